Context: an optimization exercise on an open-source flow, tuned for small area and a short achievable clock period. The choices shown serve that exercise and are no tape-out recipe.
Function was checked by simulation only, so behaviour that the tests miss may differ from the original.
Runs are listed by start time; runs that overlapped did not see each other's results, and the first one shown may already differ from the original design.
The series may have gaps, and a smaller design here may also do less where the tests do not look.
The clock port is modelled as an ideal driver; clocking choices that lean on that would not hold on a real chip.

### flow/run.sh
#!/bin/bash
# synth_recipe.tcl (not shown) runs the flow's synth.tcl, then flattens the netlist and writes it again
# the make line also repeats each setting of config.mk as NAME=value (left out here)
make -C /OpenROAD-flow-scripts/flow DESIGN_CONFIG=/design/flow/config.mk WORK_HOME=/design/flow/orfs CLKGATE_MAP_FILE= SYNTH_SCRIPT=/design/flow/synth_recipe.tcl finish
### flow/config.mk
export PLATFORM = sky130hd
export DESIGN_NAME = systolic_4x4
export DESIGN_NICKNAME = systolic_4x4
export VERILOG_FILES = /design/flow/design.v
export SDC_FILE = /design/flow/constraint.sdc
export NUM_CORES = 4
export LEC_CHECK = 0
export CAP_MARGIN = 20
export CORE_MARGIN = 2
export CORE_UTILIZATION = 40
export SLEW_MARGIN = 20
### flow/design.v
`timescale 1ns / 1ps
module PE_int8( input  wire         clk, 
                input  wire         rst,
                input  wire signed [7: 0] x_in, 
                input  wire signed [7: 0] y_in, 
                output reg  signed [7: 0] x_out,  
                output reg  signed [7: 0] y_out,
                output reg  signed [15:0] result 
    ); 
    wire signed [15:0] mult;
    reg  signed [15:0] result_reg; 
    assign mult = x_in*y_in;  
    always@(posedge clk) begin 
        if(rst) begin 
            result     <= 16'b0; 
            x_out      <= 8'b0; 
            y_out      <= 8'b0; 
        end 
        else begin 
            y_out      <= y_in; 
            x_out      <= x_in; 
            result     <= result + mult; 
        end 
    end 
endmodule
`timescale 1ns / 1ps
module systolic_4x4(    input  wire clk, 
                        input  wire rst, 
                        input  wire [31: 0] x_flat,    
                        input  wire [31: 0] y_flat,    
                        output wire [255:0] out_flat,  
                        output wire done
        );
    wire signed [7 : 0] x_i [3: 0]; 
    wire signed [7 : 0] y_i [3: 0];
    reg  signed [15: 0] out [15: 0];
    genvar g;
    generate
        for (g = 0; g < 4; g = g + 1) begin : g_in
            assign x_i[g] = x_flat[8*g +: 8];
            assign y_i[g] = y_flat[8*g +: 8];
        end
        for (g = 0; g < 16; g = g + 1) begin : g_out
            assign out_flat[16*g +: 16] = out[g];
        end
    endgenerate
    integer i;
    integer k;
    reg  signed [7 : 0] x_o [15: 0]; 
    reg  signed [7 : 0] y_o [15: 0]; 
    reg  signed [15: 0] r_o [15: 0]; 
    reg  [3: 0] counter;
    reg  done_r; 
    assign done = done_r;
    PE_int8 Pe_00 (.clk(clk), .rst(rst), .x_in(x_i[0]), .y_in(y_i[0]), .x_out(x_o[0]), .y_out(y_o[0]), .result(r_o[0]));
    PE_int8 Pe_01 (.clk(clk), .rst(rst), .x_in(x_o[0]), .y_in(y_i[1]), .x_out(x_o[1]), .y_out(y_o[1]), .result(r_o[1]));
    PE_int8 Pe_02 (.clk(clk), .rst(rst), .x_in(x_o[1]), .y_in(y_i[2]), .x_out(x_o[2]), .y_out(y_o[2]), .result(r_o[2]));
    PE_int8 Pe_03 (.clk(clk), .rst(rst), .x_in(x_o[2]), .y_in(y_i[3]), .x_out(x_o[3]), .y_out(y_o[3]), .result(r_o[3]));
    PE_int8 Pe_10 (.clk(clk), .rst(rst), .x_in(x_i[1]), .y_in(y_o[0]), .x_out(x_o[4]), .y_out(y_o[4]), .result(r_o[4]));
    PE_int8 Pe_11 (.clk(clk), .rst(rst), .x_in(x_o[4]), .y_in(y_o[1]), .x_out(x_o[5]), .y_out(y_o[5]), .result(r_o[5]));
    PE_int8 Pe_12 (.clk(clk), .rst(rst), .x_in(x_o[5]), .y_in(y_o[2]), .x_out(x_o[6]), .y_out(y_o[6]), .result(r_o[6]));
    PE_int8 Pe_13 (.clk(clk), .rst(rst), .x_in(x_o[6]), .y_in(y_o[3]), .x_out(x_o[7]), .y_out(y_o[7]), .result(r_o[7]));
    PE_int8 Pe_20 (.clk(clk), .rst(rst), .x_in(x_i[2]) , .y_in(y_o[4]), .x_out(x_o[8]),  .y_out(y_o[8]),   .result(r_o[8]));
    PE_int8 Pe_21 (.clk(clk), .rst(rst), .x_in(x_o[8]) , .y_in(y_o[5]), .x_out(x_o[9]),  .y_out(y_o[9]),   .result(r_o[9]));
    PE_int8 Pe_22 (.clk(clk), .rst(rst), .x_in(x_o[9]) , .y_in(y_o[6]), .x_out(x_o[10]), .y_out(y_o[10]),  .result(r_o[10]));
    PE_int8 Pe_23 (.clk(clk), .rst(rst), .x_in(x_o[10]), .y_in(y_o[7]), .x_out(x_o[11]), .y_out(y_o[11]),  .result(r_o[11]));
    PE_int8 Pe_30 (.clk(clk), .rst(rst), .x_in(x_i[3]),  .y_in(y_o[8]),  .x_out(x_o[12]), .y_out(y_o[12]), .result(r_o[12]));
    PE_int8 Pe_31 (.clk(clk), .rst(rst), .x_in(x_o[12]), .y_in(y_o[9]),  .x_out(x_o[13]), .y_out(y_o[13]), .result(r_o[13]));
    PE_int8 Pe_32 (.clk(clk), .rst(rst), .x_in(x_o[13]), .y_in(y_o[10]), .x_out(x_o[14]), .y_out(y_o[14]), .result(r_o[14]));
    PE_int8 Pe_33 (.clk(clk), .rst(rst), .x_in(x_o[14]), .y_in(y_o[11]), .x_out(x_o[15]), .y_out(y_o[15]), .result(r_o[15]));
    always @(posedge clk) begin
        if(rst) begin 
            for (i = 0; i < 16; i = i + 1) begin 
                out[i] <= 16'b0; 
            end 
                done_r    <= 1'b0;
                counter   <= 4'd0;
        end 
        else begin 
            if(counter == 4'd10) begin 
                for (k = 0; k < 16; k = k + 1) begin 
                    out[k] <= r_o[k]; 
                end 
                done_r  <= 1'b1; 
                counter <= 4'd0;   
            end 
            else begin 
                done_r  <= 1'b0; 
                counter <= counter + 1'b1; 
            end 
        end 
    end 
endmodule    
### flow/constraint.sdc
create_clock -name core_clock -period 5.5 [get_ports {clk}]
set_input_delay 1.1000 -clock core_clock [delete_from_list [all_inputs] [get_ports {clk}]]
set_output_delay 1.1000 -clock core_clock [all_outputs]
set_load 0.01 [all_outputs]
==> results of run 1 <==
[layer usage]
metal / GRT usage (%) / up-vias / routed length, um
met3: 3.206 / 173 / 6691
met1: 25.76 / 21791 / 69080
met5: 0 / - / 25
met2: 31.76 / 642 / 72680
met4: 5.096 / 4 / 3610
li1: - / 20705 / -
[final cells by class]
| class | instances | share of cell area (%) |
|---|---|---|
| Timing Repair Buffer | 623 | 7.298 |
| Sequential cell | 709 | 18.66 |
| Inverter | 1141 | 5.631 |
| Clock inverter | 50 | 0.7831 |
| Clock buffer | 121 | 3.396 |
| Multi-Input combinational cell | 4314 | 60.65 |
| Tap cell | 2175 | 3.578 |
[worst register-to-register path, stage by stage (launching register included)]
cell and delay, ps:
sky130_fd_sc_hd__dfxtp_1 610, sky130_fd_sc_hd__and2_1 230, sky130_fd_sc_hd__inv_1 60, sky130_fd_sc_hd__fa_1 480, sky130_fd_sc_hd__inv_1 50, sky130_fd_sc_hd__fa_1 480, sky130_fd_sc_hd__fa_1 590, sky130_fd_sc_hd__fa_1 440
sky130_fd_sc_hd__fa_1 450, sky130_fd_sc_hd__ha_1 340, sky130_fd_sc_hd__o21ai_0 100, sky130_fd_sc_hd__nor2_1 90, sky130_fd_sc_hd__o41ai_1 520, sky130_fd_sc_hd__o31ai_1 220, sky130_fd_sc_hd__xnor2_1 180, sky130_fd_sc_hd__nor2_1 60
[cell usage in the layout, fill, tap and decap left out, types with 50 or more instances in the layout]
cell                              instances
sky130_fd_sc_hd__a21oi_1                103
sky130_fd_sc_hd__a22o_1                 256
sky130_fd_sc_hd__nor2b_1                283
sky130_fd_sc_hd__nand2_1                430
sky130_fd_sc_hd__o21a_1                  50
sky130_fd_sc_hd__buf_4                  296
sky130_fd_sc_hd__nor2_1                 297
sky130_fd_sc_hd__dfxtp_1                709
sky130_fd_sc_hd__fa_1                  1136
sky130_fd_sc_hd__clkbuf_16               93
sky130_fd_sc_hd__xor2_1                  85
sky130_fd_sc_hd__xnor2_1                234
sky130_fd_sc_hd__inv_1                 1126
sky130_fd_sc_hd__o21ai_0                 63
sky130_fd_sc_hd__and2_1                 521
sky130_fd_sc_hd__ha_1                   594
sky130_fd_sc_hd__clkdlybuf4s50_1        321
[cells by family (layout without fill, tap and decap cells)]
| group | Yosys count | in the layout | synth area share [%] |
|---|---|---|---|
| compound gates | 647 | 647 | 7.442 |
| xor+xnor | 319 | 319 | 4.283 |
| fa+ha+maj | 1730 | 1730 | 46.26 |
| buf+inv | 1301 | 1935 | 7.563 |
| flops | 709 | 709 | 21.76 |
| simple gates | 1618 | 1618 | 12.70 |
[Yosys cell counts (2+ instances only)]
master / count
sky130_fd_sc_hd__fa_1: 1136
sky130_fd_sc_hd__inv_1: 1126
sky130_fd_sc_hd__dfxtp_1: 709
sky130_fd_sc_hd__ha_1: 594
sky130_fd_sc_hd__and2_1: 525
sky130_fd_sc_hd__nand2_1: 430
sky130_fd_sc_hd__nor2_1: 298
sky130_fd_sc_hd__nor2b_1: 284
sky130_fd_sc_hd__a22o_1: 256
sky130_fd_sc_hd__xnor2_1: 234
sky130_fd_sc_hd__clkbuf_1: 111
sky130_fd_sc_hd__a21oi_1: 103
sky130_fd_sc_hd__xor2_1: 85
sky130_fd_sc_hd__o21ai_0: 63
sky130_fd_sc_hd__o21a_1: 50
sky130_fd_sc_hd__buf_2: 40
sky130_fd_sc_hd__a211oi_1: 34
sky130_fd_sc_hd__a21o_1: 34
sky130_fd_sc_hd__nand2b_1: 27
sky130_fd_sc_hd__o21bai_1: 21
sky130_fd_sc_hd__o211ai_1: 19
sky130_fd_sc_hd__nor3_1: 17
sky130_fd_sc_hd__clkinv_1: 15
sky130_fd_sc_hd__nand3_1: 13
sky130_fd_sc_hd__a31oi_1: 11
sky130_fd_sc_hd__buf_1: 9
sky130_fd_sc_hd__o31ai_1: 9
sky130_fd_sc_hd__a2111o_1: 8
sky130_fd_sc_hd__a21boi_0: 8
sky130_fd_sc_hd__nand4b_1: 8
sky130_fd_sc_hd__o22ai_1: 8
sky130_fd_sc_hd__nand4_1: 5
sky130_fd_sc_hd__and3_1: 4
sky130_fd_sc_hd__nor4_1: 4
sky130_fd_sc_hd__a211oi_2: 3
sky130_fd_sc_hd__a221oi_2: 3
sky130_fd_sc_hd__a41oi_1: 3
sky130_fd_sc_hd__a41oi_2: 3
sky130_fd_sc_hd__o41a_1: 3
sky130_fd_sc_hd__o41ai_1: 2
sky130_fd_sc_hd__or2_2: 2
[final timing paths]
kind / startpoint / endpoint / slack [ps] / cells after the start
setup / recovery: y_flat[24] / Pe_03.result[14]$_SDFF_PP0_ / 300 / 19
hold / removal: Pe_21.result[1]$_SDFF_PP0_ / out[9][1]$_SDFFE_PP0P_ / 460 / 1
setup reg to reg: Pe_21.x_out[7]$_SDFF_PP0_ / Pe_22.result[15]$_SDFF_PP0_ / 440 / 15
hold reg to reg: Pe_21.result[1]$_SDFF_PP0_ / out[9][1]$_SDFFE_PP0P_ / 460 / 1
[stage by stage]
step           instance area [um^2]  hold slack (ps)  cells
6_report                      76050            464.3   9133
4_1_cts                       76050            457.8   9133
3_3_place_gp                  72870            443.0   8962
5_1_grt                       76050            475.1   9133
3_5_place_dp                  72870            455.0   8962
2_1_floorplan                 65240            429.7   6324
==> impl_table.tex, run 1 <==
\begin{tabular}{lr}
\hline
Metric & Value \\
\hline
\multicolumn{2}{l}{\textbf{Floorplan}} \\
\quad Core Rows & 148 \\
\quad Top-level I/O count & 323 \\
\quad Vertical extent of the die & $\sim$400 um \\
\quad Floorplan Core Area & $\sim$160000 um\^{}2 \\
\quad DIE WIDTH & slightly above 400 um \\
\quad Floorplan die area & 166300 um\^{}2 \\
\quad Starting density of the core & 40.17\% \\
\multicolumn{2}{l}{\textbf{GRT}} \\
\quad Vias in the first global route & 47633 \\
\quad Global-route total usage across every layer & 19.10\% \\
\quad Largest net degree at the start of global routing & 200 \\
\quad Global-route wire length before repair & approximately 260 mm \\
\quad Remaining global-route overflow & 0 \\
\quad Initial antenna violation count & 2 \\
\multicolumn{2}{l}{\textbf{Clock network}} \\
\quad Clock latency on the worst-skew pair & 720 ps \\
\quad CTS root buffer & sky130\_fd\_sc\_hd\_\_clkbuf\_16 \\
\quad Clock-pin slew reported for the worst setup and hold paths after clock tree synthesis & 60 ps \\
\quad H-tree depth & 3 \\
\quad Clock net sink count & 709 \\
\quad Number of CTS-inserted buffers & 92 \\
\quad Buffers inserted during post-CTS setup optimization & 0 \\
\quad Clock tree from TritonCTS & built \\
\quad Count of hold-fix buffers inserted at cts & 0 \\
\quad Clk buf depth & 3 \\
\quad Post-cts resize count & 0 \\
\multicolumn{2}{l}{\textbf{Synth}} \\
\quad Synthesized area per cell & between 10 and 15 um\^{}2 \\
\quad Gate count of the mapped netlist & 6324 \\
\quad Most used flip-flop cell after synthesis & sky130\_fd\_sc\_hd\_\_dfxtp\_1 \\
\quad Number of synthesized flops with an enable pin & 0 \\
\quad Main area contributors after synthesis & sky130\_fd\_sc\_hd\_\_fa\_1 (35\%), sky130\_fd\_sc\_hd\_\_dfxtp\_1 (22\%), sky130\_fd\_sc\_hd\_\_ha\_1 (11\%) \\
\quad Count of yosys warnings during synthesis & 55 \\
\quad Cell area after synthesis & 65230 um\^{}2 \\
\quad Flip-flop and latch count after synthesis & roughly 710 \\
\quad Dominant cell type by area after synthesis & sky130\_fd\_sc\_hd\_\_fa\_1 \\
\quad Share of Yosys cell area claimed by the top area cell type & 34.86\% \\
\quad Sequential-to-total area share from yosys stat & 21.76\% \\
\quad Async set or reset register ratio after synthesis & 0\% \\
\quad Synth cell types & 48 \\
\multicolumn{2}{l}{\textbf{Final layout}} \\
\quad Fillers & 15291 \\
\quad Fraction of layout cells with a size suffix above 1 & about 6.9\% \\
\quad Largest reg by FF count & out \\
\quad Ant. Diodes & 0 \\
\quad Number of nets in the finished design & 8677 \\
\quad Max reg flops & between 200 and 300 \\
\quad Layout-stage area growth over the synthesis result & 16.59\% \\
\quad Register area & 14190 um\^{}2 \\
\quad Total area of multi-input combinational cells & 46130 um\^{}2 \\
\quad Fraction of the core area covered by cells at the end of the flow & 46.83\% \\
\multicolumn{2}{l}{\textbf{Flow run}} \\
\quad Max cap viols & 0 \\
\multicolumn{2}{l}{\textbf{Worst hold path}} \\
\quad Path class of the lowest-slack min-delay path & reg2reg \\
\multicolumn{2}{l}{\textbf{Timing}} \\
\quad Endpoints failing hold & 0 \\
\quad Final critical path time including I/O delays and setup & 5202 ps \\
\quad Worst Tran Pin Value & around 1100 ps \\
\quad Final Setup Violations & 0 \\
\quad Max-Slew Margin vs Limit & a little over a quarter \\
\quad Max Fclk & 192.2 MHz \\
\quad Setup TNS after final layout & 0 ps \\
\quad Worst Slack Setup Final & 298.4 ps \\
\quad Post-route fraction of the period consumed by the critical path & between 90 and 100\% \\
\quad RSZ-0062 raised after global routing & false \\
\quad Number of pins with negative max-slew slack in the final report & 0 \\
\quad Clock skew & between 30 and 40 ps \\
\multicolumn{2}{l}{\textbf{Detailed routing}} \\
\quad Initial DRC count & 1550 \\
\quad Residual antenna-violating net count after detailed routing & 0 \\
\quad Routed len/inst & 16.65 um \\
\quad Mean number of vias per cell & 4.743 \\
\quad Drc violations & 0 \\
\quad Number of search-and-repair iterations in the first detailed-routing pass & 6 \\
\quad Total Routed Length & about 150 mm \\
\quad Total number of vias & 43315 \\
\multicolumn{2}{l}{\textbf{Place}} \\
\quad Worst slack at placement & -449.6 ps \\
\quad Post-DP HPWL & between 100 and 150 mm \\
\quad Number of port buffers & 322 \\
\quad Final GP Congestion & around 0.87 \\
\multicolumn{2}{l}{\textbf{Worst setup path}} \\
\quad Startpoint types & input pin \\
\quad Top delay family on crit path & adder cells \\
\quad Arrival time at the worst endpoint & about 5800 ps \\
\quad CP bufs+invs & 5 \\
\quad Endpoint class of the critical path & register \\
\quad Data required time of the critical path & 6070 ps \\
\quad CP max stage delay & 610 ps \\
\quad Cell type with the highest occurrence count on the critical path & sky130\_fd\_sc\_hd\_\_fa\_1 \\
\quad CP max-delay cell & sky130\_fd\_sc\_hd\_\_clkdlybuf4s50\_1 \\
\quad Top fanout value on the critical path & 6 \\
\quad Critical path class & in2reg \\
\quad Cells along the critical path & clkdlybuf4s50\_1 > buf\_4 > nand2\_1 > fa\_1 > inv\_1 > fa\_1 > ha\_1 > inv\_1 > fa\_1 > inv\_1 > ha\_1 > ha\_1 > fa\_1 > a21o\_1 > a21oi\_1 > o21ai\_0 > a41oi\_1 > xor2\_1 > nor2\_1 \\
\multicolumn{2}{l}{\textbf{Run status}} \\
\quad Outcome & finished clean \\
\hline
\end{tabular}
Power of run 1 is not shown: the default activity estimate is doubtful for this run.
==> inputs of run 2 (changes only) <==
==> flow/design.v (replaced) <==
module PE_int8( input  wire               clk,
                input  wire               rst,
                input  wire signed [7: 0] x_in,
                input  wire signed [7: 0] y_in,
                output reg  signed [7: 0] x_out,
                output reg  signed [7: 0] y_out,
                output wire signed [15:0] result    
    );
    reg  signed [15:0] acc;
    wire signed [15:0] sum = acc + x_out * y_out;
    assign result = sum;
    always @(posedge clk) begin
        if (rst) begin
            acc   <= 16'b0;
            x_out <= 8'b0;
            y_out <= 8'b0;
        end else begin
            x_out <= x_in;
            y_out <= y_in;
            acc   <= sum;
        end
    end
endmodule
module systolic_4x4(    input  wire clk,
                        input  wire rst,
                        input  wire [31: 0] x_flat,    
                        input  wire [31: 0] y_flat,    
                        output wire [255:0] out_flat,  
                        output wire done
        );
    wire [7:0]  xo [15:0];
    wire [7:0]  yo [15:0];
    wire [15:0] r_o [15:0];
    reg  [15:0] out [15:0];
    reg  [3:0]  counter;
    reg         done_r;
    assign done = done_r;
    genvar gi, gj;
    generate
        for (gi = 0; gi < 4; gi = gi + 1) begin : g_row
            for (gj = 0; gj < 4; gj = gj + 1) begin : g_col
                wire [7:0] xin = (gj == 0) ? x_flat[8*gi +: 8] : xo[4*gi + gj - 1];
                wire [7:0] yin = (gi == 0) ? y_flat[8*gj +: 8] : yo[4*(gi-1) + gj];
                PE_int8 pe (.clk(clk), .rst(rst), .x_in(xin), .y_in(yin),
                            .x_out(xo[4*gi+gj]), .y_out(yo[4*gi+gj]), .result(r_o[4*gi+gj]));
            end
        end
        for (gi = 0; gi < 16; gi = gi + 1) begin : g_out
            assign out_flat[16*gi +: 16] = out[gi];
        end
    endgenerate
    integer k;
    always @(posedge clk) begin
        if (rst) begin
            for (k = 0; k < 16; k = k + 1) out[k] <= 16'b0;
            done_r  <= 1'b0;
            counter <= 4'd0;
        end else if (counter == 4'd10) begin
            for (k = 0; k < 16; k = k + 1) out[k] <= r_o[k];
            done_r  <= 1'b1;
            counter <= 4'd0;
        end else begin
            done_r  <= 1'b0;
            counter <= counter + 1'b1;
        end
    end
endmodule
==> run 2 against run 1 <==
Effect of this change:
- cell area rose by 1.3%
- register-to-register slack got worse by 130 ps
- area after synthesis rose by 3.4%
- clock skew rose by 9.3 ps
- core utilization fell by 0.82 points
- cell count rose by 0.93%
- via count rose by 2.4%
- non-clock buffer count fell by 233
- maximum frequency rose by 0.21%
- hold slack got worse by 17 ps
- sequential share of layout area rose by 1.4 points
- sequential cell count rose by 64
- critical endpoint is now out[7][13]$_SDFFE_PP0P_
==> impl_table.tex, run 2 <==
\begin{tabular}{lr}
\hline
Metric & Value \\
\hline
\multicolumn{2}{l}{\textbf{Run status}} \\
\quad Outcome & finished clean (unchanged) \\
\multicolumn{2}{l}{\textbf{Worst hold path}} \\
\quad Capture endpoint of the worst hold path & out[14][10]\$\_SDFFE\_PP0P\_ (was out[9][1]\$\_SDFFE\_PP0P\_) \\
\quad Cell depth of the worst min-delay path & 2 (was 1) \\
\quad Path class of the lowest-slack min-delay path & reg2reg (unchanged) \\
\quad Min-Delay Startpoint & out[14][10]\$\_SDFFE\_PP0P\_ (was Pe\_21.result[1]\$\_SDFF\_PP0\_) \\
\multicolumn{2}{l}{\textbf{Synth}} \\
\quad Share of Yosys cell area claimed by the top area cell type & 33.70\% (was 34.86\%) \\
\quad Main area contributors after synthesis & sky130\_fd\_sc\_hd\_\_fa\_1 (34\%), sky130\_fd\_sc\_hd\_\_dfxtp\_1 (23\%), sky130\_fd\_sc\_hd\_\_ha\_1 (11\%) (was sky130\_fd\_sc\_hd\_\_fa\_1 (35\%), sky130\_fd\_sc\_hd\_\_dfxtp\_1 (22\%), sky130\_fd\_sc\_hd\_\_ha\_1 (11\%)) \\
\quad Async set or reset register ratio after synthesis & 0\% (unchanged) \\
\quad Synthesized area per cell & 10.23 um\^{}2 (was 10.32 um\^{}2) \\
\quad Cell area after synthesis & 67480 um\^{}2 (was 65230 um\^{}2) \\
\quad Flip-flop and latch count after synthesis & 773 (was 709) \\
\quad Dominant cell type by area after synthesis & sky130\_fd\_sc\_hd\_\_fa\_1 (unchanged) \\
\quad Most numerous cell types in the synthesized netlist & sky130\_fd\_sc\_hd\_\_inv\_1 (1151), sky130\_fd\_sc\_hd\_\_fa\_1 (1136), sky130\_fd\_sc\_hd\_\_dfxtp\_1 (773) (was sky130\_fd\_sc\_hd\_\_fa\_1 (1136), sky130\_fd\_sc\_hd\_\_inv\_1 (1126), sky130\_fd\_sc\_hd\_\_dfxtp\_1 (709)) \\
\quad Gate count of the mapped netlist & 6596 (was 6324) \\
\quad Synth cell types & 54 (was 48) \\
\quad Count of yosys warnings during synthesis & 4 (was 55) \\
\quad Sequential-to-total area share from yosys stat & 22.93\% (was 21.76\%) \\
\quad Most used flip-flop cell after synthesis & sky130\_fd\_sc\_hd\_\_dfxtp\_1 (unchanged) \\
\quad Most frequently used cell type in the post-synthesis netlist & sky130\_fd\_sc\_hd\_\_inv\_1 (was sky130\_fd\_sc\_hd\_\_fa\_1) \\
\quad Number of synthesized flops with an enable pin & 0 (unchanged) \\
\multicolumn{2}{l}{\textbf{Clock network}} \\
\quad Clk buf depth & 3 (unchanged) \\
\quad Clock-pin slew reported for the worst setup and hold paths after clock tree synthesis & 60 ps (about the same) \\
\quad H-tree depth & 3 (unchanged) \\
\quad Count of hold-fix buffers inserted at cts & 0 (unchanged) \\
\quad Number of CTS-inserted buffers & 98 (was 92) \\
\quad CTS root buffer & sky130\_fd\_sc\_hd\_\_clkbuf\_16 (unchanged) \\
\quad Clock latency on the worst-skew pair & 730 ps (was 720 ps) \\
\quad Clock tree from TritonCTS & built (unchanged) \\
\quad Clock net sink count & 773 (was 709) \\
\multicolumn{2}{l}{\textbf{Final layout}} \\
\quad Ant. Diodes & 0 (unchanged) \\
\quad Leading cell type in the layout, fill and taps excluded & sky130\_fd\_sc\_hd\_\_inv\_1 (was sky130\_fd\_sc\_hd\_\_fa\_1) \\
\quad Post-route cell area & 77020 um\^{}2 (was 76050 um\^{}2) \\
\quad Commonest non-fill, non-tap cells in the layout & sky130\_fd\_sc\_hd\_\_inv\_1 (1150), sky130\_fd\_sc\_hd\_\_fa\_1 (1136), sky130\_fd\_sc\_hd\_\_dfxtp\_1 (771) (was sky130\_fd\_sc\_hd\_\_fa\_1 (1136), sky130\_fd\_sc\_hd\_\_inv\_1 (1126), sky130\_fd\_sc\_hd\_\_dfxtp\_1 (709)) \\
\quad Largest regs & g\_row.g\_col.pe.acc (256), out (256) \\
\quad Fraction of layout cells with a size suffix above 1 & 4.420\% (was 6.855\%) \\
\quad Layout-stage area growth over the synthesis result & 14.14\% (was 16.59\%) \\
\quad Number of nets in the finished design & 8727 (was 8677) \\
\multicolumn{2}{l}{\textbf{Floorplan}} \\
\quad Floorplan die area & 172000 um\^{}2 (was 166300 um\^{}2) \\
\quad Floorplan Core Area & 167400 um\^{}2 (was 162400 um\^{}2) \\
\quad DIE WIDTH & 414.7 um (was 407.8 um) \\
\quad Starting density of the core & 40.31\% (was 40.17\%) \\
\quad Vertical extent of the die & 414.7 um (was 407.8 um) \\
\quad Core Rows & 150 (was 148) \\
\quad Top-level I/O count & 323 (unchanged) \\
\multicolumn{2}{l}{\textbf{Worst setup path}} \\
\quad Endpoint class of the critical path & register (unchanged) \\
\quad Capture instance of the worst register-to-register path & out[7][13]\$\_SDFFE\_PP0P\_ (was Pe\_22.result[15]\$\_SDFF\_PP0\_) \\
\quad Reg-to-reg startpoint & g\_row[1].g\_col[3].pe.y\_out[1]\$\_SDFF\_PP0\_ (was Pe\_21.x\_out[7]\$\_SDFF\_PP0\_) \\
\quad Critical path class & reg2reg (was in2reg) \\
\quad Startpoint types & register (was input pin) \\
\quad Data required time of the critical path & 6090 ps (was 6070 ps) \\
\quad Arrival time at the worst endpoint & 5780 ps (about the same) \\
\quad Register-to-register setup slack & 310 ps (was 440 ps) \\
\quad Top fanout value on the critical path & 9 (was 6) \\
\quad Cells on worst reg2reg path & 13 (was 15) \\
\multicolumn{2}{l}{\textbf{Place}} \\
\quad Number of port buffers & 322 (unchanged) \\
\quad Area after DPL & 73460 um\^{}2 (was 72870 um\^{}2) \\
\quad Final GP Congestion & 0.8611 (was 0.8680) \\
\quad Worst slack at placement & 231.5 ps (was -449.6 ps) \\
\quad Post-DP HPWL & 132.3 mm (was 123.3 mm) \\
\multicolumn{2}{l}{\textbf{Detailed routing}} \\
\quad Drc violations & 0 (unchanged) \\
\quad Number of search-and-repair iterations in the first detailed-routing pass & 7 (was 6) \\
\quad Routed len/inst & 18.09 um (was 16.65 um) \\
\quad Initial DRC count & 1646 (was 1550) \\
\quad Total Routed Length & 166.8 mm (was 152.1 mm) \\
\quad Total number of vias & 44355 (was 43315) \\
\quad Residual antenna-violating net count after detailed routing & 0 (unchanged) \\
\quad Mean number of vias per cell & 4.812 (was 4.743) \\
\multicolumn{2}{l}{\textbf{GRT}} \\
\quad Initial antenna violation count & 3 (was 2) \\
\quad Global-route wire length before repair & 274.4 mm (was 256.4 mm) \\
\quad Remaining global-route overflow & 0 (unchanged) \\
\quad Largest net degree at the start of global routing & 148 (was 200) \\
\quad Global-route total usage across every layer & 20.11\% (was 19.10\%) \\
\quad Vias in the first global route & 49494 (was 47633) \\
\multicolumn{2}{l}{\textbf{Timing}} \\
\quad Max-Slew Margin vs Limit & 21.43\% (was 27.13\%) \\
\quad Endpoints failing hold & 0 (unchanged) \\
\quad Final critical path time including I/O delays and setup & 5191 ps (was 5202 ps) \\
\quad Setup TNS after final layout & 0 ps (unchanged) \\
\quad Worst Slack Setup Final & 309.2 ps (was 298.4 ps) \\
\quad Clock skew & 41.87 ps (was 32.54 ps) \\
\quad Max Fclk & 192.6 MHz (was 192.2 MHz) \\
\quad Worst Tran Pin Value & 1179 ps (was 1093 ps) \\
\quad Number of pins with negative max-slew slack in the final report & 0 (unchanged) \\
\quad Post-route fraction of the period consumed by the critical path & 94.38\% (was 94.57\%) \\
\quad RSZ-0062 raised after global routing & false (unchanged) \\
\quad Final Setup Violations & 0 (unchanged) \\
\multicolumn{2}{l}{\textbf{Flow run}} \\
\quad Max cap viols & 0 (unchanged) \\
\hline
\end{tabular}
[run 2: cells by family after synthesis]
group | synth area share [%]
AO/OA/AOI/OAI | 6.512
flip-flops | 22.93
multiplexers | 0.2967
AND/OR/NAND/NOR | 14.16
XOR/XNOR | 4.076
buffers and inverters | 7.307
adder cells (fa/ha/maj) | 44.72
[run 2: what timing repair did]
action | in CTS | in global routing
setup buffers | 0 | 0
resized for setup | 0 | 6
endpoints found under the setup margin | 0 | 5
[run 2: how the worst max path moves through the flow]
stage / start / endpoint
2_1_floorplan: g_row[0].g_col[1].pe.y_out[0]$_SDFF_PP0_ / out[1][14]$_SDFFE_PP0P_
3_5_place_dp: g_row[2].g_col[1].pe.y_out[1]$_SDFF_PP0_ / out[9][15]$_SDFFE_PP0P_
4_1_cts: g_row[3].g_col[1].pe.y_out[1]$_SDFF_PP0_ / out[13][13]$_SDFFE_PP0P_
5_1_grt: g_row[2].g_col[1].pe.y_out[0]$_SDFF_PP0_ / out[9][13]$_SDFFE_PP0P_
6_report: g_row[1].g_col[3].pe.y_out[1]$_SDFF_PP0_ / out[7][13]$_SDFFE_PP0P_
3_3_place_gp: g_row[2].g_col[1].pe.y_out[1]$_SDFF_PP0_ / out[9][15]$_SDFFE_PP0P_
[run 2: per-layer routing]
metal	wire length [um]	vias up	global-route usage (%)	share of wire [%]
li1	-	20960	-	-
met1	72640	22540	25.80	44
met2	83730	653	35.39	50
met3	5200	202	2.270	3.1
met4	5232	0	6.328	3.1
met5	0	-	0	0
[run 2: stage by stage]
| stage | cells | utilization, % | hold WS, ps |
|---|---|---|---|
| finish | 9218 | 46.01 | 447.7 |
| global route | 9218 | 46.01 | 476.8 |
| CTS | 9218 | 46.00 | 453.4 |
| detailed placement | 9035 | 43.88 | 440.8 |
| global placement | 9035 | 43.88 | 434.8 |
| floorplan | 6596 | - | 429.7 |
[run 2: area by class of cell]
| type | count | area [um^2] |
|---|---|---|
| fillers | 15821 | 90390 |
| multi-input cells | 4517 | 47090 |
| clock buffers | 127 | 2794 |
| clock inverters | 56 | 757.0 |
| inverters | 1151 | 4325 |
| well taps | 2204 | 2758 |
| repair buffers | 390 | 3814 |
| flip-flops and latches | 773 | 15480 |
[run 2: critical path, stage by stage (launching register included)]
cell and delay [ps]:
sky130_fd_sc_hd__dfxtp_1 570, sky130_fd_sc_hd__and2_1 500, sky130_fd_sc_hd__fa_1 520, sky130_fd_sc_hd__fa_1 490, sky130_fd_sc_hd__fa_1 560, sky130_fd_sc_hd__fa_1 420
sky130_fd_sc_hd__ha_1 290, sky130_fd_sc_hd__ha_1 370, sky130_fd_sc_hd__a2111o_1 410, sky130_fd_sc_hd__o21bai_1 190, sky130_fd_sc_hd__a21oi_1 230, sky130_fd_sc_hd__o21bai_1 100
sky130_fd_sc_hd__xnor2_1 260, sky130_fd_sc_hd__o21ai_0 130
Power of run 2 is not shown: the default activity estimate is doubtful for this run.
==> inputs of run 3 (changes only) <==
==> flow/design.v (replaced) <==
module PE_int8(input wire [15:0] acc, input wire [7:0] x, input wire [7:0] y, output wire [15:0] s);
    wire n0 = x[0] & y[0];
    wire n1 = x[0] & y[1];
    wire n2 = x[0] & y[2];
    wire n3 = x[0] & y[3];
    wire n4 = x[0] & y[4];
    wire n5 = x[0] & y[5];
    wire n6 = x[0] & y[6];
    wire n7 = ~(x[0] & y[7]);
    wire n8 = x[1] & y[0];
    wire n9 = x[1] & y[1];
    wire n10 = x[1] & y[2];
    wire n11 = x[1] & y[3];
    wire n12 = x[1] & y[4];
    wire n13 = x[1] & y[5];
    wire n14 = x[1] & y[6];
    wire n15 = ~(x[1] & y[7]);
    wire n16 = x[2] & y[0];
    wire n17 = x[2] & y[1];
    wire n18 = x[2] & y[2];
    wire n19 = x[2] & y[3];
    wire n20 = x[2] & y[4];
    wire n21 = x[2] & y[5];
    wire n22 = x[2] & y[6];
    wire n23 = ~(x[2] & y[7]);
    wire n24 = x[3] & y[0];
    wire n25 = x[3] & y[1];
    wire n26 = x[3] & y[2];
    wire n27 = x[3] & y[3];
    wire n28 = x[3] & y[4];
    wire n29 = x[3] & y[5];
    wire n30 = x[3] & y[6];
    wire n31 = ~(x[3] & y[7]);
    wire n32 = x[4] & y[0];
    wire n33 = x[4] & y[1];
    wire n34 = x[4] & y[2];
    wire n35 = x[4] & y[3];
    wire n36 = x[4] & y[4];
    wire n37 = x[4] & y[5];
    wire n38 = x[4] & y[6];
    wire n39 = ~(x[4] & y[7]);
    wire n40 = x[5] & y[0];
    wire n41 = x[5] & y[1];
    wire n42 = x[5] & y[2];
    wire n43 = x[5] & y[3];
    wire n44 = x[5] & y[4];
    wire n45 = x[5] & y[5];
    wire n46 = x[5] & y[6];
    wire n47 = ~(x[5] & y[7]);
    wire n48 = x[6] & y[0];
    wire n49 = x[6] & y[1];
    wire n50 = x[6] & y[2];
    wire n51 = x[6] & y[3];
    wire n52 = x[6] & y[4];
    wire n53 = x[6] & y[5];
    wire n54 = x[6] & y[6];
    wire n55 = ~(x[6] & y[7]);
    wire n56 = ~(x[7] & y[0]);
    wire n57 = ~(x[7] & y[1]);
    wire n58 = ~(x[7] & y[2]);
    wire n59 = ~(x[7] & y[3]);
    wire n60 = ~(x[7] & y[4]);
    wire n61 = ~(x[7] & y[5]);
    wire n62 = ~(x[7] & y[6]);
    wire n63 = x[7] & y[7];
    wire n64 = ~acc[8];
    wire n65, n66;
    HA un65 (.a(acc[5]), .b(n12), .s(n65), .co(n66));
    wire n67, n68;
    FA un67 (.a(acc[6]), .b(n13), .c(n20), .s(n67), .co(n68));
    wire n69, n70;
    HA un69 (.a(n27), .b(n34), .s(n69), .co(n70));
    wire n71, n72;
    FA un71 (.a(acc[7]), .b(n14), .c(n21), .s(n71), .co(n72));
    wire n73, n74;
    FA un73 (.a(n28), .b(n35), .c(n42), .s(n73), .co(n74));
    wire n75, n76;
    HA un75 (.a(n49), .b(n56), .s(n75), .co(n76));
    wire n77, n78;
    FA un77 (.a(n64), .b(n15), .c(n22), .s(n77), .co(n78));
    wire n79, n80;
    FA un79 (.a(n29), .b(n36), .c(n43), .s(n79), .co(n80));
    wire n81, n82;
    HA un81 (.a(n50), .b(n57), .s(n81), .co(n82));
    wire n83, n84;
    FA un83 (.a(acc[8]), .b(acc[9]), .c(n23), .s(n83), .co(n84));
    wire n85, n86;
    FA un85 (.a(n30), .b(n37), .c(n44), .s(n85), .co(n86));
    wire n87, n88;
    HA un87 (.a(n51), .b(n58), .s(n87), .co(n88));
    wire n89, n90;
    FA un89 (.a(acc[10]), .b(n31), .c(n38), .s(n89), .co(n90));
    wire n91, n92;
    HA un91 (.a(n45), .b(n52), .s(n91), .co(n92));
    wire n93, n94;
    HA un93 (.a(acc[11]), .b(n39), .s(n93), .co(n94));
    wire n95, n96;
    HA un95 (.a(acc[3]), .b(n10), .s(n95), .co(n96));
    wire n97, n98;
    FA un97 (.a(acc[4]), .b(n11), .c(n18), .s(n97), .co(n98));
    wire n99, n100;
    HA un99 (.a(n25), .b(n32), .s(n99), .co(n100));
    wire n101, n102;
    FA un101 (.a(n19), .b(n26), .c(n33), .s(n101), .co(n102));
    wire n103, n104;
    FA un103 (.a(n40), .b(n5), .c(n65), .s(n103), .co(n104));
    wire n105, n106;
    FA un105 (.a(n41), .b(n48), .c(n6), .s(n105), .co(n106));
    wire n107, n108;
    FA un107 (.a(n66), .b(n69), .c(n67), .s(n107), .co(n108));
    wire n109, n110;
    FA un109 (.a(n7), .b(n70), .c(n75), .s(n109), .co(n110));
    wire n111, n112;
    FA un111 (.a(n68), .b(n71), .c(n73), .s(n111), .co(n112));
    wire n113, n114;
    FA un113 (.a(n76), .b(n81), .c(n72), .s(n113), .co(n114));
    wire n115, n116;
    FA un115 (.a(n74), .b(n77), .c(n79), .s(n115), .co(n116));
    wire n117, n118;
    FA un117 (.a(n82), .b(n87), .c(n78), .s(n117), .co(n118));
    wire n119, n120;
    FA un119 (.a(n80), .b(n83), .c(n85), .s(n119), .co(n120));
    wire n121, n122;
    FA un121 (.a(n59), .b(n88), .c(n91), .s(n121), .co(n122));
    wire n123, n124;
    FA un123 (.a(n84), .b(n86), .c(n89), .s(n123), .co(n124));
    wire n125, n126;
    FA un125 (.a(n46), .b(n53), .c(n60), .s(n125), .co(n126));
    wire n127, n128;
    FA un127 (.a(n92), .b(n93), .c(n90), .s(n127), .co(n128));
    wire n129, n130;
    FA un129 (.a(acc[12]), .b(n47), .c(n54), .s(n129), .co(n130));
    wire n131, n132;
    HA un131 (.a(n61), .b(n94), .s(n131), .co(n132));
    wire n133, n134;
    HA un133 (.a(acc[13]), .b(n55), .s(n133), .co(n134));
    wire n135, n136;
    HA un135 (.a(acc[2]), .b(n16), .s(n135), .co(n136));
    wire n137, n138;
    FA un137 (.a(n17), .b(n24), .c(n3), .s(n137), .co(n138));
    wire n139, n140;
    FA un139 (.a(n4), .b(n96), .c(n99), .s(n139), .co(n140));
    wire n141, n142;
    FA un141 (.a(n100), .b(n98), .c(n101), .s(n141), .co(n142));
    wire n143, n144;
    FA un143 (.a(n102), .b(n105), .c(n104), .s(n143), .co(n144));
    wire n145, n146;
    FA un145 (.a(n106), .b(n109), .c(n108), .s(n145), .co(n146));
    wire n147, n148;
    FA un147 (.a(n110), .b(n112), .c(n113), .s(n147), .co(n148));
    wire n149, n150;
    FA un149 (.a(n114), .b(n116), .c(n117), .s(n149), .co(n150));
    wire n151, n152;
    FA un151 (.a(n121), .b(n118), .c(n120), .s(n151), .co(n152));
    wire n153, n154;
    FA un153 (.a(n125), .b(n122), .c(n124), .s(n153), .co(n154));
    wire n155, n156;
    FA un155 (.a(n126), .b(n129), .c(n131), .s(n155), .co(n156));
    wire n157, n158;
    FA un157 (.a(n62), .b(n133), .c(n130), .s(n157), .co(n158));
    wire n159, n160;
    HA un159 (.a(acc[14]), .b(n63), .s(n159), .co(n160));
    wire n161, n162;
    HA un161 (.a(acc[1]), .b(n1), .s(n161), .co(n162));
    wire n163, n164;
    FA un163 (.a(n2), .b(n9), .c(n135), .s(n163), .co(n164));
    wire n165, n166;
    FA un165 (.a(n136), .b(n95), .c(n137), .s(n165), .co(n166));
    wire n167, n168;
    FA un167 (.a(n138), .b(n97), .c(n139), .s(n167), .co(n168));
    wire n169, n170;
    FA un169 (.a(n140), .b(n103), .c(n141), .s(n169), .co(n170));
    wire n171, n172;
    FA un171 (.a(n142), .b(n107), .c(n143), .s(n171), .co(n172));
    wire n173, n174;
    FA un173 (.a(n111), .b(n144), .c(n145), .s(n173), .co(n174));
    wire n175, n176;
    FA un175 (.a(n115), .b(n146), .c(n147), .s(n175), .co(n176));
    wire n177, n178;
    FA un177 (.a(n119), .b(n148), .c(n149), .s(n177), .co(n178));
    wire n179, n180;
    FA un179 (.a(n123), .b(n150), .c(n151), .s(n179), .co(n180));
    wire n181, n182;
    FA un181 (.a(n127), .b(n152), .c(n153), .s(n181), .co(n182));
    wire n183, n184;
    FA un183 (.a(n128), .b(n155), .c(n154), .s(n183), .co(n184));
    wire n185, n186;
    FA un185 (.a(n132), .b(n157), .c(n156), .s(n185), .co(n186));
    wire n187, n188;
    FA un187 (.a(n134), .b(n159), .c(n158), .s(n187), .co(n188));
    wire n189 = 1'b1 ^ acc[15] ^ n160;
    wire [15:0] ra = {n188, n186, n184, n182, n180, n178, n176, n174, n172, n170, n168, n166, n164, n162, n161, acc[0]};
    wire [15:0] rb = {n189, n187, n185, n183, n181, n179, n177, n175, n173, n171, n169, n167, n165, n163, n8, n0};
    assign s = ra + rb;
endmodule
module FA(input wire a, input wire b, input wire c, output wire s, output wire co);
    assign s = a ^ b ^ c;
    assign co = (a & b) | (a & c) | (b & c);
endmodule
module HA(input wire a, input wire b, output wire s, output wire co);
    assign s = a ^ b;
    assign co = a & b;
endmodule
module systolic_4x4(    input  wire clk,
                        input  wire rst,
                        input  wire [31: 0] x_flat,    
                        input  wire [31: 0] y_flat,    
                        output wire [255:0] out_flat,  
                        output wire done
        );
    reg  [7:0]  xo  [15:0];
    reg  [7:0]  yo  [15:0];
    reg  [15:0] acc [15:0];
    reg  [15:0] out [15:0];
    wire [15:0] sum [15:0];
    reg  [3:0]  counter;
    reg         done_r;
    assign done = done_r;
    genvar g;
    generate
        for (g = 0; g < 16; g = g + 1) begin : g_pe
            PE_int8 pe (.acc(acc[g]), .x(xo[g]), .y(yo[g]), .s(sum[g]));
            assign out_flat[16*g +: 16] = out[g];
        end
    endgenerate
    integer i, j;
    always @(posedge clk) begin
        for (i = 0; i < 4; i = i + 1)
            for (j = 0; j < 4; j = j + 1) begin
                if (rst) begin
                    xo[4*i+j]  <= 8'd0;
                    yo[4*i+j]  <= 8'd0;
                    acc[4*i+j] <= 16'd0;
                end else begin
                    xo[4*i+j]  <= (j == 0) ? x_flat[8*i +: 8] : xo[4*i+j-1];
                    yo[4*i+j]  <= (i == 0) ? y_flat[8*j +: 8] : yo[4*i+j-4];
                    acc[4*i+j] <= sum[4*i+j];
                end
            end
        if (rst) begin
            for (i = 0; i < 16; i = i + 1) out[i] <= 16'd0;
            done_r  <= 1'b0;
            counter <= 4'd0;
        end else if (counter == 4'd10) begin
            for (i = 0; i < 16; i = i + 1) out[i] <= sum[i];
            done_r  <= 1'b1;
            counter <= 4'd0;
        end else begin
            done_r  <= 1'b0;
            counter <= counter + 1'b1;
        end
    end
endmodule
--- a/flow/config.mk
+++ b/flow/config.mk
@@ -11 +11,3 @@
 export SLEW_MARGIN = 20
+export SYNTH_HIERARCHICAL = 1
+export SYNTH_MINIMUM_KEEP_SIZE = 0
==> run 3 against run 2 <==
Effect of this change:
- first-iteration DRC count grew 20%
- via count shrank 7.1%
- area after synthesis shrank 13%
- largest cell class unchanged
==> impl_table.tex, run 3 <==
\begin{tabular}{lr}
\hline
Metric & Value \\
\hline
\multicolumn{2}{l}{\textbf{Final layout}} \\
\quad Number of nets in the finished design & 7270 (was 8727) \\
\quad Register area & 15470 um\^{}2 (was 15480 um\^{}2) \\
\quad Fillers & 13769 (was 15821) \\
\quad Leading cell type in the layout, fill and taps excluded & sky130\_fd\_sc\_hd\_\_nand2\_1 (was sky130\_fd\_sc\_hd\_\_inv\_1) \\
\quad Largest regs & acc (256), out (256) (was g\_row.g\_col.pe.acc (256), out (256)) \\
\quad Commonest non-fill, non-tap cells in the layout & sky130\_fd\_sc\_hd\_\_nand2\_1 (867), sky130\_fd\_sc\_hd\_\_and2\_1 (816), sky130\_fd\_sc\_hd\_\_fa\_1 (784) (was sky130\_fd\_sc\_hd\_\_inv\_1 (1150), sky130\_fd\_sc\_hd\_\_fa\_1 (1136), sky130\_fd\_sc\_hd\_\_dfxtp\_1 (771)) \\
\quad Total area of multi-input combinational cells & 41830 um\^{}2 (was 47090 um\^{}2) \\
\quad Fraction of layout cells with a size suffix above 1 & 4.095\% (was 4.420\%) \\
\quad Layout-stage area growth over the synthesis result & 14.17\% (was 14.14\%) \\
\multicolumn{2}{l}{\textbf{Synth}} \\
\quad Sequential-to-total area share from yosys stat & 26.49\% (was 22.93\%) \\
\quad Most frequently used cell type in the post-synthesis netlist & sky130\_fd\_sc\_hd\_\_nand2\_1 (was sky130\_fd\_sc\_hd\_\_inv\_1) \\
\quad Main area contributors after synthesis & sky130\_fd\_sc\_hd\_\_fa\_1 (27\%), sky130\_fd\_sc\_hd\_\_dfxtp\_1 (26\%), sky130\_fd\_sc\_hd\_\_ha\_1 (10\%) (was sky130\_fd\_sc\_hd\_\_fa\_1 (34\%), sky130\_fd\_sc\_hd\_\_dfxtp\_1 (23\%), sky130\_fd\_sc\_hd\_\_ha\_1 (11\%)) \\
\quad Number of synthesized flops with an enable pin & 0 (unchanged) \\
\quad Synthesized area per cell & 10.21 um\^{}2 (was 10.23 um\^{}2) \\
\quad Share of Yosys cell area claimed by the top area cell type & 26.87\% (was 33.70\%) \\
\quad Most numerous cell types in the synthesized netlist & sky130\_fd\_sc\_hd\_\_nand2\_1 (867), sky130\_fd\_sc\_hd\_\_and2\_1 (816), sky130\_fd\_sc\_hd\_\_fa\_1 (784) (was sky130\_fd\_sc\_hd\_\_inv\_1 (1151), sky130\_fd\_sc\_hd\_\_fa\_1 (1136), sky130\_fd\_sc\_hd\_\_dfxtp\_1 (773)) \\
\quad Count of yosys warnings during synthesis & 15 (was 4) \\
\quad Cell area after synthesis & 58410 um\^{}2 (was 67480 um\^{}2) \\
\quad Flip-flop and latch count after synthesis & 773 (unchanged) \\
\quad Gate count of the mapped netlist & 5718 (was 6596) \\
\quad Synth cell types & 42 (was 54) \\
\quad Dominant cell type by area after synthesis & sky130\_fd\_sc\_hd\_\_fa\_1 (unchanged) \\
\quad Most used flip-flop cell after synthesis & sky130\_fd\_sc\_hd\_\_dfxtp\_1 (unchanged) \\
\quad Async set or reset register ratio after synthesis & 0\% (unchanged) \\
\multicolumn{2}{l}{\textbf{Worst hold path}} \\
\quad Cell depth of the worst min-delay path & 2 (unchanged) \\
\quad Capture endpoint of the worst hold path & out[9][10]\$\_SDFFE\_PP0N\_ (was out[14][10]\$\_SDFFE\_PP0P\_) \\
\quad Min-Delay Startpoint & out[9][10]\$\_SDFFE\_PP0N\_ (was out[14][10]\$\_SDFFE\_PP0P\_) \\
\quad Path class of the lowest-slack min-delay path & reg2reg (unchanged) \\
\multicolumn{2}{l}{\textbf{Timing}} \\
\quad Post-route fraction of the period consumed by the critical path & 83.83\% (was 94.38\%) \\
\quad Final Setup Violations & 0 (unchanged) \\
\quad Final critical path time including I/O delays and setup & 4611 ps (was 5191 ps) \\
\quad Max Fclk & 216.9 MHz (was 192.6 MHz) \\
\quad Setup TNS after final layout & 0 ps (unchanged) \\
\quad Clock skew & 24.95 ps (was 41.87 ps) \\
\quad RSZ-0062 raised after global routing & false (unchanged) \\
\quad Worst Tran Pin Value & 837.8 ps (was 1179 ps) \\
\quad Max-Slew Margin vs Limit & 44.15\% (was 21.43\%) \\
\quad Endpoints failing hold & 0 (unchanged) \\
\quad Number of pins with negative max-slew slack in the final report & 0 (unchanged) \\
\multicolumn{2}{l}{\textbf{Clock network}} \\
\quad Post-cts resize count & 0 (unchanged) \\
\quad Number of CTS-inserted buffers & 93 (was 98) \\
\quad Count of hold-fix buffers inserted at cts & 0 (unchanged) \\
\quad Clock latency on the worst-skew pair & 730 ps (about the same) \\
\quad H-tree depth & 3 (unchanged) \\
\quad CTS root buffer & sky130\_fd\_sc\_hd\_\_clkbuf\_16 (unchanged) \\
\quad Clock net sink count & 773 (unchanged) \\
\quad Buffers inserted during post-CTS setup optimization & 0 (unchanged) \\
\quad Clock tree from TritonCTS & built (unchanged) \\
\quad Clk buf depth & 3 (unchanged) \\
\quad Clock-pin slew reported for the worst setup and hold paths after clock tree synthesis & 60 ps (about the same) \\
\multicolumn{2}{l}{\textbf{GRT}} \\
\quad Remaining global-route overflow & 0 (unchanged) \\
\quad Global-route track usage on met2 & 35.55\% (was 35.39\%) \\
\quad Initial antenna violation count & 8 (was 3) \\
\quad Global-route wire length before repair & 252.1 mm (was 274.4 mm) \\
\quad Largest net degree at the start of global routing & 151 (was 148) \\
\quad Global-route total usage across every layer & 21.58\% (was 20.11\%) \\
\quad GR met3 Demand/Resource & 4.022\% (was 2.270\%) \\
\quad Grt met1 use & 28.64\% (was 25.80\%) \\
\quad Gr busiest metal & met2 (unchanged) \\
\quad Vias in the first global route & 44160 (was 49494) \\
\multicolumn{2}{l}{\textbf{Floorplan}} \\
\quad Floorplan die area & 149100 um\^{}2 (was 172000 um\^{}2) \\
\quad Floorplan Core Area & 145400 um\^{}2 (was 167400 um\^{}2) \\
\quad Starting density of the core & 40.17\% (was 40.31\%) \\
\quad Top-level I/O count & 323 (unchanged) \\
\quad Core Rows & 140 (was 150) \\
\quad Vertical extent of the die & 386.1 um (was 414.7 um) \\
\quad DIE WIDTH & 386.1 um (was 414.7 um) \\
\multicolumn{2}{l}{\textbf{Worst setup path}} \\
\quad Critical path class & reg2reg (unchanged) \\
\quad Top fanout value on the critical path & 9 (unchanged) \\
\quad Startpoint types & register (unchanged) \\
\quad Reg-to-reg startpoint & yo[4][5]\$\_SDFF\_PP0\_ (was g\_row[1].g\_col[3].pe.y\_out[1]\$\_SDFF\_PP0\_) \\
\quad Capture instance of the worst register-to-register path & out[4][13]\$\_SDFFE\_PP0N\_ (was out[7][13]\$\_SDFFE\_PP0P\_) \\
\quad Cells on worst reg2reg path & 13 (unchanged) \\
\quad Arrival time at the worst endpoint & 5250 ps (was 5780 ps) \\
\quad Register-to-register setup slack & 890 ps (was 310 ps) \\
\quad Data required time of the critical path & 6140 ps (was 6090 ps) \\
\quad Endpoint class of the critical path & register (unchanged) \\
\multicolumn{2}{l}{\textbf{Run status}} \\
\quad Outcome & finished clean (unchanged) \\
\multicolumn{2}{l}{\textbf{Detailed routing}} \\
\quad Mean number of vias per cell & 5.183 (was 4.812) \\
\quad Total Routed Length & 157.5 mm (was 166.8 mm) \\
\quad Number of search-and-repair iterations in the first detailed-routing pass & 5 (was 7) \\
\quad Drc violations & 0 (unchanged) \\
\quad Residual antenna-violating net count after detailed routing & 0 (unchanged) \\
\quad Routed len/inst & 19.81 um (was 18.09 um) \\
\quad Total number of vias & 41204 (was 44355) \\
\quad Initial DRC count & 1971 (was 1646) \\
\multicolumn{2}{l}{\textbf{Place}} \\
\quad Final GP Congestion & 0.8714 (was 0.8611) \\
\quad Post-DP HPWL & 120.9 mm (was 132.3 mm) \\
\quad Number of port buffers & 322 (unchanged) \\
\multicolumn{2}{l}{\textbf{Flow run}} \\
\quad Max cap viols & 0 (unchanged) \\
\hline
\end{tabular}
run 3: worst max-delay path, stage by stage (launching register included):
cell,delay [ps]
sky130_fd_sc_hd__dfxtp_1,740
sky130_fd_sc_hd__and2_1,240
sky130_fd_sc_hd__fa_1,440
sky130_fd_sc_hd__fa_1,430
sky130_fd_sc_hd__fa_1,540
sky130_fd_sc_hd__fa_1,420
sky130_fd_sc_hd__ha_1,390
sky130_fd_sc_hd__a21oi_1,290
sky130_fd_sc_hd__nor3_1,90
sky130_fd_sc_hd__a2111oi_0,290
sky130_fd_sc_hd__o31ai_1,160
sky130_fd_sc_hd__xor2_1,300
sky130_fd_sc_hd__nand2_1,90
sky130_fd_sc_hd__a21oi_1,130
run 3: logic make-up after synthesis:
group           synth area share (%)
xor+xnor                       3.599
simple gates                   22.75
compound gates                 8.417
flops                          26.49
buf+inv                        1.889
fa+ha+maj                      36.85
run 3: Yosys stat by module, one instance, submodules excluded:
module / cells inside / flops+latches
HA: 1 / 0
FA: 1 / 0
PE_int8: 157 / 0
systolic_4x4: 2214 / 773
run 3: how the worst max path moves through the flow:
stage,end,slack [ps],start
2_1_floorplan,acc[0][14]$_SDFF_PP0_,1480,yo[0][7]$_SDFF_PP0_
3_3_place_gp,out[4][13]$_SDFFE_PP0N_,1000,yo[4][5]$_SDFF_PP0_
3_5_place_dp,out[4][13]$_SDFFE_PP0N_,920,yo[4][5]$_SDFF_PP0_
4_1_cts,out[4][13]$_SDFFE_PP0N_,900,yo[4][5]$_SDFF_PP0_
5_1_grt,out[4][13]$_SDFFE_PP0N_,600,yo[4][5]$_SDFF_PP0_
6_report,out[4][13]$_SDFFE_PP0N_,890,yo[4][5]$_SDFF_PP0_
run 3: per-layer routing:
layer  wire length (um)  part of all wire (%)  vias to the layer above
met5                 70                 0.044                        -
met4               5107                   3.2                       10
met3               7420                   4.7                      239
met2              74620                    47                      847
met1              70300                    45                    20691
li1                   -                     -                    19417
run 3: per-stage QoR:
step                      worst slack, ps  utilization [%]  area, um^2  hold WS, ps  instances
after CTS                           902.6            45.86       66680        454.4       7949
after global routing                596.8            45.86       66680        467.2       7949
final                               889.3            45.87       66680        451.5       7950
after global placement              995.5            43.57       63340        442.6       7776
after detailed placement            918.2            43.57       63340        446.3       7776
after floorplan                      1481                -       58410        436.1       5718
run 3: area by class of cell:
cell class / count / share of cell area (%)
Sequential cell: 773 / 23.21
Tap cell: 1917 / 3.597
Antenna cell: 1 / 0.003753
Multi-Input combinational cell: 4705 / 62.73
Clock inverter: 46 / 1.054
Inverter: 33 / 0.1858
Timing Repair Buffer: 348 / 5.265
Clock buffer: 127 / 3.955
Power of run 3 is not shown: the default activity estimate is doubtful for this run.
==> inputs of run 4 (changes only) <==
--- a/flow/design.v
+++ b/flow/design.v
@@ -215,10 +215,26 @@
     wire [15:0] sum [15:0];
+    wire [15:0] res [15:0];      
+    wire [15:0] clr;
     reg  [3:0]  counter;
     reg         done_r;
+    reg  [4:1]  warm;            
     assign done = done_r;
-    genvar g;
+    genvar gi, gj;
     generate
-        for (g = 0; g < 16; g = g + 1) begin : g_pe
-            PE_int8 pe (.acc(acc[g]), .x(xo[g]), .y(yo[g]), .s(sum[g]));
-            assign out_flat[16*g +: 16] = out[g];
+        for (gi = 0; gi < 4; gi = gi + 1) begin : g_row
+            for (gj = 0; gj < 4; gj = gj + 1) begin : g_col
+                localparam integer N   = 4*gi + gj;
+                localparam integer LAG = (gi == 0 || gj == 0);
+                localparam integer K   = (gi > gj) ? gi : gj;
+                localparam integer M   = LAG ? K + 1 : K;
+                if (LAG) begin : g_lag
+                    PE_int8 pe (.acc(acc[N]), .x(xo[N]), .y(yo[N]), .s(sum[N]));
+                    assign res[N] = sum[N];
+                end else begin : g_nolag
+                    PE_int8 pe (.acc(acc[N]), .x(xo[N-1]), .y(yo[N-4]), .s(sum[N]));
+                    assign res[N] = acc[N];
+                end
+                assign clr[N] = rst | ~warm[M];
+                assign out_flat[16*N +: 16] = out[N];
+            end
         end
@@ -229,12 +245,8 @@
             for (j = 0; j < 4; j = j + 1) begin
-                if (rst) begin
-                    xo[4*i+j]  <= 8'd0;
-                    yo[4*i+j]  <= 8'd0;
-                    acc[4*i+j] <= 16'd0;
-                end else begin
-                    xo[4*i+j]  <= (j == 0) ? x_flat[8*i +: 8] : xo[4*i+j-1];
-                    yo[4*i+j]  <= (i == 0) ? y_flat[8*j +: 8] : yo[4*i+j-4];
-                    acc[4*i+j] <= sum[4*i+j];
-                end
+                if (j < 3 || i == 0) xo[4*i+j] <= (j == 0) ? x_flat[8*i +: 8] : xo[4*i+j-1];
+                if (i < 3 || j == 0) yo[4*i+j] <= (i == 0) ? y_flat[8*j +: 8] : yo[4*i+j-4];
             end
+        for (i = 0; i < 16; i = i + 1)
+            acc[i] <= clr[i] ? 16'd0 : sum[i];
+        warm <= rst ? 4'd0 : {warm[3:1], 1'b1};
         if (rst) begin
@@ -244,3 +256,3 @@
         end else if (counter == 4'd10) begin
-            for (i = 0; i < 16; i = i + 1) out[i] <= sum[i];
+            for (i = 0; i < 16; i = i + 1) out[i] <= res[i];
             done_r  <= 1'b1;
==> run 4 against run 3 <==
Effect of this change:
- cell count shrank 5.2%
- area after synthesis shrank 4.7%
- count of clock-buffer cells in the layout shrank 7
- hold slack is essentially flat
- sequential share of layout area shrank 0.27 points
- via count shrank 4.8%
- register-to-register slack lost 190 ps
- setup slack lost 190 ps
- clock skew grew 8.7 ps
- cell area shrank 4.6%
- core utilization grew 0.30 points
- maximum frequency shrank 3.9%
==> impl_table.tex, run 4 <==
\begin{tabular}{lr}
\hline
Metric & Value \\
\hline
\multicolumn{2}{l}{\textbf{GRT}} \\
\quad Remaining global-route overflow & 0 (unchanged) \\
\quad Global-route wire length before repair & 236.3 mm (was 252.1 mm) \\
\quad Global-route total usage across every layer & 21.12\% (was 21.58\%) \\
\quad Largest net degree at the start of global routing & 191 (was 151) \\
\quad Vias in the first global route & 41712 (was 44160) \\
\quad Initial antenna violation count & 5 (was 8) \\
\multicolumn{2}{l}{\textbf{Synth}} \\
\quad Most numerous cell types in the synthesized netlist & sky130\_fd\_sc\_hd\_\_and2\_1 (1056), sky130\_fd\_sc\_hd\_\_fa\_1 (784), sky130\_fd\_sc\_hd\_\_nand2\_1 (771) (was sky130\_fd\_sc\_hd\_\_nand2\_1 (867), sky130\_fd\_sc\_hd\_\_and2\_1 (816), sky130\_fd\_sc\_hd\_\_fa\_1 (784)) \\
\quad Number of synthesized flops with an enable pin & 0 (unchanged) \\
\quad Most frequently used cell type in the post-synthesis netlist & sky130\_fd\_sc\_hd\_\_and2\_1 (was sky130\_fd\_sc\_hd\_\_nand2\_1) \\
\quad Sequential-to-total area share from yosys stat & 26.23\% (was 26.49\%) \\
\quad Share of cell area taken by muxes after synthesis & 0\% (unchanged) \\
\quad Gate count of the mapped netlist & 5393 (was 5718) \\
\quad Share of Yosys cell area claimed by the top area cell type & 28.21\% (was 26.87\%) \\
\quad Synthesized area per cell & 10.32 um\^{}2 (was 10.21 um\^{}2) \\
\quad Synth Area in Simple Gates & 19.53\% (was 22.75\%) \\
\quad Synth cell types & 43 (was 42) \\
\quad Count of yosys warnings during synthesis & 15 (unchanged) \\
\quad Xor and xnor area share after synthesis & 3.275\% (was 3.599\%) \\
\quad Dominant combinational cell family by area after synthesis & adder cells (unchanged) \\
\quad Synth Area in Compound Gates & 10.20\% (was 8.417\%) \\
\quad Main area contributors after synthesis & sky130\_fd\_sc\_hd\_\_fa\_1 (28\%), sky130\_fd\_sc\_hd\_\_dfxtp\_1 (26\%), sky130\_fd\_sc\_hd\_\_and2\_1 (12\%) (was sky130\_fd\_sc\_hd\_\_fa\_1 (27\%), sky130\_fd\_sc\_hd\_\_dfxtp\_1 (26\%), sky130\_fd\_sc\_hd\_\_ha\_1 (10\%)) \\
\quad Most used flip-flop cell after synthesis & sky130\_fd\_sc\_hd\_\_dfxtp\_1 (unchanged) \\
\quad Async set or reset register ratio after synthesis & 0\% (unchanged) \\
\quad Dominant cell type by area after synthesis & sky130\_fd\_sc\_hd\_\_fa\_1 (unchanged) \\
\quad Synthesized-area fraction occupied by adder cells & 38.69\% (was 36.85\%) \\
\quad Cell area after synthesis & 55630 um\^{}2 (was 58410 um\^{}2) \\
\quad Flip-flop and latch count after synthesis & 729 (was 773) \\
\multicolumn{2}{l}{\textbf{Place}} \\
\quad Post-DP HPWL & 112.3 mm (was 120.9 mm) \\
\quad Number of port buffers & 322 (unchanged) \\
\quad Final GP Congestion & 0.8922 (was 0.8714) \\
\quad Area after DPL & 60540 um\^{}2 (was 63340 um\^{}2) \\
\quad Number of placed instances, taps included & 7375 (was 7776) \\
\multicolumn{2}{l}{\textbf{Worst setup path}} \\
\quad Cells along the critical path & and2\_1 > fa\_1 > fa\_1 > fa\_1 > fa\_1 > ha\_1 > inv\_1 > a211oi\_2 > o41ai\_2 > a21boi\_1 > o41ai\_1 > nor2\_1 > nand2\_1 > a21oi\_1 (was and2\_1 > fa\_1 > fa\_1 > fa\_1 > fa\_1 > ha\_1 > a21oi\_1 > nor3\_1 > a2111oi\_0 > o31ai\_1 > xor2\_1 > nand2\_1 > a21oi\_1) \\
\quad Endpoint class of the critical path & register (unchanged) \\
\quad CP bufs+invs & 1 (was 0) \\
\quad Startpoint types & register (unchanged) \\
\quad Arrival time at the worst endpoint & 5350 ps (was 5250 ps) \\
\quad Critical path class & reg2reg (unchanged) \\
\quad Reg-to-reg startpoint & yo[2][5]\$\_DFF\_P\_ (was yo[4][5]\$\_SDFF\_PP0\_) \\
\quad CP max stage delay & 970 ps (was 740 ps) \\
\quad Top fanout value on the critical path & 17 (was 9) \\
\quad Cell type with the highest occurrence count on the critical path & sky130\_fd\_sc\_hd\_\_fa\_1 (unchanged) \\
\quad Data required time of the critical path & 6060 ps (was 6140 ps) \\
\quad Top delay family on crit path & adder cells (unchanged) \\
\quad Register-to-register setup slack & 700 ps (was 890 ps) \\
\quad Capture instance of the worst register-to-register path & out[2][11]\$\_SDFFE\_PP0N\_ (was out[4][13]\$\_SDFFE\_PP0N\_) \\
\quad CP max-delay cell & sky130\_fd\_sc\_hd\_\_dfxtp\_1 (unchanged) \\
\quad Cells on worst reg2reg path & 14 (was 13) \\
\multicolumn{2}{l}{\textbf{Clock network}} \\
\quad CTS root buffer & sky130\_fd\_sc\_hd\_\_clkbuf\_16 (unchanged) \\
\quad Clock net sink count & 729 (was 773) \\
\quad Post-cts resize count & 0 (unchanged) \\
\quad Clock-pin slew reported for the worst setup and hold paths after clock tree synthesis & 60 ps (about the same) \\
\quad Buffers inserted during post-CTS setup optimization & 0 (unchanged) \\
\quad Count of hold-fix buffers inserted at cts & 0 (unchanged) \\
\quad Number of CTS-inserted buffers & 89 (was 93) \\
\quad Clk buf depth & 3 (unchanged) \\
\quad Clock latency on the worst-skew pair & 720 ps (was 730 ps) \\
\quad Clock tree from TritonCTS & built (unchanged) \\
\quad H-tree depth & 3 (unchanged) \\
\multicolumn{2}{l}{\textbf{Floorplan}} \\
\quad Starting density of the core & 40.36\% (was 40.17\%) \\
\quad Floorplan die area & 142100 um\^{}2 (was 149100 um\^{}2) \\
\quad Vertical extent of the die & 376.9 um (was 386.1 um) \\
\quad DIE WIDTH & 376.9 um (was 386.1 um) \\
\quad Core Rows & 136 (was 140) \\
\quad Top-level I/O count & 323 (unchanged) \\
\quad Floorplan Core Area & 137800 um\^{}2 (was 145400 um\^{}2) \\
\multicolumn{2}{l}{\textbf{Timing}} \\
\quad Endpoints failing hold & 0 (unchanged) \\
\quad Number of pins with negative max-slew slack in the final report & 0 (unchanged) \\
\quad Worst hold slack & 451.2 ps (was 451.5 ps) \\
\quad Final Setup Violations & 0 (unchanged) \\
\quad Clock skew & 33.67 ps (was 24.95 ps) \\
\quad Max-Slew Margin vs Limit & 32.10\% (was 44.15\%) \\
\quad Max Fclk & 208.5 MHz (was 216.9 MHz) \\
\quad Post-route fraction of the period consumed by the critical path & 87.22\% (was 83.83\%) \\
\quad Worst Tran Pin Value & 1019 ps (was 837.8 ps) \\
\quad RSZ-0062 raised after global routing & false (unchanged) \\
\quad Final critical path time including I/O delays and setup & 4797 ps (was 4611 ps) \\
\quad Setup TNS after final layout & 0 ps (unchanged) \\
\multicolumn{2}{l}{\textbf{Run status}} \\
\quad Outcome & finished clean (unchanged) \\
\multicolumn{2}{l}{\textbf{Final layout}} \\
\quad Largest regs & acc (256), out (256) (unchanged) \\
\quad Commonest non-fill, non-tap cells in the layout & sky130\_fd\_sc\_hd\_\_and2\_1 (1056), sky130\_fd\_sc\_hd\_\_fa\_1 (784), sky130\_fd\_sc\_hd\_\_nand2\_1 (771) (was sky130\_fd\_sc\_hd\_\_nand2\_1 (867), sky130\_fd\_sc\_hd\_\_and2\_1 (816), sky130\_fd\_sc\_hd\_\_fa\_1 (784)) \\
\quad Finished Layout Cells & 7538 (was 7950) \\
\quad Leading cell type in the layout, fill and taps excluded & sky130\_fd\_sc\_hd\_\_and2\_1 (was sky130\_fd\_sc\_hd\_\_nand2\_1) \\
\quad Ant. Diodes & 0 (was 1) \\
\quad Fraction of layout cells with a size suffix above 1 & 4.822\% (was 4.095\%) \\
\quad Layout-stage area growth over the synthesis result & 14.38\% (was 14.17\%) \\
\quad Number of nets in the finished design & 6988 (was 7270) \\
\quad Post-route cell area & 63630 um\^{}2 (was 66680 um\^{}2) \\
\multicolumn{2}{l}{\textbf{Detailed routing}} \\
\quad Residual antenna-violating net count after detailed routing & 0 (unchanged) \\
\quad Mean number of vias per cell & 5.206 (was 5.183) \\
\quad Routed len/inst & 19.41 um (was 19.81 um) \\
\quad Total number of vias & 39243 (was 41204) \\
\quad Initial DRC count & 2056 (was 1971) \\
\quad Number of search-and-repair iterations in the first detailed-routing pass & 5 (unchanged) \\
\quad Total Routed Length & 146.3 mm (was 157.5 mm) \\
\quad Drc violations & 0 (unchanged) \\
\multicolumn{2}{l}{\textbf{Worst hold path}} \\
\quad Path class of the lowest-slack min-delay path & reg2reg (unchanged) \\
\quad Min-Delay Startpoint & out[14][3]\$\_SDFFE\_PP0N\_ (was out[9][10]\$\_SDFFE\_PP0N\_) \\
\quad Capture endpoint of the worst hold path & out[14][3]\$\_SDFFE\_PP0N\_ (was out[9][10]\$\_SDFFE\_PP0N\_) \\
\quad Cell depth of the worst min-delay path & 2 (unchanged) \\
\multicolumn{2}{l}{\textbf{Flow run}} \\
\quad Max cap viols & 0 (unchanged) \\
\hline
\end{tabular}
## run 4: changes by cell type after synthesis, moves of 44 or more
cell	change
sky130_fd_sc_hd__and2_1	+240
sky130_fd_sc_hd__clkbuf_1	-76
sky130_fd_sc_hd__inv_1	+49
sky130_fd_sc_hd__nor2b_1	-492
sky130_fd_sc_hd__nor2_1	+48
sky130_fd_sc_hd__a21oi_1	+80
sky130_fd_sc_hd__dfxtp_1	-44
sky130_fd_sc_hd__nand2_1	-96
## run 4: logic make-up after synthesis
group | Yosys count
adder cells (fa/ha/maj) | 1250
buffers and inverters | 243
flip-flops | 729
AO/OA/AOI/OAI | 866
AND/OR/NAND/NOR | 2097
XOR/XNOR | 208
## run 4: metal layers
metal / track usage, % / part of all wire (%) / up-vias
li1: - / - / 18525
met1: 28.24 / 45 / 19690
met2: 34.74 / 47 / 817
met3: 3.651 / 4.7 / 203
met4: 6.747 / 3.1 / 8
met5: 0 / 0.042 / -
## run 4: cell type report
class                           instances  area [um^2]
Fill cell                           12903        74200
Multi-Input combinational cell       4421        39910
Sequential cell                       729        14590
Timing Repair Buffer                  349         3481
Clock buffer                          120         2525
Tap cell                             1794         2245
Clock inverter                         43        569.3
Inverter                               82        307.8
## run 4: modules after synthesis, one instance, submodules excluded
module / cells / times used
PE_int8: 157 / 16
HA: 1 / 224
FA: 1 / 768
systolic_4x4: 1889 / 1
## run 4: worst max path at each step
stage | depth (start not counted) | from | to | slack (ps)
3_5_place_dp | 14 | yo[2][5]$_DFF_P_ | out[2][11]$_SDFFE_PP0N_ | 700
6_report | 14 | yo[2][5]$_DFF_P_ | out[2][11]$_SDFFE_PP0N_ | 700
4_1_cts | 14 | yo[2][3]$_DFF_P_ | out[2][15]$_SDFFE_PP0N_ | 660
5_1_grt | 14 | yo[2][5]$_DFF_P_ | out[2][11]$_SDFFE_PP0N_ | 450
2_1_floorplan | 15 | yo[1][7]$_DFF_P_ | out[1][14]$_SDFFE_PP0N_ | 1590
3_3_place_gp | 14 | yo[2][3]$_DFF_P_ | out[2][15]$_SDFFE_PP0N_ | 680
## run 4: through the flow
step / setup slack, ps / utilization [%]
2_1_floorplan: 1594 / -
3_3_place_gp: 676.9 / 43.92
3_5_place_dp: 703.2 / 43.92
4_1_cts: 656.0 / 46.17
5_1_grt: 451.1 / 46.17
6_report: 702.9 / 46.17
## run 4: worst reg2reg max path: cells and delay by family, from the launching register on
kind	cells	cell delay (ps)
AO/OA/AOI/OAI	5	990
adder cells (fa/ha/maj)	5	2130
buffers and inverters	1	120
flip-flops	1	970
AND/OR/NAND/NOR	3	440
Power of run 4 is not shown: the default activity estimate is doubtful for this run.
==> inputs of run 5 (changes only) <==
--- a/flow/config.mk
+++ b/flow/config.mk
@@ -9,3 +9,5 @@
 export CORE_MARGIN = 2
-export CORE_UTILIZATION = 40
+export CORE_UTILIZATION = 65
+export CTS_BUF_LIST = sky130_fd_sc_hd__clkbuf_4 sky130_fd_sc_hd__clkbuf_8
+export PLACE_DENSITY = 0.75
 export SLEW_MARGIN = 20
==> run 5 against run 4 <==
Effect of this change:
- sequential cell count is the same
- register-to-register slack improved by 80 ps
- area after synthesis is the same
- non-clock buffer count is 9 lower
- cell count fell by 7.8%
- critical path type unchanged
==> impl_table.tex, run 5 <==
\begin{tabular}{lr}
\hline
Metric & Value \\
\hline
\multicolumn{2}{l}{\textbf{Timing}} \\
\quad Number of pins with negative max-slew slack in the final report & 0 (unchanged) \\
\quad Clock skew & 44.00 ps (was 33.67 ps) \\
\quad Worst Tran Pin Value & 1162 ps (was 1019 ps) \\
\quad Post-route fraction of the period consumed by the critical path & 85.79\% (was 87.22\%) \\
\quad Final critical path time including I/O delays and setup & 4718 ps (was 4797 ps) \\
\quad Setup TNS after final layout & 0 ps (unchanged) \\
\quad Final Setup Violations & 0 (unchanged) \\
\quad Max-Slew Margin vs Limit & 22.55\% (was 32.10\%) \\
\quad Endpoints failing hold & 0 (unchanged) \\
\quad RSZ-0062 raised after global routing & false (unchanged) \\
\quad Max Fclk & 211.9 MHz (was 208.5 MHz) \\
\quad Worst Slack Setup Final & 781.8 ps (was 702.9 ps) \\
\multicolumn{2}{l}{\textbf{Clock network}} \\
\quad Buffers inserted during post-CTS setup optimization & 0 (unchanged) \\
\quad Clock tree from TritonCTS & built (unchanged) \\
\quad Number of CTS-inserted buffers & 131 (was 89) \\
\quad Clock net sink count & 729 (unchanged) \\
\quad CTS root buffer & sky130\_fd\_sc\_hd\_\_clkbuf\_8 (was sky130\_fd\_sc\_hd\_\_clkbuf\_16) \\
\quad Clk buf depth & 3 (unchanged) \\
\quad Clock latency on the worst-skew pair & 850 ps (was 720 ps) \\
\quad Clock-pin slew reported for the worst setup and hold paths after clock tree synthesis & 60 ps (about the same) \\
\quad Count of hold-fix buffers inserted at cts & 0 (unchanged) \\
\quad Post-cts resize count & 0 (unchanged) \\
\quad H-tree depth & 4 (was 3) \\
\multicolumn{2}{l}{\textbf{GRT}} \\
\quad Vias in the first global route & 41798 (was 41712) \\
\quad Largest net degree at the start of global routing & 184 (was 191) \\
\quad Remaining global-route overflow & 0 (unchanged) \\
\quad Global-route total usage across every layer & 32.00\% (was 21.12\%) \\
\quad Initial antenna violation count & 8 (was 5) \\
\quad Global-route wire length before repair & 220.7 mm (was 236.3 mm) \\
\multicolumn{2}{l}{\textbf{Worst hold path}} \\
\quad Path class of the lowest-slack min-delay path & reg2reg (unchanged) \\
\quad Min-Delay Startpoint & out[11][12]\$\_SDFFE\_PP0N\_ (was out[14][3]\$\_SDFFE\_PP0N\_) \\
\multicolumn{2}{l}{\textbf{Synth}} \\
\quad Most used flip-flop cell after synthesis & sky130\_fd\_sc\_hd\_\_dfxtp\_1 (unchanged) \\
\quad Sequential-to-total area share from yosys stat & 26.23\% (unchanged) \\
\quad Synthesized area per cell & 10.32 um\^{}2 (unchanged) \\
\quad Most numerous cell types in the synthesized netlist & sky130\_fd\_sc\_hd\_\_and2\_1 (1056), sky130\_fd\_sc\_hd\_\_fa\_1 (784), sky130\_fd\_sc\_hd\_\_nand2\_1 (771) (unchanged) \\
\quad Async set or reset register ratio after synthesis & 0\% (unchanged) \\
\quad Main area contributors after synthesis & sky130\_fd\_sc\_hd\_\_fa\_1 (28\%), sky130\_fd\_sc\_hd\_\_dfxtp\_1 (26\%), sky130\_fd\_sc\_hd\_\_and2\_1 (12\%) (unchanged) \\
\quad Gate count of the mapped netlist & 5393 (unchanged) \\
\quad Synth cell types & 43 (unchanged) \\
\quad Dominant cell type by area after synthesis & sky130\_fd\_sc\_hd\_\_fa\_1 (unchanged) \\
\quad Count of yosys warnings during synthesis & 15 (unchanged) \\
\quad Share of Yosys cell area claimed by the top area cell type & 28.21\% (unchanged) \\
\quad Most frequently used cell type in the post-synthesis netlist & sky130\_fd\_sc\_hd\_\_and2\_1 (unchanged) \\
\quad Cell area after synthesis & 55630 um\^{}2 (unchanged) \\
\quad Flip-flop and latch count after synthesis & 729 (unchanged) \\
\quad Number of synthesized flops with an enable pin & 0 (unchanged) \\
\multicolumn{2}{l}{\textbf{Floorplan}} \\
\quad Floorplan die area & 87940 um\^{}2 (was 142100 um\^{}2) \\
\quad Floorplan Core Area & 85010 um\^{}2 (was 137800 um\^{}2) \\
\quad Starting density of the core & 65.44\% (was 40.36\%) \\
\quad Vertical extent of the die & 296.6 um (was 376.9 um) \\
\quad Top-level I/O count & 323 (unchanged) \\
\quad DIE WIDTH & 296.6 um (was 376.9 um) \\
\quad Core Rows & 107 (was 136) \\
\multicolumn{2}{l}{\textbf{Worst setup path}} \\
\quad Reg-to-reg startpoint & xo[4][1]\$\_DFF\_P\_ (was yo[2][5]\$\_DFF\_P\_) \\
\quad Startpoint types & register (unchanged) \\
\quad Arrival time at the worst endpoint & 5420 ps (was 5350 ps) \\
\quad Crit path launch & xo[4][1]\$\_DFF\_P\_ (was yo[2][5]\$\_DFF\_P\_) \\
\quad Critical path class & reg2reg (unchanged) \\
\quad Endpoint class of the critical path & register (unchanged) \\
\quad Top fanout value on the critical path & 17 (unchanged) \\
\quad Data required time of the critical path & 6200 ps (was 6060 ps) \\
\multicolumn{2}{l}{\textbf{Place}} \\
\quad Final GP Congestion & 0.9122 (was 0.8922) \\
\quad Area after DPL & 59630 um\^{}2 (was 60540 um\^{}2) \\
\quad Post-DP HPWL & 103.2 mm (was 112.3 mm) \\
\quad Worst slack at placement & 865.6 ps (was 703.2 ps) \\
\quad Number of port buffers & 322 (unchanged) \\
\multicolumn{2}{l}{\textbf{Detailed routing}} \\
\quad Routed len/inst & 19.49 um (was 19.41 um) \\
\quad Mean number of vias per cell & 5.744 (was 5.206) \\
\quad Residual antenna-violating net count after detailed routing & 0 (unchanged) \\
\quad Drc violations & 0 (unchanged) \\
\quad Number of search-and-repair iterations in the first detailed-routing pass & 6 (was 5) \\
\quad Initial DRC count & 2009 (was 2056) \\
\quad Total Routed Length & 135.5 mm (was 146.3 mm) \\
\quad Total number of vias & 39938 (was 39243) \\
\multicolumn{2}{l}{\textbf{Final layout}} \\
\quad Fraction of the core area covered by cells at the end of the flow & 73.48\% (was 46.17\%) \\
\quad Leading cell type in the layout, fill and taps excluded & sky130\_fd\_sc\_hd\_\_and2\_1 (unchanged) \\
\quad Number of nets in the finished design & 7021 (was 6988) \\
\quad Layout-stage area growth over the synthesis result & 12.28\% (was 14.38\%) \\
\quad Commonest non-fill, non-tap cells in the layout & sky130\_fd\_sc\_hd\_\_and2\_1 (1056), sky130\_fd\_sc\_hd\_\_fa\_1 (784), sky130\_fd\_sc\_hd\_\_nand2\_1 (771) (unchanged) \\
\quad Fillers & 6352 (was 12903) \\
\quad Largest regs & acc (256), out (256) (unchanged) \\
\quad Fraction of layout cells with a size suffix above 1 & 5.998\% (was 4.822\%) \\
\quad Post-route cell area & 62460 um\^{}2 (was 63630 um\^{}2) \\
\multicolumn{2}{l}{\textbf{Flow run}} \\
\quad Max cap viols & 0 (unchanged) \\
\multicolumn{2}{l}{\textbf{Run status}} \\
\quad Outcome & finished clean (unchanged) \\
\hline
\end{tabular}
[run 5: cell types whose count changed in the layout (fill, tap and decap cells not counted), moves of 4 or more]
cell	before	now
sky130_fd_sc_hd__inv_6	2	6
sky130_fd_sc_hd__inv_8	0	4
sky130_fd_sc_hd__diode_2	0	7
sky130_fd_sc_hd__buf_4	23	16
sky130_fd_sc_hd__clkbuf_4	0	32
sky130_fd_sc_hd__bufinv_16	11	6
sky130_fd_sc_hd__clkbuf_8	16	155
sky130_fd_sc_hd__clkinvlp_4	3	7
sky130_fd_sc_hd__clkbuf_16	90	0
sky130_fd_sc_hd__clkbuf_1	14	0
sky130_fd_sc_hd__clkinv_4	4	0
[run 5: routing by layer]
layer / global-route usage, % / part of all wire [%] / vias up
li1: - / - / 18595
met1: 41.16 / 42 / 19961
met2: 53.57 / 49 / 1106
met3: 6.059 / 5.9 / 272
met4: 12.69 / 3.6 / 4
met5: 0 / 0.025 / -
[run 5: through the flow]
stage	hold slack, ps	instances
global placement	441.9	6716
floorplan	329.0	5393
detailed placement	445.5	6716
global route	466.9	6952
CTS	452.8	6946
finish	449.7	6953
[run 5: modules after synthesis (local to each module, per instance)]
module | cells | times used | flops+latches
PE_int8 | 157 | 16 | 0
HA | 1 | 224 | 0
systolic_4x4 | 1889 | 1 | 729
FA | 1 | 768 | 0
[run 5: layout make-up]
class | instances | area [um^2] | area share [%]
multi-input cells | 4421 | 39910 | 63.89
flip-flops and latches | 729 | 14590 | 23.36
repair buffers | 340 | 3388 | 5.424
clock buffers | 187 | 2374 | 3.800
well taps | 1144 | 1431 | 2.291
clock inverters | 43 | 441.7 | 0.7071
inverters | 82 | 307.8 | 0.4927
diodes | 7 | 17.52 | 0.02804
[run 5: worst paths after layout]
check                        endpoint  slack [ps]  cells after the start
min          out[11][12]$_SDFFE_PP0N_         450                      2
max           out[4][11]$_SDFFE_PP0N_         780                     14
max reg2reg   out[4][11]$_SDFFE_PP0N_         780                     14
min reg2reg  out[11][12]$_SDFFE_PP0N_         450                      2
[run 5: cell families after synthesis]
family          share of synthesized area, %
buf+inv                                2.062
xor+xnor                               3.275
fa+ha+maj                              38.69
flops                                  26.23
compound gates                         10.20
simple gates                           19.53
[run 5: worst max-delay path, stage by stage, from the launching register on]
cell,delay (ps)
sky130_fd_sc_hd__dfxtp_1,750
sky130_fd_sc_hd__and2_1,250
sky130_fd_sc_hd__fa_1,450
sky130_fd_sc_hd__fa_1,440
sky130_fd_sc_hd__fa_1,530
sky130_fd_sc_hd__fa_1,460
sky130_fd_sc_hd__ha_1,350
sky130_fd_sc_hd__inv_1,130
sky130_fd_sc_hd__a211oi_2,70
sky130_fd_sc_hd__o41ai_2,510
sky130_fd_sc_hd__a21boi_1,160
sky130_fd_sc_hd__o41ai_1,270
sky130_fd_sc_hd__nor2_1,110
sky130_fd_sc_hd__nand2_1,70
sky130_fd_sc_hd__a21oi_1,60
Power of run 5 is not shown: the default activity estimate is doubtful for this run.
==> inputs of run 6 (changes only) <==
--- a/flow/config.mk
+++ b/flow/config.mk
@@ -12,2 +12,3 @@
 export PLACE_DENSITY = 0.75
+export SETUP_SLACK_MARGIN = 1.5
 export SLEW_MARGIN = 20
==> run 6 against run 5 <==
Effect of this change:
- still clean on timing, DRC and antenna
- via count is 5.4% higher
- count of clock-buffer cells in the layout stayed put
- hold slack worse by 52 ps
- setup slack better by 590 ps
- sequential cell count stayed put
- synthesized cell count stayed put
- clock skew is 4.4 ps higher
- cell area is 8.9% higher
- maximum frequency is 14% higher
- critical path depth is 1 lower
- critical endpoint is now acc[11][11]$_SDFF_PP0_
- largest cell class unchanged
- highest routed layer unchanged
==> impl_table.tex, run 6 <==
\begin{tabular}{lr}
\hline
Metric & Value \\
\hline
\multicolumn{2}{l}{\textbf{Clock network}} \\
\quad Clock tree from TritonCTS & built (unchanged) \\
\quad Count of hold-fix buffers inserted at cts & 0 (unchanged) \\
\quad Clock net sink count & 729 (unchanged) \\
\quad Clock-pin slew reported for the worst setup and hold paths after clock tree synthesis & 70 ps (was 60 ps) \\
\quad H-tree depth & 4 (unchanged) \\
\quad CTS root buffer & sky130\_fd\_sc\_hd\_\_clkbuf\_8 (unchanged) \\
\quad Clk buf depth & 3 (unchanged) \\
\quad Clock latency on the worst-skew pair & 860 ps (was 850 ps) \\
\quad Number of CTS-inserted buffers & 131 (unchanged) \\
\multicolumn{2}{l}{\textbf{Timing}} \\
\quad RSZ-0062 raised after global routing & true (was false) \\
\quad Max Fclk & 242.0 MHz (was 211.9 MHz) \\
\quad Max-Slew Margin vs Limit & 8.950\% (was 22.55\%) \\
\quad Final critical path time including I/O delays and setup & 4133 ps (was 4718 ps) \\
\quad Number of pins with negative max-slew slack in the final report & 0 (unchanged) \\
\quad Clock skew & 48.41 ps (was 44.00 ps) \\
\quad Worst Tran Pin Value & 1366 ps (was 1162 ps) \\
\quad Setup TNS after final layout & 0 ps (unchanged) \\
\quad Post-route fraction of the period consumed by the critical path & 75.14\% (was 85.79\%) \\
\quad Final Setup Violations & 0 (unchanged) \\
\quad Endpoints failing hold & 0 (unchanged) \\
\multicolumn{2}{l}{\textbf{Synth}} \\
\quad Cell area after synthesis & 55630 um\^{}2 (unchanged) \\
\quad Most numerous cell types in the synthesized netlist & sky130\_fd\_sc\_hd\_\_and2\_1 (1056), sky130\_fd\_sc\_hd\_\_fa\_1 (784), sky130\_fd\_sc\_hd\_\_nand2\_1 (771) (unchanged) \\
\quad Async set or reset register ratio after synthesis & 0\% (unchanged) \\
\quad Share of cell area taken by muxes after synthesis & 0\% (unchanged) \\
\quad Most used flip-flop cell after synthesis & sky130\_fd\_sc\_hd\_\_dfxtp\_1 (unchanged) \\
\quad Synth Area in Compound Gates & 10.20\% (unchanged) \\
\quad Synth cell types & 43 (unchanged) \\
\quad Dominant cell type by area after synthesis & sky130\_fd\_sc\_hd\_\_fa\_1 (unchanged) \\
\quad Most frequently used cell type in the post-synthesis netlist & sky130\_fd\_sc\_hd\_\_and2\_1 (unchanged) \\
\quad Count of yosys warnings during synthesis & 15 (unchanged) \\
\quad Share of Yosys cell area claimed by the top area cell type & 28.21\% (unchanged) \\
\quad Number of synthesized flops with an enable pin & 0 (unchanged) \\
\quad Dominant combinational cell family by area after synthesis & adder cells (unchanged) \\
\quad Synthesized area per cell & 10.32 um\^{}2 (unchanged) \\
\quad Flip-flop and latch count after synthesis & 729 (unchanged) \\
\quad Sequential-to-total area share from yosys stat & 26.23\% (unchanged) \\
\quad Xor and xnor area share after synthesis & 3.275\% (unchanged) \\
\quad Synth Area in Simple Gates & 19.53\% (unchanged) \\
\quad Synthesized-area fraction occupied by adder cells & 38.69\% (unchanged) \\
\quad Main area contributors after synthesis & sky130\_fd\_sc\_hd\_\_fa\_1 (28\%), sky130\_fd\_sc\_hd\_\_dfxtp\_1 (26\%), sky130\_fd\_sc\_hd\_\_and2\_1 (12\%) (unchanged) \\
\quad Gate count of the mapped netlist & 5393 (unchanged) \\
\multicolumn{2}{l}{\textbf{Detailed routing}} \\
\quad Total number of vias & 42091 (was 39938) \\
\quad Drc violations & 0 (unchanged) \\
\quad Initial DRC count & 2378 (was 2009) \\
\quad Residual antenna-violating net count after detailed routing & 0 (unchanged) \\
\quad Total Routed Length & 149.8 mm (was 135.5 mm) \\
\quad Number of search-and-repair iterations in the first detailed-routing pass & 5 (was 6) \\
\quad Routed len/inst & 20.79 um (was 19.49 um) \\
\quad Mean number of vias per cell & 5.842 (was 5.744) \\
\multicolumn{2}{l}{\textbf{Final layout}} \\
\quad Largest regs & acc (256), out (256) (unchanged) \\
\quad Leading cell type in the layout, fill and taps excluded & sky130\_fd\_sc\_hd\_\_and2\_1 (unchanged) \\
\quad Number of nets in the finished design & 7271 (was 7021) \\
\quad Finished Layout Cells & 7205 (was 6953) \\
\quad Fraction of layout cells with a size suffix above 1 & 20.62\% (was 5.998\%) \\
\quad Commonest non-fill, non-tap cells in the layout & sky130\_fd\_sc\_hd\_\_and2\_1 (1020), sky130\_fd\_sc\_hd\_\_nand2\_1 (770), sky130\_fd\_sc\_hd\_\_fa\_1 (697) (was sky130\_fd\_sc\_hd\_\_and2\_1 (1056), sky130\_fd\_sc\_hd\_\_fa\_1 (784), sky130\_fd\_sc\_hd\_\_nand2\_1 (771)) \\
\quad Layout-stage area growth over the synthesis result & 22.25\% (was 12.28\%) \\
\multicolumn{2}{l}{\textbf{Worst setup path}} \\
\quad CP max stage delay & 610 ps (was 750 ps) \\
\quad Top delay family on crit path & adder cells (unchanged) \\
\quad Critical path class & reg2reg (unchanged) \\
\quad Register-to-register setup slack & 1370 ps (was 780 ps) \\
\quad Data required time of the critical path & 6210 ps (was 6200 ps) \\
\quad Cell type with the highest occurrence count on the critical path & sky130\_fd\_sc\_hd\_\_fa\_1 (unchanged) \\
\quad Endpoint class of the critical path & register (unchanged) \\
\quad Startpoint types & register (unchanged) \\
\quad Cells on worst reg2reg path & 13 (was 14) \\
\quad Arrival time at the worst endpoint & 4850 ps (was 5420 ps) \\
\quad Capture instance of the worst register-to-register path & acc[11][11]\$\_SDFF\_PP0\_ (was out[4][11]\$\_SDFFE\_PP0N\_) \\
\quad Cells along the critical path & and2\_4 > fa\_1 > fa\_2 > fa\_1 > fa\_1 > ha\_4 > inv\_4 > nor2\_4 > o41ai\_4 > a21boi\_2 > o41ai\_2 > nor2\_1 > and2\_1 (was and2\_1 > fa\_1 > fa\_1 > fa\_1 > fa\_1 > ha\_1 > inv\_1 > a211oi\_2 > o41ai\_2 > a21boi\_1 > o41ai\_1 > nor2\_1 > nand2\_1 > a21oi\_1) \\
\quad CP bufs+invs & 1 (unchanged) \\
\quad CP max-delay cell & sky130\_fd\_sc\_hd\_\_fa\_1 (was sky130\_fd\_sc\_hd\_\_dfxtp\_1) \\
\quad Reg-to-reg startpoint & yo[7][4]\$\_DFF\_P\_ (was xo[4][1]\$\_DFF\_P\_) \\
\quad Top fanout value on the critical path & 6 (was 17) \\
\multicolumn{2}{l}{\textbf{Floorplan}} \\
\quad Top-level I/O count & 323 (unchanged) \\
\quad Floorplan Core Area & 85010 um\^{}2 (unchanged) \\
\quad Starting density of the core & 65.44\% (unchanged) \\
\quad Vertical extent of the die & 296.6 um (unchanged) \\
\quad DIE WIDTH & 296.6 um (unchanged) \\
\quad Core Rows & 107 (unchanged) \\
\quad Floorplan die area & 87940 um\^{}2 (unchanged) \\
\multicolumn{2}{l}{\textbf{Worst hold path}} \\
\quad Path class of the lowest-slack min-delay path & reg2reg (unchanged) \\
\quad Min-Delay Startpoint & yo[8][6]\$\_DFF\_P\_ (was out[11][12]\$\_SDFFE\_PP0N\_) \\
\quad Cell depth of the worst min-delay path & 0 (was 2) \\
\quad Capture endpoint of the worst hold path & yo[12][6]\$\_DFF\_P\_ (was out[11][12]\$\_SDFFE\_PP0N\_) \\
\multicolumn{2}{l}{\textbf{GRT}} \\
\quad Global-route track usage on met2 & 54.97\% (was 53.57\%) \\
\quad Gr busiest metal & met2 (unchanged) \\
\quad Remaining global-route overflow & 0 (unchanged) \\
\quad Global-route total usage across every layer & 32.90\% (was 32.00\%) \\
\quad Grt met1 use & 42.18\% (was 41.16\%) \\
\quad Vias in the first global route & 42864 (was 41798) \\
\quad Largest net degree at the start of global routing & 184 (unchanged) \\
\quad Global-route wire length before repair & 226.7 mm (was 220.7 mm) \\
\quad GR met3 Demand/Resource & 5.985\% (was 6.059\%) \\
\quad Initial antenna violation count & 13 (was 8) \\
\multicolumn{2}{l}{\textbf{Place}} \\
\quad Number of port buffers & 322 (unchanged) \\
\quad Post-DP HPWL & 103.2 mm (unchanged) \\
\quad Final GP Congestion & 0.9122 (unchanged) \\
\quad Number of placed instances, taps included & 6716 (unchanged) \\
\multicolumn{2}{l}{\textbf{Run status}} \\
\quad Outcome & finished clean (unchanged) \\
\multicolumn{2}{l}{\textbf{Flow run}} \\
\quad Max cap viols & 0 (unchanged) \\
\hline
\end{tabular}
run 6: cell counts after synthesis:
No cell type changed its count.
run 6: layout make-up:
| type | instances | area [um^2] |
|---|---|---|
| multi-input cells | 4421 | 42820 |
| fillers | 5397 | 17000 |
| flip-flops and latches | 729 | 15160 |
| repair buffers | 590 | 5421 |
| clock buffers | 187 | 2374 |
| well taps | 1144 | 1431 |
| clock inverters | 43 | 441.7 |
| inverters | 82 | 337.8 |
| diodes | 9 | 22.52 |
run 6: cells by family (layout without fill, tap and decap cells):
kind of cell	after synthesis	after routing
flops	729	729
fa+ha+maj	1250	1250
other cells	0	9
simple gates	2097	2097
xor+xnor	208	208
buf+inv	243	902
compound gates	866	866
run 6: metrics by stage:
step / hold WS [ps] / setup slack, ps / cell area (um^2) / utilization, %
2_1_floorplan: 329.0 / 1594 / 55630 / -
3_3_place_gp: 441.9 / 934.7 / 59630 / 70.15
3_5_place_dp: 445.5 / 865.6 / 59630 / 70.15
4_1_cts: 399.3 / 1467 / 64400 / 75.75
5_1_grt: 402.8 / 1233 / 68010 / 79.99
6_report: 397.9 / 1367 / 68010 / 80.00
run 6: layer usage:
metal / vias up / share of wire (%)
met2: 1390 / 49
met4: 6 / 4.6
li1: 19073 / -
met5: - / 0.025
met1: 21210 / 40
met3: 412 / 6.2
run 6: repair_timing:
| item | 4_1_cts | 5_1_grt |
|---|---|---|
| pin swaps | 42 | 282 |
| endpoints found under the setup margin | 180 | 141 |
| buffers inserted | 109 | 141 |
| gates resized for setup | 375 | 577 |
run 6: Yosys stat by module (local to each module, per instance):
module	cell area, um^2	cells inside	flip-flops and latches
systolic_4x4	20120	1889	729
HA	12.51	1	0
PE_int8	1084	157	0
FA	20.02	1	0
run 6: how the worst max path moves through the flow:
| stage | end | depth (start not counted) | start | slack [ps] |
|---|---|---|---|---|
| 6_report | acc[11][11]$_SDFF_PP0_ | 13 | yo[7][4]$_DFF_P_ | 1370 |
| 2_1_floorplan | out[1][14]$_SDFFE_PP0N_ | 15 | yo[1][7]$_DFF_P_ | 1590 |
| 5_1_grt | acc[11][11]$_SDFF_PP0_ | 13 | yo[7][4]$_DFF_P_ | 1230 |
| 4_1_cts | out[1][11]$_SDFFE_PP0N_ | 14 | xo[1][2]$_DFF_P_ | 1470 |
| 3_3_place_gp | out[3][11]$_SDFFE_PP0N_ | 14 | yo[3][5]$_DFF_P_ | 930 |
| 3_5_place_dp | out[3][11]$_SDFFE_PP0N_ | 14 | yo[3][5]$_DFF_P_ | 870 |
run 6: worst register-to-register path: cells and delay by family (launching register included):
family | cells | cell delay [ps]
fa+ha+maj | 5 | 2210
compound gates | 3 | 890
flops | 1 | 380
buf+inv | 1 | 90
simple gates | 4 | 450
Power of run 6 is not shown: the default activity estimate is doubtful for this run.
==> inputs of run 7 (changes only) <==
--- a/flow/design.v
+++ b/flow/design.v
@@ -190,6 +190,134 @@
     FA un187 (.a(n134), .b(n159), .c(n158), .s(n187), .co(n188));
-    wire n189 = 1'b1 ^ acc[15] ^ n160;
-    wire [15:0] ra = {n188, n186, n184, n182, n180, n178, n176, n174, n172, n170, n168, n166, n164, n162, n161, acc[0]};
-    wire [15:0] rb = {n189, n187, n185, n183, n181, n179, n177, n175, n173, n171, n169, n167, n165, n163, n8, n0};
-    assign s = ra + rb;
+    wire n189 = acc[15] ^ n160;
+    wire n190, n191;
+    HA un190 (.a(acc[0]), .b(n0), .s(n190), .co(n191));
+    wire n192, n193;
+    HA un192 (.a(n8), .b(n161), .s(n192), .co(n193));
+    wire n194, n195;
+    HA un194 (.a(n162), .b(n163), .s(n194), .co(n195));
+    wire n196, n197;
+    HA un196 (.a(n164), .b(n165), .s(n196), .co(n197));
+    wire n198, n199;
+    HA un198 (.a(n166), .b(n167), .s(n198), .co(n199));
+    wire n200, n201;
+    HA un200 (.a(n168), .b(n169), .s(n200), .co(n201));
+    wire n202, n203;
+    HA un202 (.a(n170), .b(n171), .s(n202), .co(n203));
+    wire n204, n205;
+    HA un204 (.a(n172), .b(n173), .s(n204), .co(n205));
+    wire n206, n207;
+    HA un206 (.a(n174), .b(n175), .s(n206), .co(n207));
+    wire n208, n209;
+    HA un208 (.a(n176), .b(n177), .s(n208), .co(n209));
+    wire n210, n211;
+    HA un210 (.a(n178), .b(n179), .s(n210), .co(n211));
+    wire n212, n213;
+    HA un212 (.a(n180), .b(n181), .s(n212), .co(n213));
+    wire n214, n215;
+    HA un214 (.a(n183), .b(n182), .s(n214), .co(n215));
+    wire n216, n217;
+    HA un216 (.a(n185), .b(n184), .s(n216), .co(n217));
+    wire n218, n219;
+    HA un218 (.a(n187), .b(n186), .s(n218), .co(n219));
+    wire n220 = n189 ^ n188;
+    wire n221;
+    GC111 un221 (.i0(n193), .i1(n192), .i2(n191), .o(n221));
+    wire n222;
+    GC111 un222 (.i0(n197), .i1(n196), .i2(n195), .o(n222));
+    wire n223;
+    PC11 un223 (.i0(n196), .i1(n194), .o(n223));
+    wire n224;
+    GC111 un224 (.i0(n201), .i1(n200), .i2(n199), .o(n224));
+    wire n225;
+    PC11 un225 (.i0(n200), .i1(n198), .o(n225));
+    wire n226;
+    GC111 un226 (.i0(n205), .i1(n204), .i2(n203), .o(n226));
+    wire n227;
+    PC11 un227 (.i0(n204), .i1(n202), .o(n227));
+    wire n228;
+    GC111 un228 (.i0(n209), .i1(n208), .i2(n207), .o(n228));
+    wire n229;
+    PC11 un229 (.i0(n208), .i1(n206), .o(n229));
+    wire n230;
+    GC111 un230 (.i0(n213), .i1(n212), .i2(n211), .o(n230));
+    wire n231;
+    PC11 un231 (.i0(n212), .i1(n210), .o(n231));
+    wire n232;
+    GC111 un232 (.i0(n217), .i1(n216), .i2(n215), .o(n232));
+    wire n233;
+    PC11 un233 (.i0(n216), .i1(n214), .o(n233));
+    wire n234;
+    GC110 un234 (.i0(n195), .i1(n194), .i2(n221), .o(n234));
+    wire n235;
+    GC000 un235 (.i0(n222), .i1(n223), .i2(n221), .o(n235));
+    wire n236;
+    GC110 un236 (.i0(n203), .i1(n202), .i2(n224), .o(n236));
+    wire n237;
+    PC10 un237 (.i0(n202), .i1(n225), .o(n237));
+    wire n238;
+    GC000 un238 (.i0(n226), .i1(n227), .i2(n224), .o(n238));
+    wire n239;
+    PC00 un239 (.i0(n227), .i1(n225), .o(n239));
+    wire n240;
+    GC110 un240 (.i0(n211), .i1(n210), .i2(n228), .o(n240));
+    wire n241;
+    PC10 un241 (.i0(n210), .i1(n229), .o(n241));
+    wire n242;
+    GC000 un242 (.i0(n230), .i1(n231), .i2(n228), .o(n242));
+    wire n243;
+    PC00 un243 (.i0(n231), .i1(n229), .o(n243));
+    wire n244;
+    GC110 un244 (.i0(n219), .i1(n218), .i2(n232), .o(n244));
+    wire n245;
+    PC10 un245 (.i0(n218), .i1(n233), .o(n245));
+    wire n246;
+    GC110 un246 (.i0(n199), .i1(n198), .i2(n235), .o(n246));
+    wire n247;
+    GC000 un247 (.i0(n224), .i1(n225), .i2(n235), .o(n247));
+    wire n248;
+    GC000 un248 (.i0(n236), .i1(n237), .i2(n235), .o(n248));
+    wire n249;
+    GC000 un249 (.i0(n238), .i1(n239), .i2(n235), .o(n249));
+    wire n250;
+    GC110 un250 (.i0(n215), .i1(n214), .i2(n242), .o(n250));
+    wire n251;
+    PC10 un251 (.i0(n214), .i1(n243), .o(n251));
+    wire n252;
+    GC000 un252 (.i0(n232), .i1(n233), .i2(n242), .o(n252));
+    wire n253;
+    PC00 un253 (.i0(n233), .i1(n243), .o(n253));
+    wire n254;
+    GC000 un254 (.i0(n244), .i1(n245), .i2(n242), .o(n254));
+    wire n255;
+    PC00 un255 (.i0(n245), .i1(n243), .o(n255));
+    wire n256;
+    GC110 un256 (.i0(n207), .i1(n206), .i2(n249), .o(n256));
+    wire n257;
+    GC000 un257 (.i0(n228), .i1(n229), .i2(n249), .o(n257));
+    wire n258;
+    GC000 un258 (.i0(n240), .i1(n241), .i2(n249), .o(n258));
+    wire n259;
+    GC000 un259 (.i0(n242), .i1(n243), .i2(n249), .o(n259));
+    wire n260;
+    GC000 un260 (.i0(n250), .i1(n251), .i2(n249), .o(n260));
+    wire n261;
+    GC000 un261 (.i0(n252), .i1(n253), .i2(n249), .o(n261));
+    wire n262;
+    GC000 un262 (.i0(n254), .i1(n255), .i2(n249), .o(n262));
+    assign s[0] = n190;
+    assign s[1] = n192 ^ n191;
+    assign s[2] = n194 ^ ~n221;
+    assign s[3] = n196 ^ ~n234;
+    assign s[4] = n198 ^ ~n235;
+    assign s[5] = n200 ^ ~n246;
+    assign s[6] = n202 ^ ~n247;
+    assign s[7] = n204 ^ ~n248;
+    assign s[8] = n206 ^ ~n249;
+    assign s[9] = n208 ^ ~n256;
+    assign s[10] = n210 ^ ~n257;
+    assign s[11] = n212 ^ ~n258;
+    assign s[12] = n214 ^ ~n259;
+    assign s[13] = n216 ^ ~n260;
+    assign s[14] = n218 ^ ~n261;
+    assign s[15] = n220 ^ n262;
 endmodule
@@ -203,2 +331,20 @@
 endmodule
+module GC000(input wire i0, input wire i1, input wire i2, output wire o);
+    assign o = ~(~i0 | (~i1 & ~i2));
+endmodule
+module GC110(input wire i0, input wire i1, input wire i2, output wire o);
+    assign o = ~(i0 | (i1 & ~i2));
+endmodule
+module GC111(input wire i0, input wire i1, input wire i2, output wire o);
+    assign o = ~(i0 | (i1 & i2));
+endmodule
+module PC00(input wire i0, input wire i1, output wire o);
+    assign o = ~(~i0 & ~i1);
+endmodule
+module PC10(input wire i0, input wire i1, output wire o);
+    assign o = ~(i0 & ~i1);
+endmodule
+module PC11(input wire i0, input wire i1, output wire o);
+    assign o = ~(i0 & i1);
+endmodule
 module systolic_4x4(    input  wire clk,
--- a/flow/config.mk
+++ b/flow/config.mk
@@ -12,3 +12,3 @@
 export PLACE_DENSITY = 0.75
-export SETUP_SLACK_MARGIN = 1.5
+export SETUP_SLACK_MARGIN = 2.0
 export SLEW_MARGIN = 20
==> run 7 against run 6 <==
Effect of this change:
- maximum frequency is 0.72% lower
- setup slack got worse by 30 ps
- sequential cell count did not move
- critical endpoint is now out[8][10]$_SDFFE_PP0N_
==> impl_table.tex, run 7 <==
\begin{tabular}{lr}
\hline
Metric & Value \\
\hline
\multicolumn{2}{l}{\textbf{Flow run}} \\
\quad Max cap viols & 0 (unchanged) \\
\multicolumn{2}{l}{\textbf{Final layout}} \\
\quad Leading cell type in the layout, fill and taps excluded & sky130\_fd\_sc\_hd\_\_and2\_1 (unchanged) \\
\quad Fraction of layout cells with a size suffix above 1 & 27.66\% (was 20.62\%) \\
\quad Layout-stage area growth over the synthesis result & 25.65\% (was 22.25\%) \\
\quad Commonest non-fill, non-tap cells in the layout & sky130\_fd\_sc\_hd\_\_and2\_1 (933), sky130\_fd\_sc\_hd\_\_nand2\_1 (778), sky130\_fd\_sc\_hd\_\_fa\_1 (589) (was sky130\_fd\_sc\_hd\_\_and2\_1 (1020), sky130\_fd\_sc\_hd\_\_nand2\_1 (770), sky130\_fd\_sc\_hd\_\_fa\_1 (697)) \\
\quad Number of nets in the finished design & 7243 (was 7271) \\
\quad Largest regs & acc (256), out (256) (unchanged) \\
\multicolumn{2}{l}{\textbf{Timing}} \\
\quad Final critical path time including I/O delays and setup & 4163 ps (was 4133 ps) \\
\quad Endpoints failing hold & 0 (unchanged) \\
\quad Number of pins with negative max-slew slack in the final report & 0 (unchanged) \\
\quad Setup TNS after final layout & 0 ps (unchanged) \\
\quad Max-Slew Margin vs Limit & 31.49\% (was 8.950\%) \\
\quad Worst Tran Pin Value & 1028 ps (was 1366 ps) \\
\quad Clock skew & 31.30 ps (was 48.41 ps) \\
\quad Final Setup Violations & 0 (unchanged) \\
\quad Post-route fraction of the period consumed by the critical path & 75.69\% (was 75.14\%) \\
\quad Max Fclk & 240.2 MHz (was 242.0 MHz) \\
\quad RSZ-0062 raised after global routing & true (unchanged) \\
\multicolumn{2}{l}{\textbf{Synth}} \\
\quad Gate count of the mapped netlist & 5249 (was 5393) \\
\quad Share of Yosys cell area claimed by the top area cell type & 27.95\% (was 28.21\%) \\
\quad Dominant cell type by area after synthesis & sky130\_fd\_sc\_hd\_\_fa\_1 (unchanged) \\
\quad Most numerous cell types in the synthesized netlist & sky130\_fd\_sc\_hd\_\_and2\_1 (1056), sky130\_fd\_sc\_hd\_\_nand2\_1 (835), sky130\_fd\_sc\_hd\_\_fa\_1 (768) (was sky130\_fd\_sc\_hd\_\_and2\_1 (1056), sky130\_fd\_sc\_hd\_\_fa\_1 (784), sky130\_fd\_sc\_hd\_\_nand2\_1 (771)) \\
\quad Most used flip-flop cell after synthesis & sky130\_fd\_sc\_hd\_\_dfxtp\_1 (unchanged) \\
\quad Async set or reset register ratio after synthesis & 0\% (unchanged) \\
\quad Cell area after synthesis & 55010 um\^{}2 (was 55630 um\^{}2) \\
\quad Main area contributors after synthesis & sky130\_fd\_sc\_hd\_\_fa\_1 (28\%), sky130\_fd\_sc\_hd\_\_dfxtp\_1 (27\%), sky130\_fd\_sc\_hd\_\_and2\_1 (12\%) (was sky130\_fd\_sc\_hd\_\_fa\_1 (28\%), sky130\_fd\_sc\_hd\_\_dfxtp\_1 (26\%), sky130\_fd\_sc\_hd\_\_and2\_1 (12\%)) \\
\quad Most frequently used cell type in the post-synthesis netlist & sky130\_fd\_sc\_hd\_\_and2\_1 (unchanged) \\
\quad Synth cell types & 26 (was 43) \\
\quad Flip-flop and latch count after synthesis & 729 (unchanged) \\
\quad Synthesized area per cell & 10.48 um\^{}2 (was 10.32 um\^{}2) \\
\quad Sequential-to-total area share from yosys stat & 26.53\% (was 26.23\%) \\
\quad Number of synthesized flops with an enable pin & 0 (unchanged) \\
\quad Count of yosys warnings during synthesis & 15 (unchanged) \\
\multicolumn{2}{l}{\textbf{Floorplan}} \\
\quad Starting density of the core & 65.74\% (was 65.44\%) \\
\quad Floorplan Core Area & 83690 um\^{}2 (was 85010 um\^{}2) \\
\quad Top-level I/O count & 323 (unchanged) \\
\quad DIE WIDTH & 294.9 um (was 296.6 um) \\
\quad Floorplan die area & 86980 um\^{}2 (was 87940 um\^{}2) \\
\quad Vertical extent of the die & 294.9 um (was 296.6 um) \\
\quad Core Rows & 106 (was 107) \\
\multicolumn{2}{l}{\textbf{Clock network}} \\
\quad Clk buf depth & 3 (unchanged) \\
\quad CTS root buffer & sky130\_fd\_sc\_hd\_\_clkbuf\_8 (unchanged) \\
\quad Clock latency on the worst-skew pair & 820 ps (was 860 ps) \\
\quad Clock tree from TritonCTS & built (unchanged) \\
\quad Clock net sink count & 729 (unchanged) \\
\quad Clock-pin slew reported for the worst setup and hold paths after clock tree synthesis & 60 ps (was 70 ps) \\
\quad H-tree depth & 4 (unchanged) \\
\quad Number of CTS-inserted buffers & 131 (unchanged) \\
\multicolumn{2}{l}{\textbf{Worst hold path}} \\
\quad Min-Delay Startpoint & yo[8][1]\$\_DFF\_P\_ (was yo[8][6]\$\_DFF\_P\_) \\
\quad Path class of the lowest-slack min-delay path & reg2reg (unchanged) \\
\quad Cell depth of the worst min-delay path & 0 (unchanged) \\
\quad Capture endpoint of the worst hold path & yo[12][1]\$\_DFF\_P\_ (was yo[12][6]\$\_DFF\_P\_) \\
\multicolumn{2}{l}{\textbf{Worst setup path}} \\
\quad Top fanout value on the critical path & 7 (was 6) \\
\quad Data required time of the critical path & 6240 ps (was 6210 ps) \\
\quad Critical path class & reg2reg (unchanged) \\
\quad Arrival time at the worst endpoint & 4900 ps (was 4850 ps) \\
\quad Register-to-register setup slack & 1340 ps (was 1370 ps) \\
\quad Crit path launch & xo[8][2]\$\_DFF\_P\_ (was yo[7][4]\$\_DFF\_P\_) \\
\quad Endpoint class of the critical path & register (unchanged) \\
\quad Cells on worst reg2reg path & 15 (was 13) \\
\quad Startpoint types & register (unchanged) \\
\quad Reg-to-reg startpoint & xo[8][2]\$\_DFF\_P\_ (was yo[7][4]\$\_DFF\_P\_) \\
\quad Capture instance of the worst register-to-register path & out[8][10]\$\_SDFFE\_PP0N\_ (was acc[11][11]\$\_SDFF\_PP0\_) \\
\multicolumn{2}{l}{\textbf{GRT}} \\
\quad Remaining global-route overflow & 0 (unchanged) \\
\quad Vias in the first global route & 42363 (was 42864) \\
\quad Global-route total usage across every layer & 32.85\% (was 32.90\%) \\
\quad Global-route wire length before repair & 223.6 mm (was 226.7 mm) \\
\quad Largest net degree at the start of global routing & 86 (was 184) \\
\quad Initial antenna violation count & 5 (was 13) \\
\multicolumn{2}{l}{\textbf{Detailed routing}} \\
\quad Initial DRC count & 2157 (was 2378) \\
\quad Mean number of vias per cell & 5.550 (was 5.842) \\
\quad Total Routed Length & 145.0 mm (was 149.8 mm) \\
\quad Drc violations & 0 (unchanged) \\
\quad Routed len/inst & 20.18 um (was 20.79 um) \\
\quad Residual antenna-violating net count after detailed routing & 0 (unchanged) \\
\quad Total number of vias & 39885 (was 42091) \\
\quad Number of search-and-repair iterations in the first detailed-routing pass & 7 (was 5) \\
\multicolumn{2}{l}{\textbf{Place}} \\
\quad Number of port buffers & 322 (unchanged) \\
\quad Final GP Congestion & 0.8981 (was 0.9122) \\
\quad Post-DP HPWL & 98.82 mm (was 103.2 mm) \\
\multicolumn{2}{l}{\textbf{Run status}} \\
\quad Outcome & finished clean (unchanged) \\
\hline
\end{tabular}
==> run 7: cell count changes after synthesis, sizes merged, moves of 80 or more <==
cell	previous run	this run
a21o	112	0
o21a	0	224
nor2	82	2
xnor2	128	240
==> run 7: how the worst max path moves through the flow <==
stage | depth (start not counted) | slack (ps) | end
final | 15 | 1340 | out[8][10]$_SDFFE_PP0N_
after detailed placement | 14 | 1140 | out[2][15]$_SDFFE_PP0N_
after global routing | 15 | 1210 | out[12][15]$_SDFFE_PP0N_
after CTS | 14 | 1400 | out[1][15]$_SDFFE_PP0N_
after floorplan | 14 | 1670 | out[8][15]$_SDFFE_PP0N_
after global placement | 14 | 1160 | out[1][15]$_SDFFE_PP0N_
==> run 7: logic make-up (layout without fill, tap and decap cells) <==
kind of cell	after synthesis	after routing	synth area share [%]
compound gates	706	706	8.972
xor+xnor	272	272	4.330
fa+ha+maj	1234	1234	38.55
buf+inv	275	1071	2.304
flops	729	729	26.53
other cells	0	7	0
simple gates	2033	2033	19.32
==> run 7: critical path, cell delays in order, from the launching register on <==
cell	delay, ps
sky130_fd_sc_hd__dfxtp_4	390
sky130_fd_sc_hd__buf_6	150
sky130_fd_sc_hd__buf_6	120
sky130_fd_sc_hd__and2_4	160
sky130_fd_sc_hd__fa_1	590
sky130_fd_sc_hd__fa_1	450
sky130_fd_sc_hd__fa_1	490
sky130_fd_sc_hd__ha_4	330
sky130_fd_sc_hd__nand2_4	60
sky130_fd_sc_hd__or2_1	250
sky130_fd_sc_hd__o21a_4	240
sky130_fd_sc_hd__buf_6	130
sky130_fd_sc_hd__o21a_1	190
sky130_fd_sc_hd__xnor2_2	230
sky130_fd_sc_hd__nand2_2	140
sky130_fd_sc_hd__a21oi_2	180
==> run 7: metrics by stage <==
stage / cell area [um^2] / setup slack (ps) / utilization, % / std cells / hold WS (ps)
6_report: 69130 / 1337 / 82.60 / 7186 / 409.8
5_1_grt: 69120 / 1214 / 82.59 / 7182 / 423.3
4_1_cts: 66600 / 1404 / 79.58 / 7042 / 414.8
3_5_place_dp: 60700 / 1144 / 72.53 / 6576 / 429.7
3_3_place_gp: 60700 / 1162 / 72.53 / 6576 / 425.8
2_1_floorplan: 56730 / 1666 / - / 5249 / 325.8
==> run 7: area by class of cell <==
cell class                 count  area, um^2
antenna                        7       17.52
inverter                     130       498.0
clock buffer                 205        2565
multi-input combinational   4245       42580
timing repair buffer         706        6616
sequential                   729       15170
clock inverter                30       260.3
tap                         1134        1419
fill                        4981       14560
==> run 7: what timing repair did <==
item                                    in CTS  in global routing
endpoints found under the setup margin     194                206
hold buffers                                 0                  0
resized for setup                          433                321
pin swaps                                  207                251
buffers inserted                           231                136
==> run 7: Yosys stat by module, one instance, submodules excluded, a selection <==
module	cells	flops+latches
GC000	1	0
GC110	2	0
GC111	1	0
PC00	1	0
PC10	1	0
PC11	1	0
PE_int8	84	0
==> run 7: layer usage <==
| metal | share of wire [%] | track usage, % | up-vias | wire (um) |
|---|---|---|---|---|
| met5 | 0.019 | 0 | - | 27 |
| met4 | 4.1 | 14.11 | 4 | 5920 |
| met3 | 5.8 | 6.116 | 336 | 8342 |
| met2 | 49 | 55.07 | 1145 | 71510 |
| met1 | 41 | 41.78 | 20126 | 59220 |
| li1 | - | - | 18274 | - |
Power of run 7 is not shown: the default activity estimate is doubtful for this run.
==> inputs of run 8 (changes only) <==
==> flow/design.v (replaced) <==
module PE_int8(input wire [15:0] acc, input wire [7:0] x, input wire [11:0] yb, output wire [15:0] s);
    wire n0;
    BSEL0 un0 (.one(yb[0]), .neg(yb[2]), .xa(x[0]), .pp(n0));
    wire n1;
    BSEL un1 (.one(yb[0]), .two(yb[1]), .neg(yb[2]), .xa(x[1]), .xb(x[0]), .pp(n1));
    wire n2;
    BSEL un2 (.one(yb[0]), .two(yb[1]), .neg(yb[2]), .xa(x[2]), .xb(x[1]), .pp(n2));
    wire n3;
    BSEL un3 (.one(yb[0]), .two(yb[1]), .neg(yb[2]), .xa(x[3]), .xb(x[2]), .pp(n3));
    wire n4;
    BSEL un4 (.one(yb[0]), .two(yb[1]), .neg(yb[2]), .xa(x[4]), .xb(x[3]), .pp(n4));
    wire n5;
    BSEL un5 (.one(yb[0]), .two(yb[1]), .neg(yb[2]), .xa(x[5]), .xb(x[4]), .pp(n5));
    wire n6;
    BSEL un6 (.one(yb[0]), .two(yb[1]), .neg(yb[2]), .xa(x[6]), .xb(x[5]), .pp(n6));
    wire n7;
    BSEL un7 (.one(yb[0]), .two(yb[1]), .neg(yb[2]), .xa(x[7]), .xb(x[6]), .pp(n7));
    wire n8;
    BSEL8N un8 (.one(yb[0]), .two(yb[1]), .neg(yb[2]), .xa(x[7]), .pp(n8));
    wire n9;
    BSEL0 un9 (.one(yb[3]), .neg(yb[5]), .xa(x[0]), .pp(n9));
    wire n10;
    BSEL un10 (.one(yb[3]), .two(yb[4]), .neg(yb[5]), .xa(x[1]), .xb(x[0]), .pp(n10));
    wire n11;
    BSEL un11 (.one(yb[3]), .two(yb[4]), .neg(yb[5]), .xa(x[2]), .xb(x[1]), .pp(n11));
    wire n12;
    BSEL un12 (.one(yb[3]), .two(yb[4]), .neg(yb[5]), .xa(x[3]), .xb(x[2]), .pp(n12));
    wire n13;
    BSEL un13 (.one(yb[3]), .two(yb[4]), .neg(yb[5]), .xa(x[4]), .xb(x[3]), .pp(n13));
    wire n14;
    BSEL un14 (.one(yb[3]), .two(yb[4]), .neg(yb[5]), .xa(x[5]), .xb(x[4]), .pp(n14));
    wire n15;
    BSEL un15 (.one(yb[3]), .two(yb[4]), .neg(yb[5]), .xa(x[6]), .xb(x[5]), .pp(n15));
    wire n16;
    BSEL un16 (.one(yb[3]), .two(yb[4]), .neg(yb[5]), .xa(x[7]), .xb(x[6]), .pp(n16));
    wire n17;
    BSEL8N un17 (.one(yb[3]), .two(yb[4]), .neg(yb[5]), .xa(x[7]), .pp(n17));
    wire n18;
    BSEL0 un18 (.one(yb[6]), .neg(yb[8]), .xa(x[0]), .pp(n18));
    wire n19;
    BSEL un19 (.one(yb[6]), .two(yb[7]), .neg(yb[8]), .xa(x[1]), .xb(x[0]), .pp(n19));
    wire n20;
    BSEL un20 (.one(yb[6]), .two(yb[7]), .neg(yb[8]), .xa(x[2]), .xb(x[1]), .pp(n20));
    wire n21;
    BSEL un21 (.one(yb[6]), .two(yb[7]), .neg(yb[8]), .xa(x[3]), .xb(x[2]), .pp(n21));
    wire n22;
    BSEL un22 (.one(yb[6]), .two(yb[7]), .neg(yb[8]), .xa(x[4]), .xb(x[3]), .pp(n22));
    wire n23;
    BSEL un23 (.one(yb[6]), .two(yb[7]), .neg(yb[8]), .xa(x[5]), .xb(x[4]), .pp(n23));
    wire n24;
    BSEL un24 (.one(yb[6]), .two(yb[7]), .neg(yb[8]), .xa(x[6]), .xb(x[5]), .pp(n24));
    wire n25;
    BSEL un25 (.one(yb[6]), .two(yb[7]), .neg(yb[8]), .xa(x[7]), .xb(x[6]), .pp(n25));
    wire n26;
    BSEL8N un26 (.one(yb[6]), .two(yb[7]), .neg(yb[8]), .xa(x[7]), .pp(n26));
    wire n27;
    BSEL0 un27 (.one(yb[9]), .neg(yb[11]), .xa(x[0]), .pp(n27));
    wire n28;
    BSEL un28 (.one(yb[9]), .two(yb[10]), .neg(yb[11]), .xa(x[1]), .xb(x[0]), .pp(n28));
    wire n29;
    BSEL un29 (.one(yb[9]), .two(yb[10]), .neg(yb[11]), .xa(x[2]), .xb(x[1]), .pp(n29));
    wire n30;
    BSEL un30 (.one(yb[9]), .two(yb[10]), .neg(yb[11]), .xa(x[3]), .xb(x[2]), .pp(n30));
    wire n31;
    BSEL un31 (.one(yb[9]), .two(yb[10]), .neg(yb[11]), .xa(x[4]), .xb(x[3]), .pp(n31));
    wire n32;
    BSEL un32 (.one(yb[9]), .two(yb[10]), .neg(yb[11]), .xa(x[5]), .xb(x[4]), .pp(n32));
    wire n33;
    BSEL un33 (.one(yb[9]), .two(yb[10]), .neg(yb[11]), .xa(x[6]), .xb(x[5]), .pp(n33));
    wire n34;
    BSEL un34 (.one(yb[9]), .two(yb[10]), .neg(yb[11]), .xa(x[7]), .xb(x[6]), .pp(n34));
    wire n35;
    BSEL8N un35 (.one(yb[9]), .two(yb[10]), .neg(yb[11]), .xa(x[7]), .pp(n35));
    wire n36 = ~acc[8];
    wire n37 = ~acc[8];
    wire n38 = ~acc[11];
    wire n39 = ~acc[13];
    wire n40, n41;
    HA un40 (.a(acc[4]), .b(yb[8]), .s(n40), .co(n41));
    wire n42, n43;
    HA un42 (.a(acc[5]), .b(n12), .s(n42), .co(n43));
    wire n44, n45;
    FA un44 (.a(acc[6]), .b(yb[11]), .c(n13), .s(n44), .co(n45));
    wire n46, n47;
    HA un46 (.a(n20), .b(n27), .s(n46), .co(n47));
    wire n48, n49;
    FA un48 (.a(acc[7]), .b(n14), .c(n21), .s(n48), .co(n49));
    wire n50, n51;
    HA un50 (.a(n28), .b(n7), .s(n50), .co(n51));
    wire n52, n53;
    FA un52 (.a(n36), .b(n15), .c(n22), .s(n52), .co(n53));
    wire n54, n55;
    HA un54 (.a(n29), .b(n8), .s(n54), .co(n55));
    wire n56, n57;
    FA un56 (.a(acc[9]), .b(n37), .c(n16), .s(n56), .co(n57));
    wire n58, n59;
    HA un58 (.a(n23), .b(n30), .s(n58), .co(n59));
    wire n60, n61;
    FA un60 (.a(acc[10]), .b(acc[8]), .c(n17), .s(n60), .co(n61));
    wire n62, n63;
    HA un62 (.a(n24), .b(n31), .s(n62), .co(n63));
    wire n64, n65;
    HA un64 (.a(n38), .b(n25), .s(n64), .co(n65));
    wire n66, n67;
    HA un66 (.a(acc[11]), .b(acc[12]), .s(n66), .co(n67));
    wire n68, n69;
    HA un68 (.a(acc[2]), .b(yb[5]), .s(n68), .co(n69));
    wire n70, n71;
    HA un70 (.a(acc[3]), .b(n10), .s(n70), .co(n71));
    wire n72, n73;
    FA un72 (.a(n11), .b(n18), .c(n4), .s(n72), .co(n73));
    wire n74, n75;
    FA un74 (.a(n19), .b(n5), .c(n41), .s(n74), .co(n75));
    wire n76, n77;
    FA un76 (.a(n6), .b(n43), .c(n46), .s(n76), .co(n77));
    wire n78, n79;
    FA un78 (.a(n47), .b(n50), .c(n45), .s(n78), .co(n79));
    wire n80, n81;
    FA un80 (.a(n51), .b(n54), .c(n49), .s(n80), .co(n81));
    wire n82, n83;
    FA un82 (.a(n55), .b(n58), .c(n53), .s(n82), .co(n83));
    wire n84, n85;
    FA un84 (.a(n59), .b(n62), .c(n57), .s(n84), .co(n85));
    wire n86, n87;
    FA un86 (.a(n32), .b(n63), .c(n64), .s(n86), .co(n87));
    wire n88, n89;
    FA un88 (.a(n26), .b(n33), .c(n66), .s(n88), .co(n89));
    wire n90, n91;
    HA un90 (.a(n39), .b(n67), .s(n90), .co(n91));
    wire n92, n93;
    HA un92 (.a(acc[13]), .b(acc[14]), .s(n92), .co(n93));
    wire n94, n95;
    HA un94 (.a(acc[0]), .b(yb[2]), .s(n94), .co(n95));
    wire n96, n97;
    HA un96 (.a(acc[1]), .b(n1), .s(n96), .co(n97));
    wire n98, n99;
    FA un98 (.a(n2), .b(n9), .c(n68), .s(n98), .co(n99));
    wire n100, n101;
    FA un100 (.a(n3), .b(n69), .c(n70), .s(n100), .co(n101));
    wire n102, n103;
    FA un102 (.a(n40), .b(n71), .c(n72), .s(n102), .co(n103));
    wire n104, n105;
    FA un104 (.a(n42), .b(n73), .c(n74), .s(n104), .co(n105));
    wire n106, n107;
    FA un106 (.a(n44), .b(n75), .c(n76), .s(n106), .co(n107));
    wire n108, n109;
    FA un108 (.a(n48), .b(n77), .c(n78), .s(n108), .co(n109));
    wire n110, n111;
    FA un110 (.a(n52), .b(n79), .c(n80), .s(n110), .co(n111));
    wire n112, n113;
    FA un112 (.a(n56), .b(n81), .c(n82), .s(n112), .co(n113));
    wire n114, n115;
    FA un114 (.a(n60), .b(n83), .c(n84), .s(n114), .co(n115));
    wire n116, n117;
    FA un116 (.a(n61), .b(n86), .c(n85), .s(n116), .co(n117));
    wire n118, n119;
    FA un118 (.a(n65), .b(n88), .c(n87), .s(n118), .co(n119));
    wire n120, n121;
    FA un120 (.a(n34), .b(n90), .c(n89), .s(n120), .co(n121));
    wire n122, n123;
    FA un122 (.a(n35), .b(n92), .c(n91), .s(n122), .co(n123));
    wire n124 = acc[15] ^ n93;
    wire n125, n126;
    HA un125 (.a(n0), .b(n94), .s(n125), .co(n126));
    wire n127, n128;
    HA un127 (.a(n95), .b(n96), .s(n127), .co(n128));
    wire n129, n130;
    HA un129 (.a(n97), .b(n98), .s(n129), .co(n130));
    wire n131, n132;
    HA un131 (.a(n99), .b(n100), .s(n131), .co(n132));
    wire n133, n134;
    HA un133 (.a(n101), .b(n102), .s(n133), .co(n134));
    wire n135, n136;
    HA un135 (.a(n103), .b(n104), .s(n135), .co(n136));
    wire n137, n138;
    HA un137 (.a(n105), .b(n106), .s(n137), .co(n138));
    wire n139, n140;
    HA un139 (.a(n107), .b(n108), .s(n139), .co(n140));
    wire n141, n142;
    HA un141 (.a(n109), .b(n110), .s(n141), .co(n142));
    wire n143, n144;
    HA un143 (.a(n111), .b(n112), .s(n143), .co(n144));
    wire n145, n146;
    HA un145 (.a(n113), .b(n114), .s(n145), .co(n146));
    wire n147, n148;
    HA un147 (.a(n115), .b(n116), .s(n147), .co(n148));
    wire n149, n150;
    HA un149 (.a(n118), .b(n117), .s(n149), .co(n150));
    wire n151, n152;
    HA un151 (.a(n120), .b(n119), .s(n151), .co(n152));
    wire n153, n154;
    HA un153 (.a(n122), .b(n121), .s(n153), .co(n154));
    wire n155 = n124 ^ n123;
    wire n156;
    GC111 un156 (.i0(n128), .i1(n127), .i2(n126), .o(n156));
    wire n157;
    GC111 un157 (.i0(n132), .i1(n131), .i2(n130), .o(n157));
    wire n158;
    PC11 un158 (.i0(n131), .i1(n129), .o(n158));
    wire n159;
    GC111 un159 (.i0(n136), .i1(n135), .i2(n134), .o(n159));
    wire n160;
    PC11 un160 (.i0(n135), .i1(n133), .o(n160));
    wire n161;
    GC111 un161 (.i0(n140), .i1(n139), .i2(n138), .o(n161));
    wire n162;
    PC11 un162 (.i0(n139), .i1(n137), .o(n162));
    wire n163;
    GC111 un163 (.i0(n144), .i1(n143), .i2(n142), .o(n163));
    wire n164;
    PC11 un164 (.i0(n143), .i1(n141), .o(n164));
    wire n165;
    GC111 un165 (.i0(n148), .i1(n147), .i2(n146), .o(n165));
    wire n166;
    PC11 un166 (.i0(n147), .i1(n145), .o(n166));
    wire n167;
    GC111 un167 (.i0(n152), .i1(n151), .i2(n150), .o(n167));
    wire n168;
    PC11 un168 (.i0(n151), .i1(n149), .o(n168));
    wire n169;
    GC110 un169 (.i0(n130), .i1(n129), .i2(n156), .o(n169));
    wire n170;
    GC000 un170 (.i0(n157), .i1(n158), .i2(n156), .o(n170));
    wire n171;
    GC110 un171 (.i0(n138), .i1(n137), .i2(n159), .o(n171));
    wire n172;
    PC10 un172 (.i0(n137), .i1(n160), .o(n172));
    wire n173;
    GC000 un173 (.i0(n161), .i1(n162), .i2(n159), .o(n173));
    wire n174;
    PC00 un174 (.i0(n162), .i1(n160), .o(n174));
    wire n175;
    GC110 un175 (.i0(n146), .i1(n145), .i2(n163), .o(n175));
    wire n176;
    PC10 un176 (.i0(n145), .i1(n164), .o(n176));
    wire n177;
    GC000 un177 (.i0(n165), .i1(n166), .i2(n163), .o(n177));
    wire n178;
    PC00 un178 (.i0(n166), .i1(n164), .o(n178));
    wire n179;
    GC110 un179 (.i0(n154), .i1(n153), .i2(n167), .o(n179));
    wire n180;
    PC10 un180 (.i0(n153), .i1(n168), .o(n180));
    wire n181;
    GC110 un181 (.i0(n134), .i1(n133), .i2(n170), .o(n181));
    wire n182;
    GC000 un182 (.i0(n159), .i1(n160), .i2(n170), .o(n182));
    wire n183;
    GC000 un183 (.i0(n171), .i1(n172), .i2(n170), .o(n183));
    wire n184;
    GC000 un184 (.i0(n173), .i1(n174), .i2(n170), .o(n184));
    wire n185;
    GC110 un185 (.i0(n150), .i1(n149), .i2(n177), .o(n185));
    wire n186;
    PC10 un186 (.i0(n149), .i1(n178), .o(n186));
    wire n187;
    GC000 un187 (.i0(n167), .i1(n168), .i2(n177), .o(n187));
    wire n188;
    PC00 un188 (.i0(n168), .i1(n178), .o(n188));
    wire n189;
    GC000 un189 (.i0(n179), .i1(n180), .i2(n177), .o(n189));
    wire n190;
    PC00 un190 (.i0(n180), .i1(n178), .o(n190));
    wire n191;
    GC110 un191 (.i0(n142), .i1(n141), .i2(n184), .o(n191));
    wire n192;
    GC000 un192 (.i0(n163), .i1(n164), .i2(n184), .o(n192));
    wire n193;
    GC000 un193 (.i0(n175), .i1(n176), .i2(n184), .o(n193));
    wire n194;
    GC000 un194 (.i0(n177), .i1(n178), .i2(n184), .o(n194));
    wire n195;
    GC000 un195 (.i0(n185), .i1(n186), .i2(n184), .o(n195));
    wire n196;
    GC000 un196 (.i0(n187), .i1(n188), .i2(n184), .o(n196));
    wire n197;
    GC000 un197 (.i0(n189), .i1(n190), .i2(n184), .o(n197));
    assign s[0] = n125;
    assign s[1] = n127 ^ n126;
    assign s[2] = n129 ^ ~n156;
    assign s[3] = n131 ^ ~n169;
    assign s[4] = n133 ^ ~n170;
    assign s[5] = n135 ^ ~n181;
    assign s[6] = n137 ^ ~n182;
    assign s[7] = n139 ^ ~n183;
    assign s[8] = n141 ^ ~n184;
    assign s[9] = n143 ^ ~n191;
    assign s[10] = n145 ^ ~n192;
    assign s[11] = n147 ^ ~n193;
    assign s[12] = n149 ^ ~n194;
    assign s[13] = n151 ^ ~n195;
    assign s[14] = n153 ^ ~n196;
    assign s[15] = n155 ^ n197;
endmodule
module FA(input wire a, input wire b, input wire c, output wire s, output wire co);
    assign s = a ^ b ^ c;
    assign co = (a & b) | (a & c) | (b & c);
endmodule
module HA(input wire a, input wire b, output wire s, output wire co);
    assign s = a ^ b;
    assign co = a & b;
endmodule
module BSEL(input wire one, input wire two, input wire neg, input wire xa, input wire xb, output wire pp);
    assign pp = ((one & xa) | (two & xb)) ^ neg;
endmodule
module BSEL0(input wire one, input wire neg, input wire xa, output wire pp);
    assign pp = (one & xa) ^ neg;
endmodule
module BSEL8N(input wire one, input wire two, input wire neg, input wire xa, output wire pp);
    assign pp = ~(((one | two) & xa) ^ neg);
endmodule
module BENC(input wire b2, input wire b1, input wire b0, output wire one, output wire two, output wire neg);
    assign one = b1 ^ b0;
    assign two = (b2 & ~b1 & ~b0) | (~b2 & b1 & b0);
    assign neg = b2;
endmodule
module GC000(input wire i0, input wire i1, input wire i2, output wire o);
    assign o = ~(~i0 | (~i1 & ~i2));
endmodule
module GC110(input wire i0, input wire i1, input wire i2, output wire o);
    assign o = ~(i0 | (i1 & ~i2));
endmodule
module GC111(input wire i0, input wire i1, input wire i2, output wire o);
    assign o = ~(i0 | (i1 & i2));
endmodule
module PC00(input wire i0, input wire i1, output wire o);
    assign o = ~(~i0 & ~i1);
endmodule
module PC10(input wire i0, input wire i1, output wire o);
    assign o = ~(i0 & ~i1);
endmodule
module PC11(input wire i0, input wire i1, output wire o);
    assign o = ~(i0 & i1);
endmodule
module systolic_4x4(    input  wire clk,
                        input  wire rst,
                        input  wire [31: 0] x_flat,    
                        input  wire [31: 0] y_flat,    
                        output wire [255:0] out_flat,  
                        output wire done
        );
    reg  [7:0]  xo  [15:0];
    reg  [11:0] yo  [15:0];      
    wire [11:0] ytop [3:0];      
    reg  [15:0] acc [15:0];
    reg  [15:0] out [15:0];
    wire [15:0] sum [15:0];
    wire [15:0] res [15:0];      
    wire [15:0] clr;
    reg  [3:0]  counter;
    reg         done_r;
    reg  [4:1]  warm;            
    assign done = done_r;
    genvar gi, gj;
    generate
        for (gj = 0; gj < 4; gj = gj + 1) begin : g_enc
            BENC e0 (.b2(y_flat[8*gj+1]), .b1(y_flat[8*gj+0]), .b0(1'b0),
                     .one(ytop[gj][0]), .two(ytop[gj][1]), .neg(ytop[gj][2]));
            BENC e1 (.b2(y_flat[8*gj+3]), .b1(y_flat[8*gj+2]), .b0(y_flat[8*gj+1]),
                     .one(ytop[gj][3]), .two(ytop[gj][4]), .neg(ytop[gj][5]));
            BENC e2 (.b2(y_flat[8*gj+5]), .b1(y_flat[8*gj+4]), .b0(y_flat[8*gj+3]),
                     .one(ytop[gj][6]), .two(ytop[gj][7]), .neg(ytop[gj][8]));
            BENC e3 (.b2(y_flat[8*gj+7]), .b1(y_flat[8*gj+6]), .b0(y_flat[8*gj+5]),
                     .one(ytop[gj][9]), .two(ytop[gj][10]), .neg(ytop[gj][11]));
        end
        for (gi = 0; gi < 4; gi = gi + 1) begin : g_row
            for (gj = 0; gj < 4; gj = gj + 1) begin : g_col
                localparam integer N   = 4*gi + gj;
                localparam integer LAG = (gi == 0 || gj == 0);
                localparam integer K   = (gi > gj) ? gi : gj;
                localparam integer M   = LAG ? K + 1 : K;
                if (LAG) begin : g_lag
                    PE_int8 pe (.acc(acc[N]), .x(xo[N]), .yb(yo[N]), .s(sum[N]));
                    assign res[N] = sum[N];
                end else begin : g_nolag
                    PE_int8 pe (.acc(acc[N]), .x(xo[N-1]), .yb(yo[N-4]), .s(sum[N]));
                    assign res[N] = acc[N];
                end
                assign clr[N] = rst | ~warm[M];
                assign out_flat[16*N +: 16] = out[N];
            end
        end
    endgenerate
    integer i, j;
    always @(posedge clk) begin
        for (i = 0; i < 4; i = i + 1)
            for (j = 0; j < 4; j = j + 1) begin
                if (j < 3 || i == 0) xo[4*i+j] <= (j == 0) ? x_flat[8*i +: 8] : xo[4*i+j-1];
                if (i < 3 || j == 0) yo[4*i+j] <= (i == 0) ? ytop[j] : yo[4*i+j-4];
            end
        for (i = 0; i < 16; i = i + 1)
            acc[i] <= clr[i] ? 16'd0 : sum[i];
        warm <= rst ? 4'd0 : {warm[3:1], 1'b1};
        if (rst) begin
            for (i = 0; i < 16; i = i + 1) out[i] <= 16'd0;
            done_r  <= 1'b0;
            counter <= 4'd0;
        end else if (counter == 4'd10) begin
            for (i = 0; i < 16; i = i + 1) out[i] <= res[i];
            done_r  <= 1'b1;
            counter <= 4'd0;
        end else begin
            done_r  <= 1'b0;
            counter <= counter + 1'b1;
        end
    end
endmodule
==> run 8 against run 7 <==
Effect of this change:
- sequential share of layout area rose by 1.1 points
- critical path depth fell by 1
- critical path type unchanged
- hold slack improved by 8.7 ps
- via count rose by 6.0%
==> impl_table.tex, run 8 <==
\begin{tabular}{lr}
\hline
Metric & Value \\
\hline
\multicolumn{2}{l}{\textbf{Run status}} \\
\quad Outcome & finished clean (unchanged) \\
\multicolumn{2}{l}{\textbf{Final layout}} \\
\quad Layout-stage area growth over the synthesis result & 27.85\% (was 25.65\%) \\
\quad Number of nets in the finished design & 7038 (was 7243) \\
\quad Largest regs & acc (256), out (256), yo (156) (was acc (256), out (256)) \\
\quad Commonest non-fill, non-tap cells in the layout & sky130\_fd\_sc\_hd\_\_xnor2\_1 (657), sky130\_fd\_sc\_hd\_\_nand2\_1 (649), sky130\_fd\_sc\_hd\_\_dfxtp\_1 (523) (was sky130\_fd\_sc\_hd\_\_and2\_1 (933), sky130\_fd\_sc\_hd\_\_nand2\_1 (778), sky130\_fd\_sc\_hd\_\_fa\_1 (589)) \\
\quad Fraction of layout cells with a size suffix above 1 & 35.48\% (was 27.66\%) \\
\quad Leading cell type in the layout, fill and taps excluded & sky130\_fd\_sc\_hd\_\_xnor2\_1 (was sky130\_fd\_sc\_hd\_\_and2\_1) \\
\multicolumn{2}{l}{\textbf{GRT}} \\
\quad Global-route wire length before repair & 234.1 mm (was 223.6 mm) \\
\quad Global-route total usage across every layer & 33.02\% (was 32.85\%) \\
\quad Largest net degree at the start of global routing & 137 (was 86) \\
\quad Vias in the first global route & 43319 (was 42363) \\
\quad Initial antenna violation count & 2 (was 5) \\
\quad Remaining global-route overflow & 0 (unchanged) \\
\multicolumn{2}{l}{\textbf{Timing}} \\
\quad Max-Slew Margin vs Limit & 28.30\% (was 31.49\%) \\
\quad Clock skew & 28.49 ps (was 31.30 ps) \\
\quad Setup TNS after final layout & 0 ps (unchanged) \\
\quad Final Setup Violations & 0 (unchanged) \\
\quad Endpoints failing hold & 0 (unchanged) \\
\quad Worst hold slack & 418.4 ps (was 409.8 ps) \\
\quad Post-route fraction of the period consumed by the critical path & 72.47\% (was 75.69\%) \\
\quad Final critical path time including I/O delays and setup & 3986 ps (was 4163 ps) \\
\quad Max Fclk & 250.9 MHz (was 240.2 MHz) \\
\quad RSZ-0062 raised after global routing & true (unchanged) \\
\quad Worst Tran Pin Value & 1076 ps (was 1028 ps) \\
\quad Number of pins with negative max-slew slack in the final report & 0 (unchanged) \\
\multicolumn{2}{l}{\textbf{Synth}} \\
\quad Most numerous cell types in the synthesized netlist & sky130\_fd\_sc\_hd\_\_dfxtp\_1 (781), sky130\_fd\_sc\_hd\_\_xnor2\_1 (752), sky130\_fd\_sc\_hd\_\_nand2\_1 (691) (was sky130\_fd\_sc\_hd\_\_and2\_1 (1056), sky130\_fd\_sc\_hd\_\_nand2\_1 (835), sky130\_fd\_sc\_hd\_\_fa\_1 (768)) \\
\quad Most frequently used cell type in the post-synthesis netlist & sky130\_fd\_sc\_hd\_\_dfxtp\_1 (was sky130\_fd\_sc\_hd\_\_and2\_1) \\
\quad Most used flip-flop cell after synthesis & sky130\_fd\_sc\_hd\_\_dfxtp\_1 (unchanged) \\
\quad Main area contributors after synthesis & sky130\_fd\_sc\_hd\_\_dfxtp\_1 (28\%), sky130\_fd\_sc\_hd\_\_fa\_1 (15\%), sky130\_fd\_sc\_hd\_\_xnor2\_1 (12\%) (was sky130\_fd\_sc\_hd\_\_fa\_1 (28\%), sky130\_fd\_sc\_hd\_\_dfxtp\_1 (27\%), sky130\_fd\_sc\_hd\_\_and2\_1 (12\%)) \\
\quad Share of Yosys cell area claimed by the top area cell type & 28.02\% (was 27.95\%) \\
\quad Gate count of the mapped netlist & 5206 (was 5249) \\
\quad Dominant cell type by area after synthesis & sky130\_fd\_sc\_hd\_\_dfxtp\_1 (was sky130\_fd\_sc\_hd\_\_fa\_1) \\
\quad Flip-flop and latch count after synthesis & 781 (was 729) \\
\quad Synth cell types & 30 (was 26) \\
\quad Sequential-to-total area share from yosys stat & 28.02\% (was 26.53\%) \\
\quad Count of yosys warnings during synthesis & 15 (unchanged) \\
\quad Async set or reset register ratio after synthesis & 0\% (unchanged) \\
\quad Synthesized area per cell & 10.72 um\^{}2 (was 10.48 um\^{}2) \\
\quad Cell area after synthesis & 55800 um\^{}2 (was 55010 um\^{}2) \\
\quad Number of synthesized flops with an enable pin & 0 (unchanged) \\
\multicolumn{2}{l}{\textbf{Detailed routing}} \\
\quad Number of search-and-repair iterations in the first detailed-routing pass & 5 (was 7) \\
\quad Drc violations & 0 (unchanged) \\
\quad Residual antenna-violating net count after detailed routing & 0 (unchanged) \\
\quad Mean number of vias per cell & 5.779 (was 5.550) \\
\quad Routed len/inst & 20.91 um (was 20.18 um) \\
\quad Total Routed Length & 152.9 mm (was 145.0 mm) \\
\quad Initial DRC count & 2734 (was 2157) \\
\quad Total number of vias & 42259 (was 39885) \\
\multicolumn{2}{l}{\textbf{Worst hold path}} \\
\quad Path class of the lowest-slack min-delay path & reg2reg (unchanged) \\
\multicolumn{2}{l}{\textbf{Clock network}} \\
\quad Clock net sink count & 781 (was 729) \\
\quad Clock-pin slew reported for the worst setup and hold paths after clock tree synthesis & 60 ps (about the same) \\
\quad CTS root buffer & sky130\_fd\_sc\_hd\_\_clkbuf\_8 (unchanged) \\
\quad Clock tree from TritonCTS & built (unchanged) \\
\quad H-tree depth & 4 (unchanged) \\
\quad Clock latency on the worst-skew pair & 850 ps (was 820 ps) \\
\quad Clk buf depth & 3 (unchanged) \\
\quad Number of CTS-inserted buffers & 136 (was 131) \\
\quad Count of hold-fix buffers inserted at cts & 0 (unchanged) \\
\multicolumn{2}{l}{\textbf{Floorplan}} \\
\quad Core Rows & 107 (was 106) \\
\quad Floorplan die area & 88200 um\^{}2 (was 86980 um\^{}2) \\
\quad Vertical extent of the die & 297.0 um (was 294.9 um) \\
\quad Floorplan Core Area & 85150 um\^{}2 (was 83690 um\^{}2) \\
\quad DIE WIDTH & 297.0 um (was 294.9 um) \\
\quad Top-level I/O count & 323 (unchanged) \\
\quad Starting density of the core & 65.53\% (was 65.74\%) \\
\multicolumn{2}{l}{\textbf{Worst setup path}} \\
\quad CP max stage delay & 580 ps (was 590 ps) \\
\quad Startpoint types & register (unchanged) \\
\quad Arrival time at the worst endpoint & 4750 ps (was 4900 ps) \\
\quad Data required time of the critical path & 6260 ps (was 6240 ps) \\
\quad Cells along the critical path & a22oi\_2 > xnor2\_1 > fa\_2 > fa\_1 > fa\_2 > ha\_4 > nand2\_2 > or2\_4 > or2\_1 > o21a\_1 > xor2\_1 > xnor2\_1 > nand2\_1 > a21oi\_2 (was buf\_6 > buf\_6 > and2\_4 > fa\_1 > fa\_1 > fa\_1 > ha\_4 > nand2\_4 > or2\_1 > o21a\_4 > buf\_6 > o21a\_1 > xnor2\_2 > nand2\_2 > a21oi\_2) \\
\quad Top fanout value on the critical path & 8 (was 7) \\
\quad Endpoint class of the critical path & register (unchanged) \\
\quad Critical path class & reg2reg (unchanged) \\
\quad CP max-delay cell & sky130\_fd\_sc\_hd\_\_fa\_1 (unchanged) \\
\quad Register-to-register setup slack & 1510 ps (was 1340 ps) \\
\multicolumn{2}{l}{\textbf{Place}} \\
\quad Post-DP HPWL & 96.54 mm (was 98.82 mm) \\
\quad Number of port buffers & 322 (unchanged) \\
\quad Final GP Congestion & 0.8805 (was 0.8981) \\
\multicolumn{2}{l}{\textbf{Flow run}} \\
\quad Max cap viols & 0 (unchanged) \\
\hline
\end{tabular}
## run 8: cell count changes after synthesis, sizes merged, moves of 32 or more
cell   previous run  this run
and2           1056       256
xnor2           240       752
a22oi             0       448
fa              768       432
nand2           835       691
xor2             32       112
o21ai             0        64
dfxtp           729       781
inv             130       162
## run 8: final timing paths
kind | start | to | depth (start not counted)
setup / recovery | yo[1][6]$_DFF_P_ | out[1][15]$_SDFFE_PP0N_ | 14
hold / removal | xo[2][6]$_DFF_P_ | xo[3][6]$_DFF_P_ | 0
setup reg to reg | yo[1][6]$_DFF_P_ | out[1][15]$_SDFFE_PP0N_ | 14
hold reg to reg | xo[2][6]$_DFF_P_ | xo[3][6]$_DFF_P_ | 0
## run 8: kinds of logic (layout without fill, tap and decap cells)
family                   after synthesis  after routing  synth area share [%]
XOR/XNOR                             864            864                 13.56
other                                  1             14              0.006721
buffers and inverters                307           1257                 2.559
AND/OR/NAND/NOR                     1105           1105                 9.288
AO/OA/AOI/OAI                       1234           1234                 20.26
flip-flops                           781            781                 28.02
adder cells (fa/ha/maj)              914            914                 26.31
## run 8: what timing repair did
action                                 CTS  global route
gates resized for setup                419           237
endpoints found under the hold margin    0             0
setup endpoints to repair              184           187
buffers inserted                       394           115
cloned                                   0             0
pin swaps                              259           245
## run 8: per-layer routing
layer | routed length [um] | GRT usage, % | up-vias | part of all wire [%]
met4 | 5600 | 12.58 | 0 | 3.7
met2 | 74070 | 54.24 | 1434 | 48
met1 | 64100 | 43.93 | 21007 | 42
li1 | - | - | 19432 | -
met5 | 0 | 0 | - | 0
met3 | 9155 | 5.302 | 386 | 6.0
## run 8: area by class of cell
class / count / area (um^2)
well taps: 1144 / 1431
inverters: 162 / 620.6
clock buffers: 201 / 2541
fillers: 4813 / 13810
multi-input cells: 4129 / 41710
repair buffers: 848 / 8108
diodes: 2 / 5.005
clock inverters: 46 / 478.0
flip-flops and latches: 781 / 16440
## run 8: worst max-delay path, delay by kind of cell, from the launching register on
kind                     cells  cell delay [ps]
AO/OA/AOI/OAI                3              470
XOR/XNOR                     3              500
adder cells (fa/ha/maj)      4             1740
flip-flops                   1              470
AND/OR/NAND/NOR              4              710
## run 8: through the flow
stage | worst slack, ps | instances | instance area, um^2 | util, %
global route | 1419 | 7312 | 71330 | 83.78
CTS | 1682 | 7196 | 69160 | 81.22
floorplan | 1921 | 5217 | 56920 | -
global placement | 1505 | 6554 | 60930 | 71.55
finish | 1514 | 7313 | 71340 | 83.78
detailed placement | 1489 | 6555 | 60950 | 71.58
## run 8: modules after synthesis (local to each module, per instance), a selection
module / flops+latches / cells / times used
PC11: 0 / 1 / 96
systolic_4x4: 781 / 1942 / 1
BSEL8N: 0 / 2 / 64
BSEL: 0 / 2 / 448
PC00: 0 / 1 / 64
GC000: 0 / 1 / 224
BENC: 0 / 5 / 16
FA: 0 / 1 / 432
PE_int8: 0 / 21 / 16
GC111: 0 / 1 / 112
GC110: 0 / 2 / 112
PC10: 0 / 1 / 64
BSEL0: 0 / 2 / 64
Power of run 8 is not shown: the default activity estimate is doubtful for this run.
==> inputs of run 9 (changes only) <==
==> flow/design.v (replaced) <==
module PE_int8(input wire [15:0] acc, input wire [7:0] x, input wire [7:0] y, output wire [15:0] s);
    wire n0 = x[0] & y[0];
    wire n1 = x[0] & y[1];
    wire n2 = x[0] & y[2];
    wire n3 = x[0] & y[3];
    wire n4 = x[0] & y[4];
    wire n5 = x[0] & y[5];
    wire n6 = x[0] & y[6];
    wire n7 = ~(x[0] & y[7]);
    wire n8 = x[1] & y[0];
    wire n9 = x[1] & y[1];
    wire n10 = x[1] & y[2];
    wire n11 = x[1] & y[3];
    wire n12 = x[1] & y[4];
    wire n13 = x[1] & y[5];
    wire n14 = x[1] & y[6];
    wire n15 = ~(x[1] & y[7]);
    wire n16 = x[2] & y[0];
    wire n17 = x[2] & y[1];
    wire n18 = x[2] & y[2];
    wire n19 = x[2] & y[3];
    wire n20 = x[2] & y[4];
    wire n21 = x[2] & y[5];
    wire n22 = x[2] & y[6];
    wire n23 = ~(x[2] & y[7]);
    wire n24 = x[3] & y[0];
    wire n25 = x[3] & y[1];
    wire n26 = x[3] & y[2];
    wire n27 = x[3] & y[3];
    wire n28 = x[3] & y[4];
    wire n29 = x[3] & y[5];
    wire n30 = x[3] & y[6];
    wire n31 = ~(x[3] & y[7]);
    wire n32 = x[4] & y[0];
    wire n33 = x[4] & y[1];
    wire n34 = x[4] & y[2];
    wire n35 = x[4] & y[3];
    wire n36 = x[4] & y[4];
    wire n37 = x[4] & y[5];
    wire n38 = x[4] & y[6];
    wire n39 = ~(x[4] & y[7]);
    wire n40 = x[5] & y[0];
    wire n41 = x[5] & y[1];
    wire n42 = x[5] & y[2];
    wire n43 = x[5] & y[3];
    wire n44 = x[5] & y[4];
    wire n45 = x[5] & y[5];
    wire n46 = x[5] & y[6];
    wire n47 = ~(x[5] & y[7]);
    wire n48 = x[6] & y[0];
    wire n49 = x[6] & y[1];
    wire n50 = x[6] & y[2];
    wire n51 = x[6] & y[3];
    wire n52 = x[6] & y[4];
    wire n53 = x[6] & y[5];
    wire n54 = x[6] & y[6];
    wire n55 = ~(x[6] & y[7]);
    wire n56 = ~(x[7] & y[0]);
    wire n57 = ~(x[7] & y[1]);
    wire n58 = ~(x[7] & y[2]);
    wire n59 = ~(x[7] & y[3]);
    wire n60 = ~(x[7] & y[4]);
    wire n61 = ~(x[7] & y[5]);
    wire n62 = ~(x[7] & y[6]);
    wire n63 = x[7] & y[7];
    wire n64 = ~acc[8];
    wire n65, n66;
    HA un65 (.a(acc[5]), .b(n12), .s(n65), .co(n66));
    wire n67, n68;
    FA un67 (.a(acc[6]), .b(n13), .c(n20), .s(n67), .co(n68));
    wire n69, n70;
    HA un69 (.a(n27), .b(n34), .s(n69), .co(n70));
    wire n71, n72;
    FA un71 (.a(acc[7]), .b(n14), .c(n21), .s(n71), .co(n72));
    wire n73, n74;
    FA un73 (.a(n28), .b(n35), .c(n42), .s(n73), .co(n74));
    wire n75, n76;
    HA un75 (.a(n49), .b(n56), .s(n75), .co(n76));
    wire n77, n78;
    FA un77 (.a(n64), .b(n15), .c(n22), .s(n77), .co(n78));
    wire n79, n80;
    FA un79 (.a(n29), .b(n36), .c(n43), .s(n79), .co(n80));
    wire n81, n82;
    HA un81 (.a(n50), .b(n57), .s(n81), .co(n82));
    wire n83, n84;
    FA un83 (.a(acc[8]), .b(acc[9]), .c(n23), .s(n83), .co(n84));
    wire n85, n86;
    FA un85 (.a(n30), .b(n37), .c(n44), .s(n85), .co(n86));
    wire n87, n88;
    HA un87 (.a(n51), .b(n58), .s(n87), .co(n88));
    wire n89, n90;
    FA un89 (.a(acc[10]), .b(n31), .c(n38), .s(n89), .co(n90));
    wire n91, n92;
    HA un91 (.a(n45), .b(n52), .s(n91), .co(n92));
    wire n93, n94;
    HA un93 (.a(acc[11]), .b(n39), .s(n93), .co(n94));
    wire n95, n96;
    HA un95 (.a(acc[3]), .b(n10), .s(n95), .co(n96));
    wire n97, n98;
    FA un97 (.a(acc[4]), .b(n11), .c(n18), .s(n97), .co(n98));
    wire n99, n100;
    HA un99 (.a(n25), .b(n32), .s(n99), .co(n100));
    wire n101, n102;
    FA un101 (.a(n19), .b(n26), .c(n33), .s(n101), .co(n102));
    wire n103, n104;
    FA un103 (.a(n40), .b(n5), .c(n65), .s(n103), .co(n104));
    wire n105, n106;
    FA un105 (.a(n41), .b(n48), .c(n6), .s(n105), .co(n106));
    wire n107, n108;
    FA un107 (.a(n66), .b(n69), .c(n67), .s(n107), .co(n108));
    wire n109, n110;
    FA un109 (.a(n7), .b(n70), .c(n75), .s(n109), .co(n110));
    wire n111, n112;
    FA un111 (.a(n68), .b(n71), .c(n73), .s(n111), .co(n112));
    wire n113, n114;
    FA un113 (.a(n76), .b(n81), .c(n72), .s(n113), .co(n114));
    wire n115, n116;
    FA un115 (.a(n74), .b(n77), .c(n79), .s(n115), .co(n116));
    wire n117, n118;
    FA un117 (.a(n82), .b(n87), .c(n78), .s(n117), .co(n118));
    wire n119, n120;
    FA un119 (.a(n80), .b(n83), .c(n85), .s(n119), .co(n120));
    wire n121, n122;
    FA un121 (.a(n59), .b(n88), .c(n91), .s(n121), .co(n122));
    wire n123, n124;
    FA un123 (.a(n84), .b(n86), .c(n89), .s(n123), .co(n124));
    wire n125, n126;
    FA un125 (.a(n46), .b(n53), .c(n60), .s(n125), .co(n126));
    wire n127, n128;
    FA un127 (.a(n92), .b(n93), .c(n90), .s(n127), .co(n128));
    wire n129, n130;
    FA un129 (.a(acc[12]), .b(n47), .c(n54), .s(n129), .co(n130));
    wire n131, n132;
    HA un131 (.a(n61), .b(n94), .s(n131), .co(n132));
    wire n133, n134;
    HA un133 (.a(acc[13]), .b(n55), .s(n133), .co(n134));
    wire n135, n136;
    HA un135 (.a(acc[2]), .b(n16), .s(n135), .co(n136));
    wire n137, n138;
    FA un137 (.a(n17), .b(n24), .c(n3), .s(n137), .co(n138));
    wire n139, n140;
    FA un139 (.a(n4), .b(n96), .c(n99), .s(n139), .co(n140));
    wire n141, n142;
    FA un141 (.a(n100), .b(n98), .c(n101), .s(n141), .co(n142));
    wire n143, n144;
    FA un143 (.a(n102), .b(n105), .c(n104), .s(n143), .co(n144));
    wire n145, n146;
    FA un145 (.a(n106), .b(n109), .c(n108), .s(n145), .co(n146));
    wire n147, n148;
    FA un147 (.a(n110), .b(n112), .c(n113), .s(n147), .co(n148));
    wire n149, n150;
    FA un149 (.a(n114), .b(n116), .c(n117), .s(n149), .co(n150));
    wire n151, n152;
    FA un151 (.a(n121), .b(n118), .c(n120), .s(n151), .co(n152));
    wire n153, n154;
    FA un153 (.a(n125), .b(n122), .c(n124), .s(n153), .co(n154));
    wire n155, n156;
    FA un155 (.a(n126), .b(n129), .c(n131), .s(n155), .co(n156));
    wire n157, n158;
    FA un157 (.a(n62), .b(n133), .c(n130), .s(n157), .co(n158));
    wire n159, n160;
    HA un159 (.a(acc[14]), .b(n63), .s(n159), .co(n160));
    wire n161, n162;
    HA un161 (.a(acc[1]), .b(n1), .s(n161), .co(n162));
    wire n163, n164;
    FA un163 (.a(n2), .b(n9), .c(n135), .s(n163), .co(n164));
    wire n165, n166;
    FA un165 (.a(n136), .b(n95), .c(n137), .s(n165), .co(n166));
    wire n167, n168;
    FA un167 (.a(n138), .b(n97), .c(n139), .s(n167), .co(n168));
    wire n169, n170;
    FA un169 (.a(n140), .b(n103), .c(n141), .s(n169), .co(n170));
    wire n171, n172;
    FA un171 (.a(n142), .b(n107), .c(n143), .s(n171), .co(n172));
    wire n173, n174;
    FA un173 (.a(n111), .b(n144), .c(n145), .s(n173), .co(n174));
    wire n175, n176;
    FA un175 (.a(n115), .b(n146), .c(n147), .s(n175), .co(n176));
    wire n177, n178;
    FA un177 (.a(n119), .b(n148), .c(n149), .s(n177), .co(n178));
    wire n179, n180;
    FA un179 (.a(n123), .b(n150), .c(n151), .s(n179), .co(n180));
    wire n181, n182;
    FA un181 (.a(n127), .b(n152), .c(n153), .s(n181), .co(n182));
    wire n183, n184;
    FA un183 (.a(n128), .b(n155), .c(n154), .s(n183), .co(n184));
    wire n185, n186;
    FA un185 (.a(n132), .b(n157), .c(n156), .s(n185), .co(n186));
    wire n187, n188;
    FA un187 (.a(n134), .b(n159), .c(n158), .s(n187), .co(n188));
    wire n189 = acc[15] ^ n160;
    wire n190, n191;
    HA un190 (.a(acc[0]), .b(n0), .s(n190), .co(n191));
    wire n192, n193;
    HA un192 (.a(n8), .b(n161), .s(n192), .co(n193));
    wire n194, n195;
    HA un194 (.a(n162), .b(n163), .s(n194), .co(n195));
    wire n196, n197;
    HA un196 (.a(n164), .b(n165), .s(n196), .co(n197));
    wire n198, n199;
    HA un198 (.a(n166), .b(n167), .s(n198), .co(n199));
    wire n200, n201;
    HA un200 (.a(n168), .b(n169), .s(n200), .co(n201));
    wire n202, n203;
    HA un202 (.a(n170), .b(n171), .s(n202), .co(n203));
    wire n204, n205;
    HA un204 (.a(n172), .b(n173), .s(n204), .co(n205));
    wire n206, n207;
    HA un206 (.a(n174), .b(n175), .s(n206), .co(n207));
    wire n208, n209;
    HA un208 (.a(n176), .b(n177), .s(n208), .co(n209));
    wire n210, n211;
    HA un210 (.a(n178), .b(n179), .s(n210), .co(n211));
    wire n212, n213;
    HA un212 (.a(n180), .b(n181), .s(n212), .co(n213));
    wire n214, n215;
    HA un214 (.a(n183), .b(n182), .s(n214), .co(n215));
    wire n216, n217;
    HA un216 (.a(n185), .b(n184), .s(n216), .co(n217));
    wire n218, n219;
    HA un218 (.a(n187), .b(n186), .s(n218), .co(n219));
    wire n220 = n189 ^ n188;
    wire n221;
    GC111 un221 (.i0(n193), .i1(n192), .i2(n191), .o(n221));
    wire n222;
    GC111 un222 (.i0(n197), .i1(n196), .i2(n195), .o(n222));
    wire n223;
    PC11 un223 (.i0(n196), .i1(n194), .o(n223));
    wire n224;
    GC111 un224 (.i0(n201), .i1(n200), .i2(n199), .o(n224));
    wire n225;
    PC11 un225 (.i0(n200), .i1(n198), .o(n225));
    wire n226;
    GC111 un226 (.i0(n205), .i1(n204), .i2(n203), .o(n226));
    wire n227;
    PC11 un227 (.i0(n204), .i1(n202), .o(n227));
    wire n228;
    GC111 un228 (.i0(n209), .i1(n208), .i2(n207), .o(n228));
    wire n229;
    PC11 un229 (.i0(n208), .i1(n206), .o(n229));
    wire n230;
    GC111 un230 (.i0(n213), .i1(n212), .i2(n211), .o(n230));
    wire n231;
    PC11 un231 (.i0(n212), .i1(n210), .o(n231));
    wire n232;
    GC111 un232 (.i0(n217), .i1(n216), .i2(n215), .o(n232));
    wire n233;
    PC11 un233 (.i0(n216), .i1(n214), .o(n233));
    wire n234;
    GC110 un234 (.i0(n195), .i1(n194), .i2(n221), .o(n234));
    wire n235;
    GC000 un235 (.i0(n222), .i1(n223), .i2(n221), .o(n235));
    wire n236;
    GC110 un236 (.i0(n203), .i1(n202), .i2(n224), .o(n236));
    wire n237;
    PC10 un237 (.i0(n202), .i1(n225), .o(n237));
    wire n238;
    GC000 un238 (.i0(n226), .i1(n227), .i2(n224), .o(n238));
    wire n239;
    PC00 un239 (.i0(n227), .i1(n225), .o(n239));
    wire n240;
    GC110 un240 (.i0(n211), .i1(n210), .i2(n228), .o(n240));
    wire n241;
    PC10 un241 (.i0(n210), .i1(n229), .o(n241));
    wire n242;
    GC000 un242 (.i0(n230), .i1(n231), .i2(n228), .o(n242));
    wire n243;
    PC00 un243 (.i0(n231), .i1(n229), .o(n243));
    wire n244;
    GC110 un244 (.i0(n219), .i1(n218), .i2(n232), .o(n244));
    wire n245;
    PC10 un245 (.i0(n218), .i1(n233), .o(n245));
    wire n246;
    GC111 un246 (.i0(n199), .i1(n198), .i2(n235), .o(n246));
    wire n247;
    GC001 un247 (.i0(n224), .i1(n225), .i2(n235), .o(n247));
    wire n248;
    GC001 un248 (.i0(n236), .i1(n237), .i2(n235), .o(n248));
    wire n249;
    GC111 un249 (.i0(n238), .i1(n239), .i2(n235), .o(n249));
    wire n250;
    GC111 un250 (.i0(n215), .i1(n214), .i2(n242), .o(n250));
    wire n251;
    PC11 un251 (.i0(n214), .i1(n243), .o(n251));
    wire n252;
    GC001 un252 (.i0(n232), .i1(n233), .i2(n242), .o(n252));
    wire n253;
    PC01 un253 (.i0(n233), .i1(n243), .o(n253));
    wire n254;
    GC001 un254 (.i0(n244), .i1(n245), .i2(n242), .o(n254));
    wire n255;
    PC01 un255 (.i0(n245), .i1(n243), .o(n255));
    wire n256;
    GC110 un256 (.i0(n207), .i1(n206), .i2(n249), .o(n256));
    wire n257;
    GC000 un257 (.i0(n228), .i1(n229), .i2(n249), .o(n257));
    wire n258;
    GC000 un258 (.i0(n240), .i1(n241), .i2(n249), .o(n258));
    wire n259;
    GC110 un259 (.i0(n242), .i1(n243), .i2(n249), .o(n259));
    wire n260;
    GC000 un260 (.i0(n250), .i1(n251), .i2(n249), .o(n260));
    wire n261;
    GC000 un261 (.i0(n252), .i1(n253), .i2(n249), .o(n261));
    wire n262;
    GC000 un262 (.i0(n254), .i1(n255), .i2(n249), .o(n262));
    assign s[0] = n190;
    assign s[1] = n192 ^ n191;
    assign s[2] = n194 ^ ~n221;
    assign s[3] = n196 ^ ~n234;
    assign s[4] = n198 ^ n235;
    assign s[5] = n200 ^ ~n246;
    assign s[6] = n202 ^ ~n247;
    assign s[7] = n204 ^ ~n248;
    assign s[8] = n206 ^ ~n249;
    assign s[9] = n208 ^ ~n256;
    assign s[10] = n210 ^ n257;
    assign s[11] = n212 ^ n258;
    assign s[12] = n214 ^ ~n259;
    assign s[13] = n216 ^ n260;
    assign s[14] = n218 ^ n261;
    assign s[15] = n220 ^ ~n262;
endmodule
module FA(input wire a, input wire b, input wire c, output wire s, output wire co);
    assign s = a ^ b ^ c;
    assign co = (a & b) | (a & c) | (b & c);
endmodule
module HA(input wire a, input wire b, output wire s, output wire co);
    assign s = a ^ b;
    assign co = a & b;
endmodule
module GC000(input wire i0, input wire i1, input wire i2, output wire o);
    assign o = (~i0 | (~i1 & ~i2));
endmodule
module GC001(input wire i0, input wire i1, input wire i2, output wire o);
    assign o = ~(~i0 | (~i1 & i2));
endmodule
module GC110(input wire i0, input wire i1, input wire i2, output wire o);
    assign o = ~(i0 | (i1 & ~i2));
endmodule
module GC111(input wire i0, input wire i1, input wire i2, output wire o);
    assign o = ~(i0 | (i1 & i2));
endmodule
module PC00(input wire i0, input wire i1, output wire o);
    assign o = (~i0 & ~i1);
endmodule
module PC01(input wire i0, input wire i1, output wire o);
    assign o = ~(~i0 & i1);
endmodule
module PC10(input wire i0, input wire i1, output wire o);
    assign o = ~(i0 & ~i1);
endmodule
module PC11(input wire i0, input wire i1, output wire o);
    assign o = ~(i0 & i1);
endmodule
module systolic_4x4(    input  wire clk,
                        input  wire rst,
                        input  wire [31: 0] x_flat,    
                        input  wire [31: 0] y_flat,    
                        output wire [255:0] out_flat,  
                        output wire done
        );
    reg  [7:0]  xo  [15:0];
    reg  [7:0]  yo  [15:0];
    reg  [15:0] acc [15:0];
    reg  [15:0] out [15:0];
    wire [15:0] sum [15:0];
    wire [15:0] res [15:0];      
    wire [15:0] clr;
    reg  [3:0]  counter;
    reg         done_r;
    reg  [4:1]  warm;            
    assign done = done_r;
    genvar gi, gj;
    generate
        for (gi = 0; gi < 4; gi = gi + 1) begin : g_row
            for (gj = 0; gj < 4; gj = gj + 1) begin : g_col
                localparam integer N   = 4*gi + gj;
                localparam integer K   = (gi > gj) ? gi : gj;
                localparam integer M   = K + 1;
                PE_int8 pe (.acc(acc[N]), .x(xo[N]), .y(yo[N]), .s(sum[N]));
                assign res[N] = sum[N];
                assign clr[N] = rst | ~warm[M];
                assign out_flat[16*N +: 16] = out[N];
            end
        end
    endgenerate
    integer i, j;
    always @(posedge clk) begin
        for (i = 0; i < 4; i = i + 1)
            for (j = 0; j < 4; j = j + 1) begin
                xo[4*i+j] <= (j == 0) ? x_flat[8*i +: 8] : xo[4*i+j-1];
                yo[4*i+j] <= (i == 0) ? y_flat[8*j +: 8] : yo[4*i+j-4];
            end
        for (i = 0; i < 16; i = i + 1)
            acc[i] <= clr[i] ? 16'd0 : sum[i];
        warm <= rst ? 4'd0 : {warm[3:1], 1'b1};
        if (rst) begin
            for (i = 0; i < 16; i = i + 1) out[i] <= 16'd0;
            done_r  <= 1'b0;
            counter <= 4'd0;
        end else if (counter == 4'd10) begin
            for (i = 0; i < 16; i = i + 1) out[i] <= res[i];
            done_r  <= 1'b1;
            counter <= 4'd0;
        end else begin
            done_r  <= 1'b0;
            counter <= counter + 1'b1;
        end
    end
endmodule
--- a/flow/config.mk
+++ b/flow/config.mk
@@ -12,3 +12,3 @@
 export PLACE_DENSITY = 0.75
-export SETUP_SLACK_MARGIN = 2.0
+export SETUP_SLACK_MARGIN = 1.5
 export SLEW_MARGIN = 20
==> run 9 against run 8 <==
Effect of this change:
- still clean
- first-iteration DRC count down 28%
- global-route usage decreased by 2.1 points
- count of clock-buffer cells in the layout decreased by 8
- cell count down 4.0%
- cell area decreased by 6.3%
- critical path depth did not move
- non-clock buffer count fell by 414
- critical path type unchanged
- highest routed layer unchanged
==> impl_table.tex, run 9 <==
\begin{tabular}{lr}
\hline
Metric & Value \\
\hline
\multicolumn{2}{l}{\textbf{Run status}} \\
\quad Outcome & finished clean (unchanged) \\
\multicolumn{2}{l}{\textbf{Final layout}} \\
\quad Largest regs & acc (256), out (256) (was acc (256), out (256), yo (156)) \\
\quad Post-route cell area & 66830 um\^{}2 (was 71340 um\^{}2) \\
\quad Leading cell type in the layout, fill and taps excluded & sky130\_fd\_sc\_hd\_\_and2\_1 (was sky130\_fd\_sc\_hd\_\_xnor2\_1) \\
\quad Layout-stage area growth over the synthesis result & 19.71\% (was 27.85\%) \\
\quad Fillers & 5593 (was 4813) \\
\quad Fraction of layout cells with a size suffix above 1 & 20.24\% (was 35.48\%) \\
\quad Commonest non-fill, non-tap cells in the layout & sky130\_fd\_sc\_hd\_\_and2\_1 (1045), sky130\_fd\_sc\_hd\_\_nand2\_1 (817), sky130\_fd\_sc\_hd\_\_fa\_1 (727) (was sky130\_fd\_sc\_hd\_\_xnor2\_1 (657), sky130\_fd\_sc\_hd\_\_nand2\_1 (649), sky130\_fd\_sc\_hd\_\_dfxtp\_1 (523)) \\
\quad Number of nets in the finished design & 7072 (was 7038) \\
\multicolumn{2}{l}{\textbf{Floorplan}} \\
\quad Vertical extent of the die & 297.1 um (was 297.0 um) \\
\quad DIE WIDTH & 297.1 um (was 297.0 um) \\
\quad Floorplan Core Area & 85150 um\^{}2 (unchanged) \\
\quad Top-level I/O count & 323 (unchanged) \\
\quad Core Rows & 107 (unchanged) \\
\quad Floorplan die area & 88250 um\^{}2 (was 88200 um\^{}2) \\
\quad Starting density of the core & 65.57\% (was 65.53\%) \\
\multicolumn{2}{l}{\textbf{Timing}} \\
\quad Setup TNS after final layout & 0 ps (unchanged) \\
\quad Max Fclk & 249.2 MHz (was 250.9 MHz) \\
\quad RSZ-0062 raised after global routing & true (unchanged) \\
\quad Final critical path time including I/O delays and setup & 4013 ps (was 3986 ps) \\
\quad Clock skew & 40.74 ps (was 28.49 ps) \\
\quad Max-Slew Margin vs Limit & 31.63\% (was 28.30\%) \\
\quad Number of pins with negative max-slew slack in the final report & 0 (unchanged) \\
\quad Endpoints failing hold & 0 (unchanged) \\
\quad Final Setup Violations & 0 (unchanged) \\
\quad Post-route fraction of the period consumed by the critical path & 72.96\% (was 72.47\%) \\
\quad Worst Tran Pin Value & 1026 ps (was 1076 ps) \\
\multicolumn{2}{l}{\textbf{Worst hold path}} \\
\quad Min-Delay Startpoint & xo[12][5]\$\_DFF\_P\_ (was xo[2][6]\$\_DFF\_P\_) \\
\quad Path class of the lowest-slack min-delay path & reg2reg (unchanged) \\
\quad Capture endpoint of the worst hold path & xo[13][5]\$\_DFF\_P\_ (was xo[3][6]\$\_DFF\_P\_) \\
\quad Cell depth of the worst min-delay path & 0 (unchanged) \\
\multicolumn{2}{l}{\textbf{Worst setup path}} \\
\quad Top fanout value on the critical path & 8 (unchanged) \\
\quad Register-to-register setup slack & 1490 ps (was 1510 ps) \\
\quad Startpoint types & register (unchanged) \\
\quad Capture instance of the worst register-to-register path & out[6][13]\$\_SDFFE\_PP0N\_ (was out[1][15]\$\_SDFFE\_PP0N\_) \\
\quad Reg-to-reg startpoint & yo[6][4]\$\_DFF\_P\_ (was yo[1][6]\$\_DFF\_P\_) \\
\quad Arrival time at the worst endpoint & 4760 ps (was 4750 ps) \\
\quad Data required time of the critical path & 6250 ps (was 6260 ps) \\
\quad Cells on worst reg2reg path & 14 (unchanged) \\
\quad Endpoint class of the critical path & register (unchanged) \\
\quad Critical path class & reg2reg (unchanged) \\
\multicolumn{2}{l}{\textbf{Detailed routing}} \\
\quad Initial DRC count & 1959 (was 2734) \\
\quad Routed len/inst & 19.69 um (was 20.91 um) \\
\quad Number of search-and-repair iterations in the first detailed-routing pass & 7 (was 5) \\
\quad Mean number of vias per cell & 5.578 (was 5.779) \\
\quad Total number of vias & 39163 (was 42259) \\
\quad Total Routed Length & 138.3 mm (was 152.9 mm) \\
\quad Drc violations & 0 (unchanged) \\
\quad Residual antenna-violating net count after detailed routing & 0 (unchanged) \\
\multicolumn{2}{l}{\textbf{Place}} \\
\quad Number of port buffers & 322 (unchanged) \\
\quad Area after DPL & 59780 um\^{}2 (was 60950 um\^{}2) \\
\quad Post-DP HPWL & 98.87 mm (was 96.54 mm) \\
\quad Final GP Congestion & 0.8882 (was 0.8805) \\
\multicolumn{2}{l}{\textbf{GRT}} \\
\quad Global-route wire length before repair & 218.8 mm (was 234.1 mm) \\
\quad Largest net degree at the start of global routing & 172 (was 137) \\
\quad Remaining global-route overflow & 0 (unchanged) \\
\quad Initial antenna violation count & 3 (was 2) \\
\quad Global-route total usage across every layer & 30.89\% (was 33.02\%) \\
\quad Vias in the first global route & 41561 (was 43319) \\
\multicolumn{2}{l}{\textbf{Clock network}} \\
\quad Clock net sink count & 777 (was 781) \\
\quad Clock tree from TritonCTS & built (unchanged) \\
\quad Number of CTS-inserted buffers & 136 (unchanged) \\
\quad CTS root buffer & sky130\_fd\_sc\_hd\_\_clkbuf\_8 (unchanged) \\
\quad Clock latency on the worst-skew pair & 850 ps (about the same) \\
\quad H-tree depth & 4 (unchanged) \\
\quad Clk buf depth & 3 (unchanged) \\
\quad Clock-pin slew reported for the worst setup and hold paths after clock tree synthesis & 60 ps (about the same) \\
\multicolumn{2}{l}{\textbf{Synth}} \\
\quad Gate count of the mapped netlist & 5345 (was 5206) \\
\quad Main area contributors after synthesis & sky130\_fd\_sc\_hd\_\_dfxtp\_1 (28\%), sky130\_fd\_sc\_hd\_\_fa\_1 (28\%), sky130\_fd\_sc\_hd\_\_and2\_1 (12\%) (was sky130\_fd\_sc\_hd\_\_dfxtp\_1 (28\%), sky130\_fd\_sc\_hd\_\_fa\_1 (15\%), sky130\_fd\_sc\_hd\_\_xnor2\_1 (12\%)) \\
\quad Sequential-to-total area share from yosys stat & 27.86\% (was 28.02\%) \\
\quad Flip-flop and latch count after synthesis & 777 (was 781) \\
\quad Dominant cell type by area after synthesis & sky130\_fd\_sc\_hd\_\_dfxtp\_1 (unchanged) \\
\quad Share of Yosys cell area claimed by the top area cell type & 27.86\% (was 28.02\%) \\
\quad Synthesized area per cell & 10.45 um\^{}2 (was 10.72 um\^{}2) \\
\quad Most used flip-flop cell after synthesis & sky130\_fd\_sc\_hd\_\_dfxtp\_1 (unchanged) \\
\quad Number of synthesized flops with an enable pin & 0 (unchanged) \\
\quad Most frequently used cell type in the post-synthesis netlist & sky130\_fd\_sc\_hd\_\_and2\_1 (was sky130\_fd\_sc\_hd\_\_dfxtp\_1) \\
\quad Async set or reset register ratio after synthesis & 0\% (unchanged) \\
\quad Cell area after synthesis & 55830 um\^{}2 (was 55800 um\^{}2) \\
\quad Most numerous cell types in the synthesized netlist & sky130\_fd\_sc\_hd\_\_and2\_1 (1056), sky130\_fd\_sc\_hd\_\_nand2\_1 (851), sky130\_fd\_sc\_hd\_\_dfxtp\_1 (777) (was sky130\_fd\_sc\_hd\_\_dfxtp\_1 (781), sky130\_fd\_sc\_hd\_\_xnor2\_1 (752), sky130\_fd\_sc\_hd\_\_nand2\_1 (691)) \\
\quad Count of yosys warnings during synthesis & 15 (unchanged) \\
\quad Synth cell types & 25 (was 30) \\
\multicolumn{2}{l}{\textbf{Flow run}} \\
\quad Max cap viols & 0 (unchanged) \\
\hline
\end{tabular}
-- run 9: how the worst max path moves through the flow --
stage,start,to,slack (ps)
floorplan,yo[0][7]$_DFF_P_,out[0][15]$_SDFFE_PP0N_,1750
global placement,yo[6][4]$_DFF_P_,out[6][12]$_SDFFE_PP0N_,1230
detailed placement,yo[3][7]$_DFF_P_,out[3][15]$_SDFFE_PP0N_,1210
CTS,yo[11][4]$_DFF_P_,out[11][15]$_SDFFE_PP0N_,1500
global route,xo[7][2]$_DFF_P_,out[7][15]$_SDFFE_PP0N_,1340
finish,yo[6][4]$_DFF_P_,out[6][13]$_SDFFE_PP0N_,1490
-- run 9: cell type report --
| type | count | area (um^2) | share of cell area, % |
|---|---|---|---|
| Timing Repair Buffer | 434 | 4149 | 6.208 |
| Tap cell | 1144 | 1431 | 2.142 |
| Clock inverter | 48 | 580.6 | 0.8687 |
| Inverter | 178 | 678.2 | 1.015 |
| Clock buffer | 193 | 2450 | 3.666 |
| Antenna cell | 2 | 5.005 | 0.007489 |
| Sequential cell | 777 | 16120 | 24.12 |
| Multi-Input combinational cell | 4245 | 41410 | 61.97 |
-- run 9: metal layers --
layer	track usage, %	up-vias	part of all wire [%]
li1	-	17935	-
met1	40.40	19924	42
met2	51.85	1031	50
met3	5.901	273	5.6
met4	10.23	0	2.9
met5	0	-	0
-- run 9: logic make-up after synthesis --
| family | after synthesis | synth area share [%] |
|---|---|---|
| AO/OA/AOI/OAI | 706 | 8.339 |
| XOR/XNOR | 272 | 4.267 |
| adder cells (fa/ha/maj) | 1234 | 37.98 |
| buffers and inverters | 323 | 2.727 |
| flip-flops | 777 | 27.86 |
| AND/OR/NAND/NOR | 2033 | 18.82 |
-- run 9: critical path, stage by stage (launching register included) --
cell and delay [ps]:
sky130_fd_sc_hd__dfxtp_4 380, sky130_fd_sc_hd__and2_4 150, sky130_fd_sc_hd__fa_1 490, sky130_fd_sc_hd__fa_2 380, sky130_fd_sc_hd__fa_1 510, sky130_fd_sc_hd__fa_1 530, sky130_fd_sc_hd__ha_4 330, sky130_fd_sc_hd__nand2_4 70
sky130_fd_sc_hd__o21ai_4 170, sky130_fd_sc_hd__a21oi_4 50, sky130_fd_sc_hd__buf_12 190, sky130_fd_sc_hd__o21ai_4 160, sky130_fd_sc_hd__xor2_2 180, sky130_fd_sc_hd__nand2_1 140, sky130_fd_sc_hd__a21oi_1 180
-- run 9: what timing repair did --
action / 4_1_cts / 5_1_grt
endpoints found under the setup margin: 210 / 201
buffers inserted: 17 / 82
gates resized for setup: 312 / 483
hold buffers: 0 / 0
gates cloned: 0 / 0
pin swaps: 28 / 210
-- run 9: modules after synthesis, one instance, submodules excluded --
module | cells inside | times used | area [um^2] | flops+latches
FA | 1 | 768 | 20.02 | 0
GC000 | 1 | 128 | 5.005 | 0
GC001 | 2 | 64 | 11.26 | 0
GC110 | 2 | 96 | 12.51 | 0
GC111 | 1 | 160 | 8.758 | 0
HA | 1 | 464 | 12.51 | 0
PC00 | 1 | 32 | 3.754 | 0
PC01 | 1 | 32 | 6.256 | 0
PC10 | 1 | 48 | 6.256 | 0
PC11 | 1 | 112 | 3.754 | 0
PE_int8 | 84 | 16 | 530.5 | 0
systolic_4x4 | 1937 | 1 | 21160 | 777
-- run 9: through the flow --
step | setup slack, ps | utilization [%] | instances | hold WS [ps]
6_report | 1487 | 78.49 | 7021 | 389.7
2_1_floorplan | 1753 | - | 5345 | 325.8
4_1_cts | 1501 | 74.96 | 6936 | 399.3
3_3_place_gp | 1226 | 70.21 | 6678 | 436.9
5_1_grt | 1344 | 78.49 | 7021 | 411.3
3_5_place_dp | 1212 | 70.21 | 6678 | 432.7
Power of run 9 is not shown: the default activity estimate is doubtful for this run.
==> inputs of run 10 (changes only) <==
--- a/flow/design.v
+++ b/flow/design.v
@@ -378,6 +378,12 @@
                 localparam integer N   = 4*gi + gj;
+                localparam integer LAG = (gi == 0 || gj == 0);
                 localparam integer K   = (gi > gj) ? gi : gj;
-                localparam integer M   = K + 1;
-                PE_int8 pe (.acc(acc[N]), .x(xo[N]), .y(yo[N]), .s(sum[N]));
-                assign res[N] = sum[N];
+                localparam integer M   = LAG ? K + 1 : K;
+                if (LAG) begin : g_lag
+                    PE_int8 pe (.acc(acc[N]), .x(xo[N]), .y(yo[N]), .s(sum[N]));
+                    assign res[N] = sum[N];
+                end else begin : g_nolag
+                    PE_int8 pe (.acc(acc[N]), .x(xo[N-1]), .y(yo[N-4]), .s(sum[N]));
+                    assign res[N] = acc[N];
+                end
                 assign clr[N] = rst | ~warm[M];
@@ -391,4 +397,4 @@
             for (j = 0; j < 4; j = j + 1) begin
-                xo[4*i+j] <= (j == 0) ? x_flat[8*i +: 8] : xo[4*i+j-1];
-                yo[4*i+j] <= (i == 0) ? y_flat[8*j +: 8] : yo[4*i+j-4];
+                if (j < 3 || i == 0) xo[4*i+j] <= (j == 0) ? x_flat[8*i +: 8] : xo[4*i+j-1];
+                if (i < 3 || j == 0) yo[4*i+j] <= (i == 0) ? y_flat[8*j +: 8] : yo[4*i+j-4];
             end
==> run 10 against run 9 <==
Effect of this change:
- area after synthesis fell by 1.9%
- clock skew rose by 5.7 ps
- via count fell by 0.35%
- still clean
==> impl_table.tex, run 10 <==
\begin{tabular}{lr}
\hline
Metric & Value \\
\hline
\multicolumn{2}{l}{\textbf{Detailed routing}} \\
\quad Number of search-and-repair iterations in the first detailed-routing pass & 5 (was 7) \\
\quad Routed len/inst & 20.10 um (was 19.69 um) \\
\quad Drc violations & 0 (unchanged) \\
\quad Initial DRC count & 2026 (was 1959) \\
\quad Total Routed Length & 140.4 mm (was 138.3 mm) \\
\quad Residual antenna-violating net count after detailed routing & 0 (unchanged) \\
\quad Total number of vias & 39027 (was 39163) \\
\quad Mean number of vias per cell & 5.589 (was 5.578) \\
\multicolumn{2}{l}{\textbf{Final layout}} \\
\quad Commonest non-fill, non-tap cells in the layout & sky130\_fd\_sc\_hd\_\_and2\_1 (1048), sky130\_fd\_sc\_hd\_\_nand2\_1 (835), sky130\_fd\_sc\_hd\_\_fa\_1 (719) (was sky130\_fd\_sc\_hd\_\_and2\_1 (1045), sky130\_fd\_sc\_hd\_\_nand2\_1 (817), sky130\_fd\_sc\_hd\_\_fa\_1 (727)) \\
\quad Largest regs & acc (256), out (256) (unchanged) \\
\quad Leading cell type in the layout, fill and taps excluded & sky130\_fd\_sc\_hd\_\_and2\_1 (unchanged) \\
\quad Number of nets in the finished design & 7096 (was 7072) \\
\quad Fraction of layout cells with a size suffix above 1 & 19.09\% (was 20.24\%) \\
\quad Fillers & 5557 (was 5593) \\
\quad Layout-stage area growth over the synthesis result & 19.74\% (was 19.71\%) \\
\multicolumn{2}{l}{\textbf{Clock network}} \\
\quad Number of CTS-inserted buffers & 121 (was 136) \\
\quad Clock net sink count & 729 (was 777) \\
\quad H-tree depth & 3 (was 4) \\
\quad Clock tree from TritonCTS & built (unchanged) \\
\quad Clock-pin slew reported for the worst setup and hold paths after clock tree synthesis & 70 ps (was 60 ps) \\
\quad CTS root buffer & sky130\_fd\_sc\_hd\_\_clkbuf\_8 (unchanged) \\
\quad Clk buf depth & 3 (unchanged) \\
\quad Clock latency on the worst-skew pair & 810 ps (was 850 ps) \\
\quad Count of hold-fix buffers inserted at cts & 0 (unchanged) \\
\multicolumn{2}{l}{\textbf{Worst setup path}} \\
\quad Critical path class & reg2reg (unchanged) \\
\quad Endpoint class of the critical path & register (unchanged) \\
\quad Data required time of the critical path & 6180 ps (was 6250 ps) \\
\quad Startpoint types & register (unchanged) \\
\quad CP max-delay cell & sky130\_fd\_sc\_hd\_\_fa\_1 (unchanged) \\
\quad Cells on worst reg2reg path & 15 (was 14) \\
\quad Cells along the critical path & clkbuf\_4 > buf\_12 > and2\_1 > fa\_2 > fa\_2 > fa\_1 > fa\_1 > ha\_4 > nand2\_1 > nor2\_4 > nand2b\_1 > o21ai\_1 > xnor2\_1 > xnor2\_1 > and2\_1 (was and2\_4 > fa\_1 > fa\_2 > fa\_1 > fa\_1 > ha\_4 > nand2\_4 > o21ai\_4 > a21oi\_4 > buf\_12 > o21ai\_4 > xor2\_2 > nand2\_1 > a21oi\_1) \\
\quad Top delay family on crit path & adder cells (unchanged) \\
\quad Arrival time at the worst endpoint & 4790 ps (was 4760 ps) \\
\quad Top fanout value on the critical path & 6 (was 8) \\
\quad Number of stages on the worst setup path & 15 (was 14) \\
\quad CP max stage delay & 550 ps (was 530 ps) \\
\quad CP bufs+invs & 2 (was 1) \\
\multicolumn{2}{l}{\textbf{Timing}} \\
\quad Setup TNS after final layout & 0 ps (unchanged) \\
\quad Clock skew & 46.47 ps (was 40.74 ps) \\
\quad RSZ-0062 raised after global routing & true (unchanged) \\
\quad Endpoints failing hold & 0 (unchanged) \\
\quad Post-route fraction of the period consumed by the critical path & 74.67\% (was 72.96\%) \\
\quad Final critical path time including I/O delays and setup & 4107 ps (was 4013 ps) \\
\quad Number of pins with negative max-slew slack in the final report & 0 (unchanged) \\
\quad Max Fclk & 243.5 MHz (was 249.2 MHz) \\
\quad Worst Tran Pin Value & 954.0 ps (was 1026 ps) \\
\quad Max-Slew Margin vs Limit & 36.26\% (was 31.63\%) \\
\quad Final Setup Violations & 0 (unchanged) \\
\multicolumn{2}{l}{\textbf{Synth}} \\
\quad Cell area after synthesis & 54790 um\^{}2 (was 55830 um\^{}2) \\
\quad Synth cell types & 26 (was 25) \\
\quad Synthesized area per cell & 10.34 um\^{}2 (was 10.45 um\^{}2) \\
\quad Number of synthesized flops with an enable pin & 0 (unchanged) \\
\quad Most numerous cell types in the synthesized netlist & sky130\_fd\_sc\_hd\_\_and2\_1 (1056), sky130\_fd\_sc\_hd\_\_nand2\_1 (851), sky130\_fd\_sc\_hd\_\_fa\_1 (768) (was sky130\_fd\_sc\_hd\_\_and2\_1 (1056), sky130\_fd\_sc\_hd\_\_nand2\_1 (851), sky130\_fd\_sc\_hd\_\_dfxtp\_1 (777)) \\
\quad Main area contributors after synthesis & sky130\_fd\_sc\_hd\_\_fa\_1 (28\%), sky130\_fd\_sc\_hd\_\_dfxtp\_1 (27\%), sky130\_fd\_sc\_hd\_\_and2\_1 (12\%) (was sky130\_fd\_sc\_hd\_\_dfxtp\_1 (28\%), sky130\_fd\_sc\_hd\_\_fa\_1 (28\%), sky130\_fd\_sc\_hd\_\_and2\_1 (12\%)) \\
\quad Dominant cell type by area after synthesis & sky130\_fd\_sc\_hd\_\_fa\_1 (was sky130\_fd\_sc\_hd\_\_dfxtp\_1) \\
\quad Flip-flop and latch count after synthesis & 729 (was 777) \\
\quad Sequential-to-total area share from yosys stat & 26.64\% (was 27.86\%) \\
\quad Async set or reset register ratio after synthesis & 0\% (unchanged) \\
\quad Share of Yosys cell area claimed by the top area cell type & 28.06\% (was 27.86\%) \\
\quad Most frequently used cell type in the post-synthesis netlist & sky130\_fd\_sc\_hd\_\_and2\_1 (unchanged) \\
\quad Most used flip-flop cell after synthesis & sky130\_fd\_sc\_hd\_\_dfxtp\_1 (unchanged) \\
\quad Gate count of the mapped netlist & 5297 (was 5345) \\
\quad Count of yosys warnings during synthesis & 15 (unchanged) \\
\multicolumn{2}{l}{\textbf{Flow run}} \\
\quad Max cap viols & 0 (unchanged) \\
\multicolumn{2}{l}{\textbf{GRT}} \\
\quad Vias in the first global route & 40418 (was 41561) \\
\quad Remaining global-route overflow & 0 (unchanged) \\
\quad Global-route total usage across every layer & 31.75\% (was 30.89\%) \\
\quad Initial antenna violation count & 4 (was 3) \\
\quad Global-route wire length before repair & 216.6 mm (was 218.8 mm) \\
\quad Largest net degree at the start of global routing & 134 (was 172) \\
\multicolumn{2}{l}{\textbf{Worst hold path}} \\
\quad Cell depth of the worst min-delay path & 0 (unchanged) \\
\quad Path class of the lowest-slack min-delay path & reg2reg (unchanged) \\
\multicolumn{2}{l}{\textbf{Floorplan}} \\
\quad Starting density of the core & 65.58\% (was 65.57\%) \\
\quad Vertical extent of the die & 294.3 um (was 297.1 um) \\
\quad DIE WIDTH & 294.3 um (was 297.1 um) \\
\quad Core Rows & 106 (was 107) \\
\quad Floorplan Core Area & 83560 um\^{}2 (was 85150 um\^{}2) \\
\quad Floorplan die area & 86640 um\^{}2 (was 88250 um\^{}2) \\
\quad Top-level I/O count & 323 (unchanged) \\
\multicolumn{2}{l}{\textbf{Place}} \\
\quad Number of port buffers & 322 (unchanged) \\
\quad Post-DP HPWL & 99.09 mm (was 98.87 mm) \\
\quad Final GP Congestion & 0.8957 (was 0.8882) \\
\multicolumn{2}{l}{\textbf{Run status}} \\
\quad Outcome & finished clean (unchanged) \\
\hline
\end{tabular}
-- run 10: Yosys stat by module (local to each module, per instance), excerpt --
module | copies in the design | area [um^2] | flops+latches
GC000 | 128 | 5.005 | 0
PC10 | 48 | 6.256 | 0
PC11 | 112 | 3.754 | 0
PC01 | 32 | 6.256 | 0
GC110 | 96 | 12.51 | 0
PE_int8 | 16 | 530.5 | 0
FA | 768 | 20.02 | 0
-- run 10: per-stage QoR --
step / hold WS, ps / instance area [um^2] / util (%) / setup slack [ps] / instances
after CTS: 399.5 / 62640 / 74.97 / 1455 / 6844
final: 409.7 / 65610 / 78.52 / 1393 / 6983
after global routing: 396.3 / 65600 / 78.51 / 1242 / 6979
after detailed placement: 446.2 / 58790 / 70.36 / 900.3 / 6574
after global placement: 440.9 / 58790 / 70.36 / 990.7 / 6574
after floorplan: 325.8 / 54790 / - / 1690 / 5297
-- run 10: cells by family after synthesis --
kind of cell    Yosys count  share of synthesized area, %
simple gates           2033                         19.18
buf+inv                 323                         2.642
fa+ha+maj              1234                         38.70
xor+xnor                272                         4.348
flops                   729                         26.64
compound gates          706                         8.497
-- run 10: repair_timing --
action | 4_1_cts | 5_1_grt
setup endpoints to repair | 167 | 148
buffers inserted | 46 | 133
pin swaps | 9 | 139
resized for setup | 247 | 392
-- run 10: area by class of cell --
| type | count | area (um^2) | area share (%) |
|---|---|---|---|
| antenna | 6 | 15.01 | 0.02288 |
| inverter | 178 | 668.1 | 1.018 |
| sequential | 729 | 15080 | 22.98 |
| clock inverter | 42 | 504.2 | 0.7685 |
| multi-input combinational | 4245 | 40800 | 62.18 |
| timing repair buffer | 521 | 4853 | 7.397 |
| clock buffer | 182 | 2342 | 3.570 |
| tap | 1080 | 1351 | 2.060 |
-- run 10: worst register-to-register path: stages (launching register included) --
cell,delay (ps)
sky130_fd_sc_hd__dfxtp_4,390
sky130_fd_sc_hd__clkbuf_4,230
sky130_fd_sc_hd__buf_12,130
sky130_fd_sc_hd__and2_1,150
sky130_fd_sc_hd__fa_2,450
sky130_fd_sc_hd__fa_2,370
sky130_fd_sc_hd__fa_1,550
sky130_fd_sc_hd__fa_1,470
sky130_fd_sc_hd__ha_4,320
sky130_fd_sc_hd__nand2_1,150
sky130_fd_sc_hd__nor2_4,180
sky130_fd_sc_hd__nand2b_1,80
sky130_fd_sc_hd__o21ai_1,160
sky130_fd_sc_hd__xnor2_1,160
sky130_fd_sc_hd__xnor2_1,90
sky130_fd_sc_hd__and2_1,130
-- run 10: final timing paths --
kind	start	endpoint	slack [ps]
setup / recovery	xo[4][4]$_DFF_P_	acc[5][15]$_SDFF_PP0_	1390
hold / removal	yo[8][5]$_DFF_P_	yo[12][5]$_DFF_P_	410
setup reg to reg	xo[4][4]$_DFF_P_	acc[5][15]$_SDFF_PP0_	1390
hold reg to reg	yo[8][5]$_DFF_P_	yo[12][5]$_DFF_P_	410
-- run 10: metal layers --
layer | global-route usage [%] | wire (um) | vias to the layer above
met1 | 40.87 | 56690 | 19626
met5 | 0 | 40 | -
li1 | - | - | 17972
met2 | 53.83 | 69750 | 1087
met3 | 5.980 | 8303 | 336
met4 | 10.99 | 5594 | 6
Power of run 10 is not shown: the default activity estimate is doubtful for this run.
==> inputs of run 11 (changes only) <==
==> flow/design.v (replaced) <==
module PE_int8(input wire [15:0] acc, input wire [7:0] x, input wire [11:0] yb, output wire [15:0] s);
    wire n0;
    BSEL0 un0 (.one(yb[0]), .neg(yb[2]), .xa(x[0]), .pp(n0));
    wire n1;
    BSEL un1 (.one(yb[0]), .two(yb[1]), .neg(yb[2]), .xa(x[1]), .xb(x[0]), .pp(n1));
    wire n2;
    BSEL un2 (.one(yb[0]), .two(yb[1]), .neg(yb[2]), .xa(x[2]), .xb(x[1]), .pp(n2));
    wire n3;
    BSEL un3 (.one(yb[0]), .two(yb[1]), .neg(yb[2]), .xa(x[3]), .xb(x[2]), .pp(n3));
    wire n4;
    BSEL un4 (.one(yb[0]), .two(yb[1]), .neg(yb[2]), .xa(x[4]), .xb(x[3]), .pp(n4));
    wire n5;
    BSEL un5 (.one(yb[0]), .two(yb[1]), .neg(yb[2]), .xa(x[5]), .xb(x[4]), .pp(n5));
    wire n6;
    BSEL un6 (.one(yb[0]), .two(yb[1]), .neg(yb[2]), .xa(x[6]), .xb(x[5]), .pp(n6));
    wire n7;
    BSEL un7 (.one(yb[0]), .two(yb[1]), .neg(yb[2]), .xa(x[7]), .xb(x[6]), .pp(n7));
    wire n8;
    BSEL8N un8 (.one(yb[0]), .two(yb[1]), .neg(yb[2]), .xa(x[7]), .pp(n8));
    wire n9;
    BSEL0 un9 (.one(yb[3]), .neg(yb[5]), .xa(x[0]), .pp(n9));
    wire n10;
    BSEL un10 (.one(yb[3]), .two(yb[4]), .neg(yb[5]), .xa(x[1]), .xb(x[0]), .pp(n10));
    wire n11;
    BSEL un11 (.one(yb[3]), .two(yb[4]), .neg(yb[5]), .xa(x[2]), .xb(x[1]), .pp(n11));
    wire n12;
    BSEL un12 (.one(yb[3]), .two(yb[4]), .neg(yb[5]), .xa(x[3]), .xb(x[2]), .pp(n12));
    wire n13;
    BSEL un13 (.one(yb[3]), .two(yb[4]), .neg(yb[5]), .xa(x[4]), .xb(x[3]), .pp(n13));
    wire n14;
    BSEL un14 (.one(yb[3]), .two(yb[4]), .neg(yb[5]), .xa(x[5]), .xb(x[4]), .pp(n14));
    wire n15;
    BSEL un15 (.one(yb[3]), .two(yb[4]), .neg(yb[5]), .xa(x[6]), .xb(x[5]), .pp(n15));
    wire n16;
    BSEL un16 (.one(yb[3]), .two(yb[4]), .neg(yb[5]), .xa(x[7]), .xb(x[6]), .pp(n16));
    wire n17;
    BSEL8N un17 (.one(yb[3]), .two(yb[4]), .neg(yb[5]), .xa(x[7]), .pp(n17));
    wire n18;
    BSEL0 un18 (.one(yb[6]), .neg(yb[8]), .xa(x[0]), .pp(n18));
    wire n19;
    BSEL un19 (.one(yb[6]), .two(yb[7]), .neg(yb[8]), .xa(x[1]), .xb(x[0]), .pp(n19));
    wire n20;
    BSEL un20 (.one(yb[6]), .two(yb[7]), .neg(yb[8]), .xa(x[2]), .xb(x[1]), .pp(n20));
    wire n21;
    BSEL un21 (.one(yb[6]), .two(yb[7]), .neg(yb[8]), .xa(x[3]), .xb(x[2]), .pp(n21));
    wire n22;
    BSEL un22 (.one(yb[6]), .two(yb[7]), .neg(yb[8]), .xa(x[4]), .xb(x[3]), .pp(n22));
    wire n23;
    BSEL un23 (.one(yb[6]), .two(yb[7]), .neg(yb[8]), .xa(x[5]), .xb(x[4]), .pp(n23));
    wire n24;
    BSEL un24 (.one(yb[6]), .two(yb[7]), .neg(yb[8]), .xa(x[6]), .xb(x[5]), .pp(n24));
    wire n25;
    BSEL un25 (.one(yb[6]), .two(yb[7]), .neg(yb[8]), .xa(x[7]), .xb(x[6]), .pp(n25));
    wire n26;
    BSEL8N un26 (.one(yb[6]), .two(yb[7]), .neg(yb[8]), .xa(x[7]), .pp(n26));
    wire n27;
    BSEL0 un27 (.one(yb[9]), .neg(yb[11]), .xa(x[0]), .pp(n27));
    wire n28;
    BSEL un28 (.one(yb[9]), .two(yb[10]), .neg(yb[11]), .xa(x[1]), .xb(x[0]), .pp(n28));
    wire n29;
    BSEL un29 (.one(yb[9]), .two(yb[10]), .neg(yb[11]), .xa(x[2]), .xb(x[1]), .pp(n29));
    wire n30;
    BSEL un30 (.one(yb[9]), .two(yb[10]), .neg(yb[11]), .xa(x[3]), .xb(x[2]), .pp(n30));
    wire n31;
    BSEL un31 (.one(yb[9]), .two(yb[10]), .neg(yb[11]), .xa(x[4]), .xb(x[3]), .pp(n31));
    wire n32;
    BSEL un32 (.one(yb[9]), .two(yb[10]), .neg(yb[11]), .xa(x[5]), .xb(x[4]), .pp(n32));
    wire n33;
    BSEL un33 (.one(yb[9]), .two(yb[10]), .neg(yb[11]), .xa(x[6]), .xb(x[5]), .pp(n33));
    wire n34;
    BSEL un34 (.one(yb[9]), .two(yb[10]), .neg(yb[11]), .xa(x[7]), .xb(x[6]), .pp(n34));
    wire n35;
    BSEL8N un35 (.one(yb[9]), .two(yb[10]), .neg(yb[11]), .xa(x[7]), .pp(n35));
    wire n36 = ~acc[8];
    wire n37 = ~acc[8];
    wire n38 = ~acc[11];
    wire n39 = ~acc[13];
    wire n40, n41;
    HA un40 (.a(acc[4]), .b(yb[8]), .s(n40), .co(n41));
    wire n42, n43;
    HA un42 (.a(acc[5]), .b(n12), .s(n42), .co(n43));
    wire n44, n45;
    FA un44 (.a(acc[6]), .b(yb[11]), .c(n13), .s(n44), .co(n45));
    wire n46, n47;
    HA un46 (.a(n20), .b(n27), .s(n46), .co(n47));
    wire n48, n49;
    FA un48 (.a(acc[7]), .b(n14), .c(n21), .s(n48), .co(n49));
    wire n50, n51;
    HA un50 (.a(n28), .b(n7), .s(n50), .co(n51));
    wire n52, n53;
    FA un52 (.a(n36), .b(n15), .c(n22), .s(n52), .co(n53));
    wire n54, n55;
    HA un54 (.a(n29), .b(n8), .s(n54), .co(n55));
    wire n56, n57;
    FA un56 (.a(acc[9]), .b(n37), .c(n16), .s(n56), .co(n57));
    wire n58, n59;
    HA un58 (.a(n23), .b(n30), .s(n58), .co(n59));
    wire n60, n61;
    FA un60 (.a(acc[10]), .b(acc[8]), .c(n17), .s(n60), .co(n61));
    wire n62, n63;
    HA un62 (.a(n24), .b(n31), .s(n62), .co(n63));
    wire n64, n65;
    HA un64 (.a(n38), .b(n25), .s(n64), .co(n65));
    wire n66, n67;
    HA un66 (.a(acc[11]), .b(acc[12]), .s(n66), .co(n67));
    wire n68, n69;
    HA un68 (.a(acc[2]), .b(yb[5]), .s(n68), .co(n69));
    wire n70, n71;
    HA un70 (.a(acc[3]), .b(n10), .s(n70), .co(n71));
    wire n72, n73;
    FA un72 (.a(n11), .b(n18), .c(n4), .s(n72), .co(n73));
    wire n74, n75;
    FA un74 (.a(n19), .b(n5), .c(n41), .s(n74), .co(n75));
    wire n76, n77;
    FA un76 (.a(n6), .b(n43), .c(n46), .s(n76), .co(n77));
    wire n78, n79;
    FA un78 (.a(n47), .b(n50), .c(n45), .s(n78), .co(n79));
    wire n80, n81;
    FA un80 (.a(n51), .b(n54), .c(n49), .s(n80), .co(n81));
    wire n82, n83;
    FA un82 (.a(n55), .b(n58), .c(n53), .s(n82), .co(n83));
    wire n84, n85;
    FA un84 (.a(n59), .b(n62), .c(n57), .s(n84), .co(n85));
    wire n86, n87;
    FA un86 (.a(n32), .b(n63), .c(n64), .s(n86), .co(n87));
    wire n88, n89;
    FA un88 (.a(n26), .b(n33), .c(n66), .s(n88), .co(n89));
    wire n90, n91;
    HA un90 (.a(n39), .b(n67), .s(n90), .co(n91));
    wire n92, n93;
    HA un92 (.a(acc[13]), .b(acc[14]), .s(n92), .co(n93));
    wire n94, n95;
    HA un94 (.a(acc[0]), .b(yb[2]), .s(n94), .co(n95));
    wire n96, n97;
    HA un96 (.a(acc[1]), .b(n1), .s(n96), .co(n97));
    wire n98, n99;
    FA un98 (.a(n2), .b(n9), .c(n68), .s(n98), .co(n99));
    wire n100, n101;
    FA un100 (.a(n3), .b(n69), .c(n70), .s(n100), .co(n101));
    wire n102, n103;
    FA un102 (.a(n40), .b(n71), .c(n72), .s(n102), .co(n103));
    wire n104, n105;
    FA un104 (.a(n42), .b(n73), .c(n74), .s(n104), .co(n105));
    wire n106, n107;
    FA un106 (.a(n44), .b(n75), .c(n76), .s(n106), .co(n107));
    wire n108, n109;
    FA un108 (.a(n48), .b(n77), .c(n78), .s(n108), .co(n109));
    wire n110, n111;
    FA un110 (.a(n52), .b(n79), .c(n80), .s(n110), .co(n111));
    wire n112, n113;
    FA un112 (.a(n56), .b(n81), .c(n82), .s(n112), .co(n113));
    wire n114, n115;
    FA un114 (.a(n60), .b(n83), .c(n84), .s(n114), .co(n115));
    wire n116, n117;
    FA un116 (.a(n61), .b(n86), .c(n85), .s(n116), .co(n117));
    wire n118, n119;
    FA un118 (.a(n65), .b(n88), .c(n87), .s(n118), .co(n119));
    wire n120, n121;
    FA un120 (.a(n34), .b(n90), .c(n89), .s(n120), .co(n121));
    wire n122, n123;
    FA un122 (.a(n35), .b(n92), .c(n91), .s(n122), .co(n123));
    wire n124 = acc[15] ^ n93;
    wire n125, n126;
    HA un125 (.a(n0), .b(n94), .s(n125), .co(n126));
    wire n127, n128;
    HA un127 (.a(n95), .b(n96), .s(n127), .co(n128));
    wire n129, n130;
    HA un129 (.a(n97), .b(n98), .s(n129), .co(n130));
    wire n131, n132;
    HA un131 (.a(n99), .b(n100), .s(n131), .co(n132));
    wire n133, n134;
    HA un133 (.a(n101), .b(n102), .s(n133), .co(n134));
    wire n135, n136;
    HA un135 (.a(n103), .b(n104), .s(n135), .co(n136));
    wire n137, n138;
    HA un137 (.a(n105), .b(n106), .s(n137), .co(n138));
    wire n139, n140;
    HA un139 (.a(n107), .b(n108), .s(n139), .co(n140));
    wire n141, n142;
    HA un141 (.a(n109), .b(n110), .s(n141), .co(n142));
    wire n143, n144;
    HA un143 (.a(n111), .b(n112), .s(n143), .co(n144));
    wire n145, n146;
    HA un145 (.a(n113), .b(n114), .s(n145), .co(n146));
    wire n147, n148;
    HA un147 (.a(n115), .b(n116), .s(n147), .co(n148));
    wire n149, n150;
    HA un149 (.a(n118), .b(n117), .s(n149), .co(n150));
    wire n151, n152;
    HA un151 (.a(n120), .b(n119), .s(n151), .co(n152));
    wire n153, n154;
    HA un153 (.a(n122), .b(n121), .s(n153), .co(n154));
    wire n155 = n124 ^ n123;
    wire n156;
    GC111 un156 (.i0(n128), .i1(n127), .i2(n126), .o(n156));
    wire n157;
    GC111 un157 (.i0(n132), .i1(n131), .i2(n130), .o(n157));
    wire n158;
    PC11 un158 (.i0(n131), .i1(n129), .o(n158));
    wire n159;
    GC111 un159 (.i0(n136), .i1(n135), .i2(n134), .o(n159));
    wire n160;
    PC11 un160 (.i0(n135), .i1(n133), .o(n160));
    wire n161;
    GC111 un161 (.i0(n140), .i1(n139), .i2(n138), .o(n161));
    wire n162;
    PC11 un162 (.i0(n139), .i1(n137), .o(n162));
    wire n163;
    GC111 un163 (.i0(n144), .i1(n143), .i2(n142), .o(n163));
    wire n164;
    PC11 un164 (.i0(n143), .i1(n141), .o(n164));
    wire n165;
    GC111 un165 (.i0(n148), .i1(n147), .i2(n146), .o(n165));
    wire n166;
    PC11 un166 (.i0(n147), .i1(n145), .o(n166));
    wire n167;
    GC111 un167 (.i0(n152), .i1(n151), .i2(n150), .o(n167));
    wire n168;
    PC11 un168 (.i0(n151), .i1(n149), .o(n168));
    wire n169;
    GC110 un169 (.i0(n130), .i1(n129), .i2(n156), .o(n169));
    wire n170;
    GC000 un170 (.i0(n157), .i1(n158), .i2(n156), .o(n170));
    wire n171;
    GC110 un171 (.i0(n138), .i1(n137), .i2(n159), .o(n171));
    wire n172;
    PC10 un172 (.i0(n137), .i1(n160), .o(n172));
    wire n173;
    GC000 un173 (.i0(n161), .i1(n162), .i2(n159), .o(n173));
    wire n174;
    PC00 un174 (.i0(n162), .i1(n160), .o(n174));
    wire n175;
    GC110 un175 (.i0(n146), .i1(n145), .i2(n163), .o(n175));
    wire n176;
    PC10 un176 (.i0(n145), .i1(n164), .o(n176));
    wire n177;
    GC000 un177 (.i0(n165), .i1(n166), .i2(n163), .o(n177));
    wire n178;
    PC00 un178 (.i0(n166), .i1(n164), .o(n178));
    wire n179;
    GC110 un179 (.i0(n154), .i1(n153), .i2(n167), .o(n179));
    wire n180;
    PC10 un180 (.i0(n153), .i1(n168), .o(n180));
    wire n181;
    GC111 un181 (.i0(n134), .i1(n133), .i2(n170), .o(n181));
    wire n182;
    GC001 un182 (.i0(n159), .i1(n160), .i2(n170), .o(n182));
    wire n183;
    GC001 un183 (.i0(n171), .i1(n172), .i2(n170), .o(n183));
    wire n184;
    GC111 un184 (.i0(n173), .i1(n174), .i2(n170), .o(n184));
    wire n185;
    GC111 un185 (.i0(n150), .i1(n149), .i2(n177), .o(n185));
    wire n186;
    PC11 un186 (.i0(n149), .i1(n178), .o(n186));
    wire n187;
    GC001 un187 (.i0(n167), .i1(n168), .i2(n177), .o(n187));
    wire n188;
    PC01 un188 (.i0(n168), .i1(n178), .o(n188));
    wire n189;
    GC001 un189 (.i0(n179), .i1(n180), .i2(n177), .o(n189));
    wire n190;
    PC01 un190 (.i0(n180), .i1(n178), .o(n190));
    wire n191;
    GC110 un191 (.i0(n142), .i1(n141), .i2(n184), .o(n191));
    wire n192;
    GC000 un192 (.i0(n163), .i1(n164), .i2(n184), .o(n192));
    wire n193;
    GC000 un193 (.i0(n175), .i1(n176), .i2(n184), .o(n193));
    wire n194;
    GC110 un194 (.i0(n177), .i1(n178), .i2(n184), .o(n194));
    wire n195;
    GC000 un195 (.i0(n185), .i1(n186), .i2(n184), .o(n195));
    wire n196;
    GC000 un196 (.i0(n187), .i1(n188), .i2(n184), .o(n196));
    wire n197;
    GC000 un197 (.i0(n189), .i1(n190), .i2(n184), .o(n197));
    assign s[0] = n125;
    assign s[1] = n127 ^ n126;
    assign s[2] = n129 ^ ~n156;
    assign s[3] = n131 ^ ~n169;
    assign s[4] = n133 ^ n170;
    assign s[5] = n135 ^ ~n181;
    assign s[6] = n137 ^ ~n182;
    assign s[7] = n139 ^ ~n183;
    assign s[8] = n141 ^ ~n184;
    assign s[9] = n143 ^ ~n191;
    assign s[10] = n145 ^ n192;
    assign s[11] = n147 ^ n193;
    assign s[12] = n149 ^ ~n194;
    assign s[13] = n151 ^ n195;
    assign s[14] = n153 ^ n196;
    assign s[15] = n155 ^ ~n197;
endmodule
module FA(input wire a, input wire b, input wire c, output wire s, output wire co);
    assign s = a ^ b ^ c;
    assign co = (a & b) | (a & c) | (b & c);
endmodule
module HA(input wire a, input wire b, output wire s, output wire co);
    assign s = a ^ b;
    assign co = a & b;
endmodule
module BSEL(input wire one, input wire two, input wire neg, input wire xa, input wire xb, output wire pp);
    wire sn;
    BSELA ua (.one(one), .two(two), .xa(xa), .xb(xb), .sn(sn));
    BXNOR ux (.a(sn), .b(neg), .y(pp));
endmodule
module BSELA(input wire one, input wire two, input wire xa, input wire xb, output wire sn);
    assign sn = ~((one & xa) | (two & xb));
endmodule
module BXNOR(input wire a, input wire b, output wire y);
    assign y = ~(a ^ b);
endmodule
module BSEL0(input wire one, input wire neg, input wire xa, output wire pp);
    assign pp = (one & xa) ^ neg;
endmodule
module BSEL8N(input wire one, input wire two, input wire neg, input wire xa, output wire pp);
    assign pp = ~(((one | two) & xa) ^ neg);
endmodule
module BENC(input wire b2, input wire b1, input wire b0, output wire one, output wire two, output wire neg);
    assign one = b1 ^ b0;
    assign two = (b2 & ~b1 & ~b0) | (~b2 & b1 & b0);
    assign neg = b2;
endmodule
module GC000(input wire i0, input wire i1, input wire i2, output wire o);
    assign o = (~i0 | (~i1 & ~i2));
endmodule
module GC001(input wire i0, input wire i1, input wire i2, output wire o);
    assign o = ~(~i0 | (~i1 & i2));
endmodule
module GC110(input wire i0, input wire i1, input wire i2, output wire o);
    assign o = ~(i0 | (i1 & ~i2));
endmodule
module GC111(input wire i0, input wire i1, input wire i2, output wire o);
    assign o = ~(i0 | (i1 & i2));
endmodule
module PC00(input wire i0, input wire i1, output wire o);
    assign o = (~i0 & ~i1);
endmodule
module PC01(input wire i0, input wire i1, output wire o);
    assign o = ~(~i0 & i1);
endmodule
module PC10(input wire i0, input wire i1, output wire o);
    assign o = ~(i0 & ~i1);
endmodule
module PC11(input wire i0, input wire i1, output wire o);
    assign o = ~(i0 & i1);
endmodule
module systolic_4x4(    input  wire clk,
                        input  wire rst,
                        input  wire [31: 0] x_flat,    
                        input  wire [31: 0] y_flat,    
                        output wire [255:0] out_flat,  
                        output wire done
        );
    reg  [7:0]  xo  [15:0];
    reg  [11:0] yo  [15:0];      
    wire [11:0] ytop [3:0];      
    reg  [15:0] acc [15:0];
    reg  [15:0] out [15:0];
    wire [15:0] sum [15:0];
    wire [15:0] res [15:0];      
    wire [15:0] clr;
    reg  [3:0]  counter;
    reg         done_r;
    reg  [4:1]  warm;            
    assign done = done_r;
    genvar gi, gj;
    generate
        for (gj = 0; gj < 4; gj = gj + 1) begin : g_enc
            BENC e0 (.b2(y_flat[8*gj+1]), .b1(y_flat[8*gj+0]), .b0(1'b0),
                     .one(ytop[gj][0]), .two(ytop[gj][1]), .neg(ytop[gj][2]));
            BENC e1 (.b2(y_flat[8*gj+3]), .b1(y_flat[8*gj+2]), .b0(y_flat[8*gj+1]),
                     .one(ytop[gj][3]), .two(ytop[gj][4]), .neg(ytop[gj][5]));
            BENC e2 (.b2(y_flat[8*gj+5]), .b1(y_flat[8*gj+4]), .b0(y_flat[8*gj+3]),
                     .one(ytop[gj][6]), .two(ytop[gj][7]), .neg(ytop[gj][8]));
            BENC e3 (.b2(y_flat[8*gj+7]), .b1(y_flat[8*gj+6]), .b0(y_flat[8*gj+5]),
                     .one(ytop[gj][9]), .two(ytop[gj][10]), .neg(ytop[gj][11]));
        end
        for (gi = 0; gi < 4; gi = gi + 1) begin : g_row
            for (gj = 0; gj < 4; gj = gj + 1) begin : g_col
                localparam integer N   = 4*gi + gj;
                localparam integer K   = (gi > gj) ? gi : gj;
                localparam integer M   = K + 1;
                PE_int8 pe (.acc(acc[N]), .x(xo[N]), .yb(yo[N]), .s(sum[N]));
                assign res[N] = sum[N];
                assign clr[N] = rst | ~warm[M];
                assign out_flat[16*N +: 16] = out[N];
            end
        end
    endgenerate
    integer i, j;
    always @(posedge clk) begin
        for (i = 0; i < 4; i = i + 1)
            for (j = 0; j < 4; j = j + 1) begin
                xo[4*i+j] <= (j == 0) ? x_flat[8*i +: 8] : xo[4*i+j-1];
                yo[4*i+j] <= (i == 0) ? ytop[j] : yo[4*i+j-4];
            end
        for (i = 0; i < 16; i = i + 1)
            acc[i] <= clr[i] ? 16'd0 : sum[i];
        warm <= rst ? 4'd0 : {warm[3:1], 1'b1};
        if (rst) begin
            for (i = 0; i < 16; i = i + 1) out[i] <= 16'd0;
            done_r  <= 1'b0;
            counter <= 4'd0;
        end else if (counter == 4'd10) begin
            for (i = 0; i < 16; i = i + 1) out[i] <= res[i];
            done_r  <= 1'b1;
            counter <= 4'd0;
        end else begin
            done_r  <= 1'b0;
            counter <= counter + 1'b1;
        end
    end
endmodule
==> run 11 against run 10 <==
Effect of this change:
- non-clock buffer count decreased by 180
- critical path type unchanged
- first-iteration DRC count increased by 13%
- still clean on timing, DRC and antenna
- register-to-register slack improved by 240 ps
- cell count decreased by 0.87%
- sequential share of layout area increased by 3.8 points
==> impl_table.tex, run 11 <==
\begin{tabular}{lr}
\hline
Metric & Value \\
\hline
\multicolumn{2}{l}{\textbf{Detailed routing}} \\
\quad Number of search-and-repair iterations in the first detailed-routing pass & 6 (was 5) \\
\quad Total number of vias & 38996 (was 39027) \\
\quad Mean number of vias per cell & 5.634 (was 5.589) \\
\quad Drc violations & 0 (unchanged) \\
\quad Total Routed Length & 135.8 mm (was 140.4 mm) \\
\quad Residual antenna-violating net count after detailed routing & 0 (unchanged) \\
\quad Routed len/inst & 19.62 um (was 20.10 um) \\
\quad Initial DRC count & 2287 (was 2026) \\
\multicolumn{2}{l}{\textbf{Final layout}} \\
\quad Leading cell type in the layout, fill and taps excluded & sky130\_fd\_sc\_hd\_\_nand2\_1 (was sky130\_fd\_sc\_hd\_\_and2\_1) \\
\quad Fraction of layout cells with a size suffix above 1 & 23.87\% (was 19.09\%) \\
\quad Commonest non-fill, non-tap cells in the layout & sky130\_fd\_sc\_hd\_\_nand2\_1 (707), sky130\_fd\_sc\_hd\_\_xnor2\_1 (688), sky130\_fd\_sc\_hd\_\_dfxtp\_1 (534) (was sky130\_fd\_sc\_hd\_\_and2\_1 (1048), sky130\_fd\_sc\_hd\_\_nand2\_1 (835), sky130\_fd\_sc\_hd\_\_fa\_1 (719)) \\
\quad Layout-stage area growth over the synthesis result & 13.76\% (was 19.74\%) \\
\quad Number of nets in the finished design & 6646 (was 7096) \\
\quad Largest regs & acc (256), out (256), yo (192) (was acc (256), out (256)) \\
\multicolumn{2}{l}{\textbf{Place}} \\
\quad Post-DP HPWL & 101.4 mm (was 99.09 mm) \\
\quad Final GP Congestion & 0.8990 (was 0.8957) \\
\quad Number of port buffers & 322 (unchanged) \\
\multicolumn{2}{l}{\textbf{GRT}} \\
\quad Vias in the first global route & 40351 (was 40418) \\
\quad Remaining global-route overflow & 0 (unchanged) \\
\quad Largest net degree at the start of global routing & 220 (was 134) \\
\quad Initial antenna violation count & 8 (was 4) \\
\quad Global-route total usage across every layer & 30.66\% (was 31.75\%) \\
\quad Global-route wire length before repair & 218.9 mm (was 216.6 mm) \\
\multicolumn{2}{l}{\textbf{Synth}} \\
\quad Async set or reset register ratio after synthesis & 0\% (unchanged) \\
\quad Share of Yosys cell area claimed by the top area cell type & 29.61\% (was 28.06\%) \\
\quad Flip-flop and latch count after synthesis & 841 (was 729) \\
\quad Cell area after synthesis & 56850 um\^{}2 (was 54790 um\^{}2) \\
\quad Sequential-to-total area share from yosys stat & 29.61\% (was 26.64\%) \\
\quad Synthesized area per cell & 10.70 um\^{}2 (was 10.34 um\^{}2) \\
\quad Most used flip-flop cell after synthesis & sky130\_fd\_sc\_hd\_\_dfxtp\_1 (unchanged) \\
\quad Gate count of the mapped netlist & 5314 (was 5297) \\
\quad Count of yosys warnings during synthesis & 15 (unchanged) \\
\quad Synth cell types & 29 (was 26) \\
\quad Main area contributors after synthesis & sky130\_fd\_sc\_hd\_\_dfxtp\_1 (30\%), sky130\_fd\_sc\_hd\_\_fa\_1 (15\%), sky130\_fd\_sc\_hd\_\_ha\_1 (11\%) (was sky130\_fd\_sc\_hd\_\_fa\_1 (28\%), sky130\_fd\_sc\_hd\_\_dfxtp\_1 (27\%), sky130\_fd\_sc\_hd\_\_and2\_1 (12\%)) \\
\quad Number of synthesized flops with an enable pin & 0 (unchanged) \\
\quad Dominant cell type by area after synthesis & sky130\_fd\_sc\_hd\_\_dfxtp\_1 (was sky130\_fd\_sc\_hd\_\_fa\_1) \\
\quad Most numerous cell types in the synthesized netlist & sky130\_fd\_sc\_hd\_\_dfxtp\_1 (841), sky130\_fd\_sc\_hd\_\_nand2\_1 (707), sky130\_fd\_sc\_hd\_\_xnor2\_1 (688) (was sky130\_fd\_sc\_hd\_\_and2\_1 (1056), sky130\_fd\_sc\_hd\_\_nand2\_1 (851), sky130\_fd\_sc\_hd\_\_fa\_1 (768)) \\
\quad Most frequently used cell type in the post-synthesis netlist & sky130\_fd\_sc\_hd\_\_dfxtp\_1 (was sky130\_fd\_sc\_hd\_\_and2\_1) \\
\multicolumn{2}{l}{\textbf{Worst setup path}} \\
\quad CP max stage delay & 540 ps (was 550 ps) \\
\quad CP bufs+invs & 0 (was 2) \\
\quad Top delay family on crit path & adder cells (unchanged) \\
\quad Endpoint class of the critical path & register (unchanged) \\
\quad Critical path class & reg2reg (unchanged) \\
\quad Data required time of the critical path & 6270 ps (was 6180 ps) \\
\quad Arrival time at the worst endpoint & 4640 ps (was 4790 ps) \\
\quad Number of stages on the worst setup path & 14 (was 15) \\
\quad Top fanout value on the critical path & 9 (was 6) \\
\quad Cells along the critical path & a22oi\_2 > xnor2\_1 > fa\_1 > fa\_1 > fa\_1 > ha\_1 > a21oi\_2 > o21ai\_2 > a21boi\_1 > o21ai\_1 > xnor2\_1 > xnor2\_1 > nand2\_1 > a21oi\_1 (was clkbuf\_4 > buf\_12 > and2\_1 > fa\_2 > fa\_2 > fa\_1 > fa\_1 > ha\_4 > nand2\_1 > nor2\_4 > nand2b\_1 > o21ai\_1 > xnor2\_1 > xnor2\_1 > and2\_1) \\
\quad Startpoint types & register (unchanged) \\
\quad Cells on worst reg2reg path & 14 (was 15) \\
\quad CP max-delay cell & sky130\_fd\_sc\_hd\_\_fa\_1 (unchanged) \\
\multicolumn{2}{l}{\textbf{Timing}} \\
\quad Post-route fraction of the period consumed by the critical path & 70.29\% (was 74.67\%) \\
\quad Final critical path time including I/O delays and setup & 3866 ps (was 4107 ps) \\
\quad Final Setup Violations & 0 (unchanged) \\
\quad Worst Tran Pin Value & 1011 ps (was 954.0 ps) \\
\quad RSZ-0062 raised after global routing & true (unchanged) \\
\quad Max-Slew Margin vs Limit & 32.48\% (was 36.26\%) \\
\quad Clock skew & 36.99 ps (was 46.47 ps) \\
\quad Max Fclk & 258.7 MHz (was 243.5 MHz) \\
\quad Number of pins with negative max-slew slack in the final report & 0 (unchanged) \\
\quad Setup TNS after final layout & 0 ps (unchanged) \\
\quad Endpoints failing hold & 0 (unchanged) \\
\multicolumn{2}{l}{\textbf{Clock network}} \\
\quad Clock latency on the worst-skew pair & 850 ps (was 810 ps) \\
\quad Count of hold-fix buffers inserted at cts & 0 (unchanged) \\
\quad Clock net sink count & 841 (was 729) \\
\quad H-tree depth & 4 (was 3) \\
\quad Clock-pin slew reported for the worst setup and hold paths after clock tree synthesis & 70 ps (about the same) \\
\quad Number of CTS-inserted buffers & 143 (was 121) \\
\quad Clock tree from TritonCTS & built (unchanged) \\
\quad CTS root buffer & sky130\_fd\_sc\_hd\_\_clkbuf\_8 (unchanged) \\
\quad Clk buf depth & 3 (unchanged) \\
\multicolumn{2}{l}{\textbf{Floorplan}} \\
\quad Top-level I/O count & 323 (unchanged) \\
\quad Starting density of the core & 65.53\% (was 65.58\%) \\
\quad Core Rows & 108 (was 106) \\
\quad Vertical extent of the die & 299.7 um (was 294.3 um) \\
\quad Floorplan die area & 89850 um\^{}2 (was 86640 um\^{}2) \\
\quad DIE WIDTH & 299.7 um (was 294.3 um) \\
\quad Floorplan Core Area & 86750 um\^{}2 (was 83560 um\^{}2) \\
\multicolumn{2}{l}{\textbf{Worst hold path}} \\
\quad Cell depth of the worst min-delay path & 0 (unchanged) \\
\quad Path class of the lowest-slack min-delay path & reg2reg (unchanged) \\
\multicolumn{2}{l}{\textbf{Run status}} \\
\quad Outcome & finished clean (unchanged) \\
\multicolumn{2}{l}{\textbf{Flow run}} \\
\quad Max cap viols & 0 (unchanged) \\
\hline
\end{tabular}
-- run 11: cell count changes in the layout (fill, tap and decap cells not counted), moves of 97 or more --
cell,change
sky130_fd_sc_hd__a22oi_2,+448
sky130_fd_sc_hd__and2_1,-792
sky130_fd_sc_hd__buf_4,-157
sky130_fd_sc_hd__dfxtp_2,+186
sky130_fd_sc_hd__fa_1,-287
sky130_fd_sc_hd__ha_1,+97
sky130_fd_sc_hd__nand2_1,-128
sky130_fd_sc_hd__xnor2_1,+522
-- run 11: Yosys stat by module, one instance, submodules excluded, excerpt --
module        cell area [um^2]  cells inside
GC111                    8.758             1
systolic_4x4             22440          2002
BXNOR                    8.758             1
FA                       20.02             1
BSELA                    12.51             1
BENC                     38.79             5
PE_int8                  167.7            21
PC11                     3.754             1
GC000                    5.005             1
PC00                     3.754             1
-- run 11: repair_timing --
action	CTS	global route
setup endpoints to repair	72	181
setup buffers	0	2
gates resized for setup	82	293
gates cloned	0	0
-- run 11: layer usage --
layer | track usage (%) | wire [um] | vias to the layer above | part of all wire [%]
met2 | 50.36 | 64030 | 1016 | 47
met4 | 13.30 | 5729 | 10 | 4.2
met3 | 6.077 | 7957 | 283 | 5.9
met1 | 39.48 | 58010 | 18995 | 43
li1 | - | - | 18692 | -
met5 | 0 | 65 | - | 0.048
-- run 11: path summary, 6_finish.rpt --
kind	start	to	slack (ps)
hold / removal	xo[9][0]$_DFF_P_	xo[10][0]$_DFF_P_	440
setup reg to reg	xo[6][6]$_DFF_P_	out[6][15]$_SDFFE_PP0N_	1630
setup / recovery	xo[6][6]$_DFF_P_	out[6][15]$_SDFFE_PP0N_	1630
hold reg to reg	xo[9][0]$_DFF_P_	xo[10][0]$_DFF_P_	440
-- run 11: cell type report --
type,count,area (um^2)
Tap cell,1155,1445
Multi-Input combinational cell,4129,38560
Clock buffer,203,2656
Sequential cell,841,17310
Fill cell,6359,22070
Timing Repair Buffer,341,3428
Clock inverter,37,480.5
Antenna cell,6,15.01
Inverter,210,788.3
-- run 11: logic make-up after synthesis --
family / count (synthesis) / share of synthesized area (%)
AOI/OAI and AO/OA: 1234 / 19.39
and+or+nand+nor: 1105 / 8.904
other: 1 / 0.006596
adders and majority gates: 914 / 25.82
buffers and inverters: 355 / 2.960
DFF: 841 / 29.61
xor gates and xnor gates: 864 / 13.31
-- run 11: worst reg2reg max path, stage by stage (launching register included) --
cell and delay (ps):
sky130_fd_sc_hd__dfxtp_2 500, sky130_fd_sc_hd__a22oi_2 140, sky130_fd_sc_hd__xnor2_1 160, sky130_fd_sc_hd__fa_1 450, sky130_fd_sc_hd__fa_1 540, sky130_fd_sc_hd__fa_1 450, sky130_fd_sc_hd__ha_1 350, sky130_fd_sc_hd__a21oi_2 220
sky130_fd_sc_hd__o21ai_2 130, sky130_fd_sc_hd__a21boi_1 140, sky130_fd_sc_hd__o21ai_1 100, sky130_fd_sc_hd__xnor2_1 150, sky130_fd_sc_hd__xnor2_1 240, sky130_fd_sc_hd__nand2_1 80, sky130_fd_sc_hd__a21oi_1 130
-- run 11: per-stage QoR --
stage	utilization [%]	instances	worst slack (ps)	hold WS, ps	area (um^2)
2_1_floorplan	-	5325	1940	460.0	56890
3_3_place_gp	70.12	6672	1238	440.6	60830
3_5_place_dp	70.12	6672	1222	445.9	60830
4_1_cts	73.86	6912	1477	453.8	64070
5_1_grt	74.54	6917	1458	448.2	64670
6_report	74.55	6922	1634	438.8	64680
Power of run 11 is not shown: the default activity estimate is doubtful for this run.
==> inputs of run 12 (changes only) <==
==> flow/design.v: back to that of run 9 <==
--- a/flow/config.mk
+++ b/flow/config.mk
@@ -10,3 +10,5 @@
 export CORE_UTILIZATION = 65
-export CTS_BUF_LIST = sky130_fd_sc_hd__clkbuf_4 sky130_fd_sc_hd__clkbuf_8
+export CTS_BUF_LIST = sky130_fd_sc_hd__clkbuf_8 sky130_fd_sc_hd__clkbuf_16
+export CTS_CLUSTER_DIAMETER = 100
+export CTS_CLUSTER_SIZE = 30
 export PLACE_DENSITY = 0.75
==> run 12 against run 11 <==
Effect of this change:
- cell count down 1.1%
- cell area increased by 0.46%
- sequential cell count fell by 64
- register-to-register slack got worse by 160 ps
- sequential share of layout area shrank 1.8 points
- core utilization rose by 1.8 points
- setup slack got worse by 160 ps
- via count down 2.0%
- critical path type unchanged
- critical path depth unchanged
- non-clock buffer count grew 105
- still clean
- wire length fell by 0.63%
==> impl_table.tex, run 12 <==
\begin{tabular}{lr}
\hline
Metric & Value \\
\hline
\multicolumn{2}{l}{\textbf{Floorplan}} \\
\quad Floorplan die area & 88250 um\^{}2 (was 89850 um\^{}2) \\
\quad Core Rows & 107 (was 108) \\
\quad Starting density of the core & 65.57\% (was 65.53\%) \\
\quad Vertical extent of the die & 297.1 um (was 299.7 um) \\
\quad Floorplan Core Area & 85150 um\^{}2 (was 86750 um\^{}2) \\
\quad DIE WIDTH & 297.1 um (was 299.7 um) \\
\quad Top-level I/O count & 323 (unchanged) \\
\multicolumn{2}{l}{\textbf{Worst setup path}} \\
\quad Cells on worst reg2reg path & 14 (unchanged) \\
\quad Cell type with the highest occurrence count on the critical path & sky130\_fd\_sc\_hd\_\_fa\_1 \\
\quad Cells along the critical path & and2\_1 > fa\_1 > fa\_2 > fa\_1 > fa\_1 > ha\_4 > nand2\_4 > o21ai\_4 > a21oi\_4 > buf\_12 > o21ai\_2 > xor2\_1 > nand2\_1 > a21oi\_1 (was a22oi\_2 > xnor2\_1 > fa\_1 > fa\_1 > fa\_1 > ha\_1 > a21oi\_2 > o21ai\_2 > a21boi\_1 > o21ai\_1 > xnor2\_1 > xnor2\_1 > nand2\_1 > a21oi\_1) \\
\quad CP max stage delay & 550 ps (was 540 ps) \\
\quad Register-to-register setup slack & 1480 ps (was 1630 ps) \\
\quad Crit path launch & yo[6][5]\$\_DFF\_P\_ (was xo[6][6]\$\_DFF\_P\_) \\
\quad Arrival time at the worst endpoint & 4560 ps (was 4640 ps) \\
\quad End of the critical path & out[6][13]\$\_SDFFE\_PP0N\_ (was out[6][15]\$\_SDFFE\_PP0N\_) \\
\quad Data required time of the critical path & 6040 ps (was 6270 ps) \\
\quad Top fanout value on the critical path & 8 (was 9) \\
\quad CP bufs+invs & 1 (was 0) \\
\quad Top delay family on crit path & adder cells (unchanged) \\
\quad Reg-to-reg startpoint & yo[6][5]\$\_DFF\_P\_ (was xo[6][6]\$\_DFF\_P\_) \\
\quad CP max-delay cell & sky130\_fd\_sc\_hd\_\_fa\_1 (unchanged) \\
\quad Startpoint types & register (unchanged) \\
\quad Endpoint class of the critical path & register (unchanged) \\
\quad Number of stages on the worst setup path & 14 (unchanged) \\
\quad Capture instance of the worst register-to-register path & out[6][13]\$\_SDFFE\_PP0N\_ (was out[6][15]\$\_SDFFE\_PP0N\_) \\
\quad Critical path class & reg2reg (unchanged) \\
\multicolumn{2}{l}{\textbf{Timing}} \\
\quad Final critical path time including I/O delays and setup & 4024 ps (was 3866 ps) \\
\quad Number of pins with negative max-slew slack in the final report & 0 (unchanged) \\
\quad Post-route fraction of the period consumed by the critical path & 73.17\% (was 70.29\%) \\
\quad Endpoints failing hold & 0 (unchanged) \\
\quad Max-Slew Margin vs Limit & 27.19\% (was 32.48\%) \\
\quad Clock skew & 23.46 ps (was 36.99 ps) \\
\quad Max Fclk & 248.5 MHz (was 258.7 MHz) \\
\quad RSZ-0062 raised after global routing & true (unchanged) \\
\quad Worst Tran Pin Value & 1090 ps (was 1011 ps) \\
\quad Final Setup Violations & 0 (unchanged) \\
\quad Setup TNS after final layout & 0 ps (unchanged) \\
\multicolumn{2}{l}{\textbf{GRT}} \\
\quad Global-route wire length before repair & 214.2 mm (was 218.9 mm) \\
\quad Largest net degree at the start of global routing & 172 (was 220) \\
\quad Remaining global-route overflow & 0 (unchanged) \\
\quad Global-route total usage across every layer & 30.10\% (was 30.66\%) \\
\quad Vias in the first global route & 40388 (was 40351) \\
\quad Initial antenna violation count & 2 (was 8) \\
\multicolumn{2}{l}{\textbf{Final layout}} \\
\quad Number of nets in the finished design & 6985 (was 6646) \\
\quad Total area of multi-input combinational cells & 41300 um\^{}2 (was 38560 um\^{}2) \\
\quad Finished Layout Cells & 6847 (was 6922) \\
\quad Fraction of layout cells with a size suffix above 1 & 17.60\% (was 23.87\%) \\
\quad Largest regs & acc (256), out (256) (was acc (256), out (256), yo (192)) \\
\quad Post-route cell area & 64980 um\^{}2 (was 64680 um\^{}2) \\
\quad Leading cell type in the layout, fill and taps excluded & sky130\_fd\_sc\_hd\_\_and2\_1 (was sky130\_fd\_sc\_hd\_\_nand2\_1) \\
\quad Layout-stage area growth over the synthesis result & 16.39\% (was 13.76\%) \\
\quad Register area & 16210 um\^{}2 (was 17310 um\^{}2) \\
\quad Fraction of the core area covered by cells at the end of the flow & 76.31\% (was 74.55\%) \\
\quad Fillers & 5827 (was 6359) \\
\quad Commonest non-fill, non-tap cells in the layout & sky130\_fd\_sc\_hd\_\_and2\_1 (1047), sky130\_fd\_sc\_hd\_\_nand2\_1 (816), sky130\_fd\_sc\_hd\_\_fa\_1 (722) (was sky130\_fd\_sc\_hd\_\_nand2\_1 (707), sky130\_fd\_sc\_hd\_\_xnor2\_1 (688), sky130\_fd\_sc\_hd\_\_dfxtp\_1 (534)) \\
\quad Ant. Diodes & 0 (was 6) \\
\multicolumn{2}{l}{\textbf{Synth}} \\
\quad Most frequently used cell type in the post-synthesis netlist & sky130\_fd\_sc\_hd\_\_and2\_1 (was sky130\_fd\_sc\_hd\_\_dfxtp\_1) \\
\quad Most numerous cell types in the synthesized netlist & sky130\_fd\_sc\_hd\_\_and2\_1 (1056), sky130\_fd\_sc\_hd\_\_nand2\_1 (851), sky130\_fd\_sc\_hd\_\_dfxtp\_1 (777) (was sky130\_fd\_sc\_hd\_\_dfxtp\_1 (841), sky130\_fd\_sc\_hd\_\_nand2\_1 (707), sky130\_fd\_sc\_hd\_\_xnor2\_1 (688)) \\
\quad Dominant cell type by area after synthesis & sky130\_fd\_sc\_hd\_\_dfxtp\_1 (unchanged) \\
\quad Sequential-to-total area share from yosys stat & 27.86\% (was 29.61\%) \\
\quad Most used flip-flop cell after synthesis & sky130\_fd\_sc\_hd\_\_dfxtp\_1 (unchanged) \\
\quad Share of Yosys cell area claimed by the top area cell type & 27.86\% (was 29.61\%) \\
\quad Main area contributors after synthesis & sky130\_fd\_sc\_hd\_\_dfxtp\_1 (28\%), sky130\_fd\_sc\_hd\_\_fa\_1 (28\%), sky130\_fd\_sc\_hd\_\_and2\_1 (12\%) (was sky130\_fd\_sc\_hd\_\_dfxtp\_1 (30\%), sky130\_fd\_sc\_hd\_\_fa\_1 (15\%), sky130\_fd\_sc\_hd\_\_ha\_1 (11\%)) \\
\quad Gate count of the mapped netlist & 5345 (was 5314) \\
\quad Count of yosys warnings during synthesis & 15 (unchanged) \\
\quad Synthesized area per cell & 10.45 um\^{}2 (was 10.70 um\^{}2) \\
\quad Number of synthesized flops with an enable pin & 0 (unchanged) \\
\quad Cell area after synthesis & 55830 um\^{}2 (was 56850 um\^{}2) \\
\quad Flip-flop and latch count after synthesis & 777 (was 841) \\
\quad Synth cell types & 25 (was 29) \\
\quad Async set or reset register ratio after synthesis & 0\% (unchanged) \\
\multicolumn{2}{l}{\textbf{Detailed routing}} \\
\quad Number of search-and-repair iterations in the first detailed-routing pass & 5 (was 6) \\
\quad Total number of vias & 38205 (was 38996) \\
\quad Drc violations & 0 (unchanged) \\
\quad Residual antenna-violating net count after detailed routing & 0 (unchanged) \\
\quad Total Routed Length & 134.9 mm (was 135.8 mm) \\
\quad Initial DRC count & 1848 (was 2287) \\
\quad Mean number of vias per cell & 5.580 (was 5.634) \\
\quad Routed len/inst & 19.71 um (was 19.62 um) \\
\multicolumn{2}{l}{\textbf{Place}} \\
\quad Area after DPL & 59780 um\^{}2 (was 60830 um\^{}2) \\
\quad Number of placed instances, taps included & 6678 (was 6672) \\
\quad Number of port buffers & 322 (unchanged) \\
\quad Final GP Congestion & 0.8882 (was 0.8990) \\
\quad Post-DP HPWL & 98.87 mm (was 101.4 mm) \\
\multicolumn{2}{l}{\textbf{Clock network}} \\
\quad Number of CTS-inserted buffers & 37 (was 143) \\
\quad Clock net sink count & 777 (was 841) \\
\quad Clock latency on the worst-skew pair & 610 ps (was 850 ps) \\
\quad H-tree depth & 2 (was 4) \\
\quad Clock tree from TritonCTS & built (unchanged) \\
\quad Clk buf depth & 3 (unchanged) \\
\quad CTS root buffer & sky130\_fd\_sc\_hd\_\_clkbuf\_16 (was sky130\_fd\_sc\_hd\_\_clkbuf\_8) \\
\quad Clock-pin slew reported for the worst setup and hold paths after clock tree synthesis & 110 ps (was 70 ps) \\
\quad Count of hold-fix buffers inserted at cts & 0 (unchanged) \\
\multicolumn{2}{l}{\textbf{Worst hold path}} \\
\quad Path class of the lowest-slack min-delay path & reg2reg (unchanged) \\
\multicolumn{2}{l}{\textbf{Flow run}} \\
\quad Max cap viols & 0 (unchanged) \\
\multicolumn{2}{l}{\textbf{Run status}} \\
\quad Outcome & finished clean (unchanged) \\
\hline
\end{tabular}
[run 12: cell types whose count changed after synthesis, sizes merged, moves of 16 or more]
| cell | before | now |
|---|---|---|
| and2 | 256 | 1056 |
| xnor2 | 688 | 176 |
| a22oi | 448 | 0 |
| fa | 432 | 768 |
| nand2 | 707 | 851 |
| xor2 | 176 | 96 |
| dfxtp | 841 | 777 |
| o21ai | 192 | 128 |
| inv | 210 | 178 |
| ha | 482 | 466 |
| nand2b | 97 | 81 |
| o22ai | 16 | 0 |
[run 12: repair_timing]
action / CTS / global route
gates resized for setup: 331 / 476
setup buffers: 14 / 97
endpoints found under the setup margin: 214 / 191
pin swaps: 19 / 187
hold endpoints to repair: 0 / 0
[run 12: layer usage]
layer	vias to the layer above	global-route usage [%]	routed length, um
met5	-	0	19
met1	19404	39.89	57000
met4	4	8.381	3885
li1	17701	-	-
met3	220	5.010	6904
met2	876	51.26	67130
[run 12: worst min-delay path by stage]
stage	slack (ps)	end	from	cells after the start
finish	410	yo[14][5]$_DFF_P_	yo[10][5]$_DFF_P_	0
global route	410	yo[14][5]$_DFF_P_	yo[10][5]$_DFF_P_	0
CTS	410	xo[11][2]$_DFF_P_	xo[10][2]$_DFF_P_	0
detailed placement	430	xo[11][1]$_DFF_P_	xo[10][1]$_DFF_P_	0
global placement	440	xo[11][4]$_DFF_P_	xo[10][4]$_DFF_P_	0
floorplan	330	yo[10][7]$_DFF_P_	yo[6][7]$_DFF_P_	0
[run 12: final cells by class]
cell class | count | share of cell area (%)
well taps | 1144 | 2.203
clock inverters | 20 | 0.3505
multi-input cells | 4245 | 63.56
inverters | 178 | 1.028
clock buffers | 37 | 1.425
flip-flops and latches | 777 | 24.94
repair buffers | 446 | 6.489
[run 12: cells by family after synthesis]
kind of cell,after synthesis,share of synthesized area (%)
XOR/XNOR,272,4.267
flip-flops,777,27.86
AND/OR/NAND/NOR,2033,18.82
AO/OA/AOI/OAI,706,8.339
adder cells (fa/ha/maj),1234,37.98
buffers and inverters,323,2.727
[run 12: stage by stage]
step,hold WS [ps],setup slack (ps)
after floorplan,325.8,1753
after global placement,436.9,1226
after detailed placement,432.7,1212
after CTS,409.5,1501
after global routing,414.6,1358
final,408.0,1476
[run 12: per-module statistics from Yosys, one instance, submodules excluded]
module | cell area (um^2) | times used | cells
PC10 | 6.256 | 48 | 1
PC00 | 3.754 | 32 | 1
PC11 | 3.754 | 112 | 1
PC01 | 6.256 | 32 | 1
GC111 | 8.758 | 160 | 1
systolic_4x4 | 21160 | 1 | 1937
GC110 | 12.51 | 96 | 2
HA | 12.51 | 464 | 1
FA | 20.02 | 768 | 1
GC001 | 11.26 | 64 | 2
PE_int8 | 530.5 | 16 | 84
GC000 | 5.005 | 128 | 1
Power of run 12 is not shown: the default activity estimate is doubtful for this run.
==> inputs of run 13 (changes only) <==
==> flow/design.v (replaced) <==
module PE_int8(input wire [15:0] acc, input wire [7:0] x, input wire [11:0] yb, output wire [15:0] s);
    wire n0;
    BSEL0 un0 (.one(yb[0]), .neg(yb[2]), .xa(x[0]), .pp(n0));
    wire n1;
    BSEL un1 (.one(yb[0]), .two(yb[1]), .neg(yb[2]), .xa(x[1]), .xb(x[0]), .pp(n1));
    wire n2;
    BSEL un2 (.one(yb[0]), .two(yb[1]), .neg(yb[2]), .xa(x[2]), .xb(x[1]), .pp(n2));
    wire n3;
    BSEL un3 (.one(yb[0]), .two(yb[1]), .neg(yb[2]), .xa(x[3]), .xb(x[2]), .pp(n3));
    wire n4;
    BSEL un4 (.one(yb[0]), .two(yb[1]), .neg(yb[2]), .xa(x[4]), .xb(x[3]), .pp(n4));
    wire n5;
    BSEL un5 (.one(yb[0]), .two(yb[1]), .neg(yb[2]), .xa(x[5]), .xb(x[4]), .pp(n5));
    wire n6;
    BSEL un6 (.one(yb[0]), .two(yb[1]), .neg(yb[2]), .xa(x[6]), .xb(x[5]), .pp(n6));
    wire n7;
    BSEL un7 (.one(yb[0]), .two(yb[1]), .neg(yb[2]), .xa(x[7]), .xb(x[6]), .pp(n7));
    wire n8;
    BSEL8N un8 (.one(yb[0]), .two(yb[1]), .neg(yb[2]), .xa(x[7]), .pp(n8));
    wire n9;
    BSEL0 un9 (.one(yb[3]), .neg(yb[5]), .xa(x[0]), .pp(n9));
    wire n10;
    BSEL un10 (.one(yb[3]), .two(yb[4]), .neg(yb[5]), .xa(x[1]), .xb(x[0]), .pp(n10));
    wire n11;
    BSEL un11 (.one(yb[3]), .two(yb[4]), .neg(yb[5]), .xa(x[2]), .xb(x[1]), .pp(n11));
    wire n12;
    BSEL un12 (.one(yb[3]), .two(yb[4]), .neg(yb[5]), .xa(x[3]), .xb(x[2]), .pp(n12));
    wire n13;
    BSEL un13 (.one(yb[3]), .two(yb[4]), .neg(yb[5]), .xa(x[4]), .xb(x[3]), .pp(n13));
    wire n14;
    BSEL un14 (.one(yb[3]), .two(yb[4]), .neg(yb[5]), .xa(x[5]), .xb(x[4]), .pp(n14));
    wire n15;
    BSEL un15 (.one(yb[3]), .two(yb[4]), .neg(yb[5]), .xa(x[6]), .xb(x[5]), .pp(n15));
    wire n16;
    BSEL un16 (.one(yb[3]), .two(yb[4]), .neg(yb[5]), .xa(x[7]), .xb(x[6]), .pp(n16));
    wire n17;
    BSEL8N un17 (.one(yb[3]), .two(yb[4]), .neg(yb[5]), .xa(x[7]), .pp(n17));
    wire n18;
    BSEL0 un18 (.one(yb[6]), .neg(yb[8]), .xa(x[0]), .pp(n18));
    wire n19;
    BSEL un19 (.one(yb[6]), .two(yb[7]), .neg(yb[8]), .xa(x[1]), .xb(x[0]), .pp(n19));
    wire n20;
    BSEL un20 (.one(yb[6]), .two(yb[7]), .neg(yb[8]), .xa(x[2]), .xb(x[1]), .pp(n20));
    wire n21;
    BSEL un21 (.one(yb[6]), .two(yb[7]), .neg(yb[8]), .xa(x[3]), .xb(x[2]), .pp(n21));
    wire n22;
    BSEL un22 (.one(yb[6]), .two(yb[7]), .neg(yb[8]), .xa(x[4]), .xb(x[3]), .pp(n22));
    wire n23;
    BSEL un23 (.one(yb[6]), .two(yb[7]), .neg(yb[8]), .xa(x[5]), .xb(x[4]), .pp(n23));
    wire n24;
    BSEL un24 (.one(yb[6]), .two(yb[7]), .neg(yb[8]), .xa(x[6]), .xb(x[5]), .pp(n24));
    wire n25;
    BSEL un25 (.one(yb[6]), .two(yb[7]), .neg(yb[8]), .xa(x[7]), .xb(x[6]), .pp(n25));
    wire n26;
    BSEL8N un26 (.one(yb[6]), .two(yb[7]), .neg(yb[8]), .xa(x[7]), .pp(n26));
    wire n27;
    BSEL0 un27 (.one(yb[9]), .neg(yb[11]), .xa(x[0]), .pp(n27));
    wire n28;
    BSEL un28 (.one(yb[9]), .two(yb[10]), .neg(yb[11]), .xa(x[1]), .xb(x[0]), .pp(n28));
    wire n29;
    BSEL un29 (.one(yb[9]), .two(yb[10]), .neg(yb[11]), .xa(x[2]), .xb(x[1]), .pp(n29));
    wire n30;
    BSEL un30 (.one(yb[9]), .two(yb[10]), .neg(yb[11]), .xa(x[3]), .xb(x[2]), .pp(n30));
    wire n31;
    BSEL un31 (.one(yb[9]), .two(yb[10]), .neg(yb[11]), .xa(x[4]), .xb(x[3]), .pp(n31));
    wire n32;
    BSEL un32 (.one(yb[9]), .two(yb[10]), .neg(yb[11]), .xa(x[5]), .xb(x[4]), .pp(n32));
    wire n33;
    BSEL un33 (.one(yb[9]), .two(yb[10]), .neg(yb[11]), .xa(x[6]), .xb(x[5]), .pp(n33));
    wire n34;
    BSEL un34 (.one(yb[9]), .two(yb[10]), .neg(yb[11]), .xa(x[7]), .xb(x[6]), .pp(n34));
    wire n35;
    BSEL8N un35 (.one(yb[9]), .two(yb[10]), .neg(yb[11]), .xa(x[7]), .pp(n35));
    wire n36 = ~acc[8];
    wire n37 = ~acc[8];
    wire n38 = ~acc[11];
    wire n39 = ~acc[13];
    wire n40, n41;
    HA un40 (.a(yb[8]), .b(acc[4]), .s(n40), .co(n41));
    wire n42, n43;
    HA un42 (.a(acc[5]), .b(n12), .s(n42), .co(n43));
    wire n44, n45;
    FA un44 (.a(yb[11]), .b(acc[6]), .c(n13), .s(n44), .co(n45));
    wire n46, n47;
    HA un46 (.a(n20), .b(n27), .s(n46), .co(n47));
    wire n48, n49;
    FA un48 (.a(acc[7]), .b(n14), .c(n21), .s(n48), .co(n49));
    wire n50, n51;
    HA un50 (.a(n28), .b(n7), .s(n50), .co(n51));
    wire n52, n53;
    FA un52 (.a(n15), .b(n22), .c(n29), .s(n52), .co(n53));
    wire n54, n55;
    HA un54 (.a(n8), .b(n36), .s(n54), .co(n55));
    wire n56, n57;
    FA un56 (.a(acc[9]), .b(n16), .c(n23), .s(n56), .co(n57));
    wire n58, n59;
    HA un58 (.a(n30), .b(n37), .s(n58), .co(n59));
    wire n60, n61;
    FA un60 (.a(acc[10]), .b(acc[8]), .c(n17), .s(n60), .co(n61));
    wire n62, n63;
    HA un62 (.a(n24), .b(n31), .s(n62), .co(n63));
    wire n64, n65;
    HA un64 (.a(n25), .b(n32), .s(n64), .co(n65));
    wire n66, n67;
    HA un66 (.a(acc[11]), .b(acc[12]), .s(n66), .co(n67));
    wire n68, n69;
    HA un68 (.a(yb[5]), .b(acc[2]), .s(n68), .co(n69));
    wire n70, n71;
    HA un70 (.a(acc[3]), .b(n10), .s(n70), .co(n71));
    wire n72, n73;
    FA un72 (.a(n11), .b(n18), .c(n4), .s(n72), .co(n73));
    wire n74, n75;
    FA un74 (.a(n19), .b(n5), .c(n41), .s(n74), .co(n75));
    wire n76, n77;
    FA un76 (.a(n6), .b(n43), .c(n46), .s(n76), .co(n77));
    wire n78, n79;
    FA un78 (.a(n47), .b(n50), .c(n45), .s(n78), .co(n79));
    wire n80, n81;
    FA un80 (.a(n51), .b(n54), .c(n49), .s(n80), .co(n81));
    wire n82, n83;
    FA un82 (.a(n55), .b(n58), .c(n53), .s(n82), .co(n83));
    wire n84, n85;
    FA un84 (.a(n59), .b(n62), .c(n57), .s(n84), .co(n85));
    wire n86, n87;
    FA un86 (.a(n38), .b(n63), .c(n64), .s(n86), .co(n87));
    wire n88, n89;
    FA un88 (.a(n26), .b(n33), .c(n65), .s(n88), .co(n89));
    wire n90, n91;
    HA un90 (.a(n34), .b(n39), .s(n90), .co(n91));
    wire n92, n93;
    HA un92 (.a(acc[13]), .b(acc[14]), .s(n92), .co(n93));
    wire n94, n95;
    HA un94 (.a(yb[2]), .b(acc[0]), .s(n94), .co(n95));
    wire n96, n97;
    HA un96 (.a(acc[1]), .b(n1), .s(n96), .co(n97));
    wire n98, n99;
    FA un98 (.a(n2), .b(n9), .c(n68), .s(n98), .co(n99));
    wire n100, n101;
    FA un100 (.a(n3), .b(n69), .c(n70), .s(n100), .co(n101));
    wire n102, n103;
    FA un102 (.a(n71), .b(n40), .c(n72), .s(n102), .co(n103));
    wire n104, n105;
    FA un104 (.a(n42), .b(n73), .c(n74), .s(n104), .co(n105));
    wire n106, n107;
    FA un106 (.a(n44), .b(n75), .c(n76), .s(n106), .co(n107));
    wire n108, n109;
    FA un108 (.a(n48), .b(n77), .c(n78), .s(n108), .co(n109));
    wire n110, n111;
    FA un110 (.a(n52), .b(n79), .c(n80), .s(n110), .co(n111));
    wire n112, n113;
    FA un112 (.a(n56), .b(n81), .c(n82), .s(n112), .co(n113));
    wire n114, n115;
    FA un114 (.a(n60), .b(n83), .c(n84), .s(n114), .co(n115));
    wire n116, n117;
    FA un116 (.a(n61), .b(n86), .c(n85), .s(n116), .co(n117));
    wire n118, n119;
    FA un118 (.a(n66), .b(n88), .c(n87), .s(n118), .co(n119));
    wire n120, n121;
    FA un120 (.a(n67), .b(n90), .c(n89), .s(n120), .co(n121));
    wire n122, n123;
    FA un122 (.a(n35), .b(n91), .c(n92), .s(n122), .co(n123));
    wire n124 = acc[15] ^ n93;
    wire n125, n126;
    HA un125 (.a(n0), .b(n94), .s(n125), .co(n126));
    wire n127, n128;
    HA un127 (.a(n95), .b(n96), .s(n127), .co(n128));
    wire n129, n130;
    HA un129 (.a(n97), .b(n98), .s(n129), .co(n130));
    wire n131, n132;
    HA un131 (.a(n99), .b(n100), .s(n131), .co(n132));
    wire n133, n134;
    HA un133 (.a(n101), .b(n102), .s(n133), .co(n134));
    wire n135, n136;
    HA un135 (.a(n103), .b(n104), .s(n135), .co(n136));
    wire n137, n138;
    HA un137 (.a(n105), .b(n106), .s(n137), .co(n138));
    wire n139, n140;
    HA un139 (.a(n107), .b(n108), .s(n139), .co(n140));
    wire n141, n142;
    HA un141 (.a(n109), .b(n110), .s(n141), .co(n142));
    wire n143, n144;
    HA un143 (.a(n111), .b(n112), .s(n143), .co(n144));
    wire n145, n146;
    HA un145 (.a(n113), .b(n114), .s(n145), .co(n146));
    wire n147, n148;
    HA un147 (.a(n115), .b(n116), .s(n147), .co(n148));
    wire n149, n150;
    HA un149 (.a(n118), .b(n117), .s(n149), .co(n150));
    wire n151, n152;
    HA un151 (.a(n120), .b(n119), .s(n151), .co(n152));
    wire n153, n154;
    HA un153 (.a(n122), .b(n121), .s(n153), .co(n154));
    wire n155 = n124 ^ n123;
    wire n156;
    GC111 un156 (.i0(n128), .i1(n127), .i2(n126), .o(n156));
    wire n157;
    GC111 un157 (.i0(n132), .i1(n131), .i2(n130), .o(n157));
    wire n158;
    PC11 un158 (.i0(n131), .i1(n129), .o(n158));
    wire n159;
    GC111 un159 (.i0(n136), .i1(n135), .i2(n134), .o(n159));
    wire n160;
    PC11 un160 (.i0(n135), .i1(n133), .o(n160));
    wire n161;
    GC111 un161 (.i0(n140), .i1(n139), .i2(n138), .o(n161));
    wire n162;
    PC11 un162 (.i0(n139), .i1(n137), .o(n162));
    wire n163;
    GC111 un163 (.i0(n144), .i1(n143), .i2(n142), .o(n163));
    wire n164;
    PC11 un164 (.i0(n143), .i1(n141), .o(n164));
    wire n165;
    GC111 un165 (.i0(n148), .i1(n147), .i2(n146), .o(n165));
    wire n166;
    PC11 un166 (.i0(n147), .i1(n145), .o(n166));
    wire n167;
    GC111 un167 (.i0(n152), .i1(n151), .i2(n150), .o(n167));
    wire n168;
    PC11 un168 (.i0(n151), .i1(n149), .o(n168));
    wire n169;
    GC110 un169 (.i0(n130), .i1(n129), .i2(n156), .o(n169));
    wire n170;
    GC000 un170 (.i0(n157), .i1(n158), .i2(n156), .o(n170));
    wire n171;
    GC110 un171 (.i0(n138), .i1(n137), .i2(n159), .o(n171));
    wire n172;
    PC10 un172 (.i0(n137), .i1(n160), .o(n172));
    wire n173;
    GC000 un173 (.i0(n161), .i1(n162), .i2(n159), .o(n173));
    wire n174;
    PC00 un174 (.i0(n162), .i1(n160), .o(n174));
    wire n175;
    GC110 un175 (.i0(n146), .i1(n145), .i2(n163), .o(n175));
    wire n176;
    PC10 un176 (.i0(n145), .i1(n164), .o(n176));
    wire n177;
    GC000 un177 (.i0(n165), .i1(n166), .i2(n163), .o(n177));
    wire n178;
    PC00 un178 (.i0(n166), .i1(n164), .o(n178));
    wire n179;
    GC110 un179 (.i0(n154), .i1(n153), .i2(n167), .o(n179));
    wire n180;
    PC10 un180 (.i0(n153), .i1(n168), .o(n180));
    wire n181;
    GC111 un181 (.i0(n134), .i1(n133), .i2(n170), .o(n181));
    wire n182;
    GC001 un182 (.i0(n159), .i1(n160), .i2(n170), .o(n182));
    wire n183;
    GC001 un183 (.i0(n171), .i1(n172), .i2(n170), .o(n183));
    wire n184;
    GC111 un184 (.i0(n173), .i1(n174), .i2(n170), .o(n184));
    wire n185;
    GC111 un185 (.i0(n150), .i1(n149), .i2(n177), .o(n185));
    wire n186;
    PC11 un186 (.i0(n149), .i1(n178), .o(n186));
    wire n187;
    GC001 un187 (.i0(n167), .i1(n168), .i2(n177), .o(n187));
    wire n188;
    PC01 un188 (.i0(n168), .i1(n178), .o(n188));
    wire n189;
    GC001 un189 (.i0(n179), .i1(n180), .i2(n177), .o(n189));
    wire n190;
    PC01 un190 (.i0(n180), .i1(n178), .o(n190));
    wire n191;
    GC110 un191 (.i0(n142), .i1(n141), .i2(n184), .o(n191));
    wire n192;
    GC000 un192 (.i0(n163), .i1(n164), .i2(n184), .o(n192));
    wire n193;
    GC000 un193 (.i0(n175), .i1(n176), .i2(n184), .o(n193));
    wire n194;
    GC110 un194 (.i0(n177), .i1(n178), .i2(n184), .o(n194));
    wire n195;
    GC000 un195 (.i0(n185), .i1(n186), .i2(n184), .o(n195));
    wire n196;
    GC000 un196 (.i0(n187), .i1(n188), .i2(n184), .o(n196));
    wire n197;
    GC000 un197 (.i0(n189), .i1(n190), .i2(n184), .o(n197));
    assign s[0] = n125;
    assign s[1] = n127 ^ n126;
    assign s[2] = n129 ^ ~n156;
    assign s[3] = n131 ^ ~n169;
    assign s[4] = n133 ^ n170;
    assign s[5] = n135 ^ ~n181;
    assign s[6] = n137 ^ ~n182;
    assign s[7] = n139 ^ ~n183;
    assign s[8] = n141 ^ ~n184;
    assign s[9] = n143 ^ ~n191;
    assign s[10] = n145 ^ n192;
    assign s[11] = n147 ^ n193;
    assign s[12] = n149 ^ ~n194;
    assign s[13] = n151 ^ n195;
    assign s[14] = n153 ^ n196;
    assign s[15] = n155 ^ ~n197;
endmodule
module FA(input wire a, input wire b, input wire c, output wire s, output wire co);
    assign s = a ^ b ^ c;
    assign co = (a & b) | (a & c) | (b & c);
endmodule
module HA(input wire a, input wire b, output wire s, output wire co);
    assign s = a ^ b;
    assign co = a & b;
endmodule
module BSEL(input wire one, input wire two, input wire neg, input wire xa, input wire xb, output wire pp);
    wire sn;
    BSELA ua (.one(one), .two(two), .xa(xa), .xb(xb), .sn(sn));
    BXNOR ux (.a(sn), .b(neg), .y(pp));
endmodule
module BSELA(input wire one, input wire two, input wire xa, input wire xb, output wire sn);
    assign sn = ~((one & xa) | (two & xb));
endmodule
module BXNOR(input wire a, input wire b, output wire y);
    assign y = ~(a ^ b);
endmodule
module BSEL0(input wire one, input wire neg, input wire xa, output wire pp);
    assign pp = (one & xa) ^ neg;
endmodule
module BSEL8N(input wire one, input wire two, input wire neg, input wire xa, output wire pp);
    assign pp = ~(((one | two) & xa) ^ neg);
endmodule
module BENC(input wire b2, input wire b1, input wire b0, output wire one, output wire two, output wire neg);
    assign one = b1 ^ b0;
    assign two = (b2 & ~b1 & ~b0) | (~b2 & b1 & b0);
    assign neg = b2;
endmodule
module GC000(input wire i0, input wire i1, input wire i2, output wire o);
    assign o = (~i0 | (~i1 & ~i2));
endmodule
module GC001(input wire i0, input wire i1, input wire i2, output wire o);
    assign o = ~(~i0 | (~i1 & i2));
endmodule
module GC110(input wire i0, input wire i1, input wire i2, output wire o);
    assign o = ~(i0 | (i1 & ~i2));
endmodule
module GC111(input wire i0, input wire i1, input wire i2, output wire o);
    assign o = ~(i0 | (i1 & i2));
endmodule
module PC00(input wire i0, input wire i1, output wire o);
    assign o = (~i0 & ~i1);
endmodule
module PC01(input wire i0, input wire i1, output wire o);
    assign o = ~(~i0 & i1);
endmodule
module PC10(input wire i0, input wire i1, output wire o);
    assign o = ~(i0 & ~i1);
endmodule
module PC11(input wire i0, input wire i1, output wire o);
    assign o = ~(i0 & i1);
endmodule
module systolic_4x4(    input  wire clk,
                        input  wire rst,
                        input  wire [31: 0] x_flat,    
                        input  wire [31: 0] y_flat,    
                        output wire [255:0] out_flat,  
                        output wire done
        );
    reg  [7:0]  xo  [15:0];
    reg  [11:0] yo  [15:0];      
    wire [11:0] ytop [3:0];      
    reg  [15:0] acc [15:0];
    reg  [15:0] out [15:0];
    wire [15:0] sum [15:0];      
    wire [15:0] out_d [15:0];
    reg  [3:0]  counter;
    reg         done_r;
    reg  [4:1]  warm;            
    reg  [15:0] keep;            
    assign done = done_r;
    wire snap = (counter == 4'd10);
    wire ld   = snap & ~rst;     
    wire kp   = ~snap & ~rst;    
    genvar gi, gj, gb;
    generate
        for (gj = 0; gj < 4; gj = gj + 1) begin : g_enc
            BENC e0 (.b2(y_flat[8*gj+1]), .b1(y_flat[8*gj+0]), .b0(1'b0),
                     .one(ytop[gj][0]), .two(ytop[gj][1]), .neg(ytop[gj][2]));
            BENC e1 (.b2(y_flat[8*gj+3]), .b1(y_flat[8*gj+2]), .b0(y_flat[8*gj+1]),
                     .one(ytop[gj][3]), .two(ytop[gj][4]), .neg(ytop[gj][5]));
            BENC e2 (.b2(y_flat[8*gj+5]), .b1(y_flat[8*gj+4]), .b0(y_flat[8*gj+3]),
                     .one(ytop[gj][6]), .two(ytop[gj][7]), .neg(ytop[gj][8]));
            BENC e3 (.b2(y_flat[8*gj+7]), .b1(y_flat[8*gj+6]), .b0(y_flat[8*gj+5]),
                     .one(ytop[gj][9]), .two(ytop[gj][10]), .neg(ytop[gj][11]));
        end
        for (gi = 0; gi < 4; gi = gi + 1) begin : g_row
            for (gj = 0; gj < 4; gj = gj + 1) begin : g_col
                localparam integer N = 4*gi + gj;
                localparam integer K = (gi > gj) ? gi : gj;
                always @(posedge clk) keep[N] <= ~rst & warm[K+1];
                wire [15:0] acc_in = acc[N] & {16{keep[N]}};
                PE_int8 pe (.acc(acc_in), .x(xo[N]), .yb(yo[N]), .s(sum[N]));
                for (gb = 0; gb < 16; gb = gb + 1) begin : g_bit
                    OMUX m (.s(sum[N][gb]), .o(out[N][gb]), .ld(ld), .kp(kp), .y(out_d[N][gb]));
                end
                assign out_flat[16*N +: 16] = out[N];
            end
        end
    endgenerate
    integer i, j;
    always @(posedge clk) begin
        for (i = 0; i < 4; i = i + 1)
            for (j = 0; j < 4; j = j + 1) begin
                xo[4*i+j] <= (j == 0) ? x_flat[8*i +: 8] : xo[4*i+j-1];
                yo[4*i+j] <= (i == 0) ? ytop[j] : yo[4*i+j-4];
            end
        for (i = 0; i < 16; i = i + 1) begin
            acc[i] <= sum[i];
            out[i] <= out_d[i];
        end
        warm <= rst ? 4'd0 : {warm[3:1], 1'b1};
        if (rst) begin
            done_r  <= 1'b0;
            counter <= 4'd0;
        end else if (snap) begin
            done_r  <= 1'b1;
            counter <= 4'd0;
        end else begin
            done_r  <= 1'b0;
            counter <= counter + 1'b1;
        end
    end
endmodule
module OMUX(input wire s, input wire o, input wire ld, input wire kp, output wire y);
    assign y = (s & ld) | (o & kp);
endmodule
--- a/flow/config.mk
+++ b/flow/config.mk
@@ -10,5 +10,3 @@
 export CORE_UTILIZATION = 65
-export CTS_BUF_LIST = sky130_fd_sc_hd__clkbuf_8 sky130_fd_sc_hd__clkbuf_16
-export CTS_CLUSTER_DIAMETER = 100
-export CTS_CLUSTER_SIZE = 30
+export CTS_BUF_LIST = sky130_fd_sc_hd__clkbuf_4 sky130_fd_sc_hd__clkbuf_8
 export PLACE_DENSITY = 0.75
==> run 13 against run 12 <==
Effect of this change:
- still clean on timing, DRC and antenna
- cell count fell by 6.1%
- sequential cell count rose by 68
- clock skew rose by 15 ps
- sequential share of layout area rose by 2.1 points
- die area fell by 0.67%
- maximum frequency rose by 3.4%
- critical endpoint is now out[10][15]$_DFF_P_
- largest cell class unchanged
==> impl_table.tex, run 13 <==
\begin{tabular}{lr}
\hline
Metric & Value \\
\hline
\multicolumn{2}{l}{\textbf{Timing}} \\
\quad Max-Slew Margin vs Limit & 41.24\% (was 27.19\%) \\
\quad Post-route fraction of the period consumed by the critical path & 70.79\% (was 73.17\%) \\
\quad Final critical path time including I/O delays and setup & 3893 ps (was 4024 ps) \\
\quad Final Setup Violations & 0 (unchanged) \\
\quad Max Fclk & 256.9 MHz (was 248.5 MHz) \\
\quad Setup TNS after final layout & 0 ps (unchanged) \\
\quad Endpoints failing hold & 0 (unchanged) \\
\quad Worst Tran Pin Value & 881.4 ps (was 1090 ps) \\
\quad RSZ-0062 raised after global routing & true (unchanged) \\
\quad Clock skew & 38.80 ps (was 23.46 ps) \\
\quad Number of pins with negative max-slew slack in the final report & 0 (unchanged) \\
\quad Worst hold slack & 389.4 ps (was 408.0 ps) \\
\multicolumn{2}{l}{\textbf{Synth}} \\
\quad Count of yosys warnings during synthesis & 15 (unchanged) \\
\quad Async set or reset register ratio after synthesis & 0\% (unchanged) \\
\quad Synth Area in Compound Gates & 21.62\% (was 8.339\%) \\
\quad Sequential-to-total area share from yosys stat & 30.51\% (was 27.86\%) \\
\quad Synthesized-area fraction occupied by adder cells & 26.47\% (was 37.98\%) \\
\quad Share of Yosys cell area claimed by the top area cell type & 30.51\% (was 27.86\%) \\
\quad Dominant cell type by area after synthesis & sky130\_fd\_sc\_hd\_\_dfxtp\_1 (unchanged) \\
\quad Most used flip-flop cell after synthesis & sky130\_fd\_sc\_hd\_\_dfxtp\_1 (unchanged) \\
\quad Dominant combinational cell family by area after synthesis & adder cells (unchanged) \\
\quad Flip-flop and latch count after synthesis & 845 (was 777) \\
\quad Synthesized area per cell & 11.74 um\^{}2 (was 10.45 um\^{}2) \\
\quad Cell area after synthesis & 55450 um\^{}2 (was 55830 um\^{}2) \\
\quad Most numerous cell types in the synthesized netlist & sky130\_fd\_sc\_hd\_\_dfxtp\_1 (845), sky130\_fd\_sc\_hd\_\_xnor2\_1 (688), sky130\_fd\_sc\_hd\_\_ha\_1 (482) (was sky130\_fd\_sc\_hd\_\_and2\_1 (1056), sky130\_fd\_sc\_hd\_\_nand2\_1 (851), sky130\_fd\_sc\_hd\_\_dfxtp\_1 (777)) \\
\quad Main area contributors after synthesis & sky130\_fd\_sc\_hd\_\_dfxtp\_1 (31\%), sky130\_fd\_sc\_hd\_\_fa\_1 (16\%), sky130\_fd\_sc\_hd\_\_ha\_1 (11\%) (was sky130\_fd\_sc\_hd\_\_dfxtp\_1 (28\%), sky130\_fd\_sc\_hd\_\_fa\_1 (28\%), sky130\_fd\_sc\_hd\_\_and2\_1 (12\%)) \\
\quad Xor and xnor area share after synthesis & 13.65\% (was 4.267\%) \\
\quad Most frequently used cell type in the post-synthesis netlist & sky130\_fd\_sc\_hd\_\_dfxtp\_1 (was sky130\_fd\_sc\_hd\_\_and2\_1) \\
\quad Gate count of the mapped netlist & 4723 (was 5345) \\
\quad Number of synthesized flops with an enable pin & 0 (unchanged) \\
\quad Synth Area in Simple Gates & 5.659\% (was 18.82\%) \\
\quad Share of cell area taken by muxes after synthesis & 0.01805\% (was 0\%) \\
\quad Synth cell types & 31 (was 25) \\
\multicolumn{2}{l}{\textbf{Final layout}} \\
\quad Leading cell type in the layout, fill and taps excluded & sky130\_fd\_sc\_hd\_\_xnor2\_1 (was sky130\_fd\_sc\_hd\_\_and2\_1) \\
\quad Register area & 17340 um\^{}2 (was 16210 um\^{}2) \\
\quad Total area of multi-input combinational cells & 37640 um\^{}2 (was 41300 um\^{}2) \\
\quad Layout-stage area growth over the synthesis result & 15.75\% (was 16.39\%) \\
\quad Number of nets in the finished design & 6151 (was 6985) \\
\quad Fillers & 5963 (was 5827) \\
\quad Largest regs & acc (256), out (256), yo (192) (was acc (256), out (256)) \\
\quad Finished Layout Cells & 6432 (was 6847) \\
\quad Fraction of layout cells with a size suffix above 1 & 26.64\% (was 17.60\%) \\
\quad Commonest non-fill, non-tap cells in the layout & sky130\_fd\_sc\_hd\_\_xnor2\_1 (688), sky130\_fd\_sc\_hd\_\_dfxtp\_1 (542), sky130\_fd\_sc\_hd\_\_ha\_1 (482) (was sky130\_fd\_sc\_hd\_\_and2\_1 (1047), sky130\_fd\_sc\_hd\_\_nand2\_1 (816), sky130\_fd\_sc\_hd\_\_fa\_1 (722)) \\
\multicolumn{2}{l}{\textbf{Clock network}} \\
\quad Clock net sink count & 845 (was 777) \\
\quad Clk buf depth & 3 (unchanged) \\
\quad Clock latency on the worst-skew pair & 860 ps (was 610 ps) \\
\quad Count of hold-fix buffers inserted at cts & 0 (unchanged) \\
\quad CTS root buffer & sky130\_fd\_sc\_hd\_\_clkbuf\_8 (was sky130\_fd\_sc\_hd\_\_clkbuf\_16) \\
\quad H-tree depth & 4 (was 2) \\
\quad Clock-pin slew reported for the worst setup and hold paths after clock tree synthesis & 60 ps (was 110 ps) \\
\quad Clock tree from TritonCTS & built (unchanged) \\
\quad Number of CTS-inserted buffers & 144 (was 37) \\
\multicolumn{2}{l}{\textbf{GRT}} \\
\quad Largest net degree at the start of global routing & 163 (was 172) \\
\quad Remaining global-route overflow & 0 (unchanged) \\
\quad Global-route wire length before repair & 204.4 mm (was 214.2 mm) \\
\quad Initial antenna violation count & 3 (was 2) \\
\quad Global-route total usage across every layer & 29.23\% (was 30.10\%) \\
\quad Vias in the first global route & 38249 (was 40388) \\
\multicolumn{2}{l}{\textbf{Worst setup path}} \\
\quad CP max-delay cell & sky130\_fd\_sc\_hd\_\_dfxtp\_2 (was sky130\_fd\_sc\_hd\_\_fa\_1) \\
\quad Top delay family on crit path & adder cells (unchanged) \\
\quad Register-to-register setup slack & 1610 ps (was 1480 ps) \\
\quad Capture instance of the worst register-to-register path & out[10][15]\$\_DFF\_P\_ (was out[6][13]\$\_SDFFE\_PP0N\_) \\
\quad Cells along the critical path & a22oi\_2 > xnor2\_1 > fa\_1 > fa\_1 > fa\_1 > ha\_1 > a21oi\_2 > o21ai\_1 > a21oi\_4 > o21ai\_1 > xnor2\_1 > xnor2\_1 > a22o\_1 (was and2\_1 > fa\_1 > fa\_2 > fa\_1 > fa\_1 > ha\_4 > nand2\_4 > o21ai\_4 > a21oi\_4 > buf\_12 > o21ai\_2 > xor2\_1 > nand2\_1 > a21oi\_1) \\
\quad CP max stage delay & 520 ps (was 550 ps) \\
\quad Critical path class & reg2reg (unchanged) \\
\quad Cells on worst reg2reg path & 13 (was 14) \\
\quad Endpoint class of the critical path & register (unchanged) \\
\quad CP bufs+invs & 0 (was 1) \\
\quad Top fanout value on the critical path & 9 (was 8) \\
\quad Arrival time at the worst endpoint & 4610 ps (was 4560 ps) \\
\quad Crit path launch & xo[10][4]\$\_DFF\_P\_ (was yo[6][5]\$\_DFF\_P\_) \\
\quad Startpoint types & register (unchanged) \\
\quad Reg-to-reg startpoint & xo[10][4]\$\_DFF\_P\_ (was yo[6][5]\$\_DFF\_P\_) \\
\quad Data required time of the critical path & 6220 ps (was 6040 ps) \\
\multicolumn{2}{l}{\textbf{Detailed routing}} \\
\quad Total number of vias & 36976 (was 38205) \\
\quad Met2 WL post-DR & 60.51 mm (was 67.13 mm) \\
\quad Sum of routed wire segments on met1 & 56.15 mm (was 57.00 mm) \\
\quad Mean number of vias per cell & 5.749 (was 5.580) \\
\quad Highest routing layer actually used & met4 (was met5) \\
\quad Number of search-and-repair iterations in the first detailed-routing pass & 5 (unchanged) \\
\quad Residual antenna-violating net count after detailed routing & 0 (unchanged) \\
\quad Initial DRC count & 1855 (was 1848) \\
\quad Routed len/inst & 19.75 um (was 19.71 um) \\
\quad Total Routed Length & 127.0 mm (was 134.9 mm) \\
\quad Routed met3 length & 6.863 mm (was 6.904 mm) \\
\quad Drc violations & 0 (unchanged) \\
\multicolumn{2}{l}{\textbf{Floorplan}} \\
\quad Floorplan die area & 87660 um\^{}2 (was 88250 um\^{}2) \\
\quad DIE WIDTH & 296.1 um (was 297.1 um) \\
\quad Floorplan Core Area & 84880 um\^{}2 (was 85150 um\^{}2) \\
\quad Vertical extent of the die & 296.1 um (was 297.1 um) \\
\quad Top-level I/O count & 323 (unchanged) \\
\quad Starting density of the core & 65.33\% (was 65.57\%) \\
\quad Core Rows & 107 (unchanged) \\
\multicolumn{2}{l}{\textbf{Place}} \\
\quad Number of placed instances, taps included & 6155 (was 6678) \\
\quad Final GP Congestion & 0.8643 (was 0.8882) \\
\quad Post-DP HPWL & 93.33 mm (was 98.87 mm) \\
\quad Number of port buffers & 322 (unchanged) \\
\multicolumn{2}{l}{\textbf{Run status}} \\
\quad Outcome & finished clean (unchanged) \\
\multicolumn{2}{l}{\textbf{Flow run}} \\
\quad Max cap viols & 0 (unchanged) \\
\multicolumn{2}{l}{\textbf{Worst hold path}} \\
\quad Path class of the lowest-slack min-delay path & reg2reg (unchanged) \\
\quad Capture endpoint of the worst hold path & xo[5][6]\$\_DFF\_P\_ (was yo[14][5]\$\_DFF\_P\_) \\
\quad Min-Delay Startpoint & xo[4][6]\$\_DFF\_P\_ (was yo[10][5]\$\_DFF\_P\_) \\
\quad Cell depth of the worst min-delay path & 0 (unchanged) \\
\hline
\end{tabular}
run 13: worst register-to-register path: cells and delay by family (launching register included):
family	cells	cell delay (ps)
adder cells (fa/ha/maj)	4	1710
AO/OA/AOI/OAI	6	1060
flip-flops	1	520
XOR/XNOR	3	490
run 13: timing repair:
item / 4_1_cts / 5_1_grt
setup endpoints to repair: 61 / 111
endpoints found under the hold margin: 0 / 0
buffers inserted: 1 / 11
pin swaps: 0 / 6
gates cloned: 0 / 2
gates resized for setup: 116 / 256
run 13: metal layers:
layer  GRT usage (%)  up-vias
li1                -    17465
met1           38.48    18476
met2           47.89      814
met3           6.078      221
met4           10.19        0
met5               0        -
run 13: worst max-delay path by stage:
stage | to | depth (start not counted) | slack [ps]
2_1_floorplan | out[0][0]$_DFF_P_ | 3 | -560
3_3_place_gp | out[5][15]$_DFF_P_ | 13 | 1320
3_5_place_dp | out[8][15]$_DFF_P_ | 14 | 1230
4_1_cts | out[2][15]$_DFF_P_ | 13 | 1460
5_1_grt | out[1][15]$_DFF_P_ | 13 | 1430
6_report | out[10][15]$_DFF_P_ | 13 | 1610
run 13: cell families (layout without fill, tap and decap cells):
kind of cell	count (synthesis)	after routing
AOI/OAI and AO/OA	1235	1235
xor gates and xnor gates	864	864
adders and majority gates	914	914
buffers and inverters	270	822
DFF	845	845
muxes	1	1
other	1	14
and+or+nand+nor	593	593
run 13: through the flow:
step,utilization (%),setup WS [ps],instance area (um^2)
2_1_floorplan,-,-557.4,55520
3_3_place_gp,70.66,1321,59980
3_5_place_dp,70.66,1227,59980
4_1_cts,74.86,1459,63540
5_1_grt,75.62,1427,64180
6_report,75.62,1607,64180
run 13: area by class of cell:
class,count,area share [%]
multi-input combinational,3619,58.65
clock buffer,203,4.031
sequential,845,27.01
tap,1144,2.230
antenna,2,0.007798
timing repair buffer,350,5.560
clock inverter,58,1.267
inverter,211,1.246
run 13: Yosys stat by module, one instance, submodules excluded, a selection:
module / times used / area, um^2 / cells inside / flops+latches
PE_int8: 16 / 167.7 / 21 / 0
BENC: 16 / 38.79 / 5 / 0
FA: 432 / 20.02 / 1 / 0
BSEL8N: 64 / 17.52 / 2 / 0
GC110: 96 / 12.51 / 2 / 0
BSELA: 448 / 12.51 / 1 / 0
GC001: 64 / 11.26 / 2 / 0
GC111: 160 / 8.758 / 1 / 0
BXNOR: 448 / 8.758 / 1 / 0
OMUX: 256 / 8.758 / 1 / 0
PC10: 48 / 6.256 / 1 / 0
PC01: 32 / 6.256 / 1 / 0
PC11: 112 / 3.754 / 1 / 0
Power of run 13 is not shown: the default activity estimate is doubtful for this run.
==> inputs of run 14 (changes only) <==
--- a/flow/config.mk
+++ b/flow/config.mk
@@ -10,3 +10,5 @@
 export CORE_UTILIZATION = 65
-export CTS_BUF_LIST = sky130_fd_sc_hd__clkbuf_4 sky130_fd_sc_hd__clkbuf_8
+export CTS_BUF_LIST = sky130_fd_sc_hd__clkbuf_8 sky130_fd_sc_hd__clkbuf_16
+export CTS_CLUSTER_DIAMETER = 80
+export CTS_CLUSTER_SIZE = 24
 export PLACE_DENSITY = 0.75
==> run 14 against run 13 <==
Effect of this change:
- die area unchanged
- non-clock buffer count decreased by 3
- sequential cell count unchanged
- wire length decreased by 1.2%
- core utilization decreased by 2.1 points
- cell area decreased by 2.8%
- maximum frequency about the same
- setup slack got worse by 3.0 ps
- clock skew decreased by 12 ps
- register-to-register slack about the same
- critical path depth unchanged
==> impl_table.tex, run 14 <==
\begin{tabular}{lr}
\hline
Metric & Value \\
\hline
\multicolumn{2}{l}{\textbf{Worst setup path}} \\
\quad Top fanout value on the critical path & 9 (unchanged) \\
\quad Startpoint types & register (unchanged) \\
\quad Cells on worst reg2reg path & 13 (unchanged) \\
\quad Data required time of the critical path & 6020 ps (was 6220 ps) \\
\quad Critical path class & reg2reg (unchanged) \\
\quad Capture instance of the worst register-to-register path & out[10][15]\$\_DFF\_P\_ (unchanged) \\
\quad Register-to-register setup slack & 1600 ps (was 1610 ps) \\
\quad Arrival time at the worst endpoint & 4410 ps (was 4610 ps) \\
\quad Endpoint class of the critical path & register (unchanged) \\
\quad Reg-to-reg startpoint & xo[10][6]\$\_DFF\_P\_ (was xo[10][4]\$\_DFF\_P\_) \\
\multicolumn{2}{l}{\textbf{Floorplan}} \\
\quad Vertical extent of the die & 296.1 um (unchanged) \\
\quad DIE WIDTH & 296.1 um (unchanged) \\
\quad Starting density of the core & 65.33\% (unchanged) \\
\quad Core Rows & 107 (unchanged) \\
\quad Top-level I/O count & 323 (unchanged) \\
\quad Floorplan Core Area & 84880 um\^{}2 (unchanged) \\
\quad Floorplan die area & 87660 um\^{}2 (unchanged) \\
\multicolumn{2}{l}{\textbf{Timing}} \\
\quad Number of pins with negative max-slew slack in the final report & 0 (unchanged) \\
\quad Clock skew & 26.54 ps (was 38.80 ps) \\
\quad Worst Tran Pin Value & 890.2 ps (was 881.4 ps) \\
\quad Max Fclk & 256.7 MHz (was 256.9 MHz) \\
\quad RSZ-0062 raised after global routing & true (unchanged) \\
\quad Final Setup Violations & 0 (unchanged) \\
\quad Endpoints failing hold & 0 (unchanged) \\
\quad Final critical path time including I/O delays and setup & 3896 ps (was 3893 ps) \\
\quad Post-route fraction of the period consumed by the critical path & 70.84\% (was 70.79\%) \\
\quad Max-Slew Margin vs Limit & 40.65\% (was 41.24\%) \\
\multicolumn{2}{l}{\textbf{Clock network}} \\
\quad Clock net sink count & 845 (unchanged) \\
\quad Clock-pin slew reported for the worst setup and hold paths after clock tree synthesis & 100 ps (was 60 ps) \\
\quad H-tree depth & 2 (was 4) \\
\quad Clk buf depth & 3 (unchanged) \\
\quad CTS root buffer & sky130\_fd\_sc\_hd\_\_clkbuf\_16 (was sky130\_fd\_sc\_hd\_\_clkbuf\_8) \\
\quad Clock latency on the worst-skew pair & 640 ps (was 860 ps) \\
\quad Clock tree from TritonCTS & built (unchanged) \\
\quad Number of CTS-inserted buffers & 48 (was 144) \\
\multicolumn{2}{l}{\textbf{Synth}} \\
\quad Number of synthesized flops with an enable pin & 0 (unchanged) \\
\quad Dominant cell type by area after synthesis & sky130\_fd\_sc\_hd\_\_dfxtp\_1 (unchanged) \\
\quad Sequential-to-total area share from yosys stat & 30.51\% (unchanged) \\
\quad Most used flip-flop cell after synthesis & sky130\_fd\_sc\_hd\_\_dfxtp\_1 (unchanged) \\
\quad Most frequently used cell type in the post-synthesis netlist & sky130\_fd\_sc\_hd\_\_dfxtp\_1 (unchanged) \\
\quad Synth cell types & 31 (unchanged) \\
\quad Main area contributors after synthesis & sky130\_fd\_sc\_hd\_\_dfxtp\_1 (31\%), sky130\_fd\_sc\_hd\_\_fa\_1 (16\%), sky130\_fd\_sc\_hd\_\_ha\_1 (11\%) (unchanged) \\
\quad Flip-flop and latch count after synthesis & 845 (unchanged) \\
\quad Most numerous cell types in the synthesized netlist & sky130\_fd\_sc\_hd\_\_dfxtp\_1 (845), sky130\_fd\_sc\_hd\_\_xnor2\_1 (688), sky130\_fd\_sc\_hd\_\_ha\_1 (482) (unchanged) \\
\quad Gate count of the mapped netlist & 4723 (unchanged) \\
\quad Cell area after synthesis & 55450 um\^{}2 (unchanged) \\
\quad Count of yosys warnings during synthesis & 15 (unchanged) \\
\quad Share of Yosys cell area claimed by the top area cell type & 30.51\% (unchanged) \\
\quad Synthesized area per cell & 11.74 um\^{}2 (unchanged) \\
\quad Async set or reset register ratio after synthesis & 0\% (unchanged) \\
\multicolumn{2}{l}{\textbf{Worst hold path}} \\
\quad Capture endpoint of the worst hold path & xo[5][6]\$\_DFF\_P\_ (unchanged) \\
\quad Path class of the lowest-slack min-delay path & reg2reg (unchanged) \\
\quad Min-Delay Startpoint & xo[4][6]\$\_DFF\_P\_ (unchanged) \\
\quad Cell depth of the worst min-delay path & 0 (unchanged) \\
\multicolumn{2}{l}{\textbf{GRT}} \\
\quad Initial antenna violation count & 2 (was 3) \\
\quad Global-route total usage across every layer & 28.52\% (was 29.23\%) \\
\quad Vias in the first global route & 37538 (was 38249) \\
\quad Remaining global-route overflow & 0 (unchanged) \\
\quad Global-route wire length before repair & 201.9 mm (was 204.4 mm) \\
\quad Largest net degree at the start of global routing & 163 (unchanged) \\
\multicolumn{2}{l}{\textbf{Run status}} \\
\quad Outcome & finished clean (unchanged) \\
\multicolumn{2}{l}{\textbf{Place}} \\
\quad Number of placed instances, taps included & 6155 (unchanged) \\
\quad Post-DP HPWL & 93.33 mm (unchanged) \\
\quad Final GP Congestion & 0.8643 (unchanged) \\
\quad Number of port buffers & 322 (unchanged) \\
\multicolumn{2}{l}{\textbf{Final layout}} \\
\quad Commonest non-fill, non-tap cells in the layout & sky130\_fd\_sc\_hd\_\_xnor2\_1 (688), sky130\_fd\_sc\_hd\_\_dfxtp\_1 (533), sky130\_fd\_sc\_hd\_\_ha\_1 (482) (was sky130\_fd\_sc\_hd\_\_xnor2\_1 (688), sky130\_fd\_sc\_hd\_\_dfxtp\_1 (542), sky130\_fd\_sc\_hd\_\_ha\_1 (482)) \\
\quad Finished Layout Cells & 6241 (was 6432) \\
\quad Leading cell type in the layout, fill and taps excluded & sky130\_fd\_sc\_hd\_\_xnor2\_1 (unchanged) \\
\quad Fraction of layout cells with a size suffix above 1 & 24.09\% (was 26.64\%) \\
\quad Ant. Diodes & 0 (was 2) \\
\quad Number of nets in the finished design & 6052 (was 6151) \\
\quad Fillers & 6157 (was 5963) \\
\quad Largest regs & acc (256), out (256), yo (192) (unchanged) \\
\quad Layout-stage area growth over the synthesis result & 12.50\% (was 15.75\%) \\
\multicolumn{2}{l}{\textbf{Detailed routing}} \\
\quad Drc violations & 0 (unchanged) \\
\quad Initial DRC count & 1853 (was 1855) \\
\quad Total Routed Length & 125.5 mm (was 127.0 mm) \\
\quad Number of search-and-repair iterations in the first detailed-routing pass & 6 (was 5) \\
\quad Mean number of vias per cell & 5.805 (was 5.749) \\
\quad Routed len/inst & 20.11 um (was 19.75 um) \\
\quad Residual antenna-violating net count after detailed routing & 0 (unchanged) \\
\quad Total number of vias & 36231 (was 36976) \\
\multicolumn{2}{l}{\textbf{Flow run}} \\
\quad Max cap viols & 0 (unchanged) \\
\hline
\end{tabular}
[run 14: cell type report]
type | instances | area, um^2 | area share (%)
Multi-Input combinational cell | 3619 | 37640 | 60.34
Clock buffer | 51 | 1254 | 2.010
Tap cell | 1144 | 1431 | 2.295
Clock inverter | 24 | 310.3 | 0.4974
Sequential cell | 845 | 17380 | 27.86
Inverter | 211 | 799.5 | 1.282
Timing Repair Buffer | 347 | 3570 | 5.722
[run 14: cells by family after synthesis]
kind of cell | count (synthesis) | share of synthesized area [%]
AOI/OAI and AO/OA | 1235 | 21.62
adders and majority gates | 914 | 26.47
xor gates and xnor gates | 864 | 13.65
DFF | 845 | 30.51
and+or+nand+nor | 593 | 5.659
buffers and inverters | 270 | 2.069
other | 1 | 0.006763
muxes | 1 | 0.01805
[run 14: routing by layer]
layer	GRT usage [%]	vias up	share of wire, %
li1	-	17164	-
met1	38.81	18255	45
met2	48.32	650	48
met3	3.980	162	4.0
met4	6.516	0	2.3
met5	0	-	0
[run 14: timing repair]
action,CTS,global route
resized for setup,122,271
hold buffers,0,0
endpoints found under the setup margin,59,117
buffers inserted,1,7
pin swaps,0,7
cloned,0,3
[run 14: modules after synthesis, one instance, submodules excluded, excerpt]
module   flops+latches  times used  cells  area, um^2
GC001                0          64      2       11.26
PC00                 0          32      1       3.754
BSEL8N               0          64      2       17.52
PE_int8              0          16     21       167.7
BXNOR                0         448      1       8.758
GC000                0         128      1       5.005
[run 14: worst max-delay path by stage]
stage | start | endpoint | slack [ps] | cells past startpoint
global placement | yo[5][3]$_DFF_P_ | out[5][15]$_DFF_P_ | 1320 | 13
detailed placement | keep[2]$_DFF_P_ | out[8][15]$_DFF_P_ | 1230 | 14
global route | xo[1][4]$_DFF_P_ | out[1][15]$_DFF_P_ | 1450 | 13
CTS | yo[2][4]$_DFF_P_ | out[2][15]$_DFF_P_ | 1450 | 13
floorplan | rst | out[0][0]$_DFF_P_ | -560 | 3
finish | xo[10][6]$_DFF_P_ | out[10][15]$_DFF_P_ | 1600 | 13
[run 14: stage by stage]
step,area [um^2],setup TNS [ps],setup slack (ps),util [%],hold slack (ps)
floorplan,55520,-142700,-557.4,-,413.8
global placement,59980,0,1321,70.66,377.3
detailed placement,59980,0,1227,70.66,389.0
CTS,61710,0,1448,72.70,397.8
global route,62380,0,1452,73.49,412.2
finish,62380,0,1604,73.49,397.0
[run 14: worst max-delay path: stages (launching register included)]
cell and delay [ps]:
sky130_fd_sc_hd__dfxtp_2 520, sky130_fd_sc_hd__a22oi_2 130, sky130_fd_sc_hd__xnor2_1 170, sky130_fd_sc_hd__fa_1 460, sky130_fd_sc_hd__fa_1 530, sky130_fd_sc_hd__fa_1 420, sky130_fd_sc_hd__ha_1 330, sky130_fd_sc_hd__a21oi_2 230
sky130_fd_sc_hd__o21ai_2 140, sky130_fd_sc_hd__a21boi_1 170, sky130_fd_sc_hd__o21ai_1 120, sky130_fd_sc_hd__xnor2_1 210, sky130_fd_sc_hd__xnor2_1 120, sky130_fd_sc_hd__a22o_1 230
Power of run 14 is not shown: the default activity estimate is doubtful for this run.
==> inputs of run 15 (changes only) <==
==> flow/flow/run.sh (new file) <==
#!/bin/bash
# Layout flow: the standard synthesis, then every combinational cell that
# synthesis mapped at a drive strength above 1 is set to drive strength 1
# (timing repair later sizes up what needs it), then the standard layout.
set -euo pipefail
R=orfs/results/${FLOW_PLATFORM}/systolic_4x4/base
bash standard.sh synth > synth.log 2>&1
openroad -no_init -exit flow/downsize.tcl > downsize.log 2>&1
bash standard.sh > layout.log 2>&1
==> flow/flow/downsize.tcl (new file) <==
# Set combinational cells of 1_synth.odb to drive strength 1 where the
# library has that variant.  Registers, buffers and clock cells are left alone.
set r orfs/results/$::env(FLOW_PLATFORM)/systolic_4x4/base
read_db $r/1_synth.odb
set db [ord::get_db]
set n 0
set saved 0.0
foreach inst [[ord::get_db_block] getInsts] {
  set name [[$inst getMaster] getName]
  if {![regexp {^(sky130_fd_sc_hd__([a-z0-9]+))_([0-9]+)$} $name -> base kind drive]} { continue }
  if {$drive <= 1} { continue }
  if {[regexp {^(df|sdf|edf|dl|buf|clk|conb|tap|fill|decap|diode|lpflow|probe|bufbuf|bufinv)} $kind]} { continue }
  set m [$db findMaster ${base}_1]
  if {$m == "NULL" || $m == ""} { continue }
  set saved [expr {$saved + ([[$inst getMaster] getWidth] - [$m getWidth]) * [$m getHeight] / 1e6}]
  $inst swapMaster $m
  incr n
}
puts "downsized $n cells, [format %.1f $saved] um2"
write_db $r/1_synth.odb
==> flow/standard.sh (new file) <==
#!/bin/bash
# synth_recipe.tcl (not shown) runs the flow's synth.tcl, then flattens the netlist and writes it again
# the make line also repeats each setting of config.mk as NAME=value (left out here)
make -C /OpenROAD-flow-scripts/flow DESIGN_CONFIG=/design/flow/config.mk WORK_HOME=/design/flow/orfs CLKGATE_MAP_FILE= SYNTH_SCRIPT=/design/flow/synth_recipe.tcl "${@:-finish}"
removed: flow/run.sh
==> run 15 against run 14 <==
Effect of this change:
- highest routed layer unchanged
- still clean on timing, DRC and antenna
- sequential cell count stayed put
- register-to-register slack worse by 50 ps
- setup slack worse by 54 ps
- largest cell class unchanged
- count of clock-buffer cells in the layout is 2 higher
==> impl_table.tex, run 15 <==
\begin{tabular}{lr}
\hline
Metric & Value \\
\hline
\multicolumn{2}{l}{\textbf{Run status}} \\
\quad Outcome & finished clean (unchanged) \\
\multicolumn{2}{l}{\textbf{Floorplan}} \\
\quad Core Rows & 103 (was 107) \\
\quad Floorplan Core Area & 79000 um\^{}2 (was 84880 um\^{}2) \\
\quad Starting density of the core & 65.70\% (was 65.33\%) \\
\quad DIE WIDTH & 286.6 um (was 296.1 um) \\
\quad Top-level I/O count & 323 (unchanged) \\
\quad Vertical extent of the die & 286.6 um (was 296.1 um) \\
\quad Floorplan die area & 82130 um\^{}2 (was 87660 um\^{}2) \\
\multicolumn{2}{l}{\textbf{Final layout}} \\
\quad Fraction of the core area covered by cells at the end of the flow & 74.75\% (was 73.49\%) \\
\quad Commonest non-fill, non-tap cells in the layout & sky130\_fd\_sc\_hd\_\_xnor2\_1 (684), sky130\_fd\_sc\_hd\_\_dfxtp\_1 (580), sky130\_fd\_sc\_hd\_\_ha\_1 (474) (was sky130\_fd\_sc\_hd\_\_xnor2\_1 (688), sky130\_fd\_sc\_hd\_\_dfxtp\_1 (533), sky130\_fd\_sc\_hd\_\_ha\_1 (482)) \\
\quad Largest regs & acc (256), out (256), yo (192) (unchanged) \\
\quad Finished Layout Cells & 6176 (was 6241) \\
\quad Leading cell type in the layout, fill and taps excluded & sky130\_fd\_sc\_hd\_\_xnor2\_1 (unchanged) \\
\quad Number of nets in the finished design & 6080 (was 6052) \\
\quad Layout-stage area growth over the synthesis result & 13.76\% (was 12.50\%) \\
\quad Fraction of layout cells with a size suffix above 1 & 8.937\% (was 24.09\%) \\
\multicolumn{2}{l}{\textbf{Clock network}} \\
\quad Clk buf depth & 3 (unchanged) \\
\quad Clock-pin slew reported for the worst setup and hold paths after clock tree synthesis & 90 ps (was 100 ps) \\
\quad Clock net sink count & 845 (unchanged) \\
\quad H-tree depth & 2 (unchanged) \\
\quad CTS root buffer & sky130\_fd\_sc\_hd\_\_clkbuf\_16 (unchanged) \\
\quad Number of CTS-inserted buffers & 47 (was 48) \\
\quad Clock latency on the worst-skew pair & 640 ps (about the same) \\
\quad Clock tree from TritonCTS & built (unchanged) \\
\multicolumn{2}{l}{\textbf{Detailed routing}} \\
\quad Number of search-and-repair iterations in the first detailed-routing pass & 7 (was 6) \\
\quad Routed len/inst & 20.35 um (was 20.11 um) \\
\quad Residual antenna-violating net count after detailed routing & 0 (unchanged) \\
\quad Total number of vias & 36783 (was 36231) \\
\quad Initial DRC count & 2509 (was 1853) \\
\quad Total Routed Length & 125.7 mm (was 125.5 mm) \\
\quad Drc violations & 0 (unchanged) \\
\quad Mean number of vias per cell & 5.956 (was 5.805) \\
\multicolumn{2}{l}{\textbf{Place}} \\
\quad Number of port buffers & 322 (unchanged) \\
\quad Post-DP HPWL & 94.18 mm (was 93.33 mm) \\
\quad Final GP Congestion & 0.9074 (was 0.8643) \\
\quad Number of placed instances, taps included & 6079 (was 6155) \\
\multicolumn{2}{l}{\textbf{Worst setup path}} \\
\quad Data required time of the critical path & 6080 ps (was 6020 ps) \\
\quad Arrival time at the worst endpoint & 4530 ps (was 4410 ps) \\
\quad Top fanout value on the critical path & 11 (was 9) \\
\quad Endpoint class of the critical path & register (unchanged) \\
\quad Startpoint types & register (unchanged) \\
\quad Critical path class & reg2reg (unchanged) \\
\multicolumn{2}{l}{\textbf{GRT}} \\
\quad Initial antenna violation count & 0 (was 2) \\
\quad Vias in the first global route & 37410 (was 37538) \\
\quad Remaining global-route overflow & 0 (unchanged) \\
\quad Largest net degree at the start of global routing & 117 (was 163) \\
\quad Global-route wire length before repair & 200.5 mm (was 201.9 mm) \\
\quad Global-route total usage across every layer & 30.29\% (was 28.52\%) \\
\multicolumn{2}{l}{\textbf{Worst hold path}} \\
\quad Path class of the lowest-slack min-delay path & reg2reg (unchanged) \\
\multicolumn{2}{l}{\textbf{Timing}} \\
\quad Final critical path time including I/O delays and setup & 3950 ps (was 3896 ps) \\
\quad Max Fclk & 253.2 MHz (was 256.7 MHz) \\
\quad Endpoints failing hold & 0 (unchanged) \\
\quad Number of pins with negative max-slew slack in the final report & 0 (unchanged) \\
\quad RSZ-0062 raised after global routing & true (unchanged) \\
\quad Final Setup Violations & 0 (unchanged) \\
\quad Clock skew & 38.49 ps (was 26.54 ps) \\
\quad Worst Tran Pin Value & 978.4 ps (was 890.2 ps) \\
\quad Max-Slew Margin vs Limit & 34.56\% (was 40.65\%) \\
\quad Post-route fraction of the period consumed by the critical path & 71.82\% (was 70.84\%) \\
\multicolumn{2}{l}{\textbf{Synth}} \\
\quad Count of yosys warnings during synthesis & 15 (unchanged) \\
\quad Gate count of the mapped netlist & 4723 (unchanged) \\
\quad Cell area after synthesis & 51910 um\^{}2 (was 55450 um\^{}2) \\
\quad Synthesized area per cell & 10.99 um\^{}2 (was 11.74 um\^{}2) \\
\multicolumn{2}{l}{\textbf{Flow run}} \\
\quad Max cap viols & 0 (unchanged) \\
\hline
\end{tabular}
run 15: cell types whose count changed in the layout (fill, tap and decap cells not counted), moves of 47 or more:
cell	delta
sky130_fd_sc_hd__o21ai_1	+72
sky130_fd_sc_hd__dfxtp_1	+47
sky130_fd_sc_hd__o21ai_2	-74
sky130_fd_sc_hd__a21oi_2	-223
sky130_fd_sc_hd__a22oi_1	+447
sky130_fd_sc_hd__a22oi_2	-447
sky130_fd_sc_hd__a21oi_1	+222
run 15: layout make-up:
type | instances | area, um^2
Multi-Input combinational cell | 3619 | 34340
Timing Repair Buffer | 376 | 3767
Clock inverter | 21 | 267.8
Fill cell | 5722 | 19950
Inverter | 211 | 799.5
Clock buffer | 53 | 1270
Tap cell | 1050 | 1314
Antenna cell | 1 | 2.502
Sequential cell | 845 | 17290
run 15: final timing paths:
kind / from / end / slack, ps / cells past startpoint
worst max-delay path: keep[3]$_DFF_P_ / out[7][8]$_DFF_P_ / 1550 / 13
worst min-delay path: xo[9][7]$_DFF_P_ / xo[10][7]$_DFF_P_ / 430 / 0
worst max register to register: keep[3]$_DFF_P_ / out[7][8]$_DFF_P_ / 1550 / 13
worst min register to register: xo[9][7]$_DFF_P_ / xo[10][7]$_DFF_P_ / 430 / 0
run 15: metal layers:
| metal | track usage, % | wire, um | vias to the layer above |
|---|---|---|---|
| met1 | 39.73 | 53000 | 18164 |
| met5 | 0 | 0 | - |
| met4 | 9.882 | 3862 | 0 |
| met2 | 51.93 | 61730 | 1161 |
| met3 | 3.919 | 7094 | 215 |
| li1 | - | - | 17243 |
run 15: repair_timing:
item                                    4_1_cts  5_1_grt
pin swaps                                     0       12
gates cloned                                  0        1
endpoints found under the hold margin         0        0
endpoints found under the setup margin      197      121
setup buffers                                 2       19
resized for setup                            87      284
hold buffers                                  0        0
run 15: stage by stage:
| stage | setup WS, ps | cell area [um^2] | hold WS, ps | TNS, ps |
|---|---|---|---|---|
| floorplan | -557.4 | 51980 | 413.8 | -142700 |
| global placement | 1029 | 56430 | 440.7 | 0 |
| CTS | 1441 | 58160 | 449.1 | 0 |
| finish | 1550 | 59050 | 429.3 | 0 |
| global route | 1414 | 59050 | 433.1 | 0 |
| detailed placement | 890.7 | 56430 | 449.7 | 0 |
run 15: worst max-delay path: stages (launching register included):
cell	delay, ps
sky130_fd_sc_hd__dfxtp_4	380
sky130_fd_sc_hd__buf_4	180
sky130_fd_sc_hd__buf_6	170
sky130_fd_sc_hd__and2_1	170
sky130_fd_sc_hd__fa_1	410
sky130_fd_sc_hd__fa_1	470
sky130_fd_sc_hd__fa_1	520
sky130_fd_sc_hd__ha_4	320
sky130_fd_sc_hd__nand2_1	90
sky130_fd_sc_hd__nor2_2	180
sky130_fd_sc_hd__a21oi_4	120
sky130_fd_sc_hd__buf_4	180
sky130_fd_sc_hd__xnor2_1	450
sky130_fd_sc_hd__a22o_1	240
Power of run 15 is not shown: the default activity estimate is doubtful for this run.
==> inputs of run 16 (changes only) <==
==> flow/run.sh (new file) <==
#!/bin/bash
# synth_recipe.tcl (not shown) runs the flow's synth.tcl, then flattens the netlist and writes it again
# the make line also repeats each setting of config.mk as NAME=value (left out here)
make -C /OpenROAD-flow-scripts/flow DESIGN_CONFIG=/design/flow/config.mk WORK_HOME=/design/flow/orfs CLKGATE_MAP_FILE= SYNTH_SCRIPT=/design/flow/synth_recipe.tcl finish
--- a/flow/config.mk
+++ b/flow/config.mk
@@ -14,3 +14,3 @@
 export PLACE_DENSITY = 0.75
-export SETUP_SLACK_MARGIN = 1.5
+export SETUP_SLACK_MARGIN = 1.9
 export SLEW_MARGIN = 20
removed: flow/flow/run.sh
removed: flow/flow/downsize.tcl
removed: flow/standard.sh
==> run 16 against run 15 <==
Effect of this change:
- still clean
- count of clock-buffer cells in the layout down 2
- cell area increased by 17%
- area after synthesis increased by 6.8%
- largest cell class unchanged
==> impl_table.tex, run 16 <==
\begin{tabular}{lr}
\hline
Metric & Value \\
\hline
\multicolumn{2}{l}{\textbf{Worst hold path}} \\
\quad Min-Delay Startpoint & xo[4][6]\$\_DFF\_P\_ (was xo[9][7]\$\_DFF\_P\_) \\
\quad Cell depth of the worst min-delay path & 0 (unchanged) \\
\quad Capture endpoint of the worst hold path & xo[5][6]\$\_DFF\_P\_ (was xo[10][7]\$\_DFF\_P\_) \\
\quad Path class of the lowest-slack min-delay path & reg2reg (unchanged) \\
\multicolumn{2}{l}{\textbf{Timing}} \\
\quad Max Fclk & 262.5 MHz (was 253.2 MHz) \\
\quad Number of pins with negative max-slew slack in the final report & 0 (unchanged) \\
\quad Final Setup Violations & 0 (unchanged) \\
\quad RSZ-0062 raised after global routing & true (unchanged) \\
\quad Clock skew & 23.23 ps (was 38.49 ps) \\
\quad Final critical path time including I/O delays and setup & 3809 ps (was 3950 ps) \\
\quad Post-route fraction of the period consumed by the critical path & 69.26\% (was 71.82\%) \\
\quad Max-Slew Margin vs Limit & 41.05\% (was 34.56\%) \\
\quad Worst Tran Pin Value & 884.2 ps (was 978.4 ps) \\
\quad Endpoints failing hold & 0 (unchanged) \\
\quad Worst hold slack & 399.3 ps (was 429.3 ps) \\
\multicolumn{2}{l}{\textbf{Clock network}} \\
\quad Number of CTS-inserted buffers & 48 (was 47) \\
\quad Clock tree from TritonCTS & built (unchanged) \\
\quad Count of hold-fix buffers inserted at cts & 0 (unchanged) \\
\quad CTS root buffer & sky130\_fd\_sc\_hd\_\_clkbuf\_16 (unchanged) \\
\quad Clk buf depth & 3 (unchanged) \\
\quad Clock net sink count & 845 (unchanged) \\
\quad H-tree depth & 2 (unchanged) \\
\quad Clock latency on the worst-skew pair & 640 ps (about the same) \\
\quad Clock-pin slew reported for the worst setup and hold paths after clock tree synthesis & 90 ps (about the same) \\
\multicolumn{2}{l}{\textbf{Synth}} \\
\quad Dominant cell type by area after synthesis & sky130\_fd\_sc\_hd\_\_dfxtp\_1 \\
\quad Flip-flop and latch count after synthesis & between 800 and 900 \\
\quad Number of synthesized flops with an enable pin & 0 \\
\quad Gate count of the mapped netlist & 4723 (unchanged) \\
\quad Synth cell types & 31 \\
\quad Most frequently used cell type in the post-synthesis netlist & sky130\_fd\_sc\_hd\_\_dfxtp\_1 \\
\quad Cell area after synthesis & 55450 um\^{}2 (was 51910 um\^{}2) \\
\quad Most used flip-flop cell after synthesis & sky130\_fd\_sc\_hd\_\_dfxtp\_1 \\
\quad Most numerous cell types in the synthesized netlist & sky130\_fd\_sc\_hd\_\_dfxtp\_1 (845), sky130\_fd\_sc\_hd\_\_xnor2\_1 (688), sky130\_fd\_sc\_hd\_\_ha\_1 (482) \\
\quad Share of Yosys cell area claimed by the top area cell type & a little under a third \\
\quad Count of yosys warnings during synthesis & 15 (unchanged) \\
\quad Synthesized area per cell & 11.74 um\^{}2 (was 10.99 um\^{}2) \\
\quad Async set or reset register ratio after synthesis & 0\% \\
\quad Main area contributors after synthesis & sky130\_fd\_sc\_hd\_\_dfxtp\_1 (31\%), sky130\_fd\_sc\_hd\_\_fa\_1 (16\%), sky130\_fd\_sc\_hd\_\_ha\_1 (11\%) \\
\quad Sequential-to-total area share from yosys stat & 30.51\% \\
\multicolumn{2}{l}{\textbf{Final layout}} \\
\quad Fillers & 5018 (was 5722) \\
\quad Largest regs & acc (256), out (256), yo (192) (unchanged) \\
\quad Leading cell type in the layout, fill and taps excluded & sky130\_fd\_sc\_hd\_\_xnor2\_1 (unchanged) \\
\quad Total area of multi-input combinational cells & 40960 um\^{}2 (was 34340 um\^{}2) \\
\quad Commonest non-fill, non-tap cells in the layout & sky130\_fd\_sc\_hd\_\_xnor2\_1 (644), sky130\_fd\_sc\_hd\_\_dfxtp\_1 (524), sky130\_fd\_sc\_hd\_\_a22oi\_2 (448) (was sky130\_fd\_sc\_hd\_\_xnor2\_1 (684), sky130\_fd\_sc\_hd\_\_dfxtp\_1 (580), sky130\_fd\_sc\_hd\_\_ha\_1 (474)) \\
\quad Post-route cell area & 69010 um\^{}2 (was 59050 um\^{}2) \\
\quad Register area & 17890 um\^{}2 (was 17290 um\^{}2) \\
\quad Finished Layout Cells & 6551 (was 6176) \\
\quad Number of nets in the finished design & 6361 (was 6080) \\
\quad Layout-stage area growth over the synthesis result & 24.46\% (was 13.76\%) \\
\quad Fraction of layout cells with a size suffix above 1 & 36.77\% (was 8.937\%) \\
\multicolumn{2}{l}{\textbf{Worst setup path}} \\
\quad CP max stage delay & 500 ps (was 520 ps) \\
\quad CP bufs+invs & 2 (was 3) \\
\quad Capture instance of the worst register-to-register path & out[14][14]\$\_DFF\_P\_ (was out[7][8]\$\_DFF\_P\_) \\
\quad Arrival time at the worst endpoint & 4330 ps (was 4530 ps) \\
\quad Register-to-register setup slack & 1690 ps (was 1550 ps) \\
\quad Reg-to-reg startpoint & yo[14][4]\$\_DFF\_P\_ (was keep[3]\$\_DFF\_P\_) \\
\quad Critical path class & reg2reg (unchanged) \\
\quad Top delay family on crit path & adder cells (unchanged) \\
\quad Startpoint types & register (unchanged) \\
\quad Cells along the critical path & buf\_12 > a22oi\_2 > xnor2\_1 > fa\_1 > fa\_1 > fa\_1 > ha\_1 > a21oi\_2 > o21ai\_4 > buf\_6 > a21boi\_2 > o21ai\_2 > xor2\_1 > a22o\_1 (was buf\_4 > buf\_6 > and2\_1 > fa\_1 > fa\_1 > fa\_1 > ha\_4 > nand2\_1 > nor2\_2 > a21oi\_4 > buf\_4 > xnor2\_1 > a22o\_1) \\
\quad Data required time of the critical path & 6020 ps (was 6080 ps) \\
\quad CP max-delay cell & sky130\_fd\_sc\_hd\_\_fa\_1 (unchanged) \\
\quad Top fanout value on the critical path & 5 (was 11) \\
\quad Cell type with the highest occurrence count on the critical path & sky130\_fd\_sc\_hd\_\_fa\_1 (unchanged) \\
\quad Endpoint class of the critical path & register (unchanged) \\
\quad Cells on worst reg2reg path & 14 (was 13) \\
\multicolumn{2}{l}{\textbf{Floorplan}} \\
\quad Starting density of the core & 65.33\% (was 65.70\%) \\
\quad DIE WIDTH & 296.1 um (was 286.6 um) \\
\quad Floorplan Core Area & 84880 um\^{}2 (was 79000 um\^{}2) \\
\quad Floorplan die area & 87660 um\^{}2 (was 82130 um\^{}2) \\
\quad Core Rows & 107 (was 103) \\
\quad Top-level I/O count & 323 (unchanged) \\
\quad Vertical extent of the die & 296.1 um (was 286.6 um) \\
\multicolumn{2}{l}{\textbf{Place}} \\
\quad Number of placed instances, taps included & 6155 (was 6079) \\
\quad Area after DPL & 59980 um\^{}2 (was 56430 um\^{}2) \\
\quad Number of port buffers & 322 (unchanged) \\
\quad Final GP Congestion & 0.8643 (was 0.9074) \\
\quad Post-DP HPWL & 93.33 mm (was 94.18 mm) \\
\multicolumn{2}{l}{\textbf{GRT}} \\
\quad Largest net degree at the start of global routing & 163 (was 117) \\
\quad Remaining global-route overflow & 0 (unchanged) \\
\quad Global-route total usage across every layer & 30.44\% (was 30.29\%) \\
\quad Global-route wire length before repair & 213.7 mm (was 200.5 mm) \\
\quad Initial antenna violation count & 4 (was 0) \\
\quad Vias in the first global route & 39102 (was 37410) \\
\multicolumn{2}{l}{\textbf{Detailed routing}} \\
\quad Mean number of vias per cell & 5.930 (was 5.956) \\
\quad Total number of vias & 38846 (was 36783) \\
\quad Drc violations & 0 (unchanged) \\
\quad Number of search-and-repair iterations in the first detailed-routing pass & 5 (was 7) \\
\quad Initial DRC count & 2434 (was 2509) \\
\quad Routed len/inst & 22.08 um (was 20.35 um) \\
\quad Total Routed Length & 144.6 mm (was 125.7 mm) \\
\quad Residual antenna-violating net count after detailed routing & 0 (unchanged) \\
\multicolumn{2}{l}{\textbf{Run status}} \\
\quad Outcome & finished clean (unchanged) \\
\multicolumn{2}{l}{\textbf{Flow run}} \\
\quad Max cap viols & 0 (unchanged) \\
\hline
\end{tabular}
-- run 16: logic make-up (layout without fill, tap and decap cells) --
group	after synthesis	in the layout	share of synthesized area, %
AOI/OAI and AO/OA	1235	1235	21.62
buffers and inverters	270	942	2.069
DFF	845	845	30.51
adders and majority gates	914	914	26.47
muxes	1	1	0.01805
and+or+nand+nor	593	593	5.659
xor gates and xnor gates	864	864	13.65
other	1	13	0.006763
-- run 16: how the worst max path moves through the flow --
| stage | from | endpoint | depth (start not counted) |
|---|---|---|---|
| floorplan | rst | out[0][0]$_DFF_P_ | 3 |
| global placement | yo[5][3]$_DFF_P_ | out[5][15]$_DFF_P_ | 13 |
| detailed placement | keep[2]$_DFF_P_ | out[8][15]$_DFF_P_ | 14 |
| CTS | keep[3]$_DFF_P_ | out[15][15]$_DFF_P_ | 14 |
| global route | xo[14][4]$_DFF_P_ | out[14][14]$_DFF_P_ | 14 |
| finish | yo[14][4]$_DFF_P_ | out[14][14]$_DFF_P_ | 14 |
-- run 16: area by class of cell --
class / count / share of cell area [%]
antenna: 1 / 0.003626
clock buffer: 51 / 1.817
clock inverter: 24 / 0.4496
inverter: 211 / 1.184
multi-input combinational: 3619 / 59.35
sequential: 845 / 25.92
tap: 1144 / 2.074
timing repair buffer: 656 / 9.206
-- run 16: per-layer routing --
metal	up-vias	wire [um]	global-route usage (%)
met4	0	4839	8.721
li1	17804	-	-
met3	308	7233	4.152
met2	1075	71940	51.47
met1	19659	60630	40.87
met5	-	0	0
-- run 16: what timing repair did --
action                                 in CTS  in global routing
cloned                                      7                  3
pin swaps                                 124                310
setup endpoints to repair                 255                167
gates resized for setup                   717                499
endpoints found under the hold margin       0                  0
buffers inserted                          115                195
-- run 16: metrics by stage --
| stage | TNS [ps] | utilization (%) | worst slack, ps |
|---|---|---|---|
| 2_1_floorplan | -142700 | - | -557.4 |
| 3_3_place_gp | 0 | 70.66 | 1321 |
| 3_5_place_dp | 0 | 70.66 | 1227 |
| 4_1_cts | 0 | 76.63 | 1800 |
| 5_1_grt | 0 | 81.31 | 1587 |
| 6_report | 0 | 81.31 | 1691 |
-- run 16: Yosys stat by module, one instance, submodules excluded, a selection --
module | area, um^2 | flops+latches | cells inside | times used
systolic_4x4 | 18790 | 845 | 1155 | 1
OMUX | 8.758 | 0 | 1 | 256
BSEL0 | 12.51 | 0 | 2 | 64
PC10 | 6.256 | 0 | 1 | 48
FA | 20.02 | 0 | 1 | 432
BENC | 38.79 | 0 | 5 | 16
GC110 | 12.51 | 0 | 2 | 96
PE_int8 | 167.7 | 0 | 21 | 16
BXNOR | 8.758 | 0 | 1 | 448
HA | 12.51 | 0 | 1 | 480
Power of run 16 is not shown: the default activity estimate is doubtful for this run.
==> inputs of run 17 (changes only) <==
==> flow/flow/run.sh (new file) <==
#!/bin/bash
# Layout flow: the standard synthesis; then every combinational cell that
# synthesis mapped at a drive strength above 1 is set to drive strength 1
# (timing repair later sizes up what needs it); then the standard layout,
# with the port buffers made of sky130_fd_sc_hd__buf_1 cells.
set -euo pipefail
bash standard.sh synth > synth.log 2>&1
openroad -no_init -exit flow/downsize.tcl > downsize.log 2>&1
export BUFFER_PORTS_ARGS="-buffer_cell sky130_fd_sc_hd__buf_1"
bash standard.sh > layout.log 2>&1
==> flow/flow/downsize.tcl (new file) <==
# Set combinational cells of 1_synth.odb to drive strength 1 where the
# library has that variant.  Registers, buffers and clock cells are left alone.
set r orfs/results/$::env(FLOW_PLATFORM)/systolic_4x4/base
read_db $r/1_synth.odb
set db [ord::get_db]
set n 0
set saved 0.0
foreach inst [[ord::get_db_block] getInsts] {
  set name [[$inst getMaster] getName]
  if {![regexp {^(sky130_fd_sc_hd__([a-z0-9]+))_([0-9]+)$} $name -> base kind drive]} { continue }
  if {$drive <= 1} { continue }
  if {[regexp {^(df|sdf|edf|dl|buf|clk|conb|tap|fill|decap|diode|lpflow|probe|bufbuf|bufinv)} $kind]} { continue }
  set m [$db findMaster ${base}_1]
  if {$m == "NULL" || $m == ""} { continue }
  set saved [expr {$saved + ([[$inst getMaster] getWidth] - [$m getWidth]) * [$m getHeight] / 1e6}]
  $inst swapMaster $m
  incr n
}
puts "downsized $n cells, [format %.1f $saved] um2"
write_db $r/1_synth.odb
==> flow/standard.sh (new file) <==
#!/bin/bash
# synth_recipe.tcl (not shown) runs the flow's synth.tcl, then flattens the netlist and writes it again
# the make line also repeats each setting of config.mk as NAME=value (left out here)
make -C /OpenROAD-flow-scripts/flow DESIGN_CONFIG=/design/flow/config.mk WORK_HOME=/design/flow/orfs CLKGATE_MAP_FILE= SYNTH_SCRIPT=/design/flow/synth_recipe.tcl "${@:-finish}"
--- a/flow/config.mk
+++ b/flow/config.mk
@@ -14,3 +14,3 @@
 export PLACE_DENSITY = 0.75
-export SETUP_SLACK_MARGIN = 1.9
+export SETUP_SLACK_MARGIN = 1.5
 export SLEW_MARGIN = 20
removed: flow/run.sh
==> run 17 against run 16 <==
Effect of this change:
- still clean
- synthesized cell count stayed put
- register-to-register slack worse by 80 ps
- core utilization shrank 9.2 points
- setup slack worse by 81 ps
- area after synthesis is 6.4% lower
- critical endpoint is now out[7][13]$_DFF_P_
==> impl_table.tex, run 17 <==
\begin{tabular}{lr}
\hline
Metric & Value \\
\hline
\multicolumn{2}{l}{\textbf{Floorplan}} \\
\quad Core Rows & 103 (was 107) \\
\quad DIE WIDTH & 286.6 um (was 296.1 um) \\
\quad Starting density of the core & 65.70\% (was 65.33\%) \\
\quad Top-level I/O count & 323 (unchanged) \\
\quad Floorplan die area & 82130 um\^{}2 (was 87660 um\^{}2) \\
\quad Vertical extent of the die & 286.6 um (was 296.1 um) \\
\quad Floorplan Core Area & 79000 um\^{}2 (was 84880 um\^{}2) \\
\multicolumn{2}{l}{\textbf{Timing}} \\
\quad Clock skew & 30.50 ps (was 23.23 ps) \\
\quad Max-Slew Margin vs Limit & 40.78\% (was 41.05\%) \\
\quad Post-route fraction of the period consumed by the critical path & 70.73\% (was 69.26\%) \\
\quad Final critical path time including I/O delays and setup & 3890 ps (was 3809 ps) \\
\quad Number of pins with negative max-slew slack in the final report & 0 (unchanged) \\
\quad RSZ-0062 raised after global routing & true (unchanged) \\
\quad Max Fclk & 257.1 MHz (was 262.5 MHz) \\
\quad Worst Tran Pin Value & 888.3 ps (was 884.2 ps) \\
\quad Final Setup Violations & 0 (unchanged) \\
\quad Endpoints failing hold & 0 (unchanged) \\
\multicolumn{2}{l}{\textbf{Worst setup path}} \\
\quad CP max-delay cell & sky130\_fd\_sc\_hd\_\_fa\_1 (unchanged) \\
\quad CP max stage delay & 520 ps (was 500 ps) \\
\quad Register-to-register setup slack & 1610 ps (was 1690 ps) \\
\quad Cell type with the highest occurrence count on the critical path & sky130\_fd\_sc\_hd\_\_fa\_1 (unchanged) \\
\quad Critical path class & reg2reg (unchanged) \\
\quad Capture instance of the worst register-to-register path & out[7][13]\$\_DFF\_P\_ (was out[14][14]\$\_DFF\_P\_) \\
\quad Top fanout value on the critical path & 23 (was 5) \\
\quad Cells along the critical path & buf\_4 > buf\_16 > and2\_1 > fa\_1 > fa\_1 > fa\_1 > ha\_4 > nand2\_1 > o21ai\_2 > buf\_4 > a21oi\_1 > o21ai\_1 > xor2\_1 > a22o\_1 (was buf\_12 > a22oi\_2 > xnor2\_1 > fa\_1 > fa\_1 > fa\_1 > ha\_1 > a21oi\_2 > o21ai\_4 > buf\_6 > a21boi\_2 > o21ai\_2 > xor2\_1 > a22o\_1) \\
\quad Arrival time at the worst endpoint & 4440 ps (was 4330 ps) \\
\quad Reg-to-reg startpoint & keep[3]\$\_DFF\_P\_ (was yo[14][4]\$\_DFF\_P\_) \\
\quad Data required time of the critical path & 6050 ps (was 6020 ps) \\
\quad Startpoint types & register (unchanged) \\
\quad Endpoint class of the critical path & register (unchanged) \\
\quad Cells on worst reg2reg path & 14 (unchanged) \\
\quad Top delay family on crit path & adder cells (unchanged) \\
\quad CP bufs+invs & 3 (was 2) \\
\multicolumn{2}{l}{\textbf{Clock network}} \\
\quad H-tree depth & 2 (unchanged) \\
\quad CTS root buffer & sky130\_fd\_sc\_hd\_\_clkbuf\_16 (unchanged) \\
\quad Clock tree from TritonCTS & built (unchanged) \\
\quad Number of CTS-inserted buffers & 49 (was 48) \\
\quad Clock net sink count & 845 (unchanged) \\
\quad Count of hold-fix buffers inserted at cts & 0 (unchanged) \\
\quad Clock latency on the worst-skew pair & 630 ps (was 640 ps) \\
\quad Clock-pin slew reported for the worst setup and hold paths after clock tree synthesis & 90 ps (about the same) \\
\quad Clk buf depth & 3 (unchanged) \\
\multicolumn{2}{l}{\textbf{Detailed routing}} \\
\quad Number of search-and-repair iterations in the first detailed-routing pass & 7 (was 5) \\
\quad Routed len/inst & 20.32 um (was 22.08 um) \\
\quad Total number of vias & 36602 (was 38846) \\
\quad Drc violations & 0 (unchanged) \\
\quad Mean number of vias per cell & 5.918 (was 5.930) \\
\quad Total Routed Length & 125.7 mm (was 144.6 mm) \\
\quad Residual antenna-violating net count after detailed routing & 0 (unchanged) \\
\quad Initial DRC count & 2585 (was 2434) \\
\multicolumn{2}{l}{\textbf{GRT}} \\
\quad Global-route wire length before repair & 200.3 mm (was 213.7 mm) \\
\quad Largest net degree at the start of global routing & 158 (was 163) \\
\quad Global-route total usage across every layer & 30.33\% (was 30.44\%) \\
\quad Remaining global-route overflow & 0 (unchanged) \\
\quad Vias in the first global route & 37169 (was 39102) \\
\quad Initial antenna violation count & 2 (was 4) \\
\multicolumn{2}{l}{\textbf{Final layout}} \\
\quad Post-route cell area & 57000 um\^{}2 (was 69010 um\^{}2) \\
\quad Largest regs & acc (256), out (256), yo (192) (unchanged) \\
\quad Leading cell type in the layout, fill and taps excluded & sky130\_fd\_sc\_hd\_\_xnor2\_1 (unchanged) \\
\quad Fillers & 5861 (was 5018) \\
\quad Total area of multi-input combinational cells & 34350 um\^{}2 (was 40960 um\^{}2) \\
\quad Number of nets in the finished design & 6089 (was 6361) \\
\quad Layout-stage area growth over the synthesis result & 9.823\% (was 24.46\%) \\
\quad Commonest non-fill, non-tap cells in the layout & sky130\_fd\_sc\_hd\_\_xnor2\_1 (688), sky130\_fd\_sc\_hd\_\_dfxtp\_1 (597), sky130\_fd\_sc\_hd\_\_ha\_1 (476) (was sky130\_fd\_sc\_hd\_\_xnor2\_1 (644), sky130\_fd\_sc\_hd\_\_dfxtp\_1 (524), sky130\_fd\_sc\_hd\_\_a22oi\_2 (448)) \\
\quad Fraction of layout cells with a size suffix above 1 & 8.747\% (was 36.77\%) \\
\quad Register area & 17250 um\^{}2 (was 17890 um\^{}2) \\
\multicolumn{2}{l}{\textbf{Synth}} \\
\quad Cell area after synthesis & 51910 um\^{}2 (was 55450 um\^{}2) \\
\quad Gate count of the mapped netlist & 4723 (unchanged) \\
\quad Synthesized area per cell & 10.99 um\^{}2 (was 11.74 um\^{}2) \\
\quad Count of yosys warnings during synthesis & 15 (unchanged) \\
\multicolumn{2}{l}{\textbf{Worst hold path}} \\
\quad Min-Delay Startpoint & yo[3][7]\$\_DFF\_P\_ (was xo[4][6]\$\_DFF\_P\_) \\
\quad Path class of the lowest-slack min-delay path & reg2reg (unchanged) \\
\quad Cell depth of the worst min-delay path & 0 (unchanged) \\
\quad Capture endpoint of the worst hold path & yo[7][7]\$\_DFF\_P\_ (was xo[5][6]\$\_DFF\_P\_) \\
\multicolumn{2}{l}{\textbf{Flow run}} \\
\quad Max cap viols & 0 (unchanged) \\
\multicolumn{2}{l}{\textbf{Place}} \\
\quad Final GP Congestion & 0.9311 (was 0.8643) \\
\quad Area after DPL & 54440 um\^{}2 (was 59980 um\^{}2) \\
\quad Number of port buffers & 322 (unchanged) \\
\quad Post-DP HPWL & 93.43 mm (was 93.33 mm) \\
\multicolumn{2}{l}{\textbf{Run status}} \\
\quad Outcome & finished clean (unchanged) \\
\hline
\end{tabular}
[run 17: final cells by class]
type	count	share of cell area, %
diodes	2	0.008780
clock buffers	49	2.151
clock inverters	26	0.5202
inverters	211	1.403
multi-input cells	3619	60.26
flip-flops and latches	845	30.26
well taps	1050	2.305
repair buffers	383	3.093
[run 17: how the worst max path moves through the flow]
| stage | from | end | slack, ps | cells past startpoint |
|---|---|---|---|---|
| 2_1_floorplan | rst | out[0][0]$_DFF_P_ | -560 | 3 |
| 3_3_place_gp | keep[3]$_DFF_P_ | out[15][15]$_DFF_P_ | 1010 | 13 |
| 3_5_place_dp | keep[3]$_DFF_P_ | out[15][15]$_DFF_P_ | 870 | 13 |
| 4_1_cts | yo[10][5]$_DFF_P_ | out[10][15]$_DFF_P_ | 1500 | 12 |
| 5_1_grt | xo[2][0]$_DFF_P_ | out[2][15]$_DFF_P_ | 1420 | 13 |
| 6_report | keep[3]$_DFF_P_ | out[7][13]$_DFF_P_ | 1610 | 14 |
[run 17: per-stage QoR]
| stage | hold WS, ps | instances | util, % | TNS, ps | setup slack, ps |
|---|---|---|---|---|---|
| final | 427.9 | 6185 | 72.16 | 0 | 1610 |
| after global routing | 434.6 | 6183 | 72.15 | 0 | 1423 |
| after CTS | 436.5 | 6164 | 71.16 | 0 | 1501 |
| after detailed placement | 435.0 | 6082 | 68.91 | 0 | 871.9 |
| after global placement | 436.0 | 6082 | 68.91 | 0 | 1007 |
| after floorplan | 413.8 | 4734 | - | -142700 | -557.4 |
[run 17: worst register-to-register path: cells and delay by family, from the launching register on]
family	cells	cell delay (ps)
XOR/XNOR	1	320
AND/OR/NAND/NOR	2	290
buffers and inverters	3	510
flip-flops	1	420
AO/OA/AOI/OAI	4	550
adder cells (fa/ha/maj)	4	1730
[run 17: per-layer routing]
| metal | up-vias | share of wire, % | track usage, % |
|---|---|---|---|
| met5 | - | 0.021 | 0 |
| met4 | 4 | 3.6 | 11.03 |
| met3 | 229 | 6.1 | 3.839 |
| met2 | 1196 | 48 | 51.25 |
| met1 | 17935 | 42 | 40.04 |
| li1 | 17238 | - | - |
[run 17: what timing repair did]
action / 4_1_cts / 5_1_grt
pin swaps: 0 / 8
endpoints found under the setup margin: 224 / 120
setup buffers: 7 / 19
resized for setup: 80 / 268
Power of run 17 is not shown: the default activity estimate is doubtful for this run.
==> inputs of run 18 (changes only) <==
--- a/flow/config.mk
+++ b/flow/config.mk
@@ -14,3 +14,3 @@
 export PLACE_DENSITY = 0.75
-export SETUP_SLACK_MARGIN = 1.5
+export SETUP_SLACK_MARGIN = 1.2
 export SLEW_MARGIN = 20
==> run 18 against run 17 <==
Effect of this change:
- clock skew increased by 4.8 ps
- cell area decreased by 1.5%
- critical path type unchanged
- critical path depth decreased by 2
- largest cell class unchanged
- critical endpoint is now out[5][15]$_DFF_P_
- non-clock buffer count decreased by 23
==> impl_table.tex, run 18 <==
\begin{tabular}{lr}
\hline
Metric & Value \\
\hline
\multicolumn{2}{l}{\textbf{Final layout}} \\
\quad Layout-stage area growth over the synthesis result & 8.128\% (was 9.823\%) \\
\quad Number of nets in the finished design & 6066 (was 6089) \\
\quad Register area & 16950 um\^{}2 (was 17250 um\^{}2) \\
\quad Leading cell type in the layout, fill and taps excluded & sky130\_fd\_sc\_hd\_\_dfxtp\_1 (was sky130\_fd\_sc\_hd\_\_xnor2\_1) \\
\quad Largest regs & acc (256), out (256), yo (192) (unchanged) \\
\quad Fillers & 5999 (was 5861) \\
\quad Total area of multi-input combinational cells & 33950 um\^{}2 (was 34350 um\^{}2) \\
\quad Fraction of layout cells with a size suffix above 1 & 2.896\% (was 8.747\%) \\
\quad Commonest non-fill, non-tap cells in the layout & sky130\_fd\_sc\_hd\_\_dfxtp\_1 (823), sky130\_fd\_sc\_hd\_\_xnor2\_1 (688), sky130\_fd\_sc\_hd\_\_ha\_1 (482) (was sky130\_fd\_sc\_hd\_\_xnor2\_1 (688), sky130\_fd\_sc\_hd\_\_dfxtp\_1 (597), sky130\_fd\_sc\_hd\_\_ha\_1 (476)) \\
\multicolumn{2}{l}{\textbf{Detailed routing}} \\
\quad Number of search-and-repair iterations in the first detailed-routing pass & 6 (was 7) \\
\quad Residual antenna-violating net count after detailed routing & 0 (unchanged) \\
\quad Routed len/inst & 20.06 um (was 20.32 um) \\
\quad Drc violations & 0 (unchanged) \\
\quad Total number of vias & 36302 (was 36602) \\
\quad Initial DRC count & 2605 (was 2585) \\
\quad Mean number of vias per cell & 5.889 (was 5.918) \\
\quad Total Routed Length & 123.6 mm (was 125.7 mm) \\
\multicolumn{2}{l}{\textbf{GRT}} \\
\quad Initial antenna violation count & 3 (was 2) \\
\quad Remaining global-route overflow & 0 (unchanged) \\
\quad Global-route wire length before repair & 198.5 mm (was 200.3 mm) \\
\quad Vias in the first global route & 37143 (was 37169) \\
\quad Largest net degree at the start of global routing & 158 (unchanged) \\
\quad Global-route total usage across every layer & 29.94\% (was 30.33\%) \\
\multicolumn{2}{l}{\textbf{Timing}} \\
\quad Worst Tran Pin Value & 910.2 ps (was 888.3 ps) \\
\quad Number of pins with negative max-slew slack in the final report & 0 (unchanged) \\
\quad Endpoints failing hold & 0 (unchanged) \\
\quad Final critical path time including I/O delays and setup & 4150 ps (was 3890 ps) \\
\quad Post-route fraction of the period consumed by the critical path & 75.46\% (was 70.73\%) \\
\quad RSZ-0062 raised after global routing & true (unchanged) \\
\quad Worst hold slack & 442.6 ps (was 427.9 ps) \\
\quad Max-Slew Margin vs Limit & 39.32\% (was 40.78\%) \\
\quad Final Setup Violations & 0 (unchanged) \\
\quad Clock skew & 35.32 ps (was 30.50 ps) \\
\quad Max Fclk & 241.0 MHz (was 257.1 MHz) \\
\multicolumn{2}{l}{\textbf{Clock network}} \\
\quad Clock tree from TritonCTS & built (unchanged) \\
\quad Number of CTS-inserted buffers & 49 (unchanged) \\
\quad Clock latency on the worst-skew pair & 630 ps (about the same) \\
\quad Clock net sink count & 845 (unchanged) \\
\quad Clk buf depth & 3 (unchanged) \\
\quad H-tree depth & 2 (unchanged) \\
\quad CTS root buffer & sky130\_fd\_sc\_hd\_\_clkbuf\_16 (unchanged) \\
\quad Clock-pin slew reported for the worst setup and hold paths after clock tree synthesis & 90 ps (about the same) \\
\multicolumn{2}{l}{\textbf{Worst setup path}} \\
\quad Critical path class & reg2reg (unchanged) \\
\quad Startpoint types & register (unchanged) \\
\quad Top fanout value on the critical path & 11 (was 23) \\
\quad Cells on worst reg2reg path & 12 (was 14) \\
\quad Data required time of the critical path & 6020 ps (was 6050 ps) \\
\quad Arrival time at the worst endpoint & 4670 ps (was 4440 ps) \\
\quad Endpoint class of the critical path & register (unchanged) \\
\multicolumn{2}{l}{\textbf{Place}} \\
\quad Final GP Congestion & 0.9311 (unchanged) \\
\quad Post-DP HPWL & 93.43 mm (unchanged) \\
\quad Number of port buffers & 322 (unchanged) \\
\multicolumn{2}{l}{\textbf{Flow run}} \\
\quad Max cap viols & 0 (unchanged) \\
\multicolumn{2}{l}{\textbf{Floorplan}} \\
\quad DIE WIDTH & 286.6 um (unchanged) \\
\quad Vertical extent of the die & 286.6 um (unchanged) \\
\quad Floorplan Core Area & 79000 um\^{}2 (unchanged) \\
\quad Floorplan die area & 82130 um\^{}2 (unchanged) \\
\quad Starting density of the core & 65.70\% (unchanged) \\
\quad Core Rows & 103 (unchanged) \\
\quad Top-level I/O count & 323 (unchanged) \\
\multicolumn{2}{l}{\textbf{Worst hold path}} \\
\quad Cell depth of the worst min-delay path & 0 (unchanged) \\
\quad Path class of the lowest-slack min-delay path & reg2reg (unchanged) \\
\multicolumn{2}{l}{\textbf{Synth}} \\
\quad Cell area after synthesis & 51910 um\^{}2 (unchanged) \\
\quad Synthesized area per cell & 10.99 um\^{}2 (unchanged) \\
\quad Count of yosys warnings during synthesis & 15 (unchanged) \\
\quad Gate count of the mapped netlist & 4723 (unchanged) \\
\multicolumn{2}{l}{\textbf{Run status}} \\
\quad Outcome & finished clean (unchanged) \\
\hline
\end{tabular}
-- run 18: final cells by class --
| cell class | instances | area share [%] |
|---|---|---|
| inverter | 211 | 1.425 |
| multi-input combinational | 3619 | 60.49 |
| sequential | 845 | 30.20 |
| tap | 1050 | 2.341 |
| clock buffer | 49 | 2.185 |
| clock inverter | 26 | 0.5283 |
| antenna | 4 | 0.01783 |
| timing repair buffer | 360 | 2.813 |
-- run 18: metrics by stage --
stage          util [%]  instance area [um^2]  instances  setup slack [ps]  TNS [ps]
3_5_place_dp      68.91                 54440       6082             871.9         0
4_1_cts           70.85                 55970       6157              1158         0
3_3_place_gp      68.91                 54440       6082              1007         0
6_report          71.04                 56130       6164              1350         0
5_1_grt           71.03                 56120       6160              1129         0
2_1_floorplan         -                 51980       4734            -557.4   -142700
-- run 18: worst paths after layout --
| check | endpoint | slack (ps) | start |
|---|---|---|---|
| max | out[5][15]$_DFF_P_ | 1350 | yo[5][8]$_DFF_P_ |
| min | yo[6][5]$_DFF_P_ | 440 | yo[2][5]$_DFF_P_ |
| max reg2reg | out[5][15]$_DFF_P_ | 1350 | yo[5][8]$_DFF_P_ |
| min reg2reg | yo[6][5]$_DFF_P_ | 440 | yo[2][5]$_DFF_P_ |
-- run 18: timing repair --
action | 4_1_cts | 5_1_grt
gates resized for setup | 6 | 31
setup buffers | 0 | 3
setup endpoints to repair | 82 | 107
pin swaps | 0 | 0
hold buffers | 0 | 0
-- run 18: layer usage --
| metal | global-route usage (%) | vias to the layer above | wire length [um] |
|---|---|---|---|
| li1 | - | 17212 | - |
| met1 | 39.54 | 17741 | 52240 |
| met4 | 10.84 | 2 | 4525 |
| met5 | 0 | - | 12 |
| met3 | 3.951 | 213 | 7352 |
| met2 | 50.49 | 1134 | 59520 |
-- run 18: worst max-delay path, stage by stage, from the launching register on --
cell and delay (ps):
sky130_fd_sc_hd__dfxtp_1 830, sky130_fd_sc_hd__xnor2_1 200, sky130_fd_sc_hd__fa_1 470, sky130_fd_sc_hd__fa_1 520, sky130_fd_sc_hd__fa_1 420, sky130_fd_sc_hd__ha_1 330, sky130_fd_sc_hd__a21oi_1 270, sky130_fd_sc_hd__o21ai_1 190
sky130_fd_sc_hd__a21boi_1 150, sky130_fd_sc_hd__o21ai_1 90, sky130_fd_sc_hd__xnor2_1 200, sky130_fd_sc_hd__xnor2_1 130, sky130_fd_sc_hd__a22o_1 240
Power of run 18 is not shown: the default activity estimate is doubtful for this run.
==> inputs of run 19 (changes only) <==
--- a/flow/config.mk
+++ b/flow/config.mk
@@ -14,3 +14,3 @@
 export PLACE_DENSITY = 0.75
-export SETUP_SLACK_MARGIN = 1.2
+export SETUP_SLACK_MARGIN = 1.7
 export SLEW_MARGIN = 20
==> run 19 against run 18 <==
Effect of this change:
- first-iteration DRC count is 13% higher
- via count is 2.4% higher
- cell area up 5.6%
- highest routed layer unchanged
- largest cell class unchanged
- wire length is 5.8% higher
- still clean on timing, DRC and antenna
- synthesized cell count stayed put
==> impl_table.tex, run 19 <==
\begin{tabular}{lr}
\hline
Metric & Value \\
\hline
\multicolumn{2}{l}{\textbf{Timing}} \\
\quad Final critical path time including I/O delays and setup & 3792 ps (was 4150 ps) \\
\quad Endpoints failing hold & 0 (unchanged) \\
\quad Final Setup Violations & 0 (unchanged) \\
\quad RSZ-0062 raised after global routing & true (unchanged) \\
\quad Max-Slew Margin vs Limit & 40.11\% (was 39.32\%) \\
\quad Post-route fraction of the period consumed by the critical path & 68.94\% (was 75.46\%) \\
\quad Worst Tran Pin Value & 898.4 ps (was 910.2 ps) \\
\quad Max Fclk & 263.7 MHz (was 241.0 MHz) \\
\quad Worst Slack Setup Final & 1708 ps (was 1350 ps) \\
\quad Number of pins with negative max-slew slack in the final report & 0 (unchanged) \\
\quad Clock skew & 31.89 ps (was 35.32 ps) \\
\multicolumn{2}{l}{\textbf{GRT}} \\
\quad Global-route total usage across every layer & 30.55\% (was 29.94\%) \\
\quad Remaining global-route overflow & 0 (unchanged) \\
\quad Largest net degree at the start of global routing & 158 (unchanged) \\
\quad Vias in the first global route & 37368 (was 37143) \\
\quad Initial antenna violation count & 2 (was 3) \\
\quad Global-route wire length before repair & 201.7 mm (was 198.5 mm) \\
\multicolumn{2}{l}{\textbf{Detailed routing}} \\
\quad Drc violations & 0 (unchanged) \\
\quad Mean number of vias per cell & 5.967 (was 5.889) \\
\quad Routed len/inst & 21.00 um (was 20.06 um) \\
\quad Total number of vias & 37160 (was 36302) \\
\quad Number of search-and-repair iterations in the first detailed-routing pass & 6 (unchanged) \\
\quad Residual antenna-violating net count after detailed routing & 0 (unchanged) \\
\quad Initial DRC count & 2952 (was 2605) \\
\quad Total Routed Length & 130.8 mm (was 123.6 mm) \\
\multicolumn{2}{l}{\textbf{Final layout}} \\
\quad Largest regs & acc (256), out (256), yo (192) (unchanged) \\
\quad Fraction of the core area covered by cells at the end of the flow & 75.01\% (was 71.04\%) \\
\quad Number of nets in the finished design & 6132 (was 6066) \\
\quad Leading cell type in the layout, fill and taps excluded & sky130\_fd\_sc\_hd\_\_xnor2\_1 (was sky130\_fd\_sc\_hd\_\_dfxtp\_1) \\
\quad Fraction of layout cells with a size suffix above 1 & 15.07\% (was 2.896\%) \\
\quad Layout-stage area growth over the synthesis result & 14.16\% (was 8.128\%) \\
\quad Commonest non-fill, non-tap cells in the layout & sky130\_fd\_sc\_hd\_\_xnor2\_1 (678), sky130\_fd\_sc\_hd\_\_dfxtp\_1 (532), sky130\_fd\_sc\_hd\_\_a22oi\_1 (427) (was sky130\_fd\_sc\_hd\_\_dfxtp\_1 (823), sky130\_fd\_sc\_hd\_\_xnor2\_1 (688), sky130\_fd\_sc\_hd\_\_ha\_1 (482)) \\
\multicolumn{2}{l}{\textbf{Worst setup path}} \\
\quad Startpoint types & register (unchanged) \\
\quad Critical path class & reg2reg (unchanged) \\
\quad CP max stage delay & 620 ps (was 830 ps) \\
\quad CP max-delay cell & sky130\_fd\_sc\_hd\_\_fa\_1 (was sky130\_fd\_sc\_hd\_\_dfxtp\_1) \\
\quad Cells along the critical path & a22oi\_1 > xnor2\_1 > ha\_1 > fa\_1 > fa\_1 > ha\_4 > a21oi\_2 > o21ai\_2 > a21oi\_4 > buf\_4 > o21ai\_1 > xor2\_1 > a22o\_1 (was xnor2\_1 > fa\_1 > fa\_1 > fa\_1 > ha\_1 > a21oi\_1 > o21ai\_1 > a21boi\_1 > o21ai\_1 > xnor2\_1 > xnor2\_1 > a22o\_1) \\
\quad Cell type with the highest occurrence count on the critical path & sky130\_fd\_sc\_hd\_\_fa\_1 \\
\quad Endpoint class of the critical path & register (unchanged) \\
\quad Top delay family on crit path & adder cells (unchanged) \\
\quad Top fanout value on the critical path & 9 (was 11) \\
\quad Data required time of the critical path & 6030 ps (was 6020 ps) \\
\quad CP bufs+invs & 1 (was 0) \\
\quad Arrival time at the worst endpoint & 4320 ps (was 4670 ps) \\
\multicolumn{2}{l}{\textbf{Clock network}} \\
\quad Clock-pin slew reported for the worst setup and hold paths after clock tree synthesis & 100 ps (was 90 ps) \\
\quad Clock tree from TritonCTS & built (unchanged) \\
\quad Clock net sink count & 845 (unchanged) \\
\quad CTS root buffer & sky130\_fd\_sc\_hd\_\_clkbuf\_16 (unchanged) \\
\quad Clk buf depth & 3 (unchanged) \\
\quad Clock latency on the worst-skew pair & 630 ps (about the same) \\
\quad H-tree depth & 2 (unchanged) \\
\quad Number of CTS-inserted buffers & 49 (unchanged) \\
\quad Count of hold-fix buffers inserted at cts & 0 (unchanged) \\
\multicolumn{2}{l}{\textbf{Synth}} \\
\quad Synthesized area per cell & 10.99 um\^{}2 (unchanged) \\
\quad Cell area after synthesis & 51910 um\^{}2 (unchanged) \\
\quad Count of yosys warnings during synthesis & 15 (unchanged) \\
\quad Gate count of the mapped netlist & 4723 (unchanged) \\
\multicolumn{2}{l}{\textbf{Floorplan}} \\
\quad Starting density of the core & 65.70\% (unchanged) \\
\quad Vertical extent of the die & 286.6 um (unchanged) \\
\quad Floorplan die area & 82130 um\^{}2 (unchanged) \\
\quad DIE WIDTH & 286.6 um (unchanged) \\
\quad Floorplan Core Area & 79000 um\^{}2 (unchanged) \\
\quad Core Rows & 103 (unchanged) \\
\quad Top-level I/O count & 323 (unchanged) \\
\multicolumn{2}{l}{\textbf{Place}} \\
\quad Post-DP HPWL & 93.43 mm (unchanged) \\
\quad Final GP Congestion & 0.9311 (unchanged) \\
\quad Number of port buffers & 322 (unchanged) \\
\quad Worst slack at placement & 871.9 ps (unchanged) \\
\multicolumn{2}{l}{\textbf{Flow run}} \\
\quad Max cap viols & 0 (unchanged) \\
\multicolumn{2}{l}{\textbf{Worst hold path}} \\
\quad Path class of the lowest-slack min-delay path & reg2reg (unchanged) \\
\multicolumn{2}{l}{\textbf{Run status}} \\
\quad Outcome & finished clean (unchanged) \\
\hline
\end{tabular}
run 19: worst paths after layout:
kind                                       start                  to  slack [ps]  depth (start not counted)
worst max-delay path            xo[2][7]$_DFF_P_  out[2][10]$_DFF_P_        1710                         13
worst min-delay path            yo[2][5]$_DFF_P_    yo[6][5]$_DFF_P_         410                          0
worst max register to register  xo[2][7]$_DFF_P_  out[2][10]$_DFF_P_        1710                         13
worst min register to register  yo[2][5]$_DFF_P_    yo[6][5]$_DFF_P_         410                          0
run 19: metrics by stage:
step	cell area, um^2	instances	setup TNS [ps]	hold slack, ps
CTS	56890	6175	0	427.2
global placement	54440	6082	0	436.0
floorplan	51980	4734	-142700	413.8
global route	59250	6226	0	407.7
finish	59250	6228	0	410.3
detailed placement	54440	6082	0	435.0
run 19: worst register-to-register path, delay by kind of cell, from the launching register on:
kind	cells	cell delay [ps]
flops	1	470
compound gates	6	1000
xor+xnor	2	410
buf+inv	1	180
fa+ha+maj	4	1630
run 19: area by class of cell:
class,instances,area [um^2]
multi-input combinational,3619,35970
sequential,845,17450
tap,1050,1314
fill,5438,19750
clock buffer,49,1226
clock inverter,26,296.5
timing repair buffer,426,2195
inverter,211,799.5
antenna,2,5.005
run 19: timing repair:
action,in CTS,in global routing
gates cloned,0,0
pin swaps,13,103
gates resized for setup,311,424
setup endpoints to repair,257,133
setup buffers,18,51
run 19: routing by layer:
layer | vias up | wire (um) | track usage, %
met1 | 18303 | 53420 | 39.98
met4 | 4 | 4783 | 11.51
met3 | 252 | 8104 | 4.221
li1 | 17334 | - | -
met2 | 1267 | 64480 | 51.58
met5 | - | 28 | 0
Power of run 19 is not shown: the default activity estimate is doubtful for this run.
==> inputs of run 20 (changes only) <==
--- a/flow/config.mk
+++ b/flow/config.mk
@@ -9,3 +9,3 @@
 export CORE_MARGIN = 2
-export CORE_UTILIZATION = 65
+export CORE_UTILIZATION = 75
 export CTS_BUF_LIST = sky130_fd_sc_hd__clkbuf_8 sky130_fd_sc_hd__clkbuf_16
@@ -13,4 +13,4 @@
 export CTS_CLUSTER_SIZE = 24
-export PLACE_DENSITY = 0.75
-export SETUP_SLACK_MARGIN = 1.7
+export PLACE_DENSITY = 0.85
+export SETUP_SLACK_MARGIN = 1.5
 export SLEW_MARGIN = 20
==> run 20 against run 19 <==
Effect of this change:
- synthesized cell count unchanged
- largest cell class unchanged
- count of clock-buffer cells in the layout grew 2
- non-clock buffer count is 78 lower
- die area shrank 13%
- first-iteration DRC count grew 15%
- register-to-register slack got worse by 190 ps
- hold slack better by 14 ps
==> impl_table.tex, run 20 <==
\begin{tabular}{lr}
\hline
Metric & Value \\
\hline
\multicolumn{2}{l}{\textbf{Run status}} \\
\quad Outcome & finished clean (unchanged) \\
\multicolumn{2}{l}{\textbf{Clock network}} \\
\quad Clk buf depth & 3 (unchanged) \\
\quad Clock net sink count & 845 (unchanged) \\
\quad Clock-pin slew reported for the worst setup and hold paths after clock tree synthesis & 100 ps (about the same) \\
\quad Count of hold-fix buffers inserted at cts & 0 (unchanged) \\
\quad Clock tree from TritonCTS & built (unchanged) \\
\quad CTS root buffer & sky130\_fd\_sc\_hd\_\_clkbuf\_16 (unchanged) \\
\quad Number of CTS-inserted buffers & 46 (was 49) \\
\quad Clock latency on the worst-skew pair & 630 ps (about the same) \\
\quad H-tree depth & 2 (unchanged) \\
\multicolumn{2}{l}{\textbf{Worst setup path}} \\
\quad Cells on worst reg2reg path & 13 (unchanged) \\
\quad Critical path class & reg2reg (unchanged) \\
\quad Arrival time at the worst endpoint & 4520 ps (was 4320 ps) \\
\quad Top fanout value on the critical path & 9 (unchanged) \\
\quad Startpoint types & register (unchanged) \\
\quad Data required time of the critical path & 6030 ps (about the same) \\
\quad Endpoint class of the critical path & register (unchanged) \\
\multicolumn{2}{l}{\textbf{Timing}} \\
\quad Max Fclk & 251.0 MHz (was 263.7 MHz) \\
\quad Max-Slew Margin vs Limit & 15.23\% (was 40.11\%) \\
\quad Worst Slack Setup Final & 1517 ps (was 1708 ps) \\
\quad Final critical path time including I/O delays and setup & 3983 ps (was 3792 ps) \\
\quad Endpoints failing hold & 0 (unchanged) \\
\quad Number of pins with negative max-slew slack in the final report & 0 (unchanged) \\
\quad Post-route fraction of the period consumed by the critical path & 72.42\% (was 68.94\%) \\
\quad RSZ-0062 raised after global routing & true (unchanged) \\
\quad Clock skew & 25.84 ps (was 31.89 ps) \\
\quad Worst Tran Pin Value & 1272 ps (was 898.4 ps) \\
\quad Final Setup Violations & 0 (unchanged) \\
\multicolumn{2}{l}{\textbf{GRT}} \\
\quad Initial antenna violation count & 4 (was 2) \\
\quad Global-route total usage across every layer & 34.94\% (was 30.55\%) \\
\quad Remaining global-route overflow & 0 (unchanged) \\
\quad Global-route wire length before repair & 199.5 mm (was 201.7 mm) \\
\quad Vias in the first global route & 38419 (was 37368) \\
\quad Largest net degree at the start of global routing & 194 (was 158) \\
\multicolumn{2}{l}{\textbf{Place}} \\
\quad Worst slack at placement & 989.0 ps (was 871.9 ps) \\
\quad Post-DP HPWL & 91.66 mm (was 93.43 mm) \\
\quad Number of port buffers & 322 (unchanged) \\
\quad Final GP Congestion & 0.9080 (was 0.9311) \\
\multicolumn{2}{l}{\textbf{Detailed routing}} \\
\quad Total number of vias & 37790 (was 37160) \\
\quad Routed len/inst & 20.94 um (was 21.00 um) \\
\quad Residual antenna-violating net count after detailed routing & 0 (unchanged) \\
\quad Total Routed Length & 126.2 mm (was 130.8 mm) \\
\quad Number of search-and-repair iterations in the first detailed-routing pass & 7 (was 6) \\
\quad Initial DRC count & 3409 (was 2952) \\
\quad Drc violations & 0 (unchanged) \\
\quad Mean number of vias per cell & 6.268 (was 5.967) \\
\multicolumn{2}{l}{\textbf{Floorplan}} \\
\quad Top-level I/O count & 323 (unchanged) \\
\quad Vertical extent of the die & 267.1 um (was 286.6 um) \\
\quad Core Rows & 96 (was 103) \\
\quad Floorplan die area & 71330 um\^{}2 (was 82130 um\^{}2) \\
\quad DIE WIDTH & 267.1 um (was 286.6 um) \\
\quad Starting density of the core & 75.68\% (was 65.70\%) \\
\quad Floorplan Core Area & 68590 um\^{}2 (was 79000 um\^{}2) \\
\multicolumn{2}{l}{\textbf{Final layout}} \\
\quad Register area & 17260 um\^{}2 (was 17450 um\^{}2) \\
\quad Number of nets in the finished design & 6051 (was 6132) \\
\quad Largest regs & acc (256), out (256), yo (192) (unchanged) \\
\quad Commonest non-fill, non-tap cells in the layout & sky130\_fd\_sc\_hd\_\_xnor2\_1 (688), sky130\_fd\_sc\_hd\_\_dfxtp\_1 (595), sky130\_fd\_sc\_hd\_\_ha\_1 (481) (was sky130\_fd\_sc\_hd\_\_xnor2\_1 (678), sky130\_fd\_sc\_hd\_\_dfxtp\_1 (532), sky130\_fd\_sc\_hd\_\_a22oi\_1 (427)) \\
\quad Layout-stage area growth over the synthesis result & 8.603\% (was 14.16\%) \\
\quad Leading cell type in the layout, fill and taps excluded & sky130\_fd\_sc\_hd\_\_xnor2\_1 (unchanged) \\
\quad Fraction of layout cells with a size suffix above 1 & 7.540\% (was 15.07\%) \\
\quad Total area of multi-input combinational cells & 34140 um\^{}2 (was 35970 um\^{}2) \\
\quad Fillers & 4169 (was 5438) \\
\multicolumn{2}{l}{\textbf{Synth}} \\
\quad Synthesized area per cell & 10.99 um\^{}2 (unchanged) \\
\quad Gate count of the mapped netlist & 4723 (unchanged) \\
\quad Cell area after synthesis & 51910 um\^{}2 (unchanged) \\
\quad Count of yosys warnings during synthesis & 15 (unchanged) \\
\multicolumn{2}{l}{\textbf{Worst hold path}} \\
\quad Path class of the lowest-slack min-delay path & reg2reg (unchanged) \\
\quad Cell depth of the worst min-delay path & 0 (unchanged) \\
\multicolumn{2}{l}{\textbf{Flow run}} \\
\quad Max cap viols & 0 (unchanged) \\
\hline
\end{tabular}
-- run 20: cell count changes in the layout (fill, tap and decap cells not counted), moves of 33 or more --
| cell | before | now |
|---|---|---|
| sky130_fd_sc_hd__ha_1 | 415 | 481 |
| sky130_fd_sc_hd__dfxtp_4 | 57 | 14 |
| sky130_fd_sc_hd__o21ai_1 | 157 | 190 |
| sky130_fd_sc_hd__buf_4 | 80 | 16 |
| sky130_fd_sc_hd__ha_4 | 66 | 1 |
| sky130_fd_sc_hd__a21oi_1 | 190 | 229 |
| sky130_fd_sc_hd__dfxtp_1 | 532 | 595 |
-- run 20: area by class of cell --
class                   count  share of cell area (%)
repair buffers            348                   2.679
multi-input cells        3619                   60.56
diodes                      5                 0.02220
inverters                 211                   1.418
clock inverters            19                  0.4017
well taps                 931                   2.066
clock buffers              51                   2.224
flip-flops and latches    845                   30.63
-- run 20: critical path, stage by stage (launching register included) --
cell and delay (ps):
sky130_fd_sc_hd__dfxtp_1 600, sky130_fd_sc_hd__a22oi_1 180, sky130_fd_sc_hd__xnor2_1 180, sky130_fd_sc_hd__fa_1 460
sky130_fd_sc_hd__fa_1 540, sky130_fd_sc_hd__fa_1 420, sky130_fd_sc_hd__ha_1 320, sky130_fd_sc_hd__a21oi_1 240
sky130_fd_sc_hd__o21ai_1 180, sky130_fd_sc_hd__a21boi_1 160, sky130_fd_sc_hd__o21ai_1 90, sky130_fd_sc_hd__xnor2_1 180
sky130_fd_sc_hd__xnor2_1 110, sky130_fd_sc_hd__a22o_1 230
-- run 20: worst paths after layout --
check,from,endpoint,slack (ps)
worst max register to register,xo[2][3]$_DFF_P_,out[2][15]$_DFF_P_,1520
worst max-delay path,xo[2][3]$_DFF_P_,out[2][15]$_DFF_P_,1520
worst min register to register,xo[4][6]$_DFF_P_,xo[5][6]$_DFF_P_,420
worst min-delay path,xo[4][6]$_DFF_P_,xo[5][6]$_DFF_P_,420
-- run 20: what timing repair did --
action | in CTS | in global routing
setup endpoints to repair | 165 | 130
gates cloned | 1 | 0
gates resized for setup | 74 | 246
setup buffers | 3 | 5
-- run 20: metal layers --
layer  up-vias  track usage, %  wire length [um]
li1      17188               -                 -
met1     18550           44.70             49470
met2      1692           58.85             61270
met3       358           5.333              9566
met4         2           15.67              5912
met5         -               0                10
-- run 20: per-stage QoR --
step / cells / setup TNS [ps] / instance area [um^2] / utilization, % / hold slack [ps]
floorplan: 4734 / -142700 / 51980 / - / 413.8
global placement: 5945 / 0 / 54150 / 78.96 / 436.1
detailed placement: 5945 / 0 / 54150 / 78.96 / 443.5
CTS: 6019 / 0 / 55840 / 81.41 / 454.5
global route: 6026 / 0 / 56360 / 82.18 / 428.1
finish: 6029 / 0 / 56370 / 82.19 / 424.3
Power of run 20 is not shown: the default activity estimate is doubtful for this run.
==> inputs of run 21 (changes only) <==
--- a/flow/design.v
+++ b/flow/design.v
@@ -73,68 +73,68 @@
     BSEL8N un35 (.one(yb[9]), .two(yb[10]), .neg(yb[11]), .xa(x[7]), .pp(n35));
-    wire n36 = ~acc[8];
-    wire n37 = ~acc[8];
-    wire n38 = ~acc[11];
-    wire n39 = ~acc[13];
+    wire n36 = ~n15;
+    wire n37 = ~n15;
+    wire n38 = ~n25;
+    wire n39 = ~n34;
     wire n40, n41;
-    HA un40 (.a(yb[8]), .b(acc[4]), .s(n40), .co(n41));
+    HA un40 (.a(yb[8]), .b(n11), .s(n40), .co(n41));
     wire n42, n43;
-    HA un42 (.a(acc[5]), .b(n12), .s(n42), .co(n43));
+    HA un42 (.a(n12), .b(n19), .s(n42), .co(n43));
     wire n44, n45;
-    FA un44 (.a(yb[11]), .b(acc[6]), .c(n13), .s(n44), .co(n45));
+    FA un44 (.a(yb[11]), .b(n13), .c(n20), .s(n44), .co(n45));
     wire n46, n47;
-    HA un46 (.a(n20), .b(n27), .s(n46), .co(n47));
+    HA un46 (.a(n27), .b(n6), .s(n46), .co(n47));
     wire n48, n49;
-    FA un48 (.a(acc[7]), .b(n14), .c(n21), .s(n48), .co(n49));
+    FA un48 (.a(n14), .b(n21), .c(n28), .s(n48), .co(n49));
     wire n50, n51;
-    HA un50 (.a(n28), .b(n7), .s(n50), .co(n51));
+    HA un50 (.a(n7), .b(acc[7]), .s(n50), .co(n51));
     wire n52, n53;
-    FA un52 (.a(n15), .b(n22), .c(n29), .s(n52), .co(n53));
+    FA un52 (.a(n22), .b(n29), .c(n8), .s(n52), .co(n53));
     wire n54, n55;
-    HA un54 (.a(n8), .b(n36), .s(n54), .co(n55));
+    HA un54 (.a(n36), .b(acc[8]), .s(n54), .co(n55));
     wire n56, n57;
-    FA un56 (.a(acc[9]), .b(n16), .c(n23), .s(n56), .co(n57));
+    FA un56 (.a(n16), .b(n23), .c(n30), .s(n56), .co(n57));
     wire n58, n59;
-    HA un58 (.a(n30), .b(n37), .s(n58), .co(n59));
+    HA un58 (.a(n37), .b(acc[9]), .s(n58), .co(n59));
     wire n60, n61;
-    FA un60 (.a(acc[10]), .b(acc[8]), .c(n17), .s(n60), .co(n61));
+    FA un60 (.a(n15), .b(n17), .c(n24), .s(n60), .co(n61));
     wire n62, n63;
-    HA un62 (.a(n24), .b(n31), .s(n62), .co(n63));
+    HA un62 (.a(n31), .b(acc[10]), .s(n62), .co(n63));
     wire n64, n65;
-    HA un64 (.a(n25), .b(n32), .s(n64), .co(n65));
+    HA un64 (.a(n32), .b(n38), .s(n64), .co(n65));
     wire n66, n67;
-    HA un66 (.a(acc[11]), .b(acc[12]), .s(n66), .co(n67));
+    HA un66 (.a(n25), .b(n26), .s(n66), .co(n67));
     wire n68, n69;
-    HA un68 (.a(yb[5]), .b(acc[2]), .s(n68), .co(n69));
+    HA un68 (.a(yb[5]), .b(n2), .s(n68), .co(n69));
     wire n70, n71;
-    HA un70 (.a(acc[3]), .b(n10), .s(n70), .co(n71));
+    HA un70 (.a(n10), .b(n3), .s(n70), .co(n71));
     wire n72, n73;
-    FA un72 (.a(n11), .b(n18), .c(n4), .s(n72), .co(n73));
+    FA un72 (.a(n18), .b(n4), .c(acc[4]), .s(n72), .co(n73));
     wire n74, n75;
-    FA un74 (.a(n19), .b(n5), .c(n41), .s(n74), .co(n75));
+    FA un74 (.a(n5), .b(acc[5]), .c(n41), .s(n74), .co(n75));
     wire n76, n77;
-    FA un76 (.a(n6), .b(n43), .c(n46), .s(n76), .co(n77));
+    FA un76 (.a(acc[6]), .b(n43), .c(n46), .s(n76), .co(n77));
     wire n78, n79;
-    FA un78 (.a(n47), .b(n50), .c(n45), .s(n78), .co(n79));
+    FA un78 (.a(n47), .b(n45), .c(n48), .s(n78), .co(n79));
     wire n80, n81;
-    FA un80 (.a(n51), .b(n54), .c(n49), .s(n80), .co(n81));
+    FA un80 (.a(n49), .b(n51), .c(n52), .s(n80), .co(n81));
     wire n82, n83;
-    FA un82 (.a(n55), .b(n58), .c(n53), .s(n82), .co(n83));
+    FA un82 (.a(n53), .b(n55), .c(n56), .s(n82), .co(n83));
     wire n84, n85;
-    FA un84 (.a(n59), .b(n62), .c(n57), .s(n84), .co(n85));
+    FA un84 (.a(n57), .b(n59), .c(n60), .s(n84), .co(n85));
     wire n86, n87;
-    FA un86 (.a(n38), .b(n63), .c(n64), .s(n86), .co(n87));
+    FA un86 (.a(acc[11]), .b(n64), .c(n61), .s(n86), .co(n87));
     wire n88, n89;
-    FA un88 (.a(n26), .b(n33), .c(n65), .s(n88), .co(n89));
+    FA un88 (.a(n33), .b(acc[12]), .c(n65), .s(n88), .co(n89));
     wire n90, n91;
-    HA un90 (.a(n34), .b(n39), .s(n90), .co(n91));
+    HA un90 (.a(n39), .b(acc[13]), .s(n90), .co(n91));
     wire n92, n93;
-    HA un92 (.a(acc[13]), .b(acc[14]), .s(n92), .co(n93));
+    HA un92 (.a(n34), .b(n35), .s(n92), .co(n93));
     wire n94, n95;
-    HA un94 (.a(yb[2]), .b(acc[0]), .s(n94), .co(n95));
+    HA un94 (.a(yb[2]), .b(n0), .s(n94), .co(n95));
     wire n96, n97;
-    HA un96 (.a(acc[1]), .b(n1), .s(n96), .co(n97));
+    HA un96 (.a(n1), .b(acc[1]), .s(n96), .co(n97));
     wire n98, n99;
-    FA un98 (.a(n2), .b(n9), .c(n68), .s(n98), .co(n99));
+    FA un98 (.a(n9), .b(acc[2]), .c(n68), .s(n98), .co(n99));
     wire n100, n101;
-    FA un100 (.a(n3), .b(n69), .c(n70), .s(n100), .co(n101));
+    FA un100 (.a(acc[3]), .b(n69), .c(n70), .s(n100), .co(n101));
     wire n102, n103;
@@ -146,11 +146,11 @@
     wire n108, n109;
-    FA un108 (.a(n48), .b(n77), .c(n78), .s(n108), .co(n109));
+    FA un108 (.a(n50), .b(n77), .c(n78), .s(n108), .co(n109));
     wire n110, n111;
-    FA un110 (.a(n52), .b(n79), .c(n80), .s(n110), .co(n111));
+    FA un110 (.a(n54), .b(n79), .c(n80), .s(n110), .co(n111));
     wire n112, n113;
-    FA un112 (.a(n56), .b(n81), .c(n82), .s(n112), .co(n113));
+    FA un112 (.a(n58), .b(n81), .c(n82), .s(n112), .co(n113));
     wire n114, n115;
-    FA un114 (.a(n60), .b(n83), .c(n84), .s(n114), .co(n115));
+    FA un114 (.a(n62), .b(n83), .c(n84), .s(n114), .co(n115));
     wire n116, n117;
-    FA un116 (.a(n61), .b(n86), .c(n85), .s(n116), .co(n117));
+    FA un116 (.a(n63), .b(n85), .c(n86), .s(n116), .co(n117));
     wire n118, n119;
@@ -160,6 +160,6 @@
     wire n122, n123;
-    FA un122 (.a(n35), .b(n91), .c(n92), .s(n122), .co(n123));
+    FA un122 (.a(acc[14]), .b(n92), .c(n91), .s(n122), .co(n123));
     wire n124 = acc[15] ^ n93;
     wire n125, n126;
-    HA un125 (.a(n0), .b(n94), .s(n125), .co(n126));
+    HA un125 (.a(acc[0]), .b(n94), .s(n125), .co(n126));
     wire n127, n128;
@@ -187,3 +187,3 @@
     wire n149, n150;
-    HA un149 (.a(n118), .b(n117), .s(n149), .co(n150));
+    HA un149 (.a(n117), .b(n118), .s(n149), .co(n150));
     wire n151, n152;
==> flow/flow/run.sh (replaced) <==
#!/bin/bash
# Layout flow:
#  1. the standard synthesis;
#  2. every combinational cell that synthesis mapped at a drive strength
#     above 1 is set to drive strength 1 (timing repair later sizes up what
#     needs it);
#  3. the standard floorplan, placement and clock tree, with the port
#     buffers made of sky130_fd_sc_hd__buf_1 cells;
#  4. the accumulator and out registers get their clock through a short
#     chain of clock cells per leaf clock net (skew for the MAC paths,
#     flow/skew.tcl);
#  5. the standard routing and finishing.
set -euo pipefail
bash standard.sh synth > synth.log 2>&1
openroad -no_init -exit flow/downsize.tcl > downsize.log 2>&1
export BUFFER_PORTS_ARGS="-buffer_cell sky130_fd_sc_hd__buf_1"
bash standard.sh cts > layout_cts.log 2>&1
openroad -no_init -exit flow/skew.tcl > skew.log 2>&1
bash standard.sh > layout.log 2>&1
==> flow/flow/skew.tcl (new file) <==
# Clock skew for register-to-register paths inside the design: the
# accumulator and out registers, which capture the MAC result, take their
# clock through a short chain of clock cells per leaf clock net.  The accumulator outputs feed only the
# MAC (through the input gating), the out outputs only the output ports and
# their own hold path, so the later clock gives the MAC paths more time and
# takes it from the accumulator launch and from the output paths, which then
# have less slack.  Input paths are not affected.
set r orfs/results/$::env(FLOW_PLATFORM)/systolic_4x4/base
read_db $r/4_cts.odb
set db [ord::get_db]
set block [ord::get_db_block]
# Per leaf clock net that clocks accumulator or out registers: a common
# chain of clock cells (SKEW_COMMON) from the leaf net, then one chain for the
# accumulator registers (SKEW_CHAIN_ACC) and one for the out registers
# (SKEW_CHAIN_OUT); the last cell of each of these drives the registers.
proc envor {name def} { expr {[info exists ::env($name)] ? $::env($name) : $def} }
set common [envor SKEW_COMMON "sky130_fd_sc_hd__clkdlybuf4s50_1"]
set chains [dict create acc [envor SKEW_CHAIN_ACC "sky130_fd_sc_hd__clkbuf_8"] \
                        out [envor SKEW_CHAIN_OUT "sky130_fd_sc_hd__clkbuf_2 sky130_fd_sc_hd__clkbuf_8"]]
set added 0
set moved 0
proc centre {its} {
  set sx 0
  set sy 0
  foreach it $its {
    set l [[$it getInst] getLocation]
    set sx [expr {$sx + [lindex $l 0]}]
    set sy [expr {$sy + [lindex $l 1]}]
  }
  list [expr {$sx / [llength $its]}] [expr {$sy / [llength $its]}]
}
# a chain of cells from net $in, placed at $loc; returns the last net
proc chain {cells in loc tag} {
  global db block added
  set k 0
  foreach cell $cells {
    set master [$db findMaster $cell]
    set b [odb::dbInst_create $block $master "skewbuf_${tag}_$k"]
    $b setLocation [lindex $loc 0] [lindex $loc 1]
    $b setPlacementStatus PLACED
    set nn [odb::dbNet_create $block "skewnet_${tag}_$k"]
    $nn setSigType CLOCK
    foreach mt [$master getMTerms] {
      set sig [$mt getSigType]
      if {$sig == "POWER" || $sig == "GROUND"} { continue }
      set bit [$b findITerm [$mt getName]]
      if {[$mt getIoType] == "INPUT"} { $bit connect $in } else { $bit connect $nn }
    }
    set in $nn
    incr k
    incr added
  }
  return $in
}
set clknets {}
foreach net [$block getNets] {
  if {[$net getSigType] == "CLOCK"} { lappend clknets $net }
}
set n 0
foreach net $clknets {
  set drv ""
  set sinks [dict create acc {} out {}]
  foreach it [$net getITerms] {
    if {[$it isOutputSignal]} { set drv $it; continue }
    set inst [$it getInst]
    if {[regexp {^(acc|out)\\?\[} [$inst getName] -> grp] && [[$it getMTerm] getName] == "CLK"} {
      dict lappend sinks $grp $it
    }
  }
  set all [concat [dict get $sinks acc] [dict get $sinks out]]
  if {$drv == "" || [llength $all] == 0} { continue }
  set base [chain $common $net [centre $all] "c$n"]
  foreach grp {acc out} {
    set its [dict get $sinks $grp]
    if {[llength $its] == 0} { continue }
    set last [chain [dict get $chains $grp] $base [centre $its] "${grp}$n"]
    foreach it $its { $it disconnect; $it connect $last; incr moved }
  }
  incr n
}
puts "skew buffers added: $added, register clock pins moved: $moved"
# power pins of the new cells
foreach inst [$block getInsts] {
  if {![string match skewbuf_* [$inst getName]]} { continue }
  foreach it [$inst getITerms] {
    set s [[$it getMTerm] getSigType]
    if {$s == "POWER"} { $it connect [$block findNet VDD] }
    if {$s == "GROUND"} { $it connect [$block findNet VSS] }
  }
}
detailed_placement
check_placement
write_db $r/4_cts.odb
--- a/flow/config.mk
+++ b/flow/config.mk
@@ -9,3 +9,3 @@
 export CORE_MARGIN = 2
-export CORE_UTILIZATION = 75
+export CORE_UTILIZATION = 65
 export CTS_BUF_LIST = sky130_fd_sc_hd__clkbuf_8 sky130_fd_sc_hd__clkbuf_16
@@ -13,3 +13,3 @@
 export CTS_CLUSTER_SIZE = 24
-export PLACE_DENSITY = 0.85
+export PLACE_DENSITY = 0.75
 export SETUP_SLACK_MARGIN = 1.5
==> run 21 against run 20 <==
Effect of this change:
- core utilization fell by 8.6 points
- count of clock-buffer cells in the layout grew 4
- critical path depth unchanged
- clock skew up 860 ps
- sequential share of layout area down 1.2 points
- hold slack worse by 280 ps
- first-iteration DRC count is 27% lower
- critical endpoint is now out[9][15]$_DFF_P_
- non-clock buffer count increased by 162
==> impl_table.tex, run 21 <==
\begin{tabular}{lr}
\hline
Metric & Value \\
\hline
\multicolumn{2}{l}{\textbf{Synth}} \\
\quad Gate count of the mapped netlist & 4723 (unchanged) \\
\quad Cell area after synthesis & 51910 um\^{}2 (unchanged) \\
\quad Synthesized area per cell & 10.99 um\^{}2 (unchanged) \\
\quad Count of yosys warnings during synthesis & 15 (unchanged) \\
\multicolumn{2}{l}{\textbf{Detailed routing}} \\
\quad Routed len/inst & 19.64 um (was 20.94 um) \\
\quad Mean number of vias per cell & 5.900 (was 6.268) \\
\quad Total Routed Length & 124.1 mm (was 126.2 mm) \\
\quad Number of search-and-repair iterations in the first detailed-routing pass & 6 (was 7) \\
\quad Total number of vias & 37268 (was 37790) \\
\quad Initial DRC count & 2501 (was 3409) \\
\quad Residual antenna-violating net count after detailed routing & 0 (unchanged) \\
\quad Drc violations & 0 (unchanged) \\
\multicolumn{2}{l}{\textbf{Place}} \\
\quad Final GP Congestion & 0.9303 (was 0.9080) \\
\quad Post-DP HPWL & 90.26 mm (was 91.66 mm) \\
\quad Number of port buffers & 322 (unchanged) \\
\quad Number of placed instances, taps included & 6065 (was 5945) \\
\quad Area after DPL & 54320 um\^{}2 (was 54150 um\^{}2) \\
\multicolumn{2}{l}{\textbf{Timing}} \\
\quad Endpoints failing hold & 0 (unchanged) \\
\quad Final Setup Violations & 0 (unchanged) \\
\quad Worst Tran Pin Value & 934.3 ps (was 1272 ps) \\
\quad Clock skew & 881.1 ps (was 25.84 ps) \\
\quad RSZ-0062 raised after global routing & false (was true) \\
\quad Final critical path time including I/O delays and setup & 3342 ps (was 3983 ps) \\
\quad Post-route fraction of the period consumed by the critical path & 60.76\% (was 72.42\%) \\
\quad Max Fclk & 299.2 MHz (was 251.0 MHz) \\
\quad Number of pins with negative max-slew slack in the final report & 0 (unchanged) \\
\quad Max-Slew Margin vs Limit & 37.71\% (was 15.23\%) \\
\multicolumn{2}{l}{\textbf{Clock network}} \\
\quad Count of hold-fix buffers inserted at cts & 0 (unchanged) \\
\quad CTS root buffer & sky130\_fd\_sc\_hd\_\_clkbuf\_16 (unchanged) \\
\quad Number of CTS-inserted buffers & 49 (was 46) \\
\quad H-tree depth & 2 (unchanged) \\
\quad Clock-pin slew reported for the worst setup and hold paths after clock tree synthesis & 80 ps (was 100 ps) \\
\quad Clk buf depth & 3 (unchanged) \\
\quad Clock net sink count & 845 (unchanged) \\
\quad Clock tree from TritonCTS & built (unchanged) \\
\quad Clock latency on the worst-skew pair & 1470 ps (was 630 ps) \\
\multicolumn{2}{l}{\textbf{GRT}} \\
\quad Remaining global-route overflow & 0 (unchanged) \\
\quad Initial antenna violation count & 1 (was 4) \\
\quad Vias in the first global route & 38721 (was 38419) \\
\quad Global-route total usage across every layer & 30.35\% (was 34.94\%) \\
\quad Largest net degree at the start of global routing & 169 (was 194) \\
\quad Global-route wire length before repair & 202.7 mm (was 199.5 mm) \\
\multicolumn{2}{l}{\textbf{Run status}} \\
\quad Outcome & finished clean (unchanged) \\
\multicolumn{2}{l}{\textbf{Final layout}} \\
\quad Post-route cell area & 58100 um\^{}2 (was 56370 um\^{}2) \\
\quad Fraction of the core area covered by cells at the end of the flow & 73.55\% (was 82.19\%) \\
\quad Largest regs & acc (256), out (256), yo (192) (unchanged) \\
\quad Layout-stage area growth over the synthesis result & 11.94\% (was 8.603\%) \\
\quad Number of nets in the finished design & 6216 (was 6051) \\
\quad Leading cell type in the layout, fill and taps excluded & sky130\_fd\_sc\_hd\_\_dfxtp\_1 (was sky130\_fd\_sc\_hd\_\_xnor2\_1) \\
\quad Finished Layout Cells & 6317 (was 6029) \\
\quad Fraction of layout cells with a size suffix above 1 & 7.539\% (was 7.540\%) \\
\quad Commonest non-fill, non-tap cells in the layout & sky130\_fd\_sc\_hd\_\_dfxtp\_1 (690), sky130\_fd\_sc\_hd\_\_xnor2\_1 (686), sky130\_fd\_sc\_hd\_\_ha\_1 (482) (was sky130\_fd\_sc\_hd\_\_xnor2\_1 (688), sky130\_fd\_sc\_hd\_\_dfxtp\_1 (595), sky130\_fd\_sc\_hd\_\_ha\_1 (481)) \\
\multicolumn{2}{l}{\textbf{Floorplan}} \\
\quad DIE WIDTH & 286.6 um (was 267.1 um) \\
\quad Floorplan die area & 82130 um\^{}2 (was 71330 um\^{}2) \\
\quad Floorplan Core Area & 79000 um\^{}2 (was 68590 um\^{}2) \\
\quad Core Rows & 103 (was 96) \\
\quad Top-level I/O count & 323 (unchanged) \\
\quad Starting density of the core & 65.70\% (was 75.68\%) \\
\quad Vertical extent of the die & 286.6 um (was 267.1 um) \\
\multicolumn{2}{l}{\textbf{Flow run}} \\
\quad Max cap viols & 0 (unchanged) \\
\multicolumn{2}{l}{\textbf{Worst setup path}} \\
\quad Arrival time at the worst endpoint & 4610 ps (was 4520 ps) \\
\quad Cells along the critical path & a22oi\_1 > xnor2\_1 > fa\_1 > fa\_1 > fa\_1 > ha\_1 > a21oi\_1 > o21ai\_1 > a21boi\_1 > o21ai\_1 > xnor2\_1 > xnor2\_1 > a22o\_1 (unchanged) \\
\quad Data required time of the critical path & 6770 ps (was 6030 ps) \\
\quad Startpoint types & register (unchanged) \\
\quad Top fanout value on the critical path & 9 (unchanged) \\
\quad CP max stage delay & 510 ps (was 600 ps) \\
\quad Critical path class & reg2reg (unchanged) \\
\quad Endpoint class of the critical path & register (unchanged) \\
\quad CP max-delay cell & sky130\_fd\_sc\_hd\_\_fa\_1 (was sky130\_fd\_sc\_hd\_\_dfxtp\_1) \\
\multicolumn{2}{l}{\textbf{Worst hold path}} \\
\quad Path class of the lowest-slack min-delay path & reg2reg (unchanged) \\
\hline
\end{tabular}
-- run 21: final timing paths --
check	end	slack (ps)	cells after the start	startpoint
worst max-delay path	out[9][15]$_DFF_P_	2160	13	xo[9][7]$_DFF_P_
worst min-delay path	acc[15][0]$_DFF_P_	140	4	xo[15][0]$_DFF_P_
worst max register to register	out[9][15]$_DFF_P_	2160	13	xo[9][7]$_DFF_P_
worst min register to register	acc[15][0]$_DFF_P_	140	4	xo[15][0]$_DFF_P_
-- run 21: per-layer routing --
layer / share of wire [%] / GRT usage, % / up-vias
li1: - / - / 17515
met1: 43 / 40.52 / 18281
met2: 47 / 49.92 / 1182
met3: 4.9 / 3.506 / 290
met4: 4.4 / 13.42 / 0
met5: 0 / 0 / -
-- run 21: what timing repair did --
action / CTS / global route
gates resized for setup: 182 / 0
setup buffers: 0 / 0
endpoints found under the setup margin: 187 / 0
-- run 21: metrics by stage --
stage | hold slack [ps] | setup TNS, ps | worst slack (ps)
global route | 217.8 | 0 | 1953
global placement | 439.1 | 0 | 1101
floorplan | 413.8 | -142700 | -557.4
finish | 144.3 | 0 | 2158
CTS | 433.5 | 0 | 1489
detailed placement | 446.1 | 0 | 1050
-- run 21: critical path: cells and delay by family, from the launching register on --
kind / cells / cell delay, ps
fa+ha+maj: 4 / 1740
compound gates: 6 / 1160
xor+xnor: 3 / 600
flops: 1 / 470
-- run 21: cell type report --
cell class	count	area (um^2)
Antenna cell	1	2.502
Buffer	170	1815
Clock buffer	55	1331
Clock inverter	26	284.0
Fill cell	5743	20900
Inverter	211	799.5
Multi-Input combinational cell	3619	34050
Sequential cell	845	17110
Tap cell	1050	1314
Timing Repair Buffer	340	1394
Power of run 21 is not shown: the default activity estimate is doubtful for this run.
==> inputs of run 22 (changes only) <==
--- a/flow/flow/run.sh
+++ b/flow/flow/run.sh
@@ -6,3 +6,4 @@
 #     needs it);
-#  3. the standard floorplan, placement and clock tree, with the port
+#  3. the standard floorplan, placement and clock tree (timing repair
+#     aiming at 1.0 ns of setup slack), with the port
 #     buffers made of sky130_fd_sc_hd__buf_1 cells;
@@ -11,3 +12,4 @@
 #     flow/skew.tcl);
-#  5. the standard routing and finishing.
+#  5. the standard routing and finishing (timing repair aiming at
+#     1.8 ns of setup slack).
 set -euo pipefail
@@ -16,4 +18,4 @@
 export BUFFER_PORTS_ARGS="-buffer_cell sky130_fd_sc_hd__buf_1"
-bash standard.sh cts > layout_cts.log 2>&1
+bash standard.sh SETUP_SLACK_MARGIN=1.0 cts > layout_cts.log 2>&1
 openroad -no_init -exit flow/skew.tcl > skew.log 2>&1
-bash standard.sh > layout.log 2>&1
+bash standard.sh SETUP_SLACK_MARGIN=1.8 > layout.log 2>&1
==> run 22 against run 21 <==
Effect of this change:
- critical endpoint is now out[6][15]$_DFF_P_
- global-route usage is 0.093 points lower
- register-to-register slack worse by 180 ps
- sequential share of layout area is 0.18 points lower
- area after synthesis stayed put
- wire length is 0.20% lower
- clock skew is 0.72 ps lower
- cell count hardly changed
- sequential cell count stayed put
- maximum frequency is 5.0% lower
==> impl_table.tex, run 22 <==
\begin{tabular}{lr}
\hline
Metric & Value \\
\hline
\multicolumn{2}{l}{\textbf{Run status}} \\
\quad Outcome & finished clean (unchanged) \\
\multicolumn{2}{l}{\textbf{GRT}} \\
\quad Global-route wire length before repair & 202.0 mm (was 202.7 mm) \\
\quad Remaining global-route overflow & 0 (unchanged) \\
\quad Vias in the first global route & 38579 (was 38721) \\
\quad Global-route total usage across every layer & 30.25\% (was 30.35\%) \\
\quad Largest net degree at the start of global routing & 169 (unchanged) \\
\quad Initial antenna violation count & 1 (unchanged) \\
\multicolumn{2}{l}{\textbf{Floorplan}} \\
\quad Top-level I/O count & 323 (unchanged) \\
\quad Floorplan Core Area & 79000 um\^{}2 (unchanged) \\
\quad Starting density of the core & 65.70\% (unchanged) \\
\quad Vertical extent of the die & 286.6 um (unchanged) \\
\quad Core Rows & 103 (unchanged) \\
\quad DIE WIDTH & 286.6 um (unchanged) \\
\quad Floorplan die area & 82130 um\^{}2 (unchanged) \\
\multicolumn{2}{l}{\textbf{Clock network}} \\
\quad Clk buf depth & 3 (unchanged) \\
\quad Number of CTS-inserted buffers & 49 (unchanged) \\
\quad Buffers inserted during post-CTS setup optimization & 0 (unchanged) \\
\quad Clock tree from TritonCTS & built (unchanged) \\
\quad Clock latency on the worst-skew pair & 1470 ps (about the same) \\
\quad CTS root buffer & sky130\_fd\_sc\_hd\_\_clkbuf\_16 (unchanged) \\
\quad Clock net sink count & 845 (unchanged) \\
\quad H-tree depth & 2 (unchanged) \\
\quad Count of hold-fix buffers inserted at cts & 0 (unchanged) \\
\quad Clock-pin slew reported for the worst setup and hold paths after clock tree synthesis & 90 ps (was 80 ps) \\
\multicolumn{2}{l}{\textbf{Synth}} \\
\quad Count of yosys warnings during synthesis & 15 (unchanged) \\
\quad Synthesized area per cell & 10.99 um\^{}2 (unchanged) \\
\quad Gate count of the mapped netlist & 4723 (unchanged) \\
\quad Cell area after synthesis & 51910 um\^{}2 (unchanged) \\
\multicolumn{2}{l}{\textbf{Worst setup path}} \\
\quad Top fanout value on the critical path & 9 (unchanged) \\
\quad CP bufs+invs & 0 (unchanged) \\
\quad Startpoint types & register (unchanged) \\
\quad Arrival time at the worst endpoint & 4770 ps (was 4610 ps) \\
\quad Data required time of the critical path & 6750 ps (was 6770 ps) \\
\quad Top delay family on crit path & adder cells (unchanged) \\
\quad Critical path class & reg2reg (unchanged) \\
\quad Endpoint class of the critical path & register (unchanged) \\
\quad CP max stage delay & 640 ps (was 510 ps) \\
\quad CP max-delay cell & sky130\_fd\_sc\_hd\_\_dfxtp\_1 (was sky130\_fd\_sc\_hd\_\_fa\_1) \\
\quad Cells along the critical path & a22oi\_1 > xnor2\_1 > fa\_1 > fa\_1 > fa\_1 > ha\_1 > a21oi\_1 > o21ai\_1 > a21oi\_2 > o21ai\_1 > xnor2\_1 > xnor2\_1 > a22o\_1 (was a22oi\_1 > xnor2\_1 > fa\_1 > fa\_1 > fa\_1 > ha\_1 > a21oi\_1 > o21ai\_1 > a21boi\_1 > o21ai\_1 > xnor2\_1 > xnor2\_1 > a22o\_1) \\
\multicolumn{2}{l}{\textbf{Worst hold path}} \\
\quad Path class of the lowest-slack min-delay path & reg2reg (unchanged) \\
\multicolumn{2}{l}{\textbf{Place}} \\
\quad Number of placed instances, taps included & 6065 (unchanged) \\
\quad Post-DP HPWL & 90.26 mm (unchanged) \\
\quad Final GP Congestion & 0.9303 (unchanged) \\
\quad Number of port buffers & 322 (unchanged) \\
\multicolumn{2}{l}{\textbf{Final layout}} \\
\quad Leading cell type in the layout, fill and taps excluded & sky130\_fd\_sc\_hd\_\_dfxtp\_1 (unchanged) \\
\quad Largest regs & acc (256), out (256), yo (192) (unchanged) \\
\quad Register area & 16920 um\^{}2 (was 17110 um\^{}2) \\
\quad Fraction of layout cells with a size suffix above 1 & 4.615\% (was 7.539\%) \\
\quad Layout-stage area growth over the synthesis result & 11.38\% (was 11.94\%) \\
\quad Ant. Diodes & 0 (was 1) \\
\quad Total area of multi-input combinational cells & 33950 um\^{}2 (was 34050 um\^{}2) \\
\quad Commonest non-fill, non-tap cells in the layout & sky130\_fd\_sc\_hd\_\_dfxtp\_1 (841), sky130\_fd\_sc\_hd\_\_xnor2\_1 (688), sky130\_fd\_sc\_hd\_\_ha\_1 (482) (was sky130\_fd\_sc\_hd\_\_dfxtp\_1 (690), sky130\_fd\_sc\_hd\_\_xnor2\_1 (686), sky130\_fd\_sc\_hd\_\_ha\_1 (482)) \\
\quad Fillers & 5767 (was 5743) \\
\quad Finished Layout Cells & 6316 (was 6317) \\
\quad Number of nets in the finished design & 6216 (unchanged) \\
\multicolumn{2}{l}{\textbf{Timing}} \\
\quad Post-route fraction of the period consumed by the critical path & 63.98\% (was 60.76\%) \\
\quad Worst Tran Pin Value & 919.9 ps (was 934.3 ps) \\
\quad Clock skew & 880.4 ps (was 881.1 ps) \\
\quad Max-Slew Margin vs Limit & 38.68\% (was 37.71\%) \\
\quad Final Setup Violations & 0 (unchanged) \\
\quad RSZ-0062 raised after global routing & true (was false) \\
\quad Max Fclk & 284.2 MHz (was 299.2 MHz) \\
\quad Final critical path time including I/O delays and setup & 3519 ps (was 3342 ps) \\
\quad Endpoints failing hold & 0 (unchanged) \\
\quad Number of pins with negative max-slew slack in the final report & 0 (unchanged) \\
\multicolumn{2}{l}{\textbf{Detailed routing}} \\
\quad Total number of vias & 37321 (was 37268) \\
\quad Initial DRC count & 2548 (was 2501) \\
\quad Drc violations & 0 (unchanged) \\
\quad Number of search-and-repair iterations in the first detailed-routing pass & 10 (was 6) \\
\quad Residual antenna-violating net count after detailed routing & 0 (unchanged) \\
\quad Routed len/inst & 19.61 um (was 19.64 um) \\
\quad Total Routed Length & 123.8 mm (was 124.1 mm) \\
\quad Mean number of vias per cell & 5.909 (was 5.900) \\
\multicolumn{2}{l}{\textbf{Flow run}} \\
\quad Max cap viols & 0 (unchanged) \\
\hline
\end{tabular}
run 22: worst register-to-register path, delay by kind of cell (launching register included):
family	cells	cell delay (ps)
xor gates and xnor gates	3	550
DFF	1	640
adders and majority gates	4	1720
AOI/OAI and AO/OA	6	1210
run 22: metal layers:
layer	global-route usage, %	part of all wire [%]	wire, um	vias up
li1	-	-	-	17524
met1	40.51	43	53460	18274
met2	49.75	48	58830	1241
met3	3.410	5.1	6291	282
met4	13.26	4.2	5250	0
met5	0	0	0	-
run 22: cell type report:
class,instances,area share (%)
Buffer,170,3.140
Timing Repair Buffer,340,2.411
Inverter,211,1.383
Clock inverter,26,0.4913
Sequential cell,845,29.27
Clock buffer,55,2.303
Tap cell,1050,2.273
Multi-Input combinational cell,3619,58.73
run 22: what timing repair did:
action | 4_1_cts | 5_1_grt
setup endpoints to repair | 0 | 78
resized for setup | 0 | 17
hold endpoints to repair | 0 | 0
run 22: through the flow:
stage                     hold WS [ps]  cell area [um^2]  setup WS [ps]  utilization, %  TNS, ps
final                            147.7             57810           1981           73.18        0
after floorplan                  413.8             51980         -557.4               -  -142700
after global placement           439.1             54320           1101           68.76        0
after global routing             217.8             57810           1751           73.18        0
after CTS                        459.7             55940           1008           70.81        0
after detailed placement         446.1             54320           1050           68.76        0
run 22: path summary, 6_finish.rpt:
kind / from / to / slack (ps) / depth (start not counted)
max reg2reg: xo[6][3]$_DFF_P_ / out[6][15]$_DFF_P_ / 1980 / 13
max: xo[6][3]$_DFF_P_ / out[6][15]$_DFF_P_ / 1980 / 13
min reg2reg: xo[15][0]$_DFF_P_ / acc[15][0]$_DFF_P_ / 150 / 4
min: xo[15][0]$_DFF_P_ / acc[15][0]$_DFF_P_ / 150 / 4
Power of run 22 is not shown: the default activity estimate is doubtful for this run.
==> inputs of run 23 (changes only) <==
--- a/flow/flow/run.sh
+++ b/flow/flow/run.sh
@@ -6,4 +6,3 @@
 #     needs it);
-#  3. the standard floorplan, placement and clock tree (timing repair
-#     aiming at 1.0 ns of setup slack), with the port
+#  3. the standard floorplan, placement and clock tree, with the port
 #     buffers made of sky130_fd_sc_hd__buf_1 cells;
@@ -13,3 +12,3 @@
 #  5. the standard routing and finishing (timing repair aiming at
-#     1.8 ns of setup slack).
+#     2.4 ns of setup slack).
 set -euo pipefail
@@ -18,4 +17,4 @@
 export BUFFER_PORTS_ARGS="-buffer_cell sky130_fd_sc_hd__buf_1"
-bash standard.sh SETUP_SLACK_MARGIN=1.0 cts > layout_cts.log 2>&1
+bash standard.sh cts > layout_cts.log 2>&1
 openroad -no_init -exit flow/skew.tcl > skew.log 2>&1
-bash standard.sh SETUP_SLACK_MARGIN=1.8 > layout.log 2>&1
+bash standard.sh SETUP_SLACK_MARGIN=2.4 > layout.log 2>&1
==> run 23 against run 22 <==
Effect of this change:
- global-route usage up 0.093 points
- critical path depth grew 1
- first-iteration DRC count fell by 1.7%
- sequential cell count is the same
- maximum frequency increased by 13%
- critical path type unchanged
- highest routed layer unchanged
==> impl_table.tex, run 23 <==
\begin{tabular}{lr}
\hline
Metric & Value \\
\hline
\multicolumn{2}{l}{\textbf{Timing}} \\
\quad Endpoints failing hold & 0 (unchanged) \\
\quad Post-route fraction of the period consumed by the critical path & 56.74\% (was 63.98\%) \\
\quad RSZ-0062 raised after global routing & true (unchanged) \\
\quad Final Setup Violations & 0 (unchanged) \\
\quad Number of pins with negative max-slew slack in the final report & 0 (unchanged) \\
\quad Clock skew & 885.3 ps (was 880.4 ps) \\
\quad Max-Slew Margin vs Limit & 37.74\% (was 38.68\%) \\
\quad Worst hold slack & 92.34 ps (was 147.7 ps) \\
\quad Worst Tran Pin Value & 933.9 ps (was 919.9 ps) \\
\quad Max Fclk & 320.4 MHz (was 284.2 MHz) \\
\quad Worst Slack Setup Final & 2379 ps (was 1981 ps) \\
\quad Final critical path time including I/O delays and setup & 3121 ps (was 3519 ps) \\
\multicolumn{2}{l}{\textbf{Run status}} \\
\quad Outcome & finished clean (unchanged) \\
\multicolumn{2}{l}{\textbf{Final layout}} \\
\quad Layout-stage area growth over the synthesis result & 18.69\% (was 11.38\%) \\
\quad Fraction of layout cells with a size suffix above 1 & 19.39\% (was 4.615\%) \\
\quad Post-route cell area & 61610 um\^{}2 (was 57810 um\^{}2) \\
\quad Ant. Diodes & 0 (unchanged) \\
\quad Leading cell type in the layout, fill and taps excluded & sky130\_fd\_sc\_hd\_\_xnor2\_1 (was sky130\_fd\_sc\_hd\_\_dfxtp\_1) \\
\quad Number of nets in the finished design & 6299 (was 6216) \\
\quad Commonest non-fill, non-tap cells in the layout & sky130\_fd\_sc\_hd\_\_xnor2\_1 (647), sky130\_fd\_sc\_hd\_\_dfxtp\_1 (515), sky130\_fd\_sc\_hd\_\_fa\_1 (425) (was sky130\_fd\_sc\_hd\_\_dfxtp\_1 (841), sky130\_fd\_sc\_hd\_\_xnor2\_1 (688), sky130\_fd\_sc\_hd\_\_ha\_1 (482)) \\
\quad Largest regs & acc (256), out (256), yo (192) (unchanged) \\
\multicolumn{2}{l}{\textbf{Place}} \\
\quad Final GP Congestion & 0.9303 (unchanged) \\
\quad Area after DPL & 54320 um\^{}2 (unchanged) \\
\quad Post-DP HPWL & 90.26 mm (unchanged) \\
\quad Number of port buffers & 322 (unchanged) \\
\quad Worst slack at placement & 1050 ps (unchanged) \\
\multicolumn{2}{l}{\textbf{Clock network}} \\
\quad Number of CTS-inserted buffers & 49 (unchanged) \\
\quad H-tree depth & 2 (unchanged) \\
\quad Count of hold-fix buffers inserted at cts & 0 (unchanged) \\
\quad Clock latency on the worst-skew pair & 1480 ps (was 1470 ps) \\
\quad Clock tree from TritonCTS & built (unchanged) \\
\quad Clk buf depth & 3 (unchanged) \\
\quad Clock net sink count & 845 (unchanged) \\
\quad CTS root buffer & sky130\_fd\_sc\_hd\_\_clkbuf\_16 (unchanged) \\
\quad Clock-pin slew reported for the worst setup and hold paths after clock tree synthesis & 90 ps (about the same) \\
\multicolumn{2}{l}{\textbf{Detailed routing}} \\
\quad Initial DRC count & 2505 (was 2548) \\
\quad Number of search-and-repair iterations in the first detailed-routing pass & 6 (was 10) \\
\quad Routed len/inst & 20.44 um (was 19.61 um) \\
\quad Total number of vias & 38207 (was 37321) \\
\quad Mean number of vias per cell & 5.971 (was 5.909) \\
\quad Total Routed Length & 130.8 mm (was 123.8 mm) \\
\quad Drc violations & 0 (unchanged) \\
\quad Residual antenna-violating net count after detailed routing & 0 (unchanged) \\
\multicolumn{2}{l}{\textbf{Worst hold path}} \\
\quad Path class of the lowest-slack min-delay path & reg2reg (unchanged) \\
\quad Cell depth of the worst min-delay path & 4 (unchanged) \\
\quad Min-Delay Startpoint & xo[15][0]\$\_DFF\_P\_ (unchanged) \\
\quad Capture endpoint of the worst hold path & acc[15][0]\$\_DFF\_P\_ (unchanged) \\
\multicolumn{2}{l}{\textbf{Worst setup path}} \\
\quad Cell type with the highest occurrence count on the critical path & sky130\_fd\_sc\_hd\_\_fa\_1 \\
\quad Startpoint types & register (unchanged) \\
\quad Register-to-register setup slack & 2380 ps (was 1980 ps) \\
\quad CP max-delay cell & sky130\_fd\_sc\_hd\_\_fa\_1 (was sky130\_fd\_sc\_hd\_\_dfxtp\_1) \\
\quad Reg-to-reg startpoint & yo[5][6]\$\_DFF\_P\_ (was xo[6][3]\$\_DFF\_P\_) \\
\quad Capture instance of the worst register-to-register path & out[5][9]\$\_DFF\_P\_ (was out[6][15]\$\_DFF\_P\_) \\
\quad Critical path class & reg2reg (unchanged) \\
\quad CP bufs+invs & 2 (was 0) \\
\quad CP max stage delay & 610 ps (was 640 ps) \\
\quad Endpoint class of the critical path & register (unchanged) \\
\quad Top delay family on crit path & adder cells (unchanged) \\
\quad Top fanout value on the critical path & 6 (was 9) \\
\quad Cells along the critical path & a22oi\_2 > xnor2\_2 > fa\_1 > fa\_1 > fa\_1 > ha\_4 > a21oi\_2 > o21ai\_2 > a21oi\_4 > buf\_12 > inv\_1 > a21oi\_2 > xnor2\_1 > a22o\_1 (was a22oi\_1 > xnor2\_1 > fa\_1 > fa\_1 > fa\_1 > ha\_1 > a21oi\_1 > o21ai\_1 > a21oi\_2 > o21ai\_1 > xnor2\_1 > xnor2\_1 > a22o\_1) \\
\quad Data required time of the critical path & 6770 ps (was 6750 ps) \\
\quad Arrival time at the worst endpoint & 4390 ps (was 4770 ps) \\
\quad Cells on worst reg2reg path & 14 (was 13) \\
\multicolumn{2}{l}{\textbf{GRT}} \\
\quad Vias in the first global route & 38721 (was 38579) \\
\quad Remaining global-route overflow & 0 (unchanged) \\
\quad Initial antenna violation count & 1 (unchanged) \\
\quad Largest net degree at the start of global routing & 169 (unchanged) \\
\quad Global-route total usage across every layer & 30.35\% (was 30.25\%) \\
\quad Global-route wire length before repair & 202.7 mm (was 202.0 mm) \\
\multicolumn{2}{l}{\textbf{Floorplan}} \\
\quad Floorplan Core Area & 79000 um\^{}2 (unchanged) \\
\quad Starting density of the core & 65.70\% (unchanged) \\
\quad Vertical extent of the die & 286.6 um (unchanged) \\
\quad Top-level I/O count & 323 (unchanged) \\
\quad DIE WIDTH & 286.6 um (unchanged) \\
\quad Floorplan die area & 82130 um\^{}2 (unchanged) \\
\quad Core Rows & 103 (unchanged) \\
\multicolumn{2}{l}{\textbf{Synth}} \\
\quad Count of yosys warnings during synthesis & 15 (unchanged) \\
\quad Synthesized area per cell & 10.99 um\^{}2 (unchanged) \\
\quad Gate count of the mapped netlist & 4723 (unchanged) \\
\quad Cell area after synthesis & 51910 um\^{}2 (unchanged) \\
\multicolumn{2}{l}{\textbf{Flow run}} \\
\quad Max cap viols & 0 (unchanged) \\
\hline
\end{tabular}
## run 23: cell types whose count changed in the layout (fill, tap and decap cells not counted), sizes merged
cell | previous run | this run
clkbuf | 181 | 232
buf | 340 | 372
## run 23: repair_timing
item | CTS | global route
buffers inserted | 0 | 83
pin swaps | 0 | 158
resized for setup | 182 | 743
setup endpoints to repair | 187 | 288
## run 23: worst register-to-register path: stages (launching register included)
cell,delay [ps]
sky130_fd_sc_hd__dfxtp_4,380
sky130_fd_sc_hd__a22oi_2,240
sky130_fd_sc_hd__xnor2_2,120
sky130_fd_sc_hd__fa_1,570
sky130_fd_sc_hd__fa_1,450
sky130_fd_sc_hd__fa_1,610
sky130_fd_sc_hd__ha_4,230
sky130_fd_sc_hd__a21oi_2,140
sky130_fd_sc_hd__o21ai_2,80
sky130_fd_sc_hd__a21oi_4,240
sky130_fd_sc_hd__buf_12,160
sky130_fd_sc_hd__inv_1,50
sky130_fd_sc_hd__a21oi_2,130
sky130_fd_sc_hd__xnor2_1,100
sky130_fd_sc_hd__a22o_1,240
## run 23: per-stage QoR
| step | util, % | instances | setup TNS (ps) |
|---|---|---|---|
| after floorplan | - | 4734 | -142700 |
| after global placement | 68.76 | 6065 | 0 |
| after detailed placement | 68.76 | 6065 | 0 |
| after CTS | 71.25 | 6146 | 0 |
| after global routing | 77.98 | 6399 | 0 |
| final | 77.98 | 6399 | 0 |
## run 23: layer usage
layer / vias to the layer above / wire length, um / GRT usage, %
met1: 18826 / 54980 / 40.52
met3: 345 / 6784 / 3.506
met5: - / 0 / 0
met4: 0 / 6144 / 13.42
li1: 17707 / - / -
met2: 1329 / 62870 / 49.92
## run 23: final cells by class
| class | count | area [um^2] |
|---|---|---|
| Multi-Input combinational cell | 3619 | 36260 |
| Timing Repair Buffer | 423 | 2153 |
| Inverter | 211 | 799.5 |
| Clock buffer | 55 | 1331 |
| Tap cell | 1050 | 1314 |
| Fill cell | 5102 | 17390 |
| Clock inverter | 26 | 284.0 |
| Sequential cell | 845 | 17650 |
| Buffer | 170 | 1815 |
## run 23: worst max path at each step
stage	depth (start not counted)	start	slack, ps	endpoint
after detailed placement	13	xo[6][5]$_DFF_P_	1050	out[6][15]$_DFF_P_
after global routing	13	xo[4][4]$_DFF_P_	2290	out[4][15]$_DFF_P_
after global placement	12	yo[8][5]$_DFF_P_	1100	out[8][15]$_DFF_P_
final	14	yo[5][6]$_DFF_P_	2380	out[5][9]$_DFF_P_
after CTS	12	yo[6][2]$_DFF_P_	1490	out[6][15]$_DFF_P_
after floorplan	3	rst	-560	out[0][0]$_DFF_P_
Power of run 23 is not shown: the default activity estimate is doubtful for this run.
==> inputs of run 24 (changes only) <==
--- a/flow/design.v
+++ b/flow/design.v
@@ -278,17 +278,17 @@
     assign s[0] = n125;
-    assign s[1] = n127 ^ n126;
-    assign s[2] = n129 ^ ~n156;
-    assign s[3] = n131 ^ ~n169;
-    assign s[4] = n133 ^ n170;
-    assign s[5] = n135 ^ ~n181;
-    assign s[6] = n137 ^ ~n182;
-    assign s[7] = n139 ^ ~n183;
-    assign s[8] = n141 ^ ~n184;
-    assign s[9] = n143 ^ ~n191;
-    assign s[10] = n145 ^ n192;
-    assign s[11] = n147 ^ n193;
-    assign s[12] = n149 ^ ~n194;
-    assign s[13] = n151 ^ n195;
-    assign s[14] = n153 ^ n196;
-    assign s[15] = n155 ^ ~n197;
+    XOR2S us1 (.a(n127), .b(n126), .y(s[1]));
+    XNOR2S us2 (.a(n129), .b(n156), .y(s[2]));
+    XNOR2S us3 (.a(n131), .b(n169), .y(s[3]));
+    XOR2S us4 (.a(n133), .b(n170), .y(s[4]));
+    XNOR2S us5 (.a(n135), .b(n181), .y(s[5]));
+    XNOR2S us6 (.a(n137), .b(n182), .y(s[6]));
+    XNOR2S us7 (.a(n139), .b(n183), .y(s[7]));
+    XNOR2S us8 (.a(n141), .b(n184), .y(s[8]));
+    XNOR2S us9 (.a(n143), .b(n191), .y(s[9]));
+    XOR2S us10 (.a(n145), .b(n192), .y(s[10]));
+    XOR2S us11 (.a(n147), .b(n193), .y(s[11]));
+    XNOR2S us12 (.a(n149), .b(n194), .y(s[12]));
+    XOR2S us13 (.a(n151), .b(n195), .y(s[13]));
+    XOR2S us14 (.a(n153), .b(n196), .y(s[14]));
+    XNOR2S us15 (.a(n155), .b(n197), .y(s[15]));
 endmodule
@@ -298,2 +298,8 @@
 endmodule
+module XOR2S(input wire a, input wire b, output wire y);
+    assign y = a ^ b;
+endmodule
+module XNOR2S(input wire a, input wire b, output wire y);
+    assign y = ~(a ^ b);
+endmodule
 module HA(input wire a, input wire b, output wire s, output wire co);
--- a/flow/flow/run.sh
+++ b/flow/flow/run.sh
@@ -11,4 +11,3 @@
 #     flow/skew.tcl);
-#  5. the standard routing and finishing (timing repair aiming at
-#     2.4 ns of setup slack).
+#  5. the standard routing and finishing.
 set -euo pipefail
@@ -19,2 +18,2 @@
 openroad -no_init -exit flow/skew.tcl > skew.log 2>&1
-bash standard.sh SETUP_SLACK_MARGIN=2.4 > layout.log 2>&1
+bash standard.sh > layout.log 2>&1
==> run 24 against run 23 <==
Effect of this change:
- count of clock-buffer cells in the layout is 5 lower
- cell area is 6.0% lower
- clock skew is 31 ps lower
- via count is 3.0% lower
- register-to-register slack worse by 210 ps
- area after synthesis is 0.19% higher
- core utilization is 4.8 points lower
- wire length is 4.3% lower
- die area is 0.19% higher
- non-clock buffer count is 84 lower
- global-route usage is 0.26 points higher
==> impl_table.tex, run 24 <==
\begin{tabular}{lr}
\hline
Metric & Value \\
\hline
\multicolumn{2}{l}{\textbf{Timing}} \\
\quad Worst hold slack & 121.1 ps (was 92.34 ps) \\
\quad Clock skew & 854.0 ps (was 885.3 ps) \\
\quad Post-route fraction of the period consumed by the critical path & 60.59\% (was 56.74\%) \\
\quad Final Setup Violations & 0 (unchanged) \\
\quad Worst Tran Pin Value & 942.7 ps (was 933.9 ps) \\
\quad Endpoints failing hold & 0 (unchanged) \\
\quad Final critical path time including I/O delays and setup & 3332 ps (was 3121 ps) \\
\quad Max-Slew Margin vs Limit & 37.16\% (was 37.74\%) \\
\quad Number of pins with negative max-slew slack in the final report & 0 (unchanged) \\
\quad RSZ-0062 raised after global routing & false (was true) \\
\quad Max Fclk & 300.1 MHz (was 320.4 MHz) \\
\multicolumn{2}{l}{\textbf{Worst setup path}} \\
\quad Data required time of the critical path & 6750 ps (was 6770 ps) \\
\quad Critical path class & reg2reg (unchanged) \\
\quad Cell type with the highest occurrence count on the critical path & sky130\_fd\_sc\_hd\_\_fa\_1 (unchanged) \\
\quad Top fanout value on the critical path & 9 (was 6) \\
\quad CP bufs+invs & 1 (was 2) \\
\quad Endpoint class of the critical path & register (unchanged) \\
\quad CP max stage delay & 630 ps (was 610 ps) \\
\quad Startpoint types & register (unchanged) \\
\quad Arrival time at the worst endpoint & 4590 ps (was 4390 ps) \\
\quad Cells along the critical path & a22oi\_1 > xnor2\_1 > fa\_1 > fa\_1 > fa\_1 > ha\_1 > a21oi\_1 > o21ai\_1 > a21oi\_2 > inv\_1 > a21oi\_1 > xnor2\_1 > a22o\_1 (was a22oi\_2 > xnor2\_2 > fa\_1 > fa\_1 > fa\_1 > ha\_4 > a21oi\_2 > o21ai\_2 > a21oi\_4 > buf\_12 > inv\_1 > a21oi\_2 > xnor2\_1 > a22o\_1) \\
\quad CP max-delay cell & sky130\_fd\_sc\_hd\_\_dfxtp\_1 (was sky130\_fd\_sc\_hd\_\_fa\_1) \\
\quad Top delay family on crit path & adder cells (unchanged) \\
\multicolumn{2}{l}{\textbf{Detailed routing}} \\
\quad Total number of vias & 37043 (was 38207) \\
\quad Total Routed Length & 125.2 mm (was 130.8 mm) \\
\quad Residual antenna-violating net count after detailed routing & 0 (unchanged) \\
\quad Number of search-and-repair iterations in the first detailed-routing pass & 7 (was 6) \\
\quad Initial DRC count & 2421 (was 2505) \\
\quad Routed len/inst & 19.88 um (was 20.44 um) \\
\quad Drc violations & 0 (unchanged) \\
\quad Mean number of vias per cell & 5.882 (was 5.971) \\
\multicolumn{2}{l}{\textbf{Synth}} \\
\quad Count of yosys warnings during synthesis & 15 (unchanged) \\
\quad Cell area after synthesis & 52010 um\^{}2 (was 51910 um\^{}2) \\
\quad Gate count of the mapped netlist & 4707 (was 4723) \\
\quad Synthesized area per cell & 11.05 um\^{}2 (was 10.99 um\^{}2) \\
\multicolumn{2}{l}{\textbf{Clock network}} \\
\quad Clk buf depth & 3 (unchanged) \\
\quad Number of CTS-inserted buffers & 47 (was 49) \\
\quad Clock tree from TritonCTS & built (unchanged) \\
\quad CTS root buffer & sky130\_fd\_sc\_hd\_\_clkbuf\_16 (unchanged) \\
\quad H-tree depth & 2 (unchanged) \\
\quad Clock-pin slew reported for the worst setup and hold paths after clock tree synthesis & 70 ps (was 90 ps) \\
\quad Clock net sink count & 845 (unchanged) \\
\quad Clock latency on the worst-skew pair & 1460 ps (was 1480 ps) \\
\multicolumn{2}{l}{\textbf{Flow run}} \\
\quad Max cap viols & 0 (unchanged) \\
\multicolumn{2}{l}{\textbf{GRT}} \\
\quad GR met3 Demand/Resource & 3.659\% (was 3.506\%) \\
\quad Grt met1 use & 42.02\% (was 40.52\%) \\
\quad Gr busiest metal & met2 (unchanged) \\
\quad Global-route total usage across every layer & 30.60\% (was 30.35\%) \\
\quad Global-route wire length before repair & 203.7 mm (was 202.7 mm) \\
\quad Remaining global-route overflow & 0 (unchanged) \\
\quad Vias in the first global route & 38376 (was 38721) \\
\quad Global-route track usage on met2 & 49.92\% (unchanged) \\
\quad Initial antenna violation count & 4 (was 1) \\
\quad Largest net degree at the start of global routing & 135 (was 169) \\
\multicolumn{2}{l}{\textbf{Final layout}} \\
\quad Leading cell type in the layout, fill and taps excluded & sky130\_fd\_sc\_hd\_\_dfxtp\_1 (was sky130\_fd\_sc\_hd\_\_xnor2\_1) \\
\quad Largest regs & acc (256), out (256), yo (192) (unchanged) \\
\quad Number of nets in the finished design & 6197 (was 6299) \\
\quad Register area & 16990 um\^{}2 (was 17650 um\^{}2) \\
\quad Commonest non-fill, non-tap cells in the layout & sky130\_fd\_sc\_hd\_\_dfxtp\_1 (794), sky130\_fd\_sc\_hd\_\_xnor2\_1 (656), sky130\_fd\_sc\_hd\_\_ha\_1 (482) (was sky130\_fd\_sc\_hd\_\_xnor2\_1 (647), sky130\_fd\_sc\_hd\_\_dfxtp\_1 (515), sky130\_fd\_sc\_hd\_\_fa\_1 (425)) \\
\quad Fraction of layout cells with a size suffix above 1 & 5.474\% (was 19.39\%) \\
\quad Fillers & 5769 (was 5102) \\
\quad Total area of multi-input combinational cells & 34080 um\^{}2 (was 36260 um\^{}2) \\
\quad Layout-stage area growth over the synthesis result & 11.38\% (was 18.69\%) \\
\multicolumn{2}{l}{\textbf{Place}} \\
\quad Post-DP HPWL & 90.50 mm (was 90.26 mm) \\
\quad Final GP Congestion & 0.9145 (was 0.9303) \\
\quad Number of port buffers & 322 (unchanged) \\
\multicolumn{2}{l}{\textbf{Floorplan}} \\
\quad DIE WIDTH & 286.9 um (was 286.6 um) \\
\quad Top-level I/O count & 323 (unchanged) \\
\quad Starting density of the core & 65.72\% (was 65.70\%) \\
\quad Floorplan die area & 82290 um\^{}2 (was 82130 um\^{}2) \\
\quad Core Rows & 103 (unchanged) \\
\quad Vertical extent of the die & 286.9 um (was 286.6 um) \\
\quad Floorplan Core Area & 79130 um\^{}2 (was 79000 um\^{}2) \\
\multicolumn{2}{l}{\textbf{Run status}} \\
\quad Outcome & finished clean (unchanged) \\
\multicolumn{2}{l}{\textbf{Worst hold path}} \\
\quad Path class of the lowest-slack min-delay path & reg2reg (unchanged) \\
\hline
\end{tabular}
run 24: worst register-to-register path: stages (launching register included):
cell and delay, ps:
sky130_fd_sc_hd__dfxtp_1 630, sky130_fd_sc_hd__a22oi_1 160, sky130_fd_sc_hd__xnor2_1 220, sky130_fd_sc_hd__fa_1 460, sky130_fd_sc_hd__fa_1 510, sky130_fd_sc_hd__fa_1 420
sky130_fd_sc_hd__ha_1 330, sky130_fd_sc_hd__a21oi_1 170, sky130_fd_sc_hd__o21ai_1 100, sky130_fd_sc_hd__a21oi_2 370, sky130_fd_sc_hd__inv_1 90, sky130_fd_sc_hd__a21oi_1 170
sky130_fd_sc_hd__xnor2_1 110, sky130_fd_sc_hd__a22o_1 230
run 24: timing repair:
item / 4_1_cts / 5_1_grt
setup endpoints to repair: 212 / 0
buffers inserted: 0 / 0
gates resized for setup: 70 / 0
hold buffers: 0 / 0
run 24: worst paths after layout:
path                         start                end  slack (ps)  cells past startpoint
min          counter[3]$_SDFF_PP0_  out[0][2]$_DFF_P_         120                      3
min reg2reg  counter[3]$_SDFF_PP0_  out[0][2]$_DFF_P_         120                      3
max               yo[9][7]$_DFF_P_  out[9][9]$_DFF_P_        2170                     13
max reg2reg       yo[9][7]$_DFF_P_  out[9][9]$_DFF_P_        2170                     13
run 24: per-stage QoR:
stage | instance area, um^2 | utilization (%) | instances | setup slack (ps) | TNS [ps]
finish | 57930 | 73.20 | 6298 | 2168 | 0
global route | 57920 | 73.20 | 6297 | 1951 | 0
CTS | 56160 | 70.98 | 6129 | 1499 | 0
detailed placement | 54470 | 68.84 | 6054 | 1107 | 0
global placement | 54470 | 68.84 | 6054 | 1147 | 0
floorplan | 52080 | - | 4718 | -557.4 | -142700
run 24: routing by layer:
metal | vias to the layer above | part of all wire, %
li1 | 17491 | -
met1 | 18229 | 44
met2 | 1092 | 47
met3 | 231 | 4.8
met4 | 0 | 3.4
met5 | - | 0
run 24: layout make-up:
class | instances | area share [%]
Timing Repair Buffer | 345 | 2.493
Inverter | 211 | 1.380
Multi-Input combinational cell | 3603 | 58.84
Clock inverter | 25 | 0.5573
Sequential cell | 845 | 29.32
Clock buffer | 50 | 2.102
Buffer | 164 | 3.020
Antenna cell | 5 | 0.02160
Tap cell | 1050 | 2.268
Power of run 24 is not shown: the default activity estimate is doubtful for this run.
==> inputs of run 25 (changes only) <==
--- a/flow/design.v
+++ b/flow/design.v
@@ -278,17 +278,17 @@
     assign s[0] = n125;
-    XOR2S us1 (.a(n127), .b(n126), .y(s[1]));
-    XNOR2S us2 (.a(n129), .b(n156), .y(s[2]));
-    XNOR2S us3 (.a(n131), .b(n169), .y(s[3]));
-    XOR2S us4 (.a(n133), .b(n170), .y(s[4]));
-    XNOR2S us5 (.a(n135), .b(n181), .y(s[5]));
-    XNOR2S us6 (.a(n137), .b(n182), .y(s[6]));
-    XNOR2S us7 (.a(n139), .b(n183), .y(s[7]));
-    XNOR2S us8 (.a(n141), .b(n184), .y(s[8]));
-    XNOR2S us9 (.a(n143), .b(n191), .y(s[9]));
-    XOR2S us10 (.a(n145), .b(n192), .y(s[10]));
-    XOR2S us11 (.a(n147), .b(n193), .y(s[11]));
-    XNOR2S us12 (.a(n149), .b(n194), .y(s[12]));
-    XOR2S us13 (.a(n151), .b(n195), .y(s[13]));
-    XOR2S us14 (.a(n153), .b(n196), .y(s[14]));
-    XNOR2S us15 (.a(n155), .b(n197), .y(s[15]));
+    assign s[1] = n127 ^ n126;
+    assign s[2] = n129 ^ ~n156;
+    assign s[3] = n131 ^ ~n169;
+    assign s[4] = n133 ^ n170;
+    assign s[5] = n135 ^ ~n181;
+    assign s[6] = n137 ^ ~n182;
+    assign s[7] = n139 ^ ~n183;
+    assign s[8] = n141 ^ ~n184;
+    assign s[9] = n143 ^ ~n191;
+    assign s[10] = n145 ^ n192;
+    assign s[11] = n147 ^ n193;
+    assign s[12] = n149 ^ ~n194;
+    assign s[13] = n151 ^ n195;
+    assign s[14] = n153 ^ n196;
+    assign s[15] = n155 ^ ~n197;
 endmodule
@@ -298,8 +298,2 @@
 endmodule
-module XOR2S(input wire a, input wire b, output wire y);
-    assign y = a ^ b;
-endmodule
-module XNOR2S(input wire a, input wire b, output wire y);
-    assign y = ~(a ^ b);
-endmodule
 module HA(input wire a, input wire b, output wire s, output wire co);
--- a/flow/flow/run.sh
+++ b/flow/flow/run.sh
@@ -11,3 +11,4 @@
 #     flow/skew.tcl);
-#  5. the standard routing and finishing.
+#  5. the standard routing and finishing (timing repair aiming at
+#     2.4 ns of setup slack).
 set -euo pipefail
@@ -18,2 +19,2 @@
 openroad -no_init -exit flow/skew.tcl > skew.log 2>&1
-bash standard.sh > layout.log 2>&1
+bash standard.sh SETUP_SLACK_MARGIN=2.4 > layout.log 2>&1
--- a/flow/config.mk
+++ b/flow/config.mk
@@ -18 +18,2 @@
 export SYNTH_MINIMUM_KEEP_SIZE = 0
+export TNS_END_PERCENT = 20
==> run 25 against run 24 <==
Effect of this change:
- global-route usage fell by 0.19 points
- hold slack gained 43 ps
- area after synthesis fell by 0.19%
- count of clock-buffer cells in the layout grew 1
- sequential share of layout area decreased by 0.45 points
- first-iteration DRC count up 2.8%
- still clean on timing, DRC and antenna
- setup slack improved by 190 ps
- wire length grew 3.9%
- synthesized cell count up 0.34%
- cell count is 1.3% higher
- core utilization grew 4.0 points
- die area decreased by 0.19%
==> impl_table.tex, run 25 <==
\begin{tabular}{lr}
\hline
Metric & Value \\
\hline
\multicolumn{2}{l}{\textbf{Final layout}} \\
\quad Largest regs & acc (256), out (256), yo (192) (unchanged) \\
\quad Layout-stage area growth over the synthesis result & 17.52\% (was 11.38\%) \\
\quad Fraction of layout cells with a size suffix above 1 & 16.70\% (was 5.474\%) \\
\quad Total area of multi-input combinational cells & 35990 um\^{}2 (was 34080 um\^{}2) \\
\quad Leading cell type in the layout, fill and taps excluded & sky130\_fd\_sc\_hd\_\_xnor2\_1 (was sky130\_fd\_sc\_hd\_\_dfxtp\_1) \\
\quad Fillers & 5128 (was 5769) \\
\quad Commonest non-fill, non-tap cells in the layout & sky130\_fd\_sc\_hd\_\_xnor2\_1 (652), sky130\_fd\_sc\_hd\_\_dfxtp\_1 (537), sky130\_fd\_sc\_hd\_\_fa\_1 (430) (was sky130\_fd\_sc\_hd\_\_dfxtp\_1 (794), sky130\_fd\_sc\_hd\_\_xnor2\_1 (656), sky130\_fd\_sc\_hd\_\_ha\_1 (482)) \\
\quad Fraction of the core area covered by cells at the end of the flow & 77.22\% (was 73.20\%) \\
\quad Finished Layout Cells & 6383 (was 6298) \\
\quad Register area & 17610 um\^{}2 (was 16990 um\^{}2) \\
\quad Number of nets in the finished design & 6285 (was 6197) \\
\multicolumn{2}{l}{\textbf{Place}} \\
\quad Final GP Congestion & 0.9330 (was 0.9145) \\
\quad Number of port buffers & 322 (unchanged) \\
\quad Worst slack at placement & 1005 ps (was 1107 ps) \\
\quad Post-DP HPWL & 89.64 mm (was 90.50 mm) \\
\quad Number of placed instances, taps included & 6066 (was 6054) \\
\multicolumn{2}{l}{\textbf{Detailed routing}} \\
\quad Total number of vias & 37847 (was 37043) \\
\quad Total Routed Length & 130.0 mm (was 125.2 mm) \\
\quad Routed len/inst & 20.37 um (was 19.88 um) \\
\quad Mean number of vias per cell & 5.929 (was 5.882) \\
\quad Initial DRC count & 2488 (was 2421) \\
\quad Number of search-and-repair iterations in the first detailed-routing pass & 8 (was 7) \\
\quad Residual antenna-violating net count after detailed routing & 0 (unchanged) \\
\quad Drc violations & 0 (unchanged) \\
\multicolumn{2}{l}{\textbf{Floorplan}} \\
\quad Core Rows & 103 (unchanged) \\
\quad Floorplan die area & 82130 um\^{}2 (was 82290 um\^{}2) \\
\quad DIE WIDTH & 286.6 um (was 286.9 um) \\
\quad Starting density of the core & 65.70\% (was 65.72\%) \\
\quad Vertical extent of the die & 286.6 um (was 286.9 um) \\
\quad Top-level I/O count & 323 (unchanged) \\
\quad Floorplan Core Area & 79000 um\^{}2 (was 79130 um\^{}2) \\
\multicolumn{2}{l}{\textbf{Worst setup path}} \\
\quad Critical path class & reg2out (was reg2reg) \\
\quad CP max-delay cell & sky130\_fd\_sc\_hd\_\_dfxtp\_1 (unchanged) \\
\quad Startpoint types & register (unchanged) \\
\quad Top delay family on crit path & flip-flops (was adder cells) \\
\quad Cells along the critical path & buf\_1 (was a22oi\_1 > xnor2\_1 > fa\_1 > fa\_1 > fa\_1 > ha\_1 > a21oi\_1 > o21ai\_1 > a21oi\_2 > inv\_1 > a21oi\_1 > xnor2\_1 > a22o\_1) \\
\quad CP bufs+invs & 1 (unchanged) \\
\quad Top fanout value on the critical path & 2 (was 9) \\
\quad Data required time of the critical path & 4400 ps (was 6750 ps) \\
\quad CP max stage delay & 330 ps (was 630 ps) \\
\quad Endpoint class of the critical path & output pin (was register) \\
\quad Arrival time at the worst endpoint & 2040 ps (was 4590 ps) \\
\multicolumn{2}{l}{\textbf{Clock network}} \\
\quad Clock-pin slew reported for the worst setup and hold paths after clock tree synthesis & 70 ps (about the same) \\
\quad CTS root buffer & sky130\_fd\_sc\_hd\_\_clkbuf\_16 (unchanged) \\
\quad Clk buf depth & 3 (unchanged) \\
\quad Clock tree from TritonCTS & built (unchanged) \\
\quad Clock latency on the worst-skew pair & 1460 ps (about the same) \\
\quad Number of CTS-inserted buffers & 48 (was 47) \\
\quad Clock net sink count & 845 (unchanged) \\
\quad H-tree depth & 2 (unchanged) \\
\multicolumn{2}{l}{\textbf{Timing}} \\
\quad Endpoints failing hold & 0 (unchanged) \\
\quad Max Fclk & 318.0 MHz (was 300.1 MHz) \\
\quad Number of pins with negative max-slew slack in the final report & 0 (unchanged) \\
\quad Worst Tran Pin Value & 1083 ps (was 942.7 ps) \\
\quad Worst hold slack & 164.3 ps (was 121.1 ps) \\
\quad Worst Slack Setup Final & 2355 ps (was 2168 ps) \\
\quad Max-Slew Margin vs Limit & 27.82\% (was 37.16\%) \\
\quad Final Setup Violations & 0 (unchanged) \\
\quad Post-route fraction of the period consumed by the critical path & 57.18\% (was 60.59\%) \\
\quad RSZ-0062 raised after global routing & true (was false) \\
\quad Clock skew & 867.1 ps (was 854.0 ps) \\
\quad Final critical path time including I/O delays and setup & 3145 ps (was 3332 ps) \\
\multicolumn{2}{l}{\textbf{GRT}} \\
\quad Global-route wire length before repair & 202.9 mm (was 203.7 mm) \\
\quad Largest net degree at the start of global routing & 171 (was 135) \\
\quad Vias in the first global route & 38939 (was 38376) \\
\quad Initial antenna violation count & 2 (was 4) \\
\quad Remaining global-route overflow & 0 (unchanged) \\
\quad Global-route total usage across every layer & 30.42\% (was 30.60\%) \\
\multicolumn{2}{l}{\textbf{Synth}} \\
\quad Gate count of the mapped netlist & 4723 (was 4707) \\
\quad Synthesized area per cell & 10.99 um\^{}2 (was 11.05 um\^{}2) \\
\quad Cell area after synthesis & 51910 um\^{}2 (was 52010 um\^{}2) \\
\quad Count of yosys warnings during synthesis & 15 (unchanged) \\
\multicolumn{2}{l}{\textbf{Worst hold path}} \\
\quad Path class of the lowest-slack min-delay path & reg2reg (unchanged) \\
\multicolumn{2}{l}{\textbf{Flow run}} \\
\quad Max cap viols & 0 (unchanged) \\
\multicolumn{2}{l}{\textbf{Run status}} \\
\quad Outcome & finished clean (unchanged) \\
\hline
\end{tabular}
-- run 25: routing by layer --
metal	GRT usage [%]	part of all wire, %
met4	12.53	3.8
met1	39.95	42
met2	50.69	49
met5	0	0.0077
met3	4.205	5.5
-- run 25: layout make-up --
cell class / instances / area share [%]
Antenna cell: 3 / 0.01231
Buffer: 170 / 2.968
Clock buffer: 51 / 2.055
Clock inverter: 24 / 0.4820
Inverter: 211 / 1.311
Multi-Input combinational cell: 3619 / 58.99
Sequential cell: 845 / 28.87
Tap cell: 1050 / 2.154
Timing Repair Buffer: 410 / 3.157
-- run 25: repair_timing --
item                                    4_1_cts  5_1_grt
resized for setup                           159      614
pin swaps                                     0      126
buffers inserted                              2       67
hold buffers                                  0        0
endpoints found under the setup margin      199      315
-- run 25: path summary, 6_finish.rpt --
kind	start	end	slack, ps	cells after the start
worst max-delay path	out[5][9]$_DFF_P_	out_flat[89]	2360	1
worst min-delay path	keep[1]$_DFF_P_	acc[5][0]$_DFF_P_	160	2
worst max register to register	xo[4][6]$_DFF_P_	out[4][15]$_DFF_P_	2400	14
worst min register to register	keep[1]$_DFF_P_	acc[5][0]$_DFF_P_	160	2
-- run 25: per-stage QoR --
step	setup TNS [ps]	area, um^2
6_report	0	61000
5_1_grt	0	60990
4_1_cts	0	56170
3_5_place_dp	0	54300
3_3_place_gp	0	54300
2_1_floorplan	-142700	51980
Power of run 25 is not shown: the default activity estimate is doubtful for this run.
==> inputs of run 26 (changes only) <==
--- a/flow/config.mk
+++ b/flow/config.mk
@@ -13,2 +13,3 @@
 export CTS_CLUSTER_SIZE = 24
+export HOLD_SLACK_MARGIN = 0.1
 export PLACE_DENSITY = 0.75
@@ -18,2 +19 @@
 export SYNTH_MINIMUM_KEEP_SIZE = 0
-export TNS_END_PERCENT = 20
==> run 26 against run 25 <==
Effect of this change:
- still clean
- cell count up 0.25%
- setup slack improved by 24 ps
- hold slack worse by 72 ps
- wire length rose by 0.58%
- area after synthesis stayed put
- first-iteration DRC count rose by 0.68%
- sequential share of layout area down 0.22 points
- clock skew rose by 18 ps
- synthesized cell count unchanged
- non-clock buffer count up 13
- core utilization up 0.77 points
- die area did not move
- critical path type is now reg2reg
- critical endpoint is now out[5][9]$_DFF_P_
==> impl_table.tex, run 26 <==
\begin{tabular}{lr}
\hline
Metric & Value \\
\hline
\multicolumn{2}{l}{\textbf{Detailed routing}} \\
\quad Residual antenna-violating net count after detailed routing & 0 (unchanged) \\
\quad Routed len/inst & 20.44 um (was 20.37 um) \\
\quad Initial DRC count & 2505 (was 2488) \\
\quad Total number of vias & 38207 (was 37847) \\
\quad Mean number of vias per cell & 5.971 (was 5.929) \\
\quad Number of search-and-repair iterations in the first detailed-routing pass & 6 (was 8) \\
\quad Total Routed Length & 130.8 mm (was 130.0 mm) \\
\quad Drc violations & 0 (unchanged) \\
\multicolumn{2}{l}{\textbf{Worst hold path}} \\
\quad Path class of the lowest-slack min-delay path & reg2reg (unchanged) \\
\quad Capture endpoint of the worst hold path & acc[15][0]\$\_DFF\_P\_ (was acc[5][0]\$\_DFF\_P\_) \\
\quad Cell depth of the worst min-delay path & 4 (was 2) \\
\quad Min-Delay Startpoint & xo[15][0]\$\_DFF\_P\_ (was keep[1]\$\_DFF\_P\_) \\
\multicolumn{2}{l}{\textbf{Timing}} \\
\quad Final critical path time including I/O delays and setup & 3121 ps (was 3145 ps) \\
\quad Clock skew & 885.3 ps (was 867.1 ps) \\
\quad Endpoints failing hold & 0 (unchanged) \\
\quad Worst Slack Setup Final & 2379 ps (was 2355 ps) \\
\quad Worst Tran Pin Value & 933.9 ps (was 1083 ps) \\
\quad Number of pins with negative max-slew slack in the final report & 0 (unchanged) \\
\quad Post-route fraction of the period consumed by the critical path & 56.74\% (was 57.18\%) \\
\quad RSZ-0062 raised after global routing & true (unchanged) \\
\quad Final Setup Violations & 0 (unchanged) \\
\quad Max Fclk & 320.4 MHz (was 318.0 MHz) \\
\quad Max-Slew Margin vs Limit & 37.74\% (was 27.82\%) \\
\multicolumn{2}{l}{\textbf{Clock network}} \\
\quad CTS root buffer & sky130\_fd\_sc\_hd\_\_clkbuf\_16 (unchanged) \\
\quad Clock latency on the worst-skew pair & 1480 ps (was 1460 ps) \\
\quad H-tree depth & 2 (unchanged) \\
\quad Clk buf depth & 3 (unchanged) \\
\quad Number of CTS-inserted buffers & 49 (was 48) \\
\quad Clock tree from TritonCTS & built (unchanged) \\
\quad Clock-pin slew reported for the worst setup and hold paths after clock tree synthesis & 90 ps (was 70 ps) \\
\quad Clock net sink count & 845 (unchanged) \\
\multicolumn{2}{l}{\textbf{Worst setup path}} \\
\quad Cell type with the highest occurrence count on the critical path & sky130\_fd\_sc\_hd\_\_fa\_1 \\
\quad Critical path class & reg2reg (was reg2out) \\
\quad Register-to-register setup slack & 2380 ps (was 2400 ps) \\
\quad Arrival time at the worst endpoint & 4390 ps (was 2040 ps) \\
\quad Endpoint class of the critical path & register (was output pin) \\
\quad Cells along the critical path & a22oi\_2 > xnor2\_2 > fa\_1 > fa\_1 > fa\_1 > ha\_4 > a21oi\_2 > o21ai\_2 > a21oi\_4 > buf\_12 > inv\_1 > a21oi\_2 > xnor2\_1 > a22o\_1 (was buf\_1) \\
\quad Top fanout value on the critical path & 6 (was 2) \\
\quad Data required time of the critical path & 6770 ps (was 4400 ps) \\
\quad Reg-to-reg startpoint & yo[5][6]\$\_DFF\_P\_ (was xo[4][6]\$\_DFF\_P\_) \\
\quad Startpoint types & register (unchanged) \\
\quad CP max stage delay & 610 ps (was 330 ps) \\
\quad Capture instance of the worst register-to-register path & out[5][9]\$\_DFF\_P\_ (was out[4][15]\$\_DFF\_P\_) \\
\quad Cells on worst reg2reg path & 14 (unchanged) \\
\quad CP max-delay cell & sky130\_fd\_sc\_hd\_\_fa\_1 (was sky130\_fd\_sc\_hd\_\_dfxtp\_1) \\
\multicolumn{2}{l}{\textbf{Run status}} \\
\quad Outcome & finished clean (unchanged) \\
\multicolumn{2}{l}{\textbf{Floorplan}} \\
\quad Core Rows & 103 (unchanged) \\
\quad DIE WIDTH & 286.6 um (unchanged) \\
\quad Starting density of the core & 65.70\% (unchanged) \\
\quad Vertical extent of the die & 286.6 um (unchanged) \\
\quad Floorplan die area & 82130 um\^{}2 (unchanged) \\
\quad Floorplan Core Area & 79000 um\^{}2 (unchanged) \\
\quad Top-level I/O count & 323 (unchanged) \\
\multicolumn{2}{l}{\textbf{Place}} \\
\quad Post-DP HPWL & 90.26 mm (was 89.64 mm) \\
\quad Final GP Congestion & 0.9303 (was 0.9330) \\
\quad Worst slack at placement & 1050 ps (was 1005 ps) \\
\quad Number of port buffers & 322 (unchanged) \\
\multicolumn{2}{l}{\textbf{GRT}} \\
\quad Global-route wire length before repair & 202.7 mm (was 202.9 mm) \\
\quad Remaining global-route overflow & 0 (unchanged) \\
\quad Initial antenna violation count & 1 (was 2) \\
\quad Largest net degree at the start of global routing & 169 (was 171) \\
\quad Vias in the first global route & 38721 (was 38939) \\
\quad Global-route total usage across every layer & 30.35\% (was 30.42\%) \\
\multicolumn{2}{l}{\textbf{Final layout}} \\
\quad Number of nets in the finished design & 6299 (was 6285) \\
\quad Leading cell type in the layout, fill and taps excluded & sky130\_fd\_sc\_hd\_\_xnor2\_1 (unchanged) \\
\quad Fraction of layout cells with a size suffix above 1 & 19.39\% (was 16.70\%) \\
\quad Largest regs & acc (256), out (256), yo (192) (unchanged) \\
\quad Commonest non-fill, non-tap cells in the layout & sky130\_fd\_sc\_hd\_\_xnor2\_1 (647), sky130\_fd\_sc\_hd\_\_dfxtp\_1 (515), sky130\_fd\_sc\_hd\_\_fa\_1 (425) (was sky130\_fd\_sc\_hd\_\_xnor2\_1 (652), sky130\_fd\_sc\_hd\_\_dfxtp\_1 (537), sky130\_fd\_sc\_hd\_\_fa\_1 (430)) \\
\quad Layout-stage area growth over the synthesis result & 18.69\% (was 17.52\%) \\
\quad Ant. Diodes & 0 (was 3) \\
\quad Fillers & 5102 (was 5128) \\
\multicolumn{2}{l}{\textbf{Synth}} \\
\quad Count of yosys warnings during synthesis & 15 (unchanged) \\
\quad Cell area after synthesis & 51910 um\^{}2 (unchanged) \\
\quad Gate count of the mapped netlist & 4723 (unchanged) \\
\quad Synthesized area per cell & 10.99 um\^{}2 (unchanged) \\
\multicolumn{2}{l}{\textbf{Flow run}} \\
\quad Max cap viols & 0 (unchanged) \\
\hline
\end{tabular}
-- run 26: per-stage QoR --
stage,hold WS (ps),area [um^2],TNS [ps],util (%),instances
after floorplan,413.8,51980,-142700,-,4734
after global placement,439.1,54320,0,68.76,6065
after detailed placement,446.1,54320,0,68.76,6065
after CTS,433.5,56290,0,71.25,6146
after global routing,153.2,61610,0,77.98,6399
final,92.34,61610,0,77.98,6399
-- run 26: worst max-delay path: cells and delay by family (launching register included) --
| family | cells | cell delay [ps] |
|---|---|---|
| buffers and inverters | 2 | 200 |
| DFF | 1 | 380 |
| AOI/OAI and AO/OA | 6 | 1070 |
| xor gates and xnor gates | 2 | 220 |
| adders and majority gates | 4 | 1860 |
-- run 26: worst max-delay path by stage --
stage	startpoint	endpoint	slack [ps]
finish	yo[5][6]$_DFF_P_	out[5][9]$_DFF_P_	2380
global route	xo[4][4]$_DFF_P_	out[4][15]$_DFF_P_	2290
CTS	yo[6][2]$_DFF_P_	out[6][15]$_DFF_P_	1490
detailed placement	xo[6][5]$_DFF_P_	out[6][15]$_DFF_P_	1050
global placement	yo[8][5]$_DFF_P_	out[8][15]$_DFF_P_	1100
floorplan	rst	out[0][0]$_DFF_P_	-560
-- run 26: area by class of cell --
type                            instances  area (um^2)  share of cell area (%)
Tap cell                             1050         1314                   2.132
Multi-Input combinational cell       3619        36260                   58.86
Buffer                                170         1815                   2.947
Clock buffer                           55         1331                   2.161
Timing Repair Buffer                  423         2153                   3.495
Sequential cell                       845        17650                   28.65
Inverter                              211        799.5                   1.298
Clock inverter                         26        284.0                  0.4610
-- run 26: layer usage --
| metal | GRT usage [%] | wire length, um | vias up |
|---|---|---|---|
| met5 | 0 | 0 | - |
| met4 | 13.42 | 6144 | 0 |
| met3 | 3.506 | 6784 | 345 |
| met2 | 49.92 | 62870 | 1329 |
| met1 | 40.52 | 54980 | 18826 |
| li1 | - | - | 17707 |
-- run 26: timing repair --
action / in CTS / in global routing
hold buffers: 0 / 0
pin swaps: 0 / 158
setup buffers: 0 / 83
gates resized for setup: 182 / 743
endpoints found under the setup margin: 187 / 288
Power of run 26 is not shown: the default activity estimate is doubtful for this run.
==> inputs of run 27 (changes only) <==
--- a/flow/design.v
+++ b/flow/design.v
@@ -324,2 +324,7 @@
 endmodule
+module BENC0(input wire b2, input wire b1, output wire one, output wire two, output wire neg);
+    assign one = b1;
+    assign two = b2 & ~b1;
+    assign neg = b2;
+endmodule
 module GC000(input wire i0, input wire i1, input wire i2, output wire o);
@@ -373,4 +378,4 @@
         for (gj = 0; gj < 4; gj = gj + 1) begin : g_enc
-            BENC e0 (.b2(y_flat[8*gj+1]), .b1(y_flat[8*gj+0]), .b0(1'b0),
-                     .one(ytop[gj][0]), .two(ytop[gj][1]), .neg(ytop[gj][2]));
+            BENC0 e0 (.b2(y_flat[8*gj+1]), .b1(y_flat[8*gj+0]),
+                      .one(ytop[gj][0]), .two(ytop[gj][1]), .neg(ytop[gj][2]));
             BENC e1 (.b2(y_flat[8*gj+3]), .b1(y_flat[8*gj+2]), .b0(y_flat[8*gj+1]),
--- a/flow/config.mk
+++ b/flow/config.mk
@@ -13,3 +13,2 @@
 export CTS_CLUSTER_SIZE = 24
-export HOLD_SLACK_MARGIN = 0.1
 export PLACE_DENSITY = 0.75
@@ -19 +18,2 @@
 export SYNTH_MINIMUM_KEEP_SIZE = 0
+export TNS_END_PERCENT = 20
==> run 27 against run 26 <==
Effect of this change:
- still clean
- sequential cell count unchanged
- critical path depth is 13 lower
- synthesized cell count fell by 0.19%
- via count is 0.47% lower
- critical path type is now reg2out
==> impl_table.tex, run 27 <==
\begin{tabular}{lr}
\hline
Metric & Value \\
\hline
\multicolumn{2}{l}{\textbf{GRT}} \\
\quad Initial antenna violation count & 1 (unchanged) \\
\quad Global-route total usage across every layer & 30.41\% (was 30.35\%) \\
\quad Remaining global-route overflow & 0 (unchanged) \\
\quad Vias in the first global route & 38338 (was 38721) \\
\quad Global-route wire length before repair & 202.3 mm (was 202.7 mm) \\
\quad Largest net degree at the start of global routing & 170 (was 169) \\
\multicolumn{2}{l}{\textbf{Clock network}} \\
\quad Clock latency on the worst-skew pair & 1470 ps (was 1480 ps) \\
\quad CTS root buffer & sky130\_fd\_sc\_hd\_\_clkbuf\_16 (unchanged) \\
\quad Clock-pin slew reported for the worst setup and hold paths after clock tree synthesis & 70 ps (was 90 ps) \\
\quad H-tree depth & 2 (unchanged) \\
\quad Clock net sink count & 845 (unchanged) \\
\quad Number of CTS-inserted buffers & 48 (was 49) \\
\quad Clock tree from TritonCTS & built (unchanged) \\
\quad Clk buf depth & 3 (unchanged) \\
\multicolumn{2}{l}{\textbf{Timing}} \\
\quad Post-route fraction of the period consumed by the critical path & 57.65\% (was 56.74\%) \\
\quad Clock skew & 867.0 ps (was 885.3 ps) \\
\quad Number of pins with negative max-slew slack in the final report & 0 (unchanged) \\
\quad Max-Slew Margin vs Limit & 24.65\% (was 37.74\%) \\
\quad Final Setup Violations & 0 (unchanged) \\
\quad Endpoints failing hold & 0 (unchanged) \\
\quad Setup TNS after final layout & 0 ps (unchanged) \\
\quad Final critical path time including I/O delays and setup & 3171 ps (was 3121 ps) \\
\quad Worst Tran Pin Value & 1130 ps (was 933.9 ps) \\
\quad RSZ-0062 raised after global routing & true (unchanged) \\
\quad Max Fclk & 315.4 MHz (was 320.4 MHz) \\
\multicolumn{2}{l}{\textbf{Detailed routing}} \\
\quad Routed len/inst & 20.66 um (was 20.44 um) \\
\quad Drc violations & 0 (unchanged) \\
\quad Mean number of vias per cell & 5.978 (was 5.971) \\
\quad Residual antenna-violating net count after detailed routing & 0 (unchanged) \\
\quad Number of search-and-repair iterations in the first detailed-routing pass & 6 (unchanged) \\
\quad Total number of vias & 38026 (was 38207) \\
\quad Initial DRC count & 2469 (was 2505) \\
\quad Total Routed Length & 131.4 mm (was 130.8 mm) \\
\multicolumn{2}{l}{\textbf{Floorplan}} \\
\quad DIE WIDTH & 286.5 um (was 286.6 um) \\
\quad Core Rows & 103 (unchanged) \\
\quad Floorplan die area & 82060 um\^{}2 (was 82130 um\^{}2) \\
\quad Starting density of the core & 65.64\% (was 65.70\%) \\
\quad Vertical extent of the die & 286.5 um (was 286.6 um) \\
\quad Top-level I/O count & 323 (unchanged) \\
\quad Floorplan Core Area & 79000 um\^{}2 (unchanged) \\
\multicolumn{2}{l}{\textbf{Final layout}} \\
\quad Register area & 17590 um\^{}2 (was 17650 um\^{}2) \\
\quad Fraction of the core area covered by cells at the end of the flow & 77.04\% (was 77.98\%) \\
\quad Number of nets in the finished design & 6264 (was 6299) \\
\quad Fillers & 5223 (was 5102) \\
\quad Ant. Diodes & 0 (unchanged) \\
\quad Commonest non-fill, non-tap cells in the layout & sky130\_fd\_sc\_hd\_\_xnor2\_1 (658), sky130\_fd\_sc\_hd\_\_dfxtp\_1 (541), sky130\_fd\_sc\_hd\_\_ha\_1 (427), sky130\_fd\_sc\_hd\_\_fa\_1 (427), sky130\_fd\_sc\_hd\_\_a22oi\_1 (393) (was sky130\_fd\_sc\_hd\_\_xnor2\_1 (647), sky130\_fd\_sc\_hd\_\_dfxtp\_1 (515), sky130\_fd\_sc\_hd\_\_fa\_1 (425)) \\
\quad Leading cell type in the layout, fill and taps excluded & sky130\_fd\_sc\_hd\_\_xnor2\_1 (unchanged) \\
\quad Fraction of layout cells with a size suffix above 1 & 17.06\% (was 19.39\%) \\
\quad Layout-stage area growth over the synthesis result & 17.37\% (was 18.69\%) \\
\quad Total area of multi-input combinational cells & 35780 um\^{}2 (was 36260 um\^{}2) \\
\quad Finished Layout Cells & 6361 (was 6399) \\
\quad Largest regs & acc (256), out (256), yo (192) (unchanged) \\
\multicolumn{2}{l}{\textbf{Worst setup path}} \\
\quad Top fanout value on the critical path & 2 (was 6) \\
\quad Startpoint types & register (unchanged) \\
\quad Top delay family on crit path & flip-flops (was adder cells) \\
\quad CP max stage delay & 330 ps (was 610 ps) \\
\quad Data required time of the critical path & 4400 ps (was 6770 ps) \\
\quad CP bufs+invs & 1 (was 2) \\
\quad CP max-delay cell & sky130\_fd\_sc\_hd\_\_dfxtp\_1 (was sky130\_fd\_sc\_hd\_\_fa\_1) \\
\quad Arrival time at the worst endpoint & 2070 ps (was 4390 ps) \\
\quad Critical path class & reg2out (was reg2reg) \\
\quad Cells along the critical path & buf\_1 (was a22oi\_2 > xnor2\_2 > fa\_1 > fa\_1 > fa\_1 > ha\_4 > a21oi\_2 > o21ai\_2 > a21oi\_4 > buf\_12 > inv\_1 > a21oi\_2 > xnor2\_1 > a22o\_1) \\
\quad Endpoint class of the critical path & output pin (was register) \\
\multicolumn{2}{l}{\textbf{Synth}} \\
\quad Synthesized area per cell & 11.00 um\^{}2 (was 10.99 um\^{}2) \\
\quad Gate count of the mapped netlist & 4714 (was 4723) \\
\quad Count of yosys warnings during synthesis & 15 (unchanged) \\
\quad Cell area after synthesis & 51860 um\^{}2 (was 51910 um\^{}2) \\
\multicolumn{2}{l}{\textbf{Run status}} \\
\quad Outcome & finished clean (unchanged) \\
\multicolumn{2}{l}{\textbf{Flow run}} \\
\quad Max cap viols & 0 (unchanged) \\
\multicolumn{2}{l}{\textbf{Place}} \\
\quad Number of placed instances, taps included & 6040 (was 6065) \\
\quad Final GP Congestion & 0.9303 (unchanged) \\
\quad Post-DP HPWL & 89.89 mm (was 90.26 mm) \\
\quad Number of port buffers & 322 (unchanged) \\
\multicolumn{2}{l}{\textbf{Worst hold path}} \\
\quad Path class of the lowest-slack min-delay path & reg2reg (unchanged) \\
\hline
\end{tabular}
[run 27: layout make-up]
type	count	share of cell area (%)
clock inverters	26	0.4872
clock buffers	51	2.060
repair buffers	419	3.421
plain buffers	164	2.874
multi-input cells	3595	58.79
inverters	211	1.314
well taps	1050	2.159
flip-flops and latches	845	28.90
[run 27: metal layers]
metal  share of wire [%]  global-route usage [%]  up-vias
met1                  42                   40.97    18744
met2                  48                   49.43     1356
met5                   0                       0        -
met3                 5.6                   4.436      312
met4                 4.4                   12.37        0
li1                    -                       -    17614
[run 27: timing repair]
| item | in CTS | in global routing |
|---|---|---|
| setup endpoints to repair | 208 | 319 |
| endpoints found under the hold margin | 0 | 0 |
| gates resized for setup | 148 | 636 |
| cloned | 0 | 1 |
| buffers inserted | 3 | 76 |
| pin swaps | 0 | 132 |
| hold buffers | 0 | 0 |
[run 27: worst paths after layout]
| path | start | endpoint | slack [ps] | cells past startpoint |
|---|---|---|---|---|
| setup / recovery | out[6][7]$_DFF_P_ | out_flat[103] | 2330 | 1 |
| setup reg to reg | acc[12][5]$_DFF_P_ | out[12][12]$_DFF_P_ | 2350 | 12 |
| hold reg to reg | xo[10][0]$_DFF_P_ | acc[10][0]$_DFF_P_ | 170 | 4 |
| hold / removal | xo[10][0]$_DFF_P_ | acc[10][0]$_DFF_P_ | 170 | 4 |
[run 27: per-stage QoR]
step / setup WS (ps) / hold slack (ps) / area (um^2)
finish: 2329 / 172.9 / 60860
floorplan: -557.4 / 413.8 / 51890
CTS: 1312 / 412.6 / 56080
detailed placement: 1007 / 433.1 / 54210
global placement: 1067 / 419.0 / 54210
global route: 2257 / 213.1 / 60860
Power of run 27 is not shown: the default activity estimate is doubtful for this run.
==> inputs of run 28 (changes only) <==
--- a/flow/design.v
+++ b/flow/design.v
@@ -324,7 +324,2 @@
 endmodule
-module BENC0(input wire b2, input wire b1, output wire one, output wire two, output wire neg);
-    assign one = b1;
-    assign two = b2 & ~b1;
-    assign neg = b2;
-endmodule
 module GC000(input wire i0, input wire i1, input wire i2, output wire o);
@@ -378,4 +373,4 @@
         for (gj = 0; gj < 4; gj = gj + 1) begin : g_enc
-            BENC0 e0 (.b2(y_flat[8*gj+1]), .b1(y_flat[8*gj+0]),
-                      .one(ytop[gj][0]), .two(ytop[gj][1]), .neg(ytop[gj][2]));
+            BENC e0 (.b2(y_flat[8*gj+1]), .b1(y_flat[8*gj+0]), .b0(1'b0),
+                     .one(ytop[gj][0]), .two(ytop[gj][1]), .neg(ytop[gj][2]));
             BENC e1 (.b2(y_flat[8*gj+3]), .b1(y_flat[8*gj+2]), .b0(y_flat[8*gj+1]),
--- a/flow/flow/run.sh
+++ b/flow/flow/run.sh
@@ -12,3 +12,3 @@
 #  5. the standard routing and finishing (timing repair aiming at
-#     2.4 ns of setup slack).
+#     2.7 ns of setup slack).
 set -euo pipefail
@@ -19,2 +19,2 @@
 openroad -no_init -exit flow/skew.tcl > skew.log 2>&1
-bash standard.sh SETUP_SLACK_MARGIN=2.4 > layout.log 2>&1
+bash standard.sh SETUP_SLACK_MARGIN=2.7 > layout.log 2>&1
==> run 28 against run 27 <==
Effect of this change:
- still clean on timing, DRC and antenna
- core utilization increased by 3.9 points
- area after synthesis about the same
- register-to-register slack got worse by 20 ps
- setup slack better by 2.7 ps
- non-clock buffer count up 112
- first-iteration DRC count increased by 9.5%
- wire length rose by 6.2%
- cell area increased by 5.0%
- maximum frequency is essentially flat
- global-route usage about the same
==> impl_table.tex, run 28 <==
\begin{tabular}{lr}
\hline
Metric & Value \\
\hline
\multicolumn{2}{l}{\textbf{Timing}} \\
\quad Final critical path time including I/O delays and setup & 3168 ps (was 3171 ps) \\
\quad Final Setup Violations & 0 (unchanged) \\
\quad Max Fclk & 315.6 MHz (was 315.4 MHz) \\
\quad Worst Tran Pin Value & 1204 ps (was 1130 ps) \\
\quad Post-route fraction of the period consumed by the critical path & 57.60\% (was 57.65\%) \\
\quad Setup TNS after final layout & 0 ps (unchanged) \\
\quad RSZ-0062 raised after global routing & true (unchanged) \\
\quad Clock skew & 867.4 ps (was 867.0 ps) \\
\quad Endpoints failing hold & 0 (unchanged) \\
\quad Number of pins with negative max-slew slack in the final report & 0 (unchanged) \\
\quad Max-Slew Margin vs Limit & 19.71\% (was 24.65\%) \\
\multicolumn{2}{l}{\textbf{Worst setup path}} \\
\quad Critical path class & reg2reg (was reg2out) \\
\quad CP max stage delay & 550 ps (was 330 ps) \\
\quad Cells on worst reg2reg path & 12 (unchanged) \\
\quad Endpoint class of the critical path & register (was output pin) \\
\quad Capture instance of the worst register-to-register path & out[9][13]\$\_DFF\_P\_ (was out[12][12]\$\_DFF\_P\_) \\
\quad Cell type with the highest occurrence count on the critical path & sky130\_fd\_sc\_hd\_\_fa\_1 \\
\quad Top fanout value on the critical path & 4 (was 2) \\
\quad Arrival time at the worst endpoint & 4560 ps (was 2070 ps) \\
\quad Register-to-register setup slack & 2330 ps (was 2350 ps) \\
\quad Startpoint types & register (unchanged) \\
\quad CP max-delay cell & sky130\_fd\_sc\_hd\_\_fa\_1 (was sky130\_fd\_sc\_hd\_\_dfxtp\_1) \\
\quad CP bufs+invs & 1 (unchanged) \\
\quad Data required time of the critical path & 6890 ps (was 4400 ps) \\
\quad Cells along the critical path & and2\_1 > ha\_1 > fa\_1 > fa\_1 > ha\_4 > nand2\_4 > o21ai\_4 > buf\_6 > a21oi\_2 > o21ai\_1 > xor2\_1 > a22o\_1 (was buf\_1) \\
\quad Reg-to-reg startpoint & acc[9][9]\$\_DFF\_P\_ (was acc[12][5]\$\_DFF\_P\_) \\
\quad Top delay family on crit path & adder cells (was flip-flops) \\
\multicolumn{2}{l}{\textbf{Clock network}} \\
\quad Count of hold-fix buffers inserted at cts & 0 (unchanged) \\
\quad H-tree depth & 2 (unchanged) \\
\quad CTS root buffer & sky130\_fd\_sc\_hd\_\_clkbuf\_16 (unchanged) \\
\quad Number of CTS-inserted buffers & 48 (unchanged) \\
\quad Clock latency on the worst-skew pair & 1470 ps (about the same) \\
\quad Clock net sink count & 845 (unchanged) \\
\quad Clk buf depth & 3 (unchanged) \\
\quad Clock-pin slew reported for the worst setup and hold paths after clock tree synthesis & 80 ps (was 70 ps) \\
\quad Clock tree from TritonCTS & built (unchanged) \\
\multicolumn{2}{l}{\textbf{Detailed routing}} \\
\quad Initial DRC count & 2704 (was 2469) \\
\quad Total number of vias & 39181 (was 38026) \\
\quad Drc violations & 0 (unchanged) \\
\quad Mean number of vias per cell & 6.031 (was 5.978) \\
\quad Residual antenna-violating net count after detailed routing & 0 (unchanged) \\
\quad Routed len/inst & 21.49 um (was 20.66 um) \\
\quad Total Routed Length & 139.6 mm (was 131.4 mm) \\
\quad Number of search-and-repair iterations in the first detailed-routing pass & 7 (was 6) \\
\multicolumn{2}{l}{\textbf{Floorplan}} \\
\quad Floorplan Core Area & 79000 um\^{}2 (unchanged) \\
\quad DIE WIDTH & 286.6 um (was 286.5 um) \\
\quad Core Rows & 103 (unchanged) \\
\quad Starting density of the core & 65.70\% (was 65.64\%) \\
\quad Floorplan die area & 82130 um\^{}2 (was 82060 um\^{}2) \\
\quad Vertical extent of the die & 286.6 um (was 286.5 um) \\
\quad Top-level I/O count & 323 (unchanged) \\
\multicolumn{2}{l}{\textbf{Synth}} \\
\quad Synthesized area per cell & 10.99 um\^{}2 (was 11.00 um\^{}2) \\
\quad Gate count of the mapped netlist & 4723 (was 4714) \\
\quad Count of yosys warnings during synthesis & 15 (unchanged) \\
\quad Cell area after synthesis & 51910 um\^{}2 (was 51860 um\^{}2) \\
\multicolumn{2}{l}{\textbf{Final layout}} \\
\quad Finished Layout Cells & 6497 (was 6361) \\
\quad Largest regs & acc (256), out (256), yo (192) (unchanged) \\
\quad Commonest non-fill, non-tap cells in the layout & sky130\_fd\_sc\_hd\_\_xnor2\_1 (622), sky130\_fd\_sc\_hd\_\_dfxtp\_1 (526), sky130\_fd\_sc\_hd\_\_fa\_1 (413) (was sky130\_fd\_sc\_hd\_\_xnor2\_1 (658), sky130\_fd\_sc\_hd\_\_dfxtp\_1 (541), sky130\_fd\_sc\_hd\_\_ha\_1 (427), sky130\_fd\_sc\_hd\_\_fa\_1 (427), sky130\_fd\_sc\_hd\_\_a22oi\_1 (393)) \\
\quad Layout-stage area growth over the synthesis result & 23.17\% (was 17.37\%) \\
\quad Number of nets in the finished design & 6400 (was 6264) \\
\quad Leading cell type in the layout, fill and taps excluded & sky130\_fd\_sc\_hd\_\_xnor2\_1 (unchanged) \\
\quad Post-route cell area & 63940 um\^{}2 (was 60860 um\^{}2) \\
\quad Fraction of layout cells with a size suffix above 1 & 24.11\% (was 17.06\%) \\
\multicolumn{2}{l}{\textbf{Place}} \\
\quad Final GP Congestion & 0.9330 (was 0.9303) \\
\quad Post-DP HPWL & 89.64 mm (was 89.89 mm) \\
\quad Number of port buffers & 322 (unchanged) \\
\quad Number of placed instances, taps included & 6066 (was 6040) \\
\quad Area after DPL & 54300 um\^{}2 (was 54210 um\^{}2) \\
\multicolumn{2}{l}{\textbf{GRT}} \\
\quad Global-route total usage across every layer & 30.42\% (was 30.41\%) \\
\quad Initial antenna violation count & 1 (unchanged) \\
\quad Global-route wire length before repair & 202.9 mm (was 202.3 mm) \\
\quad Remaining global-route overflow & 0 (unchanged) \\
\quad Vias in the first global route & 38939 (was 38338) \\
\quad Largest net degree at the start of global routing & 171 (was 170) \\
\multicolumn{2}{l}{\textbf{Flow run}} \\
\quad Max cap viols & 0 (unchanged) \\
\multicolumn{2}{l}{\textbf{Run status}} \\
\quad Outcome & finished clean (unchanged) \\
\multicolumn{2}{l}{\textbf{Worst hold path}} \\
\quad Capture endpoint of the worst hold path & acc[5][0]\$\_DFF\_P\_ (was acc[10][0]\$\_DFF\_P\_) \\
\quad Cell depth of the worst min-delay path & 2 (was 4) \\
\quad Min-Delay Startpoint & keep[1]\$\_DFF\_P\_ (was xo[10][0]\$\_DFF\_P\_) \\
\quad Path class of the lowest-slack min-delay path & reg2reg (unchanged) \\
\hline
\end{tabular}
-- run 28: cell type report --
class / count / area [um^2]
clock inverter: 24 / 294.0
antenna: 2 / 5.005
timing repair buffer: 525 / 2927
inverter: 211 / 804.5
buffer: 170 / 1810
clock buffer: 51 / 1254
multi-input combinational: 3619 / 37810
tap: 1050 / 1314
sequential: 845 / 17720
fill: 4622 / 15060
-- run 28: worst max-delay path by stage --
stage	start	to	slack [ps]	depth (start not counted)
finish	acc[9][9]$_DFF_P_	out[9][13]$_DFF_P_	2330	12
global route	yo[14][9]$_DFF_P_	out[14][14]$_DFF_P_	2230	14
CTS	yo[3][3]$_DFF_P_	out[3][15]$_DFF_P_	1320	14
detailed placement	xo[1][4]$_DFF_P_	out[1][15]$_DFF_P_	1010	13
global placement	yo[5][6]$_DFF_P_	out[5][15]$_DFF_P_	1070	13
floorplan	rst	out[0][0]$_DFF_P_	-560	3
-- run 28: routing by layer --
metal	GRT usage, %	up-vias	share of wire, %
li1	-	17896	-
met1	39.95	19525	40
met2	50.69	1427	50
met3	4.205	333	5.6
met4	12.53	0	4.3
met5	0	-	0
-- run 28: per-stage QoR --
step                      hold WS, ps  utilization, %  setup slack [ps]
after global routing            212.1           80.92              2235
after global placement          435.1           68.74              1074
after CTS                       418.7           71.10              1321
after detailed placement        445.6           68.74              1005
after floorplan                 413.8               -            -557.4
final                           176.0           80.93              2332
-- run 28: worst min-delay path: cells and delay by family, from the launching register on --
family	cells	cell delay [ps]
flops	1	500
simple gates	1	170
fa+ha+maj	1	160
-- run 28: what timing repair did --
item | CTS | global route
gates cloned | 0 | 0
gates resized for setup | 159 | 1044
setup buffers | 2 | 182
hold endpoints to repair | 0 | 0
pin swaps | 0 | 340
endpoints found under the setup margin | 199 | 540
Power of run 28 is not shown: the default activity estimate is doubtful for this run.
==> inputs of run 29 (changes only) <==
--- a/flow/design.v
+++ b/flow/design.v
@@ -278,17 +278,17 @@
     assign s[0] = n125;
-    assign s[1] = n127 ^ n126;
-    assign s[2] = n129 ^ ~n156;
-    assign s[3] = n131 ^ ~n169;
-    assign s[4] = n133 ^ n170;
-    assign s[5] = n135 ^ ~n181;
-    assign s[6] = n137 ^ ~n182;
-    assign s[7] = n139 ^ ~n183;
-    assign s[8] = n141 ^ ~n184;
-    assign s[9] = n143 ^ ~n191;
-    assign s[10] = n145 ^ n192;
-    assign s[11] = n147 ^ n193;
-    assign s[12] = n149 ^ ~n194;
-    assign s[13] = n151 ^ n195;
-    assign s[14] = n153 ^ n196;
-    assign s[15] = n155 ^ ~n197;
+    XOR2S us1 (.a(n127), .b(n126), .y(s[1]));
+    XNOR2S us2 (.a(n129), .b(n156), .y(s[2]));
+    XNOR2S us3 (.a(n131), .b(n169), .y(s[3]));
+    XOR2S us4 (.a(n133), .b(n170), .y(s[4]));
+    XNOR2S us5 (.a(n135), .b(n181), .y(s[5]));
+    XNOR2S us6 (.a(n137), .b(n182), .y(s[6]));
+    XNOR2S us7 (.a(n139), .b(n183), .y(s[7]));
+    XNOR2S us8 (.a(n141), .b(n184), .y(s[8]));
+    XNOR2S us9 (.a(n143), .b(n191), .y(s[9]));
+    XOR2S us10 (.a(n145), .b(n192), .y(s[10]));
+    XOR2S us11 (.a(n147), .b(n193), .y(s[11]));
+    XNOR2S us12 (.a(n149), .b(n194), .y(s[12]));
+    XOR2S us13 (.a(n151), .b(n195), .y(s[13]));
+    XOR2S us14 (.a(n153), .b(n196), .y(s[14]));
+    XNOR2S us15 (.a(n155), .b(n197), .y(s[15]));
 endmodule
@@ -298,2 +298,8 @@
 endmodule
+module XOR2S(input wire a, input wire b, output wire y);
+    assign y = a ^ b;
+endmodule
+module XNOR2S(input wire a, input wire b, output wire y);
+    assign y = ~(a ^ b);
+endmodule
 module HA(input wire a, input wire b, output wire s, output wire co);
@@ -324,2 +330,7 @@
 endmodule
+module BENC0(input wire b2, input wire b1, output wire one, output wire two, output wire neg);
+    assign one = b1;
+    assign two = b2 & ~b1;
+    assign neg = b2;
+endmodule
 module GC000(input wire i0, input wire i1, input wire i2, output wire o);
@@ -373,4 +384,4 @@
         for (gj = 0; gj < 4; gj = gj + 1) begin : g_enc
-            BENC e0 (.b2(y_flat[8*gj+1]), .b1(y_flat[8*gj+0]), .b0(1'b0),
-                     .one(ytop[gj][0]), .two(ytop[gj][1]), .neg(ytop[gj][2]));
+            BENC0 e0 (.b2(y_flat[8*gj+1]), .b1(y_flat[8*gj+0]),
+                      .one(ytop[gj][0]), .two(ytop[gj][1]), .neg(ytop[gj][2]));
             BENC e1 (.b2(y_flat[8*gj+3]), .b1(y_flat[8*gj+2]), .b0(y_flat[8*gj+1]),
--- a/flow/flow/run.sh
+++ b/flow/flow/run.sh
@@ -12,3 +12,3 @@
 #  5. the standard routing and finishing (timing repair aiming at
-#     2.7 ns of setup slack).
+#     2.4 ns of setup slack).
 set -euo pipefail
@@ -19,2 +19,2 @@
 openroad -no_init -exit flow/skew.tcl > skew.log 2>&1
-bash standard.sh SETUP_SLACK_MARGIN=2.7 > layout.log 2>&1
+bash standard.sh SETUP_SLACK_MARGIN=2.4 > layout.log 2>&1
==> run 29 against run 28 <==
Effect of this change:
- non-clock buffer count down 177
- global-route usage down 0.30 points
- count of clock-buffer cells in the layout down 3
- critical path type is now reg2out
- area after synthesis about the same
- register-to-register slack better by 70 ps
==> impl_table.tex, run 29 <==
\begin{tabular}{lr}
\hline
Metric & Value \\
\hline
\multicolumn{2}{l}{\textbf{Worst setup path}} \\
\quad CP max-delay cell & sky130\_fd\_sc\_hd\_\_dfxtp\_1 (was sky130\_fd\_sc\_hd\_\_fa\_1) \\
\quad Arrival time at the worst endpoint & 2020 ps (was 4560 ps) \\
\quad CP bufs+invs & 1 (unchanged) \\
\quad Startpoint types & register (unchanged) \\
\quad Data required time of the critical path & 4400 ps (was 6890 ps) \\
\quad CP max stage delay & 430 ps (was 550 ps) \\
\quad Endpoint class of the critical path & output pin (was register) \\
\quad Top delay family on crit path & flip-flops (was adder cells) \\
\quad Cells along the critical path & buf\_1 (was and2\_1 > ha\_1 > fa\_1 > fa\_1 > ha\_4 > nand2\_4 > o21ai\_4 > buf\_6 > a21oi\_2 > o21ai\_1 > xor2\_1 > a22o\_1) \\
\quad Top fanout value on the critical path & 2 (was 4) \\
\quad Critical path class & reg2out (was reg2reg) \\
\multicolumn{2}{l}{\textbf{Clock network}} \\
\quad Clock net sink count & 845 (unchanged) \\
\quad Number of CTS-inserted buffers & 47 (was 48) \\
\quad CTS root buffer & sky130\_fd\_sc\_hd\_\_clkbuf\_16 (unchanged) \\
\quad Count of hold-fix buffers inserted at cts & 0 (unchanged) \\
\quad Clk buf depth & 3 (unchanged) \\
\quad Clock-pin slew reported for the worst setup and hold paths after clock tree synthesis & 70 ps (was 80 ps) \\
\quad Clock tree from TritonCTS & built (unchanged) \\
\quad Clock latency on the worst-skew pair & 1430 ps (was 1470 ps) \\
\quad H-tree depth & 2 (unchanged) \\
\multicolumn{2}{l}{\textbf{Final layout}} \\
\quad Leading cell type in the layout, fill and taps excluded & sky130\_fd\_sc\_hd\_\_xnor2\_1 (unchanged) \\
\quad Register area & 17460 um\^{}2 (was 17720 um\^{}2) \\
\quad Number of nets in the finished design & 6182 (was 6400) \\
\quad Commonest non-fill, non-tap cells in the layout & sky130\_fd\_sc\_hd\_\_xnor2\_1 (648), sky130\_fd\_sc\_hd\_\_dfxtp\_1 (541), sky130\_fd\_sc\_hd\_\_ha\_1 (474) (was sky130\_fd\_sc\_hd\_\_xnor2\_1 (622), sky130\_fd\_sc\_hd\_\_dfxtp\_1 (526), sky130\_fd\_sc\_hd\_\_fa\_1 (413)) \\
\quad Fillers & 5614 (was 4622) \\
\quad Largest regs & acc (256), out (256), yo (192) (unchanged) \\
\quad Fraction of layout cells with a size suffix above 1 & 12.26\% (was 24.11\%) \\
\quad Fraction of the core area covered by cells at the end of the flow & 74.54\% (was 80.93\%) \\
\quad Total area of multi-input combinational cells & 34510 um\^{}2 (was 37810 um\^{}2) \\
\quad Layout-stage area growth over the synthesis result & 13.33\% (was 23.17\%) \\
\multicolumn{2}{l}{\textbf{GRT}} \\
\quad Global-route total usage across every layer & 30.11\% (was 30.42\%) \\
\quad Initial antenna violation count & 2 (was 1) \\
\quad Global-route wire length before repair & 200.7 mm (was 202.9 mm) \\
\quad Remaining global-route overflow & 0 (unchanged) \\
\quad Largest net degree at the start of global routing & 100 (was 171) \\
\quad Vias in the first global route & 37882 (was 38939) \\
\multicolumn{2}{l}{\textbf{Floorplan}} \\
\quad Top-level I/O count & 323 (unchanged) \\
\quad Vertical extent of the die & 286.7 um (was 286.6 um) \\
\quad Core Rows & 103 (unchanged) \\
\quad Floorplan Core Area & 79000 um\^{}2 (unchanged) \\
\quad Starting density of the core & 65.77\% (was 65.70\%) \\
\quad DIE WIDTH & 286.7 um (was 286.6 um) \\
\quad Floorplan die area & 82210 um\^{}2 (was 82130 um\^{}2) \\
\multicolumn{2}{l}{\textbf{Timing}} \\
\quad Worst Tran Pin Value & 925.8 ps (was 1204 ps) \\
\quad Clock skew & 842.6 ps (was 867.4 ps) \\
\quad Number of pins with negative max-slew slack in the final report & 0 (unchanged) \\
\quad Max-Slew Margin vs Limit & 38.08\% (was 19.71\%) \\
\quad Max Fclk & 320.5 MHz (was 315.6 MHz) \\
\quad Final Setup Violations & 0 (unchanged) \\
\quad Post-route fraction of the period consumed by the critical path & 56.73\% (was 57.60\%) \\
\quad Endpoints failing hold & 0 (unchanged) \\
\quad Final critical path time including I/O delays and setup & 3120 ps (was 3168 ps) \\
\quad RSZ-0062 raised after global routing & true (unchanged) \\
\multicolumn{2}{l}{\textbf{Detailed routing}} \\
\quad Initial DRC count & 2404 (was 2704) \\
\quad Number of search-and-repair iterations in the first detailed-routing pass & 6 (was 7) \\
\quad Mean number of vias per cell & 5.896 (was 6.031) \\
\quad Residual antenna-violating net count after detailed routing & 0 (unchanged) \\
\quad Total Routed Length & 124.9 mm (was 139.6 mm) \\
\quad Drc violations & 0 (unchanged) \\
\quad Total number of vias & 37032 (was 39181) \\
\quad Routed len/inst & 19.89 um (was 21.49 um) \\
\multicolumn{2}{l}{\textbf{Synth}} \\
\quad Cell area after synthesis & 51960 um\^{}2 (was 51910 um\^{}2) \\
\quad Count of yosys warnings during synthesis & 15 (unchanged) \\
\quad Synthesized area per cell & 11.06 um\^{}2 (was 10.99 um\^{}2) \\
\quad Gate count of the mapped netlist & 4698 (was 4723) \\
\multicolumn{2}{l}{\textbf{Worst hold path}} \\
\quad Path class of the lowest-slack min-delay path & reg2reg (unchanged) \\
\multicolumn{2}{l}{\textbf{Run status}} \\
\quad Outcome & finished clean (unchanged) \\
\multicolumn{2}{l}{\textbf{Flow run}} \\
\quad Max cap viols & 0 (unchanged) \\
\multicolumn{2}{l}{\textbf{Place}} \\
\quad Post-DP HPWL & 90.11 mm (was 89.64 mm) \\
\quad Number of port buffers & 322 (unchanged) \\
\quad Final GP Congestion & 0.9024 (was 0.9330) \\
\hline
\end{tabular}
## run 29: area by class of cell
type / count / area share [%]
flip-flops and latches: 845 / 29.65
diodes: 2 / 0.008499
clock buffers: 48 / 2.021
plain buffers: 163 / 2.947
well taps: 1050 / 2.231
multi-input cells: 3579 / 58.60
repair buffers: 355 / 2.618
inverters: 211 / 1.358
clock inverters: 28 / 0.5695
## run 29: metal layers
layer | wire (um) | global-route usage, % | share of wire [%] | up-vias
met5 | 0 | 0 | 0 | -
met4 | 3913 | 10.51 | 3.1 | 0
met1 | 54540 | 41.43 | 44 | 18232
met2 | 59950 | 49.29 | 48 | 1133
li1 | - | - | - | 17440
met3 | 6548 | 3.633 | 5.2 | 227
## run 29: worst paths after layout
kind	depth (start not counted)	end	slack, ps	start
max	1	out_flat[82]	2380	out[5][2]$_DFF_P_
min	3	out[2][6]$_DFF_P_	140	counter[3]$_SDFF_PP0_
max reg2reg	11	out[4][13]$_DFF_P_	2400	acc[4][8]$_DFF_P_
min reg2reg	3	out[2][6]$_DFF_P_	140	counter[3]$_SDFF_PP0_
## run 29: timing repair
action | CTS | global route
pin swaps | 0 | 17
setup endpoints to repair | 226 | 325
gates resized for setup | 65 | 427
buffers inserted | 0 | 14
## run 29: through the flow
stage	setup slack, ps	instances	hold WS, ps	setup TNS [ps]	instance area [um^2]
6_report	2380	6281	140.2	0	58890
5_1_grt	2297	6281	186.9	0	58890
2_1_floorplan	-557.4	4698	413.8	-142700	51990
4_1_cts	1289	6102	429.2	0	55960
3_5_place_dp	1035	6026	444.2	0	54320
3_3_place_gp	1116	6026	438.8	0	54320
Power of run 29 is not shown: the default activity estimate is doubtful for this run.
==> inputs of run 30 (changes only) <==
--- a/flow/design.v
+++ b/flow/design.v
@@ -278,17 +278,17 @@
     assign s[0] = n125;
-    XOR2S us1 (.a(n127), .b(n126), .y(s[1]));
-    XNOR2S us2 (.a(n129), .b(n156), .y(s[2]));
-    XNOR2S us3 (.a(n131), .b(n169), .y(s[3]));
-    XOR2S us4 (.a(n133), .b(n170), .y(s[4]));
-    XNOR2S us5 (.a(n135), .b(n181), .y(s[5]));
-    XNOR2S us6 (.a(n137), .b(n182), .y(s[6]));
-    XNOR2S us7 (.a(n139), .b(n183), .y(s[7]));
-    XNOR2S us8 (.a(n141), .b(n184), .y(s[8]));
-    XNOR2S us9 (.a(n143), .b(n191), .y(s[9]));
-    XOR2S us10 (.a(n145), .b(n192), .y(s[10]));
-    XOR2S us11 (.a(n147), .b(n193), .y(s[11]));
-    XNOR2S us12 (.a(n149), .b(n194), .y(s[12]));
-    XOR2S us13 (.a(n151), .b(n195), .y(s[13]));
-    XOR2S us14 (.a(n153), .b(n196), .y(s[14]));
-    XNOR2S us15 (.a(n155), .b(n197), .y(s[15]));
+    assign s[1] = n127 ^ n126;
+    assign s[2] = n129 ^ ~n156;
+    assign s[3] = n131 ^ ~n169;
+    assign s[4] = n133 ^ n170;
+    assign s[5] = n135 ^ ~n181;
+    assign s[6] = n137 ^ ~n182;
+    assign s[7] = n139 ^ ~n183;
+    assign s[8] = n141 ^ ~n184;
+    assign s[9] = n143 ^ ~n191;
+    assign s[10] = n145 ^ n192;
+    assign s[11] = n147 ^ n193;
+    assign s[12] = n149 ^ ~n194;
+    assign s[13] = n151 ^ n195;
+    assign s[14] = n153 ^ n196;
+    assign s[15] = n155 ^ ~n197;
 endmodule
@@ -298,8 +298,2 @@
 endmodule
-module XOR2S(input wire a, input wire b, output wire y);
-    assign y = a ^ b;
-endmodule
-module XNOR2S(input wire a, input wire b, output wire y);
-    assign y = ~(a ^ b);
-endmodule
 module HA(input wire a, input wire b, output wire s, output wire co);
@@ -330,7 +324,2 @@
 endmodule
-module BENC0(input wire b2, input wire b1, output wire one, output wire two, output wire neg);
-    assign one = b1;
-    assign two = b2 & ~b1;
-    assign neg = b2;
-endmodule
 module GC000(input wire i0, input wire i1, input wire i2, output wire o);
@@ -384,4 +373,4 @@
         for (gj = 0; gj < 4; gj = gj + 1) begin : g_enc
-            BENC0 e0 (.b2(y_flat[8*gj+1]), .b1(y_flat[8*gj+0]),
-                      .one(ytop[gj][0]), .two(ytop[gj][1]), .neg(ytop[gj][2]));
+            BENC e0 (.b2(y_flat[8*gj+1]), .b1(y_flat[8*gj+0]), .b0(1'b0),
+                     .one(ytop[gj][0]), .two(ytop[gj][1]), .neg(ytop[gj][2]));
             BENC e1 (.b2(y_flat[8*gj+3]), .b1(y_flat[8*gj+2]), .b0(y_flat[8*gj+1]),
--- a/flow/config.mk
+++ b/flow/config.mk
@@ -18,2 +18,2 @@
 export SYNTH_MINIMUM_KEEP_SIZE = 0
-export TNS_END_PERCENT = 20
+export TNS_END_PERCENT = 5
==> run 30 against run 29 <==
Effect of this change:
- still clean
- cell area up 2.6%
- sequential share of layout area down 0.60 points
- register-to-register slack about the same
- first-iteration DRC count is 3.8% higher
- cell count is 1.4% higher
- area after synthesis about the same
- clock skew grew 4.9 ps
- setup slack got worse by 23 ps
==> impl_table.tex, run 30 <==
\begin{tabular}{lr}
\hline
Metric & Value \\
\hline
\multicolumn{2}{l}{\textbf{Worst hold path}} \\
\quad Min-Delay Startpoint & keep[0]\$\_DFF\_P\_ (was counter[3]\$\_SDFF\_PP0\_) \\
\quad Capture endpoint of the worst hold path & acc[0][15]\$\_DFF\_P\_ (was out[2][6]\$\_DFF\_P\_) \\
\quad Path class of the lowest-slack min-delay path & reg2reg (unchanged) \\
\quad Cell depth of the worst min-delay path & 3 (unchanged) \\
\multicolumn{2}{l}{\textbf{Final layout}} \\
\quad Commonest non-fill, non-tap cells in the layout & sky130\_fd\_sc\_hd\_\_xnor2\_1 (656), sky130\_fd\_sc\_hd\_\_dfxtp\_1 (542), sky130\_fd\_sc\_hd\_\_ha\_1 (435) (was sky130\_fd\_sc\_hd\_\_xnor2\_1 (648), sky130\_fd\_sc\_hd\_\_dfxtp\_1 (541), sky130\_fd\_sc\_hd\_\_ha\_1 (474)) \\
\quad Fraction of the core area covered by cells at the end of the flow & 76.46\% (was 74.54\%) \\
\quad Finished Layout Cells & 6368 (was 6281) \\
\quad Leading cell type in the layout, fill and taps excluded & sky130\_fd\_sc\_hd\_\_xnor2\_1 (unchanged) \\
\quad Post-route cell area & 60410 um\^{}2 (was 58890 um\^{}2) \\
\quad Total area of multi-input combinational cells & 35570 um\^{}2 (was 34510 um\^{}2) \\
\quad Register area & 17550 um\^{}2 (was 17460 um\^{}2) \\
\quad Fillers & 5279 (was 5614) \\
\quad Fraction of layout cells with a size suffix above 1 & 15.30\% (was 12.26\%) \\
\quad Layout-stage area growth over the synthesis result & 16.37\% (was 13.33\%) \\
\quad Number of nets in the finished design & 6270 (was 6182) \\
\quad Largest regs & acc (256), out (256), yo (192) (unchanged) \\
\multicolumn{2}{l}{\textbf{Detailed routing}} \\
\quad Number of search-and-repair iterations in the first detailed-routing pass & 6 (unchanged) \\
\quad Total Routed Length & 128.6 mm (was 124.9 mm) \\
\quad Total number of vias & 37724 (was 37032) \\
\quad Mean number of vias per cell & 5.924 (was 5.896) \\
\quad Residual antenna-violating net count after detailed routing & 0 (unchanged) \\
\quad Routed len/inst & 20.19 um (was 19.89 um) \\
\quad Drc violations & 0 (unchanged) \\
\quad Initial DRC count & 2495 (was 2404) \\
\multicolumn{2}{l}{\textbf{Clock network}} \\
\quad H-tree depth & 2 (unchanged) \\
\quad Count of hold-fix buffers inserted at cts & 0 (unchanged) \\
\quad Number of CTS-inserted buffers & 48 (was 47) \\
\quad CTS root buffer & sky130\_fd\_sc\_hd\_\_clkbuf\_16 (unchanged) \\
\quad Clk buf depth & 3 (unchanged) \\
\quad Clock net sink count & 845 (unchanged) \\
\quad Clock latency on the worst-skew pair & 1440 ps (was 1430 ps) \\
\quad Clock-pin slew reported for the worst setup and hold paths after clock tree synthesis & 70 ps (about the same) \\
\quad Clock tree from TritonCTS & built (unchanged) \\
\multicolumn{2}{l}{\textbf{Flow run}} \\
\quad Max cap viols & 0 (unchanged) \\
\multicolumn{2}{l}{\textbf{Place}} \\
\quad Final GP Congestion & 0.9330 (was 0.9024) \\
\quad Number of port buffers & 322 (unchanged) \\
\quad Post-DP HPWL & 89.64 mm (was 90.11 mm) \\
\quad Area after DPL & 54300 um\^{}2 (was 54320 um\^{}2) \\
\quad Number of placed instances, taps included & 6066 (was 6026) \\
\multicolumn{2}{l}{\textbf{Floorplan}} \\
\quad DIE WIDTH & 286.6 um (was 286.7 um) \\
\quad Floorplan Core Area & 79000 um\^{}2 (unchanged) \\
\quad Starting density of the core & 65.70\% (was 65.77\%) \\
\quad Core Rows & 103 (unchanged) \\
\quad Floorplan die area & 82130 um\^{}2 (was 82210 um\^{}2) \\
\quad Top-level I/O count & 323 (unchanged) \\
\quad Vertical extent of the die & 286.6 um (was 286.7 um) \\
\multicolumn{2}{l}{\textbf{Timing}} \\
\quad Post-route fraction of the period consumed by the critical path & 57.14\% (was 56.73\%) \\
\quad Worst Tran Pin Value & 1264 ps (was 925.8 ps) \\
\quad RSZ-0062 raised after global routing & true (unchanged) \\
\quad Max-Slew Margin vs Limit & 15.74\% (was 38.08\%) \\
\quad Final Setup Violations & 0 (unchanged) \\
\quad Clock skew & 847.5 ps (was 842.6 ps) \\
\quad Final critical path time including I/O delays and setup & 3143 ps (was 3120 ps) \\
\quad Endpoints failing hold & 0 (unchanged) \\
\quad Max Fclk & 318.2 MHz (was 320.5 MHz) \\
\quad Number of pins with negative max-slew slack in the final report & 0 (unchanged) \\
\quad Setup TNS after final layout & 0 ps (unchanged) \\
\multicolumn{2}{l}{\textbf{Worst setup path}} \\
\quad CP max stage delay & 330 ps (was 430 ps) \\
\quad Critical path class & reg2out (unchanged) \\
\quad Data required time of the critical path & 4400 ps (about the same) \\
\quad Register-to-register setup slack & 2390 ps (was 2400 ps) \\
\quad Capture instance of the worst register-to-register path & out[1][11]\$\_DFF\_P\_ (was out[4][13]\$\_DFF\_P\_) \\
\quad Cells on worst reg2reg path & 13 (was 11) \\
\quad Reg-to-reg startpoint & xo[1][5]\$\_DFF\_P\_ (was acc[4][8]\$\_DFF\_P\_) \\
\quad Arrival time at the worst endpoint & 2040 ps (was 2020 ps) \\
\quad Endpoint class of the critical path & output pin (unchanged) \\
\quad Cells along the critical path & buf\_1 (unchanged) \\
\quad CP bufs+invs & 1 (unchanged) \\
\quad CP max-delay cell & sky130\_fd\_sc\_hd\_\_buf\_1 (was sky130\_fd\_sc\_hd\_\_dfxtp\_1) \\
\quad Startpoint types & register (unchanged) \\
\quad Top delay family on crit path & buffers and inverters (was flip-flops) \\
\quad Top fanout value on the critical path & 2 (unchanged) \\
\multicolumn{2}{l}{\textbf{Synth}} \\
\quad Synthesized area per cell & 10.99 um\^{}2 (was 11.06 um\^{}2) \\
\quad Cell area after synthesis & 51910 um\^{}2 (was 51960 um\^{}2) \\
\quad Count of yosys warnings during synthesis & 15 (unchanged) \\
\quad Gate count of the mapped netlist & 4723 (was 4698) \\
\multicolumn{2}{l}{\textbf{Run status}} \\
\quad Outcome & finished clean (unchanged) \\
\multicolumn{2}{l}{\textbf{GRT}} \\
\quad Largest net degree at the start of global routing & 171 (was 100) \\
\quad Remaining global-route overflow & 0 (unchanged) \\
\quad Global-route total usage across every layer & 30.32\% (was 30.11\%) \\
\quad Global-route wire length before repair & 202.4 mm (was 200.7 mm) \\
\quad Vias in the first global route & 38856 (was 37882) \\
\quad Initial antenna violation count & 1 (was 2) \\
\hline
\end{tabular}
run 30: area by class of cell:
cell class	count	share of cell area (%)
Multi-Input combinational cell	3619	58.89
Sequential cell	845	29.05
Buffer	170	2.997
Timing Repair Buffer	395	2.991
Tap cell	1050	2.175
Clock buffer	51	2.075
Inverter	211	1.324
Clock inverter	24	0.4868
Antenna cell	3	0.01243
run 30: how the worst max path moves through the flow:
| stage | startpoint | to | slack (ps) | depth (start not counted) |
|---|---|---|---|---|
| final | out[10][2]$_DFF_P_ | out_flat[162] | 2360 | 1 |
| after global routing | acc[6][5]$_DFF_P_ | out[6][15]$_DFF_P_ | 2260 | 11 |
| after CTS | yo[4][2]$_DFF_P_ | out[4][15]$_DFF_P_ | 1320 | 12 |
| after detailed placement | xo[1][4]$_DFF_P_ | out[1][15]$_DFF_P_ | 1010 | 13 |
| after global placement | yo[5][6]$_DFF_P_ | out[5][15]$_DFF_P_ | 1070 | 13 |
| after floorplan | rst | out[0][0]$_DFF_P_ | -560 | 3 |
run 30: worst min-delay path: stages, from the launching register on:
cell and delay [ps]:
sky130_fd_sc_hd__dfxtp_1 440, sky130_fd_sc_hd__and2_1 220, sky130_fd_sc_hd__xnor2_1 160, sky130_fd_sc_hd__xnor2_1 70
run 30: metal layers:
layer | up-vias | wire, um | GRT usage [%]
li1 | 17627 | - | -
met1 | 18660 | 54350 | 39.87
met2 | 1174 | 62600 | 50.39
met3 | 263 | 6584 | 4.189
met4 | 0 | 5037 | 12.70
met5 | - | 0 | 0
run 30: through the flow:
stage / hold WS [ps] / worst slack, ps
global placement: 435.1 / 1074
floorplan: 413.8 / -557.4
finish: 172.9 / 2357
CTS: 418.7 / 1316
global route: 209.5 / 2260
detailed placement: 445.6 / 1005
run 30: timing repair:
| item | 4_1_cts | 5_1_grt |
|---|---|---|
| pin swaps | 0 | 93 |
| hold endpoints to repair | 0 | 0 |
| setup endpoints to repair | 199 | 313 |
| resized for setup | 106 | 571 |
| buffers inserted | 2 | 52 |
Power of run 30 is not shown: the default activity estimate is doubtful for this run.
==> inputs of run 31 (changes only) <==
--- a/flow/design.v
+++ b/flow/design.v
@@ -278,17 +278,17 @@
     assign s[0] = n125;
-    assign s[1] = n127 ^ n126;
-    assign s[2] = n129 ^ ~n156;
-    assign s[3] = n131 ^ ~n169;
-    assign s[4] = n133 ^ n170;
-    assign s[5] = n135 ^ ~n181;
-    assign s[6] = n137 ^ ~n182;
-    assign s[7] = n139 ^ ~n183;
-    assign s[8] = n141 ^ ~n184;
-    assign s[9] = n143 ^ ~n191;
-    assign s[10] = n145 ^ n192;
-    assign s[11] = n147 ^ n193;
-    assign s[12] = n149 ^ ~n194;
-    assign s[13] = n151 ^ n195;
-    assign s[14] = n153 ^ n196;
-    assign s[15] = n155 ^ ~n197;
+    XOR2S us1 (.a(n127), .b(n126), .y(s[1]));
+    XNOR2S us2 (.a(n129), .b(n156), .y(s[2]));
+    XNOR2S us3 (.a(n131), .b(n169), .y(s[3]));
+    XOR2S us4 (.a(n133), .b(n170), .y(s[4]));
+    XNOR2S us5 (.a(n135), .b(n181), .y(s[5]));
+    XNOR2S us6 (.a(n137), .b(n182), .y(s[6]));
+    XNOR2S us7 (.a(n139), .b(n183), .y(s[7]));
+    XNOR2S us8 (.a(n141), .b(n184), .y(s[8]));
+    XNOR2S us9 (.a(n143), .b(n191), .y(s[9]));
+    XOR2S us10 (.a(n145), .b(n192), .y(s[10]));
+    XOR2S us11 (.a(n147), .b(n193), .y(s[11]));
+    XNOR2S us12 (.a(n149), .b(n194), .y(s[12]));
+    XOR2S us13 (.a(n151), .b(n195), .y(s[13]));
+    XOR2S us14 (.a(n153), .b(n196), .y(s[14]));
+    XNOR2S us15 (.a(n155), .b(n197), .y(s[15]));
 endmodule
@@ -298,2 +298,8 @@
 endmodule
+module XOR2S(input wire a, input wire b, output wire y);
+    assign y = a ^ b;
+endmodule
+module XNOR2S(input wire a, input wire b, output wire y);
+    assign y = ~(a ^ b);
+endmodule
 module HA(input wire a, input wire b, output wire s, output wire co);
@@ -324,2 +330,7 @@
 endmodule
+module BENC0(input wire b2, input wire b1, output wire one, output wire two, output wire neg);
+    assign one = b1;
+    assign two = b2 & ~b1;
+    assign neg = b2;
+endmodule
 module GC000(input wire i0, input wire i1, input wire i2, output wire o);
@@ -373,4 +384,4 @@
         for (gj = 0; gj < 4; gj = gj + 1) begin : g_enc
-            BENC e0 (.b2(y_flat[8*gj+1]), .b1(y_flat[8*gj+0]), .b0(1'b0),
-                     .one(ytop[gj][0]), .two(ytop[gj][1]), .neg(ytop[gj][2]));
+            BENC0 e0 (.b2(y_flat[8*gj+1]), .b1(y_flat[8*gj+0]),
+                      .one(ytop[gj][0]), .two(ytop[gj][1]), .neg(ytop[gj][2]));
             BENC e1 (.b2(y_flat[8*gj+3]), .b1(y_flat[8*gj+2]), .b0(y_flat[8*gj+1]),
==> run 31 against run 30 <==
Effect of this change:
- largest cell class unchanged
- register-to-register slack about the same
- maximum frequency up 0.53%
- sequential share of layout area rose by 0.63 points
- wire length down 2.9%
- via count down 2.0%
==> impl_table.tex, run 31 <==
\begin{tabular}{lr}
\hline
Metric & Value \\
\hline
\multicolumn{2}{l}{\textbf{GRT}} \\
\quad Largest net degree at the start of global routing & 100 (was 171) \\
\quad Vias in the first global route & 37860 (was 38856) \\
\quad Remaining global-route overflow & 0 (unchanged) \\
\quad Global-route total usage across every layer & 30.10\% (was 30.32\%) \\
\quad Global-route wire length before repair & 200.6 mm (was 202.4 mm) \\
\quad Initial antenna violation count & 2 (was 1) \\
\multicolumn{2}{l}{\textbf{Final layout}} \\
\quad Leading cell type in the layout, fill and taps excluded & sky130\_fd\_sc\_hd\_\_xnor2\_1 (unchanged) \\
\quad Finished Layout Cells & 6281 (was 6368) \\
\quad Number of nets in the finished design & 6182 (was 6270) \\
\quad Layout-stage area growth over the synthesis result & 13.26\% (was 16.37\%) \\
\quad Largest regs & acc (256), out (256), yo (192) (unchanged) \\
\quad Commonest non-fill, non-tap cells in the layout & sky130\_fd\_sc\_hd\_\_xnor2\_1 (649), sky130\_fd\_sc\_hd\_\_dfxtp\_1 (542), sky130\_fd\_sc\_hd\_\_ha\_1 (476) (was sky130\_fd\_sc\_hd\_\_xnor2\_1 (656), sky130\_fd\_sc\_hd\_\_dfxtp\_1 (542), sky130\_fd\_sc\_hd\_\_ha\_1 (435)) \\
\quad Fraction of the core area covered by cells at the end of the flow & 74.49\% (was 76.46\%) \\
\quad Fillers & 5626 (was 5279) \\
\quad Fraction of layout cells with a size suffix above 1 & 12.14\% (was 15.30\%) \\
\quad Post-route cell area & 58850 um\^{}2 (was 60410 um\^{}2) \\
\multicolumn{2}{l}{\textbf{Timing}} \\
\quad Worst hold slack & 155.7 ps (was 172.9 ps) \\
\quad Clock skew & 859.8 ps (was 847.5 ps) \\
\quad Final Setup Violations & 0 (unchanged) \\
\quad Max Fclk & 319.9 MHz (was 318.2 MHz) \\
\quad Final critical path time including I/O delays and setup & 3126 ps (was 3143 ps) \\
\quad Number of pins with negative max-slew slack in the final report & 0 (unchanged) \\
\quad Max-Slew Margin vs Limit & 38.18\% (was 15.74\%) \\
\quad Endpoints failing hold & 0 (unchanged) \\
\quad Worst Tran Pin Value & 924.3 ps (was 1264 ps) \\
\quad RSZ-0062 raised after global routing & true (unchanged) \\
\quad Post-route fraction of the period consumed by the critical path & 56.84\% (was 57.14\%) \\
\multicolumn{2}{l}{\textbf{Detailed routing}} \\
\quad Residual antenna-violating net count after detailed routing & 0 (unchanged) \\
\quad Routed len/inst & 19.88 um (was 20.19 um) \\
\quad Total number of vias & 36962 (was 37724) \\
\quad Initial DRC count & 2456 (was 2495) \\
\quad Number of search-and-repair iterations in the first detailed-routing pass & 6 (unchanged) \\
\quad Mean number of vias per cell & 5.885 (was 5.924) \\
\quad Total Routed Length & 124.9 mm (was 128.6 mm) \\
\quad Drc violations & 0 (unchanged) \\
\multicolumn{2}{l}{\textbf{Worst setup path}} \\
\quad Reg-to-reg startpoint & acc[4][8]\$\_DFF\_P\_ (was xo[1][5]\$\_DFF\_P\_) \\
\quad Capture instance of the worst register-to-register path & out[4][13]\$\_DFF\_P\_ (was out[1][11]\$\_DFF\_P\_) \\
\quad CP max-delay cell & sky130\_fd\_sc\_hd\_\_dfxtp\_1 (was sky130\_fd\_sc\_hd\_\_buf\_1) \\
\quad Register-to-register setup slack & 2400 ps (was 2390 ps) \\
\quad CP bufs+invs & 1 (unchanged) \\
\quad Data required time of the critical path & 4400 ps (about the same) \\
\quad Cells along the critical path & buf\_1 (unchanged) \\
\quad Critical path class & reg2out (unchanged) \\
\quad Top delay family on crit path & flip-flops (was buffers and inverters) \\
\quad CP max stage delay & 380 ps (was 330 ps) \\
\quad Top fanout value on the critical path & 2 (unchanged) \\
\quad Cells on worst reg2reg path & 11 (was 13) \\
\quad Endpoint class of the critical path & output pin (unchanged) \\
\quad Startpoint types & register (unchanged) \\
\quad Arrival time at the worst endpoint & 2030 ps (was 2040 ps) \\
\multicolumn{2}{l}{\textbf{Floorplan}} \\
\quad Floorplan Core Area & 79000 um\^{}2 (unchanged) \\
\quad Starting density of the core & 65.77\% (was 65.70\%) \\
\quad Core Rows & 103 (unchanged) \\
\quad Vertical extent of the die & 286.7 um (was 286.6 um) \\
\quad Top-level I/O count & 323 (unchanged) \\
\quad DIE WIDTH & 286.7 um (was 286.6 um) \\
\quad Floorplan die area & 82210 um\^{}2 (was 82130 um\^{}2) \\
\multicolumn{2}{l}{\textbf{Synth}} \\
\quad Count of yosys warnings during synthesis & 15 (unchanged) \\
\quad Gate count of the mapped netlist & 4698 (was 4723) \\
\quad Synthesized area per cell & 11.06 um\^{}2 (was 10.99 um\^{}2) \\
\quad Cell area after synthesis & 51960 um\^{}2 (was 51910 um\^{}2) \\
\multicolumn{2}{l}{\textbf{Worst hold path}} \\
\quad Min-Delay Startpoint & counter[3]\$\_SDFF\_PP0\_ (was keep[0]\$\_DFF\_P\_) \\
\quad Path class of the lowest-slack min-delay path & reg2reg (unchanged) \\
\quad Cell depth of the worst min-delay path & 3 (unchanged) \\
\quad Capture endpoint of the worst hold path & out[2][6]\$\_DFF\_P\_ (was acc[0][15]\$\_DFF\_P\_) \\
\multicolumn{2}{l}{\textbf{Clock network}} \\
\quad Clock tree from TritonCTS & built (unchanged) \\
\quad CTS root buffer & sky130\_fd\_sc\_hd\_\_clkbuf\_16 (unchanged) \\
\quad Clock-pin slew reported for the worst setup and hold paths after clock tree synthesis & 80 ps (was 70 ps) \\
\quad Number of CTS-inserted buffers & 47 (was 48) \\
\quad H-tree depth & 2 (unchanged) \\
\quad Clock net sink count & 845 (unchanged) \\
\quad Clk buf depth & 3 (unchanged) \\
\quad Clock latency on the worst-skew pair & 1450 ps (was 1440 ps) \\
\quad Count of hold-fix buffers inserted at cts & 0 (unchanged) \\
\multicolumn{2}{l}{\textbf{Run status}} \\
\quad Outcome & finished clean (unchanged) \\
\multicolumn{2}{l}{\textbf{Place}} \\
\quad Number of placed instances, taps included & 6026 (was 6066) \\
\quad Number of port buffers & 322 (unchanged) \\
\quad Post-DP HPWL & 90.11 mm (was 89.64 mm) \\
\quad Final GP Congestion & 0.9024 (was 0.9330) \\
\quad Area after DPL & 54320 um\^{}2 (was 54300 um\^{}2) \\
\multicolumn{2}{l}{\textbf{Flow run}} \\
\quad Max cap viols & 0 (unchanged) \\
\hline
\end{tabular}
-- run 31: how the worst max path moves through the flow --
stage | startpoint | end | depth (start not counted)
detailed placement | keep[1]$_DFF_P_ | out[1][12]$_DFF_P_ | 12
global route | yo[6][3]$_DFF_P_ | out[6][9]$_DFF_P_ | 13
finish | out[11][10]$_DFF_P_ | out_flat[186] | 1
CTS | yo[11][3]$_DFF_P_ | out[11][12]$_DFF_P_ | 13
floorplan | rst | out[0][0]$_DFF_P_ | 3
global placement | xo[1][3]$_DFF_P_ | out[1][9]$_DFF_P_ | 13
-- run 31: cell type report --
| class | count | area [um^2] | area share, % |
|---|---|---|---|
| Antenna cell | 2 | 5.005 | 0.008505 |
| Buffer | 163 | 1735 | 2.949 |
| Clock buffer | 48 | 1190 | 2.022 |
| Clock inverter | 28 | 335.3 | 0.5698 |
| Inverter | 211 | 799.5 | 1.359 |
| Multi-Input combinational cell | 3579 | 34460 | 58.56 |
| Sequential cell | 845 | 17470 | 29.68 |
| Tap cell | 1050 | 1314 | 2.232 |
| Timing Repair Buffer | 355 | 1541 | 2.619 |
-- run 31: per-stage QoR --
stage	setup slack (ps)	TNS (ps)
6_report	2374	0
5_1_grt	2297	0
4_1_cts	1289	0
3_5_place_dp	1035	0
3_3_place_gp	1116	0
2_1_floorplan	-557.4	-142700
-- run 31: layer usage --
layer / share of wire, % / track usage [%]
met5: 0 / 0
met4: 3.1 / 10.55
met3: 5.4 / 3.633
met2: 48 / 49.24
met1: 44 / 41.43
-- run 31: what timing repair did --
| action | in CTS | in global routing |
|---|---|---|
| buffers inserted | 0 | 14 |
| resized for setup | 32 | 456 |
| pin swaps | 0 | 17 |
| endpoints found under the setup margin | 226 | 327 |
Power of run 31 is not shown: the default activity estimate is doubtful for this run.
==> inputs of run 32 (changes only) <==
--- a/flow/config.mk
+++ b/flow/config.mk
@@ -18,2 +18,2 @@
 export SYNTH_MINIMUM_KEEP_SIZE = 0
-export TNS_END_PERCENT = 5
+export TNS_END_PERCENT = 0
==> run 32 against run 31 <==
Effect of this change:
- global-route usage rose by 0.40 points
- largest cell class unchanged
- area after synthesis did not move
- cell count unchanged
==> impl_table.tex, run 32 <==
\begin{tabular}{lr}
\hline
Metric & Value \\
\hline
\multicolumn{2}{l}{\textbf{Detailed routing}} \\
\quad Highest routing layer actually used & met5 (was met4) \\
\quad Mean number of vias per cell & 5.917 (was 5.885) \\
\quad Total Routed Length & 127.0 mm (was 124.9 mm) \\
\quad Number of search-and-repair iterations in the first detailed-routing pass & 7 (was 6) \\
\quad Initial DRC count & 2507 (was 2456) \\
\quad Sum of routed wire segments on met1 & 54.71 mm (was 54.55 mm) \\
\quad Routed met3 length & 7.199 mm (was 6.685 mm) \\
\quad Residual antenna-violating net count after detailed routing & 0 (unchanged) \\
\quad Met2 WL post-DR & 60.39 mm (was 59.79 mm) \\
\quad Drc violations & 0 (unchanged) \\
\quad Total number of vias & 37166 (was 36962) \\
\quad Routed len/inst & 20.22 um (was 19.88 um) \\
\multicolumn{2}{l}{\textbf{Worst setup path}} \\
\quad CP max-delay cell & sky130\_fd\_sc\_hd\_\_dfxtp\_1 (unchanged) \\
\quad CP bufs+invs & 1 (unchanged) \\
\quad Endpoint class of the critical path & output pin (unchanged) \\
\quad Startpoint types & register (unchanged) \\
\quad Cells along the critical path & buf\_1 (unchanged) \\
\quad Crit path launch & out[6][15]\$\_DFF\_P\_ (was out[11][10]\$\_DFF\_P\_) \\
\quad Reg-to-reg startpoint & yo[8][6]\$\_DFF\_P\_ (was acc[4][8]\$\_DFF\_P\_) \\
\quad CP max stage delay & 420 ps (was 380 ps) \\
\quad Register-to-register setup slack & 2400 ps (about the same) \\
\quad Top delay family on crit path & flip-flops (unchanged) \\
\quad Cells on worst reg2reg path & 13 (was 11) \\
\quad Top fanout value on the critical path & 2 (unchanged) \\
\quad Data required time of the critical path & 4400 ps (about the same) \\
\quad Critical path class & reg2out (unchanged) \\
\quad Capture instance of the worst register-to-register path & out[8][12]\$\_DFF\_P\_ (was out[4][13]\$\_DFF\_P\_) \\
\quad Number of stages on the worst setup path & 1 (unchanged) \\
\quad End of the critical path & out\_flat[111] (was out\_flat[186]) \\
\quad Arrival time at the worst endpoint & 2040 ps (was 2030 ps) \\
\multicolumn{2}{l}{\textbf{Final layout}} \\
\quad Finished Layout Cells & 6281 (unchanged) \\
\quad Largest regs & acc (256), out (256), yo (192) (unchanged) \\
\quad Leading cell type in the layout, fill and taps excluded & sky130\_fd\_sc\_hd\_\_xnor2\_1 (unchanged) \\
\quad Commonest non-fill, non-tap cells in the layout & sky130\_fd\_sc\_hd\_\_xnor2\_1 (640), sky130\_fd\_sc\_hd\_\_dfxtp\_1 (540), sky130\_fd\_sc\_hd\_\_ha\_1 (481) (was sky130\_fd\_sc\_hd\_\_xnor2\_1 (649), sky130\_fd\_sc\_hd\_\_dfxtp\_1 (542), sky130\_fd\_sc\_hd\_\_ha\_1 (476)) \\
\quad Number of nets in the finished design & 6185 (was 6182) \\
\quad Post-route cell area & 58840 um\^{}2 (was 58850 um\^{}2) \\
\quad Fraction of layout cells with a size suffix above 1 & 12.29\% (was 12.14\%) \\
\quad Layout-stage area growth over the synthesis result & 13.25\% (was 13.26\%) \\
\multicolumn{2}{l}{\textbf{Synth}} \\
\quad Cell area after synthesis & 51960 um\^{}2 (unchanged) \\
\quad Synthesized area per cell & 11.06 um\^{}2 (unchanged) \\
\quad Count of yosys warnings during synthesis & 15 (unchanged) \\
\quad Gate count of the mapped netlist & 4698 (unchanged) \\
\multicolumn{2}{l}{\textbf{Place}} \\
\quad Area after DPL & 54270 um\^{}2 (was 54320 um\^{}2) \\
\quad Number of placed instances, taps included & 6022 (was 6026) \\
\quad Post-DP HPWL & 90.47 mm (was 90.11 mm) \\
\quad Final GP Congestion & 0.9021 (was 0.9024) \\
\quad Number of port buffers & 322 (unchanged) \\
\multicolumn{2}{l}{\textbf{Clock network}} \\
\quad Clk buf depth & 3 (unchanged) \\
\quad H-tree depth & 2 (unchanged) \\
\quad Count of hold-fix buffers inserted at cts & 0 (unchanged) \\
\quad Clock net sink count & 845 (unchanged) \\
\quad Number of CTS-inserted buffers & 46 (was 47) \\
\quad Clock tree from TritonCTS & built (unchanged) \\
\quad Clock-pin slew reported for the worst setup and hold paths after clock tree synthesis & 50 ps (was 80 ps) \\
\quad Clock latency on the worst-skew pair & 1480 ps (was 1450 ps) \\
\quad CTS root buffer & sky130\_fd\_sc\_hd\_\_clkbuf\_16 (unchanged) \\
\multicolumn{2}{l}{\textbf{Timing}} \\
\quad Worst hold slack & 149.3 ps (was 155.7 ps) \\
\quad Endpoints failing hold & 0 (unchanged) \\
\quad Number of pins with negative max-slew slack in the final report & 0 (unchanged) \\
\quad Worst Tran Pin Value & 1132 ps (was 924.3 ps) \\
\quad Post-route fraction of the period consumed by the critical path & 57.17\% (was 56.84\%) \\
\quad Setup TNS after final layout & 0 ps (unchanged) \\
\quad RSZ-0062 raised after global routing & true (unchanged) \\
\quad Max-Slew Margin vs Limit & 24.57\% (was 38.18\%) \\
\quad Clock skew & 889.8 ps (was 859.8 ps) \\
\quad Final critical path time including I/O delays and setup & 3144 ps (was 3126 ps) \\
\quad Final Setup Violations & 0 (unchanged) \\
\quad Max Fclk & 318.0 MHz (was 319.9 MHz) \\
\multicolumn{2}{l}{\textbf{Floorplan}} \\
\quad Floorplan Core Area & 79000 um\^{}2 (unchanged) \\
\quad Floorplan die area & 82210 um\^{}2 (unchanged) \\
\quad Core Rows & 103 (unchanged) \\
\quad Vertical extent of the die & 286.7 um (unchanged) \\
\quad Starting density of the core & 65.77\% (unchanged) \\
\quad Top-level I/O count & 323 (unchanged) \\
\quad DIE WIDTH & 286.7 um (unchanged) \\
\multicolumn{2}{l}{\textbf{GRT}} \\
\quad Global-route total usage across every layer & 30.50\% (was 30.10\%) \\
\quad Vias in the first global route & 38382 (was 37860) \\
\quad Initial antenna violation count & 3 (was 2) \\
\quad Remaining global-route overflow & 0 (unchanged) \\
\quad Global-route wire length before repair & 202.6 mm (was 200.6 mm) \\
\quad Largest net degree at the start of global routing & 168 (was 100) \\
\multicolumn{2}{l}{\textbf{Flow run}} \\
\quad Max cap viols & 0 (unchanged) \\
\multicolumn{2}{l}{\textbf{Worst hold path}} \\
\quad Path class of the lowest-slack min-delay path & reg2reg (unchanged) \\
\multicolumn{2}{l}{\textbf{Run status}} \\
\quad Outcome & finished clean (unchanged) \\
\hline
\end{tabular}
run 32: cell count changes in the layout (fill, tap and decap cells not counted), sizes merged:
cell and delta:
clkbuf +4, inv -4, buf +2, clkdlybuf4s50 -1
clkinv -1, clkinvlp +1, diode -1
run 32: worst min path at each step:
stage / startpoint / endpoint / slack, ps / cells past startpoint
after global routing: yo[3][2]$_DFF_P_ / acc[3][0]$_DFF_P_ / 190 / 3
after global placement: warm[4]$_SDFF_PP0_ / keep[3]$_DFF_P_ / 430 / 1
after CTS: warm[4]$_SDFF_PP0_ / keep[3]$_DFF_P_ / 450 / 1
after floorplan: warm[4]$_SDFF_PP0_ / keep[3]$_DFF_P_ / 410 / 1
after detailed placement: warm[4]$_SDFF_PP0_ / keep[3]$_DFF_P_ / 440 / 1
final: yo[3][2]$_DFF_P_ / acc[3][0]$_DFF_P_ / 150 / 3
run 32: area by class of cell:
class                      count  area [um^2]
timing repair buffer         363         1627
clock inverter                24        315.3
clock buffer                  49         1192
tap                         1050         1314
antenna                        1        2.502
inverter                     211        799.5
multi-input combinational   3579        34450
sequential                   845        17450
buffer                       159         1693
fill                        5575        20160
run 32: through the flow:
step / setup slack [ps] / utilization (%)
floorplan: -667.4 / -
global placement: 1109 / 68.69
detailed placement: 1048 / 68.69
CTS: 1243 / 70.64
global route: 2248 / 74.48
finish: 2356 / 74.48
run 32: repair_timing:
item                       CTS  global route
setup buffers                0            26
cloned                       0             0
pin swaps                    0            18
setup endpoints to repair  234           313
gates resized for setup     11           482
run 32: routing by layer:
metal | global-route usage, % | vias to the layer above
met3 | 4.340 | 228
li1 | - | 17428
met5 | 0 | -
met1 | 41.27 | 18252
met4 | 12.74 | 4
met2 | 49.26 | 1254
Power of run 32 is not shown: the default activity estimate is doubtful for this run.
==> inputs of run 33 (changes only) <==
--- a/flow/flow/run.sh
+++ b/flow/flow/run.sh
@@ -7,3 +7,3 @@
 #  3. the standard floorplan, placement and clock tree, with the port
-#     buffers made of sky130_fd_sc_hd__buf_1 cells;
+#     buffers made of sky130_fd_sc_hd__buf_2 cells;
 #  4. the accumulator and out registers get their clock through a short
@@ -16,3 +16,3 @@
 openroad -no_init -exit flow/downsize.tcl > downsize.log 2>&1
-export BUFFER_PORTS_ARGS="-buffer_cell sky130_fd_sc_hd__buf_1"
+export BUFFER_PORTS_ARGS="-buffer_cell sky130_fd_sc_hd__buf_2"
 bash standard.sh cts > layout_cts.log 2>&1
==> run 33 against run 32 <==
Effect of this change:
- critical endpoint is now out[5][12]$_DFF_P_
- critical path type is now reg2reg
- core utilization up 0.20 points
- maximum frequency up 1.2%
- hold slack worse by 100 ps
- setup slack better by 36 ps
- non-clock buffer count down 7
==> impl_table.tex, run 33 <==
\begin{tabular}{lr}
\hline
Metric & Value \\
\hline
\multicolumn{2}{l}{\textbf{Run status}} \\
\quad Outcome & finished clean (unchanged) \\
\multicolumn{2}{l}{\textbf{Detailed routing}} \\
\quad Drc violations & 0 (unchanged) \\
\quad Mean number of vias per cell & 5.902 (was 5.917) \\
\quad Number of search-and-repair iterations in the first detailed-routing pass & 5 (was 7) \\
\quad Initial DRC count & 2357 (was 2507) \\
\quad Total Routed Length & 126.1 mm (was 127.0 mm) \\
\quad Routed len/inst & 20.10 um (was 20.22 um) \\
\quad Residual antenna-violating net count after detailed routing & 0 (unchanged) \\
\quad Total number of vias & 37036 (was 37166) \\
\multicolumn{2}{l}{\textbf{Worst setup path}} \\
\quad Data required time of the critical path & 6790 ps (was 4400 ps) \\
\quad Endpoint class of the critical path & register (was output pin) \\
\quad Reg-to-reg startpoint & xo[5][5]\$\_DFF\_P\_ (was yo[8][6]\$\_DFF\_P\_) \\
\quad Arrival time at the worst endpoint & 4400 ps (was 2040 ps) \\
\quad Cells on worst reg2reg path & 13 (unchanged) \\
\quad Startpoint types & register (unchanged) \\
\quad Register-to-register setup slack & 2390 ps (was 2400 ps) \\
\quad Top fanout value on the critical path & 9 (was 2) \\
\quad Capture instance of the worst register-to-register path & out[5][12]\$\_DFF\_P\_ (was out[8][12]\$\_DFF\_P\_) \\
\quad Critical path class & reg2reg (was reg2out) \\
\multicolumn{2}{l}{\textbf{Synth}} \\
\quad Cell area after synthesis & 51960 um\^{}2 (unchanged) \\
\quad Synthesized area per cell & 11.06 um\^{}2 (unchanged) \\
\quad Count of yosys warnings during synthesis & 15 (unchanged) \\
\quad Gate count of the mapped netlist & 4698 (unchanged) \\
\multicolumn{2}{l}{\textbf{Worst hold path}} \\
\quad Path class of the lowest-slack min-delay path & reg2reg (unchanged) \\
\quad Min-Delay Startpoint & keep[1]\$\_DFF\_P\_ (was yo[3][2]\$\_DFF\_P\_) \\
\quad Capture endpoint of the worst hold path & acc[5][0]\$\_DFF\_P\_ (was acc[3][0]\$\_DFF\_P\_) \\
\quad Cell depth of the worst min-delay path & 2 (was 3) \\
\multicolumn{2}{l}{\textbf{GRT}} \\
\quad Vias in the first global route & 38619 (was 38382) \\
\quad Remaining global-route overflow & 0 (unchanged) \\
\quad Global-route total usage across every layer & 30.56\% (was 30.50\%) \\
\quad Initial antenna violation count & 3 (unchanged) \\
\quad Global-route wire length before repair & 203.5 mm (was 202.6 mm) \\
\quad Largest net degree at the start of global routing & 165 (was 168) \\
\multicolumn{2}{l}{\textbf{Clock network}} \\
\quad Count of hold-fix buffers inserted at cts & 0 (unchanged) \\
\quad Clock-pin slew reported for the worst setup and hold paths after clock tree synthesis & 80 ps (was 50 ps) \\
\quad Clk buf depth & 3 (unchanged) \\
\quad CTS root buffer & sky130\_fd\_sc\_hd\_\_clkbuf\_16 (unchanged) \\
\quad Number of CTS-inserted buffers & 47 (was 46) \\
\quad H-tree depth & 2 (unchanged) \\
\quad Clock net sink count & 845 (unchanged) \\
\quad Clock latency on the worst-skew pair & 1420 ps (was 1480 ps) \\
\quad Clock tree from TritonCTS & built (unchanged) \\
\multicolumn{2}{l}{\textbf{Final layout}} \\
\quad Commonest non-fill, non-tap cells in the layout & sky130\_fd\_sc\_hd\_\_xnor2\_1 (642), sky130\_fd\_sc\_hd\_\_dfxtp\_1 (539), sky130\_fd\_sc\_hd\_\_ha\_1 (482) (was sky130\_fd\_sc\_hd\_\_xnor2\_1 (640), sky130\_fd\_sc\_hd\_\_dfxtp\_1 (540), sky130\_fd\_sc\_hd\_\_ha\_1 (481)) \\
\quad Leading cell type in the layout, fill and taps excluded & sky130\_fd\_sc\_hd\_\_xnor2\_1 (unchanged) \\
\quad Largest regs & acc (256), out (256), yo (192) (unchanged) \\
\quad Number of nets in the finished design & 6179 (was 6185) \\
\quad Fillers & 5612 (was 5575) \\
\quad Fraction of layout cells with a size suffix above 1 & 17.50\% (was 12.29\%) \\
\quad Layout-stage area growth over the synthesis result & 13.55\% (was 13.25\%) \\
\multicolumn{2}{l}{\textbf{Timing}} \\
\quad Final Setup Violations & 0 (unchanged) \\
\quad Final critical path time including I/O delays and setup & 3109 ps (was 3144 ps) \\
\quad Number of pins with negative max-slew slack in the final report & 0 (unchanged) \\
\quad Worst Tran Pin Value & 1014 ps (was 1132 ps) \\
\quad Max Fclk & 321.7 MHz (was 318.0 MHz) \\
\quad Post-route fraction of the period consumed by the critical path & 56.52\% (was 57.17\%) \\
\quad RSZ-0062 raised after global routing & true (unchanged) \\
\quad Endpoints failing hold & 0 (unchanged) \\
\quad Max-Slew Margin vs Limit & 32.38\% (was 24.57\%) \\
\quad Clock skew & 840.1 ps (was 889.8 ps) \\
\quad Worst hold slack & 47.62 ps (was 149.3 ps) \\
\multicolumn{2}{l}{\textbf{Place}} \\
\quad Number of port buffers & 322 (unchanged) \\
\quad Post-DP HPWL & 90.63 mm (was 90.47 mm) \\
\quad Final GP Congestion & 0.9043 (was 0.9021) \\
\multicolumn{2}{l}{\textbf{Flow run}} \\
\quad Max cap viols & 0 (unchanged) \\
\multicolumn{2}{l}{\textbf{Floorplan}} \\
\quad DIE WIDTH & 286.7 um (unchanged) \\
\quad Floorplan die area & 82210 um\^{}2 (unchanged) \\
\quad Vertical extent of the die & 286.7 um (unchanged) \\
\quad Starting density of the core & 65.77\% (unchanged) \\
\quad Core Rows & 103 (unchanged) \\
\quad Floorplan Core Area & 79000 um\^{}2 (unchanged) \\
\quad Top-level I/O count & 323 (unchanged) \\
\hline
\end{tabular}
## run 33: worst max path at each step
stage	start	endpoint	slack, ps
2_1_floorplan	rst	out[0][0]$_DFF_P_	-670
3_3_place_gp	keep[3]$_DFF_P_	out[13][9]$_DFF_P_	1080
3_5_place_dp	keep[3]$_DFF_P_	out[13][10]$_DFF_P_	930
4_1_cts	yo[3][11]$_DFF_P_	out[3][11]$_DFF_P_	1260
5_1_grt	acc[4][5]$_DFF_P_	out[4][9]$_DFF_P_	2290
6_report	xo[5][5]$_DFF_P_	out[5][12]$_DFF_P_	2390
## run 33: through the flow
step | setup slack [ps] | TNS (ps) | instances | cell area, um^2 | utilization (%)
floorplan | -667.4 | -170860 | 4698 | 51970 | -
global placement | 1082 | 0 | 6027 | 54710 | 69.25
detailed placement | 926.3 | 0 | 6027 | 54710 | 69.25
CTS | 1258 | 0 | 6101 | 56270 | 71.23
global route | 2294 | 0 | 6274 | 59000 | 74.68
finish | 2391 | 0 | 6275 | 59000 | 74.68
## run 33: worst max-delay path, cell delays in order, from the launching register on
cell and delay (ps):
sky130_fd_sc_hd__dfxtp_2 480, sky130_fd_sc_hd__a22oi_1 150, sky130_fd_sc_hd__xnor2_1 170, sky130_fd_sc_hd__fa_1 570
sky130_fd_sc_hd__fa_1 440, sky130_fd_sc_hd__fa_1 470, sky130_fd_sc_hd__ha_1 340, sky130_fd_sc_hd__a21oi_1 150
sky130_fd_sc_hd__o21ai_1 130, sky130_fd_sc_hd__a21oi_4 300, sky130_fd_sc_hd__inv_1 90, sky130_fd_sc_hd__a21oi_1 160
sky130_fd_sc_hd__xnor2_1 110, sky130_fd_sc_hd__a22o_1 240
## run 33: per-layer routing
metal	GRT usage (%)	wire (um)
met1	41.50	55020
met2	50.01	59560
met3	3.911	6726
met4	11.74	4779
met5	0	13
## run 33: area by class of cell
type                            instances  area [um^2]  share of cell area (%)
Antenna cell                            1        2.502                0.004241
Multi-Input combinational cell       3579        34280                   58.11
Sequential cell                       845        17430                   29.54
Tap cell                             1050         1314                   2.227
Inverter                              211        799.5                   1.355
Timing Repair Buffer                  353         1919                   3.253
Buffer                                162         1730                   2.933
Clock buffer                           51         1254                   2.125
Clock inverter                         23        269.0                  0.4560
## run 33: timing repair
| item | 4_1_cts | 5_1_grt |
|---|---|---|
| pin swaps | 0 | 6 |
| setup endpoints to repair | 249 | 289 |
| buffers inserted | 0 | 11 |
| gates resized for setup | 14 | 420 |
Power of run 33 is not shown: the default activity estimate is doubtful for this run.

[afterwards: timing with drivers on the ports]
The flow's constraints put no driver on any port. The routed layouts listed below were extracted and timed again, unchanged, in two steps. Step 1 (the two cells are an assumption about what drives the block):
set clk [get_ports {clk}]
set_driving_cell -lib_cell sky130_fd_sc_hd__clkbuf_16 $clk
set_driving_cell -lib_cell sky130_fd_sc_hd__buf_2 [delete_from_list [all_inputs] $clk]
Step 2, shift: input delay + t, output delay - t, t = (earliest + latest rising clock arrival at the registers) / 2. This alone moves slack from input paths to output paths. Three values: no drivers, after step 1, after step 2; two values: the first two.
| run | t (ns) | setup slack, ns | worst setup path after step 2 | clock arrival spread, ns |
|---|---|---|---|---|
| run 1 | 0.790 | 0.298 / 0.347 / -0.443 | input to register | 0.038 / 0.038 |
| run 2 | 0.790 | 0.309 / 0.309 / 0.309 | register to register | 0.042 / 0.042 |
| run 3 | 0.798 | 0.889 / 0.889 / 0.889 | register to register | 0.026 / 0.027 |
| run 4 | 0.780 | 0.703 / 0.703 / 0.703 | register to register | 0.040 / 0.040 |
| run 5 | 0.897 | 0.782 / 0.782 / 0.782 | register to register | 0.048 / 0.047 |
| run 6 | 0.913 | 1.367 / 1.367 / 1.367 | register to register | 0.049 / 0.049 |
| run 7 | 0.879 | 1.337 / 1.337 / 1.337 | register to register | 0.035 / 0.035 |
| run 8 | 0.905 | 1.514 / 1.514 / 1.514 | register to register | 0.032 / 0.032 |
| run 9 | 0.896 | 1.487 / 1.487 / 1.487 | register to register | 0.044 / 0.044 |
| run 10 | 0.862 | 1.393 / 1.393 / 1.393 | register to register | 0.047 / 0.046 |
| run 11 | 0.905 | 1.634 / 1.634 / 1.634 | register to register | 0.039 / 0.039 |
| run 12 | 0.669 | 1.476 / 1.476 / 1.476 | register to register | 0.028 / 0.028 |
| run 13 | 0.900 | 1.607 / 1.607 / 1.588 | input to register | 0.044 / 0.044 |
| run 14 | 0.696 | 1.604 / 1.604 / 1.590 | input to register | 0.035 / 0.035 |
| run 15 | 0.692 | 1.550 / 1.550 / 1.550 | register to register | 0.042 / 0.042 |
| run 16 | 0.700 | 1.691 / 1.691 / 1.555 | input to register | 0.032 / 0.033 |
| run 17 | 0.681 | 1.610 / 1.610 / 1.610 | register to register | 0.035 / 0.035 |
| run 18 | 0.682 | 1.350 / 1.350 / 1.350 | register to register | 0.040 / 0.041 |
| run 19 | 0.682 | 1.708 / 1.708 / 1.708 | register to register | 0.034 / 0.034 |
| run 20 | 0.697 | 1.517 / 1.517 / 1.517 | register to register | 0.036 / 0.036 |
| run 21 | 1.097 | 2.158 / 2.158 / 2.158 | register to register | 0.888 / 0.888 |
| run 22 | 1.095 | 1.981 / 1.981 / 1.981 | register to register | 0.887 / 0.887 |
| run 23 | 1.105 | 2.379 / 2.351 / 2.379 | register to register | 0.891 / 0.891 |
| run 24 | 1.085 | 2.168 / 2.168 / 2.168 | register to register | 0.878 / 0.879 |
| run 25 | 1.093 | 2.355 / 2.284 / 2.018 | input to register | 0.884 / 0.883 |
| run 26 | 1.105 | 2.379 / 2.351 / 2.379 | register to register | 0.891 / 0.891 |
| run 27 | 1.101 | 2.329 / 2.258 / 2.354 | register to register | 0.880 / 0.880 |
| run 28 | 1.099 | 2.332 / 2.280 / 2.092 | input to register | 0.882 / 0.882 |
| run 29 | 1.075 | 2.380 / 2.305 / 2.398 | register to register | 0.864 / 0.865 |
| run 30 | 1.081 | 2.357 / 2.287 / 2.038 | input to register | 0.862 / 0.862 |
| run 31 | 1.083 | 2.374 / 2.300 / 2.397 | register to register | 0.878 / 0.878 |
| run 32 | 1.099 | 2.356 / 2.284 / 2.399 | register to register | 0.905 / 0.905 |
| run 33 | 1.065 | 2.391 / 2.326 / 2.391 | register to register | 0.856 / 0.856 |
In 13 of these runs the clock reaches the registers at very different times; t lies between them, and the last value is a rough guide only. With both steps, setup timing fails in run 1, where it was met with ideal ports. For run 1, which loses most, drivers alone change the setup slack by +0.049 ns; drivers and shift together by -0.741 ns.
